Source: an optimization exercise on an open RTL-to-GDS flow (aim: small area). Production flows keep margins and buffers that such runs may drop. At most, simulation tests tie the RTL to the original design; equivalence was not proved. The runs stand in the order in which they began. Some may have run side by side, so a run need not build on the results above it, and the first need not be the original design. Not every run is shown, and edits may drop behaviour that the tests do not exercise. The RTL of runs 2, 7, 9 and 10 was laid out without a check of its function. The flow treats the clock pin as an ideal source, which a real chip does not have. Power and IR drop assume default switching activity.

==> design.v <==
module rgb2ycbcr(
	input                       clk,rst_n,
	input[7:0]                  rgb_r,
	input[7:0]                  rgb_g,
	input[7:0]                  rgb_b,
	input                       rgb_de,
	output[7:0]                 ycbcr_y,
	output[7:0]                 ycbcr_cb,
	output[7:0]                 ycbcr_cr,
	output reg                  ycbcr_de
);
reg [7:0] r1, g1, b1, r2, g2, b2, r, g, b;
always @(posedge clk) begin
	r1 <= rgb_r; g1 <= rgb_g; b1 <= rgb_b;
	r2 <= r1;    g2 <= g1;    b2 <= b1;
	r  <= r2;    g  <= g2;    b  <= b2;
end
wire [7:0] b_n = ~b;
wire [7:0] g_n = ~g;
wire [7:0] r_n = ~r;
reg [3:0] y_q;
reg [3:0] y_h;
reg [0:0] y_k;
reg [2:0] cb_q;
reg [4:0] cb_h;
reg [1:0] cb_k;
reg [4:0] cr_q;
reg [2:0] cr_h;
reg [0:0] cr_k;
wire c1 = r[0]&b[0];
wire c2 = (r[1]&b[1])|(r[1]&c1)|(b[1]&c1);
wire c3 = (r[2]&b[2])|(r[2]&c2)|(b[2]&c2);
wire s4, c4;
rgb2ycbcr_fa u4 (.a(r[3]), .b(b[0]), .c(b[3]), .s(s4), .co(c4));
wire c5 = s4&c3;
wire s6, c6;
rgb2ycbcr_fa u6 (.a(r[4]), .b(g[0]), .c(b[0]), .s(s6), .co(c6));
wire s7, c7;
rgb2ycbcr_fa u7 (.a(b[1]), .b(b[4]), .c(c4), .s(s7), .co(c7));
wire c8 = (s6&s7)|(s6&c5)|(s7&c5);
wire s9, c9;
rgb2ycbcr_fa u9 (.a(r[5]), .b(g[1]), .c(b[1]), .s(s9), .co(c9));
wire s10, c10;
rgb2ycbcr_fa u10 (.a(b[2]), .b(b[5]), .c(c6), .s(s10), .co(c10));
wire s11, c11;
rgb2ycbcr_fa u11 (.a(s9), .b(c7), .c(s10), .s(s11), .co(c11));
wire c12 = s11&c8;
wire s13, c13;
rgb2ycbcr_fa u13 (.a(r[0]), .b(r[6]), .c(g[2]), .s(s13), .co(c13));
wire s14, c14;
rgb2ycbcr_fa u14 (.a(b[2]), .b(b[3]), .c(b[6]), .s(s14), .co(c14));
wire s15, c15;
rgb2ycbcr_fa u15 (.a(c9), .b(s13), .c(s14), .s(s15), .co(c15));
wire s16, c16;
rgb2ycbcr_fa u16 (.a(c10), .b(s15), .c(c11), .s(s16), .co(c16));
wire c17 = s16&c12;
wire s18, c18;
rgb2ycbcr_fa u18 (.a(1'b1), .b(r[1]), .c(r[7]), .s(s18), .co(c18));
wire s19, c19;
rgb2ycbcr_fa u19 (.a(g[0]), .b(g[3]), .c(b[3]), .s(s19), .co(c19));
wire s20, c20;
rgb2ycbcr_fa u20 (.a(b[4]), .b(b[7]), .c(c13), .s(s20), .co(c20));
wire s21, c21;
rgb2ycbcr_fa u21 (.a(c14), .b(s18), .c(s19), .s(s21), .co(c21));
wire s22, c22;
rgb2ycbcr_fa u22 (.a(c15), .b(s20), .c(s21), .s(s22), .co(c22));
wire c23 = (s22&c16)|(s22&c17)|(c16&c17);
wire s24, c24;
rgb2ycbcr_fa u24 (.a(r[2]), .b(g[1]), .c(g[4]), .s(s24), .co(c24));
wire s25, c25;
rgb2ycbcr_fa u25 (.a(b[4]), .b(b[5]), .c(c18), .s(s25), .co(c25));
wire s26, c26;
rgb2ycbcr_fa u26 (.a(c19), .b(s24), .c(c20), .s(s26), .co(c26));
wire s27, c27;
rgb2ycbcr_fa u27 (.a(c21), .b(s25), .c(s26), .s(s27), .co(c27));
wire s28, c28;
rgb2ycbcr_fa u28 (.a(c22), .b(s27), .c(c23), .s(s28), .co(c28));
wire s29, c29;
rgb2ycbcr_fa u29 (.a(r[3]), .b(g[2]), .c(g[5]), .s(s29), .co(c29));
wire s30, c30;
rgb2ycbcr_fa u30 (.a(b[5]), .b(b[6]), .c(c24), .s(s30), .co(c30));
wire s31, c31;
rgb2ycbcr_fa u31 (.a(s29), .b(c25), .c(s30), .s(s31), .co(c31));
wire s32, c32;
rgb2ycbcr_fa u32 (.a(c26), .b(s31), .c(c27), .s(s32), .co(c32));
wire s33, c33;
rgb2ycbcr_ha u33 (.a(s32), .b(c28), .s(s33), .co(c33));
wire s34, c34;
rgb2ycbcr_fa u34 (.a(r[4]), .b(g[3]), .c(g[6]), .s(s34), .co(c34));
wire s35, c35;
rgb2ycbcr_fa u35 (.a(b[6]), .b(b[7]), .c(c29), .s(s35), .co(c35));
wire s36, c36;
rgb2ycbcr_fa u36 (.a(s34), .b(c30), .c(s35), .s(s36), .co(c36));
wire s37, c37;
rgb2ycbcr_fa u37 (.a(c31), .b(s36), .c(c32), .s(s37), .co(c37));
wire s38, c38;
rgb2ycbcr_ha u38 (.a(s37), .b(c33), .s(s38), .co(c38));
wire s39, c39;
rgb2ycbcr_fa u39 (.a(r[5]), .b(g[4]), .c(g[7]), .s(s39), .co(c39));
wire s40, c40;
rgb2ycbcr_fa u40 (.a(b[7]), .b(c34), .c(s39), .s(s40), .co(c40));
wire s41, c41;
rgb2ycbcr_fa u41 (.a(c35), .b(s40), .c(c36), .s(s41), .co(c41));
wire s42, c42;
rgb2ycbcr_fa u42 (.a(s41), .b(c37), .c(c38), .s(s42), .co(c42));
wire s43, c43;
rgb2ycbcr_fa u43 (.a(1'b1), .b(r[6]), .c(g[5]), .s(s43), .co(c43));
wire s44, c44;
rgb2ycbcr_fa u44 (.a(c39), .b(s43), .c(c40), .s(s44), .co(c44));
wire s45, c45;
rgb2ycbcr_ha u45 (.a(s44), .b(c41), .s(s45), .co(c45));
wire s46, c46;
rgb2ycbcr_fa u46 (.a(r[7]), .b(g[6]), .c(c43), .s(s46), .co(c46));
wire s47, c47;
rgb2ycbcr_fa u47 (.a(s46), .b(c44), .c(c45), .s(s47), .co(c47));
wire s48, c48;
rgb2ycbcr_fa u48 (.a(g[7]), .b(c46), .c(c47), .s(s48), .co(c48));
wire s49, c49;
rgb2ycbcr_ha u49 (.a(y_h[0]), .b(y_k[0]), .s(s49), .co(c49));
wire s50, c50;
rgb2ycbcr_ha u50 (.a(y_h[1]), .b(c49), .s(s50), .co(c50));
wire s51, c51;
rgb2ycbcr_ha u51 (.a(y_h[2]), .b(c50), .s(s51), .co(c51));
wire s52, c52;
rgb2ycbcr_ha u52 (.a(y_h[3]), .b(c51), .s(s52), .co(c52));
wire c53 = r_n[0]&g_n[0];
wire s54, c54;
rgb2ycbcr_fa u54 (.a(r_n[0]), .b(r_n[1]), .c(g_n[1]), .s(s54), .co(c54));
wire c55 = c53&s54;
wire s56, c56;
rgb2ycbcr_fa u56 (.a(r_n[1]), .b(r_n[2]), .c(g_n[0]), .s(s56), .co(c56));
wire s57, c57;
rgb2ycbcr_fa u57 (.a(g_n[2]), .b(c54), .c(s56), .s(s57), .co(c57));
wire c58 = c55&s57;
wire s59, c59;
rgb2ycbcr_fa u59 (.a(b_n[0]), .b(r_n[2]), .c(r_n[3]), .s(s59), .co(c59));
wire s60, c60;
rgb2ycbcr_fa u60 (.a(g_n[1]), .b(g_n[3]), .c(c56), .s(s60), .co(c60));
wire s61, c61;
rgb2ycbcr_fa u61 (.a(s59), .b(c57), .c(s60), .s(s61), .co(c61));
wire c62 = c58&s61;
wire s63, c63;
rgb2ycbcr_fa u63 (.a(b_n[1]), .b(r_n[0]), .c(r_n[3]), .s(s63), .co(c63));
wire s64, c64;
rgb2ycbcr_fa u64 (.a(r_n[4]), .b(g_n[2]), .c(g_n[4]), .s(s64), .co(c64));
wire s65, c65;
rgb2ycbcr_fa u65 (.a(c59), .b(s63), .c(s64), .s(s65), .co(c65));
wire s66, c66;
rgb2ycbcr_fa u66 (.a(c60), .b(s65), .c(c61), .s(s66), .co(c66));
wire c67 = c62&s66;
wire s68, c68;
rgb2ycbcr_fa u68 (.a(b_n[2]), .b(r_n[1]), .c(r_n[4]), .s(s68), .co(c68));
wire s69, c69;
rgb2ycbcr_fa u69 (.a(r_n[5]), .b(g_n[0]), .c(g_n[3]), .s(s69), .co(c69));
wire s70, c70;
rgb2ycbcr_fa u70 (.a(g_n[5]), .b(c63), .c(c64), .s(s70), .co(c70));
wire s71, c71;
rgb2ycbcr_fa u71 (.a(s68), .b(s69), .c(c65), .s(s71), .co(c71));
wire s72, c72;
rgb2ycbcr_fa u72 (.a(s70), .b(s71), .c(c66), .s(s72), .co(c72));
wire c73 = c67&s72;
wire s74, c74;
rgb2ycbcr_fa u74 (.a(b[0]), .b(b_n[3]), .c(r_n[2]), .s(s74), .co(c74));
wire s75, c75;
rgb2ycbcr_fa u75 (.a(r_n[5]), .b(r_n[6]), .c(g_n[1]), .s(s75), .co(c75));
wire s76, c76;
rgb2ycbcr_fa u76 (.a(g_n[4]), .b(g_n[6]), .c(c68), .s(s76), .co(c76));
wire s77, c77;
rgb2ycbcr_fa u77 (.a(c69), .b(s74), .c(s75), .s(s77), .co(c77));
wire s78, c78;
rgb2ycbcr_fa u78 (.a(c70), .b(s76), .c(s77), .s(s78), .co(c78));
wire s79, c79;
rgb2ycbcr_fa u79 (.a(c71), .b(s78), .c(c72), .s(s79), .co(c79));
wire c80 = c73&s79;
wire s81, c81;
rgb2ycbcr_fa u81 (.a(1'b1), .b(b[1]), .c(b_n[4]), .s(s81), .co(c81));
wire s82, c82;
rgb2ycbcr_fa u82 (.a(r_n[3]), .b(r_n[6]), .c(r_n[7]), .s(s82), .co(c82));
wire s83, c83;
rgb2ycbcr_fa u83 (.a(g_n[2]), .b(g_n[5]), .c(g_n[7]), .s(s83), .co(c83));
wire s84, c84;
rgb2ycbcr_fa u84 (.a(c74), .b(c75), .c(s81), .s(s84), .co(c84));
wire s85, c85;
rgb2ycbcr_fa u85 (.a(s82), .b(s83), .c(c76), .s(s85), .co(c85));
wire s86, c86;
rgb2ycbcr_fa u86 (.a(c77), .b(s84), .c(s85), .s(s86), .co(c86));
wire s87, c87;
rgb2ycbcr_fa u87 (.a(c78), .b(s86), .c(c79), .s(s87), .co(c87));
wire s88, c88;
rgb2ycbcr_ha u88 (.a(c80), .b(s87), .s(s88), .co(c88));
wire s89, c89;
rgb2ycbcr_fa u89 (.a(b[2]), .b(b_n[5]), .c(r_n[4]), .s(s89), .co(c89));
wire s90, c90;
rgb2ycbcr_fa u90 (.a(r_n[7]), .b(g_n[3]), .c(g_n[6]), .s(s90), .co(c90));
wire s91, c91;
rgb2ycbcr_fa u91 (.a(c81), .b(c82), .c(c83), .s(s91), .co(c91));
wire s92, c92;
rgb2ycbcr_fa u92 (.a(s89), .b(s90), .c(c84), .s(s92), .co(c92));
wire s93, c93;
rgb2ycbcr_fa u93 (.a(s91), .b(c85), .c(s92), .s(s93), .co(c93));
wire s94, c94;
rgb2ycbcr_fa u94 (.a(c86), .b(s93), .c(c87), .s(s94), .co(c94));
wire s95, c95;
rgb2ycbcr_ha u95 (.a(c88), .b(s94), .s(s95), .co(c95));
wire s96, c96;
rgb2ycbcr_fa u96 (.a(b[3]), .b(b_n[6]), .c(r_n[5]), .s(s96), .co(c96));
wire s97, c97;
rgb2ycbcr_fa u97 (.a(g_n[4]), .b(g_n[7]), .c(c89), .s(s97), .co(c97));
wire s98, c98;
rgb2ycbcr_fa u98 (.a(c90), .b(s96), .c(c91), .s(s98), .co(c98));
wire s99, c99;
rgb2ycbcr_fa u99 (.a(s97), .b(c92), .c(s98), .s(s99), .co(c99));
wire s100, c100;
rgb2ycbcr_fa u100 (.a(c93), .b(s99), .c(c94), .s(s100), .co(c100));
wire s101, c101;
rgb2ycbcr_ha u101 (.a(c95), .b(s100), .s(s101), .co(c101));
wire s102, c102;
rgb2ycbcr_fa u102 (.a(b[4]), .b(b_n[7]), .c(r_n[6]), .s(s102), .co(c102));
wire s103, c103;
rgb2ycbcr_fa u103 (.a(g_n[5]), .b(c96), .c(s102), .s(s103), .co(c103));
wire s104, c104;
rgb2ycbcr_fa u104 (.a(c97), .b(s103), .c(c98), .s(s104), .co(c104));
wire s105, c105;
rgb2ycbcr_ha u105 (.a(c99), .b(s104), .s(s105), .co(c105));
wire s106, c106;
rgb2ycbcr_fa u106 (.a(b[5]), .b(r_n[7]), .c(g_n[6]), .s(s106), .co(c106));
wire s107, c107;
rgb2ycbcr_fa u107 (.a(c102), .b(s106), .c(c103), .s(s107), .co(c107));
wire s108, c108;
rgb2ycbcr_fa u108 (.a(s107), .b(c104), .c(c105), .s(s108), .co(c108));
wire s109, c109;
rgb2ycbcr_fa u109 (.a(b[6]), .b(g_n[7]), .c(c106), .s(s109), .co(c109));
wire s110, c110;
rgb2ycbcr_fa u110 (.a(s109), .b(c107), .c(c108), .s(s110), .co(c110));
wire s111, c111;
rgb2ycbcr_fa u111 (.a(b[7]), .b(c109), .c(c110), .s(s111), .co(c111));
wire s112, c112;
rgb2ycbcr_fa u112 (.a(cb_h[0]), .b(cb_k[0]), .c(cb_k[1]), .s(s112), .co(c112));
wire s113, c113;
rgb2ycbcr_ha u113 (.a(cb_h[1]), .b(c112), .s(s113), .co(c113));
wire s114, c114;
rgb2ycbcr_ha u114 (.a(cb_h[2]), .b(c113), .s(s114), .co(c114));
wire s115, c115;
rgb2ycbcr_ha u115 (.a(cb_h[3]), .b(c114), .s(s115), .co(c115));
wire s116, c116;
rgb2ycbcr_ha u116 (.a(cb_h[4]), .b(c115), .s(s116), .co(c116));
wire c117 = (1'b1&g[0])|(1'b1&b_n[0])|(g[0]&b_n[0]);
wire c118 = (g[1]&b_n[1])|(g[1]&c117)|(b_n[1]&c117);
wire c119 = (g[2]&b_n[2])|(g[2]&c118)|(b_n[2]&c118);
wire s120, c120;
rgb2ycbcr_fa u120 (.a(r_n[0]), .b(g[3]), .c(b_n[0]), .s(s120), .co(c120));
wire c121 = (b_n[3]&s120)|(b_n[3]&c119)|(s120&c119);
wire s122, c122;
rgb2ycbcr_fa u122 (.a(r_n[1]), .b(g_n[0]), .c(g[4]), .s(s122), .co(c122));
wire s123, c123;
rgb2ycbcr_fa u123 (.a(b_n[1]), .b(b_n[4]), .c(c120), .s(s123), .co(c123));
wire c124 = (s122&s123)|(s122&c121)|(s123&c121);
wire s125, c125;
rgb2ycbcr_fa u125 (.a(r_n[2]), .b(g_n[0]), .c(g_n[1]), .s(s125), .co(c125));
wire s126, c126;
rgb2ycbcr_fa u126 (.a(g[5]), .b(b_n[2]), .c(b_n[5]), .s(s126), .co(c126));
wire s127, c127;
rgb2ycbcr_fa u127 (.a(c122), .b(s125), .c(s126), .s(s127), .co(c127));
wire c128 = (c123&s127)|(c123&c124)|(s127&c124);
wire s129, c129;
rgb2ycbcr_fa u129 (.a(r[0]), .b(r_n[3]), .c(g_n[1]), .s(s129), .co(c129));
wire s130, c130;
rgb2ycbcr_fa u130 (.a(g_n[2]), .b(g[6]), .c(b_n[3]), .s(s130), .co(c130));
wire s131, c131;
rgb2ycbcr_fa u131 (.a(b_n[6]), .b(c125), .c(c126), .s(s131), .co(c131));
wire s132, c132;
rgb2ycbcr_fa u132 (.a(s129), .b(s130), .c(c127), .s(s132), .co(c132));
wire c133 = (s131&s132)|(s131&c128)|(s132&c128);
wire s134, c134;
rgb2ycbcr_fa u134 (.a(1'b1), .b(r[1]), .c(r_n[4]), .s(s134), .co(c134));
wire s135, c135;
rgb2ycbcr_fa u135 (.a(g_n[2]), .b(g_n[3]), .c(g[7]), .s(s135), .co(c135));
wire s136, c136;
rgb2ycbcr_fa u136 (.a(b_n[4]), .b(b_n[7]), .c(c129), .s(s136), .co(c136));
wire s137, c137;
rgb2ycbcr_fa u137 (.a(c130), .b(s134), .c(s135), .s(s137), .co(c137));
wire s138, c138;
rgb2ycbcr_fa u138 (.a(c131), .b(s136), .c(s137), .s(s138), .co(c138));
wire s139, c139;
rgb2ycbcr_fa u139 (.a(c132), .b(s138), .c(c133), .s(s139), .co(c139));
wire s140, c140;
rgb2ycbcr_fa u140 (.a(1'b1), .b(r[2]), .c(r_n[5]), .s(s140), .co(c140));
wire s141, c141;
rgb2ycbcr_fa u141 (.a(g_n[3]), .b(g_n[4]), .c(b_n[5]), .s(s141), .co(c141));
wire s142, c142;
rgb2ycbcr_fa u142 (.a(c134), .b(c135), .c(s140), .s(s142), .co(c142));
wire s143, c143;
rgb2ycbcr_fa u143 (.a(s141), .b(c136), .c(c137), .s(s143), .co(c143));
wire s144, c144;
rgb2ycbcr_fa u144 (.a(s142), .b(c138), .c(s143), .s(s144), .co(c144));
wire s145, c145;
rgb2ycbcr_ha u145 (.a(s144), .b(c139), .s(s145), .co(c145));
wire s146, c146;
rgb2ycbcr_fa u146 (.a(1'b1), .b(r[3]), .c(r_n[6]), .s(s146), .co(c146));
wire s147, c147;
rgb2ycbcr_fa u147 (.a(g_n[4]), .b(g_n[5]), .c(b_n[6]), .s(s147), .co(c147));
wire s148, c148;
rgb2ycbcr_fa u148 (.a(c140), .b(c141), .c(s146), .s(s148), .co(c148));
wire s149, c149;
rgb2ycbcr_fa u149 (.a(s147), .b(c142), .c(s148), .s(s149), .co(c149));
wire s150, c150;
rgb2ycbcr_fa u150 (.a(c143), .b(s149), .c(c144), .s(s150), .co(c150));
wire s151, c151;
rgb2ycbcr_ha u151 (.a(s150), .b(c145), .s(s151), .co(c151));
wire s152, c152;
rgb2ycbcr_fa u152 (.a(1'b1), .b(r[4]), .c(r_n[7]), .s(s152), .co(c152));
wire s153, c153;
rgb2ycbcr_fa u153 (.a(g_n[5]), .b(g_n[6]), .c(b_n[7]), .s(s153), .co(c153));
wire s154, c154;
rgb2ycbcr_fa u154 (.a(c146), .b(c147), .c(s152), .s(s154), .co(c154));
wire s155, c155;
rgb2ycbcr_fa u155 (.a(s153), .b(c148), .c(s154), .s(s155), .co(c155));
wire s156, c156;
rgb2ycbcr_fa u156 (.a(c149), .b(s155), .c(c150), .s(s156), .co(c156));
wire s157, c157;
rgb2ycbcr_ha u157 (.a(s156), .b(c151), .s(s157), .co(c157));
wire s158, c158;
rgb2ycbcr_fa u158 (.a(1'b1), .b(r[5]), .c(g_n[6]), .s(s158), .co(c158));
wire s159, c159;
rgb2ycbcr_fa u159 (.a(g_n[7]), .b(c152), .c(c153), .s(s159), .co(c159));
wire s160, c160;
rgb2ycbcr_fa u160 (.a(s158), .b(c154), .c(s159), .s(s160), .co(c160));
wire s161, c161;
rgb2ycbcr_fa u161 (.a(c155), .b(s160), .c(c156), .s(s161), .co(c161));
wire s162, c162;
rgb2ycbcr_ha u162 (.a(s161), .b(c157), .s(s162), .co(c162));
wire s163, c163;
rgb2ycbcr_fa u163 (.a(1'b1), .b(r[6]), .c(g_n[7]), .s(s163), .co(c163));
wire s164, c164;
rgb2ycbcr_fa u164 (.a(c158), .b(s163), .c(c159), .s(s164), .co(c164));
wire s165, c165;
rgb2ycbcr_fa u165 (.a(c160), .b(s164), .c(c161), .s(s165), .co(c165));
wire s166, c166;
rgb2ycbcr_fa u166 (.a(1'b1), .b(r[7]), .c(c163), .s(s166), .co(c166));
wire s167, c167;
rgb2ycbcr_fa u167 (.a(s166), .b(c164), .c(c165), .s(s167), .co(c167));
wire s168, c168;
rgb2ycbcr_fa u168 (.a(1'b1), .b(c166), .c(c167), .s(s168), .co(c168));
wire s169, c169;
rgb2ycbcr_ha u169 (.a(cr_h[0]), .b(cr_k[0]), .s(s169), .co(c169));
wire s170, c170;
rgb2ycbcr_ha u170 (.a(cr_h[1]), .b(c169), .s(s170), .co(c170));
wire s171, c171;
rgb2ycbcr_ha u171 (.a(cr_h[2]), .b(c170), .s(s171), .co(c171));
always @(posedge clk) begin
	y_q[0] <= s28;
	y_q[1] <= s33;
	y_q[2] <= s38;
	y_q[3] <= s42;
	y_h[0] <= s45;
	y_h[1] <= s47;
	y_h[2] <= s48;
	y_h[3] <= c48;
	y_k[0] <= c42;
	cb_q[0] <= s88;
	cb_q[1] <= s95;
	cb_q[2] <= s101;
	cb_h[0] <= s105;
	cb_h[1] <= s108;
	cb_h[2] <= s110;
	cb_h[3] <= s111;
	cb_h[4] <= c111;
	cb_k[0] <= c100;
	cb_k[1] <= c101;
	cr_q[0] <= s139;
	cr_q[1] <= s145;
	cr_q[2] <= s151;
	cr_q[3] <= s157;
	cr_q[4] <= s162;
	cr_h[0] <= s165;
	cr_h[1] <= s167;
	cr_h[2] <= s168;
	cr_k[0] <= c162;
end
assign ycbcr_y = {s52,s51,s50,s49,y_q[3],y_q[2],y_q[1],y_q[0]};
assign ycbcr_cb = {s116,s115,s114,s113,s112,cb_q[2],cb_q[1],cb_q[0]};
assign ycbcr_cr = {s171,s170,s169,cr_q[4],cr_q[3],cr_q[2],cr_q[1],cr_q[0]};
reg de1, de2, de3;
always @(posedge clk or negedge rst_n) begin
	if (!rst_n) begin
		de1 <= 1'b0; de2 <= 1'b0; de3 <= 1'b0; ycbcr_de <= 1'b0;
	end else begin
		de1 <= rgb_de; de2 <= de1; de3 <= de2; ycbcr_de <= de3;
	end
end
endmodule
module rgb2ycbcr_fa(input a, input b, input c, output s, output co);
	assign s = a ^ b ^ c;
	assign co = (a & b) | (a & c) | (b & c);
endmodule
module rgb2ycbcr_ha(input a, input b, output s, output co);
	assign s = a ^ b;
	assign co = a & b;
endmodule
==> run.sh <==
#!/bin/bash
# synth_recipe.tcl (not shown) runs the flow's synth.tcl, then flattens the netlist and writes it again
# the make line also repeats each setting of config.mk as NAME=value (left out here)
make -C /OpenROAD-flow-scripts/flow DESIGN_CONFIG=/design/flow/config.mk WORK_HOME=/design/flow/orfs CLKGATE_MAP_FILE= SYNTH_SCRIPT=/design/flow/synth_recipe.tcl finish
==> config.mk <==
export PLATFORM = sky130hd
export DESIGN_NAME = rgb2ycbcr
export DESIGN_NICKNAME = rgb2ycbcr
export VERILOG_FILES = /design/flow/design.v
export SDC_FILE = /design/flow/constraint.sdc
export NUM_CORES = 4
export LEC_CHECK = 0
export CAP_MARGIN = 20
export CORE_MARGIN = 2
export CORE_UTILIZATION = 40
export SLEW_MARGIN = 20
export SYNTH_HIERARCHICAL = 1
==> constraint.sdc <==
create_clock -name core_clock -period 5.0 [get_ports {clk}]
set_input_delay 1.0000 -clock core_clock [delete_from_list [all_inputs] [get_ports {clk}]]
set_output_delay 1.0000 -clock core_clock [all_outputs]
set_load 0.01 [all_outputs]
==> run notes, run 1 <==
CP Capture Type=flip-flop; Clock Power Share=0.226; commonest non-fill, non-tap cells in the layout=fa_1, dfxtp_1, clkdlybuf4s50_1, buf_4, inv_1; Filler cells=around 1200; Fin. Hold Viols=0; Congestion Overflow GR=0; Largest delay share family, worst path=adder cells; first-iteration detailed-routing DRC count=72; drt total wl=about 9100 um; ys async rst share=0.03846; DR DRC count=0; commonest non-fill, non-tap cell in the layout=fa_1; IO buf count=51; sum of negative setup slack=0 ns; DP HPWL=~7900 um; CP Launch Point=g[1]; setup violators final=0; clock latency (worst-skew pair)=roughly 0.35 ns; initial antenna violation count=0; Final Critical Period=4.768 ns; initial core utilization=0.4129; maximum VDD drop=~0.00024 V; crit-path max cell delay=around 0.47 ns; Static Leakage=between 2 and 3 nW; ys flop type=dfxtp_1; Hold WC Path Type=flip-flop to flip-flop; vias per cell=approximately 4.4; outcome=finished clean; Post-Syn Area per Cell=~17 sq um; core box area=~0.013 sq mm; Die Wd=around 120 um; CP endpoint=cr_h[2]; switch share=0.3223; Required @ worst endpoint=about 5.2 ns; CP bufs+invs=1; Post-synth EDFFs=0; # hold bufs at CTS=0; overall global routing resource usage=0.1485; area delta synth->final=21.96%; FF-to-FF Start=g[1]; dpl ws=~0.16 ns; antenna diode count=0; die area=roughly 0.014 sq mm; final net count=575; dominant cell type by area after synthesis=fa_1; critical path type=flip-flop to flip-flop; DR pass1 iterations=4; crit-path most repeated cell=fa_1; Net Switching=between 0.9 and 1 mW; first-pass GRT wire length=about 15000 um; startpoint types=flip-flop; crit-path cells=inv_1 -> fa_1 -> fa_1 -> fa_1 -> fa_1 -> fa_1 -> fa_1 -> fa_1 -> fa_1 -> fa_1 -> fa_1; Critical Path AT=5.00 ns; Num CTS Buffers=9; vias in the first global route=approximately 3100; Worst R2R End=cr_h[2]; CP max stage cell=fa_1; CTS Buffer Depth=2; fraction of layout cells with a size suffix above 1=0.1089; #FFs+latches synth=about 100; unrepaired setup endpoints after global routing=no; sequential-to-total area share from yosys stat=0.4002; area fraction of the dominant cell type after synthesis=0.4840; CTS clock-pin slew for the worst setup and hold paths=0.07 ns; die height=approximately 120 um; final max-slew violation count=0; Post-Synthesis Cells=about 310; total number of vias=between 2000 and 3000; Critical Path Fanout Max=4; H-tree levels=3; gp weighted congestion=approximately 0.86; CTS root buf=clkbuf_16; std cell rows=between 40 and 50; CTS tree=built; final setup skew=around 0.010 ns; Area contributors post-synth=fa_1, dfxtp_1, ha_1; CTS sink cnt=around 100; IO Pins=between 50 and 60; Final period util=0.9535; # Max-Cap Violations=0; post-synth cell types=24; fmax=between 200 and 250 MHz; final worst slack=between 0.2 and 0.25 ns; Worst R2R Path Depth=11; largest net degree at the start of global routing=19; drt wl/cell=15.76 um; Comb pwr share=0.422; R2R Setup Slk=around 0.23 ns; Int Power=2.009 mW; ANT nets after route=0; Crit path depth=11; Post-Syn Area=0.005253 sq mm; sequential power share=0.351; Syn. warnings=7; Power Dens Cells=462.8 mW/mm^2
## cell type report
class                      count  area [sq um]  share of cell area
clock inverter                 6         53.80            0.008398
inverter                      24         90.09             0.01406
clock buffer                  10         229.0             0.03574
multi-input combinational    183          3008              0.4695
tap                          172         215.2             0.03359
sequential                   104          2105              0.3285
timing repair buffer          77         705.7              0.1102
## through the flow
step             util  hold WS [ns]  instance area (sq um)  total power, mW  std cells
2_1_floorplan       -        0.3096                   5290            1.900        323
3_3_place_gp   0.4811        0.3108                   6121            2.328        560
3_5_place_dp   0.4811        0.3128                   6121            2.361        560
4_1_cts        0.5033        0.3296                   6404            3.047        576
5_1_grt        0.5035        0.3320                   6406            3.237        576
6_report       0.5035        0.3271                   6406            2.965        576
## worst min path at each step
stage,startpoint,to,cells past startpoint
final,r1[7],r2[7],0
after global routing,b2[1],b[1],0
after CTS,b1[6],b2[6],0
after detailed placement,b1[6],b2[6],0
after global placement,b1[3],b2[3],0
after floorplan,b1[0],b2[0],0
## synth_stat cells, types with 2 or more instances
cell type / instances
nor2_1: 3
ha_1: 22
dfxtp_1: 100
o22ai_1: 2
inv_1: 24
buf_4: 12
a21oi_1: 3
fa_1: 127
dfrtp_1: 4
nand4_1: 2
## registers in the layout, summed over array words and instances, names as in the netlist
register and count:
cb_h 5, y_q 4, g 8, cb_q 3
cr_q 5, de1 1, cr_h 3, de2 1
r 8, y_k 1, cr_k 1, ycbcr_de 1
g2 8, b1 8, b2 8, r1 8
g1 8, r2 8, y_h 4, de3 1
cb_k 2, b 8
## per-module statistics from Yosys (local to each module, per instance)
module | flip-flops and latches | area [sq um]
rgb2ycbcr | 104 | 2435
rgb2ycbcr_fa | 0 | 20.02
rgb2ycbcr_ha | 0 | 12.51
## kinds of logic after synthesis
kind of cell               after synthesis  share of synthesized area
other                                    1                  0.0007139
DFF                                    104                     0.4002
and+or+nand+nor                          9                   0.008575
adders and majority gates              151                     0.5405
buffers and inverters                   36                    0.03430
AOI/OAI and AO/OA                       12                    0.01572
## power by group through the flow
stage / clock [mW] / sequential, mW / combinational, mW
4_1_cts: 0.693 / 1.05 / 1.31
6_report: 0.671 / 1.04 / 1.25
3_5_place_dp: 0 / 1.06 / 1.30
3_3_place_gp: 0 / 1.06 / 1.27
2_1_floorplan: 0 / 1.09 / 0.811
5_1_grt: 0.718 / 1.06 / 1.46
## routing by layer
layer,vias up,global-route usage,share of wire
met4,0,0.04539,0.015
li1,1121,-,-
met2,60,0.2579,0.53
met1,1341,0.1797,0.40
met5,-,0,0
met3,10,0.04102,0.049
## worst reg2reg max path, stage by stage (launching register included)
cell and delay (ns):
dfxtp_1 0.42, inv_1 0.13, fa_1 0.41, fa_1 0.47, fa_1 0.43, fa_1 0.42
fa_1 0.39, fa_1 0.39, fa_1 0.39, fa_1 0.39, fa_1 0.39, fa_1 0.43
## repair_timing
| item | 4_1_cts | 5_1_grt |
|---|---|---|
| setup buffers | 0 | 0 |
| setup endpoints to repair | 0 | 1 |
| resized for setup | 0 | 2 |
==> run 2, diff against run 1 <==
==> design.v (replaced) <==
module rgb2ycbcr(
	input                       clk,rst_n,
	input[7:0]                  rgb_r,
	input[7:0]                  rgb_g,
	input[7:0]                  rgb_b,
	input                       rgb_de,
	output[7:0]                 ycbcr_y,
	output[7:0]                 ycbcr_cb,
	output[7:0]                 ycbcr_cr,
	output reg                  ycbcr_de
);
reg [7:0] r1, g1, b1;
always @(posedge clk) begin
	r1 <= rgb_r; g1 <= rgb_g; b1 <= rgb_b;
end
reg [8:0] e1;
reg [8:0] e2;
reg [3:0] y2_q;
reg [3:0] y2_h;
reg [0:0] y2_k;
reg [7:0] y3, cb3, cr3, y4, cb4, cr4;
wire i1 = ~g1[0];
wire s2, c2;
rgb2ycbcr_ha u2 (.a(b1[0]), .b(i1), .s(s2), .co(c2));
wire i3 = ~g1[1];
wire s4, c4;
rgb2ycbcr_fa u4 (.a(b1[1]), .b(i3), .c(c2), .s(s4), .co(c4));
wire i5 = ~g1[2];
wire s6, c6;
rgb2ycbcr_fa u6 (.a(b1[2]), .b(i5), .c(c4), .s(s6), .co(c6));
wire i7 = ~g1[3];
wire s8, c8;
rgb2ycbcr_fa u8 (.a(b1[3]), .b(i7), .c(c6), .s(s8), .co(c8));
wire i9 = ~g1[4];
wire s10, c10;
rgb2ycbcr_fa u10 (.a(b1[4]), .b(i9), .c(c8), .s(s10), .co(c10));
wire i11 = ~g1[5];
wire s12, c12;
rgb2ycbcr_fa u12 (.a(b1[5]), .b(i11), .c(c10), .s(s12), .co(c12));
wire i13 = ~g1[6];
wire s14, c14;
rgb2ycbcr_fa u14 (.a(b1[6]), .b(i13), .c(c12), .s(s14), .co(c14));
wire i15 = ~g1[7];
wire s16, c16;
rgb2ycbcr_fa u16 (.a(b1[7]), .b(i15), .c(c14), .s(s16), .co(c16));
wire s17, c17;
rgb2ycbcr_ha u17 (.a(r1[0]), .b(i1), .s(s17), .co(c17));
wire s18, c18;
rgb2ycbcr_fa u18 (.a(r1[1]), .b(i3), .c(c17), .s(s18), .co(c18));
wire s19, c19;
rgb2ycbcr_fa u19 (.a(r1[2]), .b(i5), .c(c18), .s(s19), .co(c19));
wire s20, c20;
rgb2ycbcr_fa u20 (.a(r1[3]), .b(i7), .c(c19), .s(s20), .co(c20));
wire s21, c21;
rgb2ycbcr_fa u21 (.a(r1[4]), .b(i9), .c(c20), .s(s21), .co(c21));
wire s22, c22;
rgb2ycbcr_fa u22 (.a(r1[5]), .b(i11), .c(c21), .s(s22), .co(c22));
wire s23, c23;
rgb2ycbcr_fa u23 (.a(r1[6]), .b(i13), .c(c22), .s(s23), .co(c23));
wire s24, c24;
rgb2ycbcr_fa u24 (.a(r1[7]), .b(i15), .c(c23), .s(s24), .co(c24));
wire c25 = r1[0]&b1[0];
wire c26 = (r1[1]&b1[1])|(r1[1]&c25)|(b1[1]&c25);
wire c27 = (r1[2]&b1[2])|(r1[2]&c26)|(b1[2]&c26);
wire s28, c28;
rgb2ycbcr_fa u28 (.a(r1[3]), .b(b1[0]), .c(b1[3]), .s(s28), .co(c28));
wire c29 = s28&c27;
wire s30, c30;
rgb2ycbcr_fa u30 (.a(r1[4]), .b(g1[0]), .c(b1[0]), .s(s30), .co(c30));
wire s31, c31;
rgb2ycbcr_fa u31 (.a(b1[1]), .b(b1[4]), .c(c28), .s(s31), .co(c31));
wire c32 = (s30&s31)|(s30&c29)|(s31&c29);
wire s33, c33;
rgb2ycbcr_fa u33 (.a(r1[5]), .b(g1[1]), .c(b1[1]), .s(s33), .co(c33));
wire s34, c34;
rgb2ycbcr_fa u34 (.a(b1[2]), .b(b1[5]), .c(c30), .s(s34), .co(c34));
wire s35, c35;
rgb2ycbcr_fa u35 (.a(s33), .b(c31), .c(s34), .s(s35), .co(c35));
wire c36 = s35&c32;
wire s37, c37;
rgb2ycbcr_fa u37 (.a(r1[0]), .b(r1[6]), .c(g1[2]), .s(s37), .co(c37));
wire s38, c38;
rgb2ycbcr_fa u38 (.a(b1[2]), .b(b1[3]), .c(b1[6]), .s(s38), .co(c38));
wire s39, c39;
rgb2ycbcr_fa u39 (.a(c33), .b(s37), .c(s38), .s(s39), .co(c39));
wire s40, c40;
rgb2ycbcr_fa u40 (.a(c34), .b(s39), .c(c35), .s(s40), .co(c40));
wire c41 = s40&c36;
wire s42 = ~(r1[1]^r1[7]);
wire c43 = r1[1]|r1[7];
wire s44, c44;
rgb2ycbcr_fa u44 (.a(g1[0]), .b(g1[3]), .c(b1[3]), .s(s44), .co(c44));
wire s45, c45;
rgb2ycbcr_fa u45 (.a(b1[4]), .b(b1[7]), .c(c37), .s(s45), .co(c45));
wire s46, c46;
rgb2ycbcr_fa u46 (.a(c38), .b(s42), .c(s44), .s(s46), .co(c46));
wire s47, c47;
rgb2ycbcr_fa u47 (.a(c39), .b(s45), .c(s46), .s(s47), .co(c47));
wire c48 = (s47&c40)|(s47&c41)|(c40&c41);
wire s49, c49;
rgb2ycbcr_fa u49 (.a(r1[2]), .b(g1[1]), .c(g1[4]), .s(s49), .co(c49));
wire s50, c50;
rgb2ycbcr_fa u50 (.a(b1[4]), .b(b1[5]), .c(c43), .s(s50), .co(c50));
wire s51, c51;
rgb2ycbcr_fa u51 (.a(c44), .b(s49), .c(c45), .s(s51), .co(c51));
wire s52, c52;
rgb2ycbcr_fa u52 (.a(c46), .b(s50), .c(s51), .s(s52), .co(c52));
wire s53, c53;
rgb2ycbcr_fa u53 (.a(c47), .b(s52), .c(c48), .s(s53), .co(c53));
wire s54, c54;
rgb2ycbcr_fa u54 (.a(r1[3]), .b(g1[2]), .c(g1[5]), .s(s54), .co(c54));
wire s55, c55;
rgb2ycbcr_fa u55 (.a(b1[5]), .b(b1[6]), .c(c49), .s(s55), .co(c55));
wire s56, c56;
rgb2ycbcr_fa u56 (.a(s54), .b(c50), .c(s55), .s(s56), .co(c56));
wire s57, c57;
rgb2ycbcr_fa u57 (.a(c51), .b(s56), .c(c52), .s(s57), .co(c57));
wire s58, c58;
rgb2ycbcr_ha u58 (.a(s57), .b(c53), .s(s58), .co(c58));
wire s59, c59;
rgb2ycbcr_fa u59 (.a(r1[4]), .b(g1[3]), .c(g1[6]), .s(s59), .co(c59));
wire s60, c60;
rgb2ycbcr_fa u60 (.a(b1[6]), .b(b1[7]), .c(c54), .s(s60), .co(c60));
wire s61, c61;
rgb2ycbcr_fa u61 (.a(s59), .b(c55), .c(s60), .s(s61), .co(c61));
wire s62, c62;
rgb2ycbcr_fa u62 (.a(c56), .b(s61), .c(c57), .s(s62), .co(c62));
wire s63, c63;
rgb2ycbcr_ha u63 (.a(s62), .b(c58), .s(s63), .co(c63));
wire s64, c64;
rgb2ycbcr_fa u64 (.a(r1[5]), .b(g1[4]), .c(g1[7]), .s(s64), .co(c64));
wire s65, c65;
rgb2ycbcr_fa u65 (.a(b1[7]), .b(c59), .c(s64), .s(s65), .co(c65));
wire s66, c66;
rgb2ycbcr_fa u66 (.a(c60), .b(s65), .c(c61), .s(s66), .co(c66));
wire s67, c67;
rgb2ycbcr_fa u67 (.a(s66), .b(c62), .c(c63), .s(s67), .co(c67));
wire s68 = ~(r1[6]^g1[5]);
wire c69 = r1[6]|g1[5];
wire s70, c70;
rgb2ycbcr_fa u70 (.a(c64), .b(s68), .c(c65), .s(s70), .co(c70));
wire s71, c71;
rgb2ycbcr_ha u71 (.a(s70), .b(c66), .s(s71), .co(c71));
wire s72, c72;
rgb2ycbcr_fa u72 (.a(r1[7]), .b(g1[6]), .c(c69), .s(s72), .co(c72));
wire s73, c73;
rgb2ycbcr_fa u73 (.a(s72), .b(c70), .c(c71), .s(s73), .co(c73));
wire s74, c74;
rgb2ycbcr_fa u74 (.a(g1[7]), .b(c72), .c(c73), .s(s74), .co(c74));
wire s75, c75;
rgb2ycbcr_ha u75 (.a(y2_h[0]), .b(y2_k[0]), .s(s75), .co(c75));
wire s76, c76;
rgb2ycbcr_ha u76 (.a(y2_h[1]), .b(c75), .s(s76), .co(c76));
wire s77, c77;
rgb2ycbcr_ha u77 (.a(y2_h[2]), .b(c76), .s(s77), .co(c77));
wire s78, c78;
rgb2ycbcr_ha u78 (.a(y2_h[3]), .b(c77), .s(s78), .co(c78));
wire i79 = ~e1[0];
wire i80 = ~e1[1];
wire i81 = ~e1[2];
wire i82 = ~e1[3];
wire i83 = ~e1[4];
wire i84 = ~e1[5];
wire i85 = ~e1[6];
wire i86 = ~e1[7];
wire i87 = ~e1[8];
wire c88 = e2[0]|e2[1];
wire c89 = (e2[1]&e2[2])|(e2[1]&c88)|(e2[2]&c88);
wire s90, c90;
rgb2ycbcr_fa u90 (.a(e1[0]), .b(e2[2]), .c(e2[3]), .s(s90), .co(c90));
wire c91 = s90|c89;
wire s92, c92;
rgb2ycbcr_fa u92 (.a(e1[1]), .b(e2[0]), .c(e2[3]), .s(s92), .co(c92));
wire s93, c93;
rgb2ycbcr_fa u93 (.a(e2[4]), .b(c90), .c(s92), .s(s93), .co(c93));
wire c94 = c91|s93;
wire s95, c95;
rgb2ycbcr_fa u95 (.a(e1[2]), .b(e2[1]), .c(e2[4]), .s(s95), .co(c95));
wire s96, c96;
rgb2ycbcr_fa u96 (.a(e2[5]), .b(c92), .c(s95), .s(s96), .co(c96));
wire c97 = (c93&s96)|(c93&c94)|(s96&c94);
wire s98, c98;
rgb2ycbcr_fa u98 (.a(e1[3]), .b(e2[2]), .c(e2[5]), .s(s98), .co(c98));
wire s99, c99;
rgb2ycbcr_fa u99 (.a(e2[6]), .b(i79), .c(c95), .s(s99), .co(c99));
wire s100, c100;
rgb2ycbcr_fa u100 (.a(s98), .b(c96), .c(s99), .s(s100), .co(c100));
wire c101 = s100|c97;
wire s102, c102;
rgb2ycbcr_ha u102 (.a(e1[4]), .b(e2[3]), .s(s102), .co(c102));
wire s103, c103;
rgb2ycbcr_fa u103 (.a(e2[6]), .b(e2[7]), .c(i80), .s(s103), .co(c103));
wire s104, c104;
rgb2ycbcr_fa u104 (.a(c98), .b(s102), .c(s103), .s(s104), .co(c104));
wire s105, c105;
rgb2ycbcr_fa u105 (.a(c99), .b(s104), .c(c100), .s(s105), .co(c105));
wire c106 = s105|c101;
wire s107 = s105^c101;
wire x108 = ~s107;
wire s109, c109;
rgb2ycbcr_ha u109 (.a(e1[5]), .b(e2[4]), .s(s109), .co(c109));
wire s110, c110;
rgb2ycbcr_fa u110 (.a(e2[7]), .b(e2[8]), .c(i81), .s(s110), .co(c110));
wire s111, c111;
rgb2ycbcr_fa u111 (.a(c102), .b(c103), .c(s109), .s(s111), .co(c111));
wire s112, c112;
rgb2ycbcr_fa u112 (.a(s110), .b(c104), .c(s111), .s(s112), .co(c112));
wire s113, c113;
rgb2ycbcr_fa u113 (.a(s112), .b(c105), .c(c106), .s(s113), .co(c113));
wire s114, c114;
rgb2ycbcr_fa u114 (.a(e1[6]), .b(e2[5]), .c(e2[8]), .s(s114), .co(c114));
wire s115, c115;
rgb2ycbcr_fa u115 (.a(i82), .b(c109), .c(c110), .s(s115), .co(c115));
wire s116, c116;
rgb2ycbcr_fa u116 (.a(s114), .b(c111), .c(s115), .s(s116), .co(c116));
wire s117, c117;
rgb2ycbcr_fa u117 (.a(c112), .b(s116), .c(c113), .s(s117), .co(c117));
wire s118, c118;
rgb2ycbcr_ha u118 (.a(e1[7]), .b(e2[6]), .s(s118), .co(c118));
wire s119, c119;
rgb2ycbcr_fa u119 (.a(i83), .b(c114), .c(s118), .s(s119), .co(c119));
wire s120, c120;
rgb2ycbcr_fa u120 (.a(c115), .b(s119), .c(c116), .s(s120), .co(c120));
wire c121 = s120|c117;
wire s122 = s120^c117;
wire x123 = ~s122;
wire s124, c124;
rgb2ycbcr_fa u124 (.a(e1[8]), .b(e2[7]), .c(i84), .s(s124), .co(c124));
wire s125, c125;
rgb2ycbcr_fa u125 (.a(c118), .b(s124), .c(c119), .s(s125), .co(c125));
wire s126, c126;
rgb2ycbcr_fa u126 (.a(s125), .b(c120), .c(c121), .s(s126), .co(c126));
wire s127, c127;
rgb2ycbcr_fa u127 (.a(e2[8]), .b(i85), .c(c124), .s(s127), .co(c127));
wire s128, c128;
rgb2ycbcr_fa u128 (.a(s127), .b(c125), .c(c126), .s(s128), .co(c128));
wire s129, c129;
rgb2ycbcr_ha u129 (.a(i86), .b(c127), .s(s129), .co(c129));
wire c130 = s129|c128;
wire s131 = s129^c128;
wire x132 = ~s131;
wire s133, c133;
rgb2ycbcr_ha u133 (.a(i87), .b(c129), .s(s133), .co(c133));
wire c134 = s133|c130;
wire s135 = s133^c130;
wire x136 = ~s135;
wire i137 = ~e2[0];
wire i138 = ~e2[1];
wire i139 = ~e2[2];
wire i140 = ~e2[3];
wire i141 = ~e2[4];
wire i142 = ~e2[5];
wire i143 = ~e2[6];
wire i144 = ~e2[7];
wire i145 = ~e2[8];
wire c146 = (e2[0]&e1[0])|(e2[0]&e1[3])|(e1[0]&e1[3]);
wire s147, c147;
rgb2ycbcr_fa u147 (.a(e2[1]), .b(e1[1]), .c(e1[4]), .s(s147), .co(c147));
wire c148 = c146|s147;
wire s149, c149;
rgb2ycbcr_fa u149 (.a(e2[2]), .b(e1[2]), .c(e1[5]), .s(s149), .co(c149));
wire c150 = (c147&s149)|(c147&c148)|(s149&c148);
wire s151, c151;
rgb2ycbcr_fa u151 (.a(e2[3]), .b(e1[3]), .c(e1[6]), .s(s151), .co(c151));
wire s152, c152;
rgb2ycbcr_fa u152 (.a(i137), .b(c149), .c(s151), .s(s152), .co(c152));
wire c153 = s152|c150;
wire s154, c154;
rgb2ycbcr_ha u154 (.a(e2[4]), .b(e1[4]), .s(s154), .co(c154));
wire s155, c155;
rgb2ycbcr_fa u155 (.a(e1[7]), .b(i138), .c(c151), .s(s155), .co(c155));
wire s156, c156;
rgb2ycbcr_fa u156 (.a(s154), .b(c152), .c(s155), .s(s156), .co(c156));
wire c157 = c153|s156;
wire s158 = c153^s156;
wire x159 = ~s158;
wire s160, c160;
rgb2ycbcr_ha u160 (.a(e2[5]), .b(e1[5]), .s(s160), .co(c160));
wire s161, c161;
rgb2ycbcr_fa u161 (.a(e1[8]), .b(i139), .c(c154), .s(s161), .co(c161));
wire s162, c162;
rgb2ycbcr_fa u162 (.a(s160), .b(c155), .c(s161), .s(s162), .co(c162));
wire s163, c163;
rgb2ycbcr_fa u163 (.a(c156), .b(s162), .c(c157), .s(s163), .co(c163));
wire s164, c164;
rgb2ycbcr_ha u164 (.a(e2[6]), .b(e1[6]), .s(s164), .co(c164));
wire s165, c165;
rgb2ycbcr_fa u165 (.a(i140), .b(c160), .c(s164), .s(s165), .co(c165));
wire s166, c166;
rgb2ycbcr_fa u166 (.a(c161), .b(s165), .c(c162), .s(s166), .co(c166));
wire c167 = s166|c163;
wire s168 = s166^c163;
wire x169 = ~s168;
wire s170, c170;
rgb2ycbcr_ha u170 (.a(e2[7]), .b(e1[7]), .s(s170), .co(c170));
wire s171, c171;
rgb2ycbcr_fa u171 (.a(i141), .b(c164), .c(s170), .s(s171), .co(c171));
wire s172, c172;
rgb2ycbcr_fa u172 (.a(c165), .b(s171), .c(c166), .s(s172), .co(c172));
wire c173 = s172|c167;
wire s174 = s172^c167;
wire x175 = ~s174;
wire s176, c176;
rgb2ycbcr_ha u176 (.a(e2[8]), .b(e1[8]), .s(s176), .co(c176));
wire s177, c177;
rgb2ycbcr_fa u177 (.a(i142), .b(c170), .c(s176), .s(s177), .co(c177));
wire s178, c178;
rgb2ycbcr_fa u178 (.a(c171), .b(s177), .c(c172), .s(s178), .co(c178));
wire c179 = c173|s178;
wire s180 = c173^s178;
wire x181 = ~s180;
wire s182, c182;
rgb2ycbcr_fa u182 (.a(i143), .b(c176), .c(c177), .s(s182), .co(c182));
wire s183, c183;
rgb2ycbcr_fa u183 (.a(s182), .b(c178), .c(c179), .s(s183), .co(c183));
wire s184, c184;
rgb2ycbcr_ha u184 (.a(i144), .b(c182), .s(s184), .co(c184));
wire c185 = s184|c183;
wire s186 = s184^c183;
wire x187 = ~s186;
wire s188, c188;
rgb2ycbcr_ha u188 (.a(i145), .b(c184), .s(s188), .co(c188));
wire c189 = s188|c185;
wire s190 = s188^c185;
wire x191 = ~s190;
always @(posedge clk) begin
	e1[0] <= s2;
	e1[1] <= s4;
	e1[2] <= s6;
	e1[3] <= s8;
	e1[4] <= s10;
	e1[5] <= s12;
	e1[6] <= s14;
	e1[7] <= s16;
	e1[8] <= c16;
	e2[0] <= s17;
	e2[1] <= s18;
	e2[2] <= s19;
	e2[3] <= s20;
	e2[4] <= s21;
	e2[5] <= s22;
	e2[6] <= s23;
	e2[7] <= s24;
	e2[8] <= c24;
	y2_q[0] <= s53;
	y2_q[1] <= s58;
	y2_q[2] <= s63;
	y2_q[3] <= s67;
	y2_h[0] <= s71;
	y2_h[1] <= s73;
	y2_h[2] <= s74;
	y2_h[3] <= c74;
	y2_k[0] <= c67;
end
wire [7:0] y_d = {s78,s77,s76,s75,y2_q[3],y2_q[2],y2_q[1],y2_q[0]};
wire [7:0] cb_d = {~x136,~x132,~s128,~s126,~x123,~s117,~s113,~x108};
wire [7:0] cr_d = {~x191,~x187,~s183,~x181,~x175,~x169,~s163,~x159};
always @(posedge clk) begin
	y3 <= y_d;  cb3 <= cb_d;  cr3 <= cr_d;
	y4 <= y3;   cb4 <= cb3;   cr4 <= cr3;
end
assign ycbcr_y = y4;
assign ycbcr_cb = cb4;
assign ycbcr_cr = cr4;
reg de1, de2, de3;
always @(posedge clk or negedge rst_n) begin
	if (!rst_n) begin
		de1 <= 1'b0; de2 <= 1'b0; de3 <= 1'b0; ycbcr_de <= 1'b0;
	end else begin
		de1 <= rgb_de; de2 <= de1; de3 <= de2; ycbcr_de <= de3;
	end
end
endmodule
module rgb2ycbcr_fa(input a, input b, input c, output s, output co);
	assign s = a ^ b ^ c;
	assign co = (a & b) | (a & c) | (b & c);
endmodule
module rgb2ycbcr_ha(input a, input b, output s, output co);
	assign s = a ^ b;
	assign co = a & b;
endmodule
==> run 2 against run 1 <==
Compared with the run above: still clean; via count shrank 12%; power grew 16%; register-to-register slack gained 0.19 ns; wire length shrank 18%; combinational power grew 16%; die area shrank 10%; non-clock buffer count shrank 24; cell area shrank 11%; flip-flop and latch count shrank 1; fmax grew 4.1%; highest routed layer unchanged.
==> run notes, run 2 <==
placed insts=502 (-10%); final net count=520 (-9.6%); biggest registers after layout=e1: 9 flops, e2: 9 flops; vias in the first global route=2571 (-16%); Worst R2R End=cb3[6]; core box area=0.01142 sq mm (-10%); IO buf count=51 (unchanged); CTS tree=built; HP Start=cb3[1]; drt total wl=7401 um (-18%); dpl ws=0.4244 ns (+0.2670 ns); total number of vias=2226 (-12%); R2R Setup Slk=0.42 ns (+0.19 ns); xor/xnor share of the synthesized area=0.003734 (+0.003734); CP max stage cell=dfxtp_1; multiplexer share of the synthesized area=0 (unchanged); Syn. warnings=7 (unchanged); fmax=218.4 MHz (+4.1%); endpoint with the worst hold slack=cb4[1]; simple-gate portion of the synthesized area=0.01040 (+0.001827); Static Leakage=2.496 nW (-7.2%); die area=0.01261 sq mm (-10%); Final Core Density=0.4997 (-0.003870); Final Critical Period=4.579 ns (-0.1888 ns); final worst slack=0.4211 ns (+0.1888 ns); sum of negative setup slack=0 ns (unchanged); CTS Buffer Depth=2 (unchanged); post-synthesis adder-cell area fraction=0.4799 (-0.06063); Critical Path AT=4.81 ns (-0.19 ns); initial core utilization=0.4108 (-0.002060); vias per cell=4.297 (-2.2%); largest family of logic cells by synthesized area=adder cells; fraction of layout cells with a size suffix above 1=0.05600 (-0.05291); unrepaired setup endpoints after global routing=no; #FFs+latches synth=103 (-0.96%); Final period util=0.9158 (-0.03776); DP HPWL=6124 um (-22%); Die Wd=112.3 um (-5.3%); die height=112.3 um (-5.3%); drt wl/cell=14.29 um (-9.3%); setup violators final=0 (unchanged); H-tree levels=3 (unchanged); overall global routing resource usage=0.1371 (-0.01133); Area contributors post-synth=dfxtp_1, fa_1, ha_1; crit-path max cell delay=0.47 ns (about the same); ys flop type=dfxtp_1; CP Capture Type=flip-flop; initial antenna violation count=0 (unchanged); top post-synthesis cells by count=dfxtp_1, fa_1, inv_1, ha_1; dominant cell type by area after synthesis=dfxtp_1; CTS root buf=clkbuf_16; Worst R2R Path Depth=16 (+5); fin cells=518 (-10%); Post-Synthesis Cells=306 (-2.2%); startpoint types=flip-flop; first-iteration detailed-routing DRC count=34 (-53%); Num CTS Buffers=9 (unchanged); clock latency (worst-skew pair)=0.35 ns (about the same); Slew @ Worst Pin=between 0.3 and 0.4 ns; ANT nets after route=0 (unchanged); final max-slew violation count=0 (unchanged); placed inst area=0.005395 sq mm (-12%); Hold Path Depth=0 (unchanged); crit-path most repeated cell=fa_1; Congestion Overflow GR=0 (unchanged); largest net degree at the start of global routing=19 (unchanged); area fraction of the dominant cell type after synthesis=0.4225 (-0.06153); IO Pins=52 (unchanged); ys async rst share=0.03883 (+0.0003734); most numerous cell in the Yosys netlist=dfxtp_1; Synth Area in Compound Gates=0.01814 (+0.002416); maximum VDD drop=0.0002886 V (+23%); Largest delay share family, worst path=adder cells; commonest non-fill, non-tap cells in the layout=dfxtp_1, fa_1, inv_1, clkdlybuf4s50_1, ha_1; Setup Fix Bufs, Post-CTS=0 (unchanged); Post-Syn Area per Cell=15.33 sq um (-8.7%); Required @ worst endpoint=5.24 ns (about the same); FF-to-FF Start=e2[4]; CTS clock-pin slew for the worst setup and hold paths=0.07 ns (about the same); crit-path cells=fa_1 -> fa_1 -> fa_1 -> fa_1 -> inv_1 -> ha_1 -> inv_1 -> fa_1 -> fa_1 -> inv_1 -> ha_1 -> inv_1 -> fa_1 -> fa_1 -> inv_1 -> ha_1; DR DRC count=0 (unchanged); gp weighted congestion=0.8383 (-2.4%); Slew Limit Headroom=0.7747; Critical Path Fanout Max=5 (+1); Hold WC Path Type=flip-flop to flip-flop; std cell rows=39 (-4.9%); Post-Syn Area=0.004691 sq mm (-11%); first-pass GRT wire length=12790 um (-17%); outcome=finished clean; area delta synth->final=21.63%; cell area after layout=0.005705 sq mm (-11%); commonest non-fill, non-tap cell in the layout=dfxtp_1; critical path type=flip-flop to flip-flop; CP bufs+invs=5 (+4); final setup skew=0.006554 ns (-0.003402 ns); CTS sink cnt=103 (-0.96%); # Max-Cap Violations=0 (unchanged); Overall Power=3.435 mW (+16%); # hold bufs at CTS=0 (unchanged); Filler cells=1011 (-13%); antenna diode count=0 (unchanged); Post-synth EDFFs=0 (unchanged); sequential-to-total area share from yosys stat=0.4439 (+0.04366); DR pass1 iterations=4 (unchanged); post-synth cell types=21 (-13%); Power Dens Cells=602.0 mW/mm^2 (+30%); Fin Hold WS=0.3268 ns (-0.0003010 ns); Fin. Hold Viols=0 (unchanged); post-cts sizing count=0 (unchanged)
[run 2: per-layer routing]
| layer | part of all wire | track usage | up-vias |
|---|---|---|---|
| li1 | - | - | 1062 |
| met1 | 0.42 | 0.1670 | 1101 |
| met2 | 0.51 | 0.2277 | 46 |
| met3 | 0.040 | 0.03726 | 17 |
| met4 | 0.028 | 0.06504 | 0 |
| met5 | 0 | 0 | - |
[run 2: final cells by class]
type,instances,area (sq um),share of cell area
Multi-Input combinational cell,148,2402,0.4211
Sequential cell,103,2082,0.3649
Timing Repair Buffer,53,525.5,0.09211
Clock buffer,10,239.0,0.04189
Inverter,55,206.4,0.03618
Tap cell,143,178.9,0.03136
Clock inverter,6,71.32,0.01250
[run 2: report_power, final]
part | leakage (nW) | switching (mW) | internal, mW
Sequential | 0.882 | 0.120 | 1.14
Combinational | 1.46 | 0.698 | 0.754
Clock | 0.155 | 0.314 | 0.409
[run 2: cell families after synthesis]
kind of cell             count (synthesis)
AND/OR/NAND/NOR                          8
buffers and inverters                   55
XOR/XNOR                                 2
adder cells (fa/ha/maj)                125
AO/OA/AOI/OAI                           13
flip-flops                             103
[run 2: how the worst max path moves through the flow]
stage | start | to | slack [ns] | cells past startpoint
detailed placement | e2[4] | cb3[6] | 0.42 | 16
floorplan | e2[1] | cb3[6] | 0.63 | 16
global placement | e2[4] | cb3[6] | 0.46 | 16
finish | e2[4] | cb3[6] | 0.42 | 16
global route | e2[4] | cb3[7] | 0.21 | 17
CTS | e2[4] | cb3[6] | 0.38 | 16
[run 2: Yosys stat by module (local to each module, per instance)]
module	cell area, sq um	flip-flops and latches	times used	cells inside
rgb2ycbcr	2586	103	1	193
rgb2ycbcr_fa	20.02	0	92	1
rgb2ycbcr_ha	12.51	0	21	1
==> run 3, diff against run 2 <==
--- a/design.v
+++ b/design.v
@@ -155,174 +155,164 @@
 rgb2ycbcr_ha u77 (.a(y2_h[2]), .b(c76), .s(s77), .co(c77));
 wire s78, c78;
 rgb2ycbcr_ha u78 (.a(y2_h[3]), .b(c77), .s(s78), .co(c78));
-wire i79 = ~e1[0];
-wire i80 = ~e1[1];
-wire i81 = ~e1[2];
-wire i82 = ~e1[3];
-wire i83 = ~e1[4];
-wire i84 = ~e1[5];
-wire i85 = ~e1[6];
-wire i86 = ~e1[7];
-wire i87 = ~e1[8];
-wire c88 = e2[0]|e2[1];
-wire c89 = (e2[1]&e2[2])|(e2[1]&c88)|(e2[2]&c88);
-wire s90, c90;
-rgb2ycbcr_fa u90 (.a(e1[0]), .b(e2[2]), .c(e2[3]), .s(s90), .co(c90));
-wire c91 = s90|c89;
-wire s92, c92;
-rgb2ycbcr_fa u92 (.a(e1[1]), .b(e2[0]), .c(e2[3]), .s(s92), .co(c92));
-wire s93, c93;
-rgb2ycbcr_fa u93 (.a(e2[4]), .b(c90), .c(s92), .s(s93), .co(c93));
-wire c94 = c91|s93;
-wire s95, c95;
-rgb2ycbcr_fa u95 (.a(e1[2]), .b(e2[1]), .c(e2[4]), .s(s95), .co(c95));
-wire s96, c96;
-rgb2ycbcr_fa u96 (.a(e2[5]), .b(c92), .c(s95), .s(s96), .co(c96));
-wire c97 = (c93&s96)|(c93&c94)|(s96&c94);
-wire s98, c98;
-rgb2ycbcr_fa u98 (.a(e1[3]), .b(e2[2]), .c(e2[5]), .s(s98), .co(c98));
+wire i79 = ~e2[0];
+wire i80 = ~e2[1];
+wire i81 = ~e2[2];
+wire i82 = ~e1[0];
+wire i83 = ~e2[3];
+wire i84 = ~e1[1];
+wire i85 = ~e2[4];
+wire i86 = ~e1[2];
+wire i87 = ~e2[5];
+wire i88 = ~e1[3];
+wire i89 = ~e2[6];
+wire i90 = ~e1[4];
+wire i91 = ~e2[7];
+wire i92 = ~e1[5];
+wire i93 = ~e2[8];
+wire i94 = ~e1[6];
+wire i95 = ~e1[7];
+wire i96 = ~e1[8];
+wire c97 = i79&i80;
+wire c98 = (i80&i81)|(i80&c97)|(i81&c97);
 wire s99, c99;
-rgb2ycbcr_fa u99 (.a(e2[6]), .b(i79), .c(c95), .s(s99), .co(c99));
-wire s100, c100;
-rgb2ycbcr_fa u100 (.a(s98), .b(c96), .c(s99), .s(s100), .co(c100));
-wire c101 = s100|c97;
+rgb2ycbcr_fa u99 (.a(i82), .b(i81), .c(i83), .s(s99), .co(c99));
+wire c100 = s99&c98;
+wire s101, c101;
+rgb2ycbcr_fa u101 (.a(i84), .b(i79), .c(i83), .s(s101), .co(c101));
 wire s102, c102;
-rgb2ycbcr_ha u102 (.a(e1[4]), .b(e2[3]), .s(s102), .co(c102));
-wire s103, c103;
-rgb2ycbcr_fa u103 (.a(e2[6]), .b(e2[7]), .c(i80), .s(s103), .co(c103));
+rgb2ycbcr_fa u102 (.a(i85), .b(c99), .c(s101), .s(s102), .co(c102));
+wire c103 = c100&s102;
 wire s104, c104;
-rgb2ycbcr_fa u104 (.a(c98), .b(s102), .c(s103), .s(s104), .co(c104));
+rgb2ycbcr_fa u104 (.a(i86), .b(i80), .c(i85), .s(s104), .co(c104));
 wire s105, c105;
-rgb2ycbcr_fa u105 (.a(c99), .b(s104), .c(c100), .s(s105), .co(c105));
-wire c106 = s105|c101;
-wire s107 = s105^c101;
-wire x108 = ~s107;
+rgb2ycbcr_fa u105 (.a(i87), .b(c101), .c(s104), .s(s105), .co(c105));
+wire c106 = (c102&s105)|(c102&c103)|(s105&c103);
+wire s107, c107;
+rgb2ycbcr_fa u107 (.a(e1[0]), .b(i88), .c(i81), .s(s107), .co(c107));
+wire s108, c108;
+rgb2ycbcr_fa u108 (.a(i87), .b(i89), .c(c104), .s(s108), .co(c108));
 wire s109, c109;
-rgb2ycbcr_ha u109 (.a(e1[5]), .b(e2[4]), .s(s109), .co(c109));
-wire s110, c110;
-rgb2ycbcr_fa u110 (.a(e2[7]), .b(e2[8]), .c(i81), .s(s110), .co(c110));
-wire s111, c111;
-rgb2ycbcr_fa u111 (.a(c102), .b(c103), .c(s109), .s(s111), .co(c111));
-wire s112, c112;
-rgb2ycbcr_fa u112 (.a(s110), .b(c104), .c(s111), .s(s112), .co(c112));
+rgb2ycbcr_fa u109 (.a(s107), .b(s108), .c(c105), .s(s109), .co(c109));
+wire c110 = s109&c106;
+wire s111 = ~(e1[1]^i90);
+wire c112 = e1[1]|i90;
 wire s113, c113;
-rgb2ycbcr_fa u113 (.a(s112), .b(c105), .c(c106), .s(s113), .co(c113));
+rgb2ycbcr_fa u113 (.a(i83), .b(i89), .c(i91), .s(s113), .co(c113));
 wire s114, c114;
-rgb2ycbcr_fa u114 (.a(e1[6]), .b(e2[5]), .c(e2[8]), .s(s114), .co(c114));
+rgb2ycbcr_fa u114 (.a(c107), .b(s111), .c(s113), .s(s114), .co(c114));
 wire s115, c115;
-rgb2ycbcr_fa u115 (.a(i82), .b(c109), .c(c110), .s(s115), .co(c115));
+rgb2ycbcr_fa u115 (.a(c108), .b(s114), .c(c109), .s(s115), .co(c115));
 wire s116, c116;
-rgb2ycbcr_fa u116 (.a(s114), .b(c111), .c(s115), .s(s116), .co(c116));
-wire s117, c117;
-rgb2ycbcr_fa u117 (.a(c112), .b(s116), .c(c113), .s(s117), .co(c117));
-wire s118, c118;
-rgb2ycbcr_ha u118 (.a(e1[7]), .b(e2[6]), .s(s118), .co(c118));
+rgb2ycbcr_ha u116 (.a(s115), .b(c110), .s(s116), .co(c116));
+wire s117 = ~(e1[2]^i92);
+wire c118 = e1[2]|i92;
 wire s119, c119;
-rgb2ycbcr_fa u119 (.a(i83), .b(c114), .c(s118), .s(s119), .co(c119));
+rgb2ycbcr_fa u119 (.a(i85), .b(i91), .c(i93), .s(s119), .co(c119));
 wire s120, c120;
-rgb2ycbcr_fa u120 (.a(c115), .b(s119), .c(c116), .s(s120), .co(c120));
-wire c121 = s120|c117;
-wire s122 = s120^c117;
-wire x123 = ~s122;
+rgb2ycbcr_fa u120 (.a(c112), .b(c113), .c(s117), .s(s120), .co(c120));
+wire s121, c121;
+rgb2ycbcr_fa u121 (.a(s119), .b(c114), .c(s120), .s(s121), .co(c121));
+wire s122, c122;
+rgb2ycbcr_fa u122 (.a(s121), .b(c115), .c(c116), .s(s122), .co(c122));
+wire s123, c123;
+rgb2ycbcr_fa u123 (.a(e1[3]), .b(i94), .c(i87), .s(s123), .co(c123));
 wire s124, c124;
-rgb2ycbcr_fa u124 (.a(e1[8]), .b(e2[7]), .c(i84), .s(s124), .co(c124));
+rgb2ycbcr_fa u124 (.a(i93), .b(c118), .c(c119), .s(s124), .co(c124));
 wire s125, c125;
-rgb2ycbcr_fa u125 (.a(c118), .b(s124), .c(c119), .s(s125), .co(c125));
+rgb2ycbcr_fa u125 (.a(s123), .b(s124), .c(c120), .s(s125), .co(c125));
 wire s126, c126;
-rgb2ycbcr_fa u126 (.a(s125), .b(c120), .c(c121), .s(s126), .co(c126));
-wire s127, c127;
-rgb2ycbcr_fa u127 (.a(e2[8]), .b(i85), .c(c124), .s(s127), .co(c127));
-wire s128, c128;
-rgb2ycbcr_fa u128 (.a(s127), .b(c125), .c(c126), .s(s128), .co(c128));
+rgb2ycbcr_fa u126 (.a(c121), .b(s125), .c(c122), .s(s126), .co(c126));
+wire s127 = ~(e1[4]^i95);
+wire c128 = e1[4]|i95;
 wire s129, c129;
-rgb2ycbcr_ha u129 (.a(i86), .b(c127), .s(s129), .co(c129));
-wire c130 = s129|c128;
-wire s131 = s129^c128;
-wire x132 = ~s131;
+rgb2ycbcr_fa u129 (.a(i89), .b(c123), .c(s127), .s(s129), .co(c129));
+wire s130, c130;
+rgb2ycbcr_fa u130 (.a(c124), .b(s129), .c(c125), .s(s130), .co(c130));
+wire s131, c131;
+rgb2ycbcr_ha u131 (.a(s130), .b(c126), .s(s131), .co(c131));
+wire s132, c132;
+rgb2ycbcr_fa u132 (.a(e1[5]), .b(i96), .c(i91), .s(s132), .co(c132));
 wire s133, c133;
-rgb2ycbcr_ha u133 (.a(i87), .b(c129), .s(s133), .co(c133));
-wire c134 = s133|c130;
-wire s135 = s133^c130;
-wire x136 = ~s135;
-wire i137 = ~e2[0];
-wire i138 = ~e2[1];
-wire i139 = ~e2[2];
-wire i140 = ~e2[3];
-wire i141 = ~e2[4];
-wire i142 = ~e2[5];
-wire i143 = ~e2[6];
-wire i144 = ~e2[7];
-wire i145 = ~e2[8];
-wire c146 = (e2[0]&e1[0])|(e2[0]&e1[3])|(e1[0]&e1[3]);
-wire s147, c147;
-rgb2ycbcr_fa u147 (.a(e2[1]), .b(e1[1]), .c(e1[4]), .s(s147), .co(c147));
-wire c148 = c146|s147;
+rgb2ycbcr_fa u133 (.a(c128), .b(s132), .c(c129), .s(s133), .co(c133));
+wire s134, c134;
+rgb2ycbcr_fa u134 (.a(s133), .b(c130), .c(c131), .s(s134), .co(c134));
+wire s135, c135;
+rgb2ycbcr_fa u135 (.a(e1[6]), .b(i93), .c(c132), .s(s135), .co(c135));
+wire s136, c136;
+rgb2ycbcr_fa u136 (.a(s135), .b(c133), .c(c134), .s(s136), .co(c136));
+wire s137 = ~(e1[7]^c135);
+wire c138 = e1[7]|c135;
+wire s139, c139;
+rgb2ycbcr_ha u139 (.a(s137), .b(c136), .s(s139), .co(c139));
+wire s140 = ~(e1[8]^c138);
+wire c141 = e1[8]|c138;
+wire s142, c142;
+rgb2ycbcr_ha u142 (.a(s140), .b(c139), .s(s142), .co(c142));
+wire c143 = (i79&i82)|(i79&i88)|(i82&i88);
+wire s144, c144;
+rgb2ycbcr_fa u144 (.a(i80), .b(i84), .c(i90), .s(s144), .co(c144));
+wire c145 = c143&s144;
+wire s146, c146;
+rgb2ycbcr_fa u146 (.a(i81), .b(i86), .c(i92), .s(s146), .co(c146));
+wire c147 = (c144&s146)|(c144&c145)|(s146&c145);
+wire s148, c148;
+rgb2ycbcr_fa u148 (.a(e2[0]), .b(i83), .c(i88), .s(s148), .co(c148));
 wire s149, c149;
-rgb2ycbcr_fa u149 (.a(e2[2]), .b(e1[2]), .c(e1[5]), .s(s149), .co(c149));
-wire c150 = (c147&s149)|(c147&c148)|(s149&c148);
-wire s151, c151;
-rgb2ycbcr_fa u151 (.a(e2[3]), .b(e1[3]), .c(e1[6]), .s(s151), .co(c151));
-wire s152, c152;
-rgb2ycbcr_fa u152 (.a(i137), .b(c149), .c(s151), .s(s152), .co(c152));
-wire c153 = s152|c150;
+rgb2ycbcr_fa u149 (.a(i94), .b(c146), .c(s148), .s(s149), .co(c149));
+wire c150 = s149&c147;
+wire s151 = ~(e2[1]^i85);
+wire c152 = e2[1]|i85;
+wire s153, c153;
+rgb2ycbcr_fa u153 (.a(i90), .b(i95), .c(c148), .s(s153), .co(c153));
 wire s154, c154;
-rgb2ycbcr_ha u154 (.a(e2[4]), .b(e1[4]), .s(s154), .co(c154));
+rgb2ycbcr_fa u154 (.a(s151), .b(s153), .c(c149), .s(s154), .co(c154));
 wire s155, c155;
-rgb2ycbcr_fa u155 (.a(e1[7]), .b(i138), .c(c151), .s(s155), .co(c155));
-wire s156, c156;
-rgb2ycbcr_fa u156 (.a(s154), .b(c152), .c(s155), .s(s156), .co(c156));
-wire c157 = c153|s156;
-wire s158 = c153^s156;
-wire x159 = ~s158;
+rgb2ycbcr_ha u155 (.a(c150), .b(s154), .s(s155), .co(c155));
+wire s156 = ~(e2[2]^i87);
+wire c157 = e2[2]|i87;
+wire s158, c158;
+rgb2ycbcr_fa u158 (.a(i92), .b(i96), .c(c152), .s(s158), .co(c158));
+wire s159, c159;
+rgb2ycbcr_fa u159 (.a(s156), .b(c153), .c(s158), .s(s159), .co(c159));
 wire s160, c160;
-rgb2ycbcr_ha u160 (.a(e2[5]), .b(e1[5]), .s(s160), .co(c160));
-wire s161, c161;
-rgb2ycbcr_fa u161 (.a(e1[8]), .b(i139), .c(c154), .s(s161), .co(c161));
-wire s162, c162;
-rgb2ycbcr_fa u162 (.a(s160), .b(c155), .c(s161), .s(s162), .co(c162));
+rgb2ycbcr_fa u160 (.a(c154), .b(s159), .c(c155), .s(s160), .co(c160));
+wire s161 = ~(e2[3]^i89);
+wire c162 = e2[3]|i89;
 wire s163, c163;
-rgb2ycbcr_fa u163 (.a(c156), .b(s162), .c(c157), .s(s163), .co(c163));
+rgb2ycbcr_fa u163 (.a(i94), .b(c157), .c(s161), .s(s163), .co(c163));
 wire s164, c164;
-rgb2ycbcr_ha u164 (.a(e2[6]), .b(e1[6]), .s(s164), .co(c164));
+rgb2ycbcr_fa u164 (.a(c158), .b(s163), .c(c159), .s(s164), .co(c164));
 wire s165, c165;
-rgb2ycbcr_fa u165 (.a(i140), .b(c160), .c(s164), .s(s165), .co(c165));
-wire s166, c166;
-rgb2ycbcr_fa u166 (.a(c161), .b(s165), .c(c162), .s(s166), .co(c166));
-wire c167 = s166|c163;
-wire s168 = s166^c163;
-wire x169 = ~s168;
+rgb2ycbcr_ha u165 (.a(s164), .b(c160), .s(s165), .co(c165));
+wire s166 = ~(e2[4]^i91);
+wire c167 = e2[4]|i91;
+wire s168, c168;
+rgb2ycbcr_fa u168 (.a(i95), .b(c162), .c(s166), .s(s168), .co(c168));
+wire s169, c169;
+rgb2ycbcr_fa u169 (.a(c163), .b(s168), .c(c164), .s(s169), .co(c169));
 wire s170, c170;
-rgb2ycbcr_ha u170 (.a(e2[7]), .b(e1[7]), .s(s170), .co(c170));
-wire s171, c171;
-rgb2ycbcr_fa u171 (.a(i141), .b(c164), .c(s170), .s(s171), .co(c171));
-wire s172, c172;
-rgb2ycbcr_fa u172 (.a(c165), .b(s171), .c(c166), .s(s172), .co(c172));
-wire c173 = s172|c167;
-wire s174 = s172^c167;
-wire x175 = ~s174;
+rgb2ycbcr_ha u170 (.a(s169), .b(c165), .s(s170), .co(c170));
+wire s171 = ~(e2[5]^i93);
+wire c172 = e2[5]|i93;
+wire s173, c173;
+rgb2ycbcr_fa u173 (.a(i96), .b(c167), .c(s171), .s(s173), .co(c173));
+wire s174, c174;
+rgb2ycbcr_fa u174 (.a(c168), .b(s173), .c(c169), .s(s174), .co(c174));
+wire s175, c175;
+rgb2ycbcr_ha u175 (.a(c170), .b(s174), .s(s175), .co(c175));
 wire s176, c176;
-rgb2ycbcr_ha u176 (.a(e2[8]), .b(e1[8]), .s(s176), .co(c176));
+rgb2ycbcr_fa u176 (.a(e2[6]), .b(c172), .c(c173), .s(s176), .co(c176));
 wire s177, c177;
-rgb2ycbcr_fa u177 (.a(i142), .b(c170), .c(s176), .s(s177), .co(c177));
-wire s178, c178;
-rgb2ycbcr_fa u178 (.a(c171), .b(s177), .c(c172), .s(s178), .co(c178));
-wire c179 = c173|s178;
-wire s180 = c173^s178;
-wire x181 = ~s180;
-wire s182, c182;
-rgb2ycbcr_fa u182 (.a(i143), .b(c176), .c(c177), .s(s182), .co(c182));
+rgb2ycbcr_fa u177 (.a(s176), .b(c174), .c(c175), .s(s177), .co(c177));
+wire s178 = ~(e2[7]^c176);
+wire c179 = e2[7]|c176;
+wire s180, c180;
+rgb2ycbcr_ha u180 (.a(s178), .b(c177), .s(s180), .co(c180));
+wire s181 = ~(e2[8]^c179);
+wire c182 = e2[8]|c179;
 wire s183, c183;
-rgb2ycbcr_fa u183 (.a(s182), .b(c178), .c(c179), .s(s183), .co(c183));
-wire s184, c184;
-rgb2ycbcr_ha u184 (.a(i144), .b(c182), .s(s184), .co(c184));
-wire c185 = s184|c183;
-wire s186 = s184^c183;
-wire x187 = ~s186;
-wire s188, c188;
-rgb2ycbcr_ha u188 (.a(i145), .b(c184), .s(s188), .co(c188));
-wire c189 = s188|c185;
-wire s190 = s188^c185;
-wire x191 = ~s190;
+rgb2ycbcr_ha u183 (.a(s181), .b(c180), .s(s183), .co(c183));
 always @(posedge clk) begin
 	e1[0] <= s2;
 	e1[1] <= s4;
@@ -353,8 +343,8 @@
 	y2_k[0] <= c67;
 end
 wire [7:0] y_d = {s78,s77,s76,s75,y2_q[3],y2_q[2],y2_q[1],y2_q[0]};
-wire [7:0] cb_d = {~x136,~x132,~s128,~s126,~x123,~s117,~s113,~x108};
-wire [7:0] cr_d = {~x191,~x187,~s183,~x181,~x175,~x169,~s163,~x159};
+wire [7:0] cb_d = {s142,s139,s136,s134,s131,s126,s122,s116};
+wire [7:0] cr_d = {s183,s180,s177,s175,s170,s165,s160,s155};
 always @(posedge clk) begin
 	y3 <= y_d;  cb3 <= cb_d;  cr3 <= cr_d;
 	y4 <= y3;   cb4 <= cb3;   cr4 <= cr3;
==> flow/run.sh (new file) <==
#!/bin/bash
# The standard layout, with two changes: each port is buffered by the
# smallest buffer cell, and the clock tree uses small buffers without dummy loads.
set -euo pipefail
export BUFFER_PORTS_ARGS="-buffer_cell sky130_fd_sc_hd__buf_1"
export CTS_ARGS='-sink_clustering_enable -repair_clock_nets -buf_list {sky130_fd_sc_hd__clkbuf_2 sky130_fd_sc_hd__clkbuf_4 sky130_fd_sc_hd__clkbuf_8} -sink_clustering_size 16 -dont_use_dummy_load'
bash standard.sh finish > standard_flow.log 2>&1
==> standard.sh (new file) <==
#!/bin/bash
# synth_recipe.tcl (not shown) runs the flow's synth.tcl, then flattens the netlist and writes it again
# the make line also repeats each setting of config.mk as NAME=value (left out here)
make -C /OpenROAD-flow-scripts/flow DESIGN_CONFIG=/design/flow/config.mk WORK_HOME=/design/flow/orfs CLKGATE_MAP_FILE= SYNTH_SCRIPT=/design/flow/synth_recipe.tcl "${@:-finish}"
removed: run.sh
==> run 3 against run 2 <==
Compared with the run above: critical path depth decreased by 3; clock power is 46% lower; area after synthesis is 0.19% higher; core utilization decreased by 4.4 points; hold slack got worse by 0.0058 ns; wire length is 1.5% lower; sequential share of layout area is 3.5 points higher; global-route usage is essentially flat; power fell by 15%; combinational power fell by 11%; register-to-register slack worse by 0.12 ns; largest power group unchanged.
==> run notes, run 3 <==
multiplexer share of the synthesized area=0 (unchanged); CTS clock-pin slew for the worst setup and hold paths=0.09 ns (+0.02 ns); IO Pins=52 (unchanged); Final period util=0.9398 (+0.02399); Area contributors post-synth=dfxtp_1, fa_1, ha_1; Final Critical Period=4.699 ns (+0.1200 ns); CTS Buffer Depth=2 (unchanged); final net count=518 (-0.38%); initial antenna violation count=0 (unchanged); clock latency (worst-skew pair)=0.36 ns (about the same); outcome=finished clean; # hold bufs at CTS=0 (unchanged); area fraction of the dominant cell type after synthesis=0.4217 (-0.0007874); DP HPWL=6236 um (+1.8%); final worst slack=0.3011 ns (-0.1200 ns); std cell rows=39 (unchanged); antenna diode count=0 (unchanged); vias in the first global route=2685 (+4.4%); Slew @ Worst Pin=0.3478 ns (+0.01034 ns); crit-path max cell delay=0.48 ns (about the same); sequential-to-total area share from yosys stat=0.4430 (-0.0008272); CTS sink cnt=103 (unchanged); first-pass GRT wire length=13110 um (+2.5%); overall global routing resource usage=0.1375 (+0.0004079); vias per cell=4.361 (+1.5%); DR DRC count=0 (unchanged); CTS tree=built; CTS root buf=clkbuf_8; maximum VDD drop=0.0002306 V (-20%); #FFs+latches synth=103 (unchanged); multi-input logic area=0.002419 sq mm (+0.68%); total number of vias=2220 (-0.27%); dominant cell type by area after synthesis=dfxtp_1; Setup Fix Bufs, Post-CTS=0 (unchanged); post-synth cell types=22 (+4.8%); simple-gate portion of the synthesized area=0.01065 (+0.0002469); commonest non-fill, non-tap cell in the layout=dfxtp_1; H-tree levels=3 (unchanged); Worst R2R Path Depth=13 (-3); largest family of logic cells by synthesized area=adder cells; final setup skew=0.02387 ns (+0.01732 ns); Syn. warnings=7 (unchanged); ys flop type=dfxtp_1; Hold Path Depth=0 (unchanged); largest net degree at the start of global routing=18 (-1); top post-synthesis cells by count=dfxtp_1, fa_1, inv_1, ha_1; Slew Limit Headroom=0.7678 (-0.006902); Critical Path Fanout Max=4 (-1); ANT nets after route=0 (unchanged); Fin. Hold Viols=0 (unchanged); crit-path most repeated cell=fa_1; FF+latch area=0.002082 sq mm (unchanged); startpoint types=flip-flop; gp weighted congestion=0.7889 (-5.9%); critical path type=flip-flop to flip-flop; Num CTS Buffers=9 (unchanged); area delta synth->final=10.68%; Congestion Overflow GR=0 (unchanged); drt wl/cell=14.32 um (+0.26%); Post-Synthesis Cells=305 (-0.33%); crit-path cells=inv_1 -> fa_1 -> fa_1 -> fa_1 -> fa_1 -> ha_1 -> fa_1 -> fa_1 -> ha_1 -> fa_1 -> fa_1 -> ha_1 -> ha_1; biggest registers after layout=e1: 9 flops, e2: 9 flops; CP bufs+invs=1 (-4); CP max stage cell=fa_1; DR pass1 iterations=4 (unchanged); setup violators final=0 (unchanged); Post-Syn Area per Cell=15.41 sq um (+0.52%); first-iteration detailed-routing DRC count=41 (+21%); Hold WC Path Type=flip-flop to flip-flop; unrepaired setup endpoints after global routing=no; Filler cells=1068 (+5.6%); Required @ worst endpoint=5.25 ns (about the same); fmax=212.8 MHz (-2.6%); IO buf count=51 (unchanged); Static Leakage=2.254 nW (-9.7%); Synth Area in Compound Gates=0.02583 (+0.007687); Post-Syn Area=0.004700 sq mm (+0.19%); ys async rst share=0.03883 (unchanged); die area=0.01263 sq mm (+0.18%); drt total wl=7291 um (-1.5%); commonest non-fill, non-tap cells in the layout=dfxtp_1, fa_1, inv_1, buf_1, ha_1; die height=112.4 um (about the same); Final Core Density=0.4555 (-0.04416); final max-slew violation count=0 (unchanged); post-cts sizing count=0 (unchanged); xor/xnor share of the synthesized area=0.003727 (-0.000006960); CP Capture Type=flip-flop; dpl ws=0.2313 ns (-0.1932 ns); Critical Path AT=4.95 ns (+0.14 ns); Largest delay share family, worst path=adder cells; Crit path depth=13 (-3); Post-synth EDFFs=0 (unchanged); Die Wd=112.4 um (about the same); core box area=0.01142 sq mm (unchanged); fraction of layout cells with a size suffix above 1=0.04098 (-0.01502); Power Dens Cells=561.3 mW/mm^2 (-6.8%); post-synthesis adder-cell area fraction=0.4744 (-0.005420); most numerous cell in the Yosys netlist=dfxtp_1; initial core utilization=0.4116 (+0.0007670); sum of negative setup slack=0 ns (unchanged); # Max-Cap Violations=0 (unchanged)
[run 3: cell count changes after synthesis, sizes merged, moves of 2 or more]
cell | previous run | this run
maj3 | 2 | 0
nand2 | 0 | 2
inv | 55 | 53
xnor2 | 2 | 0
xor2 | 0 | 2
[run 3: worst paths after layout]
kind | to | slack (ns) | startpoint
hold / removal | cb4[3] | 0.32 | cb3[3]
hold reg to reg | cb4[3] | 0.32 | cb3[3]
min in group asynchronous | ycbcr_de | 0.45 | rst_n
max in group asynchronous | de1 | 4.38 | rst_n
setup / recovery | cb3[7] | 0.30 | e2[4]
setup reg to reg | cb3[7] | 0.30 | e2[4]
[run 3: metrics by stage]
step                instance area [sq um]  power (mW)  cells  hold WS [ns]
finish                               5201       2.920    509        0.3211
global placement                     5077       2.561    500        0.3108
floorplan                            4700       2.137    305        0.3096
CTS                                  5201       3.013    509        0.3261
detailed placement                   5077       2.594    500        0.3121
global route                         5201       3.256    509        0.3151
[run 3: layout make-up]
| cell class | count | area share |
|---|---|---|
| Timing Repair Buffer | 52 | 0.03825 |
| Sequential cell | 103 | 0.4003 |
| Tap cell | 143 | 0.03440 |
| Clock buffer | 9 | 0.02382 |
| Multi-Input combinational cell | 149 | 0.4650 |
| Inverter | 53 | 0.03825 |
[run 3: layer usage]
metal | wire [um] | global-route usage | vias to the layer above
li1 | - | - | 1049
met2 | 3647 | 0.2269 | 50
met3 | 361 | 0.03726 | 7
met1 | 3169 | 0.1774 | 1114
met5 | 0 | 0 | -
met4 | 113 | 0.04634 | 0
[run 3: kinds of logic after synthesis]
kind of cell               Yosys count
adders and majority gates          123
DFF                                103
buffers and inverters               53
AOI/OAI and AO/OA                   15
and+or+nand+nor                      9
xor gates and xnor gates             2
[run 3: per-module statistics from Yosys, one instance, submodules excluded]
module,cells,flip-flops and latches,area (sq um),copies in the design
rgb2ycbcr,194,103,2620,1
rgb2ycbcr_fa,1,0,20.02,92
rgb2ycbcr_ha,1,0,12.51,19
[run 3: where the power goes]
| group | switching (mW) | internal, mW | total (mW) | leakage (nW) |
|---|---|---|---|---|
| registers | 0.0937 | 1.14 | 1.23 | 0.882 |
| clock network | 0.231 | 0.162 | 0.393 | 0.0647 |
| logic | 0.703 | 0.592 | 1.29 | 1.31 |
==> run 4, diff against run 3 <==
==> design.v (replaced) <==
module rgb2ycbcr(
	input                       clk,rst_n,
	input[7:0]                  rgb_r,
	input[7:0]                  rgb_g,
	input[7:0]                  rgb_b,
	input                       rgb_de,
	output[7:0]                 ycbcr_y,
	output[7:0]                 ycbcr_cb,
	output[7:0]                 ycbcr_cr,
	output reg                  ycbcr_de
);
reg [7:0] r1, g1, b1;
always @(posedge clk) begin
	r1 <= rgb_r; g1 <= rgb_g; b1 <= rgb_b;
end
reg [8:0] e1;
reg [8:0] e2;
reg [3:0] y2_q;
reg [3:0] y2_h;
reg [0:0] y2_k;
reg [7:0] y3, cb3, cr3, y4, cb4, cr4;
wire i1 = ~g1[0];
wire s2, c2;
rgb2ycbcr_ha u2 (.a(b1[0]), .b(i1), .s(s2), .co(c2));
wire i3 = ~g1[1];
wire s4, c4;
rgb2ycbcr_fa u4 (.a(b1[1]), .b(i3), .c(c2), .s(s4), .co(c4));
wire i5 = ~g1[2];
wire s6, c6;
rgb2ycbcr_fa u6 (.a(b1[2]), .b(i5), .c(c4), .s(s6), .co(c6));
wire i7 = ~g1[3];
wire s8, c8;
rgb2ycbcr_fa u8 (.a(b1[3]), .b(i7), .c(c6), .s(s8), .co(c8));
wire i9 = ~g1[4];
wire s10, c10;
rgb2ycbcr_fa u10 (.a(b1[4]), .b(i9), .c(c8), .s(s10), .co(c10));
wire i11 = ~g1[5];
wire s12, c12;
rgb2ycbcr_fa u12 (.a(b1[5]), .b(i11), .c(c10), .s(s12), .co(c12));
wire i13 = ~g1[6];
wire s14, c14;
rgb2ycbcr_fa u14 (.a(b1[6]), .b(i13), .c(c12), .s(s14), .co(c14));
wire i15 = ~g1[7];
wire s16, c16;
rgb2ycbcr_fa u16 (.a(b1[7]), .b(i15), .c(c14), .s(s16), .co(c16));
wire s17, c17;
rgb2ycbcr_ha u17 (.a(r1[0]), .b(i1), .s(s17), .co(c17));
wire s18, c18;
rgb2ycbcr_fa u18 (.a(r1[1]), .b(i3), .c(c17), .s(s18), .co(c18));
wire s19, c19;
rgb2ycbcr_fa u19 (.a(r1[2]), .b(i5), .c(c18), .s(s19), .co(c19));
wire s20, c20;
rgb2ycbcr_fa u20 (.a(r1[3]), .b(i7), .c(c19), .s(s20), .co(c20));
wire s21, c21;
rgb2ycbcr_fa u21 (.a(r1[4]), .b(i9), .c(c20), .s(s21), .co(c21));
wire s22, c22;
rgb2ycbcr_fa u22 (.a(r1[5]), .b(i11), .c(c21), .s(s22), .co(c22));
wire s23, c23;
rgb2ycbcr_fa u23 (.a(r1[6]), .b(i13), .c(c22), .s(s23), .co(c23));
wire s24, c24;
rgb2ycbcr_fa u24 (.a(r1[7]), .b(i15), .c(c23), .s(s24), .co(c24));
wire c25 = r1[0]&b1[0];
wire c26 = (r1[1]&b1[1])|(r1[1]&c25)|(b1[1]&c25);
wire c27 = (r1[2]&b1[2])|(r1[2]&c26)|(b1[2]&c26);
wire s28, c28;
rgb2ycbcr_fa u28 (.a(r1[3]), .b(b1[0]), .c(b1[3]), .s(s28), .co(c28));
wire c29 = s28&c27;
wire s30, c30;
rgb2ycbcr_fa u30 (.a(r1[4]), .b(g1[0]), .c(b1[0]), .s(s30), .co(c30));
wire s31, c31;
rgb2ycbcr_fa u31 (.a(b1[1]), .b(b1[4]), .c(c28), .s(s31), .co(c31));
wire c32 = (s30&s31)|(s30&c29)|(s31&c29);
wire s33, c33;
rgb2ycbcr_fa u33 (.a(r1[5]), .b(g1[1]), .c(b1[1]), .s(s33), .co(c33));
wire s34, c34;
rgb2ycbcr_fa u34 (.a(b1[2]), .b(b1[5]), .c(c30), .s(s34), .co(c34));
wire s35, c35;
rgb2ycbcr_fa u35 (.a(s33), .b(c31), .c(s34), .s(s35), .co(c35));
wire c36 = s35&c32;
wire s37, c37;
rgb2ycbcr_fa u37 (.a(r1[0]), .b(r1[6]), .c(g1[2]), .s(s37), .co(c37));
wire s38, c38;
rgb2ycbcr_fa u38 (.a(b1[2]), .b(b1[3]), .c(b1[6]), .s(s38), .co(c38));
wire s39, c39;
rgb2ycbcr_fa u39 (.a(c33), .b(s37), .c(s38), .s(s39), .co(c39));
wire s40, c40;
rgb2ycbcr_fa u40 (.a(c34), .b(s39), .c(c35), .s(s40), .co(c40));
wire c41 = s40&c36;
wire s42, c42;
rgb2ycbcr_xnor u42x (.a(r1[1]), .b(r1[7]), .y(s42));
rgb2ycbcr_or u42o (.a(r1[1]), .b(r1[7]), .y(c42));
wire s43, c43;
rgb2ycbcr_fa u43 (.a(g1[0]), .b(g1[3]), .c(b1[3]), .s(s43), .co(c43));
wire s44, c44;
rgb2ycbcr_fa u44 (.a(b1[4]), .b(b1[7]), .c(c37), .s(s44), .co(c44));
wire s45, c45;
rgb2ycbcr_fa u45 (.a(c38), .b(s42), .c(s43), .s(s45), .co(c45));
wire s46, c46;
rgb2ycbcr_fa u46 (.a(c39), .b(s44), .c(s45), .s(s46), .co(c46));
wire c47 = (s46&c40)|(s46&c41)|(c40&c41);
wire s48, c48;
rgb2ycbcr_fa u48 (.a(r1[2]), .b(g1[1]), .c(g1[4]), .s(s48), .co(c48));
wire s49, c49;
rgb2ycbcr_fa u49 (.a(b1[4]), .b(b1[5]), .c(c42), .s(s49), .co(c49));
wire s50, c50;
rgb2ycbcr_fa u50 (.a(c43), .b(s48), .c(c44), .s(s50), .co(c50));
wire s51, c51;
rgb2ycbcr_fa u51 (.a(c45), .b(s49), .c(s50), .s(s51), .co(c51));
wire s52, c52;
rgb2ycbcr_fa u52 (.a(c46), .b(s51), .c(c47), .s(s52), .co(c52));
wire s53, c53;
rgb2ycbcr_fa u53 (.a(r1[3]), .b(g1[2]), .c(g1[5]), .s(s53), .co(c53));
wire s54, c54;
rgb2ycbcr_fa u54 (.a(b1[5]), .b(b1[6]), .c(c48), .s(s54), .co(c54));
wire s55, c55;
rgb2ycbcr_fa u55 (.a(s53), .b(c49), .c(s54), .s(s55), .co(c55));
wire s56, c56;
rgb2ycbcr_fa u56 (.a(c50), .b(s55), .c(c51), .s(s56), .co(c56));
wire s57, c57;
rgb2ycbcr_ha u57 (.a(s56), .b(c52), .s(s57), .co(c57));
wire s58, c58;
rgb2ycbcr_fa u58 (.a(r1[4]), .b(g1[3]), .c(g1[6]), .s(s58), .co(c58));
wire s59, c59;
rgb2ycbcr_fa u59 (.a(b1[6]), .b(b1[7]), .c(c53), .s(s59), .co(c59));
wire s60, c60;
rgb2ycbcr_fa u60 (.a(s58), .b(c54), .c(s59), .s(s60), .co(c60));
wire s61, c61;
rgb2ycbcr_fa u61 (.a(c55), .b(s60), .c(c56), .s(s61), .co(c61));
wire s62, c62;
rgb2ycbcr_ha u62 (.a(s61), .b(c57), .s(s62), .co(c62));
wire s63, c63;
rgb2ycbcr_fa u63 (.a(r1[5]), .b(g1[4]), .c(g1[7]), .s(s63), .co(c63));
wire s64, c64;
rgb2ycbcr_fa u64 (.a(b1[7]), .b(c58), .c(s63), .s(s64), .co(c64));
wire s65, c65;
rgb2ycbcr_fa u65 (.a(c59), .b(s64), .c(c60), .s(s65), .co(c65));
wire s66, c66;
rgb2ycbcr_fa u66 (.a(s65), .b(c61), .c(c62), .s(s66), .co(c66));
wire s67, c67;
rgb2ycbcr_xnor u67x (.a(r1[6]), .b(g1[5]), .y(s67));
rgb2ycbcr_or u67o (.a(r1[6]), .b(g1[5]), .y(c67));
wire s68, c68;
rgb2ycbcr_fa u68 (.a(c63), .b(s67), .c(c64), .s(s68), .co(c68));
wire s69, c69;
rgb2ycbcr_ha u69 (.a(s68), .b(c65), .s(s69), .co(c69));
wire s70, c70;
rgb2ycbcr_fa u70 (.a(r1[7]), .b(g1[6]), .c(c67), .s(s70), .co(c70));
wire s71, c71;
rgb2ycbcr_fa u71 (.a(s70), .b(c68), .c(c69), .s(s71), .co(c71));
wire s72, c72;
rgb2ycbcr_fa u72 (.a(g1[7]), .b(c70), .c(c71), .s(s72), .co(c72));
wire s73, c73;
rgb2ycbcr_ha u73 (.a(y2_h[0]), .b(y2_k[0]), .s(s73), .co(c73));
wire s74, c74;
rgb2ycbcr_ha u74 (.a(y2_h[1]), .b(c73), .s(s74), .co(c74));
wire s75, c75;
rgb2ycbcr_ha u75 (.a(y2_h[2]), .b(c74), .s(s75), .co(c75));
wire s76, c76;
rgb2ycbcr_ha u76 (.a(y2_h[3]), .b(c75), .s(s76), .co(c76));
wire i77 = ~e2[0];
wire i78 = ~e2[1];
wire i79 = ~e2[2];
wire i80 = ~e1[0];
wire i81 = ~e2[3];
wire i82 = ~e1[1];
wire i83 = ~e2[4];
wire i84 = ~e1[2];
wire i85 = ~e2[5];
wire i86 = ~e1[3];
wire i87 = ~e2[6];
wire i88 = ~e1[4];
wire i89 = ~e2[7];
wire i90 = ~e1[5];
wire i91 = ~e2[8];
wire i92 = ~e1[6];
wire i93 = ~e1[7];
wire i94 = ~e1[8];
wire c95 = i77&i78;
wire c96 = (i78&i79)|(i78&c95)|(i79&c95);
wire s97, c97;
rgb2ycbcr_fa u97 (.a(i80), .b(i79), .c(i81), .s(s97), .co(c97));
wire c98 = s97&c96;
wire s99, c99;
rgb2ycbcr_fa u99 (.a(i82), .b(i77), .c(i81), .s(s99), .co(c99));
wire s100, c100;
rgb2ycbcr_fa u100 (.a(i83), .b(c97), .c(s99), .s(s100), .co(c100));
wire c101 = c98&s100;
wire s102, c102;
rgb2ycbcr_fa u102 (.a(i84), .b(i78), .c(i83), .s(s102), .co(c102));
wire s103, c103;
rgb2ycbcr_fa u103 (.a(i85), .b(c99), .c(s102), .s(s103), .co(c103));
wire c104 = (c100&s103)|(c100&c101)|(s103&c101);
wire s105, c105;
rgb2ycbcr_fa u105 (.a(e1[0]), .b(i86), .c(i79), .s(s105), .co(c105));
wire s106, c106;
rgb2ycbcr_fa u106 (.a(i85), .b(i87), .c(c102), .s(s106), .co(c106));
wire s107, c107;
rgb2ycbcr_fa u107 (.a(s105), .b(s106), .c(c103), .s(s107), .co(c107));
wire c108 = s107&c104;
wire s109, c109;
rgb2ycbcr_xnor u109x (.a(e1[1]), .b(i88), .y(s109));
rgb2ycbcr_or u109o (.a(e1[1]), .b(i88), .y(c109));
wire s110, c110;
rgb2ycbcr_fa u110 (.a(i81), .b(i87), .c(i89), .s(s110), .co(c110));
wire s111, c111;
rgb2ycbcr_fa u111 (.a(c105), .b(s109), .c(s110), .s(s111), .co(c111));
wire s112, c112;
rgb2ycbcr_fa u112 (.a(c106), .b(s111), .c(c107), .s(s112), .co(c112));
wire s113, c113;
rgb2ycbcr_ha u113 (.a(s112), .b(c108), .s(s113), .co(c113));
wire s114, c114;
rgb2ycbcr_xnor u114x (.a(e1[2]), .b(i90), .y(s114));
rgb2ycbcr_or u114o (.a(e1[2]), .b(i90), .y(c114));
wire s115, c115;
rgb2ycbcr_fa u115 (.a(i83), .b(i89), .c(i91), .s(s115), .co(c115));
wire s116, c116;
rgb2ycbcr_fa u116 (.a(c109), .b(c110), .c(s114), .s(s116), .co(c116));
wire s117, c117;
rgb2ycbcr_fa u117 (.a(s115), .b(c111), .c(s116), .s(s117), .co(c117));
wire s118, c118;
rgb2ycbcr_fa u118 (.a(s117), .b(c112), .c(c113), .s(s118), .co(c118));
wire s119, c119;
rgb2ycbcr_fa u119 (.a(e1[3]), .b(i92), .c(i85), .s(s119), .co(c119));
wire s120, c120;
rgb2ycbcr_fa u120 (.a(i91), .b(c114), .c(c115), .s(s120), .co(c120));
wire s121, c121;
rgb2ycbcr_fa u121 (.a(s119), .b(s120), .c(c116), .s(s121), .co(c121));
wire s122, c122;
rgb2ycbcr_fa u122 (.a(c117), .b(s121), .c(c118), .s(s122), .co(c122));
wire s123, c123;
rgb2ycbcr_xnor u123x (.a(e1[4]), .b(i93), .y(s123));
rgb2ycbcr_or u123o (.a(e1[4]), .b(i93), .y(c123));
wire s124, c124;
rgb2ycbcr_fa u124 (.a(i87), .b(c119), .c(s123), .s(s124), .co(c124));
wire s125, c125;
rgb2ycbcr_fa u125 (.a(c120), .b(s124), .c(c121), .s(s125), .co(c125));
wire s126, c126;
rgb2ycbcr_ha u126 (.a(s125), .b(c122), .s(s126), .co(c126));
wire s127, c127;
rgb2ycbcr_fa u127 (.a(e1[5]), .b(i94), .c(i89), .s(s127), .co(c127));
wire s128, c128;
rgb2ycbcr_fa u128 (.a(c123), .b(s127), .c(c124), .s(s128), .co(c128));
wire s129, c129;
rgb2ycbcr_fa u129 (.a(s128), .b(c125), .c(c126), .s(s129), .co(c129));
wire s130, c130;
rgb2ycbcr_fa u130 (.a(e1[6]), .b(i91), .c(c127), .s(s130), .co(c130));
wire s131, c131;
rgb2ycbcr_fa u131 (.a(s130), .b(c128), .c(c129), .s(s131), .co(c131));
wire s132, c132;
rgb2ycbcr_xnor u132x (.a(e1[7]), .b(c130), .y(s132));
rgb2ycbcr_or u132o (.a(e1[7]), .b(c130), .y(c132));
wire s133, c133;
rgb2ycbcr_ha u133 (.a(s132), .b(c131), .s(s133), .co(c133));
wire s134, c134;
rgb2ycbcr_xnor u134x (.a(e1[8]), .b(c132), .y(s134));
rgb2ycbcr_or u134o (.a(e1[8]), .b(c132), .y(c134));
wire s135, c135;
rgb2ycbcr_ha u135 (.a(s134), .b(c133), .s(s135), .co(c135));
wire c136 = (i77&i80)|(i77&i86)|(i80&i86);
wire s137, c137;
rgb2ycbcr_fa u137 (.a(i78), .b(i82), .c(i88), .s(s137), .co(c137));
wire c138 = c136&s137;
wire s139, c139;
rgb2ycbcr_fa u139 (.a(i79), .b(i84), .c(i90), .s(s139), .co(c139));
wire c140 = (c137&s139)|(c137&c138)|(s139&c138);
wire s141, c141;
rgb2ycbcr_fa u141 (.a(e2[0]), .b(i81), .c(i86), .s(s141), .co(c141));
wire s142, c142;
rgb2ycbcr_fa u142 (.a(i92), .b(c139), .c(s141), .s(s142), .co(c142));
wire c143 = s142&c140;
wire s144, c144;
rgb2ycbcr_xnor u144x (.a(e2[1]), .b(i83), .y(s144));
rgb2ycbcr_or u144o (.a(e2[1]), .b(i83), .y(c144));
wire s145, c145;
rgb2ycbcr_fa u145 (.a(i88), .b(i93), .c(c141), .s(s145), .co(c145));
wire s146, c146;
rgb2ycbcr_fa u146 (.a(s144), .b(s145), .c(c142), .s(s146), .co(c146));
wire s147, c147;
rgb2ycbcr_ha u147 (.a(c143), .b(s146), .s(s147), .co(c147));
wire s148, c148;
rgb2ycbcr_xnor u148x (.a(e2[2]), .b(i85), .y(s148));
rgb2ycbcr_or u148o (.a(e2[2]), .b(i85), .y(c148));
wire s149, c149;
rgb2ycbcr_fa u149 (.a(i90), .b(i94), .c(c144), .s(s149), .co(c149));
wire s150, c150;
rgb2ycbcr_fa u150 (.a(s148), .b(c145), .c(s149), .s(s150), .co(c150));
wire s151, c151;
rgb2ycbcr_fa u151 (.a(c146), .b(s150), .c(c147), .s(s151), .co(c151));
wire s152, c152;
rgb2ycbcr_xnor u152x (.a(e2[3]), .b(i87), .y(s152));
rgb2ycbcr_or u152o (.a(e2[3]), .b(i87), .y(c152));
wire s153, c153;
rgb2ycbcr_fa u153 (.a(i92), .b(c148), .c(s152), .s(s153), .co(c153));
wire s154, c154;
rgb2ycbcr_fa u154 (.a(c149), .b(s153), .c(c150), .s(s154), .co(c154));
wire s155, c155;
rgb2ycbcr_ha u155 (.a(s154), .b(c151), .s(s155), .co(c155));
wire s156, c156;
rgb2ycbcr_xnor u156x (.a(e2[4]), .b(i89), .y(s156));
rgb2ycbcr_or u156o (.a(e2[4]), .b(i89), .y(c156));
wire s157, c157;
rgb2ycbcr_fa u157 (.a(i93), .b(c152), .c(s156), .s(s157), .co(c157));
wire s158, c158;
rgb2ycbcr_fa u158 (.a(c153), .b(s157), .c(c154), .s(s158), .co(c158));
wire s159, c159;
rgb2ycbcr_ha u159 (.a(s158), .b(c155), .s(s159), .co(c159));
wire s160, c160;
rgb2ycbcr_xnor u160x (.a(e2[5]), .b(i91), .y(s160));
rgb2ycbcr_or u160o (.a(e2[5]), .b(i91), .y(c160));
wire s161, c161;
rgb2ycbcr_fa u161 (.a(i94), .b(c156), .c(s160), .s(s161), .co(c161));
wire s162, c162;
rgb2ycbcr_fa u162 (.a(c157), .b(s161), .c(c158), .s(s162), .co(c162));
wire s163, c163;
rgb2ycbcr_ha u163 (.a(c159), .b(s162), .s(s163), .co(c163));
wire s164, c164;
rgb2ycbcr_fa u164 (.a(e2[6]), .b(c160), .c(c161), .s(s164), .co(c164));
wire s165, c165;
rgb2ycbcr_fa u165 (.a(s164), .b(c162), .c(c163), .s(s165), .co(c165));
wire s166, c166;
rgb2ycbcr_xnor u166x (.a(e2[7]), .b(c164), .y(s166));
rgb2ycbcr_or u166o (.a(e2[7]), .b(c164), .y(c166));
wire s167, c167;
rgb2ycbcr_ha u167 (.a(s166), .b(c165), .s(s167), .co(c167));
wire s168, c168;
rgb2ycbcr_xnor u168x (.a(e2[8]), .b(c166), .y(s168));
rgb2ycbcr_or u168o (.a(e2[8]), .b(c166), .y(c168));
wire s169, c169;
rgb2ycbcr_ha u169 (.a(s168), .b(c167), .s(s169), .co(c169));
always @(posedge clk) begin
	e1[0] <= s2;
	e1[1] <= s4;
	e1[2] <= s6;
	e1[3] <= s8;
	e1[4] <= s10;
	e1[5] <= s12;
	e1[6] <= s14;
	e1[7] <= s16;
	e1[8] <= c16;
	e2[0] <= s17;
	e2[1] <= s18;
	e2[2] <= s19;
	e2[3] <= s20;
	e2[4] <= s21;
	e2[5] <= s22;
	e2[6] <= s23;
	e2[7] <= s24;
	e2[8] <= c24;
	y2_q[0] <= s52;
	y2_q[1] <= s57;
	y2_q[2] <= s62;
	y2_q[3] <= s66;
	y2_h[0] <= s69;
	y2_h[1] <= s71;
	y2_h[2] <= s72;
	y2_h[3] <= c72;
	y2_k[0] <= c66;
end
wire [7:0] y_d = {s76,s75,s74,s73,y2_q[3],y2_q[2],y2_q[1],y2_q[0]};
wire [7:0] cb_d = {s135,s133,s131,s129,s126,s122,s118,s113};
wire [7:0] cr_d = {s169,s167,s165,s163,s159,s155,s151,s147};
always @(posedge clk) begin
	y3 <= y_d;  cb3 <= cb_d;  cr3 <= cr_d;
	y4 <= y3;   cb4 <= cb3;   cr4 <= cr3;
end
assign ycbcr_y = y4;
assign ycbcr_cb = cb4;
assign ycbcr_cr = cr4;
reg de1, de2, de3;
always @(posedge clk or negedge rst_n) begin
	if (!rst_n) begin
		de1 <= 1'b0; de2 <= 1'b0; de3 <= 1'b0; ycbcr_de <= 1'b0;
	end else begin
		de1 <= rgb_de; de2 <= de1; de3 <= de2; ycbcr_de <= de3;
	end
end
endmodule
module rgb2ycbcr_fa(input a, input b, input c, output s, output co);
	assign s = a ^ b ^ c;
	assign co = (a & b) | (a & c) | (b & c);
endmodule
module rgb2ycbcr_ha(input a, input b, output s, output co);
	assign s = a ^ b;
	assign co = a & b;
endmodule
module rgb2ycbcr_xnor(input a, input b, output y);
	assign y = ~(a ^ b);
endmodule
module rgb2ycbcr_or(input a, input b, output y);
	assign y = a | b;
endmodule
==> run 4 against run 3 <==
Compared with the run above: global-route usage decreased by 0.54 points; sequential power barely moved; fmax is 1.8% lower; via count is 1.1% lower.
==> run notes, run 4 <==
sum of negative setup slack=0 ns (unchanged); Required @ worst endpoint=5.24 ns (about the same); #FFs+latches synth=103 (unchanged); Final Critical Period=4.786 ns (+0.08664 ns); clock latency (worst-skew pair)=0.36 ns (about the same); commonest non-fill, non-tap cells in the layout=dfxtp_1, fa_1, buf_1, inv_1, ha_1; largest net degree at the start of global routing=17 (-1); Post-Syn Area per Cell=16.03 sq um (+4.0%); die height=111.2 um (-1.0%); Critical Path Fanout Max=3 (-1); ANT nets after route=0 (unchanged); Hold WC Path Type=flip-flop to flip-flop; vias in the first global route=2631 (-2.0%); # Max-Cap Violations=0 (unchanged); # hold bufs at CTS=0 (unchanged); CTS tree=built; DP HPWL=6139 um (-1.5%); Num CTS Buffers=9 (unchanged); setup violators final=0 (unchanged); core box area=0.01132 sq mm (-0.85%); Syn. warnings=7 (unchanged); CTS sink cnt=103 (unchanged); final setup skew=0.01555 ns (-0.008317 ns); Slew @ Worst Pin=0.3564 ns (+0.008622 ns); antenna diode count=0 (unchanged); ys flop type=dfxtp_1; Fin. Hold Viols=0 (unchanged); DR DRC count=0 (unchanged); DR pass1 iterations=5 (+1); area delta synth->final=10.91%; Power Dens Cells=567.5 mW/mm^2 (+1.1%); drt total wl=7219 um (-0.99%); std cell rows=39 (unchanged); first-iteration detailed-routing DRC count=60 (+46%); final net count=488 (-5.8%); die area=0.01238 sq mm (-2.0%); Static Leakage=2.085 nW (-7.5%); initial core utilization=0.4064 (-0.005183); startpoint types=flip-flop; overall global routing resource usage=0.1322 (-0.005387); biggest registers after layout=e1: 9 flops, e2: 9 flops; maximum VDD drop=0.0002989 V (+30%); total number of vias=2195 (-1.1%); most numerous cell in the Yosys netlist=dfxtp_1; Fin Hold WS=0.3209 ns (-0.0001380 ns); commonest non-fill, non-tap cell in the layout=dfxtp_1; IO Pins=52 (unchanged); Overall Power=2.896 mW (-0.82%); Setup Fix Bufs, Post-CTS=0 (unchanged); CTS Buffer Depth=2 (unchanged); H-tree levels=3 (unchanged); first-pass GRT wire length=12380 um (-5.6%); Post-Syn Area=0.004601 sq mm (-2.1%); gp weighted congestion=0.7940 (+0.65%); ys async rst share=0.03883 (unchanged); fraction of layout cells with a size suffix above 1=0.03736 (-0.003627); CP Capture Type=flip-flop; Hold Path Depth=0 (unchanged); Final period util=0.9571 (+0.01733); drt wl/cell=14.70 um (+2.6%); top post-synthesis cells by count=dfxtp_1, fa_1, inv_1, ha_1, xnor2_1; Worst R2R Path Depth=13 (unchanged); Congestion Overflow GR=0 (unchanged); Critical Path AT=5.03 ns (+0.08 ns); post-synth cell types=23 (+4.5%); area fraction of the dominant cell type after synthesis=0.4308 (+0.009061); sequential-to-total area share from yosys stat=0.4525 (+0.009518); Post-synth EDFFs=0 (unchanged); Slew Limit Headroom=0.7562 (-0.01158); vias per cell=4.470 (+2.5%); Post-Synthesis Cells=287 (-5.9%); Die Wd=111.2 um (-1.0%); unrepaired setup endpoints after global routing=no; post-cts sizing count=0 (unchanged); initial antenna violation count=0 (unchanged); dominant cell type by area after synthesis=dfxtp_1; outcome=finished clean; IO buf count=51 (unchanged); final max-slew violation count=0 (unchanged); CTS clock-pin slew for the worst setup and hold paths=0.09 ns (about the same); Area contributors post-synth=dfxtp_1, fa_1, ha_1; CTS root buf=clkbuf_8; fmax=209.0 MHz (-1.8%); critical path type=flip-flop to flip-flop
run 4: worst paths after layout:
path,startpoint,endpoint,slack (ns)
max,e1[2],cb3[7],0.21
min,y3[5],y4[5],0.32
max reg2reg,e1[2],cb3[7],0.21
min reg2reg,y3[5],y4[5],0.32
max in group asynchronous,rst_n,de3,4.37
min in group asynchronous,rst_n,ycbcr_de,0.46
run 4: layout make-up:
cell class,count,area (sq um)
Tap cell,143,178.9
Clock buffer,9,123.9
Fill cell,1042,6218
Sequential cell,103,2082
Timing Repair Buffer,52,198.9
Multi-Input combinational cell,156,2414
Inverter,28,105.1
run 4: critical path: stages, from the launching register on:
cell,delay [ns]
dfxtp_1,0.37
inv_1,0.10
fa_1,0.46
fa_1,0.47
fa_1,0.42
fa_1,0.45
ha_1,0.22
fa_1,0.38
fa_1,0.38
ha_1,0.20
fa_1,0.37
fa_1,0.39
ha_1,0.20
ha_1,0.26
run 4: per-layer routing:
| layer | global-route usage | vias up | share of wire |
|---|---|---|---|
| li1 | - | 1004 | - |
| met3 | 0.03499 | 14 | 0.042 |
| met2 | 0.2224 | 51 | 0.53 |
| met4 | 0.06996 | 0 | 0.030 |
| met1 | 0.1551 | 1126 | 0.40 |
| met5 | 0 | - | 0 |
run 4: logic make-up (layout without fill, tap and decap cells):
group           after synthesis  in the layout  synth area share
fa+ha+maj                   112            112            0.4544
flops                       103            103            0.4525
buf+inv                      28             89           0.02284
simple gates                 19             19           0.02448
xor+xnor                     14             14           0.02665
compound gates               11             11           0.01904
run 4: stage by stage:
| step | instance area (sq um) | util | cells | worst slack, ns |
|---|---|---|---|---|
| finish | 5102 | 0.4507 | 491 | 0.2145 |
| floorplan | 4601 | - | 287 | 0.4255 |
| detailed placement | 4979 | 0.4398 | 482 | 0.1860 |
| global placement | 4979 | 0.4398 | 482 | 0.2844 |
| global route | 5102 | 0.4507 | 491 | 0.01439 |
| CTS | 5102 | 0.4507 | 491 | 0.1631 |
run 4: per-module statistics from Yosys, one instance, submodules excluded:
module | copies in the design | cell area (sq um) | cells
rgb2ycbcr | 1 | 2323 | 150
rgb2ycbcr_or | 12 | 6.256 | 1
rgb2ycbcr_ha | 19 | 12.51 | 1
rgb2ycbcr_fa | 92 | 20.02 | 1
rgb2ycbcr_xnor | 14 | 8.758 | 1
run 4: power breakdown:
| part | switching [mW] | internal, mW |
|---|---|---|
| Clock | 0.231 | 0.162 |
| Combinational | 0.673 | 0.589 |
| Sequential | 0.102 | 1.14 |
| Total | 1.01 | 1.89 |
==> run 5, diff against run 4 <==
==> flow/run.sh (replaced) <==
#!/bin/bash
# The standard layout, with two changes: each port is buffered by the
# smallest buffer cell, and the clock tree uses small buffers without dummy loads.
set -euo pipefail
export BUFFER_PORTS_ARGS="-buffer_cell sky130_fd_sc_hd__buf_1"
export CTS_ARGS='-sink_clustering_enable -repair_clock_nets -buf_list {sky130_fd_sc_hd__clkbuf_16} -sink_clustering_size 30 -sink_clustering_max_diameter 200 -dont_use_dummy_load'
bash standard.sh finish > standard_flow.log 2>&1
==> run 5 against run 4 <==
Compared with the run above: global-route usage increased by 0.057 points; area after synthesis stayed put; flip-flop and latch count did not move; first-iteration DRC count fell by 18%; sequential power barely moved; cell area up 2.0%; final cell count stayed put; sequential share of layout area fell by 0.79 points; fmax barely moved.
==> run notes, run 5 <==
CP Capture Type=flip-flop; IO buf count=51 (unchanged); initial antenna violation count=0 (unchanged); Slew @ Worst Pin=0.3564 ns (unchanged); DP HPWL=6139 um (unchanged); Hold WC Path Type=flip-flop to flip-flop; Final Critical Period=4.782 ns (-0.003697 ns); startpoint types=flip-flop; total number of vias=2198 (+0.14%); placed insts=482 (unchanged); Post-Syn Area=0.004601 sq mm (unchanged); Required @ worst endpoint=5.22 ns (-0.02 ns); Slew Limit Headroom=0.7562 (unchanged); std cell rows=39 (unchanged); Congestion Overflow GR=0 (unchanged); largest net degree at the start of global routing=17 (unchanged); unrepaired setup endpoints after global routing=no; maximum VDD drop=0.0003181 V (+6.4%); outcome=finished clean; Critical Path AT=5.00 ns (-0.03 ns); Power Dens Cells=590.3 mW/mm^2 (+4.0%); ys async rst share=0.03883 (unchanged); vias in the first global route=2631 (unchanged); clock latency (worst-skew pair)=0.34 ns (-0.02 ns); #FFs+latches synth=103 (unchanged); vias per cell=4.477 (+0.14%); biggest registers after layout=e1: 9 flops, e2: 9 flops; DR pass1 iterations=6 (+1); post-cts sizing count=0 (unchanged); first-pass GRT wire length=12390 um (+0.11%); commonest non-fill, non-tap cells in the layout=dfxtp_1, fa_1, buf_1, inv_1, ha_1; Post-Synthesis Cells=287 (unchanged); H-tree levels=3 (unchanged); Setup Fix Bufs, Post-CTS=0 (unchanged); Final period util=0.9564 (about the same); CTS Buffer Depth=2 (unchanged); fin cells=491 (unchanged); commonest non-fill, non-tap cell in the layout=dfxtp_1; core box area=0.01132 sq mm (unchanged); top post-synthesis cells by count=dfxtp_1, fa_1, inv_1, ha_1, xnor2_1; area delta synth->final=13.11%; die height=111.2 um (unchanged); CTS tree=built; gp weighted congestion=0.7940 (unchanged); ys flop type=dfxtp_1; # Max-Cap Violations=0 (unchanged); critical path type=flip-flop to flip-flop; drt wl/cell=14.65 um (-0.37%); most numerous cell in the Yosys netlist=dfxtp_1; Die Wd=111.2 um (unchanged); placed inst area=0.004979 sq mm (unchanged); area fraction of the dominant cell type after synthesis=0.4308 (unchanged); fmax=209.1 MHz (about the same); CTS sink cnt=103 (unchanged); Area contributors post-synth=dfxtp_1, fa_1, ha_1; Post-synth EDFFs=0 (unchanged); fraction of layout cells with a size suffix above 1=0.03736 (unchanged); CTS root buf=clkbuf_16; ANT nets after route=0 (unchanged); sequential-to-total area share from yosys stat=0.4525 (unchanged); initial core utilization=0.4064 (unchanged); Num CTS Buffers=9 (unchanged); CTS clock-pin slew for the worst setup and hold paths=0.06 ns (-0.03 ns); Post-Syn Area per Cell=16.03 sq um (unchanged); final max-slew violation count=0 (unchanged); Syn. warnings=7 (unchanged); post-synth cell types=23 (unchanged); Fin Hold WS=0.3212 ns (+0.0003260 ns); final net count=488 (unchanged); first-iteration detailed-routing DRC count=49 (-18%); Fin. Hold Viols=0 (unchanged); final setup skew=0.01023 ns (-0.005320 ns); Static Leakage=2.132 nW (+2.2%); DR DRC count=0 (unchanged); IO Pins=52 (unchanged); # hold bufs at CTS=0 (unchanged); cell area after layout=0.005204 sq mm (+2.0%); antenna diode count=0 (unchanged); Critical Path Fanout Max=3 (unchanged); sum of negative setup slack=0 ns (unchanged); drt total wl=7192 um (-0.37%); overall global routing resource usage=0.1327 (+0.0005733); dominant cell type by area after synthesis=dfxtp_1; setup violators final=0 (unchanged); die area=0.01238 sq mm (unchanged)
==> run 5: layer usage <==
layer / track usage / part of all wire / up-vias
li1: - / - / 1009
met1: 0.1547 / 0.40 / 1119
met2: 0.2224 / 0.52 / 56
met3: 0.03663 / 0.044 / 14
met4: 0.07243 / 0.032 / 0
met5: 0 / 0 / -
==> run 5: power by group <==
group	leakage, nW	switching (mW)	total, mW	internal [mW]
sequential	0.882	0.103	1.24	1.14
combinational	1.14	0.674	1.26	0.589
clock	0.111	0.249	0.566	0.317
total	2.13	1.03	3.07	2.05
==> run 5: path summary, 6_finish.rpt <==
kind | endpoint | cells after the start | slack, ns | from
worst max-delay path | cb3[7] | 13 | 0.22 | e1[2]
worst min-delay path | y4[5] | 0 | 0.32 | y3[5]
worst max register to register | cb3[7] | 13 | 0.22 | e1[2]
worst min register to register | y4[5] | 0 | 0.32 | y3[5]
max in group asynchronous | de3 | 1 | 4.35 | rst_n
min in group asynchronous | ycbcr_de | 1 | 0.48 | rst_n
==> run 5: cell families (layout without fill, tap and decap cells) <==
| group | Yosys count | in the layout | share of synthesized area |
|---|---|---|---|
| DFF | 103 | 103 | 0.4525 |
| AOI/OAI and AO/OA | 11 | 11 | 0.01904 |
| xor gates and xnor gates | 14 | 14 | 0.02665 |
| buffers and inverters | 28 | 89 | 0.02284 |
| adders and majority gates | 112 | 112 | 0.4544 |
| and+or+nand+nor | 19 | 19 | 0.02448 |
==> run 5: per-module statistics from Yosys, one instance, submodules excluded <==
module	flip-flops and latches	cells	cell area, sq um	copies in the design
rgb2ycbcr_ha	0	1	12.51	19
rgb2ycbcr_fa	0	1	20.02	92
rgb2ycbcr	103	150	2323	1
rgb2ycbcr_or	0	1	6.256	12
rgb2ycbcr_xnor	0	1	8.758	14
==> run 5: critical path: stages (launching register included) <==
cell     delay [ns]
dfxtp_1        0.36
inv_1          0.10
fa_1           0.46
fa_1           0.47
fa_1           0.42
fa_1           0.45
ha_1           0.22
fa_1           0.38
fa_1           0.37
ha_1           0.20
fa_1           0.37
fa_1           0.39
ha_1           0.20
ha_1           0.26
==> run 5: cell type report <==
class                   instances  area, sq um
flip-flops and latches        103         2082
inverters                      28        105.1
fillers                      1028         6117
well taps                     143        178.9
clock buffers                   9        225.2
multi-input cells             156         2414
repair buffers                 52        198.9
==> run 5: stage by stage <==
stage	total power [mW]	worst slack [ns]	utilization
floorplan	2.136	0.4255	-
global route	3.404	0.01653	0.4597
finish	3.072	0.2182	0.4597
CTS	3.165	0.1665	0.4597
global placement	2.566	0.2844	0.4398
detailed placement	2.569	0.1860	0.4398
==> run 6, diff against run 5 <==
==> flow/run.sh (replaced) <==
#!/bin/bash
# The standard layout, with two changes: each port is buffered by the
# smallest buffer cell, and the clock tree uses small buffers without dummy loads.
set -euo pipefail
export BUFFER_PORTS_ARGS="-buffer_cell sky130_fd_sc_hd__buf_1"
export CTS_ARGS='-sink_clustering_enable -repair_clock_nets -buf_list {sky130_fd_sc_hd__clkbuf_4 sky130_fd_sc_hd__clkbuf_8} -sink_clustering_size 12 -sink_clustering_max_diameter 40 -dont_use_dummy_load'
bash standard.sh finish > standard_flow.log 2>&1
==> run 6 against run 5 <==
Compared with the run above: non-clock buffer count is the same; highest routed layer unchanged; area after synthesis is the same; critical path depth is the same; clock skew grew 0.0053 ns.
==> run notes, run 6 <==
sequential-to-total area share from yosys stat=0.4525 (unchanged); most numerous cell in the Yosys netlist=dfxtp_1; core box area=0.01132 sq mm (unchanged); Final Critical Period=4.786 ns (+0.003697 ns); Critical Path Fanout Max=3 (unchanged); final setup skew=0.01555 ns (+0.005320 ns); Critical Path AT=5.03 ns (+0.03 ns); gp weighted congestion=0.7940 (unchanged); Power Dens Cells=567.5 mW/mm^2 (-3.9%); met2 Usage GRT=0.2224 (unchanged); Final Core Density=0.4507 (-0.008953); CP Launch Point=e1[2]; initial antenna violation count=0 (unchanged); final net count=488 (unchanged); FF-to-FF Start=e1[2]; Num CTS Buffers=9 (unchanged); total number of vias=2195 (-0.14%); ys async rst share=0.03883 (unchanged); area fraction of the dominant cell type after synthesis=0.4308 (unchanged); Setup Fix Bufs, Post-CTS=0 (unchanged); commonest non-fill, non-tap cell in the layout=dfxtp_1; commonest non-fill, non-tap cells in the layout=dfxtp_1, fa_1, buf_1, inv_1, ha_1; crit-path most repeated cell=fa_1; ys flop type=dfxtp_1; CTS sink cnt=103 (unchanged); drt total wl=7219 um (+0.38%); Static Leakage=2.085 nW (-2.2%); post-synth cell types=23 (unchanged); crit-path cells=inv_1 -> fa_1 -> fa_1 -> fa_1 -> fa_1 -> ha_1 -> fa_1 -> fa_1 -> ha_1 -> fa_1 -> fa_1 -> ha_1 -> ha_1; CP Capture Type=flip-flop; ANT nets after route=0 (unchanged); Clock Power Share=0.136 (-0.048); fmax=209.0 MHz (about the same); biggest registers after layout=e1: 9 flops, e2: 9 flops; first-iteration detailed-routing DRC count=60 (+22%); #FFs+latches synth=103 (unchanged); Congestion Overflow GR=0 (unchanged); CP endpoint=cb3[7]; initial core utilization=0.4064 (unchanged); Post-synth EDFFs=0 (unchanged); Worst R2R End=cb3[7]; met1 usage=0.1551 (+0.0004205); sum of negative setup slack=0 ns (unchanged); Hold WC Path Type=flip-flop to flip-flop; Post-Synthesis Cells=287 (unchanged); Slew @ Worst Pin=0.3564 ns (unchanged); maximum VDD drop=0.0002989 V (-6.0%); Post-Syn Area=0.004601 sq mm (unchanged); clock latency (worst-skew pair)=0.36 ns (+0.02 ns); CP max stage cell=fa_1; switch share=0.3476 (+0.01360); Syn. warnings=7 (unchanged); H-tree levels=3 (unchanged); unrepaired setup endpoints after global routing=no; antenna diode count=0 (unchanged); post-cts sizing count=0 (unchanged); busiest grt layer=met2; Fin. Hold Viols=0 (unchanged); Comb pwr share=0.436 (+0.025); Final period util=0.9571 (about the same); # Max-Cap Violations=0 (unchanged); top post-synthesis cells by count=dfxtp_1, fa_1, inv_1, ha_1, xnor2_1; Slew Limit Headroom=0.7562 (unchanged); die area=0.01238 sq mm (unchanged); dominant cell type by area after synthesis=dfxtp_1; startpoint types=flip-flop; final max-slew violation count=0 (unchanged); vias per cell=4.470 (-0.14%); overall global routing resource usage=0.1322 (-0.0005733); Fin Hold WS=0.3209 ns (-0.0003260 ns); CTS clock-pin slew for the worst setup and hold paths=0.09 ns (+0.03 ns); met3 Track Usage GR=0.03499 (-0.001640); CTS tree=built; Net Switching=1.006 mW (-1.9%); drt wl/cell=14.70 um (+0.38%); die height=111.2 um (unchanged); setup violators final=0 (unchanged); area delta synth->final=10.91%; CTS root buf=clkbuf_8; Post-Syn Area per Cell=16.03 sq um (unchanged); CTS Buffer Depth=2 (unchanged); # hold bufs at CTS=0 (unchanged); Int Power=1.889 mW (-7.7%); R2R Setup Slk=0.21 ns (about the same); DR pass1 iterations=5 (-1); Die Wd=111.2 um (unchanged); IO Pins=52 (unchanged); vias in the first global route=2631 (unchanged); first-pass GRT wire length=12380 um (-0.11%); Area contributors post-synth=dfxtp_1, fa_1, ha_1; fraction of layout cells with a size suffix above 1=0.03736 (unchanged); Worst R2R Path Depth=13 (unchanged); std cell rows=39 (unchanged); crit-path max cell delay=0.47 ns (about the same); outcome=finished clean; IO buf count=51 (unchanged); DR DRC count=0 (unchanged); critical path type=flip-flop to flip-flop; DP HPWL=6139 um (unchanged); sequential power share=0.429 (+0.024); largest net degree at the start of global routing=17 (unchanged); Required @ worst endpoint=5.24 ns (+0.02 ns)
-- run 6: logic make-up (layout without fill, tap and decap cells) --
group	count (synthesis)	after routing	synth area share
fa+ha+maj	112	112	0.4544
flops	103	103	0.4525
buf+inv	28	89	0.02284
simple gates	19	19	0.02448
xor+xnor	14	14	0.02665
compound gates	11	11	0.01904
-- run 6: area by class of cell --
cell class	count	area [sq um]
Fill cell	1042	6218
Multi-Input combinational cell	156	2414
Sequential cell	103	2082
Timing Repair Buffer	52	198.9
Tap cell	143	178.9
Clock buffer	9	123.9
Inverter	28	105.1
-- run 6: power by group through the flow --
stage / registers (mW) / logic, mW / clock network [mW]
finish: 1.24 / 1.26 / 0.392
global route: 1.27 / 1.51 / 0.446
CTS: 1.25 / 1.33 / 0.415
detailed placement: 1.26 / 1.31 / 0
global placement: 1.26 / 1.31 / 0
floorplan: 1.29 / 0.845 / 0
-- run 6: layer usage --
| metal | up-vias | part of all wire |
|---|---|---|
| met5 | - | 0 |
| met4 | 0 | 0.030 |
| met3 | 14 | 0.042 |
| met2 | 51 | 0.53 |
| met1 | 1126 | 0.40 |
| li1 | 1004 | - |
-- run 6: per-module statistics from Yosys (local to each module, per instance) --
module	copies in the design	flops+latches	cells inside
rgb2ycbcr	1	103	150
rgb2ycbcr_fa	92	0	1
rgb2ycbcr_ha	19	0	1
rgb2ycbcr_or	12	0	1
rgb2ycbcr_xnor	14	0	1
-- run 6: critical path, delay by kind of cell, from the launching register on --
kind,cells,cell delay [ns]
buffers and inverters,1,0.10
adders and majority gates,12,4.20
DFF,1,0.37
-- run 6: per-stage QoR --
stage / area, sq um / cells / setup slack, ns / power [mW]
floorplan: 4601 / 287 / 0.4255 / 2.136
global placement: 4979 / 482 / 0.2844 / 2.566
detailed placement: 4979 / 482 / 0.1860 / 2.569
CTS: 5102 / 491 / 0.1631 / 2.989
global route: 5102 / 491 / 0.01439 / 3.225
finish: 5102 / 491 / 0.2145 / 2.896
-- run 6: how the worst min path moves through the flow --
| stage | end | cells after the start | slack (ns) | from |
|---|---|---|---|---|
| 2_1_floorplan | cb4[0] | 0 | 0.31 | cb3[0] |
| 3_3_place_gp | cr4[1] | 0 | 0.31 | cr3[1] |
| 3_5_place_dp | cb4[1] | 0 | 0.31 | cb3[1] |
| 4_1_cts | y4[5] | 0 | 0.33 | y3[5] |
| 5_1_grt | y4[5] | 0 | 0.33 | y3[5] |
| 6_report | y4[5] | 0 | 0.32 | y3[5] |
==> run 7, diff against run 6 <==
==> design.v (replaced) <==
module rgb2ycbcr(
	input                       clk,rst_n,
	input[7:0]                  rgb_r,
	input[7:0]                  rgb_g,
	input[7:0]                  rgb_b,
	input                       rgb_de,
	output[7:0]                 ycbcr_y,
	output[7:0]                 ycbcr_cb,
	output[7:0]                 ycbcr_cr,
	output reg                  ycbcr_de
);
reg [7:0] r1, g1, b1;
always @(posedge clk) begin
	r1 <= rgb_r; g1 <= rgb_g; b1 <= rgb_b;
end
reg [8:0] e1;
reg [8:0] e2;
reg [5:0] y2_q;
reg [1:0] y2_h;
reg [0:0] y2_k;
reg [7:0] y3, cb3, cr3, y4, cb4, cr4;
wire i1 = ~g1[0];
wire s2, c2;
rgb2ycbcr_ha u2 (.a(b1[0]), .b(i1), .s(s2), .co(c2));
wire i3 = ~g1[1];
wire s4, c4;
rgb2ycbcr_fa u4 (.a(b1[1]), .b(i3), .c(c2), .s(s4), .co(c4));
wire i5 = ~g1[2];
wire s6, c6;
rgb2ycbcr_fa u6 (.a(b1[2]), .b(i5), .c(c4), .s(s6), .co(c6));
wire i7 = ~g1[3];
wire s8, c8;
rgb2ycbcr_fa u8 (.a(b1[3]), .b(i7), .c(c6), .s(s8), .co(c8));
wire i9 = ~g1[4];
wire s10, c10;
rgb2ycbcr_fa u10 (.a(b1[4]), .b(i9), .c(c8), .s(s10), .co(c10));
wire i11 = ~g1[5];
wire s12, c12;
rgb2ycbcr_fa u12 (.a(b1[5]), .b(i11), .c(c10), .s(s12), .co(c12));
wire i13 = ~g1[6];
wire s14, c14;
rgb2ycbcr_fa u14 (.a(b1[6]), .b(i13), .c(c12), .s(s14), .co(c14));
wire i15 = ~g1[7];
wire s16, c16;
rgb2ycbcr_fa u16 (.a(b1[7]), .b(i15), .c(c14), .s(s16), .co(c16));
wire s17, c17;
rgb2ycbcr_ha u17 (.a(r1[0]), .b(i1), .s(s17), .co(c17));
wire s18, c18;
rgb2ycbcr_fa u18 (.a(r1[1]), .b(i3), .c(c17), .s(s18), .co(c18));
wire s19, c19;
rgb2ycbcr_fa u19 (.a(r1[2]), .b(i5), .c(c18), .s(s19), .co(c19));
wire s20, c20;
rgb2ycbcr_fa u20 (.a(r1[3]), .b(i7), .c(c19), .s(s20), .co(c20));
wire s21, c21;
rgb2ycbcr_fa u21 (.a(r1[4]), .b(i9), .c(c20), .s(s21), .co(c21));
wire s22, c22;
rgb2ycbcr_fa u22 (.a(r1[5]), .b(i11), .c(c21), .s(s22), .co(c22));
wire s23, c23;
rgb2ycbcr_fa u23 (.a(r1[6]), .b(i13), .c(c22), .s(s23), .co(c23));
wire s24, c24;
rgb2ycbcr_fa u24 (.a(r1[7]), .b(i15), .c(c23), .s(s24), .co(c24));
wire c25 = r1[0]&b1[0];
wire c26 = (r1[1]&b1[1])|(r1[1]&c25)|(b1[1]&c25);
wire c27 = (r1[2]&b1[2])|(r1[2]&c26)|(b1[2]&c26);
wire s28, c28;
rgb2ycbcr_fa u28 (.a(r1[3]), .b(b1[0]), .c(b1[3]), .s(s28), .co(c28));
wire c29 = s28&c27;
wire s30, c30;
rgb2ycbcr_fa u30 (.a(r1[4]), .b(g1[0]), .c(b1[0]), .s(s30), .co(c30));
wire s31, c31;
rgb2ycbcr_fa u31 (.a(b1[1]), .b(b1[4]), .c(c28), .s(s31), .co(c31));
wire c32 = (s30&s31)|(s30&c29)|(s31&c29);
wire s33, c33;
rgb2ycbcr_fa u33 (.a(r1[5]), .b(g1[1]), .c(b1[1]), .s(s33), .co(c33));
wire s34, c34;
rgb2ycbcr_fa u34 (.a(b1[2]), .b(b1[5]), .c(c30), .s(s34), .co(c34));
wire s35, c35;
rgb2ycbcr_fa u35 (.a(s33), .b(c31), .c(s34), .s(s35), .co(c35));
wire c36 = s35&c32;
wire s37, c37;
rgb2ycbcr_fa u37 (.a(r1[0]), .b(r1[6]), .c(g1[2]), .s(s37), .co(c37));
wire s38, c38;
rgb2ycbcr_fa u38 (.a(b1[2]), .b(b1[3]), .c(b1[6]), .s(s38), .co(c38));
wire s39, c39;
rgb2ycbcr_fa u39 (.a(c33), .b(s37), .c(s38), .s(s39), .co(c39));
wire s40, c40;
rgb2ycbcr_fa u40 (.a(c34), .b(s39), .c(c35), .s(s40), .co(c40));
wire c41 = s40&c36;
wire s42, c42;
rgb2ycbcr_xnor u42x (.a(r1[1]), .b(r1[7]), .y(s42));
rgb2ycbcr_or u42o (.a(r1[1]), .b(r1[7]), .y(c42));
wire s43, c43;
rgb2ycbcr_fa u43 (.a(g1[0]), .b(g1[3]), .c(b1[3]), .s(s43), .co(c43));
wire s44, c44;
rgb2ycbcr_fa u44 (.a(b1[4]), .b(b1[7]), .c(c37), .s(s44), .co(c44));
wire s45, c45;
rgb2ycbcr_fa u45 (.a(c38), .b(s42), .c(s43), .s(s45), .co(c45));
wire s46, c46;
rgb2ycbcr_fa u46 (.a(c39), .b(s44), .c(s45), .s(s46), .co(c46));
wire c47 = (s46&c40)|(s46&c41)|(c40&c41);
wire s48, c48;
rgb2ycbcr_fa u48 (.a(r1[2]), .b(g1[1]), .c(g1[4]), .s(s48), .co(c48));
wire s49, c49;
rgb2ycbcr_fa u49 (.a(b1[4]), .b(b1[5]), .c(c42), .s(s49), .co(c49));
wire s50, c50;
rgb2ycbcr_fa u50 (.a(c43), .b(s48), .c(c44), .s(s50), .co(c50));
wire s51, c51;
rgb2ycbcr_fa u51 (.a(c45), .b(s49), .c(s50), .s(s51), .co(c51));
wire s52, c52;
rgb2ycbcr_fa u52 (.a(c46), .b(s51), .c(c47), .s(s52), .co(c52));
wire s53, c53;
rgb2ycbcr_fa u53 (.a(r1[3]), .b(g1[2]), .c(g1[5]), .s(s53), .co(c53));
wire s54, c54;
rgb2ycbcr_fa u54 (.a(b1[5]), .b(b1[6]), .c(c48), .s(s54), .co(c54));
wire s55, c55;
rgb2ycbcr_fa u55 (.a(s53), .b(c49), .c(s54), .s(s55), .co(c55));
wire s56, c56;
rgb2ycbcr_fa u56 (.a(c50), .b(s55), .c(c51), .s(s56), .co(c56));
wire s57, c57;
rgb2ycbcr_ha u57 (.a(s56), .b(c52), .s(s57), .co(c57));
wire s58, c58;
rgb2ycbcr_fa u58 (.a(r1[4]), .b(g1[3]), .c(g1[6]), .s(s58), .co(c58));
wire s59, c59;
rgb2ycbcr_fa u59 (.a(b1[6]), .b(b1[7]), .c(c53), .s(s59), .co(c59));
wire s60, c60;
rgb2ycbcr_fa u60 (.a(s58), .b(c54), .c(s59), .s(s60), .co(c60));
wire s61, c61;
rgb2ycbcr_fa u61 (.a(c55), .b(s60), .c(c56), .s(s61), .co(c61));
wire s62, c62;
rgb2ycbcr_ha u62 (.a(s61), .b(c57), .s(s62), .co(c62));
wire s63, c63;
rgb2ycbcr_fa u63 (.a(r1[5]), .b(g1[4]), .c(g1[7]), .s(s63), .co(c63));
wire s64, c64;
rgb2ycbcr_fa u64 (.a(b1[7]), .b(c58), .c(s63), .s(s64), .co(c64));
wire s65, c65;
rgb2ycbcr_fa u65 (.a(c59), .b(s64), .c(c60), .s(s65), .co(c65));
wire s66, c66;
rgb2ycbcr_fa u66 (.a(s65), .b(c61), .c(c62), .s(s66), .co(c66));
wire s67, c67;
rgb2ycbcr_xnor u67x (.a(r1[6]), .b(g1[5]), .y(s67));
rgb2ycbcr_or u67o (.a(r1[6]), .b(g1[5]), .y(c67));
wire s68, c68;
rgb2ycbcr_fa u68 (.a(c63), .b(s67), .c(c64), .s(s68), .co(c68));
wire s69, c69;
rgb2ycbcr_fa u69 (.a(s68), .b(c65), .c(c66), .s(s69), .co(c69));
wire s70, c70;
rgb2ycbcr_fa u70 (.a(r1[7]), .b(g1[6]), .c(c67), .s(s70), .co(c70));
wire s71, c71;
rgb2ycbcr_fa u71 (.a(s70), .b(c68), .c(c69), .s(s71), .co(c71));
wire s72, c72;
rgb2ycbcr_ha u72 (.a(g1[7]), .b(c70), .s(s72), .co(c72));
wire s73, c73;
rgb2ycbcr_ha u73 (.a(y2_h[0]), .b(y2_k[0]), .s(s73), .co(c73));
wire s74, c74;
rgb2ycbcr_ha u74 (.a(y2_h[1]), .b(c73), .s(s74), .co(c74));
wire i75 = ~e2[0];
wire i76 = ~e2[1];
wire i77 = ~e2[2];
wire i78 = ~e1[0];
wire i79 = ~e2[3];
wire i80 = ~e1[1];
wire i81 = ~e2[4];
wire i82 = ~e1[2];
wire i83 = ~e2[5];
wire i84 = ~e1[3];
wire i85 = ~e2[6];
wire i86 = ~e1[4];
wire i87 = ~e2[7];
wire i88 = ~e1[5];
wire i89 = ~e2[8];
wire i90 = ~e1[6];
wire i91 = ~e1[7];
wire i92 = ~e1[8];
wire c93 = i75&i76;
wire c94 = (i76&i77)|(i76&c93)|(i77&c93);
wire s95, c95;
rgb2ycbcr_fa u95 (.a(i78), .b(i77), .c(i79), .s(s95), .co(c95));
wire c96 = s95&c94;
wire s97, c97;
rgb2ycbcr_fa u97 (.a(i80), .b(i75), .c(i79), .s(s97), .co(c97));
wire s98, c98;
rgb2ycbcr_fa u98 (.a(i81), .b(c95), .c(s97), .s(s98), .co(c98));
wire c99 = c96&s98;
wire s100, c100;
rgb2ycbcr_fa u100 (.a(i82), .b(i76), .c(i81), .s(s100), .co(c100));
wire s101, c101;
rgb2ycbcr_fa u101 (.a(i83), .b(c97), .c(s100), .s(s101), .co(c101));
wire c102 = (c98&s101)|(c98&c99)|(s101&c99);
wire s103, c103;
rgb2ycbcr_fa u103 (.a(e1[0]), .b(i84), .c(i77), .s(s103), .co(c103));
wire s104, c104;
rgb2ycbcr_fa u104 (.a(i83), .b(i85), .c(c100), .s(s104), .co(c104));
wire s105, c105;
rgb2ycbcr_fa u105 (.a(s103), .b(s104), .c(c101), .s(s105), .co(c105));
wire c106 = s105&c102;
wire s107, c107;
rgb2ycbcr_xnor u107x (.a(e1[1]), .b(i86), .y(s107));
rgb2ycbcr_or u107o (.a(e1[1]), .b(i86), .y(c107));
wire s108, c108;
rgb2ycbcr_fa u108 (.a(i79), .b(i85), .c(i87), .s(s108), .co(c108));
wire s109, c109;
rgb2ycbcr_fa u109 (.a(c103), .b(s107), .c(s108), .s(s109), .co(c109));
wire s110, c110;
rgb2ycbcr_fa u110 (.a(c104), .b(s109), .c(c105), .s(s110), .co(c110));
wire s111, c111;
rgb2ycbcr_ha u111 (.a(s110), .b(c106), .s(s111), .co(c111));
wire s112, c112;
rgb2ycbcr_xnor u112x (.a(e1[2]), .b(i88), .y(s112));
rgb2ycbcr_or u112o (.a(e1[2]), .b(i88), .y(c112));
wire s113, c113;
rgb2ycbcr_fa u113 (.a(i81), .b(i87), .c(i89), .s(s113), .co(c113));
wire s114, c114;
rgb2ycbcr_fa u114 (.a(c107), .b(c108), .c(s112), .s(s114), .co(c114));
wire s115, c115;
rgb2ycbcr_fa u115 (.a(s113), .b(c109), .c(s114), .s(s115), .co(c115));
wire s116, c116;
rgb2ycbcr_fa u116 (.a(s115), .b(c110), .c(c111), .s(s116), .co(c116));
wire s117, c117;
rgb2ycbcr_fa u117 (.a(e1[3]), .b(i90), .c(i83), .s(s117), .co(c117));
wire s118, c118;
rgb2ycbcr_fa u118 (.a(i89), .b(c112), .c(c113), .s(s118), .co(c118));
wire s119, c119;
rgb2ycbcr_fa u119 (.a(s117), .b(s118), .c(c114), .s(s119), .co(c119));
wire s120, c120;
rgb2ycbcr_fa u120 (.a(c115), .b(s119), .c(c116), .s(s120), .co(c120));
wire s121, c121;
rgb2ycbcr_xnor u121x (.a(e1[4]), .b(i91), .y(s121));
rgb2ycbcr_or u121o (.a(e1[4]), .b(i91), .y(c121));
wire s122, c122;
rgb2ycbcr_fa u122 (.a(i85), .b(c117), .c(s121), .s(s122), .co(c122));
wire s123, c123;
rgb2ycbcr_fa u123 (.a(c118), .b(s122), .c(c119), .s(s123), .co(c123));
wire s124, c124;
rgb2ycbcr_ha u124 (.a(s123), .b(c120), .s(s124), .co(c124));
wire s125, c125;
rgb2ycbcr_fa u125 (.a(e1[5]), .b(i92), .c(i87), .s(s125), .co(c125));
wire s126, c126;
rgb2ycbcr_fa u126 (.a(c121), .b(s125), .c(c122), .s(s126), .co(c126));
wire s127, c127;
rgb2ycbcr_fa u127 (.a(s126), .b(c123), .c(c124), .s(s127), .co(c127));
wire s128, c128;
rgb2ycbcr_fa u128 (.a(e1[6]), .b(i89), .c(c125), .s(s128), .co(c128));
wire s129, c129;
rgb2ycbcr_fa u129 (.a(s128), .b(c126), .c(c127), .s(s129), .co(c129));
wire s130, c130;
rgb2ycbcr_xnor u130x (.a(e1[7]), .b(c128), .y(s130));
rgb2ycbcr_or u130o (.a(e1[7]), .b(c128), .y(c130));
wire s131, c131;
rgb2ycbcr_ha u131 (.a(s130), .b(c129), .s(s131), .co(c131));
wire s132, c132;
rgb2ycbcr_xnor u132x (.a(e1[8]), .b(c130), .y(s132));
rgb2ycbcr_or u132o (.a(e1[8]), .b(c130), .y(c132));
wire s133, c133;
rgb2ycbcr_ha u133 (.a(s132), .b(c131), .s(s133), .co(c133));
wire c134 = (i75&i78)|(i75&i84)|(i78&i84);
wire s135, c135;
rgb2ycbcr_fa u135 (.a(i76), .b(i80), .c(i86), .s(s135), .co(c135));
wire c136 = c134&s135;
wire s137, c137;
rgb2ycbcr_fa u137 (.a(i77), .b(i82), .c(i88), .s(s137), .co(c137));
wire c138 = (c135&s137)|(c135&c136)|(s137&c136);
wire s139, c139;
rgb2ycbcr_fa u139 (.a(e2[0]), .b(i79), .c(i84), .s(s139), .co(c139));
wire s140, c140;
rgb2ycbcr_fa u140 (.a(i90), .b(c137), .c(s139), .s(s140), .co(c140));
wire c141 = s140&c138;
wire s142, c142;
rgb2ycbcr_xnor u142x (.a(e2[1]), .b(i81), .y(s142));
rgb2ycbcr_or u142o (.a(e2[1]), .b(i81), .y(c142));
wire s143, c143;
rgb2ycbcr_fa u143 (.a(i86), .b(i91), .c(c139), .s(s143), .co(c143));
wire s144, c144;
rgb2ycbcr_fa u144 (.a(s142), .b(s143), .c(c140), .s(s144), .co(c144));
wire s145, c145;
rgb2ycbcr_ha u145 (.a(c141), .b(s144), .s(s145), .co(c145));
wire s146, c146;
rgb2ycbcr_xnor u146x (.a(e2[2]), .b(i83), .y(s146));
rgb2ycbcr_or u146o (.a(e2[2]), .b(i83), .y(c146));
wire s147, c147;
rgb2ycbcr_fa u147 (.a(i88), .b(i92), .c(c142), .s(s147), .co(c147));
wire s148, c148;
rgb2ycbcr_fa u148 (.a(s146), .b(c143), .c(s147), .s(s148), .co(c148));
wire s149, c149;
rgb2ycbcr_fa u149 (.a(c144), .b(s148), .c(c145), .s(s149), .co(c149));
wire s150, c150;
rgb2ycbcr_xnor u150x (.a(e2[3]), .b(i85), .y(s150));
rgb2ycbcr_or u150o (.a(e2[3]), .b(i85), .y(c150));
wire s151, c151;
rgb2ycbcr_fa u151 (.a(i90), .b(c146), .c(s150), .s(s151), .co(c151));
wire s152, c152;
rgb2ycbcr_fa u152 (.a(c147), .b(s151), .c(c148), .s(s152), .co(c152));
wire s153, c153;
rgb2ycbcr_ha u153 (.a(s152), .b(c149), .s(s153), .co(c153));
wire s154, c154;
rgb2ycbcr_xnor u154x (.a(e2[4]), .b(i87), .y(s154));
rgb2ycbcr_or u154o (.a(e2[4]), .b(i87), .y(c154));
wire s155, c155;
rgb2ycbcr_fa u155 (.a(i91), .b(c150), .c(s154), .s(s155), .co(c155));
wire s156, c156;
rgb2ycbcr_fa u156 (.a(c151), .b(s155), .c(c152), .s(s156), .co(c156));
wire s157, c157;
rgb2ycbcr_ha u157 (.a(s156), .b(c153), .s(s157), .co(c157));
wire s158, c158;
rgb2ycbcr_xnor u158x (.a(e2[5]), .b(i89), .y(s158));
rgb2ycbcr_or u158o (.a(e2[5]), .b(i89), .y(c158));
wire s159, c159;
rgb2ycbcr_fa u159 (.a(i92), .b(c154), .c(s158), .s(s159), .co(c159));
wire s160, c160;
rgb2ycbcr_fa u160 (.a(c155), .b(s159), .c(c156), .s(s160), .co(c160));
wire s161, c161;
rgb2ycbcr_ha u161 (.a(c157), .b(s160), .s(s161), .co(c161));
wire s162, c162;
rgb2ycbcr_fa u162 (.a(e2[6]), .b(c158), .c(c159), .s(s162), .co(c162));
wire s163, c163;
rgb2ycbcr_fa u163 (.a(s162), .b(c160), .c(c161), .s(s163), .co(c163));
wire s164, c164;
rgb2ycbcr_xnor u164x (.a(e2[7]), .b(c162), .y(s164));
rgb2ycbcr_or u164o (.a(e2[7]), .b(c162), .y(c164));
wire s165, c165;
rgb2ycbcr_ha u165 (.a(s164), .b(c163), .s(s165), .co(c165));
wire s166, c166;
rgb2ycbcr_xnor u166x (.a(e2[8]), .b(c164), .y(s166));
rgb2ycbcr_or u166o (.a(e2[8]), .b(c164), .y(c166));
wire s167, c167;
rgb2ycbcr_ha u167 (.a(s166), .b(c165), .s(s167), .co(c167));
always @(posedge clk) begin
	e1[0] <= s2;
	e1[1] <= s4;
	e1[2] <= s6;
	e1[3] <= s8;
	e1[4] <= s10;
	e1[5] <= s12;
	e1[6] <= s14;
	e1[7] <= s16;
	e1[8] <= c16;
	e2[0] <= s17;
	e2[1] <= s18;
	e2[2] <= s19;
	e2[3] <= s20;
	e2[4] <= s21;
	e2[5] <= s22;
	e2[6] <= s23;
	e2[7] <= s24;
	e2[8] <= c24;
	y2_q[0] <= s52;
	y2_q[1] <= s57;
	y2_q[2] <= s62;
	y2_q[3] <= s66;
	y2_q[4] <= s69;
	y2_q[5] <= s71;
	y2_h[0] <= s72;
	y2_h[1] <= c72;
	y2_k[0] <= c71;
end
wire [7:0] y_d = {s74,s73,y2_q[5],y2_q[4],y2_q[3],y2_q[2],y2_q[1],y2_q[0]};
wire [7:0] cb_d = {s133,s131,s129,s127,s124,s120,s116,s111};
wire [7:0] cr_d = {s167,s165,s163,s161,s157,s153,s149,s145};
always @(posedge clk) begin
	y3 <= y_d;  cb3 <= cb_d;  cr3 <= cr_d;
	y4 <= y3;   cb4 <= cb3;   cr4 <= cr3;
end
assign ycbcr_y = y4;
assign ycbcr_cb = cb4;
assign ycbcr_cr = cr4;
reg de1, de2, de3;
always @(posedge clk or negedge rst_n) begin
	if (!rst_n) begin
		de1 <= 1'b0; de2 <= 1'b0; de3 <= 1'b0; ycbcr_de <= 1'b0;
	end else begin
		de1 <= rgb_de; de2 <= de1; de3 <= de2; ycbcr_de <= de3;
	end
end
endmodule
module rgb2ycbcr_fa(input a, input b, input c, output s, output co);
	assign s = a ^ b ^ c;
	assign co = (a & b) | (a & c) | (b & c);
endmodule
module rgb2ycbcr_ha(input a, input b, output s, output co);
	assign s = a ^ b;
	assign co = a & b;
endmodule
module rgb2ycbcr_xnor(input a, input b, output y);
	assign y = ~(a ^ b);
endmodule
module rgb2ycbcr_or(input a, input b, output y);
	assign y = a | b;
endmodule
==> flow/run.sh (replaced) <==
#!/bin/bash
# The standard layout, with two changes: each port is buffered by the
# smallest buffer cell, and the clock tree uses small buffers without dummy loads.
set -euo pipefail
export BUFFER_PORTS_ARGS="-buffer_cell sky130_fd_sc_hd__buf_1"
export CTS_ARGS='-sink_clustering_enable -repair_clock_nets -buf_list {sky130_fd_sc_hd__clkbuf_2 sky130_fd_sc_hd__clkbuf_4 sky130_fd_sc_hd__clkbuf_8} -sink_clustering_size 16 -dont_use_dummy_load'
bash standard.sh finish > standard_flow.log 2>&1
==> run 7 against run 6 <==
Compared with the run above: sequential share of layout area is 0.27 points lower; die area is 0.52% lower; clock power hardly changed.
==> run notes, run 7 <==
outcome=finished clean; initial antenna violation count=0 (unchanged); die area=0.01231 sq mm (-0.52%); sum of negative setup slack=0 ns (unchanged); die height=111.0 um (-0.26%); initial core utilization=0.4059 (-0.0004607); IO buf count=51 (unchanged); Fin. Hold Viols=0 (unchanged); Post-Syn Area per Cell=16.05 sq um (+0.15%); final net count=492 (+0.82%); area fraction of the dominant cell type after synthesis=0.4331 (+0.002356); Power Dens Cells=568.5 mW/mm^2 (+0.17%); std cell rows=39 (unchanged); Congestion Overflow GR=0 (unchanged); Crit path depth=14 (+1); Overall Power=2.932 mW (+1.2%); Worst R2R Path Depth=14 (+1); first-pass GRT wire length=12900 um (+4.2%); Syn. warnings=7 (unchanged); fraction of layout cells with a size suffix above 1=0.08192 (+0.04456); gp weighted congestion=0.8500 (+7.1%); CP endpoint=y2_q[5]; final max-slew violation count=0 (unchanged); crit-path most repeated cell=fa_1; first-iteration detailed-routing DRC count=126 (+110%); area delta synth->final=12.72%; biggest registers after layout=e1: 9 flops, e2: 9 flops; # Max-Cap Violations=0 (unchanged); startpoint types=flip-flop; CP max stage cell=fa_1; Final Core Density=0.4575 (+0.006835); CP Capture Type=flip-flop; final setup skew=0.02632 ns (+0.01076 ns); antenna diode count=0 (unchanged); CTS root buf=clkbuf_8; crit-path cells=fa_1 -> fa_1 -> fa_2 -> fa_1 -> o2111ai_2 -> a211o_1 -> nand3_2 -> maj3_2 -> fa_1 -> ha_1 -> ha_1 -> fa_1 -> fa_2 -> fa_1; largest net degree at the start of global routing=18 (+1); CTS sink cnt=103 (unchanged); top post-synthesis cells by count=dfxtp_1, fa_1, inv_1, ha_1, xnor2_1; Post-Syn Area=0.004576 sq mm (-0.54%); Post-synth EDFFs=0 (unchanged); dominant cell type by area after synthesis=dfxtp_1; Slew @ Worst Pin=0.3563 ns (-0.0001405 ns); most numerous cell in the Yosys netlist=dfxtp_1; drt total wl=7299 um (+1.1%); Slew Limit Headroom=0.7563 (about the same); drt wl/cell=14.69 um (-0.11%); H-tree levels=3 (unchanged); DP HPWL=6198 um (+0.95%); Area contributors post-synth=dfxtp_1, fa_1, ha_1; CP bufs+invs=0 (-1); sequential-to-total area share from yosys stat=0.4550 (+0.002475); DR pass1 iterations=4 (-1); ys async rst share=0.03883 (unchanged); CTS tree=built; fmax=208.9 MHz (about the same); Post-Synthesis Cells=285 (-0.70%); Critical Path AT=5.05 ns (+0.02 ns); overall global routing resource usage=0.1417 (+0.009517); IO Pins=52 (unchanged); maximum VDD drop=0.0002843 V (-4.9%); Final period util=0.9576 (about the same); critical path type=flip-flop to flip-flop; CTS Buffer Depth=2 (unchanged); post-synth cell types=23 (unchanged); Required @ worst endpoint=5.26 ns (+0.02 ns); unrepaired setup endpoints after global routing=no; FF-to-FF Start=r1[4]; Die Wd=111.0 um (-0.26%); Worst R2R End=y2_q[5]; Num CTS Buffers=9 (unchanged); commonest non-fill, non-tap cell in the layout=dfxtp_1; core box area=0.01127 sq mm (-0.43%); Largest delay share family, worst path=adder cells; Final Critical Period=4.788 ns (+0.002453 ns); ANT nets after route=0 (unchanged); crit-path max cell delay=0.49 ns (+0.02 ns); ys flop type=dfxtp_1; DR DRC count=0 (unchanged); Critical Path Fanout Max=3 (unchanged); vias in the first global route=2624 (-0.27%); total number of vias=2187 (-0.36%); clock latency (worst-skew pair)=0.38 ns (+0.02 ns); # hold bufs at CTS=0 (unchanged); vias per cell=4.400 (-1.6%); #FFs+latches synth=103 (unchanged); Hold WC Path Type=flip-flop to flip-flop; CP Launch Point=r1[4]; commonest non-fill, non-tap cells in the layout=dfxtp_1, fa_1, buf_1, inv_1, ha_1; R2R Setup Slk=0.21 ns (about the same); CTS clock-pin slew for the worst setup and hold paths=0.10 ns (about the same); Static Leakage=2.105 nW (+0.94%); setup violators final=0 (unchanged)
[run 7: layer usage]
layer  wire length (um)  track usage  part of all wire
met5                  0            0                 0
met4                111      0.05500             0.015
met3                319      0.04538             0.044
met2               3870       0.2413              0.53
met1               2997       0.1675              0.41
[run 7: kinds of logic (layout without fill, tap and decap cells)]
kind of cell    Yosys count  in the layout  share of synthesized area
buf+inv                  28             97                    0.02297
flops                   103            103                     0.4550
xor+xnor                 14             14                    0.02680
compound gates           11             11                    0.01914
simple gates             19             19                    0.02461
fa+ha+maj               110            110                     0.4515
[run 7: where the power goes]
| group | leakage (nW) | switching, mW | internal (mW) |
|---|---|---|---|
| combinational | 1.16 | 0.690 | 0.615 |
| clock | 0.0647 | 0.233 | 0.161 |
| sequential | 0.882 | 0.0965 | 1.14 |
[run 7: layout make-up]
cell class              count  area (sq um)
clock buffers               9         123.9
multi-input cells         154          2400
fillers                  1030          6115
repair buffers             60         259.0
well taps                 143         178.9
flip-flops and latches    103          2091
inverters                  28         105.1
[run 7: repair_timing]
item / CTS / global route
buffers inserted: 0 / 0
resized for setup: 0 / 9
endpoints found under the setup margin: 0 / 2
[run 7: how the worst min path moves through the flow]
stage | slack [ns] | startpoint | end | depth (start not counted)
final | 0.33 | y3[4] | y4[4] | 0
after global routing | 0.33 | cb3[4] | cb4[4] | 0
after CTS | 0.33 | y3[4] | y4[4] | 0
after detailed placement | 0.31 | cr3[2] | cr4[2] | 0
after global placement | 0.31 | cr3[1] | cr4[1] | 0
after floorplan | 0.31 | cb3[0] | cb4[0] | 0
[run 7: metrics by stage]
| step | hold slack [ns] | std cells | cell area [sq um] | setup slack, ns |
|---|---|---|---|---|
| finish | 0.3264 | 497 | 5157 | 0.2120 |
| global route | 0.3320 | 497 | 5157 | 0.02460 |
| CTS | 0.3290 | 497 | 5137 | 0.05899 |
| detailed placement | 0.3121 | 488 | 5014 | 0.07706 |
| global placement | 0.3099 | 488 | 5014 | 0.1825 |
| floorplan | 0.3096 | 285 | 4576 | 0.3054 |
[run 7: Yosys stat by module (local to each module, per instance)]
module | flops+latches | cells inside | times used
rgb2ycbcr_fa | 0 | 1 | 92
rgb2ycbcr_ha | 0 | 1 | 17
rgb2ycbcr | 103 | 150 | 1
rgb2ycbcr_or | 0 | 1 | 12
rgb2ycbcr_xnor | 0 | 1 | 14
[run 7: worst register-to-register path, stage by stage (launching register included)]
cell and delay (ns):
dfxtp_4 0.37, fa_1 0.43, fa_1 0.47, fa_2 0.36, fa_1 0.49, o2111ai_2 0.09
a211o_1 0.14, nand3_2 0.07, maj3_2 0.32, fa_1 0.38, ha_1 0.20, ha_1 0.19
fa_1 0.39, fa_2 0.35, fa_1 0.42
==> run 8, diff against run 7 <==
==> design.v (replaced) <==
module rgb2ycbcr(
	input                       clk,rst_n,
	input[7:0]                  rgb_r,
	input[7:0]                  rgb_g,
	input[7:0]                  rgb_b,
	input                       rgb_de,
	output[7:0]                 ycbcr_y,
	output[7:0]                 ycbcr_cb,
	output[7:0]                 ycbcr_cr,
	output reg                  ycbcr_de
);
reg [7:0] r1, g1, b1;
always @(posedge clk) begin
	r1 <= rgb_r; g1 <= rgb_g; b1 <= rgb_b;
end
reg [8:0] e1;
reg [8:0] e2;
reg [4:0] y2_q;
reg [2:0] y2_h;
reg [0:0] y2_k;
reg [7:0] y3, cb3, cr3, y4, cb4, cr4;
wire i1 = ~g1[0];
wire s2, c2;
rgb2ycbcr_ha u2 (.a(b1[0]), .b(i1), .s(s2), .co(c2));
wire i3 = ~g1[1];
wire s4, c4;
rgb2ycbcr_fa u4 (.a(b1[1]), .b(i3), .c(c2), .s(s4), .co(c4));
wire i5 = ~g1[2];
wire s6, c6;
rgb2ycbcr_fa u6 (.a(b1[2]), .b(i5), .c(c4), .s(s6), .co(c6));
wire i7 = ~g1[3];
wire s8, c8;
rgb2ycbcr_fa u8 (.a(b1[3]), .b(i7), .c(c6), .s(s8), .co(c8));
wire i9 = ~g1[4];
wire s10, c10;
rgb2ycbcr_fa u10 (.a(b1[4]), .b(i9), .c(c8), .s(s10), .co(c10));
wire i11 = ~g1[5];
wire s12, c12;
rgb2ycbcr_fa u12 (.a(b1[5]), .b(i11), .c(c10), .s(s12), .co(c12));
wire i13 = ~g1[6];
wire s14, c14;
rgb2ycbcr_fa u14 (.a(b1[6]), .b(i13), .c(c12), .s(s14), .co(c14));
wire i15 = ~g1[7];
wire s16, c16;
rgb2ycbcr_fa u16 (.a(b1[7]), .b(i15), .c(c14), .s(s16), .co(c16));
wire s17, c17;
rgb2ycbcr_ha u17 (.a(r1[0]), .b(i1), .s(s17), .co(c17));
wire s18, c18;
rgb2ycbcr_fa u18 (.a(r1[1]), .b(i3), .c(c17), .s(s18), .co(c18));
wire s19, c19;
rgb2ycbcr_fa u19 (.a(r1[2]), .b(i5), .c(c18), .s(s19), .co(c19));
wire s20, c20;
rgb2ycbcr_fa u20 (.a(r1[3]), .b(i7), .c(c19), .s(s20), .co(c20));
wire s21, c21;
rgb2ycbcr_fa u21 (.a(r1[4]), .b(i9), .c(c20), .s(s21), .co(c21));
wire s22, c22;
rgb2ycbcr_fa u22 (.a(r1[5]), .b(i11), .c(c21), .s(s22), .co(c22));
wire s23, c23;
rgb2ycbcr_fa u23 (.a(r1[6]), .b(i13), .c(c22), .s(s23), .co(c23));
wire s24, c24;
rgb2ycbcr_fa u24 (.a(r1[7]), .b(i15), .c(c23), .s(s24), .co(c24));
wire c25 = r1[0]&b1[0];
wire c26 = (r1[1]&b1[1])|(r1[1]&c25)|(b1[1]&c25);
wire c27 = (r1[2]&b1[2])|(r1[2]&c26)|(b1[2]&c26);
wire s28, c28;
rgb2ycbcr_fa u28 (.a(r1[3]), .b(b1[0]), .c(b1[3]), .s(s28), .co(c28));
wire c29 = s28&c27;
wire s30, c30;
rgb2ycbcr_fa u30 (.a(r1[4]), .b(g1[0]), .c(b1[0]), .s(s30), .co(c30));
wire s31, c31;
rgb2ycbcr_fa u31 (.a(b1[1]), .b(b1[4]), .c(c28), .s(s31), .co(c31));
wire c32 = (s30&s31)|(s30&c29)|(s31&c29);
wire s33, c33;
rgb2ycbcr_fa u33 (.a(r1[5]), .b(g1[1]), .c(b1[1]), .s(s33), .co(c33));
wire s34, c34;
rgb2ycbcr_fa u34 (.a(b1[2]), .b(b1[5]), .c(c30), .s(s34), .co(c34));
wire s35, c35;
rgb2ycbcr_fa u35 (.a(s33), .b(c31), .c(s34), .s(s35), .co(c35));
wire c36 = s35&c32;
wire s37, c37;
rgb2ycbcr_fa u37 (.a(r1[0]), .b(r1[6]), .c(g1[2]), .s(s37), .co(c37));
wire s38, c38;
rgb2ycbcr_fa u38 (.a(b1[2]), .b(b1[3]), .c(b1[6]), .s(s38), .co(c38));
wire s39, c39;
rgb2ycbcr_fa u39 (.a(c33), .b(s37), .c(s38), .s(s39), .co(c39));
wire s40, c40;
rgb2ycbcr_fa u40 (.a(c34), .b(s39), .c(c35), .s(s40), .co(c40));
wire c41 = s40&c36;
wire s42, c42;
rgb2ycbcr_xnor u42x (.a(r1[1]), .b(r1[7]), .y(s42));
rgb2ycbcr_or u42o (.a(r1[1]), .b(r1[7]), .y(c42));
wire s43, c43;
rgb2ycbcr_fa u43 (.a(g1[0]), .b(g1[3]), .c(b1[3]), .s(s43), .co(c43));
wire s44, c44;
rgb2ycbcr_fa u44 (.a(b1[4]), .b(b1[7]), .c(c37), .s(s44), .co(c44));
wire s45, c45;
rgb2ycbcr_fa u45 (.a(c38), .b(s42), .c(s43), .s(s45), .co(c45));
wire s46, c46;
rgb2ycbcr_fa u46 (.a(c39), .b(s44), .c(s45), .s(s46), .co(c46));
wire c47 = (s46&c40)|(s46&c41)|(c40&c41);
wire s48, c48;
rgb2ycbcr_fa u48 (.a(r1[2]), .b(g1[1]), .c(g1[4]), .s(s48), .co(c48));
wire s49, c49;
rgb2ycbcr_fa u49 (.a(b1[4]), .b(b1[5]), .c(c42), .s(s49), .co(c49));
wire s50, c50;
rgb2ycbcr_fa u50 (.a(c43), .b(s48), .c(c44), .s(s50), .co(c50));
wire s51, c51;
rgb2ycbcr_fa u51 (.a(c45), .b(s49), .c(s50), .s(s51), .co(c51));
wire s52, c52;
rgb2ycbcr_fa u52 (.a(c46), .b(s51), .c(c47), .s(s52), .co(c52));
wire s53, c53;
rgb2ycbcr_fa u53 (.a(r1[3]), .b(g1[2]), .c(g1[5]), .s(s53), .co(c53));
wire s54, c54;
rgb2ycbcr_fa u54 (.a(b1[5]), .b(b1[6]), .c(c48), .s(s54), .co(c54));
wire s55, c55;
rgb2ycbcr_fa u55 (.a(s53), .b(c49), .c(s54), .s(s55), .co(c55));
wire s56, c56;
rgb2ycbcr_fa u56 (.a(c50), .b(s55), .c(c51), .s(s56), .co(c56));
wire s57, c57;
rgb2ycbcr_ha u57 (.a(s56), .b(c52), .s(s57), .co(c57));
wire s58, c58;
rgb2ycbcr_fa u58 (.a(r1[4]), .b(g1[3]), .c(g1[6]), .s(s58), .co(c58));
wire s59, c59;
rgb2ycbcr_fa u59 (.a(b1[6]), .b(b1[7]), .c(c53), .s(s59), .co(c59));
wire s60, c60;
rgb2ycbcr_fa u60 (.a(s58), .b(c54), .c(s59), .s(s60), .co(c60));
wire s61, c61;
rgb2ycbcr_fa u61 (.a(c55), .b(s60), .c(c56), .s(s61), .co(c61));
wire s62, c62;
rgb2ycbcr_ha u62 (.a(s61), .b(c57), .s(s62), .co(c62));
wire s63, c63;
rgb2ycbcr_fa u63 (.a(r1[5]), .b(g1[4]), .c(g1[7]), .s(s63), .co(c63));
wire s64, c64;
rgb2ycbcr_fa u64 (.a(b1[7]), .b(c58), .c(s63), .s(s64), .co(c64));
wire s65, c65;
rgb2ycbcr_fa u65 (.a(c59), .b(s64), .c(c60), .s(s65), .co(c65));
wire s66, c66;
rgb2ycbcr_fa u66 (.a(s65), .b(c61), .c(c62), .s(s66), .co(c66));
wire s67, c67;
rgb2ycbcr_xnor u67x (.a(r1[6]), .b(g1[5]), .y(s67));
rgb2ycbcr_or u67o (.a(r1[6]), .b(g1[5]), .y(c67));
wire s68, c68;
rgb2ycbcr_fa u68 (.a(c63), .b(s67), .c(c64), .s(s68), .co(c68));
wire s69, c69;
rgb2ycbcr_fa u69 (.a(s68), .b(c65), .c(c66), .s(s69), .co(c69));
wire s70, c70;
rgb2ycbcr_fa u70 (.a(r1[7]), .b(g1[6]), .c(c67), .s(s70), .co(c70));
wire s71, c71;
rgb2ycbcr_ha u71 (.a(s70), .b(c68), .s(s71), .co(c71));
wire s72, c72;
rgb2ycbcr_fa u72 (.a(g1[7]), .b(c70), .c(c71), .s(s72), .co(c72));
wire s73, c73;
rgb2ycbcr_ha u73 (.a(y2_h[0]), .b(y2_k[0]), .s(s73), .co(c73));
wire s74, c74;
rgb2ycbcr_ha u74 (.a(y2_h[1]), .b(c73), .s(s74), .co(c74));
wire s75, c75;
rgb2ycbcr_ha u75 (.a(y2_h[2]), .b(c74), .s(s75), .co(c75));
wire i76 = ~e2[0];
wire i77 = ~e2[1];
wire i78 = ~e2[2];
wire i79 = ~e1[0];
wire i80 = ~e2[3];
wire i81 = ~e1[1];
wire i82 = ~e2[4];
wire i83 = ~e1[2];
wire i84 = ~e2[5];
wire i85 = ~e1[3];
wire i86 = ~e2[6];
wire i87 = ~e1[4];
wire i88 = ~e2[7];
wire i89 = ~e1[5];
wire i90 = ~e2[8];
wire i91 = ~e1[6];
wire i92 = ~e1[7];
wire i93 = ~e1[8];
wire c94 = i76&i77;
wire c95 = (i77&i78)|(i77&c94)|(i78&c94);
wire s96, c96;
rgb2ycbcr_fa u96 (.a(i79), .b(i78), .c(i80), .s(s96), .co(c96));
wire c97 = s96&c95;
wire s98, c98;
rgb2ycbcr_fa u98 (.a(i81), .b(i76), .c(i80), .s(s98), .co(c98));
wire s99, c99;
rgb2ycbcr_fa u99 (.a(i82), .b(c96), .c(s98), .s(s99), .co(c99));
wire c100 = c97&s99;
wire s101, c101;
rgb2ycbcr_fa u101 (.a(i83), .b(i77), .c(i82), .s(s101), .co(c101));
wire s102, c102;
rgb2ycbcr_fa u102 (.a(i84), .b(c98), .c(s101), .s(s102), .co(c102));
wire c103 = (c99&s102)|(c99&c100)|(s102&c100);
wire s104, c104;
rgb2ycbcr_fa u104 (.a(e1[0]), .b(i85), .c(i78), .s(s104), .co(c104));
wire s105, c105;
rgb2ycbcr_fa u105 (.a(i84), .b(i86), .c(c101), .s(s105), .co(c105));
wire s106, c106;
rgb2ycbcr_fa u106 (.a(s104), .b(s105), .c(c102), .s(s106), .co(c106));
wire c107 = s106&c103;
wire s108, c108;
rgb2ycbcr_xnor u108x (.a(e1[1]), .b(i87), .y(s108));
rgb2ycbcr_or u108o (.a(e1[1]), .b(i87), .y(c108));
wire s109, c109;
rgb2ycbcr_fa u109 (.a(i80), .b(i86), .c(i88), .s(s109), .co(c109));
wire s110, c110;
rgb2ycbcr_fa u110 (.a(c104), .b(s108), .c(s109), .s(s110), .co(c110));
wire s111, c111;
rgb2ycbcr_fa u111 (.a(c105), .b(s110), .c(c106), .s(s111), .co(c111));
wire s112, c112;
rgb2ycbcr_ha u112 (.a(s111), .b(c107), .s(s112), .co(c112));
wire s113, c113;
rgb2ycbcr_xnor u113x (.a(e1[2]), .b(i89), .y(s113));
rgb2ycbcr_or u113o (.a(e1[2]), .b(i89), .y(c113));
wire s114, c114;
rgb2ycbcr_fa u114 (.a(i82), .b(i88), .c(i90), .s(s114), .co(c114));
wire s115, c115;
rgb2ycbcr_fa u115 (.a(c108), .b(c109), .c(s113), .s(s115), .co(c115));
wire s116, c116;
rgb2ycbcr_fa u116 (.a(s114), .b(c110), .c(s115), .s(s116), .co(c116));
wire s117, c117;
rgb2ycbcr_fa u117 (.a(s116), .b(c111), .c(c112), .s(s117), .co(c117));
wire s118, c118;
rgb2ycbcr_fa u118 (.a(e1[3]), .b(i91), .c(i84), .s(s118), .co(c118));
wire s119, c119;
rgb2ycbcr_fa u119 (.a(i90), .b(c113), .c(c114), .s(s119), .co(c119));
wire s120, c120;
rgb2ycbcr_fa u120 (.a(s118), .b(s119), .c(c115), .s(s120), .co(c120));
wire s121, c121;
rgb2ycbcr_fa u121 (.a(c116), .b(s120), .c(c117), .s(s121), .co(c121));
wire s122, c122;
rgb2ycbcr_xnor u122x (.a(e1[4]), .b(i92), .y(s122));
rgb2ycbcr_or u122o (.a(e1[4]), .b(i92), .y(c122));
wire s123, c123;
rgb2ycbcr_fa u123 (.a(i86), .b(c118), .c(s122), .s(s123), .co(c123));
wire s124, c124;
rgb2ycbcr_fa u124 (.a(c119), .b(s123), .c(c120), .s(s124), .co(c124));
wire s125, c125;
rgb2ycbcr_ha u125 (.a(s124), .b(c121), .s(s125), .co(c125));
wire s126, c126;
rgb2ycbcr_fa u126 (.a(e1[5]), .b(i93), .c(i88), .s(s126), .co(c126));
wire s127, c127;
rgb2ycbcr_fa u127 (.a(c122), .b(s126), .c(c123), .s(s127), .co(c127));
wire s128, c128;
rgb2ycbcr_fa u128 (.a(s127), .b(c124), .c(c125), .s(s128), .co(c128));
wire s129, c129;
rgb2ycbcr_fa u129 (.a(e1[6]), .b(i90), .c(c126), .s(s129), .co(c129));
wire s130, c130;
rgb2ycbcr_fa u130 (.a(s129), .b(c127), .c(c128), .s(s130), .co(c130));
wire s131, c131;
rgb2ycbcr_xnor u131x (.a(e1[7]), .b(c129), .y(s131));
rgb2ycbcr_or u131o (.a(e1[7]), .b(c129), .y(c131));
wire s132, c132;
rgb2ycbcr_ha u132 (.a(s131), .b(c130), .s(s132), .co(c132));
wire s133, c133;
rgb2ycbcr_xnor u133x (.a(e1[8]), .b(c131), .y(s133));
rgb2ycbcr_or u133o (.a(e1[8]), .b(c131), .y(c133));
wire s134, c134;
rgb2ycbcr_ha u134 (.a(s133), .b(c132), .s(s134), .co(c134));
wire c135 = (i76&i79)|(i76&i85)|(i79&i85);
wire s136, c136;
rgb2ycbcr_fa u136 (.a(i77), .b(i81), .c(i87), .s(s136), .co(c136));
wire c137 = c135&s136;
wire s138, c138;
rgb2ycbcr_fa u138 (.a(i78), .b(i83), .c(i89), .s(s138), .co(c138));
wire c139 = (c136&s138)|(c136&c137)|(s138&c137);
wire s140, c140;
rgb2ycbcr_fa u140 (.a(e2[0]), .b(i80), .c(i85), .s(s140), .co(c140));
wire s141, c141;
rgb2ycbcr_fa u141 (.a(i91), .b(c138), .c(s140), .s(s141), .co(c141));
wire c142 = s141&c139;
wire s143, c143;
rgb2ycbcr_xnor u143x (.a(e2[1]), .b(i82), .y(s143));
rgb2ycbcr_or u143o (.a(e2[1]), .b(i82), .y(c143));
wire s144, c144;
rgb2ycbcr_fa u144 (.a(i87), .b(i92), .c(c140), .s(s144), .co(c144));
wire s145, c145;
rgb2ycbcr_fa u145 (.a(s143), .b(s144), .c(c141), .s(s145), .co(c145));
wire s146, c146;
rgb2ycbcr_ha u146 (.a(c142), .b(s145), .s(s146), .co(c146));
wire s147, c147;
rgb2ycbcr_xnor u147x (.a(e2[2]), .b(i84), .y(s147));
rgb2ycbcr_or u147o (.a(e2[2]), .b(i84), .y(c147));
wire s148, c148;
rgb2ycbcr_fa u148 (.a(i89), .b(i93), .c(c143), .s(s148), .co(c148));
wire s149, c149;
rgb2ycbcr_fa u149 (.a(s147), .b(c144), .c(s148), .s(s149), .co(c149));
wire s150, c150;
rgb2ycbcr_fa u150 (.a(c145), .b(s149), .c(c146), .s(s150), .co(c150));
wire s151, c151;
rgb2ycbcr_xnor u151x (.a(e2[3]), .b(i86), .y(s151));
rgb2ycbcr_or u151o (.a(e2[3]), .b(i86), .y(c151));
wire s152, c152;
rgb2ycbcr_fa u152 (.a(i91), .b(c147), .c(s151), .s(s152), .co(c152));
wire s153, c153;
rgb2ycbcr_fa u153 (.a(c148), .b(s152), .c(c149), .s(s153), .co(c153));
wire s154, c154;
rgb2ycbcr_ha u154 (.a(s153), .b(c150), .s(s154), .co(c154));
wire s155, c155;
rgb2ycbcr_xnor u155x (.a(e2[4]), .b(i88), .y(s155));
rgb2ycbcr_or u155o (.a(e2[4]), .b(i88), .y(c155));
wire s156, c156;
rgb2ycbcr_fa u156 (.a(i92), .b(c151), .c(s155), .s(s156), .co(c156));
wire s157, c157;
rgb2ycbcr_fa u157 (.a(c152), .b(s156), .c(c153), .s(s157), .co(c157));
wire s158, c158;
rgb2ycbcr_ha u158 (.a(s157), .b(c154), .s(s158), .co(c158));
wire s159, c159;
rgb2ycbcr_xnor u159x (.a(e2[5]), .b(i90), .y(s159));
rgb2ycbcr_or u159o (.a(e2[5]), .b(i90), .y(c159));
wire s160, c160;
rgb2ycbcr_fa u160 (.a(i93), .b(c155), .c(s159), .s(s160), .co(c160));
wire s161, c161;
rgb2ycbcr_fa u161 (.a(c156), .b(s160), .c(c157), .s(s161), .co(c161));
wire s162, c162;
rgb2ycbcr_ha u162 (.a(c158), .b(s161), .s(s162), .co(c162));
wire s163, c163;
rgb2ycbcr_fa u163 (.a(e2[6]), .b(c159), .c(c160), .s(s163), .co(c163));
wire s164, c164;
rgb2ycbcr_fa u164 (.a(s163), .b(c161), .c(c162), .s(s164), .co(c164));
wire s165, c165;
rgb2ycbcr_xnor u165x (.a(e2[7]), .b(c163), .y(s165));
rgb2ycbcr_or u165o (.a(e2[7]), .b(c163), .y(c165));
wire s166, c166;
rgb2ycbcr_ha u166 (.a(s165), .b(c164), .s(s166), .co(c166));
wire s167, c167;
rgb2ycbcr_xnor u167x (.a(e2[8]), .b(c165), .y(s167));
rgb2ycbcr_or u167o (.a(e2[8]), .b(c165), .y(c167));
wire s168, c168;
rgb2ycbcr_ha u168 (.a(s167), .b(c166), .s(s168), .co(c168));
always @(posedge clk) begin
	e1[0] <= s2;
	e1[1] <= s4;
	e1[2] <= s6;
	e1[3] <= s8;
	e1[4] <= s10;
	e1[5] <= s12;
	e1[6] <= s14;
	e1[7] <= s16;
	e1[8] <= c16;
	e2[0] <= s17;
	e2[1] <= s18;
	e2[2] <= s19;
	e2[3] <= s20;
	e2[4] <= s21;
	e2[5] <= s22;
	e2[6] <= s23;
	e2[7] <= s24;
	e2[8] <= c24;
	y2_q[0] <= s52;
	y2_q[1] <= s57;
	y2_q[2] <= s62;
	y2_q[3] <= s66;
	y2_q[4] <= s69;
	y2_h[0] <= s71;
	y2_h[1] <= s72;
	y2_h[2] <= c72;
	y2_k[0] <= c69;
end
wire [7:0] y_d = {s75,s74,s73,y2_q[4],y2_q[3],y2_q[2],y2_q[1],y2_q[0]};
wire [7:0] cb_d = {s134,s132,s130,s128,s125,s121,s117,s112};
wire [7:0] cr_d = {s168,s166,s164,s162,s158,s154,s150,s146};
always @(posedge clk) begin
	y3 <= y_d;  cb3 <= cb_d;  cr3 <= cr_d;
	y4 <= y3;   cb4 <= cb3;   cr4 <= cr3;
end
assign ycbcr_y = y4;
assign ycbcr_cb = cb4;
assign ycbcr_cr = cr4;
reg de1, de2, de3;
always @(posedge clk or negedge rst_n) begin
	if (!rst_n) begin
		de1 <= 1'b0; de2 <= 1'b0; de3 <= 1'b0; ycbcr_de <= 1'b0;
	end else begin
		de1 <= rgb_de; de2 <= de1; de3 <= de2; ycbcr_de <= de3;
	end
end
endmodule
module rgb2ycbcr_fa(input a, input b, input c, output s, output co);
	assign s = a ^ b ^ c;
	assign co = (a & b) | (a & c) | (b & c);
endmodule
module rgb2ycbcr_ha(input a, input b, output s, output co);
	assign s = a ^ b;
	assign co = a & b;
endmodule
module rgb2ycbcr_xnor(input a, input b, output y);
	assign y = ~(a ^ b);
endmodule
module rgb2ycbcr_or(input a, input b, output y);
	assign y = a | b;
endmodule
==> run 8 against run 7 <==
Compared with the run above: sequential power is essentially flat; final cell count shrank 1.6%; area after synthesis grew 0.27%; critical path depth shrank 1; clock skew grew 0.0069 ns; core utilization shrank 0.86 points; clock-buffer cell count is the same; hold slack gained 0.00080 ns; critical endpoint is now cb3[7]; via count shrank 1.1%; wire length shrank 2.9%.
==> run notes, run 8 <==
post-synthesis adder-cell area fraction=0.4530 (+0.001496); dpl ws=0.2089 ns (+0.1318 ns); sum of negative setup slack=0 ns (unchanged); final worst slack=0.2242 ns (+0.01218 ns); first-iteration detailed-routing DRC count=51 (-60%); Comb pwr share=0.429 (-0.016); Final Critical Period=4.776 ns (-0.01218 ns); die area=0.01234 sq mm (+0.26%); multiplexer share of the synthesized area=0 (unchanged); largest net degree at the start of global routing=19 (+1); DR pass1 iterations=4 (unchanged); total number of vias=2162 (-1.1%); critical path type=flip-flop to flip-flop; commonest non-fill, non-tap cells in the layout=dfxtp_1, fa_1, buf_1, inv_1, ha_1; Post-Syn Area per Cell=16.04 sq um (about the same); crit-path max cell delay=0.47 ns (-0.02 ns); area fraction of the dominant cell type after synthesis=0.4320 (-0.001181); Post-Synthesis Cells=286 (+0.35%); xor/xnor share of the synthesized area=0.02672 (-0.00007308); die height=111.1 um (+0.13%); Setup Fix Bufs, Post-CTS=0 (unchanged); outcome=finished clean; CP Capture Type=flip-flop; # Max-Cap Violations=0 (unchanged); setup violators final=0 (unchanged); Hold WC Path Type=flip-flop to flip-flop; Worst R2R Path Depth=13 (-1); FF-to-FF Start=e2[1]; clock latency (worst-skew pair)=0.39 ns (about the same); final net count=485 (-1.4%); Post-synth EDFFs=0 (unchanged); Congestion Overflow GR=0 (unchanged); DP HPWL=6055 um (-2.3%); Critical Path Fanout Max=4 (+1); sequential power share=0.432 (+0.012); ys flop type=dfxtp_1; Post-Syn Area=0.004588 sq mm (+0.27%); final setup skew=0.03323 ns (+0.006909 ns); ys async rst share=0.03883 (unchanged); CTS clock-pin slew for the worst setup and hold paths=0.09 ns (about the same); CP bufs+invs=1 (+1); commonest non-fill, non-tap cell in the layout=dfxtp_1; area delta synth->final=10.77%; Syn. warnings=7 (unchanged); initial core utilization=0.4053 (-0.0006445); Clock Power Share=0.139 (+0.004); antenna diode count=0 (unchanged); crit-path cells=inv_1 -> fa_1 -> fa_1 -> fa_1 -> fa_1 -> ha_1 -> fa_1 -> fa_1 -> ha_1 -> fa_1 -> fa_1 -> ha_1 -> ha_1; std cell rows=39 (unchanged); Net Switching=0.9909 mW (-2.8%); Worst R2R End=cb3[7]; drt wl/cell=14.49 um (-1.3%); fin cells=489 (-1.6%); Slew @ Worst Pin=0.3589 ns (+0.002599 ns); gp weighted congestion=0.8841 (+4.0%); HP Start=cr3[2]; Static Leakage=2.071 nW (-1.6%); Power Dens Cells=563.1 mW/mm^2 (-0.94%); most numerous cell in the Yosys netlist=dfxtp_1; cell area after layout=0.005082 sq mm (-1.5%); largest family of logic cells by synthesized area=adder cells; crit-path most repeated cell=fa_1; Hold Path Depth=0 (unchanged); Final period util=0.9552 (-0.002436); placed insts=480 (-1.6%); CTS tree=built; switch share=0.3462 (-0.001615); maximum VDD drop=0.0002974 V (+4.6%); #FFs+latches synth=103 (unchanged); dominant cell type by area after synthesis=dfxtp_1; fmax=209.4 MHz (+0.26%); Fin. Hold Viols=0 (unchanged); initial antenna violation count=0 (unchanged); first-pass GRT wire length=12520 um (-2.9%); IO buf count=51 (unchanged); CTS Buffer Depth=2 (unchanged); vias per cell=4.421 (+0.47%); Required @ worst endpoint=5.24 ns (-0.02 ns); overall global routing resource usage=0.1366 (-0.005121); simple-gate portion of the synthesized area=0.02454 (-0.00006711); Synth Area in Compound Gates=0.01909 (-0.00005220); vias in the first global route=2621 (-0.11%); Die Wd=111.1 um (+0.13%); R2R Setup Slk=0.22 ns (about the same); H-tree levels=3 (unchanged); CP max stage cell=fa_1; CTS sink cnt=103 (unchanged); Slew Limit Headroom=0.7545 (-0.001777); CTS root buf=clkbuf_8; startpoint types=flip-flop; Largest delay share family, worst path=adder cells; placed inst area=0.004959 sq mm (-1.1%); Int Power=1.871 mW (-2.1%); Critical Path AT=5.02 ns (-0.03 ns); biggest registers after layout=e1: 9 flops, e2: 9 flops; DR DRC count=0 (unchanged); post-synth cell types=23 (unchanged); IO Pins=52 (unchanged); core box area=0.01132 sq mm (+0.43%); final max-slew violation count=0 (unchanged); top post-synthesis cells by count=dfxtp_1, fa_1, inv_1, ha_1, xnor2_1; Num CTS Buffers=9 (unchanged); unrepaired setup endpoints after global routing=no; endpoint with the worst hold slack=cr4[2]; drt total wl=7087 um (-2.9%); fraction of layout cells with a size suffix above 1=0.03757 (-0.04435); Overall Power=2.862 mW (-2.4%); Area contributors post-synth=dfxtp_1, fa_1, ha_1; sequential-to-total area share from yosys stat=0.4538 (-0.001241); ANT nets after route=0 (unchanged)
==> run 8: changes by cell type in the layout (fill, tap and decap cells not counted), moves of 2 or more <==
cell     delta
dfxtp_1     +5
buf_4       -9
dfxtp_2     -4
fa_1        +2
fa_2        -2
==> run 8: what timing repair did <==
action / CTS / global route
hold buffers: 0 / 0
resized for setup: 0 / 1
setup endpoints to repair: 0 / 1
==> run 8: cell type report <==
type | count | area (sq um)
Multi-Input combinational cell | 155 | 2401
Clock buffer | 9 | 123.9
Tap cell | 143 | 178.9
Timing Repair Buffer | 51 | 191.4
Fill cell | 1035 | 6238
Sequential cell | 103 | 2082
Inverter | 28 | 105.1
==> run 8: power groups by stage <==
stage                     Clock, mW  Combinational [mW]  Sequential, mW
after floorplan                   0               0.846            1.29
after global placement            0                1.24            1.26
after detailed placement          0                1.26            1.26
after CTS                     0.422                1.28            1.24
after global routing          0.455                1.49            1.27
final                         0.399                1.23            1.24
==> run 8: worst max path at each step <==
stage | from | to | slack (ns) | cells after the start
detailed placement | e2[4] | cb3[7] | 0.21 | 13
CTS | e2[4] | cb3[7] | 0.16 | 13
finish | e2[1] | cb3[7] | 0.22 | 13
floorplan | e1[2] | cb3[7] | 0.43 | 13
global route | e2[1] | cb3[7] | 0.04 | 13
global placement | e2[4] | cb3[7] | 0.31 | 13
==> run 8: cell families after synthesis <==
| kind of cell | Yosys count |
|---|---|
| AOI/OAI and AO/OA | 11 |
| xor gates and xnor gates | 14 |
| adders and majority gates | 111 |
| buffers and inverters | 28 |
| DFF | 103 |
| and+or+nand+nor | 19 |
==> run 8: per-layer routing <==
layer  routed length [um]  vias up  track usage
li1                     -      998            -
met4                  200        0      0.06584
met2                 3624       56       0.2294
met1                 2944     1093       0.1618
met3                  317       15      0.03937
met5                    0        -            0
==> run 8: through the flow <==
stage | utilization | hold WS, ns
6_report | 0.4489 | 0.3272
5_1_grt | 0.4489 | 0.3342
4_1_cts | 0.4489 | 0.3299
3_5_place_dp | 0.4380 | 0.3121
3_3_place_gp | 0.4380 | 0.3106
2_1_floorplan | - | 0.3096
==> run 8: modules after synthesis, one instance, submodules excluded <==
module / flops+latches / cells / copies in the design
rgb2ycbcr_ha: 0 / 1 / 18
rgb2ycbcr: 103 / 150 / 1
rgb2ycbcr_xnor: 0 / 1 / 14
rgb2ycbcr_fa: 0 / 1 / 92
rgb2ycbcr_or: 0 / 1 / 12
==> run 8: worst reg2reg max path: stages (launching register included) <==
cell,delay [ns]
dfxtp_1,0.38
inv_1,0.11
fa_1,0.42
fa_1,0.47
fa_1,0.43
fa_1,0.45
ha_1,0.22
fa_1,0.38
fa_1,0.37
ha_1,0.20
fa_1,0.38
fa_1,0.38
ha_1,0.19
ha_1,0.26
==> run 9, diff against run 8 <==
==> design.v (replaced) <==
module rgb2ycbcr(
	input                       clk,rst_n,
	input[7:0]                  rgb_r,
	input[7:0]                  rgb_g,
	input[7:0]                  rgb_b,
	input                       rgb_de,
	output[7:0]                 ycbcr_y,
	output[7:0]                 ycbcr_cb,
	output[7:0]                 ycbcr_cr,
	output reg                  ycbcr_de
);
reg [7:0] r1, g1, b1;
always @(posedge clk) begin
	r1 <= rgb_r; g1 <= rgb_g; b1 <= rgb_b;
end
reg [8:0] e1;
reg [8:0] e2;
reg [7:0] y2_q;
reg [7:0] y3, cb3, cr3, y4, cb4, cr4;
wire i1 = ~g1[0];
wire s2, c2;
rgb2ycbcr_ha u2 (.a(b1[0]), .b(i1), .s(s2), .co(c2));
wire i3 = ~g1[1];
wire s4, c4;
rgb2ycbcr_fa u4 (.a(b1[1]), .b(i3), .c(c2), .s(s4), .co(c4));
wire i5 = ~g1[2];
wire s6, c6;
rgb2ycbcr_fa u6 (.a(b1[2]), .b(i5), .c(c4), .s(s6), .co(c6));
wire i7 = ~g1[3];
wire s8, c8;
rgb2ycbcr_fa u8 (.a(b1[3]), .b(i7), .c(c6), .s(s8), .co(c8));
wire i9 = ~g1[4];
wire s10, c10;
rgb2ycbcr_fa u10 (.a(b1[4]), .b(i9), .c(c8), .s(s10), .co(c10));
wire i11 = ~g1[5];
wire s12, c12;
rgb2ycbcr_fa u12 (.a(b1[5]), .b(i11), .c(c10), .s(s12), .co(c12));
wire i13 = ~g1[6];
wire s14, c14;
rgb2ycbcr_fa u14 (.a(b1[6]), .b(i13), .c(c12), .s(s14), .co(c14));
wire i15 = ~g1[7];
wire s16, c16;
rgb2ycbcr_fa u16 (.a(b1[7]), .b(i15), .c(c14), .s(s16), .co(c16));
wire s17, c17;
rgb2ycbcr_ha u17 (.a(r1[0]), .b(i1), .s(s17), .co(c17));
wire s18, c18;
rgb2ycbcr_fa u18 (.a(r1[1]), .b(i3), .c(c17), .s(s18), .co(c18));
wire s19, c19;
rgb2ycbcr_fa u19 (.a(r1[2]), .b(i5), .c(c18), .s(s19), .co(c19));
wire s20, c20;
rgb2ycbcr_fa u20 (.a(r1[3]), .b(i7), .c(c19), .s(s20), .co(c20));
wire s21, c21;
rgb2ycbcr_fa u21 (.a(r1[4]), .b(i9), .c(c20), .s(s21), .co(c21));
wire s22, c22;
rgb2ycbcr_fa u22 (.a(r1[5]), .b(i11), .c(c21), .s(s22), .co(c22));
wire s23, c23;
rgb2ycbcr_fa u23 (.a(r1[6]), .b(i13), .c(c22), .s(s23), .co(c23));
wire s24, c24;
rgb2ycbcr_fa u24 (.a(r1[7]), .b(i15), .c(c23), .s(s24), .co(c24));
wire c25 = r1[0]&b1[0];
wire c26 = (r1[1]&b1[1])|(r1[1]&c25)|(b1[1]&c25);
wire c27 = (r1[2]&b1[2])|(r1[2]&c26)|(b1[2]&c26);
wire s28, c28;
rgb2ycbcr_fa u28 (.a(r1[3]), .b(b1[0]), .c(b1[3]), .s(s28), .co(c28));
wire c29 = s28&c27;
wire s30, c30;
rgb2ycbcr_fa u30 (.a(r1[4]), .b(g1[0]), .c(b1[0]), .s(s30), .co(c30));
wire s31, c31;
rgb2ycbcr_fa u31 (.a(b1[1]), .b(b1[4]), .c(c28), .s(s31), .co(c31));
wire c32 = (s30&s31)|(s30&c29)|(s31&c29);
wire s33, c33;
rgb2ycbcr_fa u33 (.a(r1[5]), .b(g1[1]), .c(b1[1]), .s(s33), .co(c33));
wire s34, c34;
rgb2ycbcr_fa u34 (.a(b1[2]), .b(b1[5]), .c(c30), .s(s34), .co(c34));
wire s35, c35;
rgb2ycbcr_fa u35 (.a(s33), .b(c31), .c(s34), .s(s35), .co(c35));
wire c36 = s35&c32;
wire s37, c37;
rgb2ycbcr_fa u37 (.a(r1[0]), .b(r1[6]), .c(g1[2]), .s(s37), .co(c37));
wire s38, c38;
rgb2ycbcr_fa u38 (.a(b1[2]), .b(b1[3]), .c(b1[6]), .s(s38), .co(c38));
wire s39, c39;
rgb2ycbcr_fa u39 (.a(c33), .b(s37), .c(s38), .s(s39), .co(c39));
wire s40, c40;
rgb2ycbcr_fa u40 (.a(c34), .b(s39), .c(c35), .s(s40), .co(c40));
wire c41 = s40&c36;
wire s42, c42;
rgb2ycbcr_xnor u42x (.a(r1[1]), .b(r1[7]), .y(s42));
rgb2ycbcr_or u42o (.a(r1[1]), .b(r1[7]), .y(c42));
wire s43, c43;
rgb2ycbcr_fa u43 (.a(g1[0]), .b(g1[3]), .c(b1[3]), .s(s43), .co(c43));
wire s44, c44;
rgb2ycbcr_fa u44 (.a(b1[4]), .b(b1[7]), .c(c37), .s(s44), .co(c44));
wire s45, c45;
rgb2ycbcr_fa u45 (.a(c38), .b(s42), .c(s43), .s(s45), .co(c45));
wire s46, c46;
rgb2ycbcr_fa u46 (.a(c39), .b(s44), .c(s45), .s(s46), .co(c46));
wire c47 = (s46&c40)|(s46&c41)|(c40&c41);
wire s48, c48;
rgb2ycbcr_fa u48 (.a(r1[2]), .b(g1[1]), .c(g1[4]), .s(s48), .co(c48));
wire s49, c49;
rgb2ycbcr_fa u49 (.a(b1[4]), .b(b1[5]), .c(c42), .s(s49), .co(c49));
wire s50, c50;
rgb2ycbcr_fa u50 (.a(c43), .b(s48), .c(c44), .s(s50), .co(c50));
wire s51, c51;
rgb2ycbcr_fa u51 (.a(c45), .b(s49), .c(s50), .s(s51), .co(c51));
wire s52, c52;
rgb2ycbcr_fa u52 (.a(c46), .b(s51), .c(c47), .s(s52), .co(c52));
wire s53, c53;
rgb2ycbcr_fa u53 (.a(r1[3]), .b(g1[2]), .c(g1[5]), .s(s53), .co(c53));
wire s54, c54;
rgb2ycbcr_fa u54 (.a(b1[5]), .b(b1[6]), .c(c48), .s(s54), .co(c54));
wire s55, c55;
rgb2ycbcr_fa u55 (.a(s53), .b(c49), .c(s54), .s(s55), .co(c55));
wire s56, c56;
rgb2ycbcr_fa u56 (.a(c50), .b(s55), .c(c51), .s(s56), .co(c56));
wire s57, c57;
rgb2ycbcr_ha u57 (.a(s56), .b(c52), .s(s57), .co(c57));
wire s58, c58;
rgb2ycbcr_fa u58 (.a(r1[4]), .b(g1[3]), .c(g1[6]), .s(s58), .co(c58));
wire s59, c59;
rgb2ycbcr_fa u59 (.a(b1[6]), .b(b1[7]), .c(c53), .s(s59), .co(c59));
wire s60, c60;
rgb2ycbcr_fa u60 (.a(s58), .b(c54), .c(s59), .s(s60), .co(c60));
wire s61, c61;
rgb2ycbcr_fa u61 (.a(c55), .b(s60), .c(c56), .s(s61), .co(c61));
wire s62, c62;
rgb2ycbcr_ha u62 (.a(s61), .b(c57), .s(s62), .co(c62));
wire s63, c63;
rgb2ycbcr_fa u63 (.a(r1[5]), .b(g1[4]), .c(g1[7]), .s(s63), .co(c63));
wire s64, c64;
rgb2ycbcr_fa u64 (.a(b1[7]), .b(c58), .c(s63), .s(s64), .co(c64));
wire s65, c65;
rgb2ycbcr_fa u65 (.a(c59), .b(s64), .c(c60), .s(s65), .co(c65));
wire s66, c66;
rgb2ycbcr_fa u66 (.a(s65), .b(c61), .c(c62), .s(s66), .co(c66));
wire s67, c67;
rgb2ycbcr_xnor u67x (.a(r1[6]), .b(g1[5]), .y(s67));
rgb2ycbcr_or u67o (.a(r1[6]), .b(g1[5]), .y(c67));
wire s68, c68;
rgb2ycbcr_fa u68 (.a(c63), .b(s67), .c(c64), .s(s68), .co(c68));
wire s69, c69;
rgb2ycbcr_fa u69 (.a(s68), .b(c65), .c(c66), .s(s69), .co(c69));
wire s70, c70;
rgb2ycbcr_fa u70 (.a(r1[7]), .b(g1[6]), .c(c67), .s(s70), .co(c70));
wire s71, c71;
rgb2ycbcr_fa u71 (.a(s70), .b(c68), .c(c69), .s(s71), .co(c71));
wire s72, c72;
rgb2ycbcr_fa u72 (.a(g1[7]), .b(c70), .c(c71), .s(s72), .co(c72));
wire i73 = ~e2[0];
wire i74 = ~e2[1];
wire i75 = ~e2[2];
wire i76 = ~e1[0];
wire i77 = ~e2[3];
wire i78 = ~e1[1];
wire i79 = ~e2[4];
wire i80 = ~e1[2];
wire i81 = ~e2[5];
wire i82 = ~e1[3];
wire i83 = ~e2[6];
wire i84 = ~e1[4];
wire i85 = ~e2[7];
wire i86 = ~e1[5];
wire i87 = ~e2[8];
wire i88 = ~e1[6];
wire i89 = ~e1[7];
wire i90 = ~e1[8];
wire c91 = i73&i74;
wire c92 = (i74&i75)|(i74&c91)|(i75&c91);
wire s93, c93;
rgb2ycbcr_fa u93 (.a(i76), .b(i75), .c(i77), .s(s93), .co(c93));
wire c94 = s93&c92;
wire s95, c95;
rgb2ycbcr_fa u95 (.a(i78), .b(i73), .c(i77), .s(s95), .co(c95));
wire s96, c96;
rgb2ycbcr_fa u96 (.a(i79), .b(c93), .c(s95), .s(s96), .co(c96));
wire c97 = c94&s96;
wire s98, c98;
rgb2ycbcr_fa u98 (.a(i80), .b(i74), .c(i79), .s(s98), .co(c98));
wire s99, c99;
rgb2ycbcr_fa u99 (.a(i81), .b(c95), .c(s98), .s(s99), .co(c99));
wire c100 = (c96&s99)|(c96&c97)|(s99&c97);
wire s101, c101;
rgb2ycbcr_fa u101 (.a(e1[0]), .b(i82), .c(i75), .s(s101), .co(c101));
wire s102, c102;
rgb2ycbcr_fa u102 (.a(i81), .b(i83), .c(c98), .s(s102), .co(c102));
wire s103, c103;
rgb2ycbcr_fa u103 (.a(s101), .b(s102), .c(c99), .s(s103), .co(c103));
wire c104 = s103&c100;
wire s105, c105;
rgb2ycbcr_xnor u105x (.a(e1[1]), .b(i84), .y(s105));
rgb2ycbcr_or u105o (.a(e1[1]), .b(i84), .y(c105));
wire s106, c106;
rgb2ycbcr_fa u106 (.a(i77), .b(i83), .c(i85), .s(s106), .co(c106));
wire s107, c107;
rgb2ycbcr_fa u107 (.a(c101), .b(s105), .c(s106), .s(s107), .co(c107));
wire s108, c108;
rgb2ycbcr_fa u108 (.a(c102), .b(s107), .c(c103), .s(s108), .co(c108));
wire s109, c109;
rgb2ycbcr_ha u109 (.a(s108), .b(c104), .s(s109), .co(c109));
wire s110, c110;
rgb2ycbcr_xnor u110x (.a(e1[2]), .b(i86), .y(s110));
rgb2ycbcr_or u110o (.a(e1[2]), .b(i86), .y(c110));
wire s111, c111;
rgb2ycbcr_fa u111 (.a(i79), .b(i85), .c(i87), .s(s111), .co(c111));
wire s112, c112;
rgb2ycbcr_fa u112 (.a(c105), .b(c106), .c(s110), .s(s112), .co(c112));
wire s113, c113;
rgb2ycbcr_fa u113 (.a(s111), .b(c107), .c(s112), .s(s113), .co(c113));
wire s114, c114;
rgb2ycbcr_fa u114 (.a(s113), .b(c108), .c(c109), .s(s114), .co(c114));
wire s115, c115;
rgb2ycbcr_fa u115 (.a(e1[3]), .b(i88), .c(i81), .s(s115), .co(c115));
wire s116, c116;
rgb2ycbcr_fa u116 (.a(i87), .b(c110), .c(c111), .s(s116), .co(c116));
wire s117, c117;
rgb2ycbcr_fa u117 (.a(s115), .b(s116), .c(c112), .s(s117), .co(c117));
wire s118, c118;
rgb2ycbcr_fa u118 (.a(c113), .b(s117), .c(c114), .s(s118), .co(c118));
wire s119, c119;
rgb2ycbcr_xnor u119x (.a(e1[4]), .b(i89), .y(s119));
rgb2ycbcr_or u119o (.a(e1[4]), .b(i89), .y(c119));
wire s120, c120;
rgb2ycbcr_fa u120 (.a(i83), .b(c115), .c(s119), .s(s120), .co(c120));
wire s121, c121;
rgb2ycbcr_fa u121 (.a(c116), .b(s120), .c(c117), .s(s121), .co(c121));
wire s122, c122;
rgb2ycbcr_ha u122 (.a(s121), .b(c118), .s(s122), .co(c122));
wire s123, c123;
rgb2ycbcr_fa u123 (.a(e1[5]), .b(i90), .c(i85), .s(s123), .co(c123));
wire s124, c124;
rgb2ycbcr_fa u124 (.a(c119), .b(s123), .c(c120), .s(s124), .co(c124));
wire s125, c125;
rgb2ycbcr_fa u125 (.a(s124), .b(c121), .c(c122), .s(s125), .co(c125));
wire s126, c126;
rgb2ycbcr_fa u126 (.a(e1[6]), .b(i87), .c(c123), .s(s126), .co(c126));
wire s127, c127;
rgb2ycbcr_fa u127 (.a(s126), .b(c124), .c(c125), .s(s127), .co(c127));
wire s128, c128;
rgb2ycbcr_xnor u128x (.a(e1[7]), .b(c126), .y(s128));
rgb2ycbcr_or u128o (.a(e1[7]), .b(c126), .y(c128));
wire s129, c129;
rgb2ycbcr_ha u129 (.a(s128), .b(c127), .s(s129), .co(c129));
wire s130, c130;
rgb2ycbcr_xnor u130x (.a(e1[8]), .b(c128), .y(s130));
rgb2ycbcr_or u130o (.a(e1[8]), .b(c128), .y(c130));
wire s131, c131;
rgb2ycbcr_ha u131 (.a(s130), .b(c129), .s(s131), .co(c131));
wire c132 = (i73&i76)|(i73&i82)|(i76&i82);
wire s133, c133;
rgb2ycbcr_fa u133 (.a(i74), .b(i78), .c(i84), .s(s133), .co(c133));
wire c134 = c132&s133;
wire s135, c135;
rgb2ycbcr_fa u135 (.a(i75), .b(i80), .c(i86), .s(s135), .co(c135));
wire c136 = (c133&s135)|(c133&c134)|(s135&c134);
wire s137, c137;
rgb2ycbcr_fa u137 (.a(e2[0]), .b(i77), .c(i82), .s(s137), .co(c137));
wire s138, c138;
rgb2ycbcr_fa u138 (.a(i88), .b(c135), .c(s137), .s(s138), .co(c138));
wire c139 = s138&c136;
wire s140, c140;
rgb2ycbcr_xnor u140x (.a(e2[1]), .b(i79), .y(s140));
rgb2ycbcr_or u140o (.a(e2[1]), .b(i79), .y(c140));
wire s141, c141;
rgb2ycbcr_fa u141 (.a(i84), .b(i89), .c(c137), .s(s141), .co(c141));
wire s142, c142;
rgb2ycbcr_fa u142 (.a(s140), .b(s141), .c(c138), .s(s142), .co(c142));
wire s143, c143;
rgb2ycbcr_ha u143 (.a(c139), .b(s142), .s(s143), .co(c143));
wire s144, c144;
rgb2ycbcr_xnor u144x (.a(e2[2]), .b(i81), .y(s144));
rgb2ycbcr_or u144o (.a(e2[2]), .b(i81), .y(c144));
wire s145, c145;
rgb2ycbcr_fa u145 (.a(i86), .b(i90), .c(c140), .s(s145), .co(c145));
wire s146, c146;
rgb2ycbcr_fa u146 (.a(s144), .b(c141), .c(s145), .s(s146), .co(c146));
wire s147, c147;
rgb2ycbcr_fa u147 (.a(c142), .b(s146), .c(c143), .s(s147), .co(c147));
wire s148, c148;
rgb2ycbcr_xnor u148x (.a(e2[3]), .b(i83), .y(s148));
rgb2ycbcr_or u148o (.a(e2[3]), .b(i83), .y(c148));
wire s149, c149;
rgb2ycbcr_fa u149 (.a(i88), .b(c144), .c(s148), .s(s149), .co(c149));
wire s150, c150;
rgb2ycbcr_fa u150 (.a(c145), .b(s149), .c(c146), .s(s150), .co(c150));
wire s151, c151;
rgb2ycbcr_ha u151 (.a(s150), .b(c147), .s(s151), .co(c151));
wire s152, c152;
rgb2ycbcr_xnor u152x (.a(e2[4]), .b(i85), .y(s152));
rgb2ycbcr_or u152o (.a(e2[4]), .b(i85), .y(c152));
wire s153, c153;
rgb2ycbcr_fa u153 (.a(i89), .b(c148), .c(s152), .s(s153), .co(c153));
wire s154, c154;
rgb2ycbcr_fa u154 (.a(c149), .b(s153), .c(c150), .s(s154), .co(c154));
wire s155, c155;
rgb2ycbcr_ha u155 (.a(s154), .b(c151), .s(s155), .co(c155));
wire s156, c156;
rgb2ycbcr_xnor u156x (.a(e2[5]), .b(i87), .y(s156));
rgb2ycbcr_or u156o (.a(e2[5]), .b(i87), .y(c156));
wire s157, c157;
rgb2ycbcr_fa u157 (.a(i90), .b(c152), .c(s156), .s(s157), .co(c157));
wire s158, c158;
rgb2ycbcr_fa u158 (.a(c153), .b(s157), .c(c154), .s(s158), .co(c158));
wire s159, c159;
rgb2ycbcr_ha u159 (.a(c155), .b(s158), .s(s159), .co(c159));
wire s160, c160;
rgb2ycbcr_fa u160 (.a(e2[6]), .b(c156), .c(c157), .s(s160), .co(c160));
wire s161, c161;
rgb2ycbcr_fa u161 (.a(s160), .b(c158), .c(c159), .s(s161), .co(c161));
wire s162, c162;
rgb2ycbcr_xnor u162x (.a(e2[7]), .b(c160), .y(s162));
rgb2ycbcr_or u162o (.a(e2[7]), .b(c160), .y(c162));
wire s163, c163;
rgb2ycbcr_ha u163 (.a(s162), .b(c161), .s(s163), .co(c163));
wire s164, c164;
rgb2ycbcr_xnor u164x (.a(e2[8]), .b(c162), .y(s164));
rgb2ycbcr_or u164o (.a(e2[8]), .b(c162), .y(c164));
wire s165, c165;
rgb2ycbcr_ha u165 (.a(s164), .b(c163), .s(s165), .co(c165));
always @(posedge clk) begin
	e1[0] <= s2;
	e1[1] <= s4;
	e1[2] <= s6;
	e1[3] <= s8;
	e1[4] <= s10;
	e1[5] <= s12;
	e1[6] <= s14;
	e1[7] <= s16;
	e1[8] <= c16;
	e2[0] <= s17;
	e2[1] <= s18;
	e2[2] <= s19;
	e2[3] <= s20;
	e2[4] <= s21;
	e2[5] <= s22;
	e2[6] <= s23;
	e2[7] <= s24;
	e2[8] <= c24;
	y2_q[0] <= s52;
	y2_q[1] <= s57;
	y2_q[2] <= s62;
	y2_q[3] <= s66;
	y2_q[4] <= s69;
	y2_q[5] <= s71;
	y2_q[6] <= s72;
	y2_q[7] <= c72;
end
wire [7:0] y_d = {y2_q[7],y2_q[6],y2_q[5],y2_q[4],y2_q[3],y2_q[2],y2_q[1],y2_q[0]};
wire [7:0] cb_d = {s131,s129,s127,s125,s122,s118,s114,s109};
wire [7:0] cr_d = {s165,s163,s161,s159,s155,s151,s147,s143};
always @(posedge clk) begin
	y3 <= y_d;  cb3 <= cb_d;  cr3 <= cr_d;
	y4 <= y3;   cb4 <= cb3;   cr4 <= cr3;
end
assign ycbcr_y = y4;
assign ycbcr_cb = cb4;
assign ycbcr_cr = cr4;
reg de1, de2, de3;
always @(posedge clk or negedge rst_n) begin
	if (!rst_n) begin
		de1 <= 1'b0; de2 <= 1'b0; de3 <= 1'b0; ycbcr_de <= 1'b0;
	end else begin
		de1 <= rgb_de; de2 <= de1; de3 <= de2; ycbcr_de <= de3;
	end
end
endmodule
module rgb2ycbcr_fa(input a, input b, input c, output s, output co);
	assign s = a ^ b ^ c;
	assign co = (a & b) | (a & c) | (b & c);
endmodule
module rgb2ycbcr_ha(input a, input b, output s, output co);
	assign s = a ^ b;
	assign co = a & b;
endmodule
module rgb2ycbcr_xnor(input a, input b, output y);
	assign y = ~(a ^ b);
endmodule
module rgb2ycbcr_or(input a, input b, output y);
	assign y = a | b;
endmodule
==> run 9 against run 8 <==
Compared with the run above: the layout now fails its checks (negative setup slack); core utilization rose by 3.6 points; area after synthesis fell by 1.1%; critical endpoint is now y2_q[6]; critical path type unchanged; non-clock buffer count rose by 27; clock-buffer cell count did not move.
==> run notes, run 9 <==
Required @ worst endpoint=5.32 ns (+0.08 ns); first-iteration detailed-routing DRC count=119 (+130%); post-synth cell types=23 (unchanged); Slew @ Worst Pin=0.3759 ns (+0.01701 ns); area delta synth->final=16.85%; std cell rows=38 (-2.6%); setup violators final=1 (+1); WL met2=4021 um (+11%); Syn. warnings=7 (unchanged); die height=110.5 um (-0.53%); most numerous cell in the Yosys netlist=dfxtp_1; Hold WC Path Type=flip-flop to flip-flop; startpoint types=flip-flop; Area contributors post-synth=dfxtp_1, fa_1, ha_1; fmax=198.8 MHz (-5.1%); Die Wd=110.5 um (-0.53%); critical path type=flip-flop to flip-flop; Static Leakage=2.159 nW (+4.3%); Critical Path Fanout Max=3 (-1); CP Capture Type=flip-flop; gp weighted congestion=0.8827 (-0.16%); #FFs+latches synth=102 (-0.97%); largest net degree at the start of global routing=20 (+1); CTS clock-pin slew for the worst setup and hold paths=0.09 ns (about the same); clock latency (worst-skew pair)=0.39 ns (about the same); overall global routing resource usage=0.1487 (+0.01213); first-pass GRT wire length=13700 um (+9.4%); Critical Path AT=5.35 ns (+0.33 ns); IO buf count=51 (unchanged); Post-synth EDFFs=0 (unchanged); Final period util=1.006 (+0.05091); commonest non-fill, non-tap cell in the layout=dfxtp_1; outcome=complete, but fails checks; final net count=505 (+4.1%); CTS sink cnt=102 (-0.97%); antenna diode count=0 (unchanged); area fraction of the dominant cell type after synthesis=0.4323 (about the same); initial core utilization=0.4150 (+0.009706); H-tree levels=3 (unchanged); metal3 WL=339 um (+6.9%); Power Dens Cells=563.7 mW/mm^2 (about the same); Max Used Layer=met4; Fin. Hold Viols=0 (unchanged); Final Critical Period=5.030 ns (+0.2546 ns); DR DRC count=0 (unchanged); vias in the first global route=2772 (+5.8%); CTS Buffer Depth=2 (unchanged); CTS root buf=clkbuf_8; unrepaired setup endpoints after global routing=yes; fraction of layout cells with a size suffix above 1=0.1599 (+0.1223); cell area after layout=0.005303 sq mm (+4.3%); commonest non-fill, non-tap cells in the layout=dfxtp_1, fa_1, buf_1, inv_1, buf_4; DP HPWL=6450 um (+6.5%); sequential-to-total area share from yosys stat=0.4544 (+0.0005931); biggest registers after layout=e1: 9 flops, e2: 9 flops; Congestion Overflow GR=0 (unchanged); final max-slew violation count=0 (unchanged); Post-Synthesis Cells=282 (-1.4%); Filler cells=969 (-6.4%); ANT nets after route=0 (unchanged); Num CTS Buffers=9 (unchanged); ys flop type=dfxtp_1; met1 wire length=3141 um (+6.7%); core box area=0.01094 sq mm (-3.4%); Failed Checks=negative setup slack; top post-synthesis cells by count=dfxtp_1, fa_1, inv_1, ha_1, xnor2_1; maximum VDD drop=0.0002721 V (-8.5%); die area=0.01221 sq mm (-1.0%); final setup skew=0.02939 ns (-0.003833 ns); ys async rst share=0.03922 (+0.0003807); vias per cell=4.405 (-0.37%); final worst slack=-0.03036 ns (-0.2546 ns); dominant cell type by area after synthesis=dfxtp_1; Post-Syn Area per Cell=16.09 sq um (+0.31%); # Max-Cap Violations=0 (unchanged); initial antenna violation count=0 (unchanged); total number of vias=2242 (+3.7%); IO Pins=52 (unchanged); Fin Hold WS=0.3267 ns (-0.0005480 ns); drt total wl=7708 um (+8.8%); placed inst area=0.005084 sq mm (+2.5%); CTS tree=built; Post-Syn Area=0.004538 sq mm (-1.1%); drt wl/cell=15.14 um (+4.5%); DR pass1 iterations=4 (unchanged); Slew Limit Headroom=0.7429 (-0.01164)
-- run 9: final timing paths --
path                       startpoint  endpoint  slack, ns  cells past startpoint
hold / removal                 cr3[3]    cr4[3]       0.33                      0
setup reg to reg                b1[3]   y2_q[6]      -0.03                     15
min in group asynchronous       rst_n       de1       0.45                      1
hold reg to reg                cr3[3]    cr4[3]       0.33                      0
setup / recovery                b1[3]   y2_q[6]      -0.03                     15
max in group asynchronous       rst_n       de2       4.37                      1
-- run 9: final cells by class --
class                           instances  area [sq um]  area share
Tap cell                              140         175.2     0.03303
Multi-Input combinational cell        152          2427      0.4578
Sequential cell                       102          2073      0.3910
Timing Repair Buffer                   78         397.9     0.07504
Inverter                               28         105.1     0.01982
Clock buffer                            9         123.9     0.02336
-- run 9: where the power goes --
part | internal [mW] | switching [mW] | total [mW] | leakage, nW
sequential | 1.13 | 0.0906 | 1.22 | 0.874
clock | 0.162 | 0.238 | 0.399 | 0.0647
combinational | 0.660 | 0.711 | 1.37 | 1.22
-- run 9: stage by stage --
stage | util | power (mW) | cells | setup WS (ns) | TNS, ns
final | 0.4849 | 2.989 | 509 | -0.03036 | -0.03036
after global routing | 0.4849 | 3.344 | 509 | -0.1741 | -0.2102
after CTS | 0.4797 | 3.017 | 507 | -0.1046 | -0.1305
after detailed placement | 0.4649 | 2.575 | 495 | -0.2023 | -0.3355
after global placement | 0.4649 | 2.571 | 495 | -0.09126 | -0.1112
after floorplan | - | 2.129 | 282 | 0.02920 | 0
-- run 9: cell families (layout without fill, tap and decap cells) --
| logic type | Yosys count | count (layout) | share of synthesized area |
|---|---|---|---|
| flip-flops | 102 | 102 | 0.4544 |
| AO/OA/AOI/OAI | 11 | 11 | 0.01930 |
| AND/OR/NAND/NOR | 19 | 19 | 0.02482 |
| adder cells (fa/ha/maj) | 108 | 108 | 0.4513 |
| buffers and inverters | 28 | 115 | 0.02316 |
| XOR/XNOR | 14 | 14 | 0.02702 |
-- run 9: what timing repair did --
item                                    4_1_cts  5_1_grt
buffers inserted                              3        2
pin swaps                                     5        5
gates resized for setup                       7        9
endpoints found under the setup margin        2        3
hold buffers                                  0        0
-- run 9: worst max-delay path, cell delays in order, from the launching register on --
cell and delay (ns):
dfxtp_4 0.36, buf_6 0.12, fa_2 0.36, fa_1 0.55, fa_1 0.44, a222oi_1 0.34, a211o_2 0.19, nand3_2 0.06
maj3_2 0.33, fa_2 0.36, ha_4 0.17, ha_4 0.15, fa_2 0.33, fa_2 0.35, fa_2 0.35, fa_2 0.52
-- run 9: routing by layer --
layer	up-vias	track usage
met5	-	0
met4	0	0.06583
met3	15	0.04446
met2	51	0.2483
met1	1139	0.1785
li1	1037	-
-- run 9: modules after synthesis, one instance, submodules excluded --
module	copies in the design	flops+latches	cell area, sq um
rgb2ycbcr_or	12	0	6.256
rgb2ycbcr	1	102	2303
rgb2ycbcr_ha	14	0	12.51
rgb2ycbcr_fa	93	0	20.02
rgb2ycbcr_xnor	14	0	8.758
==> run 10, diff against run 9 <==
==> design.v (replaced) <==
module rgb2ycbcr(
	input                       clk,rst_n,
	input[7:0]                  rgb_r,
	input[7:0]                  rgb_g,
	input[7:0]                  rgb_b,
	input                       rgb_de,
	output[7:0]                 ycbcr_y,
	output[7:0]                 ycbcr_cb,
	output[7:0]                 ycbcr_cr,
	output reg                  ycbcr_de
);
reg [7:0] r1, g1, b1;
always @(posedge clk) begin
	r1 <= rgb_r; g1 <= rgb_g; b1 <= rgb_b;
end
reg [8:0] e1;
reg [8:0] e2;
reg [4:0] y2_q;
reg [2:0] y2_h;
reg [0:0] y2_k;
reg [7:0] y3, cb3, cr3, y4, cb4, cr4;
wire i1 = ~g1[0];
wire s2, c2;
rgb2ycbcr_ha u2 (.a(b1[0]), .b(i1), .s(s2), .co(c2));
wire i3 = ~g1[1];
wire s4, c4;
rgb2ycbcr_fa u4 (.a(b1[1]), .b(i3), .c(c2), .s(s4), .co(c4));
wire i5 = ~g1[2];
wire s6, c6;
rgb2ycbcr_fa u6 (.a(b1[2]), .b(i5), .c(c4), .s(s6), .co(c6));
wire i7 = ~g1[3];
wire s8, c8;
rgb2ycbcr_fa u8 (.a(b1[3]), .b(i7), .c(c6), .s(s8), .co(c8));
wire i9 = ~g1[4];
wire s10, c10;
rgb2ycbcr_fa u10 (.a(b1[4]), .b(i9), .c(c8), .s(s10), .co(c10));
wire i11 = ~g1[5];
wire s12, c12;
rgb2ycbcr_fa u12 (.a(b1[5]), .b(i11), .c(c10), .s(s12), .co(c12));
wire i13 = ~g1[6];
wire s14, c14;
rgb2ycbcr_fa u14 (.a(b1[6]), .b(i13), .c(c12), .s(s14), .co(c14));
wire i15 = ~g1[7];
wire s16, c16;
rgb2ycbcr_fa u16 (.a(b1[7]), .b(i15), .c(c14), .s(s16), .co(c16));
wire s17, c17;
rgb2ycbcr_ha u17 (.a(r1[0]), .b(i1), .s(s17), .co(c17));
wire s18, c18;
rgb2ycbcr_fa u18 (.a(r1[1]), .b(i3), .c(c17), .s(s18), .co(c18));
wire s19, c19;
rgb2ycbcr_fa u19 (.a(r1[2]), .b(i5), .c(c18), .s(s19), .co(c19));
wire s20, c20;
rgb2ycbcr_fa u20 (.a(r1[3]), .b(i7), .c(c19), .s(s20), .co(c20));
wire s21, c21;
rgb2ycbcr_fa u21 (.a(r1[4]), .b(i9), .c(c20), .s(s21), .co(c21));
wire s22, c22;
rgb2ycbcr_fa u22 (.a(r1[5]), .b(i11), .c(c21), .s(s22), .co(c22));
wire s23, c23;
rgb2ycbcr_fa u23 (.a(r1[6]), .b(i13), .c(c22), .s(s23), .co(c23));
wire s24, c24;
rgb2ycbcr_fa u24 (.a(r1[7]), .b(i15), .c(c23), .s(s24), .co(c24));
wire c25 = r1[0]&b1[0];
wire c26;
rgb2ycbcr_maj u26 (.a(r1[1]), .b(b1[1]), .c(c25), .y(c26));
wire c27;
rgb2ycbcr_maj u27 (.a(r1[2]), .b(b1[2]), .c(c26), .y(c27));
wire s28, c28;
rgb2ycbcr_fa u28 (.a(r1[3]), .b(b1[0]), .c(b1[3]), .s(s28), .co(c28));
wire c29 = s28&c27;
wire s30, c30;
rgb2ycbcr_fa u30 (.a(r1[4]), .b(g1[0]), .c(b1[0]), .s(s30), .co(c30));
wire s31, c31;
rgb2ycbcr_fa u31 (.a(b1[1]), .b(b1[4]), .c(c28), .s(s31), .co(c31));
wire c32;
rgb2ycbcr_maj u32 (.a(s30), .b(s31), .c(c29), .y(c32));
wire s33, c33;
rgb2ycbcr_fa u33 (.a(r1[5]), .b(g1[1]), .c(b1[1]), .s(s33), .co(c33));
wire s34, c34;
rgb2ycbcr_fa u34 (.a(b1[2]), .b(b1[5]), .c(c30), .s(s34), .co(c34));
wire s35, c35;
rgb2ycbcr_fa u35 (.a(s33), .b(c31), .c(s34), .s(s35), .co(c35));
wire c36 = s35&c32;
wire s37, c37;
rgb2ycbcr_fa u37 (.a(r1[0]), .b(r1[6]), .c(g1[2]), .s(s37), .co(c37));
wire s38, c38;
rgb2ycbcr_fa u38 (.a(b1[2]), .b(b1[3]), .c(b1[6]), .s(s38), .co(c38));
wire s39, c39;
rgb2ycbcr_fa u39 (.a(c33), .b(s37), .c(s38), .s(s39), .co(c39));
wire s40, c40;
rgb2ycbcr_fa u40 (.a(c34), .b(s39), .c(c35), .s(s40), .co(c40));
wire c41 = s40&c36;
wire s42, c42;
rgb2ycbcr_xnor u42x (.a(r1[1]), .b(r1[7]), .y(s42));
rgb2ycbcr_or u42o (.a(r1[1]), .b(r1[7]), .y(c42));
wire s43, c43;
rgb2ycbcr_fa u43 (.a(g1[0]), .b(g1[3]), .c(b1[3]), .s(s43), .co(c43));
wire s44, c44;
rgb2ycbcr_fa u44 (.a(b1[4]), .b(b1[7]), .c(c37), .s(s44), .co(c44));
wire s45, c45;
rgb2ycbcr_fa u45 (.a(c38), .b(s42), .c(s43), .s(s45), .co(c45));
wire s46, c46;
rgb2ycbcr_fa u46 (.a(c39), .b(s44), .c(s45), .s(s46), .co(c46));
wire c47;
rgb2ycbcr_maj u47 (.a(s46), .b(c40), .c(c41), .y(c47));
wire s48, c48;
rgb2ycbcr_fa u48 (.a(r1[2]), .b(g1[1]), .c(g1[4]), .s(s48), .co(c48));
wire s49, c49;
rgb2ycbcr_fa u49 (.a(b1[4]), .b(b1[5]), .c(c42), .s(s49), .co(c49));
wire s50, c50;
rgb2ycbcr_fa u50 (.a(c43), .b(s48), .c(c44), .s(s50), .co(c50));
wire s51, c51;
rgb2ycbcr_fa u51 (.a(c45), .b(s49), .c(s50), .s(s51), .co(c51));
wire s52, c52;
rgb2ycbcr_fa u52 (.a(c46), .b(s51), .c(c47), .s(s52), .co(c52));
wire s53, c53;
rgb2ycbcr_fa u53 (.a(r1[3]), .b(g1[2]), .c(g1[5]), .s(s53), .co(c53));
wire s54, c54;
rgb2ycbcr_fa u54 (.a(b1[5]), .b(b1[6]), .c(c48), .s(s54), .co(c54));
wire s55, c55;
rgb2ycbcr_fa u55 (.a(s53), .b(c49), .c(s54), .s(s55), .co(c55));
wire s56, c56;
rgb2ycbcr_fa u56 (.a(c50), .b(s55), .c(c51), .s(s56), .co(c56));
wire s57, c57;
rgb2ycbcr_ha u57 (.a(s56), .b(c52), .s(s57), .co(c57));
wire s58, c58;
rgb2ycbcr_fa u58 (.a(r1[4]), .b(g1[3]), .c(g1[6]), .s(s58), .co(c58));
wire s59, c59;
rgb2ycbcr_fa u59 (.a(b1[6]), .b(b1[7]), .c(c53), .s(s59), .co(c59));
wire s60, c60;
rgb2ycbcr_fa u60 (.a(s58), .b(c54), .c(s59), .s(s60), .co(c60));
wire s61, c61;
rgb2ycbcr_fa u61 (.a(c55), .b(s60), .c(c56), .s(s61), .co(c61));
wire s62, c62;
rgb2ycbcr_ha u62 (.a(s61), .b(c57), .s(s62), .co(c62));
wire s63, c63;
rgb2ycbcr_fa u63 (.a(r1[5]), .b(g1[4]), .c(g1[7]), .s(s63), .co(c63));
wire s64, c64;
rgb2ycbcr_fa u64 (.a(b1[7]), .b(c58), .c(s63), .s(s64), .co(c64));
wire s65, c65;
rgb2ycbcr_fa u65 (.a(c59), .b(s64), .c(c60), .s(s65), .co(c65));
wire s66, c66;
rgb2ycbcr_fa u66 (.a(s65), .b(c61), .c(c62), .s(s66), .co(c66));
wire s67, c67;
rgb2ycbcr_xnor u67x (.a(r1[6]), .b(g1[5]), .y(s67));
rgb2ycbcr_or u67o (.a(r1[6]), .b(g1[5]), .y(c67));
wire s68, c68;
rgb2ycbcr_fa u68 (.a(c63), .b(s67), .c(c64), .s(s68), .co(c68));
wire s69, c69;
rgb2ycbcr_fa u69 (.a(s68), .b(c65), .c(c66), .s(s69), .co(c69));
wire s70, c70;
rgb2ycbcr_fa u70 (.a(r1[7]), .b(g1[6]), .c(c67), .s(s70), .co(c70));
wire s71, c71;
rgb2ycbcr_ha u71 (.a(s70), .b(c68), .s(s71), .co(c71));
wire s72, c72;
rgb2ycbcr_fa u72 (.a(g1[7]), .b(c70), .c(c71), .s(s72), .co(c72));
wire s73, c73;
rgb2ycbcr_ha u73 (.a(y2_h[0]), .b(y2_k[0]), .s(s73), .co(c73));
wire s74, c74;
rgb2ycbcr_ha u74 (.a(y2_h[1]), .b(c73), .s(s74), .co(c74));
wire s75, c75;
rgb2ycbcr_ha u75 (.a(y2_h[2]), .b(c74), .s(s75), .co(c75));
wire i76 = ~e2[0];
wire i77 = ~e2[1];
wire i78 = ~e2[2];
wire i79 = ~e1[0];
wire i80 = ~e2[3];
wire i81 = ~e1[1];
wire i82 = ~e2[4];
wire i83 = ~e1[2];
wire i84 = ~e2[5];
wire i85 = ~e1[3];
wire i86 = ~e2[6];
wire i87 = ~e1[4];
wire i88 = ~e2[7];
wire i89 = ~e1[5];
wire i90 = ~e2[8];
wire i91 = ~e1[6];
wire i92 = ~e1[7];
wire i93 = ~e1[8];
wire c94 = i76&i77;
wire c95;
rgb2ycbcr_maj u95 (.a(i77), .b(i78), .c(c94), .y(c95));
wire s96, c96;
rgb2ycbcr_fa u96 (.a(i79), .b(i78), .c(i80), .s(s96), .co(c96));
wire c97 = s96&c95;
wire s98, c98;
rgb2ycbcr_fa u98 (.a(i81), .b(i76), .c(i80), .s(s98), .co(c98));
wire s99, c99;
rgb2ycbcr_fa u99 (.a(i82), .b(c96), .c(s98), .s(s99), .co(c99));
wire c100 = c97&s99;
wire s101, c101;
rgb2ycbcr_fa u101 (.a(i83), .b(i77), .c(i82), .s(s101), .co(c101));
wire s102, c102;
rgb2ycbcr_fa u102 (.a(i84), .b(c98), .c(s101), .s(s102), .co(c102));
wire c103;
rgb2ycbcr_maj u103 (.a(c99), .b(s102), .c(c100), .y(c103));
wire s104, c104;
rgb2ycbcr_fa u104 (.a(e1[0]), .b(i85), .c(i78), .s(s104), .co(c104));
wire s105, c105;
rgb2ycbcr_fa u105 (.a(i84), .b(i86), .c(c101), .s(s105), .co(c105));
wire s106, c106;
rgb2ycbcr_fa u106 (.a(s104), .b(s105), .c(c102), .s(s106), .co(c106));
wire c107 = s106&c103;
wire s108, c108;
rgb2ycbcr_xnor u108x (.a(e1[1]), .b(i87), .y(s108));
rgb2ycbcr_or u108o (.a(e1[1]), .b(i87), .y(c108));
wire s109, c109;
rgb2ycbcr_fa u109 (.a(i80), .b(i86), .c(i88), .s(s109), .co(c109));
wire s110, c110;
rgb2ycbcr_fa u110 (.a(c104), .b(s108), .c(s109), .s(s110), .co(c110));
wire s111, c111;
rgb2ycbcr_fa u111 (.a(c105), .b(s110), .c(c106), .s(s111), .co(c111));
wire s112, c112;
rgb2ycbcr_ha u112 (.a(s111), .b(c107), .s(s112), .co(c112));
wire s113, c113;
rgb2ycbcr_xnor u113x (.a(e1[2]), .b(i89), .y(s113));
rgb2ycbcr_or u113o (.a(e1[2]), .b(i89), .y(c113));
wire s114, c114;
rgb2ycbcr_fa u114 (.a(i82), .b(i88), .c(i90), .s(s114), .co(c114));
wire s115, c115;
rgb2ycbcr_fa u115 (.a(c108), .b(c109), .c(s113), .s(s115), .co(c115));
wire s116, c116;
rgb2ycbcr_fa u116 (.a(s114), .b(c110), .c(s115), .s(s116), .co(c116));
wire s117, c117;
rgb2ycbcr_fa u117 (.a(s116), .b(c111), .c(c112), .s(s117), .co(c117));
wire s118, c118;
rgb2ycbcr_fa u118 (.a(e1[3]), .b(i91), .c(i84), .s(s118), .co(c118));
wire s119, c119;
rgb2ycbcr_fa u119 (.a(i90), .b(c113), .c(c114), .s(s119), .co(c119));
wire s120, c120;
rgb2ycbcr_fa u120 (.a(s118), .b(s119), .c(c115), .s(s120), .co(c120));
wire s121, c121;
rgb2ycbcr_fa u121 (.a(c116), .b(s120), .c(c117), .s(s121), .co(c121));
wire s122, c122;
rgb2ycbcr_xnor u122x (.a(e1[4]), .b(i92), .y(s122));
rgb2ycbcr_or u122o (.a(e1[4]), .b(i92), .y(c122));
wire s123, c123;
rgb2ycbcr_fa u123 (.a(i86), .b(c118), .c(s122), .s(s123), .co(c123));
wire s124, c124;
rgb2ycbcr_fa u124 (.a(c119), .b(s123), .c(c120), .s(s124), .co(c124));
wire s125, c125;
rgb2ycbcr_ha u125 (.a(s124), .b(c121), .s(s125), .co(c125));
wire s126, c126;
rgb2ycbcr_fa u126 (.a(e1[5]), .b(i93), .c(i88), .s(s126), .co(c126));
wire s127, c127;
rgb2ycbcr_fa u127 (.a(c122), .b(s126), .c(c123), .s(s127), .co(c127));
wire s128, c128;
rgb2ycbcr_fa u128 (.a(s127), .b(c124), .c(c125), .s(s128), .co(c128));
wire s129, c129;
rgb2ycbcr_fa u129 (.a(e1[6]), .b(i90), .c(c126), .s(s129), .co(c129));
wire s130, c130;
rgb2ycbcr_fa u130 (.a(s129), .b(c127), .c(c128), .s(s130), .co(c130));
wire s131, c131;
rgb2ycbcr_xnor u131x (.a(e1[7]), .b(c129), .y(s131));
rgb2ycbcr_or u131o (.a(e1[7]), .b(c129), .y(c131));
wire s132, c132;
rgb2ycbcr_ha u132 (.a(s131), .b(c130), .s(s132), .co(c132));
wire s133, c133;
rgb2ycbcr_xnor u133x (.a(e1[8]), .b(c131), .y(s133));
rgb2ycbcr_or u133o (.a(e1[8]), .b(c131), .y(c133));
wire s134, c134;
rgb2ycbcr_ha u134 (.a(s133), .b(c132), .s(s134), .co(c134));
wire c135;
rgb2ycbcr_maj u135 (.a(i76), .b(i79), .c(i85), .y(c135));
wire s136, c136;
rgb2ycbcr_fa u136 (.a(i77), .b(i81), .c(i87), .s(s136), .co(c136));
wire c137 = c135&s136;
wire s138, c138;
rgb2ycbcr_fa u138 (.a(i78), .b(i83), .c(i89), .s(s138), .co(c138));
wire c139;
rgb2ycbcr_maj u139 (.a(c136), .b(s138), .c(c137), .y(c139));
wire s140, c140;
rgb2ycbcr_fa u140 (.a(e2[0]), .b(i80), .c(i85), .s(s140), .co(c140));
wire s141, c141;
rgb2ycbcr_fa u141 (.a(i91), .b(c138), .c(s140), .s(s141), .co(c141));
wire c142 = s141&c139;
wire s143, c143;
rgb2ycbcr_xnor u143x (.a(e2[1]), .b(i82), .y(s143));
rgb2ycbcr_or u143o (.a(e2[1]), .b(i82), .y(c143));
wire s144, c144;
rgb2ycbcr_fa u144 (.a(i87), .b(i92), .c(c140), .s(s144), .co(c144));
wire s145, c145;
rgb2ycbcr_fa u145 (.a(s143), .b(s144), .c(c141), .s(s145), .co(c145));
wire s146, c146;
rgb2ycbcr_ha u146 (.a(c142), .b(s145), .s(s146), .co(c146));
wire s147, c147;
rgb2ycbcr_xnor u147x (.a(e2[2]), .b(i84), .y(s147));
rgb2ycbcr_or u147o (.a(e2[2]), .b(i84), .y(c147));
wire s148, c148;
rgb2ycbcr_fa u148 (.a(i89), .b(i93), .c(c143), .s(s148), .co(c148));
wire s149, c149;
rgb2ycbcr_fa u149 (.a(s147), .b(c144), .c(s148), .s(s149), .co(c149));
wire s150, c150;
rgb2ycbcr_fa u150 (.a(c145), .b(s149), .c(c146), .s(s150), .co(c150));
wire s151, c151;
rgb2ycbcr_xnor u151x (.a(e2[3]), .b(i86), .y(s151));
rgb2ycbcr_or u151o (.a(e2[3]), .b(i86), .y(c151));
wire s152, c152;
rgb2ycbcr_fa u152 (.a(i91), .b(c147), .c(s151), .s(s152), .co(c152));
wire s153, c153;
rgb2ycbcr_fa u153 (.a(c148), .b(s152), .c(c149), .s(s153), .co(c153));
wire s154, c154;
rgb2ycbcr_ha u154 (.a(s153), .b(c150), .s(s154), .co(c154));
wire s155, c155;
rgb2ycbcr_xnor u155x (.a(e2[4]), .b(i88), .y(s155));
rgb2ycbcr_or u155o (.a(e2[4]), .b(i88), .y(c155));
wire s156, c156;
rgb2ycbcr_fa u156 (.a(i92), .b(c151), .c(s155), .s(s156), .co(c156));
wire s157, c157;
rgb2ycbcr_fa u157 (.a(c152), .b(s156), .c(c153), .s(s157), .co(c157));
wire s158, c158;
rgb2ycbcr_ha u158 (.a(s157), .b(c154), .s(s158), .co(c158));
wire s159, c159;
rgb2ycbcr_xnor u159x (.a(e2[5]), .b(i90), .y(s159));
rgb2ycbcr_or u159o (.a(e2[5]), .b(i90), .y(c159));
wire s160, c160;
rgb2ycbcr_fa u160 (.a(i93), .b(c155), .c(s159), .s(s160), .co(c160));
wire s161, c161;
rgb2ycbcr_fa u161 (.a(c156), .b(s160), .c(c157), .s(s161), .co(c161));
wire s162, c162;
rgb2ycbcr_ha u162 (.a(c158), .b(s161), .s(s162), .co(c162));
wire s163, c163;
rgb2ycbcr_fa u163 (.a(e2[6]), .b(c159), .c(c160), .s(s163), .co(c163));
wire s164, c164;
rgb2ycbcr_fa u164 (.a(s163), .b(c161), .c(c162), .s(s164), .co(c164));
wire s165, c165;
rgb2ycbcr_xnor u165x (.a(e2[7]), .b(c163), .y(s165));
rgb2ycbcr_or u165o (.a(e2[7]), .b(c163), .y(c165));
wire s166, c166;
rgb2ycbcr_ha u166 (.a(s165), .b(c164), .s(s166), .co(c166));
wire s167, c167;
rgb2ycbcr_xnor u167x (.a(e2[8]), .b(c165), .y(s167));
rgb2ycbcr_or u167o (.a(e2[8]), .b(c165), .y(c167));
wire s168, c168;
rgb2ycbcr_ha u168 (.a(s167), .b(c166), .s(s168), .co(c168));
always @(posedge clk) begin
	e1[0] <= s2;
	e1[1] <= s4;
	e1[2] <= s6;
	e1[3] <= s8;
	e1[4] <= s10;
	e1[5] <= s12;
	e1[6] <= s14;
	e1[7] <= s16;
	e1[8] <= c16;
	e2[0] <= s17;
	e2[1] <= s18;
	e2[2] <= s19;
	e2[3] <= s20;
	e2[4] <= s21;
	e2[5] <= s22;
	e2[6] <= s23;
	e2[7] <= s24;
	e2[8] <= c24;
	y2_q[0] <= s52;
	y2_q[1] <= s57;
	y2_q[2] <= s62;
	y2_q[3] <= s66;
	y2_q[4] <= s69;
	y2_h[0] <= s71;
	y2_h[1] <= s72;
	y2_h[2] <= c72;
	y2_k[0] <= c69;
end
wire [7:0] y_d = {s75,s74,s73,y2_q[4],y2_q[3],y2_q[2],y2_q[1],y2_q[0]};
wire [7:0] cb_d = {s134,s132,s130,s128,s125,s121,s117,s112};
wire [7:0] cr_d = {s168,s166,s164,s162,s158,s154,s150,s146};
always @(posedge clk) begin
	y3 <= y_d;  cb3 <= cb_d;  cr3 <= cr_d;
	y4 <= y3;   cb4 <= cb3;   cr4 <= cr3;
end
assign ycbcr_y = y4;
assign ycbcr_cb = cb4;
assign ycbcr_cr = cr4;
reg de1, de2, de3;
always @(posedge clk or negedge rst_n) begin
	if (!rst_n) begin
		de1 <= 1'b0; de2 <= 1'b0; de3 <= 1'b0; ycbcr_de <= 1'b0;
	end else begin
		de1 <= rgb_de; de2 <= de1; de3 <= de2; ycbcr_de <= de3;
	end
end
endmodule
module rgb2ycbcr_fa(input a, input b, input c, output s, output co);
	assign s = a ^ b ^ c;
	assign co = (a & b) | (a & c) | (b & c);
endmodule
module rgb2ycbcr_ha(input a, input b, output s, output co);
	assign s = a ^ b;
	assign co = a & b;
endmodule
module rgb2ycbcr_maj(input a, input b, input c, output y);
	assign y = (a & b) | (a & c) | (b & c);
endmodule
module rgb2ycbcr_xnor(input a, input b, output y);
	assign y = ~(a ^ b);
endmodule
module rgb2ycbcr_or(input a, input b, output y);
	assign y = a | b;
endmodule
==> run 10 against run 9 <==
Compared with the run above: the run now finishes clean; clock-buffer cell count unchanged; cell area decreased by 4.3%; power decreased by 3.4%; critical path depth decreased by 2; global-route usage decreased by 1.8 points; die area increased by 0.93%; largest cell class unchanged.
==> run notes, run 10 <==
largest net degree at the start of global routing=18 (-10%); DR pass1 iterations=4 (unchanged); initial core utilization=0.4047 (-0.01026); total number of vias=2074 (-7.5%); vias per cell=4.285 (-2.7%); post-cts sizing count=0 (-7); # hold bufs at CTS=0 (unchanged); fmax=210.2 MHz (+5.7%); initial antenna violation count=0 (unchanged); Overall Power=2.887 mW (-3.4%); final net count=480 (-5.0%); ys flop type=dfxtp_1; placed inst area=0.004952 sq mm (-2.6%); Slew @ Worst Pin=0.3581 ns (-0.01781 ns); CP Launch Point=e2[1]; vias in the first global route=2514 (-9.3%); maximum VDD drop=0.0002193 V (-19%); Post-Syn Area=0.004582 sq mm (+0.96%); Final Critical Period=4.757 ns (-0.2730 ns); setup violators final=0 (-1); dpl ws=0.2216 ns (+0.4239 ns); Fin Hold WS=0.3263 ns (-0.0003780 ns); fraction of layout cells with a size suffix above 1=0.04985 (-0.1100); gp weighted congestion=0.7699 (-13%); CTS clock-pin slew for the worst setup and hold paths=0.08 ns (about the same); Final period util=0.9515 (-0.05460); DR DRC count=0 (unchanged); overall global routing resource usage=0.1310 (-0.01763); #FFs+latches synth=103 (+0.98%); outcome=finished clean; HP Start=cr3[0]; top post-synthesis cells by count=dfxtp_1, fa_1, inv_1, ha_1, xnor2_1; IO buf count=51 (unchanged); drt wl/cell=13.98 um (-7.7%); Slew Limit Headroom=0.7609 (+0.01803); DP HPWL=5743 um (-11%); critical path type=flip-flop to flip-flop; drt total wl=6765 um (-12%); Required @ worst endpoint=5.24 ns (-0.08 ns); Congestion Overflow GR=0 (unchanged); Int Power=1.891 mW (-3.0%); Hold WC Path Type=flip-flop to flip-flop; switch share=0.3450 (-0.002727); most numerous cell in the Yosys netlist=dfxtp_1; Post-Syn Area per Cell=16.31 sq um (+1.3%); unrepaired setup endpoints after global routing=no; first-iteration detailed-routing DRC count=48 (-60%); Setup Fix Bufs, Post-CTS=0 (-3); CTS root buf=clkbuf_8; antenna diode count=0 (unchanged); # Max-Cap Violations=0 (unchanged); die height=111.0 um (+0.46%); dominant cell type by area after synthesis=dfxtp_1; startpoint types=flip-flop; first-pass GRT wire length=12110 um (-12%); Area contributors post-synth=dfxtp_1, fa_1, ha_1; FF-to-FF Start=e2[1]; commonest non-fill, non-tap cells in the layout=dfxtp_1, fa_1, buf_1, inv_1, ha_1; Post-synth EDFFs=0 (unchanged); clock latency (worst-skew pair)=0.36 ns (-0.03 ns); Power Dens Cells=568.7 mW/mm^2 (+0.88%); ys async rst share=0.03883 (-0.0003807); area delta synth->final=10.79%; H-tree levels=3 (unchanged); Num CTS Buffers=9 (unchanged); die area=0.01233 sq mm (+0.93%); cell area after layout=0.005076 sq mm (-4.3%); sequential-to-total area share from yosys stat=0.4544 (about the same); CP Capture Type=flip-flop; final max-slew violation count=0 (unchanged); ANT nets after route=0 (unchanged); IO Pins=52 (unchanged); CTS Buffer Depth=2 (unchanged); post-synth cell types=11 (-52%); std cell rows=39 (+2.6%); Syn. warnings=7 (unchanged); Critical Path AT=5.00 ns (-0.35 ns); Clock Power Share=0.138 (+0.004); Post-Synthesis Cells=281 (-0.35%); Net Switching=0.9958 mW (-4.2%); Static Leakage=2.074 nW (-3.9%); Hold Path Depth=0 (unchanged); Die Wd=111.0 um (+0.46%); final worst slack=0.2426 ns (+0.2730 ns); final setup skew=0.02927 ns (-0.0001224 ns); Worst R2R Path Depth=13 (-2); core box area=0.01132 sq mm (+3.5%); CTS sink cnt=103 (+0.98%); Comb pwr share=0.435 (-0.024); biggest registers after layout=e1: 9 flops, e2: 9 flops; Critical Path Fanout Max=4 (+1); CTS tree=built; commonest non-fill, non-tap cell in the layout=dfxtp_1; sum of negative setup slack=0 ns (+0.03036 ns); area fraction of the dominant cell type after synthesis=0.4326 (about the same); Fin. Hold Viols=0 (unchanged); sequential power share=0.427 (+0.019)
-- run 10: modules after synthesis, one instance, submodules excluded --
module	copies in the design	cell area [sq um]
rgb2ycbcr_fa	92	20.02
rgb2ycbcr	1	2227
rgb2ycbcr_ha	18	12.51
rgb2ycbcr_maj	8	11.26
rgb2ycbcr_xnor	14	8.758
rgb2ycbcr_or	12	6.256
-- run 10: cell families after synthesis --
| group | synth area share |
|---|---|
| adder cells (fa/ha/maj) | 0.4708 |
| flip-flops | 0.4544 |
| buffers and inverters | 0.02130 |
| AND/OR/NAND/NOR | 0.02676 |
| XOR/XNOR | 0.02676 |
-- run 10: path summary, 6_finish.rpt --
| path | slack [ns] | to |
|---|---|---|
| setup / recovery | 0.24 | cb3[7] |
| hold / removal | 0.33 | cr4[0] |
| setup reg to reg | 0.24 | cb3[7] |
| hold reg to reg | 0.33 | cr4[0] |
| max in group asynchronous | 4.38 | de2 |
| min in group asynchronous | 0.45 | ycbcr_de |
-- run 10: cell type report --
| type | instances | area [sq um] |
|---|---|---|
| flip-flops and latches | 103 | 2082 |
| fillers | 1051 | 6245 |
| clock buffers | 9 | 123.9 |
| repair buffers | 51 | 191.4 |
| inverters | 26 | 97.59 |
| well taps | 143 | 178.9 |
| multi-input cells | 152 | 2402 |
-- run 10: power groups by stage --
stage | registers, mW | clock network (mW) | logic [mW]
2_1_floorplan | 1.28 | 0 | 0.833
3_3_place_gp | 1.25 | 0 | 1.28
3_5_place_dp | 1.26 | 0 | 1.30
4_1_cts | 1.24 | 0.415 | 1.31
5_1_grt | 1.26 | 0.459 | 1.53
6_report | 1.23 | 0.399 | 1.26
-- run 10: metrics by stage --
stage / cells / utilization
2_1_floorplan: 281 / -
4_1_cts: 484 / 0.4484
3_5_place_dp: 475 / 0.4374
6_report: 484 / 0.4484
5_1_grt: 484 / 0.4484
3_3_place_gp: 475 / 0.4374
-- run 10: worst max-delay path, cell delays in order (launching register included) --
cell and delay (ns):
dfxtp_1 0.39, inv_1 0.12, fa_1 0.42, fa_1 0.46, fa_1 0.42, fa_1 0.44
ha_1 0.23, fa_1 0.39, fa_1 0.38, ha_1 0.20, fa_1 0.38, fa_1 0.37
ha_1 0.20, ha_1 0.26
-- run 10: metal layers --
metal	GRT usage	part of all wire	vias up
met1	0.1764	0.46	1059
met4	0.05926	0.024	0
li1	-	-	965
met5	0	0	-
met2	0.2053	0.48	39
met3	0.02898	0.038	11
==> run 11, diff against run 10 <==
==> design.v (replaced) <==
module rgb2ycbcr(
	input                       clk,rst_n,
	input[7:0]                  rgb_r,
	input[7:0]                  rgb_g,
	input[7:0]                  rgb_b,
	input                       rgb_de,
	output[7:0]                 ycbcr_y,
	output[7:0]                 ycbcr_cb,
	output[7:0]                 ycbcr_cr,
	output reg                  ycbcr_de
);
reg [7:0] r1, g1, b1;
always @(posedge clk) begin
	r1 <= rgb_r; g1 <= rgb_g; b1 <= rgb_b;
end
reg [8:0] e1;
reg [8:0] e2;
reg [7:0] y2_q;
reg [7:0] y3, cb3, cr3, y4, cb4, cr4;
wire i1 = ~g1[0];
wire s2, c2;
rgb2ycbcr_ha u2 (.a(b1[0]), .b(i1), .s(s2), .co(c2));
wire i3 = ~g1[1];
wire s4, c4;
rgb2ycbcr_fa u4 (.a(b1[1]), .b(i3), .c(c2), .s(s4), .co(c4));
wire i5 = ~g1[2];
wire s6, c6;
rgb2ycbcr_fa u6 (.a(b1[2]), .b(i5), .c(c4), .s(s6), .co(c6));
wire i7 = ~g1[3];
wire s8, c8;
rgb2ycbcr_fa u8 (.a(b1[3]), .b(i7), .c(c6), .s(s8), .co(c8));
wire i9 = ~g1[4];
wire s10, c10;
rgb2ycbcr_fa u10 (.a(b1[4]), .b(i9), .c(c8), .s(s10), .co(c10));
wire i11 = ~g1[5];
wire s12, c12;
rgb2ycbcr_fa u12 (.a(b1[5]), .b(i11), .c(c10), .s(s12), .co(c12));
wire i13 = ~g1[6];
wire s14, c14;
rgb2ycbcr_fa u14 (.a(b1[6]), .b(i13), .c(c12), .s(s14), .co(c14));
wire i15 = ~g1[7];
wire s16, c16;
rgb2ycbcr_fa u16 (.a(b1[7]), .b(i15), .c(c14), .s(s16), .co(c16));
wire s17, c17;
rgb2ycbcr_ha u17 (.a(r1[0]), .b(i1), .s(s17), .co(c17));
wire s18, c18;
rgb2ycbcr_fa u18 (.a(r1[1]), .b(i3), .c(c17), .s(s18), .co(c18));
wire s19, c19;
rgb2ycbcr_fa u19 (.a(r1[2]), .b(i5), .c(c18), .s(s19), .co(c19));
wire s20, c20;
rgb2ycbcr_fa u20 (.a(r1[3]), .b(i7), .c(c19), .s(s20), .co(c20));
wire s21, c21;
rgb2ycbcr_fa u21 (.a(r1[4]), .b(i9), .c(c20), .s(s21), .co(c21));
wire s22, c22;
rgb2ycbcr_fa u22 (.a(r1[5]), .b(i11), .c(c21), .s(s22), .co(c22));
wire s23, c23;
rgb2ycbcr_fa u23 (.a(r1[6]), .b(i13), .c(c22), .s(s23), .co(c23));
wire s24, c24;
rgb2ycbcr_fa u24 (.a(r1[7]), .b(i15), .c(c23), .s(s24), .co(c24));
wire c25 = r1[0]&b1[0];
wire c26;
rgb2ycbcr_maj u26 (.a(r1[1]), .b(b1[1]), .c(c25), .y(c26));
wire c27;
rgb2ycbcr_maj u27 (.a(r1[2]), .b(b1[2]), .c(c26), .y(c27));
wire s28, c28;
rgb2ycbcr_fa u28 (.a(r1[3]), .b(b1[0]), .c(b1[3]), .s(s28), .co(c28));
wire c29 = s28&c27;
wire s30, c30;
rgb2ycbcr_fa u30 (.a(r1[4]), .b(g1[0]), .c(b1[0]), .s(s30), .co(c30));
wire s31, c31;
rgb2ycbcr_fa u31 (.a(b1[1]), .b(b1[4]), .c(c28), .s(s31), .co(c31));
wire c32;
rgb2ycbcr_maj u32 (.a(s30), .b(s31), .c(c29), .y(c32));
wire s33, c33;
rgb2ycbcr_fa u33 (.a(r1[5]), .b(g1[1]), .c(b1[1]), .s(s33), .co(c33));
wire s34, c34;
rgb2ycbcr_fa u34 (.a(b1[2]), .b(b1[5]), .c(c30), .s(s34), .co(c34));
wire s35, c35;
rgb2ycbcr_fa u35 (.a(s33), .b(c31), .c(s34), .s(s35), .co(c35));
wire c36 = s35&c32;
wire s37, c37;
rgb2ycbcr_fa u37 (.a(r1[0]), .b(r1[6]), .c(g1[2]), .s(s37), .co(c37));
wire s38, c38;
rgb2ycbcr_fa u38 (.a(b1[2]), .b(b1[3]), .c(b1[6]), .s(s38), .co(c38));
wire s39, c39;
rgb2ycbcr_fa u39 (.a(c33), .b(s37), .c(s38), .s(s39), .co(c39));
wire s40, c40;
rgb2ycbcr_fa u40 (.a(c34), .b(s39), .c(c35), .s(s40), .co(c40));
wire c41 = s40&c36;
wire s42, c42;
rgb2ycbcr_xnor u42x (.a(r1[1]), .b(r1[7]), .y(s42));
rgb2ycbcr_or u42o (.a(r1[1]), .b(r1[7]), .y(c42));
wire s43, c43;
rgb2ycbcr_fa u43 (.a(g1[0]), .b(g1[3]), .c(b1[3]), .s(s43), .co(c43));
wire s44, c44;
rgb2ycbcr_fa u44 (.a(b1[4]), .b(b1[7]), .c(c37), .s(s44), .co(c44));
wire s45, c45;
rgb2ycbcr_fa u45 (.a(c38), .b(s42), .c(s43), .s(s45), .co(c45));
wire s46, c46;
rgb2ycbcr_fa u46 (.a(c39), .b(s44), .c(s45), .s(s46), .co(c46));
wire c47;
rgb2ycbcr_maj u47 (.a(s46), .b(c40), .c(c41), .y(c47));
wire s48, c48;
rgb2ycbcr_fa u48 (.a(r1[2]), .b(g1[1]), .c(g1[4]), .s(s48), .co(c48));
wire s49, c49;
rgb2ycbcr_fa u49 (.a(b1[4]), .b(b1[5]), .c(c42), .s(s49), .co(c49));
wire s50, c50;
rgb2ycbcr_fa u50 (.a(c43), .b(s48), .c(c44), .s(s50), .co(c50));
wire s51, c51;
rgb2ycbcr_fa u51 (.a(c45), .b(s49), .c(s50), .s(s51), .co(c51));
wire s52, c52;
rgb2ycbcr_fa u52 (.a(c46), .b(s51), .c(c47), .s(s52), .co(c52));
wire s53, c53;
rgb2ycbcr_fa u53 (.a(r1[3]), .b(g1[2]), .c(g1[5]), .s(s53), .co(c53));
wire s54, c54;
rgb2ycbcr_fa u54 (.a(b1[5]), .b(b1[6]), .c(c48), .s(s54), .co(c54));
wire s55, c55;
rgb2ycbcr_fa u55 (.a(s53), .b(c49), .c(s54), .s(s55), .co(c55));
wire s56, c56;
rgb2ycbcr_fa u56 (.a(c50), .b(s55), .c(c51), .s(s56), .co(c56));
wire s57, c57;
rgb2ycbcr_ha u57 (.a(s56), .b(c52), .s(s57), .co(c57));
wire s58, c58;
rgb2ycbcr_fa u58 (.a(r1[4]), .b(g1[3]), .c(g1[6]), .s(s58), .co(c58));
wire s59, c59;
rgb2ycbcr_fa u59 (.a(b1[6]), .b(b1[7]), .c(c53), .s(s59), .co(c59));
wire s60, c60;
rgb2ycbcr_fa u60 (.a(s58), .b(c54), .c(s59), .s(s60), .co(c60));
wire s61, c61;
rgb2ycbcr_fa u61 (.a(c55), .b(s60), .c(c56), .s(s61), .co(c61));
wire s62, c62;
rgb2ycbcr_ha u62 (.a(s61), .b(c57), .s(s62), .co(c62));
wire s63, c63;
rgb2ycbcr_fa u63 (.a(r1[5]), .b(g1[4]), .c(g1[7]), .s(s63), .co(c63));
wire s64, c64;
rgb2ycbcr_fa u64 (.a(b1[7]), .b(c58), .c(s63), .s(s64), .co(c64));
wire s65, c65;
rgb2ycbcr_fa u65 (.a(c59), .b(s64), .c(c60), .s(s65), .co(c65));
wire s66, c66;
rgb2ycbcr_fa u66 (.a(s65), .b(c61), .c(c62), .s(s66), .co(c66));
wire s67, c67;
rgb2ycbcr_xnor u67x (.a(r1[6]), .b(g1[5]), .y(s67));
rgb2ycbcr_or u67o (.a(r1[6]), .b(g1[5]), .y(c67));
wire s68, c68;
rgb2ycbcr_fa u68 (.a(c63), .b(s67), .c(c64), .s(s68), .co(c68));
wire s69, c69;
rgb2ycbcr_fa u69 (.a(s68), .b(c65), .c(c66), .s(s69), .co(c69));
wire s70, c70;
rgb2ycbcr_fa u70 (.a(r1[7]), .b(g1[6]), .c(c67), .s(s70), .co(c70));
wire s71, c71;
rgb2ycbcr_fa u71 (.a(s70), .b(c68), .c(c69), .s(s71), .co(c71));
wire s72, c72;
rgb2ycbcr_fa u72 (.a(g1[7]), .b(c70), .c(c71), .s(s72), .co(c72));
wire i73 = ~e2[0];
wire i74 = ~e2[1];
wire i75 = ~e2[2];
wire i76 = ~e1[0];
wire i77 = ~e2[3];
wire i78 = ~e1[1];
wire i79 = ~e2[4];
wire i80 = ~e1[2];
wire i81 = ~e2[5];
wire i82 = ~e1[3];
wire i83 = ~e2[6];
wire i84 = ~e1[4];
wire i85 = ~e2[7];
wire i86 = ~e1[5];
wire i87 = ~e2[8];
wire i88 = ~e1[6];
wire i89 = ~e1[7];
wire i90 = ~e1[8];
wire c91 = i73&i74;
wire c92;
rgb2ycbcr_maj u92 (.a(i74), .b(i75), .c(c91), .y(c92));
wire s93, c93;
rgb2ycbcr_fa u93 (.a(i76), .b(i75), .c(i77), .s(s93), .co(c93));
wire c94 = s93&c92;
wire s95, c95;
rgb2ycbcr_fa u95 (.a(i78), .b(i73), .c(i77), .s(s95), .co(c95));
wire s96, c96;
rgb2ycbcr_fa u96 (.a(i79), .b(c93), .c(s95), .s(s96), .co(c96));
wire c97 = c94&s96;
wire s98, c98;
rgb2ycbcr_fa u98 (.a(i80), .b(i74), .c(i79), .s(s98), .co(c98));
wire s99, c99;
rgb2ycbcr_fa u99 (.a(i81), .b(c95), .c(s98), .s(s99), .co(c99));
wire c100;
rgb2ycbcr_maj u100 (.a(c96), .b(s99), .c(c97), .y(c100));
wire s101, c101;
rgb2ycbcr_fa u101 (.a(e1[0]), .b(i82), .c(i75), .s(s101), .co(c101));
wire s102, c102;
rgb2ycbcr_fa u102 (.a(i81), .b(i83), .c(c98), .s(s102), .co(c102));
wire s103, c103;
rgb2ycbcr_fa u103 (.a(s101), .b(s102), .c(c99), .s(s103), .co(c103));
wire c104 = s103&c100;
wire s105, c105;
rgb2ycbcr_xnor u105x (.a(e1[1]), .b(i84), .y(s105));
rgb2ycbcr_or u105o (.a(e1[1]), .b(i84), .y(c105));
wire s106, c106;
rgb2ycbcr_fa u106 (.a(i77), .b(i83), .c(i85), .s(s106), .co(c106));
wire s107, c107;
rgb2ycbcr_fa u107 (.a(c101), .b(s105), .c(s106), .s(s107), .co(c107));
wire s108, c108;
rgb2ycbcr_fa u108 (.a(c102), .b(s107), .c(c103), .s(s108), .co(c108));
wire s109, c109;
rgb2ycbcr_ha u109 (.a(s108), .b(c104), .s(s109), .co(c109));
wire s110, c110;
rgb2ycbcr_xnor u110x (.a(e1[2]), .b(i86), .y(s110));
rgb2ycbcr_or u110o (.a(e1[2]), .b(i86), .y(c110));
wire s111, c111;
rgb2ycbcr_fa u111 (.a(i79), .b(i85), .c(i87), .s(s111), .co(c111));
wire s112, c112;
rgb2ycbcr_fa u112 (.a(c105), .b(c106), .c(s110), .s(s112), .co(c112));
wire s113, c113;
rgb2ycbcr_fa u113 (.a(s111), .b(c107), .c(s112), .s(s113), .co(c113));
wire s114, c114;
rgb2ycbcr_fa u114 (.a(s113), .b(c108), .c(c109), .s(s114), .co(c114));
wire s115, c115;
rgb2ycbcr_fa u115 (.a(e1[3]), .b(i88), .c(i81), .s(s115), .co(c115));
wire s116, c116;
rgb2ycbcr_fa u116 (.a(i87), .b(c110), .c(c111), .s(s116), .co(c116));
wire s117, c117;
rgb2ycbcr_fa u117 (.a(s115), .b(s116), .c(c112), .s(s117), .co(c117));
wire s118, c118;
rgb2ycbcr_fa u118 (.a(c113), .b(s117), .c(c114), .s(s118), .co(c118));
wire s119, c119;
rgb2ycbcr_xnor u119x (.a(e1[4]), .b(i89), .y(s119));
rgb2ycbcr_or u119o (.a(e1[4]), .b(i89), .y(c119));
wire s120, c120;
rgb2ycbcr_fa u120 (.a(i83), .b(c115), .c(s119), .s(s120), .co(c120));
wire s121, c121;
rgb2ycbcr_fa u121 (.a(c116), .b(s120), .c(c117), .s(s121), .co(c121));
wire s122, c122;
rgb2ycbcr_ha u122 (.a(s121), .b(c118), .s(s122), .co(c122));
wire s123, c123;
rgb2ycbcr_fa u123 (.a(e1[5]), .b(i90), .c(i85), .s(s123), .co(c123));
wire s124, c124;
rgb2ycbcr_fa u124 (.a(c119), .b(s123), .c(c120), .s(s124), .co(c124));
wire s125, c125;
rgb2ycbcr_fa u125 (.a(s124), .b(c121), .c(c122), .s(s125), .co(c125));
wire s126, c126;
rgb2ycbcr_fa u126 (.a(e1[6]), .b(i87), .c(c123), .s(s126), .co(c126));
wire s127, c127;
rgb2ycbcr_fa u127 (.a(s126), .b(c124), .c(c125), .s(s127), .co(c127));
wire s128, c128;
rgb2ycbcr_xnor u128x (.a(e1[7]), .b(c126), .y(s128));
rgb2ycbcr_or u128o (.a(e1[7]), .b(c126), .y(c128));
wire s129, c129;
rgb2ycbcr_ha u129 (.a(s128), .b(c127), .s(s129), .co(c129));
wire s130, c130;
rgb2ycbcr_xnor u130x (.a(e1[8]), .b(c128), .y(s130));
rgb2ycbcr_or u130o (.a(e1[8]), .b(c128), .y(c130));
wire s131, c131;
rgb2ycbcr_ha u131 (.a(s130), .b(c129), .s(s131), .co(c131));
wire c132;
rgb2ycbcr_maj u132 (.a(i73), .b(i76), .c(i82), .y(c132));
wire s133, c133;
rgb2ycbcr_fa u133 (.a(i74), .b(i78), .c(i84), .s(s133), .co(c133));
wire c134 = c132&s133;
wire s135, c135;
rgb2ycbcr_fa u135 (.a(i75), .b(i80), .c(i86), .s(s135), .co(c135));
wire c136;
rgb2ycbcr_maj u136 (.a(c133), .b(s135), .c(c134), .y(c136));
wire s137, c137;
rgb2ycbcr_fa u137 (.a(e2[0]), .b(i77), .c(i82), .s(s137), .co(c137));
wire s138, c138;
rgb2ycbcr_fa u138 (.a(i88), .b(c135), .c(s137), .s(s138), .co(c138));
wire c139 = s138&c136;
wire s140, c140;
rgb2ycbcr_xnor u140x (.a(e2[1]), .b(i79), .y(s140));
rgb2ycbcr_or u140o (.a(e2[1]), .b(i79), .y(c140));
wire s141, c141;
rgb2ycbcr_fa u141 (.a(i84), .b(i89), .c(c137), .s(s141), .co(c141));
wire s142, c142;
rgb2ycbcr_fa u142 (.a(s140), .b(s141), .c(c138), .s(s142), .co(c142));
wire s143, c143;
rgb2ycbcr_ha u143 (.a(c139), .b(s142), .s(s143), .co(c143));
wire s144, c144;
rgb2ycbcr_xnor u144x (.a(e2[2]), .b(i81), .y(s144));
rgb2ycbcr_or u144o (.a(e2[2]), .b(i81), .y(c144));
wire s145, c145;
rgb2ycbcr_fa u145 (.a(i86), .b(i90), .c(c140), .s(s145), .co(c145));
wire s146, c146;
rgb2ycbcr_fa u146 (.a(s144), .b(c141), .c(s145), .s(s146), .co(c146));
wire s147, c147;
rgb2ycbcr_fa u147 (.a(c142), .b(s146), .c(c143), .s(s147), .co(c147));
wire s148, c148;
rgb2ycbcr_xnor u148x (.a(e2[3]), .b(i83), .y(s148));
rgb2ycbcr_or u148o (.a(e2[3]), .b(i83), .y(c148));
wire s149, c149;
rgb2ycbcr_fa u149 (.a(i88), .b(c144), .c(s148), .s(s149), .co(c149));
wire s150, c150;
rgb2ycbcr_fa u150 (.a(c145), .b(s149), .c(c146), .s(s150), .co(c150));
wire s151, c151;
rgb2ycbcr_ha u151 (.a(s150), .b(c147), .s(s151), .co(c151));
wire s152, c152;
rgb2ycbcr_xnor u152x (.a(e2[4]), .b(i85), .y(s152));
rgb2ycbcr_or u152o (.a(e2[4]), .b(i85), .y(c152));
wire s153, c153;
rgb2ycbcr_fa u153 (.a(i89), .b(c148), .c(s152), .s(s153), .co(c153));
wire s154, c154;
rgb2ycbcr_fa u154 (.a(c149), .b(s153), .c(c150), .s(s154), .co(c154));
wire s155, c155;
rgb2ycbcr_ha u155 (.a(s154), .b(c151), .s(s155), .co(c155));
wire s156, c156;
rgb2ycbcr_xnor u156x (.a(e2[5]), .b(i87), .y(s156));
rgb2ycbcr_or u156o (.a(e2[5]), .b(i87), .y(c156));
wire s157, c157;
rgb2ycbcr_fa u157 (.a(i90), .b(c152), .c(s156), .s(s157), .co(c157));
wire s158, c158;
rgb2ycbcr_fa u158 (.a(c153), .b(s157), .c(c154), .s(s158), .co(c158));
wire s159, c159;
rgb2ycbcr_ha u159 (.a(c155), .b(s158), .s(s159), .co(c159));
wire s160, c160;
rgb2ycbcr_fa u160 (.a(e2[6]), .b(c156), .c(c157), .s(s160), .co(c160));
wire s161, c161;
rgb2ycbcr_fa u161 (.a(s160), .b(c158), .c(c159), .s(s161), .co(c161));
wire s162, c162;
rgb2ycbcr_xnor u162x (.a(e2[7]), .b(c160), .y(s162));
rgb2ycbcr_or u162o (.a(e2[7]), .b(c160), .y(c162));
wire s163, c163;
rgb2ycbcr_ha u163 (.a(s162), .b(c161), .s(s163), .co(c163));
wire s164, c164;
rgb2ycbcr_xnor u164x (.a(e2[8]), .b(c162), .y(s164));
rgb2ycbcr_or u164o (.a(e2[8]), .b(c162), .y(c164));
wire s165, c165;
rgb2ycbcr_ha u165 (.a(s164), .b(c163), .s(s165), .co(c165));
always @(posedge clk) begin
	e1[0] <= s2;
	e1[1] <= s4;
	e1[2] <= s6;
	e1[3] <= s8;
	e1[4] <= s10;
	e1[5] <= s12;
	e1[6] <= s14;
	e1[7] <= s16;
	e1[8] <= c16;
	e2[0] <= s17;
	e2[1] <= s18;
	e2[2] <= s19;
	e2[3] <= s20;
	e2[4] <= s21;
	e2[5] <= s22;
	e2[6] <= s23;
	e2[7] <= s24;
	e2[8] <= c24;
	y2_q[0] <= s52;
	y2_q[1] <= s57;
	y2_q[2] <= s62;
	y2_q[3] <= s66;
	y2_q[4] <= s69;
	y2_q[5] <= s71;
	y2_q[6] <= s72;
	y2_q[7] <= c72;
end
wire [7:0] y_d = {y2_q[7],y2_q[6],y2_q[5],y2_q[4],y2_q[3],y2_q[2],y2_q[1],y2_q[0]};
wire [7:0] cb_d = {s131,s129,s127,s125,s122,s118,s114,s109};
wire [7:0] cr_d = {s165,s163,s161,s159,s155,s151,s147,s143};
always @(posedge clk) begin
	y3 <= y_d;  cb3 <= cb_d;  cr3 <= cr_d;
	y4 <= y3;   cb4 <= cb3;   cr4 <= cr3;
end
assign ycbcr_y = y4;
assign ycbcr_cb = cb4;
assign ycbcr_cr = cr4;
reg de1, de2, de3;
always @(posedge clk or negedge rst_n) begin
	if (!rst_n) begin
		de1 <= 1'b0; de2 <= 1'b0; de3 <= 1'b0; ycbcr_de <= 1'b0;
	end else begin
		de1 <= rgb_de; de2 <= de1; de3 <= de2; ycbcr_de <= de3;
	end
end
endmodule
module rgb2ycbcr_fa(input a, input b, input c, output s, output co);
	assign s = a ^ b ^ c;
	assign co = (a & b) | (a & c) | (b & c);
endmodule
module rgb2ycbcr_ha(input a, input b, output s, output co);
	assign s = a ^ b;
	assign co = a & b;
endmodule
module rgb2ycbcr_maj(input a, input b, input c, output y);
	assign y = (a & b) | (a & c) | (b & c);
endmodule
module rgb2ycbcr_xnor(input a, input b, output y);
	assign y = ~(a ^ b);
endmodule
module rgb2ycbcr_or(input a, input b, output y);
	assign y = a | b;
endmodule
==> run 11 against run 10 <==
Compared with the run above: still clean; sequential share of layout area shrank 0.67 points; clock power about the same; fmax fell by 1.7%; worst setup slack worse by 0.085 ns; final cell count rose by 0.83%; critical path depth did not move; critical path type unchanged; highest routed layer unchanged.
==> run notes, run 11 <==
fraction of layout cells with a size suffix above 1=0.09770 (+0.04785); CP endpoint=y2_q[6]; Power Dens Cells=566.3 mW/mm^2 (-0.41%); H-tree levels=3 (unchanged); Worst R2R End=y2_q[6]; FF-to-FF Start=r1[4]; Post-Syn Area per Cell=16.36 sq um (+0.34%); R2R Setup Slk=0.16 ns (-0.08 ns); clock latency (worst-skew pair)=0.36 ns (about the same); crit-path most repeated cell=fa_1; first-iteration detailed-routing DRC count=22 (-54%); die area=0.01220 sq mm (-1.1%); Critical Path AT=5.09 ns (+0.09 ns); setup violators final=0 (unchanged); cell area after layout=0.005117 sq mm (+0.81%); CTS Buffer Depth=2 (unchanged); #FFs+latches synth=102 (-0.97%); CTS tree=built; Num CTS Buffers=9 (unchanged); Filler cells=1018 (-3.1%); IO Pins=52 (unchanged); Post-synth EDFFs=0 (unchanged); initial core utilization=0.4144 (+0.009686); final max-slew violation count=0 (unchanged); vias per cell=4.283 (about the same); most numerous cell in the Yosys netlist=dfxtp_1; FF+latch area=0.002064 sq mm (-0.84%); Final Core Density=0.4680 (+0.01958); final worst slack=0.1581 ns (-0.08452 ns); dpl ws=-0.06844 ns (-0.2900 ns); Slew @ Worst Pin=0.3507 ns (-0.007415 ns); fmax=206.5 MHz (-1.7%); die height=110.4 um (-0.53%); drt wl/cell=14.29 um (+2.3%); critical path type=flip-flop to flip-flop; top post-synthesis cells by count=dfxtp_1, fa_1, inv_1, ha_1, xnor2_1; area delta synth->final=12.92%; CTS root buf=clkbuf_8; Worst R2R Path Depth=13 (unchanged); Final Critical Period=4.842 ns (+0.08452 ns); Setup Fix Bufs, Post-CTS=0 (unchanged); Post-Synthesis Cells=277 (-1.4%); CP max stage cell=fa_1; CP Capture Type=flip-flop; commonest non-fill, non-tap cell in the layout=dfxtp_1; startpoint types=flip-flop; # Max-Cap Violations=0 (unchanged); Slew Limit Headroom=0.7659 (+0.004950); first-pass GRT wire length=12460 um (+2.9%); DR DRC count=0 (unchanged); antenna diode count=0 (unchanged); post-synth cell types=11 (unchanged); Fin. Hold Viols=0 (unchanged); CTS clock-pin slew for the worst setup and hold paths=0.09 ns (about the same); vias in the first global route=2623 (+4.3%); Critical Path Fanout Max=2 (-2); final setup skew=0.02110 ns (-0.008175 ns); ANT nets after route=0 (unchanged); initial antenna violation count=0 (unchanged); unrepaired setup endpoints after global routing=no; Area contributors post-synth=dfxtp_1, fa_1, ha_1; Static Leakage=2.088 nW (+0.68%); multi-input logic area=0.002382 sq mm (-0.83%); outcome=finished clean; gp weighted congestion=0.8381 (+8.9%); std cell rows=38 (-2.6%); maximum VDD drop=0.0002065 V (-5.9%); core box area=0.01094 sq mm (-3.4%); largest net degree at the start of global routing=16 (-2); Fin Hold WS=0.3217 ns (-0.004601 ns); Required @ worst endpoint=5.25 ns (about the same); ys async rst share=0.03922 (+0.0003807); Congestion Overflow GR=0 (unchanged); DR pass1 iterations=4 (unchanged); Die Wd=110.4 um (-0.53%); biggest registers after layout=e1: 9 flops, e2: 9 flops; Syn. warnings=7 (unchanged); Post-Syn Area=0.004532 sq mm (-1.1%); sequential-to-total area share from yosys stat=0.4550 (+0.0006007); Hold WC Path Type=flip-flop to flip-flop; CTS sink cnt=102 (-0.97%); crit-path max cell delay=0.46 ns (about the same); DP HPWL=6019 um (+4.8%); crit-path cells=fa_1 -> fa_1 -> fa_2 -> fa_1 -> and3_1 -> maj3_2 -> fa_1 -> ha_1 -> ha_1 -> fa_2 -> fa_2 -> fa_2 -> fa_1; IO buf count=51 (unchanged); overall global routing resource usage=0.1341 (+0.003091); CP Launch Point=r1[4]; total number of vias=2090 (+0.77%); Final period util=0.9684 (+0.01690); placed inst area=0.004981 sq mm (+0.58%); dominant cell type by area after synthesis=dfxtp_1; final net count=484 (+0.83%); commonest non-fill, non-tap cells in the layout=dfxtp_1, fa_1, buf_1, inv_1; drt total wl=6975 um (+3.1%); ys flop type=dfxtp_1; area fraction of the dominant cell type after synthesis=0.4329 (about the same)
run 11: cell types whose count changed after synthesis:
cell,delta
ha_1,-4
dfxtp_1,-1
fa_1,+1
run 11: cell type report:
type                            count  area share
Tap cell                          140     0.03423
Clock buffer                        9     0.02421
Inverter                           26     0.01907
Timing Repair Buffer               62     0.05355
Multi-Input combinational cell    149      0.4655
Sequential cell                   102      0.4034
run 11: power breakdown:
group | switching [mW] | internal [mW] | total [mW]
Combinational | 0.674 | 0.610 | 1.28
Sequential | 0.0897 | 1.13 | 1.22
Clock | 0.235 | 0.162 | 0.397
run 11: worst max-delay path, delay by kind of cell, from the launching register on:
kind	cells	cell delay [ns]
adders and majority gates	12	4.19
DFF	1	0.34
and+or+nand+nor	1	0.19
run 11: kinds of logic (layout without fill, tap and decap cells):
family,count (synthesis),count (layout),synth area share
XOR/XNOR,14,14,0.02706
adder cells (fa/ha/maj),115,115,0.4694
buffers and inverters,26,97,0.02153
flip-flops,102,102,0.4550
AND/OR/NAND/NOR,20,20,0.02706
run 11: worst min path at each step:
stage,startpoint,endpoint,slack [ns],cells after the start
2_1_floorplan,cb3[0],cb4[0],0.31,0
3_3_place_gp,cr3[1],cr4[1],0.31,0
3_5_place_dp,cr3[1],cr4[1],0.31,0
4_1_cts,y2_q[3],y3[3],0.32,0
5_1_grt,cb3[4],cb4[4],0.33,0
6_report,y2_q[3],y3[3],0.32,0
run 11: Yosys stat by module (local to each module, per instance):
module | flops+latches | copies in the design | cells
rgb2ycbcr_or | 0 | 12 | 1
rgb2ycbcr_fa | 0 | 93 | 1
rgb2ycbcr_maj | 0 | 8 | 1
rgb2ycbcr | 102 | 1 | 136
rgb2ycbcr_xnor | 0 | 14 | 1
rgb2ycbcr_ha | 0 | 14 | 1
run 11: metrics by stage:
step           std cells  power (mW)  setup TNS (ns)
6_report             488       2.898               0
5_1_grt              488       3.229               0
4_1_cts              488       2.980               0
2_1_floorplan        277       2.110               0
3_3_place_gp         479       2.532               0
3_5_place_dp         479       2.555        -0.06844
run 11: repair_timing:
item                       CTS  global route
resized for setup            2             4
setup endpoints to repair    1             2
hold buffers                 0             0
run 11: metal layers:
layer / GRT usage / wire length (um) / vias up
li1: - / - / 972
met1: 0.1605 / 2910 / 1062
met2: 0.2286 / 3621 / 42
met3: 0.03568 / 290 / 14
met4: 0.05750 / 153 / 0
met5: 0 / 0 / -
==> run 12, diff against run 11 <==
--- a/design.v
+++ b/design.v
@@ -15,7 +15,9 @@
 end
 reg [8:0] e1;
 reg [8:0] e2;
-reg [7:0] y2_q;
+reg [5:0] y2_q;
+reg [1:0] y2_h;
+reg [0:0] y2_k;
 reg [7:0] y3, cb3, cr3, y4, cb4, cr4;
 wire i1 = ~g1[0];
 wire s2, c2;
@@ -150,181 +152,185 @@
 wire s71, c71;
 rgb2ycbcr_fa u71 (.a(s70), .b(c68), .c(c69), .s(s71), .co(c71));
 wire s72, c72;
-rgb2ycbcr_fa u72 (.a(g1[7]), .b(c70), .c(c71), .s(s72), .co(c72));
-wire i73 = ~e2[0];
-wire i74 = ~e2[1];
-wire i75 = ~e2[2];
-wire i76 = ~e1[0];
-wire i77 = ~e2[3];
-wire i78 = ~e1[1];
-wire i79 = ~e2[4];
-wire i80 = ~e1[2];
-wire i81 = ~e2[5];
-wire i82 = ~e1[3];
-wire i83 = ~e2[6];
-wire i84 = ~e1[4];
-wire i85 = ~e2[7];
-wire i86 = ~e1[5];
-wire i87 = ~e2[8];
-wire i88 = ~e1[6];
-wire i89 = ~e1[7];
-wire i90 = ~e1[8];
-wire c91 = i73&i74;
-wire c92;
-rgb2ycbcr_maj u92 (.a(i74), .b(i75), .c(c91), .y(c92));
-wire s93, c93;
-rgb2ycbcr_fa u93 (.a(i76), .b(i75), .c(i77), .s(s93), .co(c93));
-wire c94 = s93&c92;
+rgb2ycbcr_ha u72 (.a(g1[7]), .b(c70), .s(s72), .co(c72));
+wire s73, c73;
+rgb2ycbcr_ha u73 (.a(y2_h[0]), .b(y2_k[0]), .s(s73), .co(c73));
+wire s74, c74;
+rgb2ycbcr_ha u74 (.a(y2_h[1]), .b(c73), .s(s74), .co(c74));
+wire i75 = ~e2[0];
+wire i76 = ~e2[1];
+wire i77 = ~e2[2];
+wire i78 = ~e1[0];
+wire i79 = ~e2[3];
+wire i80 = ~e1[1];
+wire i81 = ~e2[4];
+wire i82 = ~e1[2];
+wire i83 = ~e2[5];
+wire i84 = ~e1[3];
+wire i85 = ~e2[6];
+wire i86 = ~e1[4];
+wire i87 = ~e2[7];
+wire i88 = ~e1[5];
+wire i89 = ~e2[8];
+wire i90 = ~e1[6];
+wire i91 = ~e1[7];
+wire i92 = ~e1[8];
+wire c93 = i75&i76;
+wire c94;
+rgb2ycbcr_maj u94 (.a(i76), .b(i77), .c(c93), .y(c94));
 wire s95, c95;
-rgb2ycbcr_fa u95 (.a(i78), .b(i73), .c(i77), .s(s95), .co(c95));
-wire s96, c96;
-rgb2ycbcr_fa u96 (.a(i79), .b(c93), .c(s95), .s(s96), .co(c96));
-wire c97 = c94&s96;
+rgb2ycbcr_fa u95 (.a(i78), .b(i77), .c(i79), .s(s95), .co(c95));
+wire c96 = s95&c94;
+wire s97, c97;
+rgb2ycbcr_fa u97 (.a(i80), .b(i75), .c(i79), .s(s97), .co(c97));
 wire s98, c98;
-rgb2ycbcr_fa u98 (.a(i80), .b(i74), .c(i79), .s(s98), .co(c98));
-wire s99, c99;
-rgb2ycbcr_fa u99 (.a(i81), .b(c95), .c(s98), .s(s99), .co(c99));
-wire c100;
-rgb2ycbcr_maj u100 (.a(c96), .b(s99), .c(c97), .y(c100));
+rgb2ycbcr_fa u98 (.a(i81), .b(c95), .c(s97), .s(s98), .co(c98));
+wire c99 = c96&s98;
+wire s100, c100;
+rgb2ycbcr_fa u100 (.a(i82), .b(i76), .c(i81), .s(s100), .co(c100));
 wire s101, c101;
-rgb2ycbcr_fa u101 (.a(e1[0]), .b(i82), .c(i75), .s(s101), .co(c101));
-wire s102, c102;
-rgb2ycbcr_fa u102 (.a(i81), .b(i83), .c(c98), .s(s102), .co(c102));
+rgb2ycbcr_fa u101 (.a(i83), .b(c97), .c(s100), .s(s101), .co(c101));
+wire c102;
+rgb2ycbcr_maj u102 (.a(c98), .b(s101), .c(c99), .y(c102));
 wire s103, c103;
-rgb2ycbcr_fa u103 (.a(s101), .b(s102), .c(c99), .s(s103), .co(c103));
-wire c104 = s103&c100;
+rgb2ycbcr_fa u103 (.a(e1[0]), .b(i84), .c(i77), .s(s103), .co(c103));
+wire s104, c104;
+rgb2ycbcr_fa u104 (.a(i83), .b(i85), .c(c100), .s(s104), .co(c104));
 wire s105, c105;
-rgb2ycbcr_xnor u105x (.a(e1[1]), .b(i84), .y(s105));
-rgb2ycbcr_or u105o (.a(e1[1]), .b(i84), .y(c105));
-wire s106, c106;
-rgb2ycbcr_fa u106 (.a(i77), .b(i83), .c(i85), .s(s106), .co(c106));
+rgb2ycbcr_fa u105 (.a(s103), .b(s104), .c(c101), .s(s105), .co(c105));
+wire c106 = s105&c102;
 wire s107, c107;
-rgb2ycbcr_fa u107 (.a(c101), .b(s105), .c(s106), .s(s107), .co(c107));
+rgb2ycbcr_xnor u107x (.a(e1[1]), .b(i86), .y(s107));
+rgb2ycbcr_or u107o (.a(e1[1]), .b(i86), .y(c107));
 wire s108, c108;
-rgb2ycbcr_fa u108 (.a(c102), .b(s107), .c(c103), .s(s108), .co(c108));
+rgb2ycbcr_fa u108 (.a(i79), .b(i85), .c(i87), .s(s108), .co(c108));
 wire s109, c109;
-rgb2ycbcr_ha u109 (.a(s108), .b(c104), .s(s109), .co(c109));
+rgb2ycbcr_fa u109 (.a(c103), .b(s107), .c(s108), .s(s109), .co(c109));
 wire s110, c110;
-rgb2ycbcr_xnor u110x (.a(e1[2]), .b(i86), .y(s110));
-rgb2ycbcr_or u110o (.a(e1[2]), .b(i86), .y(c110));
+rgb2ycbcr_fa u110 (.a(c104), .b(s109), .c(c105), .s(s110), .co(c110));
 wire s111, c111;
-rgb2ycbcr_fa u111 (.a(i79), .b(i85), .c(i87), .s(s111), .co(c111));
+rgb2ycbcr_ha u111 (.a(s110), .b(c106), .s(s111), .co(c111));
 wire s112, c112;
-rgb2ycbcr_fa u112 (.a(c105), .b(c106), .c(s110), .s(s112), .co(c112));
+rgb2ycbcr_xnor u112x (.a(e1[2]), .b(i88), .y(s112));
+rgb2ycbcr_or u112o (.a(e1[2]), .b(i88), .y(c112));
 wire s113, c113;
-rgb2ycbcr_fa u113 (.a(s111), .b(c107), .c(s112), .s(s113), .co(c113));
+rgb2ycbcr_fa u113 (.a(i81), .b(i87), .c(i89), .s(s113), .co(c113));
 wire s114, c114;
-rgb2ycbcr_fa u114 (.a(s113), .b(c108), .c(c109), .s(s114), .co(c114));
+rgb2ycbcr_fa u114 (.a(c107), .b(c108), .c(s112), .s(s114), .co(c114));
 wire s115, c115;
-rgb2ycbcr_fa u115 (.a(e1[3]), .b(i88), .c(i81), .s(s115), .co(c115));
+rgb2ycbcr_fa u115 (.a(s113), .b(c109), .c(s114), .s(s115), .co(c115));
 wire s116, c116;
-rgb2ycbcr_fa u116 (.a(i87), .b(c110), .c(c111), .s(s116), .co(c116));
+rgb2ycbcr_fa u116 (.a(s115), .b(c110), .c(c111), .s(s116), .co(c116));
 wire s117, c117;
-rgb2ycbcr_fa u117 (.a(s115), .b(s116), .c(c112), .s(s117), .co(c117));
+rgb2ycbcr_fa u117 (.a(e1[3]), .b(i90), .c(i83), .s(s117), .co(c117));
 wire s118, c118;
-rgb2ycbcr_fa u118 (.a(c113), .b(s117), .c(c114), .s(s118), .co(c118));
+rgb2ycbcr_fa u118 (.a(i89), .b(c112), .c(c113), .s(s118), .co(c118));
 wire s119, c119;
-rgb2ycbcr_xnor u119x (.a(e1[4]), .b(i89), .y(s119));
-rgb2ycbcr_or u119o (.a(e1[4]), .b(i89), .y(c119));
+rgb2ycbcr_fa u119 (.a(s117), .b(s118), .c(c114), .s(s119), .co(c119));
 wire s120, c120;
-rgb2ycbcr_fa u120 (.a(i83), .b(c115), .c(s119), .s(s120), .co(c120));
+rgb2ycbcr_fa u120 (.a(c115), .b(s119), .c(c116), .s(s120), .co(c120));
 wire s121, c121;
-rgb2ycbcr_fa u121 (.a(c116), .b(s120), .c(c117), .s(s121), .co(c121));
+rgb2ycbcr_xnor u121x (.a(e1[4]), .b(i91), .y(s121));
+rgb2ycbcr_or u121o (.a(e1[4]), .b(i91), .y(c121));
 wire s122, c122;
-rgb2ycbcr_ha u122 (.a(s121), .b(c118), .s(s122), .co(c122));
+rgb2ycbcr_fa u122 (.a(i85), .b(c117), .c(s121), .s(s122), .co(c122));
 wire s123, c123;
-rgb2ycbcr_fa u123 (.a(e1[5]), .b(i90), .c(i85), .s(s123), .co(c123));
+rgb2ycbcr_fa u123 (.a(c118), .b(s122), .c(c119), .s(s123), .co(c123));
 wire s124, c124;
-rgb2ycbcr_fa u124 (.a(c119), .b(s123), .c(c120), .s(s124), .co(c124));
+rgb2ycbcr_ha u124 (.a(s123), .b(c120), .s(s124), .co(c124));
 wire s125, c125;
-rgb2ycbcr_fa u125 (.a(s124), .b(c121), .c(c122), .s(s125), .co(c125));
+rgb2ycbcr_fa u125 (.a(e1[5]), .b(i92), .c(i87), .s(s125), .co(c125));
 wire s126, c126;
-rgb2ycbcr_fa u126 (.a(e1[6]), .b(i87), .c(c123), .s(s126), .co(c126));
+rgb2ycbcr_fa u126 (.a(c121), .b(s125), .c(c122), .s(s126), .co(c126));
 wire s127, c127;
-rgb2ycbcr_fa u127 (.a(s126), .b(c124), .c(c125), .s(s127), .co(c127));
+rgb2ycbcr_fa u127 (.a(s126), .b(c123), .c(c124), .s(s127), .co(c127));
 wire s128, c128;
-rgb2ycbcr_xnor u128x (.a(e1[7]), .b(c126), .y(s128));
-rgb2ycbcr_or u128o (.a(e1[7]), .b(c126), .y(c128));
+rgb2ycbcr_fa u128 (.a(e1[6]), .b(i89), .c(c125), .s(s128), .co(c128));
 wire s129, c129;
-rgb2ycbcr_ha u129 (.a(s128), .b(c127), .s(s129), .co(c129));
+rgb2ycbcr_fa u129 (.a(s128), .b(c126), .c(c127), .s(s129), .co(c129));
 wire s130, c130;
-rgb2ycbcr_xnor u130x (.a(e1[8]), .b(c128), .y(s130));
-rgb2ycbcr_or u130o (.a(e1[8]), .b(c128), .y(c130));
+rgb2ycbcr_xnor u130x (.a(e1[7]), .b(c128), .y(s130));
+rgb2ycbcr_or u130o (.a(e1[7]), .b(c128), .y(c130));
 wire s131, c131;
 rgb2ycbcr_ha u131 (.a(s130), .b(c129), .s(s131), .co(c131));
-wire c132;
-rgb2ycbcr_maj u132 (.a(i73), .b(i76), .c(i82), .y(c132));
+wire s132, c132;
+rgb2ycbcr_xnor u132x (.a(e1[8]), .b(c130), .y(s132));
+rgb2ycbcr_or u132o (.a(e1[8]), .b(c130), .y(c132));
 wire s133, c133;
-rgb2ycbcr_fa u133 (.a(i74), .b(i78), .c(i84), .s(s133), .co(c133));
-wire c134 = c132&s133;
+rgb2ycbcr_ha u133 (.a(s132), .b(c131), .s(s133), .co(c133));
+wire c134;
+rgb2ycbcr_maj u134 (.a(i75), .b(i78), .c(i84), .y(c134));
 wire s135, c135;
-rgb2ycbcr_fa u135 (.a(i75), .b(i80), .c(i86), .s(s135), .co(c135));
-wire c136;
-rgb2ycbcr_maj u136 (.a(c133), .b(s135), .c(c134), .y(c136));
+rgb2ycbcr_fa u135 (.a(i76), .b(i80), .c(i86), .s(s135), .co(c135));
+wire c136 = c134&s135;
 wire s137, c137;
-rgb2ycbcr_fa u137 (.a(e2[0]), .b(i77), .c(i82), .s(s137), .co(c137));
-wire s138, c138;
-rgb2ycbcr_fa u138 (.a(i88), .b(c135), .c(s137), .s(s138), .co(c138));
-wire c139 = s138&c136;
+rgb2ycbcr_fa u137 (.a(i77), .b(i82), .c(i88), .s(s137), .co(c137));
+wire c138;
+rgb2ycbcr_maj u138 (.a(c135), .b(s137), .c(c136), .y(c138));
+wire s139, c139;
+rgb2ycbcr_fa u139 (.a(e2[0]), .b(i79), .c(i84), .s(s139), .co(c139));
 wire s140, c140;
-rgb2ycbcr_xnor u140x (.a(e2[1]), .b(i79), .y(s140));
-rgb2ycbcr_or u140o (.a(e2[1]), .b(i79), .y(c140));
-wire s141, c141;
-rgb2ycbcr_fa u141 (.a(i84), .b(i89), .c(c137), .s(s141), .co(c141));
+rgb2ycbcr_fa u140 (.a(i90), .b(c137), .c(s139), .s(s140), .co(c140));
+wire c141 = s140&c138;
 wire s142, c142;
-rgb2ycbcr_fa u142 (.a(s140), .b(s141), .c(c138), .s(s142), .co(c142));
+rgb2ycbcr_xnor u142x (.a(e2[1]), .b(i81), .y(s142));
+rgb2ycbcr_or u142o (.a(e2[1]), .b(i81), .y(c142));
 wire s143, c143;
-rgb2ycbcr_ha u143 (.a(c139), .b(s142), .s(s143), .co(c143));
+rgb2ycbcr_fa u143 (.a(i86), .b(i91), .c(c139), .s(s143), .co(c143));
 wire s144, c144;
-rgb2ycbcr_xnor u144x (.a(e2[2]), .b(i81), .y(s144));
-rgb2ycbcr_or u144o (.a(e2[2]), .b(i81), .y(c144));
+rgb2ycbcr_fa u144 (.a(s142), .b(s143), .c(c140), .s(s144), .co(c144));
 wire s145, c145;
-rgb2ycbcr_fa u145 (.a(i86), .b(i90), .c(c140), .s(s145), .co(c145));
+rgb2ycbcr_ha u145 (.a(c141), .b(s144), .s(s145), .co(c145));
 wire s146, c146;
-rgb2ycbcr_fa u146 (.a(s144), .b(c141), .c(s145), .s(s146), .co(c146));
+rgb2ycbcr_xnor u146x (.a(e2[2]), .b(i83), .y(s146));
+rgb2ycbcr_or u146o (.a(e2[2]), .b(i83), .y(c146));
 wire s147, c147;
-rgb2ycbcr_fa u147 (.a(c142), .b(s146), .c(c143), .s(s147), .co(c147));
+rgb2ycbcr_fa u147 (.a(i88), .b(i92), .c(c142), .s(s147), .co(c147));
 wire s148, c148;
-rgb2ycbcr_xnor u148x (.a(e2[3]), .b(i83), .y(s148));
-rgb2ycbcr_or u148o (.a(e2[3]), .b(i83), .y(c148));
+rgb2ycbcr_fa u148 (.a(s146), .b(c143), .c(s147), .s(s148), .co(c148));
 wire s149, c149;
-rgb2ycbcr_fa u149 (.a(i88), .b(c144), .c(s148), .s(s149), .co(c149));
+rgb2ycbcr_fa u149 (.a(c144), .b(s148), .c(c145), .s(s149), .co(c149));
 wire s150, c150;
-rgb2ycbcr_fa u150 (.a(c145), .b(s149), .c(c146), .s(s150), .co(c150));
+rgb2ycbcr_xnor u150x (.a(e2[3]), .b(i85), .y(s150));
+rgb2ycbcr_or u150o (.a(e2[3]), .b(i85), .y(c150));
 wire s151, c151;
-rgb2ycbcr_ha u151 (.a(s150), .b(c147), .s(s151), .co(c151));
+rgb2ycbcr_fa u151 (.a(i90), .b(c146), .c(s150), .s(s151), .co(c151));
 wire s152, c152;
-rgb2ycbcr_xnor u152x (.a(e2[4]), .b(i85), .y(s152));
-rgb2ycbcr_or u152o (.a(e2[4]), .b(i85), .y(c152));
+rgb2ycbcr_fa u152 (.a(c147), .b(s151), .c(c148), .s(s152), .co(c152));
 wire s153, c153;
-rgb2ycbcr_fa u153 (.a(i89), .b(c148), .c(s152), .s(s153), .co(c153));
+rgb2ycbcr_ha u153 (.a(s152), .b(c149), .s(s153), .co(c153));
 wire s154, c154;
-rgb2ycbcr_fa u154 (.a(c149), .b(s153), .c(c150), .s(s154), .co(c154));
+rgb2ycbcr_xnor u154x (.a(e2[4]), .b(i87), .y(s154));
+rgb2ycbcr_or u154o (.a(e2[4]), .b(i87), .y(c154));
 wire s155, c155;
-rgb2ycbcr_ha u155 (.a(s154), .b(c151), .s(s155), .co(c155));
+rgb2ycbcr_fa u155 (.a(i91), .b(c150), .c(s154), .s(s155), .co(c155));
 wire s156, c156;
-rgb2ycbcr_xnor u156x (.a(e2[5]), .b(i87), .y(s156));
-rgb2ycbcr_or u156o (.a(e2[5]), .b(i87), .y(c156));
+rgb2ycbcr_fa u156 (.a(c151), .b(s155), .c(c152), .s(s156), .co(c156));
 wire s157, c157;
-rgb2ycbcr_fa u157 (.a(i90), .b(c152), .c(s156), .s(s157), .co(c157));
+rgb2ycbcr_ha u157 (.a(s156), .b(c153), .s(s157), .co(c157));
 wire s158, c158;
-rgb2ycbcr_fa u158 (.a(c153), .b(s157), .c(c154), .s(s158), .co(c158));
+rgb2ycbcr_xnor u158x (.a(e2[5]), .b(i89), .y(s158));
+rgb2ycbcr_or u158o (.a(e2[5]), .b(i89), .y(c158));
 wire s159, c159;
-rgb2ycbcr_ha u159 (.a(c155), .b(s158), .s(s159), .co(c159));
+rgb2ycbcr_fa u159 (.a(i92), .b(c154), .c(s158), .s(s159), .co(c159));
 wire s160, c160;
-rgb2ycbcr_fa u160 (.a(e2[6]), .b(c156), .c(c157), .s(s160), .co(c160));
+rgb2ycbcr_fa u160 (.a(c155), .b(s159), .c(c156), .s(s160), .co(c160));
 wire s161, c161;
-rgb2ycbcr_fa u161 (.a(s160), .b(c158), .c(c159), .s(s161), .co(c161));
+rgb2ycbcr_ha u161 (.a(c157), .b(s160), .s(s161), .co(c161));
 wire s162, c162;
-rgb2ycbcr_xnor u162x (.a(e2[7]), .b(c160), .y(s162));
-rgb2ycbcr_or u162o (.a(e2[7]), .b(c160), .y(c162));
+rgb2ycbcr_fa u162 (.a(e2[6]), .b(c158), .c(c159), .s(s162), .co(c162));
 wire s163, c163;
-rgb2ycbcr_ha u163 (.a(s162), .b(c161), .s(s163), .co(c163));
+rgb2ycbcr_fa u163 (.a(s162), .b(c160), .c(c161), .s(s163), .co(c163));
 wire s164, c164;
-rgb2ycbcr_xnor u164x (.a(e2[8]), .b(c162), .y(s164));
-rgb2ycbcr_or u164o (.a(e2[8]), .b(c162), .y(c164));
+rgb2ycbcr_xnor u164x (.a(e2[7]), .b(c162), .y(s164));
+rgb2ycbcr_or u164o (.a(e2[7]), .b(c162), .y(c164));
 wire s165, c165;
 rgb2ycbcr_ha u165 (.a(s164), .b(c163), .s(s165), .co(c165));
+wire s166, c166;
+rgb2ycbcr_xnor u166x (.a(e2[8]), .b(c164), .y(s166));
+rgb2ycbcr_or u166o (.a(e2[8]), .b(c164), .y(c166));
+wire s167, c167;
+rgb2ycbcr_ha u167 (.a(s166), .b(c165), .s(s167), .co(c167));
 always @(posedge clk) begin
 	e1[0] <= s2;
 	e1[1] <= s4;
@@ -350,12 +356,13 @@
 	y2_q[3] <= s66;
 	y2_q[4] <= s69;
 	y2_q[5] <= s71;
-	y2_q[6] <= s72;
-	y2_q[7] <= c72;
+	y2_h[0] <= s72;
+	y2_h[1] <= c72;
+	y2_k[0] <= c71;
 end
-wire [7:0] y_d = {y2_q[7],y2_q[6],y2_q[5],y2_q[4],y2_q[3],y2_q[2],y2_q[1],y2_q[0]};
-wire [7:0] cb_d = {s131,s129,s127,s125,s122,s118,s114,s109};
-wire [7:0] cr_d = {s165,s163,s161,s159,s155,s151,s147,s143};
+wire [7:0] y_d = {s74,s73,y2_q[5],y2_q[4],y2_q[3],y2_q[2],y2_q[1],y2_q[0]};
+wire [7:0] cb_d = {s133,s131,s129,s127,s124,s120,s116,s111};
+wire [7:0] cr_d = {s167,s165,s163,s161,s157,s153,s149,s145};
 always @(posedge clk) begin
 	y3 <= y_d;  cb3 <= cb_d;  cr3 <= cr_d;
 	y4 <= y3;   cb4 <= cb3;   cr4 <= cr3;
==> run 12 against run 11 <==
Compared with the run above: cell area shrank 1.1%; largest power group unchanged; clock-buffer cell count is the same; sequential power is essentially flat; critical path type unchanged; highest routed layer unchanged; non-clock buffer count shrank 11; global-route usage is essentially flat; via count grew 0.43%; worst setup slack gained 0.070 ns; hold slack lost 0.0059 ns.
==> run notes, run 12 <==
largest net degree at the start of global routing=17 (+1); IO Pins=52 (unchanged); first-pass GRT wire length=12280 um (-1.4%); ys async rst share=0.03883 (-0.0003807); maximum VDD drop=0.0002555 V (+24%); total number of vias=2099 (+0.43%); Int Power=1.896 mW (-0.18%); Required @ worst endpoint=5.26 ns (about the same); # Max-Cap Violations=0 (unchanged); startpoint types=flip-flop; CP bufs+invs=1 (+1); fmax=209.6 MHz (+1.5%); vias per cell=4.346 (+1.5%); Fin. Hold Viols=0 (unchanged); final net count=478 (-1.2%); CTS tree=built; Hold WC Path Type=flip-flop to flip-flop; sequential-to-total area share from yosys stat=0.4556 (+0.0006435); CTS root buf=clkbuf_8; CP Capture Type=flip-flop; final setup skew=0.02440 ns (+0.003307 ns); Worst R2R Path Depth=13 (unchanged); Largest delay share family, worst path=adder cells; post-cts sizing count=0 (-2); Filler cells=997 (-2.1%); initial core utilization=0.4054 (-0.009044); clock latency (worst-skew pair)=0.37 ns (about the same); IO buf count=51 (unchanged); Final period util=0.9544 (-0.01401); most numerous cell in the Yosys netlist=dfxtp_1; post-synth cell types=11 (unchanged); sum of negative setup slack=0 ns (unchanged); crit-path most repeated cell=fa_1; final max-slew violation count=0 (unchanged); antenna diode count=0 (unchanged); R2R Setup Slk=0.23 ns (+0.07 ns); H-tree levels=3 (unchanged); Post-synth EDFFs=0 (unchanged); gp weighted congestion=0.7967 (-4.9%); top post-synthesis cells by count=dfxtp_1, fa_1, inv_1, ha_1, xnor2_1; Num CTS Buffers=9 (unchanged); Final Critical Period=4.772 ns (-0.07003 ns); FF-to-FF Start=e2[1]; first-iteration detailed-routing DRC count=66 (+200%); CP Launch Point=e2[1]; DR pass1 iterations=3 (-1); ys flop type=dfxtp_1; Comb pwr share=0.438 (-0.005); CP endpoint=cb3[7]; Crit path depth=13 (unchanged); switch share=0.3466 (+0.001767); Die Wd=110.9 um (+0.40%); drt total wl=6913 um (-0.89%); commonest non-fill, non-tap cell in the layout=dfxtp_1; Power Dens Cells=572.9 mW/mm^2 (+1.2%); setup violators final=0 (unchanged); CTS sink cnt=103 (+0.98%); crit-path cells=inv_1 -> fa_1 -> fa_1 -> fa_1 -> fa_1 -> ha_1 -> fa_1 -> fa_1 -> ha_1 -> fa_1 -> fa_1 -> ha_1 -> ha_1; vias in the first global route=2619 (-0.15%); Clock Power Share=0.137 (about the same); Post-Syn Area per Cell=16.32 sq um (-0.25%); CTS clock-pin slew for the worst setup and hold paths=0.08 ns (about the same); die height=110.9 um (+0.40%); core box area=0.01127 sq mm (+3.1%); # hold bufs at CTS=0 (unchanged); Worst R2R End=cb3[7]; Congestion Overflow GR=0 (unchanged); Slew Limit Headroom=0.7809 (+0.01503); crit-path max cell delay=0.46 ns (about the same); Area contributors post-synth=dfxtp_1, fa_1, ha_1; std cell rows=39 (+2.6%); overall global routing resource usage=0.1337 (-0.0003940); Static Leakage=2.065 nW (-1.1%); Slew @ Worst Pin=0.3282 ns (-0.02251 ns); dominant cell type by area after synthesis=dfxtp_1; fraction of layout cells with a size suffix above 1=0.05000 (-0.04770); area delta synth->final=10.82%; Critical Path AT=5.03 ns (-0.06 ns); area fraction of the dominant cell type after synthesis=0.4337 (+0.0008249); Final Core Density=0.4492 (-0.01875); Critical Path Fanout Max=4 (+2); DR DRC count=0 (unchanged); commonest non-fill, non-tap cells in the layout=dfxtp_1, fa_1, buf_1, inv_1, ha_1; Setup Fix Bufs, Post-CTS=0 (unchanged); drt wl/cell=14.31 um (+0.14%); biggest registers after layout=e1: 9 flops, e2: 9 flops; Post-Syn Area=0.004569 sq mm (+0.83%); Net Switching=1.005 mW (+0.61%); CTS Buffer Depth=2 (unchanged); CP max stage cell=fa_1; DP HPWL=5884 um (-2.2%); #FFs+latches synth=103 (+0.98%); ANT nets after route=0 (unchanged); initial antenna violation count=0 (unchanged); outcome=finished clean; unrepaired setup endpoints after global routing=no; critical path type=flip-flop to flip-flop; sequential power share=0.425 (+0.005); die area=0.01229 sq mm (+0.80%); Post-Synthesis Cells=280 (+1.1%); Syn. warnings=7 (unchanged)
## run 12: metrics by stage
step	total power [mW]	instance area, sq um	hold WS [ns]	setup WS [ns]	std cells
final	2.901	5064	0.3158	0.2281	483
after detailed placement	2.569	4940	0.3121	0.2071	474
after floorplan	2.118	4569	0.3096	0.4148	280
after global placement	2.562	4940	0.3112	0.2972	474
after CTS	3.000	5064	0.3222	0.1962	483
after global routing	3.243	5064	0.3265	0.05627	483
## run 12: metal layers
| metal | global-route usage | share of wire |
|---|---|---|
| met5 | 0 | 0 |
| met4 | 0.08000 | 0.036 |
| met3 | 0.03827 | 0.048 |
| met2 | 0.2311 | 0.52 |
| met1 | 0.1459 | 0.39 |
## run 12: Yosys stat by module, one instance, submodules excluded
module | cells inside | cell area (sq um) | flops+latches | copies in the design
rgb2ycbcr | 137 | 2227 | 103 | 1
rgb2ycbcr_fa | 1 | 20.02 | 0 | 92
rgb2ycbcr_ha | 1 | 12.51 | 0 | 17
rgb2ycbcr_maj | 1 | 11.26 | 0 | 8
rgb2ycbcr_or | 1 | 6.256 | 0 | 12
rgb2ycbcr_xnor | 1 | 8.758 | 0 | 14
## run 12: cell type report
type                    instances  area, sq um  share of cell area
repair buffers                 51        191.4             0.03781
well taps                     143        178.9             0.03533
clock buffers                   9        123.9             0.02446
inverters                      26        97.59             0.01927
flip-flops and latches        103         2082              0.4112
multi-input cells             151         2390              0.4720
## run 12: cells by family after synthesis
kind of cell / share of synthesized area
fa+ha+maj: 0.4693
flops: 0.4556
buf+inv: 0.02136
simple gates: 0.02683
xor+xnor: 0.02684
## run 12: power groups by stage
stage,Combinational (mW),Clock (mW),Sequential [mW]
finish,1.27,0.397,1.23
global route,1.52,0.454,1.27
CTS,1.34,0.421,1.24
detailed placement,1.31,0,1.26
global placement,1.31,0,1.25
floorplan,0.835,0,1.28
## run 12: worst min-delay path by stage
stage | from | to | depth (start not counted)
after global placement | y3[0] | y4[0] | 0
after CTS | cr3[4] | cr4[4] | 0
after detailed placement | cr3[0] | cr4[0] | 0
after global routing | cr3[3] | cr4[3] | 0
after floorplan | cb3[0] | cb4[0] | 0
final | cr3[4] | cr4[4] | 0
## run 12: worst reg2reg max path, cell delays in order (launching register included)
cell	delay [ns]
dfxtp_1	0.39
inv_1	0.13
fa_1	0.41
fa_1	0.46
fa_1	0.42
fa_1	0.44
ha_1	0.22
fa_1	0.37
fa_1	0.37
ha_1	0.20
fa_1	0.38
fa_1	0.39
ha_1	0.20
ha_1	0.28
==> run 13, diff against run 12 <==
--- a/config.mk
+++ b/config.mk
@@ -8,5 +8,6 @@
 export CAP_MARGIN = 20
 export CORE_MARGIN = 2
 export CORE_UTILIZATION = 40
+export GPL_TIMING_DRIVEN = 0
 export SLEW_MARGIN = 20
 export SYNTH_HIERARCHICAL = 1
==> run 13 against run 12 <==
Compared with the run above: worst setup slack got worse by 0.032 ns; still clean; highest routed layer unchanged; hold slack improved by 0.0034 ns; core utilization barely moved; synthesized cell count did not move; global-route usage fell by 0.32 points.
==> run notes, run 13 <==
CTS tree=built; #FFs+latches synth=103 (unchanged); CTS root buf=clkbuf_8; CTS Buffer Depth=2 (unchanged); sequential-to-total area share from yosys stat=0.4556 (unchanged); Final period util=0.9607 (+0.006324); Static Leakage=2.064 nW (about the same); IO Pins=52 (unchanged); # Max-Cap Violations=0 (unchanged); Final Core Density=0.4493 (about the same); setup violators final=0 (unchanged); area fraction of the dominant cell type after synthesis=0.4337 (unchanged); top post-synthesis cells by count=dfxtp_1, fa_1, inv_1, ha_1, xnor2_1; largest family of logic cells by synthesized area=adder cells; WL met2=3391 um (-6.0%); final worst slack=0.1965 ns (-0.03162 ns); Slew @ Worst Pin=0.3431 ns (+0.01497 ns); Filler cells=1035 (+3.8%); die height=110.9 um (unchanged); Overall Power=2.879 mW (-0.77%); Hold WC Path Type=flip-flop to flip-flop; Post-Syn Area=0.004569 sq mm (unchanged); Post-Syn Area per Cell=16.32 sq um (unchanged); first-iteration detailed-routing DRC count=38 (-42%); # hold bufs at CTS=0 (unchanged); antenna diode count=0 (unchanged); initial core utilization=0.4054 (unchanged); Setup Fix Bufs, Post-CTS=0 (unchanged); H-tree levels=3 (unchanged); CP max stage cell=fa_1; Required @ worst endpoint=5.26 ns (about the same); overall global routing resource usage=0.1305 (-0.003247); initial antenna violation count=0 (unchanged); outcome=finished clean; final net count=478 (unchanged); Fin. Hold Viols=0 (unchanged); cell area after layout=0.005065 sq mm (about the same); ys async rst share=0.03883 (unchanged); total number of vias=2088 (-0.52%); Post-Synthesis Cells=280 (unchanged); ys flop type=dfxtp_1; Die Wd=110.9 um (unchanged); fmax=208.2 MHz (-0.66%); Num CTS Buffers=9 (unchanged); fin cells=483 (unchanged); most numerous cell in the Yosys netlist=dfxtp_1; commonest non-fill, non-tap cell in the layout=dfxtp_1; Max Used Layer=met4; dominant cell type by area after synthesis=dfxtp_1; multiplexer share of the synthesized area=0 (unchanged); CTS sink cnt=103 (unchanged); CTS clock-pin slew for the worst setup and hold paths=0.09 ns (about the same); IO buf count=51 (unchanged); Largest delay share family, worst path=adder cells; commonest non-fill, non-tap cells in the layout=dfxtp_1, fa_1, buf_1, inv_1, ha_1; final max-slew violation count=0 (unchanged); CP bufs+invs=1 (unchanged); crit-path cells=inv_2 -> fa_1 -> fa_1 -> fa_1 -> fa_1 -> ha_1 -> fa_1 -> fa_1 -> ha_1 -> fa_1 -> fa_1 -> ha_1 -> ha_1; critical path type=flip-flop to flip-flop; area delta synth->final=10.84% (about the same); simple-gate portion of the synthesized area=0.02683 (unchanged); Critical Path AT=5.06 ns (+0.03 ns); placed inst area=0.004940 sq mm (unchanged); core box area=0.01127 sq mm (unchanged); largest net degree at the start of global routing=17 (unchanged); post-synthesis adder-cell area fraction=0.4693 (unchanged); clock latency (worst-skew pair)=0.37 ns (about the same); CP Capture Type=flip-flop; Fin Hold WS=0.3192 ns (+0.003387 ns); startpoint types=flip-flop; xor/xnor share of the synthesized area=0.02683 (unchanged); die area=0.01229 sq mm (unchanged); Power Dens Cells=568.3 mW/mm^2 (-0.79%); dpl ws=0.1080 ns (-0.09910 ns); DR DRC count=0 (unchanged); Slew Limit Headroom=0.7709 (-0.009991); metal3 WL=251 um (-24%); Syn. warnings=7 (unchanged); post-synth cell types=11 (unchanged); crit-path max cell delay=0.47 ns (about the same); Final Critical Period=4.803 ns (+0.03162 ns); ANT nets after route=0 (unchanged); gp weighted congestion=0.8253 (+3.6%); post-cts sizing count=0 (unchanged); Area contributors post-synth=dfxtp_1, fa_1, ha_1; unrepaired setup endpoints after global routing=no; Synth Area in Compound Gates=0 (unchanged); maximum VDD drop=0.0002778 V (+8.7%); DR pass1 iterations=4 (+1); placed insts=474 (unchanged); fraction of layout cells with a size suffix above 1=0.05588 (+0.005882); first-pass GRT wire length=12150 um (-1.1%); crit-path most repeated cell=fa_1; biggest registers after layout=e1: 9 flops, e2: 9 flops; met1 wire length=2869 um (+5.4%); Congestion Overflow GR=0 (unchanged); drt wl/cell=13.85 um (-3.2%); drt total wl=6689 um (-3.2%); Critical Path Fanout Max=5 (+1); final setup skew=0.01985 ns (-0.004552 ns); Post-synth EDFFs=0 (unchanged); vias per cell=4.323 (-0.52%); std cell rows=39 (unchanged); vias in the first global route=2511 (-4.1%); sum of negative setup slack=0 ns (unchanged); DP HPWL=5549 um (-5.7%)
run 13: power by group:
group          switching [mW]  internal [mW]
registers              0.0964           1.13
clock network           0.233          0.162
logic                   0.659          0.593
total                   0.989           1.89
run 13: final timing paths:
check	start	end	slack, ns	depth (start not counted)
worst max-delay path	e2[4]	cb3[7]	0.20	13
worst min-delay path	y3[4]	y4[4]	0.32	0
worst max register to register	e2[4]	cb3[7]	0.20	13
worst min register to register	y3[4]	y4[4]	0.32	0
max in group asynchronous	rst_n	de1	4.38	1
min in group asynchronous	rst_n	de3	0.45	1
run 13: kinds of logic after synthesis:
kind of cell	after synthesis
xor+xnor	14
fa+ha+maj	117
buf+inv	26
simple gates	20
flops	103
run 13: area by class of cell:
type	instances	area (sq um)	share of cell area
clock buffer	9	123.9	0.02446
timing repair buffer	51	191.4	0.03780
sequential	103	2083	0.4113
multi-input combinational	151	2390	0.4718
tap	143	178.9	0.03533
inverter	26	97.59	0.01927
run 13: routing by layer:
| metal | GRT usage | vias up |
|---|---|---|
| li1 | - | 958 |
| met1 | 0.1616 | 1075 |
| met2 | 0.2151 | 43 |
| met3 | 0.02788 | 12 |
| met4 | 0.07000 | 0 |
| met5 | 0 | - |
run 13: worst register-to-register path, delay by kind of cell (launching register included):
kind / cells / cell delay, ns
fa+ha+maj: 12 / 4.16
buf+inv: 1 / 0.11
flops: 1 / 0.41
run 13: per-module statistics from Yosys, one instance, submodules excluded:
module | area, sq um | cells inside | flip-flops and latches | copies in the design
rgb2ycbcr_maj | 11.26 | 1 | 0 | 8
rgb2ycbcr | 2227 | 137 | 103 | 1
rgb2ycbcr_fa | 20.02 | 1 | 0 | 92
rgb2ycbcr_xnor | 8.758 | 1 | 0 | 14
rgb2ycbcr_ha | 12.51 | 1 | 0 | 17
rgb2ycbcr_or | 6.256 | 1 | 0 | 12
==> run 14, diff against run 13 <==
==> design.v: back to that of run 11 <==
==> run 14 against run 13 <==
Compared with the run above: still clean on timing, DRC and antenna; fmax is 0.79% lower; sequential share of layout area is 0.080 points lower; clock skew is 0.011 ns higher; power shrank 0.82%; non-clock buffer count did not move; flip-flop and latch count down 1; worst setup slack lost 0.038 ns; area after synthesis is 0.82% lower; largest cell class unchanged; highest routed layer unchanged.
==> run notes, run 14 <==
# Max-Cap Violations=0 (unchanged); ANT nets after route=0 (unchanged); ys async rst share=0.03922 (+0.0003807); cell area after layout=0.005047 sq mm (-0.35%); CP bufs+invs=0 (-1); post-cts sizing count=6 (+6); biggest registers after layout=e1: 9 flops, e2: 9 flops; gp weighted congestion=0.8339 (+1.0%); startpoint types=flip-flop; Final Critical Period=4.842 ns (+0.03824 ns); crit-path cells=fa_2 -> fa_1 -> fa_2 -> fa_1 -> and3_1 -> maj3_2 -> fa_1 -> ha_1 -> ha_1 -> fa_2 -> fa_2 -> fa_2 -> fa_1; Fin Hold WS=0.3269 ns (+0.007697 ns); FF+latch area=0.002072 sq mm (-0.54%); Required @ worst endpoint=5.24 ns (-0.02 ns); top post-synthesis cells by count=dfxtp_1, fa_1, inv_1, ha_1, xnor2_1; Slew Limit Headroom=0.7574 (-0.01351); final net count=473 (-1.0%); core box area=0.01094 sq mm (-3.0%); Critical Path Fanout Max=3 (-2); first-iteration detailed-routing DRC count=32 (-16%); Static Leakage=2.033 nW (-1.5%); Post-Syn Area=0.004532 sq mm (-0.82%); overall global routing resource usage=0.1247 (-0.005763); Die Wd=110.4 um (-0.40%); die area=0.01220 sq mm (-0.79%); Power Dens Cells=565.7 mW/mm^2 (-0.47%); final setup skew=0.03087 ns (+0.01102 ns); final max-slew violation count=0 (unchanged); #FFs+latches synth=102 (-0.97%); CTS tree=built; HP Start=cr3[2]; commonest non-fill, non-tap cell in the layout=dfxtp_1; ys flop type=dfxtp_1; fraction of layout cells with a size suffix above 1=0.08902 (+0.03314); commonest non-fill, non-tap cells in the layout=dfxtp_1, fa_1, buf_1, inv_1; maximum VDD drop=0.0002585 V (-6.9%); Hold WC Path Type=flip-flop to flip-flop; # hold bufs at CTS=0 (unchanged); DR pass1 iterations=4 (unchanged); Fin. Hold Viols=0 (unchanged); CP Launch Point=r1[4]; Post-synth EDFFs=0 (unchanged); IO buf count=51 (unchanged); vias in the first global route=2547 (+1.4%); Post-Syn Area per Cell=16.36 sq um (+0.25%); Area contributors post-synth=dfxtp_1, fa_1, ha_1; Setup Fix Bufs, Post-CTS=0 (unchanged); post-synth cell types=11 (unchanged); CTS sink cnt=102 (-0.97%); CP max stage cell=fa_1; CTS root buf=clkbuf_8; Syn. warnings=7 (unchanged); most numerous cell in the Yosys netlist=dfxtp_1; placed inst area=0.004898 sq mm (-0.84%); area fraction of the dominant cell type after synthesis=0.4329 (-0.0008249); Critical Path AT=5.08 ns (+0.02 ns); DP HPWL=5574 um (+0.45%); initial core utilization=0.4144 (+0.009044); dominant cell type by area after synthesis=dfxtp_1; Slew @ Worst Pin=0.3634 ns (+0.02024 ns); setup violators final=0 (unchanged); outcome=finished clean; Congestion Overflow GR=0 (unchanged); antenna diode count=0 (unchanged); Final period util=0.9683 (+0.007649); CP Capture Type=flip-flop; IO Pins=52 (unchanged); area delta synth->final=11.37%; Post-Synthesis Cells=277 (-1.1%); FF-to-FF Start=r1[4]; critical path type=flip-flop to flip-flop; drt wl/cell=13.97 um (+0.88%); initial antenna violation count=0 (unchanged); crit-path most repeated cell=fa_2; vias per cell=4.350 (+0.63%); drt total wl=6664 um (-0.37%); CTS clock-pin slew for the worst setup and hold paths=0.10 ns (about the same); sequential-to-total area share from yosys stat=0.4550 (-0.0006435); total number of vias=2075 (-0.62%); Num CTS Buffers=9 (unchanged); unrepaired setup endpoints after global routing=no; Largest delay share family, worst path=adder cells; first-pass GRT wire length=11900 um (-2.0%); largest net degree at the start of global routing=19 (+2); crit-path max cell delay=0.46 ns (about the same); fmax=206.5 MHz (-0.79%); DR DRC count=0 (unchanged); die height=110.4 um (-0.40%); multi-input logic area=0.002387 sq mm (-0.10%); H-tree levels=3 (unchanged); Filler cells=1021 (-1.4%); CTS Buffer Depth=2 (unchanged); std cell rows=38 (-2.6%); clock latency (worst-skew pair)=0.36 ns (about the same)
-- run 14: cell count changes after synthesis --
| cell | previous run | this run |
|---|---|---|
| fa_1 | 92 | 93 |
| ha_1 | 17 | 14 |
| dfxtp_1 | 99 | 98 |
-- run 14: layout make-up --
cell class / instances / area share
well taps: 140 / 0.03471
multi-input cells: 149 / 0.4730
inverters: 26 / 0.01934
flip-flops and latches: 102 / 0.4105
clock buffers: 9 / 0.02454
repair buffers: 51 / 0.03793
-- run 14: logic make-up (layout without fill, tap and decap cells) --
logic type	after synthesis	count (layout)	synth area share
XOR/XNOR	14	14	0.02706
adder cells (fa/ha/maj)	115	115	0.4694
buffers and inverters	26	86	0.02153
flip-flops	102	102	0.4550
AND/OR/NAND/NOR	20	20	0.02706
-- run 14: where the power goes --
part / total (mW) / internal, mW / switching (mW)
sequential: 1.22 / 1.13 / 0.0947
combinational: 1.24 / 0.588 / 0.647
clock: 0.398 / 0.162 / 0.235
-- run 14: path summary, 6_finish.rpt --
kind	endpoint	slack (ns)	cells after the start
max in group asynchronous	de2	4.36	1
min in group asynchronous	ycbcr_de	0.46	1
setup reg to reg	y2_q[6]	0.16	13
hold / removal	cr4[2]	0.33	0
setup / recovery	y2_q[6]	0.16	13
hold reg to reg	cr4[2]	0.33	0
-- run 14: per-module statistics from Yosys (local to each module, per instance) --
| module | cells inside | flip-flops and latches |
|---|---|---|
| rgb2ycbcr_xnor | 1 | 0 |
| rgb2ycbcr | 136 | 102 |
| rgb2ycbcr_ha | 1 | 0 |
| rgb2ycbcr_or | 1 | 0 |
| rgb2ycbcr_fa | 1 | 0 |
| rgb2ycbcr_maj | 1 | 0 |
-- run 14: routing by layer --
metal  GRT usage  vias up  wire length, um
li1            -      948                -
met1      0.1524     1085             2799
met2      0.2188       34             3578
met3     0.02580        8              209
met4     0.04500        0               77
met5           0        -                0
-- run 14: per-stage QoR --
step                      setup TNS, ns  power [mW]    util  setup slack (ns)  cells
after detailed placement        -0.2989       2.520  0.4479           -0.1926    468
after CTS                             0       2.945  0.4603           0.02687    477
final                                 0       2.855  0.4616            0.1583    477
after floorplan                       0       2.110       -           0.08155    277
after global routing                  0       3.212  0.4616          0.004284    477
after global placement          -0.2239       2.505  0.4479           -0.1450    468
==> run 15, diff against run 14 <==
--- a/config.mk
+++ b/config.mk
@@ -5,6 +5,7 @@
 export SDC_FILE = /design/flow/constraint.sdc
 export NUM_CORES = 4
 export LEC_CHECK = 0
+export ABC_AREA = 1
 export CAP_MARGIN = 20
 export CORE_MARGIN = 2
 export CORE_UTILIZATION = 40
==> run 15 against run 14 <==
Compared with the run above: flip-flop and latch count did not move; still clean on timing, DRC and antenna; clock-buffer cell count did not move; core utilization down 1.2 points; wire length grew 13%; power grew 2.7%; combinational power up 6%; first-iteration DRC count grew 100%; register-to-register slack gained 0.04 ns; clock power about the same; global-route usage rose by 1.4 points; clock skew increased by 0.0049 ns.
==> run notes, run 15 <==
top post-synthesis cells by count=dfxtp_1, fa_1, inv_1, nand2_1, ha_1; Final Critical Period=4.800 ns (-0.04149 ns); Largest delay share family, worst path=adder cells; Post-synth EDFFs=0 (unchanged); Num CTS Buffers=9 (unchanged); Slew Limit Headroom=0.7670 (+0.009548); Hold WC Path Type=flip-flop to flip-flop; met3 Track Usage GR=0.04516 (+0.01937); DR DRC count=0 (unchanged); CTS clock-pin slew for the worst setup and hold paths=0.10 ns (about the same); setup violators final=0 (unchanged); maximum VDD drop=0.0003103 V (+20%); Required @ worst endpoint=5.24 ns (about the same); drt wl/cell=12.66 um (-9.4%); ANT nets after route=0 (unchanged); post-synth cell types=9 (-2); Critical Path Fanout Max=5 (+2); CTS root buf=clkbuf_8; Die Wd=113.9 um (+3.2%); initial antenna violation count=0 (unchanged); drt total wl=7556 um (+13%); vias per cell=4.260 (-2.1%); most numerous cell in the Yosys netlist=dfxtp_1; CTS tree=built; gp weighted congestion=0.8474 (+1.6%); CP bufs+invs=0 (unchanged); placed inst area=0.005209 sq mm (+6.3%); fmax=208.3 MHz (+0.86%); DR pass1 iterations=4 (unchanged); core box area=0.01191 sq mm (+8.9%); fraction of layout cells with a size suffix above 1=0.06667 (-0.02235); cell area after layout=0.005350 sq mm (+6.0%); CP Capture Type=flip-flop; IO buf count=51 (unchanged); final max-slew violation count=0 (unchanged); total number of vias=2543 (+23%); Static Leakage=2.539 nW (+25%); largest net degree at the start of global routing=19 (unchanged); #FFs+latches synth=102 (unchanged); final worst slack=0.1998 ns (+0.04149 ns); met1 usage=0.1566 (+0.004171); sum of negative setup slack=0 ns (unchanged); Fin Hold WS=0.3152 ns (-0.01163 ns); CTS Buffer Depth=2 (unchanged); Post-Syn Area=0.004833 sq mm (+6.7%); ys flop type=dfxtp_1; crit-path most repeated cell=fa_1; Setup Fix Bufs, Post-CTS=0 (unchanged); overall global routing resource usage=0.1385 (+0.01375); crit-path max cell delay=0.46 ns (about the same); DP HPWL=6392 um (+15%); CP max stage cell=fa_1; CTS sink cnt=102 (unchanged); Final Core Density=0.4492 (-0.01240); IO Pins=52 (unchanged); H-tree levels=3 (unchanged); sequential-to-total area share from yosys stat=0.4266 (-0.02839); first-pass GRT wire length=13400 um (+13%); busiest grt layer=met2; die height=113.9 um (+3.2%); critical path type=flip-flop to flip-flop; commonest non-fill, non-tap cell in the layout=dfxtp_1; area delta synth->final=10.69%; ys async rst share=0.03922 (unchanged); Syn. warnings=7 (unchanged); final setup skew=0.03573 ns (+0.004859 ns); Fin. Hold Viols=0 (unchanged); Post-Syn Area per Cell=12.39 sq um (-24%); first-iteration detailed-routing DRC count=65 (+100%); die area=0.01298 sq mm (+6.4%); biggest registers after layout=e1: 9 flops, e2: 9 flops; antenna diode count=0 (unchanged); unrepaired setup endpoints after global routing=no; Final period util=0.9600 (-0.008298); final net count=586 (+24%); # hold bufs at CTS=0 (unchanged); Power Dens Cells=548.0 mW/mm^2 (-3.1%); std cell rows=40 (+5.3%); vias in the first global route=2912 (+14%); area fraction of the dominant cell type after synthesis=0.4059 (-0.02701); Slew @ Worst Pin=0.3491 ns (-0.01430 ns); Post-Synthesis Cells=390 (+41%); Area contributors post-synth=dfxtp_1, fa_1, inv_1; Critical Path AT=5.04 ns (-0.04 ns); # Max-Cap Violations=0 (unchanged); commonest non-fill, non-tap cells in the layout=dfxtp_1, fa_1, nand2_1, inv_1, buf_1; dpl ws=0.03074 ns (+0.2234 ns); crit-path cells=fa_1 -> fa_1 -> fa_1 -> fa_1 -> fa_1 -> fa_1 -> ha_1 -> fa_1 -> fa_2 -> fa_2 -> fa_1; met2 Usage GRT=0.2472 (+0.02841); startpoint types=flip-flop; Congestion Overflow GR=0 (unchanged); initial core utilization=0.4058 (-0.008639); outcome=finished clean; clock latency (worst-skew pair)=0.38 ns (+0.02 ns); dominant cell type by area after synthesis=dfxtp_1
## run 15: report_power, final
| group | switching (mW) | internal, mW | total (mW) |
|---|---|---|---|
| combinational | 0.722 | 0.591 | 1.31 |
| clock | 0.235 | 0.162 | 0.397 |
| sequential | 0.0979 | 1.13 | 1.22 |
| total | 1.05 | 1.88 | 2.93 |
## run 15: worst paths after layout
path | from | end | slack, ns | cells past startpoint
setup / recovery | r1[6] | y2_q[6] | 0.20 | 11
hold / removal | y3[6] | y4[6] | 0.32 | 0
setup reg to reg | r1[6] | y2_q[6] | 0.20 | 11
hold reg to reg | y3[6] | y4[6] | 0.32 | 0
max in group asynchronous | rst_n | de1 | 4.35 | 1
min in group asynchronous | rst_n | ycbcr_de | 0.47 | 1
## run 15: final cells by class
cell class / instances / area [sq um]
Sequential cell: 102 / 2072
Fill cell: 1147 / 6561
Clock buffer: 9 / 123.9
Tap cell: 147 / 183.9
Timing Repair Buffer: 51 / 191.4
Inverter: 85 / 319.1
Multi-Input combinational cell: 203 / 2460
## run 15: timing repair
item / in CTS / in global routing
gates resized for setup: 0 / 12
hold endpoints to repair: 0 / 0
setup endpoints to repair: 0 / 3
## run 15: modules after synthesis, one instance, submodules excluded
module	copies in the design	flip-flops and latches	cells inside
rgb2ycbcr_maj	8	0	4
rgb2ycbcr	1	102	145
rgb2ycbcr_xnor	14	0	5
rgb2ycbcr_or	12	0	3
rgb2ycbcr_ha	14	0	1
rgb2ycbcr_fa	93	0	1
## run 15: routing by layer
metal / routed length, um / part of all wire
met5: 0 / 0
met4: 131 / 0.017
met3: 288 / 0.038
met2: 4059 / 0.54
met1: 3076 / 0.41
## run 15: cells by family after synthesis
logic type / share of synthesized area
adders and majority gates: 0.4214
and+or+nand+nor: 0.08594
DFF: 0.4266
buffers and inverters: 0.06601
## run 15: through the flow
step	instances	power, mW
detailed placement	588	2.580
global route	597	3.259
global placement	588	2.545
finish	597	2.932
CTS	597	3.003
floorplan	390	2.139
==> run 16, diff against run 15 <==
==> flow/run.sh (replaced) <==
#!/bin/bash
# The standard layout, with three changes: each port is buffered by the
# smallest buffer cell; the clock tree is built from clkbuf_4 without dummy
# loads; and after it, the busier clock buffers are upsized (flow/post_cts.tcl).
set -euo pipefail
export BUFFER_PORTS_ARGS="-buffer_cell sky130_fd_sc_hd__buf_1"
export CTS_ARGS='-sink_clustering_enable -repair_clock_nets -buf_list {sky130_fd_sc_hd__clkbuf_4} -dont_use_dummy_load'
export POST_CTS_TCL="$PWD/flow/post_cts.tcl"
bash standard.sh finish > standard_flow.log 2>&1
==> flow/post_cts.tcl (new file) <==
# After clock tree synthesis with small clock buffers: a leaf buffer that
# drives more than 11 flip-flops, and the root buffer, become clkbuf_8 so the
# clock slew at every flip-flop stays low.  Then legalize the placement again.
foreach inst [get_cells clkbuf_*] {
  set nm [get_full_name $inst]
  set net [get_nets -of_objects [get_pins $nm/X]]
  set n [llength [get_pins -of_objects $net -filter "direction==input"]]
  if {$n > 11 || [string match clkbuf_0_* $nm]} {
    puts "post_cts: $nm drives $n pins, now sky130_fd_sc_hd__clkbuf_8"
    replace_cell $nm sky130_fd_sc_hd__clkbuf_8
  }
}
detailed_placement
check_placement -verbose
--- a/config.mk
+++ b/config.mk
@@ -5,7 +5,6 @@
 export SDC_FILE = /design/flow/constraint.sdc
 export NUM_CORES = 4
 export LEC_CHECK = 0
-export ABC_AREA = 1
 export CAP_MARGIN = 20
 export CORE_MARGIN = 2
 export CORE_UTILIZATION = 40
==> run 16 against run 15 <==
Compared with the run above: hold slack improved by 0.016 ns; power down 3.5%; clock-buffer cell count is the same; sequential power hardly changed; cell area down 5.6%; largest cell class unchanged.
==> run notes, run 16 <==
vias in the first global route=2546 (-13%); Slew Limit Headroom=0.7575 (-0.009506); Static Leakage=2.032 nW (-20%); Hold WC Path Type=flip-flop to flip-flop; outcome=finished clean; final worst slack=0.1244 ns (-0.07538 ns); dpl ws=-0.1926 ns (-0.2234 ns); std cell rows=38 (-5.0%); IO Pins=52 (unchanged); Syn. warnings=7 (unchanged); Fin Hold WS=0.3312 ns (+0.01599 ns); unrepaired setup endpoints after global routing=no; critical path type=flip-flop to flip-flop; maximum VDD drop=0.0002577 V (-17%); drt wl/cell=13.95 um (+10%); core box area=0.01094 sq mm (-8.2%); fmax=205.1 MHz (-1.5%); CTS sink cnt=102 (unchanged); area fraction of the dominant cell type after synthesis=0.4329 (+0.02701); initial antenna violation count=0 (unchanged); biggest registers after layout=e1: 9 flops, e2: 9 flops; most numerous cell in the Yosys netlist=dfxtp_1; final net count=475 (-19%); area delta synth->final=11.49%; setup violators final=0 (unchanged); vias per cell=4.338 (+1.8%); Post-Syn Area=0.004532 sq mm (-6.2%); ANT nets after route=0 (unchanged); largest net degree at the start of global routing=19 (unchanged); CTS tree=built; DR pass1 iterations=4 (unchanged); Final Critical Period=4.876 ns (+0.07538 ns); sum of negative setup slack=0 ns (unchanged); Slew @ Worst Pin=0.3633 ns (+0.01424 ns); die area=0.01220 sq mm (-6.0%); Die Wd=110.4 um (-3.1%); Final period util=0.9751 (+0.01508); DR DRC count=0 (unchanged); Required @ worst endpoint=5.23 ns (about the same); final setup skew=0.03202 ns (-0.003714 ns); #FFs+latches synth=102 (unchanged); overall global routing resource usage=0.1253 (-0.01316); clock latency (worst-skew pair)=0.36 ns (-0.02 ns); DP HPWL=5574 um (-13%); Area contributors post-synth=dfxtp_1, fa_1, ha_1; drt total wl=6682 um (-12%); first-iteration detailed-routing DRC count=40 (-38%); Fin. Hold Viols=0 (unchanged); gp weighted congestion=0.8339 (-1.6%); sequential-to-total area share from yosys stat=0.4550 (+0.02839); CP Capture Type=flip-flop; Post-Syn Area per Cell=16.36 sq um (+32%); Hold Path Depth=0 (unchanged); final max-slew violation count=0 (unchanged); Power Dens Cells=559.8 mW/mm^2 (+2.2%); die height=110.4 um (-3.1%); placed inst area=0.004898 sq mm (-6.0%); post-synth cell types=11 (+2); FF-to-FF Start=r1[4]; total number of vias=2078 (-18%); Congestion Overflow GR=0 (unchanged); HP Start=cb3[3]; CP Launch Point=r1[4]; ys flop type=dfxtp_1; IO buf count=51 (unchanged); dominant cell type by area after synthesis=dfxtp_1; Overall Power=2.828 mW (-3.5%); Worst R2R Path Depth=13 (+2); top post-synthesis cells by count=dfxtp_1, fa_1, inv_1, ha_1, xnor2_1; CTS clock-pin slew for the worst setup and hold paths=0.11 ns (about the same); Critical Path Fanout Max=3 (-2); # Max-Cap Violations=0 (unchanged); antenna diode count=0 (unchanged); cell area after layout=0.005052 sq mm (-5.6%); ys async rst share=0.03922 (unchanged); commonest non-fill, non-tap cells in the layout=dfxtp_1, fa_1, buf_1, inv_1, xnor2_1; initial core utilization=0.4144 (+0.008639); Post-Synthesis Cells=277 (-29%); fraction of layout cells with a size suffix above 1=0.1032 (+0.03658); Critical Path AT=5.11 ns (+0.07 ns); Post-synth EDFFs=0 (unchanged); commonest non-fill, non-tap cell in the layout=dfxtp_1; first-pass GRT wire length=11900 um (-11%); startpoint types=flip-flop
[run 16: changes by cell type after synthesis, sizes merged, moves of 5 or more]
| cell | previous run | this run |
|---|---|---|
| nand2 | 85 | 0 |
| or2 | 0 | 12 |
| maj3 | 0 | 8 |
| and2 | 0 | 5 |
| nand3 | 8 | 0 |
| inv | 85 | 26 |
| xnor2 | 0 | 14 |
[run 16: cell type report]
type,instances,area (sq um)
multi-input cells,149,2395
repair buffers,53,206.4
well taps,140,175.2
clock buffers,9,105.1
inverters,26,97.59
flip-flops and latches,102,2073
fillers,1027,5883
[run 16: report_power, final]
part,switching [mW],total (mW),internal (mW)
Combinational,0.647,1.24,0.592
Sequential,0.0943,1.22,1.13
Clock,0.231,0.367,0.137
Total,0.972,2.83,1.86
[run 16: worst max-delay path: stages, from the launching register on]
cell	delay (ns)
dfxtp_4	0.38
fa_2	0.38
fa_1	0.46
fa_2	0.36
fa_1	0.44
and3_4	0.19
maj3_2	0.31
fa_1	0.37
ha_2	0.18
ha_1	0.18
fa_2	0.35
fa_2	0.36
fa_2	0.34
fa_1	0.44
[run 16: modules after synthesis (local to each module, per instance)]
module	cell area (sq um)	cells inside	times used	flops+latches
rgb2ycbcr	2207	136	1	102
rgb2ycbcr_fa	20.02	1	93	0
rgb2ycbcr_ha	12.51	1	14	0
rgb2ycbcr_maj	11.26	1	8	0
rgb2ycbcr_or	6.256	1	12	0
rgb2ycbcr_xnor	8.758	1	14	0
[run 16: cell families (layout without fill, tap and decap cells)]
family / count (synthesis) / count (layout) / share of synthesized area
XOR/XNOR: 14 / 14 / 0.02706
buffers and inverters: 26 / 88 / 0.02153
AND/OR/NAND/NOR: 20 / 20 / 0.02706
adder cells (fa/ha/maj): 115 / 115 / 0.4694
flip-flops: 102 / 102 / 0.4550
[run 16: per-layer routing]
layer  vias up  global-route usage  wire (um)
met2        35              0.2200       3590
li1        952                   -          -
met1      1082              0.1520       2786
met3         9             0.02744        209
met5         -                   0          0
met4         0             0.04500         95
[run 16: final timing paths]
check | endpoint | slack (ns)
setup reg to reg | y2_q[6] | 0.12
hold reg to reg | cb4[3] | 0.33
setup / recovery | y2_q[6] | 0.12
hold / removal | cb4[3] | 0.33
max in group asynchronous | de2 | 4.35
min in group asynchronous | ycbcr_de | 0.47
[run 16: metrics by stage]
step / utilization / cells
6_report: 0.4620 / 479
5_1_grt: 0.4620 / 479
3_5_place_dp: 0.4479 / 468
3_3_place_gp: 0.4479 / 468
2_1_floorplan: - / 277
==> run 17, diff against run 16 <==
==> flow/run.sh (replaced) <==
#!/bin/bash
# The standard layout, with two changes: each port is buffered by the
# smallest buffer cell, and the clock tree uses small buffers without dummy loads.
set -euo pipefail
export BUFFER_PORTS_ARGS="-buffer_cell sky130_fd_sc_hd__buf_1"
export CTS_ARGS='-sink_clustering_enable -repair_clock_nets -buf_list {sky130_fd_sc_hd__clkbuf_2 sky130_fd_sc_hd__clkbuf_4 sky130_fd_sc_hd__clkbuf_8} -sink_clustering_size 16 -dont_use_dummy_load'
bash standard.sh finish > standard_flow.log 2>&1
--- a/config.mk
+++ b/config.mk
@@ -7,7 +7,7 @@
 export LEC_CHECK = 0
 export CAP_MARGIN = 20
 export CORE_MARGIN = 2
-export CORE_UTILIZATION = 40
+export CORE_UTILIZATION = 55
 export GPL_TIMING_DRIVEN = 0
 export SLEW_MARGIN = 20
 export SYNTH_HIERARCHICAL = 1
removed: flow/post_cts.tcl
==> run 17 against run 16 <==
Compared with the run above: still clean; clock power increased by 7.6%; hold slack got worse by 0.020 ns; critical path depth unchanged; core utilization increased by 16 points; sequential power about the same; clock skew increased by 0.0084 ns; via count decreased by 0.96%; combinational power about the same; final cell count decreased by 7.3%; area after synthesis unchanged; cell area decreased by 0.57%; largest cell class unchanged.
==> run notes, run 17 <==
Fin. Hold Viols=0 (unchanged); final setup skew=0.04041 ns (+0.008387 ns); Die Wd=94.77 um (-14%); area fraction of the dominant cell type after synthesis=0.4329 (unchanged); die area=0.008981 sq mm (-26%); dpl ws=-0.1818 ns (+0.01085 ns); crit-path most repeated cell=fa_2; drt wl/cell=14.50 um (+3.9%); area delta synth->final=10.85%; cell area after layout=0.005024 sq mm (-0.57%); first-pass GRT wire length=11240 um (-5.6%); Overall Power=2.854 mW (+0.90%); unrepaired setup endpoints after global routing=yes; top post-synthesis cells by count=dfxtp_1, fa_1, inv_1, ha_1, xnor2_1; fraction of layout cells with a size suffix above 1=0.1003 (-0.002950); IO Pins=52 (unchanged); CP max stage cell=fa_1; biggest registers after layout=e1: 9 flops, e2: 9 flops; multi-input logic area=0.002392 sq mm (-0.10%); Final Core Density=0.6207 (+0.1587); #FFs+latches synth=102 (unchanged); core box area=0.008093 sq mm (-26%); Final Critical Period=4.863 ns (-0.01232 ns); fin cells=444 (-7.3%); clock latency (worst-skew pair)=0.37 ns (about the same); # Max-Cap Violations=0 (unchanged); drt total wl=6437 um (-3.7%); final worst slack=0.1367 ns (+0.01232 ns); CTS root buf=clkbuf_8; gp weighted congestion=0.8495 (+1.9%); CTS clock-pin slew for the worst setup and hold paths=0.11 ns (about the same); crit-path cells=fa_2 -> fa_1 -> fa_2 -> fa_1 -> and3_1 -> maj3_2 -> fa_2 -> ha_2 -> ha_2 -> fa_2 -> fa_2 -> fa_2 -> fa_1; Post-Synthesis Cells=277 (unchanged); Area contributors post-synth=dfxtp_1, fa_1, ha_1; H-tree levels=3; outcome=finished clean; Critical Path Fanout Max=3 (unchanged); post-synth cell types=11 (unchanged); die height=94.77 um (-14%); vias in the first global route=2340 (-8.1%); Clock Power Share=0.139 (+0.009); commonest non-fill, non-tap cell in the layout=dfxtp_1; CTS Buffer Depth=2; maximum VDD drop=0.0002381 V (-7.6%); Static Leakage=2.039 nW (+0.35%); Int Power=1.879 mW (+1.2%); # hold bufs at CTS=0; Net Switching=0.9746 mW (+0.27%); DR DRC count=0 (unchanged); std cell rows=33 (-13%); Post-Syn Area per Cell=16.36 sq um (unchanged); Post-synth EDFFs=0 (unchanged); Power Dens Cells=568.1 mW/mm^2 (+1.5%); vias per cell=4.635 (+6.8%); Slew @ Worst Pin=0.3313 ns (-0.03198 ns); CTS sink cnt=102 (unchanged); startpoint types=flip-flop; Comb pwr share=0.435 (-0.003); IO buf count=51 (unchanged); Filler cells=668 (-35%); placed inst area=0.004855 sq mm (-0.89%); Post-Syn Area=0.004532 sq mm (unchanged); first-iteration detailed-routing DRC count=23 (-43%); ys async rst share=0.03922 (unchanged); final net count=475 (unchanged); ys flop type=dfxtp_1; critical path type=flip-flop to flip-flop; dominant cell type by area after synthesis=dfxtp_1; sequential-to-total area share from yosys stat=0.4550 (unchanged); Largest delay share family, worst path=adder cells; Slew Limit Headroom=0.7788 (+0.02135); initial antenna violation count=0 (unchanged); crit-path max cell delay=0.50 ns (+0.04 ns); Syn. warnings=7 (unchanged); Critical Path AT=5.13 ns (+0.02 ns); DP HPWL=5330 um (-4.4%); FF+latch area=0.002072 sq mm (about the same); CP Capture Type=flip-flop; antenna diode count=0 (unchanged); Num CTS Buffers=9; Final period util=0.9727 (-0.002464); initial core utilization=0.5600 (+0.1456); largest net degree at the start of global routing=22 (+3); fmax=205.6 MHz (+0.25%); switch share=0.3415 (-0.002147); DR pass1 iterations=4 (unchanged); CP bufs+invs=0 (unchanged); final max-slew violation count=0 (unchanged); CTS tree=built; Hold WC Path Type=flip-flop to flip-flop; placed insts=433 (-7.5%); total number of vias=2058 (-0.96%); Congestion Overflow GR=0 (unchanged); most numerous cell in the Yosys netlist=dfxtp_1; commonest non-fill, non-tap cells in the layout=dfxtp_1, fa_1, buf_1, inv_1, xnor2_1; overall global routing resource usage=0.1762 (+0.05087); ANT nets after route=0 (unchanged); Required @ worst endpoint=5.26 ns (+0.03 ns); setup violators final=0 (unchanged); sequential power share=0.427 (-0.005)
-- run 17: final timing paths --
| kind | startpoint | slack [ns] | endpoint | cells after the start |
|---|---|---|---|---|
| setup / recovery | r1[4] | 0.14 | y2_q[6] | 13 |
| hold / removal | y2_q[2] | 0.31 | y3[2] | 0 |
| setup reg to reg | r1[4] | 0.14 | y2_q[6] | 13 |
| hold reg to reg | y2_q[2] | 0.31 | y3[2] | 0 |
| max in group asynchronous | rst_n | 4.34 | de1 | 1 |
| min in group asynchronous | rst_n | 0.47 | ycbcr_de | 1 |
-- run 17: cell families (layout without fill, tap and decap cells) --
group,count (synthesis),after routing,synth area share
fa+ha+maj,115,115,0.4694
xor+xnor,14,14,0.02706
flops,102,102,0.4550
buf+inv,26,88,0.02153
simple gates,20,20,0.02706
-- run 17: modules after synthesis, one instance, submodules excluded --
module / cells inside / flip-flops and latches
rgb2ycbcr_xnor: 1 / 0
rgb2ycbcr_fa: 1 / 0
rgb2ycbcr_maj: 1 / 0
rgb2ycbcr_or: 1 / 0
rgb2ycbcr: 136 / 102
rgb2ycbcr_ha: 1 / 0
-- run 17: layer usage --
metal,vias up,track usage,routed length [um]
met4,0,0.05072,80
met3,7,0.04549,225
met2,36,0.3103,3444
li1,954,-,-
met5,-,0,0
met1,1061,0.2146,2688
-- run 17: cell type report --
cell class,count,share of cell area
well taps,105,0.02615
repair buffers,53,0.04110
clock buffers,9,0.02466
multi-input cells,149,0.4762
inverters,26,0.01943
flip-flops and latches,102,0.4125
-- run 17: through the flow --
step | setup TNS [ns] | hold WS, ns
finish | 0 | 0.3110
detailed placement | -0.3106 | 0.3121
global placement | -0.2914 | 0.3103
CTS | 0 | 0.3129
floorplan | 0 | 0.3096
global route | -0.005459 | 0.3183
-- run 17: what timing repair did --
item,in CTS,in global routing
setup endpoints to repair,2,3
gates resized for setup,6,10
pin swaps,0,3
setup buffers,0,2
cloned,0,0
-- run 17: power by group through the flow --
stage / clock network, mW / registers, mW / logic [mW]
after detailed placement: 0 / 1.24 / 1.28
after global routing: 0.456 / 1.25 / 1.51
after CTS: 0.416 / 1.22 / 1.30
after global placement: 0 / 1.24 / 1.26
after floorplan: 0 / 1.27 / 0.836
final: 0.395 / 1.22 / 1.24
==> run 18, diff against run 17 <==
--- a/config.mk
+++ b/config.mk
@@ -7,7 +7,7 @@
 export LEC_CHECK = 0
 export CAP_MARGIN = 20
 export CORE_MARGIN = 2
-export CORE_UTILIZATION = 55
+export CORE_UTILIZATION = 30
 export GPL_TIMING_DRIVEN = 0
 export SLEW_MARGIN = 20
 export SYNTH_HIERARCHICAL = 1
==> run 18 against run 17 <==
Compared with the run above: die area is 79% higher; sequential share of layout area is 0.88 points lower; synthesized cell count is the same; largest power group unchanged; critical endpoint unchanged; core utilization down 27 points; clock power grew 2%; still clean on timing, DRC and antenna; highest routed layer unchanged.
==> run notes, run 18 <==
outcome=finished clean; die height=126.9 um (+34%); Post-synth EDFFs=0 (unchanged); CTS Buffer Depth=2 (unchanged); Clock Power Share=0.137 (-0.002); critical path type=flip-flop to flip-flop; CTS tree=built; fraction of layout cells with a size suffix above 1=0.1062 (+0.005900); placed inst area=0.004954 sq mm (+2.0%); switch share=0.3486 (+0.007121); overall global routing resource usage=0.1051 (-0.07112); ys flop type=dfxtp_1; DP HPWL=5940 um (+11%); final worst slack=0.07907 ns (-0.05764 ns); initial antenna violation count=0 (unchanged); Post-Synthesis Cells=277 (unchanged); core box area=0.01464 sq mm (+81%); final setup skew=0.03071 ns (-0.009697 ns); Critical Path AT=5.18 ns (+0.05 ns); cell area after layout=0.005145 sq mm (+2.4%); sequential power share=0.418 (-0.009); startpoint types=flip-flop; Slew Limit Headroom=0.7588 (-0.02000); setup violators final=0 (unchanged); fmax=203.2 MHz (-1.2%); Final period util=0.9842 (+0.01153); vias per cell=4.021 (-13%); placed insts=512 (+18%); sequential-to-total area share from yosys stat=0.4550 (unchanged); most numerous cell in the Yosys netlist=dfxtp_1; CP Capture Type=flip-flop; Critical Path Fanout Max=3 (unchanged); DR DRC count=0 (unchanged); maximum VDD drop=0.0002614 V (+9.8%); Max Used Layer=met4; vias in the first global route=2593 (+11%); post-synth cell types=11 (unchanged); std cell rows=44 (+33%); metal3 WL=354 um (+57%); top post-synthesis cells by count=dfxtp_1, fa_1, inv_1, ha_1, xnor2_1; met1 wire length=2991 um (+11%); antenna diode count=0 (unchanged); fin cells=523 (+18%); CTS clock-pin slew for the worst setup and hold paths=0.09 ns (-0.02 ns); Final Critical Period=4.921 ns (+0.05764 ns); #FFs+latches synth=102 (unchanged); Fin. Hold Viols=0 (unchanged); gp weighted congestion=0.8293 (-2.4%); Comb pwr share=0.445 (+0.010); DR pass1 iterations=4 (unchanged); Post-Syn Area per Cell=16.36 sq um (unchanged); area delta synth->final=13.53%; Syn. warnings=7 (unchanged); drt wl/cell=13.66 um (-5.8%); largest net degree at the start of global routing=18 (-18%); WL met2=3662 um (+6.3%); Num CTS Buffers=9 (unchanged); Filler cells=1450 (+120%); die area=0.01610 sq mm (+79%); CTS root buf=clkbuf_8; Net Switching=1.024 mW (+5.1%); Static Leakage=2.038 nW (about the same); # Max-Cap Violations=0 (unchanged); Int Power=1.913 mW (+1.8%); dpl ws=-0.1845 ns (-0.002728 ns); Hold WC Path Type=flip-flop to flip-flop; area fraction of the dominant cell type after synthesis=0.4329 (unchanged); sum of negative setup slack=0 ns (unchanged); dominant cell type by area after synthesis=dfxtp_1; biggest registers after layout=e1: 9 flops, e2: 9 flops; Area contributors post-synth=dfxtp_1, fa_1, ha_1; IO buf count=51 (unchanged); final max-slew violation count=0 (unchanged); CTS sink cnt=102 (unchanged); Slew @ Worst Pin=0.3613 ns (+0.02996 ns); clock latency (worst-skew pair)=0.38 ns (about the same); final net count=475 (unchanged); unrepaired setup endpoints after global routing=yes; Die Wd=126.9 um (+34%); Fin Hold WS=0.3252 ns (+0.01426 ns); first-pass GRT wire length=12690 um (+13%); total number of vias=2103 (+2.2%); H-tree levels=3 (unchanged); ANT nets after route=0 (unchanged); first-iteration detailed-routing DRC count=50 (+120%); initial core utilization=0.3095 (-0.2505); drt total wl=7146 um (+11%); Power Dens Cells=570.8 mW/mm^2 (+0.48%); Required @ worst endpoint=5.26 ns (about the same); Congestion Overflow GR=0 (unchanged); commonest non-fill, non-tap cell in the layout=dfxtp_1; ys async rst share=0.03922 (unchanged); IO Pins=52 (unchanged); Post-Syn Area=0.004532 sq mm (unchanged); commonest non-fill, non-tap cells in the layout=dfxtp_1, fa_1, buf_1, inv_1, xnor2_1
==> run 18: power by group through the flow <==
stage	logic, mW	registers, mW	clock network, mW
after floorplan	0.836	1.27	0
final	1.31	1.23	0.403
after global placement	1.28	1.25	0
after global routing	1.57	1.27	0.455
after CTS	1.34	1.23	0.425
after detailed placement	1.31	1.25	0
==> run 18: per-module statistics from Yosys (local to each module, per instance) <==
module          cell area (sq um)  times used  cells inside
rgb2ycbcr_xnor              8.758          14             1
rgb2ycbcr_ha                12.51          14             1
rgb2ycbcr_maj               11.26           8             1
rgb2ycbcr_or                6.256          12             1
rgb2ycbcr_fa                20.02          93             1
rgb2ycbcr                    2207           1           136
==> run 18: logic make-up after synthesis <==
family | Yosys count | synth area share
adders and majority gates | 115 | 0.4694
DFF | 102 | 0.4550
buffers and inverters | 26 | 0.02153
and+or+nand+nor | 20 | 0.02706
xor gates and xnor gates | 14 | 0.02706
==> run 18: per-stage QoR <==
step | util | power (mW)
3_3_place_gp | 0.3383 | 2.530
5_1_grt | 0.3513 | 3.296
2_1_floorplan | - | 2.110
6_report | 0.3513 | 2.937
3_5_place_dp | 0.3383 | 2.555
4_1_cts | 0.3483 | 2.996
==> run 18: per-layer routing <==
layer  track usage  up-vias
met5             0        -
met4       0.04913        0
met3       0.03669       11
met2        0.1749       48
met1        0.1220     1091
li1              -      953
==> run 18: final timing paths <==
check / startpoint / to / slack [ns] / cells after the start
setup / recovery: g1[0] / y2_q[6] / 0.08 / 13
hold / removal: cr3[0] / cr4[0] / 0.33 / 0
setup reg to reg: g1[0] / y2_q[6] / 0.08 / 13
hold reg to reg: cr3[0] / cr4[0] / 0.33 / 0
max in group asynchronous: rst_n / de1 / 4.38 / 1
min in group asynchronous: rst_n / de2 / 0.45 / 1
==> run 18: critical path, cell delays in order (launching register included) <==
cell     delay (ns)
dfxtp_4        0.37
fa_2           0.39
fa_1           0.51
fa_2           0.37
fa_1           0.45
and3_4         0.20
maj3_2         0.31
fa_2           0.33
ha_2           0.19
ha_4           0.16
fa_2           0.36
fa_2           0.36
fa_2           0.37
fa_1           0.42
==> run 18: area by class of cell <==
class,count,area [sq um],share of cell area
clock buffers,9,123.9,0.02408
inverters,26,97.59,0.01897
multi-input cells,149,2410,0.4684
flip-flops and latches,102,2077,0.4037
well taps,184,230.2,0.04475
repair buffers,53,206.4,0.04013
==> run 18: timing repair <==
item / 4_1_cts / 5_1_grt
hold buffers: 0 / 0
resized for setup: 9 / 12
pin swaps: 1 / 6
endpoints found under the setup margin: 3 / 3
buffers inserted: 1 / 1

-- static timing again, ports no longer ideal --
The results above use ideal ports. As a check the final layouts listed here were re-extracted and re-timed, cells and wires unchanged.
Step 1: set_driving_cell puts a clkbuf_16 on clk and a buf_2 on each other input, an assumption about the parent block.
Step 2 moves the port delays by t, midway between the first and last clock arrival at a register: inputs arrive t later, outputs are due t later. That takes back most of the time a late clock gives input paths.
Slacks: no drivers / after step 1 / after step 2; pairs: no drivers / after step 1.
run	t (ns)	slack for setup (ns)	clock arrival spread, ns	worst data-port slew with drivers (ns)	cell pins on the clock port's net
run 1	0.387	0.232 / 0.232 / 0.232	0.010 / 0.010	0.04	1
run 2	0.387	0.421 / 0.421 / 0.421	0.006 / 0.007	0.04	1
run 3	0.378	0.301 / 0.301 / 0.301	0.025 / 0.025	0.03	1
run 4	0.388	0.214 / 0.214 / 0.214	0.016 / 0.016	0.03	1
run 5	0.371	0.218 / 0.218 / 0.218	0.011 / 0.010	0.03	1
run 6	0.388	0.214 / 0.214 / 0.214	0.016 / 0.016	0.03	1
run 7	0.395	0.212 / 0.212 / 0.212	0.030 / 0.030	0.04	1
run 8	0.400	0.224 / 0.224 / 0.224	0.034 / 0.033	0.03	1
run 9	0.403	-0.030 / -0.030 / -0.030	0.031 / 0.030	0.05	1
run 10	0.385	0.243 / 0.243 / 0.243	0.032 / 0.031	0.04	1
run 11	0.381	0.158 / 0.158 / 0.158	0.022 / 0.022	0.04	1
run 12	0.393	0.228 / 0.228 / 0.228	0.026 / 0.026	0.04	1
run 13	0.386	0.197 / 0.197 / 0.197	0.020 / 0.020	0.03	1
run 14	0.369	0.158 / 0.158 / 0.158	0.032 / 0.031	0.03	1
run 15	0.391	0.200 / 0.200 / 0.200	0.036 / 0.036	0.04	1
run 16	0.370	0.124 / 0.124 / 0.124	0.032 / 0.032	0.03	1
run 17	0.384	0.137 / 0.137 / 0.137	0.041 / 0.041	0.03	1
run 18	0.396	0.079 / 0.079 / 0.079	0.032 / 0.032	0.04	1
